Source: an optimization exercise on an open RTL-to-GDS flow (aim: small area and a short achievable clock period). Production flows keep margins and buffers that such runs may drop.
At most, simulation tests tie the RTL to the original design; equivalence was not proved.
The runs stand in the order in which they began. Some may have run side by side, so a run need not build on the results above it, and the first need not be the original design.
Some runs may be left out. An edit can pass the tests and still lose a function that they never use.
No functional check of the RTL was part of runs 2 to 14, 17 to 22 and 26.
No activity file was given, so power comes from the tool's default toggle rates.

==> design.v <==
module alu(a, b, f, s);
  input signed [15:0] a, b;  
  input [4:0] f;  
  output signed [15:0] s;  
  reg signed [15:0] s;  
  always @(a, b, f)
    case(f)
      5'b00000  : s = b + a;
      5'b00001  : s = b - a;
      5'b00010  : s = b * a;
      5'b00011  : s = b << a;
      5'b00100  : s = b >> a;
      5'b00101 : s = b & a;
      5'b00110  : s = b | a;
      5'b00111 : s = b ^ a;
      5'b01000  : s = b && a;
      5'b01001   : s = b || a;
      5'b01010   : s = b == a;
      5'b01011   : s = b != a;
      5'b01100   : s = b >= a;
      5'b01101   : s = b <= a;
      5'b01110   : s = b > a;
      5'b01111   : s = b < a;
      5'b10000  : s = -a;
      5'b10001 : s = ~a;
      5'b10010  : s = !a;
      default : s = 16'h0000;
    endcase
endmodule
module stack(clk, load, push, pop, d, qtop, qnext);
  parameter N=16;
  input clk, load, push, pop;
  input [N-1:0] d;
  output [N-1:0] qtop, qnext;
  reg [N-1:0] q[0:3];
  assign qtop=q[0];
  assign qnext=q[1];
  always @(posedge clk)
    begin
      if (load) q[0] <= d; else if (pop) q[0] <= q[1];
      if (push) q[1] <= q[0]; else if (pop) q[1] <= q[2];
      if (push) q[2] <= q[1]; else if (pop) q[2] <= q[3];
      if (push) q[3] <= q[2]; else if (pop) q[3] <= {N{1'b0}};
    end
endmodule
module opstack(clk, num, op, x, qtop);
  input clk, num, op;
  input [15:0] x;
  output [15:0] qtop;
  wire [15:0] qnext, s;
  wire load, push, pop;
  reg [15:0] d;
  alu alu0(.a(qtop), .b(qnext), .f(x[4:0]), .s(s));
  stack stack0(clk, load, push, pop, d, qtop, qnext);
  assign load=num|op;
  assign push=num;
  assign pop=op&~x[4];
  always @(num, op, x, s)
    if (num) d=x;
    else if (op) d=s;
    else d=16'hXXXX;
endmodule
==> run.sh <==
#!/bin/bash
# synth_recipe.tcl (not shown) runs the flow's synth.tcl, then flattens the netlist and writes it again
# the make line also repeats each setting of config.mk as NAME=value (left out here)
make -C /OpenROAD-flow-scripts/flow DESIGN_CONFIG=/design/flow/config.mk WORK_HOME=/design/flow/orfs CLKGATE_MAP_FILE= SYNTH_SCRIPT=/design/flow/synth_recipe.tcl finish
==> config.mk <==
export PLATFORM = sky130hd
export DESIGN_NAME = opstack
export DESIGN_NICKNAME = opstack
export VERILOG_FILES = /design/flow/design.v
export SDC_FILE = /design/flow/constraint.sdc
export NUM_CORES = 4
export LEC_CHECK = 0
export CAP_MARGIN = 20
export CORE_MARGIN = 2
export CORE_UTILIZATION = 40
export SLEW_MARGIN = 20
==> constraint.sdc <==
create_clock -name core_clock -period 7.0 [get_ports {clk}]
set_input_delay 1.4000 -clock core_clock [delete_from_list [all_inputs] [get_ports {clk}]]
set_output_delay 1.4000 -clock core_clock [all_outputs]
set_load 0.01 [all_outputs]
==> impl_table.tex, run 1 <==
\begin{tabular}{lr}
\hline
Metric & Value \\
\hline
\multicolumn{2}{l}{\textbf{Route}} \\
\quad WL final & 43200 um \\
\quad Remaining antenna violation count after routing & 0 \\
\quad Routed length per instance & roughly 25 um \\
\quad Total DRC errors in the routed layout & 0 \\
\quad Met3 wirelength from detailed routing & 5250 um \\
\quad Via total after detailed routing & roughly 10000 \\
\quad Via/cell ratio & about 6 \\
\quad Routed length on met2 & 17800 um \\
\quad DR top layer & met4 \\
\quad Number of search-and-repair iterations in the first detailed-routing pass & 5 \\
\quad DR iter-0 viols & 1584 \\
\quad Routed met1 length & 17600 um \\
\multicolumn{2}{l}{\textbf{Logic synthesis}} \\
\quad Post-synthesis average cell area & 8.36 um\^{}2 \\
\quad Cell area after technology mapping & 11100 um\^{}2 \\
\quad Flop and latch count out of synthesis & 64 \\
\quad Proportion of synthesized chip area in sequential cells & 17.3\% \\
\quad Synth warnings & 4 \\
\quad Fraction of synthesis flops using an asynchronous set or reset pin & 0\% \\
\quad Most frequently used flop master after synthesis & edfxtp\_1 \\
\quad Post-synth EDFFs & 64 \\
\quad Synthesized netlist cell count & 1331 \\
\quad Count of unique library cells instantiated by Yosys & 84 \\
\multicolumn{2}{l}{\textbf{Global routing}} \\
\quad GR Util All Layers & 30.0\% \\
\quad Grt ovf & 0 \\
\quad Largest net degree at the start of global routing & between 60 and 70 \\
\quad Global-route wire length before repair & 64500 um \\
\quad Number of antenna violations at the first check in global routing & 0 \\
\quad Via count of the first global-routing pass & 10200 \\
\multicolumn{2}{l}{\textbf{STA}} \\
\quad Tmin final & 6.22 ns \\
\quad Worst path setup slack after routing & 0.783 ns \\
\quad Final number of max-transition violations & 0 \\
\quad Layout Skew & 0.00640 ns \\
\quad Period Utilization, post-route & 88.8\% \\
\quad Final setup vio count & 0 \\
\quad Worst-margin pin slew & 1.00 ns \\
\quad Setup repair after global routing missed its margin & no \\
\quad Endpoints failing hold & 0 \\
\quad Slew Limit Headroom & between 30\% and 40\% \\
\quad Fmax & 161 MHz \\
\quad Final setup TNS & 0 ns \\
\multicolumn{2}{l}{\textbf{Layout}} \\
\quad Largest register FFs & 64 \\
\quad Fraction of final layout cells sized beyond drive strength 1 & 9.42\% \\
\quad Biggest regs & stack0.q x64 \\
\quad Antenna diode instance count & 0 \\
\quad Register containing the most flip-flops in the final layout & stack0.q \\
\quad Area grow syn2layout & 9.54\% \\
\quad Layout Nets & 1533 \\
\quad Final Core Density & $\sim$44\% \\
\multicolumn{2}{l}{\textbf{CTS}} \\
\quad Post-CTS Repair Setup Buffers & 0 \\
\quad CTS tree & built \\
\quad \# H-tree levels & 3 \\
\quad Number of CTS-inserted buffers & 9 \\
\quad CTS resizes & 0 \\
\quad Number of buffers inserted for hold repair after clock tree synthesis & 0 \\
\quad Clock transition time at the flip-flop clock pins of the worst setup and hold paths & 0.06 ns \\
\quad Buffer depth of the longest clock path & 2 \\
\quad Sink Count & 64 \\
\quad Root buffer cell & clkbuf\_16 \\
\quad Clock latency on the worst-skew pair & approximately 0.34 ns \\
\multicolumn{2}{l}{\textbf{Place}} \\
\quad Total half-perimeter wirelength after legalization and detailed placement & 33200 um \\
\quad Weighted congestion reported at the end of routability-driven placement & $\sim$1.1 \\
\quad IO Port Bufs & 34 \\
\quad Pre-CTS setup slack & between 0.8 and 0.9 ns \\
\multicolumn{2}{l}{\textbf{Critical path}} \\
\quad Critical path data required time & 7.08 ns \\
\quad Worst setup SP type & flop \\
\quad Arrival time worst endpoint & 6.29 ns \\
\quad Maximum fanout count along the critical path & 18 \\
\quad Classification of the worst setup path & flop to flop \\
\quad Kind of capture point of the worst setup path & flop \\
\multicolumn{2}{l}{\textbf{Floorplan}} \\
\quad IO Pins & 35 \\
\quad Die X-Extent & 171 um \\
\quad Total Die Area & $\sim$30000 um\^{}2 \\
\quad Core area & around 28000 um\^{}2 \\
\quad Initial cell density of the core & 40.4\% \\
\quad Number of rows created at floorplan & 61 \\
\quad Die Ht & $\sim$170 um \\
\multicolumn{2}{l}{\textbf{Power and ir drop}} \\
\quad Worst voltage drop across the vdd grid & 0.000444 V \\
\quad Ratio of total power to cell area & 413 nW/um\^{}2 \\
\quad Total power after layout & 5.03 mW \\
\quad Leakage power figure & 5.14 nW \\
\multicolumn{2}{l}{\textbf{Run status}} \\
\quad Outcome & complete, no violations \\
\multicolumn{2}{l}{\textbf{Job}} \\
\quad Number of max-cap violations & 0 \\
\multicolumn{2}{l}{\textbf{Hold path}} \\
\quad Worst min path class & flop to flop \\
\hline
\end{tabular}
## cell families (layout without fill, tap and decap cells)
family          after synthesis  after routing  share of synthesized area, %
xor+xnor                     56             56                          4.60
buf+inv                     265            261                          9.27
flops                        64             64                          17.3
mux                          67             67                          7.81
compound gates              266            266                          16.3
simple gates                421            421                          17.7
fa+ha+maj                   192            192                          27.0
## layer usage
metal | vias to the layer above | global-route usage [%]
met4 | 0 | 15.5
met3 | 153 | 8.28
met5 | - | 0
met2 | 659 | 43.2
met1 | 5085 | 40.9
li1 | 4587 | -
## final cells by class
| cell class | count | area (um^2) |
|---|---|---|
| timing repair buffer | 71 | 613 |
| multi-input combinational | 1002 | 8190 |
| clock inverter | 7 | 119 |
| tap | 378 | 473 |
| clock buffer | 9 | 225 |
| fill | 2742 | 15400 |
| inverter | 174 | 653 |
| sequential | 64 | 1920 |
## synth_stat cells (all sizes together) (11+ instances only)
cell type	instances	area, um^2
buf	27	139
mux4	12	270
o22ai	16	100
mux2	39	439
nand3	24	125
xnor2	45	402
nor4	17	113
nor2b	11	68.8
o21ai	45	225
nor2	119	452
o21bai	13	97.6
and2	22	138
mux2i	16	160
a21o	11	82.6
clkbuf	64	240
nor3	44	241
or3	11	73.8
ha	112	1400
a221oi	12	105
inv	171	642
a211oi	16	120
nand2	141	529
edfxtp	64	1920
a21oi	62	314
fa	80	1600
## worst max-delay path, cell delays in order, from the launching register on
cell and delay (ns):
edfxtp_1 0.87, inv_2 0.11, nor2_1 0.31, fa_1 0.46
inv_1 0.10, fa_1 0.38, inv_1 0.06, ha_1 0.13
inv_1 0.04, fa_1 0.47, inv_1 0.04, ha_1 0.26
inv_1 0.05, fa_1 0.48, inv_1 0.04, ha_1 0.33
o21a_1 0.13, o31a_1 0.14, o211ai_1 0.34, a21oi_1 0.15
o31ai_1 0.39, xnor2_1 0.24, a221oi_1 0.29, a32oi_1 0.13
## cells in the final DEF (no fill, tap or decap), types with 5 or more instances in the layout
master	instances
nor2_1	117
a21oi_1	61
nand4_1	5
o21ai_1	9
nor2b_1	11
a31oi_1	8
and3_1	6
a22oi_1	10
o21ai_0	36
mux2_2	39
ha_1	112
o22ai_1	16
nand2_1	141
mux4_2	12
mux2i_1	16
o21bai_1	12
xor2_1	10
inv_1	169
a211oi_1	16
and2_1	22
nor4_1	16
nand3_1	23
edfxtp_1	64
nor3_1	41
clkbuf_16	9
o2111ai_1	8
clkdlybuf4s50_1	33
a221oi_1	12
fa_1	80
buf_4	37
nand2b_1	6
or4_1	6
or3_1	10
o211ai_1	7
a21o_1	11
xnor2_1	44
## metrics by stage
step           instances  hold WS (ns)  instance area [um^2]
5_1_grt             1705         0.561                 12200
3_3_place_gp        1689         0.526                 11800
6_report            1705         0.549                 12200
3_5_place_dp        1689         0.533                 11800
4_1_cts             1705         0.553                 12200
2_1_floorplan       1331         0.525                 11100
## final timing paths
kind	startpoint	to	slack (ns)	cells after the start
max	stack0.q[0][1]	stack0.q[0][15]	0.78	23
min	stack0.q[3][4]	stack0.q[2][4]	0.55	1
max reg2reg	stack0.q[0][1]	stack0.q[0][15]	0.78	23
min reg2reg	stack0.q[3][4]	stack0.q[2][4]	0.55	1
## where the power goes
group	total [mW]	internal, mW	switching, mW
clock	0.533	0.349	0.184
combinational	3.91	1.57	2.34
sequential	0.585	0.488	0.0969
total	5.03	2.41	2.62
==> inputs of run 2 (changes only) <==
==> design.v (replaced) <==
module alu(a, b, f, s);
  input [15:0] a, b;
  input [4:0] f;
  output reg [15:0] s;
  wire add = (f == 5'b00000);
  wire neg = (f == 5'b10000);
  wire [15:0] bz = neg ? 16'h0000 : b;
  wire [15:0] ax = add ? a : ~a;
  wire [15:0] sum = bz + ax + {15'd0, ~add};
  wire [15:0] prod;
  mul_lo mul0(.a(a), .b(b), .p(prod));
  wire [15:0] bx = b ^ a;
  wire eq = ~|bx;
  wire anz = |a, bnz = |b;
  wire lt = (b[15] ^ a[15]) ? b[15] : sum[15];
  wire big = |a[15:4];
  wire [15:0] shl = big ? 16'h0000 : (b << a[3:0]);
  wire [15:0] shr = big ? 16'h0000 : (b >> a[3:0]);
  always @(*)
    case (f)
      5'b00000  : s = sum;
      5'b00001  : s = sum;
      5'b00010  : s = prod;
      5'b00011  : s = shl;
      5'b00100  : s = shr;
      5'b00101 : s = b & a;
      5'b00110  : s = b | a;
      5'b00111 : s = bx;
      5'b01000  : s = {15'd0, anz & bnz};
      5'b01001   : s = {15'd0, anz | bnz};
      5'b01010   : s = {15'd0, eq};
      5'b01011   : s = {15'd0, ~eq};
      5'b01100   : s = {15'd0, ~lt};
      5'b01101   : s = {15'd0, lt | eq};
      5'b01110   : s = {15'd0, ~(lt | eq)};
      5'b01111   : s = {15'd0, lt};
      5'b10000  : s = sum;
      5'b10001 : s = ~a;
      5'b10010  : s = {15'd0, ~anz};
      default : s = 16'h0000;
    endcase
endmodule
module mul_lo(a, b, p);
  input [15:0] a, b;
  output [15:0] p;
  wire [15:0] pp [0:15];
  genvar gi;
  generate for (gi = 0; gi < 16; gi = gi + 1) begin : g_pp
    assign pp[gi] = b & {16{a[gi]}};
  end endgenerate
  wire s1;
  wire c2;
  wire s3;
  wire c4;
  wire s5;
  wire c6;
  wire x7;
  wire x8;
  wire x9;
  wire x10;
  wire x11;
  wire s12;
  wire c13;
  wire s14;
  wire c15;
  wire s16;
  wire c17;
  wire s18;
  wire c19;
  wire s20;
  wire c21;
  wire s22;
  wire c23;
  wire s24;
  wire c25;
  wire s26;
  wire c27;
  wire s28;
  wire c29;
  wire s30;
  wire c31;
  wire s32;
  wire c33;
  wire s34;
  wire c35;
  wire s36;
  wire c37;
  wire s38;
  wire c39;
  wire s40;
  wire c41;
  wire s42;
  wire c43;
  wire s44;
  wire c45;
  wire s46;
  wire c47;
  wire x48;
  wire x49;
  wire x50;
  wire x51;
  wire x52;
  wire x53;
  wire s54;
  wire c55;
  wire s56;
  wire c57;
  wire s58;
  wire c59;
  wire s60;
  wire c61;
  wire s62;
  wire c63;
  wire s64;
  wire c65;
  wire s66;
  wire c67;
  wire s68;
  wire c69;
  wire s70;
  wire c71;
  wire s72;
  wire c73;
  wire s74;
  wire c75;
  wire s76;
  wire c77;
  wire s78;
  wire c79;
  wire s80;
  wire c81;
  wire s82;
  wire c83;
  wire s84;
  wire c85;
  wire s86;
  wire c87;
  wire s88;
  wire c89;
  wire s90;
  wire c91;
  wire s92;
  wire c93;
  wire s94;
  wire c95;
  wire s96;
  wire c97;
  wire s98;
  wire c99;
  wire s100;
  wire c101;
  wire x102;
  wire x103;
  wire x104;
  wire x105;
  wire x106;
  wire s107;
  wire c108;
  wire s109;
  wire c110;
  wire s111;
  wire c112;
  wire s113;
  wire c114;
  wire s115;
  wire c116;
  wire s117;
  wire c118;
  wire s119;
  wire c120;
  wire s121;
  wire c122;
  wire s123;
  wire c124;
  wire s125;
  wire c126;
  wire s127;
  wire c128;
  wire s129;
  wire c130;
  wire s131;
  wire c132;
  wire s133;
  wire c134;
  wire s135;
  wire c136;
  wire s137;
  wire c138;
  wire s139;
  wire c140;
  wire s141;
  wire c142;
  wire s143;
  wire c144;
  wire s145;
  wire c146;
  wire s147;
  wire c148;
  wire x149;
  wire x150;
  wire x151;
  wire x152;
  wire s153;
  wire c154;
  wire s155;
  wire c156;
  wire s157;
  wire c158;
  wire s159;
  wire c160;
  wire s161;
  wire c162;
  wire s163;
  wire c164;
  wire s165;
  wire c166;
  wire s167;
  wire c168;
  wire s169;
  wire c170;
  wire s171;
  wire c172;
  wire s173;
  wire c174;
  wire s175;
  wire c176;
  wire x177;
  wire x178;
  wire x179;
  wire s180;
  wire c181;
  wire s182;
  wire c183;
  wire s184;
  wire c185;
  wire s186;
  wire c187;
  wire s188;
  wire c189;
  wire s190;
  wire c191;
  wire s192;
  wire c193;
  wire s194;
  wire c195;
  wire s196;
  wire c197;
  wire s198;
  wire c199;
  wire s200;
  wire c201;
  wire s202;
  wire c203;
  wire s204;
  wire c205;
  wire x206;
  wire x207;
  wire x208;
  wire x209;
  assign s1 = pp[0][13] ^ pp[1][12];
  assign c2 = pp[0][13] & pp[1][12];
  assign s3 = pp[0][14] ^ pp[1][13] ^ pp[2][12];
  assign c4 = (pp[0][14] & pp[1][13]) | (pp[0][14] & pp[2][12]) | (pp[1][13] & pp[2][12]);
  assign s5 = pp[3][11] ^ pp[4][10];
  assign c6 = pp[3][11] & pp[4][10];
  assign x7 = pp[0][15] ^ pp[1][14];
  assign x8 = pp[2][13] ^ pp[3][12];
  assign x9 = pp[4][11] ^ pp[5][10];
  assign x10 = pp[6][9] ^ pp[7][8];
  assign x11 = pp[8][7] ^ pp[9][6];
  assign s12 = pp[0][9] ^ pp[1][8];
  assign c13 = pp[0][9] & pp[1][8];
  assign s14 = pp[0][10] ^ pp[1][9] ^ pp[2][8];
  assign c15 = (pp[0][10] & pp[1][9]) | (pp[0][10] & pp[2][8]) | (pp[1][9] & pp[2][8]);
  assign s16 = pp[3][7] ^ pp[4][6];
  assign c17 = pp[3][7] & pp[4][6];
  assign s18 = pp[0][11] ^ pp[1][10] ^ pp[2][9];
  assign c19 = (pp[0][11] & pp[1][10]) | (pp[0][11] & pp[2][9]) | (pp[1][10] & pp[2][9]);
  assign s20 = pp[3][8] ^ pp[4][7] ^ pp[5][6];
  assign c21 = (pp[3][8] & pp[4][7]) | (pp[3][8] & pp[5][6]) | (pp[4][7] & pp[5][6]);
  assign s22 = pp[6][5] ^ pp[7][4];
  assign c23 = pp[6][5] & pp[7][4];
  assign s24 = pp[0][12] ^ pp[1][11] ^ pp[2][10];
  assign c25 = (pp[0][12] & pp[1][11]) | (pp[0][12] & pp[2][10]) | (pp[1][11] & pp[2][10]);
  assign s26 = pp[3][9] ^ pp[4][8] ^ pp[5][7];
  assign c27 = (pp[3][9] & pp[4][8]) | (pp[3][9] & pp[5][7]) | (pp[4][8] & pp[5][7]);
  assign s28 = pp[6][6] ^ pp[7][5] ^ pp[8][4];
  assign c29 = (pp[6][6] & pp[7][5]) | (pp[6][6] & pp[8][4]) | (pp[7][5] & pp[8][4]);
  assign s30 = pp[9][3] ^ pp[10][2];
  assign c31 = pp[9][3] & pp[10][2];
  assign s32 = pp[2][11] ^ pp[3][10] ^ pp[4][9];
  assign c33 = (pp[2][11] & pp[3][10]) | (pp[2][11] & pp[4][9]) | (pp[3][10] & pp[4][9]);
  assign s34 = pp[5][8] ^ pp[6][7] ^ pp[7][6];
  assign c35 = (pp[5][8] & pp[6][7]) | (pp[5][8] & pp[7][6]) | (pp[6][7] & pp[7][6]);
  assign s36 = pp[8][5] ^ pp[9][4] ^ pp[10][3];
  assign c37 = (pp[8][5] & pp[9][4]) | (pp[8][5] & pp[10][3]) | (pp[9][4] & pp[10][3]);
  assign s38 = pp[11][2] ^ pp[12][1] ^ pp[13][0];
  assign c39 = (pp[11][2] & pp[12][1]) | (pp[11][2] & pp[13][0]) | (pp[12][1] & pp[13][0]);
  assign s40 = pp[5][9] ^ pp[6][8] ^ pp[7][7];
  assign c41 = (pp[5][9] & pp[6][8]) | (pp[5][9] & pp[7][7]) | (pp[6][8] & pp[7][7]);
  assign s42 = pp[8][6] ^ pp[9][5] ^ pp[10][4];
  assign c43 = (pp[8][6] & pp[9][5]) | (pp[8][6] & pp[10][4]) | (pp[9][5] & pp[10][4]);
  assign s44 = pp[11][3] ^ pp[12][2] ^ pp[13][1];
  assign c45 = (pp[11][3] & pp[12][2]) | (pp[11][3] & pp[13][1]) | (pp[12][2] & pp[13][1]);
  assign s46 = pp[14][0] ^ c2 ^ s3;
  assign c47 = (pp[14][0] & c2) | (pp[14][0] & s3) | (c2 & s3);
  assign x48 = pp[10][5] ^ pp[11][4];
  assign x49 = pp[12][3] ^ pp[13][2];
  assign x50 = pp[14][1] ^ pp[15][0];
  assign x51 = c4 ^ c6;
  assign x52 = x7 ^ x8;
  assign x53 = x9 ^ x10;
  assign s54 = pp[0][6] ^ pp[1][5];
  assign c55 = pp[0][6] & pp[1][5];
  assign s56 = pp[0][7] ^ pp[1][6] ^ pp[2][5];
  assign c57 = (pp[0][7] & pp[1][6]) | (pp[0][7] & pp[2][5]) | (pp[1][6] & pp[2][5]);
  assign s58 = pp[3][4] ^ pp[4][3];
  assign c59 = pp[3][4] & pp[4][3];
  assign s60 = pp[0][8] ^ pp[1][7] ^ pp[2][6];
  assign c61 = (pp[0][8] & pp[1][7]) | (pp[0][8] & pp[2][6]) | (pp[1][7] & pp[2][6]);
  assign s62 = pp[3][5] ^ pp[4][4] ^ pp[5][3];
  assign c63 = (pp[3][5] & pp[4][4]) | (pp[3][5] & pp[5][3]) | (pp[4][4] & pp[5][3]);
  assign s64 = pp[6][2] ^ pp[7][1];
  assign c65 = pp[6][2] & pp[7][1];
  assign s66 = pp[2][7] ^ pp[3][6] ^ pp[4][5];
  assign c67 = (pp[2][7] & pp[3][6]) | (pp[2][7] & pp[4][5]) | (pp[3][6] & pp[4][5]);
  assign s68 = pp[5][4] ^ pp[6][3] ^ pp[7][2];
  assign c69 = (pp[5][4] & pp[6][3]) | (pp[5][4] & pp[7][2]) | (pp[6][3] & pp[7][2]);
  assign s70 = pp[8][1] ^ pp[9][0] ^ s12;
  assign c71 = (pp[8][1] & pp[9][0]) | (pp[8][1] & s12) | (pp[9][0] & s12);
  assign s72 = pp[5][5] ^ pp[6][4] ^ pp[7][3];
  assign c73 = (pp[5][5] & pp[6][4]) | (pp[5][5] & pp[7][3]) | (pp[6][4] & pp[7][3]);
  assign s74 = pp[8][2] ^ pp[9][1] ^ pp[10][0];
  assign c75 = (pp[8][2] & pp[9][1]) | (pp[8][2] & pp[10][0]) | (pp[9][1] & pp[10][0]);
  assign s76 = c13 ^ s14 ^ s16;
  assign c77 = (c13 & s14) | (c13 & s16) | (s14 & s16);
  assign s78 = pp[8][3] ^ pp[9][2] ^ pp[10][1];
  assign c79 = (pp[8][3] & pp[9][2]) | (pp[8][3] & pp[10][1]) | (pp[9][2] & pp[10][1]);
  assign s80 = pp[11][0] ^ c15 ^ c17;
  assign c81 = (pp[11][0] & c15) | (pp[11][0] & c17) | (c15 & c17);
  assign s82 = s18 ^ s20 ^ s22;
  assign c83 = (s18 & s20) | (s18 & s22) | (s20 & s22);
  assign s84 = pp[11][1] ^ pp[12][0] ^ c19;
  assign c85 = (pp[11][1] & pp[12][0]) | (pp[11][1] & c19) | (pp[12][0] & c19);
  assign s86 = c21 ^ c23 ^ s24;
  assign c87 = (c21 & c23) | (c21 & s24) | (c23 & s24);
  assign s88 = s26 ^ s28 ^ s30;
  assign c89 = (s26 & s28) | (s26 & s30) | (s28 & s30);
  assign s90 = s1 ^ c25 ^ c27;
  assign c91 = (s1 & c25) | (s1 & c27) | (c25 & c27);
  assign s92 = c29 ^ c31 ^ s32;
  assign c93 = (c29 & c31) | (c29 & s32) | (c31 & s32);
  assign s94 = s34 ^ s36 ^ s38;
  assign c95 = (s34 & s36) | (s34 & s38) | (s36 & s38);
  assign s96 = s5 ^ c33 ^ c35;
  assign c97 = (s5 & c33) | (s5 & c35) | (c33 & c35);
  assign s98 = c37 ^ c39 ^ s40;
  assign c99 = (c37 & c39) | (c37 & s40) | (c39 & s40);
  assign s100 = s42 ^ s44 ^ s46;
  assign c101 = (s42 & s44) | (s42 & s46) | (s44 & s46);
  assign x102 = x11 ^ c41;
  assign x103 = c43 ^ c45;
  assign x104 = c47 ^ x48;
  assign x105 = x49 ^ x50;
  assign x106 = x51 ^ x52;
  assign s107 = pp[0][4] ^ pp[1][3];
  assign c108 = pp[0][4] & pp[1][3];
  assign s109 = pp[0][5] ^ pp[1][4] ^ pp[2][3];
  assign c110 = (pp[0][5] & pp[1][4]) | (pp[0][5] & pp[2][3]) | (pp[1][4] & pp[2][3]);
  assign s111 = pp[3][2] ^ pp[4][1];
  assign c112 = pp[3][2] & pp[4][1];
  assign s113 = pp[2][4] ^ pp[3][3] ^ pp[4][2];
  assign c114 = (pp[2][4] & pp[3][3]) | (pp[2][4] & pp[4][2]) | (pp[3][3] & pp[4][2]);
  assign s115 = pp[5][1] ^ pp[6][0] ^ s54;
  assign c116 = (pp[5][1] & pp[6][0]) | (pp[5][1] & s54) | (pp[6][0] & s54);
  assign s117 = pp[5][2] ^ pp[6][1] ^ pp[7][0];
  assign c118 = (pp[5][2] & pp[6][1]) | (pp[5][2] & pp[7][0]) | (pp[6][1] & pp[7][0]);
  assign s119 = c55 ^ s56 ^ s58;
  assign c120 = (c55 & s56) | (c55 & s58) | (s56 & s58);
  assign s121 = pp[8][0] ^ c57 ^ c59;
  assign c122 = (pp[8][0] & c57) | (pp[8][0] & c59) | (c57 & c59);
  assign s123 = s60 ^ s62 ^ s64;
  assign c124 = (s60 & s62) | (s60 & s64) | (s62 & s64);
  assign s125 = c61 ^ c63 ^ c65;
  assign c126 = (c61 & c63) | (c61 & c65) | (c63 & c65);
  assign s127 = s66 ^ s68 ^ s70;
  assign c128 = (s66 & s68) | (s66 & s70) | (s68 & s70);
  assign s129 = c67 ^ c69 ^ c71;
  assign c130 = (c67 & c69) | (c67 & c71) | (c69 & c71);
  assign s131 = s72 ^ s74 ^ s76;
  assign c132 = (s72 & s74) | (s72 & s76) | (s74 & s76);
  assign s133 = c73 ^ c75 ^ c77;
  assign c134 = (c73 & c75) | (c73 & c77) | (c75 & c77);
  assign s135 = s78 ^ s80 ^ s82;
  assign c136 = (s78 & s80) | (s78 & s82) | (s80 & s82);
  assign s137 = c79 ^ c81 ^ c83;
  assign c138 = (c79 & c81) | (c79 & c83) | (c81 & c83);
  assign s139 = s84 ^ s86 ^ s88;
  assign c140 = (s84 & s86) | (s84 & s88) | (s86 & s88);
  assign s141 = c85 ^ c87 ^ c89;
  assign c142 = (c85 & c87) | (c85 & c89) | (c87 & c89);
  assign s143 = s90 ^ s92 ^ s94;
  assign c144 = (s90 & s92) | (s90 & s94) | (s92 & s94);
  assign s145 = c91 ^ c93 ^ c95;
  assign c146 = (c91 & c93) | (c91 & c95) | (c93 & c95);
  assign s147 = s96 ^ s98 ^ s100;
  assign c148 = (s96 & s98) | (s96 & s100) | (s98 & s100);
  assign x149 = x53 ^ c97;
  assign x150 = c99 ^ c101;
  assign x151 = x102 ^ x103;
  assign x152 = x104 ^ x105;
  assign s153 = pp[0][3] ^ pp[1][2];
  assign c154 = pp[0][3] & pp[1][2];
  assign s155 = pp[2][2] ^ pp[3][1] ^ pp[4][0];
  assign c156 = (pp[2][2] & pp[3][1]) | (pp[2][2] & pp[4][0]) | (pp[3][1] & pp[4][0]);
  assign s157 = pp[5][0] ^ c108 ^ s109;
  assign c158 = (pp[5][0] & c108) | (pp[5][0] & s109) | (c108 & s109);
  assign s159 = c110 ^ c112 ^ s113;
  assign c160 = (c110 & c112) | (c110 & s113) | (c112 & s113);
  assign s161 = c114 ^ c116 ^ s117;
  assign c162 = (c114 & c116) | (c114 & s117) | (c116 & s117);
  assign s163 = c118 ^ c120 ^ s121;
  assign c164 = (c118 & c120) | (c118 & s121) | (c120 & s121);
  assign s165 = c122 ^ c124 ^ s125;
  assign c166 = (c122 & c124) | (c122 & s125) | (c124 & s125);
  assign s167 = c126 ^ c128 ^ s129;
  assign c168 = (c126 & c128) | (c126 & s129) | (c128 & s129);
  assign s169 = c130 ^ c132 ^ s133;
  assign c170 = (c130 & c132) | (c130 & s133) | (c132 & s133);
  assign s171 = c134 ^ c136 ^ s137;
  assign c172 = (c134 & c136) | (c134 & s137) | (c136 & s137);
  assign s173 = c138 ^ c140 ^ s141;
  assign c174 = (c138 & c140) | (c138 & s141) | (c140 & s141);
  assign s175 = c142 ^ c144 ^ s145;
  assign c176 = (c142 & c144) | (c142 & s145) | (c144 & s145);
  assign x177 = x106 ^ c146;
  assign x178 = c148 ^ x149;
  assign x179 = x150 ^ x151;
  assign s180 = pp[0][2] ^ pp[1][1];
  assign c181 = pp[0][2] & pp[1][1];
  assign s182 = pp[2][1] ^ pp[3][0] ^ s153;
  assign c183 = (pp[2][1] & pp[3][0]) | (pp[2][1] & s153) | (pp[3][0] & s153);
  assign s184 = s107 ^ c154 ^ s155;
  assign c185 = (s107 & c154) | (s107 & s155) | (c154 & s155);
  assign s186 = s111 ^ c156 ^ s157;
  assign c187 = (s111 & c156) | (s111 & s157) | (c156 & s157);
  assign s188 = s115 ^ c158 ^ s159;
  assign c189 = (s115 & c158) | (s115 & s159) | (c158 & s159);
  assign s190 = s119 ^ c160 ^ s161;
  assign c191 = (s119 & c160) | (s119 & s161) | (c160 & s161);
  assign s192 = s123 ^ c162 ^ s163;
  assign c193 = (s123 & c162) | (s123 & s163) | (c162 & s163);
  assign s194 = s127 ^ c164 ^ s165;
  assign c195 = (s127 & c164) | (s127 & s165) | (c164 & s165);
  assign s196 = s131 ^ c166 ^ s167;
  assign c197 = (s131 & c166) | (s131 & s167) | (c166 & s167);
  assign s198 = s135 ^ c168 ^ s169;
  assign c199 = (s135 & c168) | (s135 & s169) | (c168 & s169);
  assign s200 = s139 ^ c170 ^ s171;
  assign c201 = (s139 & c170) | (s139 & s171) | (c170 & s171);
  assign s202 = s143 ^ c172 ^ s173;
  assign c203 = (s143 & c172) | (s143 & s173) | (c172 & s173);
  assign s204 = s147 ^ c174 ^ s175;
  assign c205 = (s147 & c174) | (s147 & s175) | (c174 & s175);
  assign x206 = x152 ^ c176;
  assign x207 = x177 ^ x178;
  assign x208 = x179 ^ c205;
  assign x209 = x206 ^ x207;
  wire [15:0] ra = {x208, c203, c201, c199, c197, c195, c193, c191, c189, c187, c185, c183, c181, pp[2][0], pp[0][1], pp[0][0]};
  wire [15:0] rb = {x209, s204, s202, s200, s198, s196, s194, s192, s190, s188, s186, s184, s182, s180, pp[1][0], 1'b0};
  assign p = ra + rb;
endmodule
module stack(clk, load, push, pop, d, qtop, qnext);
  parameter N=16;
  input clk, load, push, pop;
  input [N-1:0] d;
  output [N-1:0] qtop, qnext;
  reg [N-1:0] q[0:3];
  assign qtop=q[0];
  assign qnext=q[1];
  always @(posedge clk)
    begin
      if (load) q[0] <= d;
      if (push) q[1] <= q[0]; else if (pop) q[1] <= q[2];
      if (push) q[2] <= q[1]; else if (pop) q[2] <= q[3];
      if (push) q[3] <= q[2]; else if (pop) q[3] <= {N{1'b0}};
    end
endmodule
module opstack(clk, num, op, x, qtop);
  input clk, num, op;
  input [15:0] x;
  output [15:0] qtop;
  wire [15:0] qnext, s, d;
  wire load, push, pop;
  alu alu0(.a(qtop), .b(qnext), .f(x[4:0]), .s(s));
  stack stack0(clk, load, push, pop, d, qtop, qnext);
  assign load=num|op;
  assign push=num;
  assign pop=op&~x[4];
  assign d = num ? x : s;
endmodule
==> run 2 against run 1 <==
Synthesized cell count is 13% lower. Core utilization is 0.54 points higher. Still clean on timing, DRC and antenna. Global-route usage down 3.2 points. Clock power is 7.9% higher.
==> impl_table.tex, run 2 <==
\begin{tabular}{lr}
\hline
Metric & Value \\
\hline
\multicolumn{2}{l}{\textbf{Run status}} \\
\quad Outcome & complete, no violations \\
\multicolumn{2}{l}{\textbf{CTS}} \\
\quad Post-CTS Repair Setup Buffers & 0 \\
\quad Buffer depth of the longest clock path & 2 \\
\quad CTS resizes & 0 \\
\quad Sink Count & 64 \\
\quad Number of buffers inserted for hold repair after clock tree synthesis & 0 \\
\quad \# H-tree levels & 3 \\
\quad Root buffer cell & clkbuf\_16 \\
\quad Number of CTS-inserted buffers & 9 \\
\quad Clock transition time at the flip-flop clock pins of the worst setup and hold paths & approximately 0.07 ns \\
\quad Clock latency on the worst-skew pair & 0.37 ns \\
\quad CTS tree & built \\
\multicolumn{2}{l}{\textbf{Floorplan}} \\
\quad IO Pins & 35 \\
\quad Die Ht & 162 um \\
\quad Core area & 24500 um\^{}2 \\
\quad Initial cell density of the core & 41.0\% \\
\quad Total Die Area & 26300 um\^{}2 \\
\quad Die X-Extent & $\sim$160 um \\
\quad Number of rows created at floorplan & 57 \\
\multicolumn{2}{l}{\textbf{Layout}} \\
\quad Area grow syn2layout & 9.29\% \\
\quad Register containing the most flip-flops in the final layout & stack0.q \\
\quad Most common cell after layout, fill and taps aside & nand2\_1 \\
\quad Flip-flop and latch area & around 1900 um\^{}2 \\
\quad Largest register FFs & 64 \\
\quad Layout Nets & roughly 1300 \\
\quad Area occupied by multi-input gates & 7210 um\^{}2 \\
\quad Commonest cells after routing, fill and taps aside & 153 x nand2\_1, 138 x inv\_1, 115 x nor2\_1, 80 x fa\_1, 74 x ha\_1 \\
\quad Antenna diode instance count & 0 \\
\quad Final std cells w/o fill & approximately 1500 \\
\quad Biggest regs & stack0.q x64 \\
\quad Filler Cell Count & 2450 \\
\quad Fraction of final layout cells sized beyond drive strength 1 & 10.4\% \\
\multicolumn{2}{l}{\textbf{Route}} \\
\quad Routed length per instance & 23.5 um \\
\quad Total DRC errors in the routed layout & 0 \\
\quad WL final & about 35000 um \\
\quad Remaining antenna violation count after routing & 0 \\
\quad Via total after detailed routing & 8971 \\
\quad Number of search-and-repair iterations in the first detailed-routing pass & 5 \\
\quad DR iter-0 viols & 991 \\
\quad Via/cell ratio & 6.04 \\
\multicolumn{2}{l}{\textbf{STA}} \\
\quad Final number of max-transition violations & 0 \\
\quad Period Utilization, post-route & 83.3\% \\
\quad Tmin final & 5.83 ns \\
\quad Setup repair after global routing missed its margin & no \\
\quad Final setup vio count & 0 \\
\quad Slew Limit Headroom & approximately 39\% \\
\quad Final setup TNS & 0 ns \\
\quad Fmax & 171 MHz \\
\quad Endpoints failing hold & 0 \\
\quad Layout Skew & 0.0101 ns \\
\quad Worst-margin pin slew & 0.909 ns \\
\multicolumn{2}{l}{\textbf{Power and ir drop}} \\
\quad Worst voltage drop across the vdd grid & 0.000286 V \\
\quad Leakage power figure & between 4 and 5 nW \\
\quad Total power after layout & $\sim$3.4 mW \\
\quad Ratio of total power to cell area & 307 nW/um\^{}2 \\
\multicolumn{2}{l}{\textbf{Hold path}} \\
\quad Worst min path class & flop to flop \\
\multicolumn{2}{l}{\textbf{Logic synthesis}} \\
\quad Cell area after technology mapping & 10000 um\^{}2 \\
\quad Synth warnings & 4 \\
\quad Top cells by area in the synthesized netlist & edfxtp\_1 19\%, fa\_1 16\%, ha\_1 9.2\% \\
\quad Flop and latch count out of synthesis & 64 \\
\quad Post-synth EDFFs & 64 \\
\quad Synthesized netlist cell count & 1162 \\
\quad Synth cell count leaders & 153 x nand2\_1, 138 x inv\_1, 116 x nor2\_1 \\
\quad Most frequently used flop master after synthesis & edfxtp\_1 \\
\quad Most instantiated library cell after synthesis & nand2\_1 \\
\quad Proportion of synthesized chip area in sequential cells & between 10\% and 20\% \\
\quad Most area-hungry cell type in the Yosys netlist & edfxtp\_1 \\
\quad Fraction of synthesis flops using an asynchronous set or reset pin & 0\% \\
\quad Top-area cell type share of the netlist area & between 10\% and 20\% \\
\quad Count of unique library cells instantiated by Yosys & 80 \\
\quad Post-synthesis average cell area & about 8.6 um\^{}2 \\
\multicolumn{2}{l}{\textbf{Critical path}} \\
\quad Max stage delay cell, worst path & edfxtp\_1 \\
\quad Classification of the worst setup path & flop to flop \\
\quad Kind of capture point of the worst setup path & flop \\
\quad Count of buffer and inverter cells on the critical path & 3 \\
\quad Most common cell on crit path & fa\_1 \\
\quad Cell class contributing the biggest share of worst-path delay & adder cells \\
\quad Cell Chain, Critical Path & inv\_1 > nor2\_1 > fa\_1 > inv\_1 > fa\_1 > inv\_1 > fa\_1 > fa\_1 > fa\_1 > ha\_1 > and3\_1 > a31oi\_1 > a21oi\_1 > xnor2\_1 > o221ai\_1 > a22o\_1 \\
\quad Worst setup SP type & flop \\
\quad Arrival time worst endpoint & roughly 6 ns \\
\quad Critical path data required time & 7.12 ns \\
\quad Largest incremental delay on the critical path & 0.68 ns \\
\quad Maximum fanout count along the critical path & 15 \\
\multicolumn{2}{l}{\textbf{Place}} \\
\quad Weighted congestion reported at the end of routability-driven placement & 0.967 \\
\quad Dpl cells & 1470 \\
\quad IO Port Bufs & 34 \\
\quad Total half-perimeter wirelength after legalization and detailed placement & 24900 um \\
\multicolumn{2}{l}{\textbf{Job}} \\
\quad Number of max-cap violations & 0 \\
\multicolumn{2}{l}{\textbf{Global routing}} \\
\quad Grt ovf & 0 \\
\quad Largest net degree at the start of global routing & 71 \\
\quad GR Util All Layers & 26.8\% \\
\quad Via count of the first global-routing pass & 8700 \\
\quad Number of antenna violations at the first check in global routing & 1 \\
\quad Global-route wire length before repair & 52600 um \\
\hline
\end{tabular}
run 2: changes by cell type in the layout (fill, tap and decap cells not counted), sizes merged, moves of 7 or more:
cell	change
ha	-38
nor3	-32
inv	-29
a21oi	-18
a31oi	+13
nand2	+12
o21bai	-11
buf	-10
nand3	-9
o22ai	-9
a22oi	-8
or4	-7
run 2: logic make-up after synthesis:
group / share of synthesized area (%)
and+or+nand+nor: 16.4
AOI/OAI and AO/OA: 15.6
buffers and inverters: 8.97
adders and majority gates: 25.2
muxes: 9.02
DFF: 19.2
xor gates and xnor gates: 5.55
run 2: worst paths after layout:
kind	from	to	slack [ns]	cells past startpoint
max	stack0.q[1][6]	stack0.q[0][15]	1.17	16
min	stack0.q[3][14]	stack0.q[2][14]	0.55	1
max reg2reg	stack0.q[1][6]	stack0.q[0][15]	1.17	16
min reg2reg	stack0.q[3][14]	stack0.q[2][14]	0.55	1
run 2: area by class of cell:
type / instances / area share, %
clock buffers: 9 / 2.06
clock inverters: 7 / 1.14
inverters: 142 / 4.86
multi-input cells: 879 / 65.8
flip-flops and latches: 64 / 17.5
well taps: 324 / 3.70
repair buffers: 61 / 4.91
run 2: per-layer routing:
metal	GRT usage (%)	share of wire (%)
met4	10.7	4.1
met1	36.4	42
met5	0	0.037
met3	6.97	10
met2	40.8	44
run 2: worst register-to-register path, cell delays in order, from the launching register on:
cell	delay [ns]
edfxtp_1	0.68
inv_1	0.39
nor2_1	0.11
fa_1	0.52
inv_1	0.06
fa_1	0.50
inv_1	0.05
fa_1	0.39
fa_1	0.54
fa_1	0.42
ha_1	0.42
and3_1	0.19
a31oi_1	0.27
a21oi_1	0.19
xnor2_1	0.36
o221ai_1	0.25
a22o_1	0.25
run 2: stage by stage:
stage	utilization, %	hold WS, ns	area (um^2)	worst slack [ns]
detailed placement	43.4	0.535	10600	1.27
finish	44.8	0.546	11000	1.17
global placement	43.3	0.526	10600	1.28
CTS	44.8	0.549	11000	1.23
global route	44.8	0.562	11000	1.08
floorplan	-	0.520	10000	1.56
run 2: report_power, final:
part	total [mW]	leakage [nW]	internal (mW)	switching [mW]
combinational	2.24	3.65	0.891	1.35
sequential	0.554	0.669	0.479	0.0749
clock	0.575	0.171	0.353	0.221
==> inputs of run 3 (changes only) <==
--- a/config.mk
+++ b/config.mk
@@ -5,6 +5,7 @@
 export SDC_FILE = /design/flow/constraint.sdc
 export NUM_CORES = 4
 export LEC_CHECK = 0
+export ABC_CLOCK_PERIOD_IN_PS = 5000
 export CAP_MARGIN = 20
 export CORE_MARGIN = 2
 export CORE_UTILIZATION = 40
==> run 3 against run 2 <==
Still clean on timing, DRC and antenna. Die area unchanged. Total power stayed put. Synthesized cell count is the same. Sequential share of layout area unchanged. Fmax did not move. Register-to-register slack hardly changed. First-iteration DRC count did not move. Count of clock-buffer cells in the layout did not move. Largest cell class unchanged.
==> impl_table.tex, run 3 <==
\begin{tabular}{lr}
\hline
Metric & Value \\
\hline
\multicolumn{2}{l}{\textbf{Place}} \\
\quad IO Port Bufs & 34 \\
\quad Dpl cells & between 1000 and 1500 \\
\quad Weighted congestion reported at the end of routability-driven placement & 0.967 \\
\quad Pre-CTS setup slack & 1.27 ns \\
\quad Total half-perimeter wirelength after legalization and detailed placement & roughly 25000 um \\
\quad Post-detailed-placement cell area & about 11000 um\^{}2 \\
\multicolumn{2}{l}{\textbf{Hold path}} \\
\quad Worst min path class & flop to flop \\
\quad Worst hold path cell count & 1 \\
\multicolumn{2}{l}{\textbf{Floorplan}} \\
\quad Die X-Extent & about 160 um \\
\quad Core area & 24500 um\^{}2 \\
\quad Number of rows created at floorplan & 57 \\
\quad IO Pins & 35 \\
\quad Total Die Area & 26300 um\^{}2 \\
\quad Initial cell density of the core & between 40\% and 50\% \\
\quad Die Ht & around 160 um \\
\multicolumn{2}{l}{\textbf{Power and ir drop}} \\
\quad Switching share of power & 48.8\% \\
\quad Portion of total power attributed to sequential cells & 16.4\% \\
\quad Ratio of total power to cell area & 307 nW/um\^{}2 \\
\quad Comb power frac & roughly 67\% \\
\quad Internal cell power & about 1.7 mW \\
\quad Leakage power figure & 4.49 nW \\
\quad Sw Pwr & 1.64 mW \\
\quad Total power after layout & 3.37 mW \\
\quad Worst voltage drop across the vdd grid & 0.000286 V \\
\quad Proportion of power drawn by the clock network & 17.1\% \\
\multicolumn{2}{l}{\textbf{STA}} \\
\quad Final setup TNS & 0 ns \\
\quad Tmin final & 5.83 ns \\
\quad Layout Skew & 0.0101 ns \\
\quad Setup repair after global routing missed its margin & no \\
\quad Worst-margin pin slew & just over 0.9 ns \\
\quad Final number of max-transition violations & 0 \\
\quad Final setup vio count & 0 \\
\quad Endpoints failing hold & 0 \\
\quad Slew Limit Headroom & 39.4\% \\
\quad Period Utilization, post-route & 83.3\% \\
\quad Fmax & 171 MHz \\
\quad Worst path setup slack after routing & 1.17 ns \\
\multicolumn{2}{l}{\textbf{Route}} \\
\quad Remaining antenna violation count after routing & 0 \\
\quad Via/cell ratio & 6.04 \\
\quad DR iter-0 viols & a little under 1000 \\
\quad WL final & 34900 um \\
\quad Via total after detailed routing & 8971 \\
\quad Routed length per instance & 23.5 um \\
\quad Total DRC errors in the routed layout & 0 \\
\quad Number of search-and-repair iterations in the first detailed-routing pass & 5 \\
\multicolumn{2}{l}{\textbf{Logic synthesis}} \\
\quad Fraction of synthesis flops using an asynchronous set or reset pin & 0\% \\
\quad Synth warnings & 4 \\
\quad Cell area after technology mapping & roughly 10000 um\^{}2 \\
\quad Most frequently used flop master after synthesis & edfxtp\_1 \\
\quad Synthesized netlist cell count & 1162 \\
\quad Post-synthesis average cell area & roughly 8.6 um\^{}2 \\
\quad Top cells by area in the synthesized netlist & edfxtp\_1 19\%, fa\_1 16\%, ha\_1 9.2\% \\
\quad Count of unique library cells instantiated by Yosys & 80 \\
\quad Flop and latch count out of synthesis & 64 \\
\quad Most area-hungry cell type in the Yosys netlist & edfxtp\_1 \\
\quad Most instantiated library cell after synthesis & nand2\_1 \\
\quad Proportion of synthesized chip area in sequential cells & 19.2\% \\
\quad Synth cell count leaders & 153 x nand2\_1, 138 x inv\_1, 116 x nor2\_1 \\
\quad Top-area cell type share of the netlist area & 19.2\% \\
\quad Post-synth EDFFs & 64 \\
\multicolumn{2}{l}{\textbf{Layout}} \\
\quad Final std cells w/o fill & approximately 1500 \\
\quad Post-Layout Inst Area & 11000 um\^{}2 \\
\quad Antenna diode instance count & 0 \\
\quad Commonest cells after routing, fill and taps aside & 153 x nand2\_1, 138 x inv\_1, 115 x nor2\_1, 80 x fa\_1, 74 x ha\_1 \\
\quad Largest register FFs & 64 \\
\quad Fraction of final layout cells sized beyond drive strength 1 & 10.4\% \\
\quad Most common cell after layout, fill and taps aside & nand2\_1 \\
\quad Filler Cell Count & 2450 \\
\quad Layout Nets & 1330 \\
\quad Biggest regs & stack0.q x64 \\
\quad Register containing the most flip-flops in the final layout & stack0.q \\
\quad Area grow syn2layout & 9.29\% \\
\multicolumn{2}{l}{\textbf{CTS}} \\
\quad CTS resizes & 0 \\
\quad Number of buffers inserted for hold repair after clock tree synthesis & 0 \\
\quad Root buffer cell & clkbuf\_16 \\
\quad \# H-tree levels & 3 \\
\quad Buffer depth of the longest clock path & 2 \\
\quad Post-CTS Repair Setup Buffers & 0 \\
\quad CTS tree & built \\
\quad Clock transition time at the flip-flop clock pins of the worst setup and hold paths & 0.07 ns \\
\quad Number of CTS-inserted buffers & 9 \\
\quad Clock latency on the worst-skew pair & roughly 0.37 ns \\
\quad Sink Count & 64 \\
\multicolumn{2}{l}{\textbf{Global routing}} \\
\quad Grt ovf & 0 \\
\quad GR Util All Layers & 26.8\% \\
\quad Largest net degree at the start of global routing & around 70 \\
\quad Number of antenna violations at the first check in global routing & 1 \\
\quad Global-route wire length before repair & about 53000 um \\
\quad Via count of the first global-routing pass & just under 9000 \\
\multicolumn{2}{l}{\textbf{Critical path}} \\
\quad Classification of the worst setup path & flop to flop \\
\quad Worst Reg2Reg Path Length in Cells & 16 \\
\quad Worst setup SP type & flop \\
\quad Arrival time worst endpoint & 5.95 ns \\
\quad Maximum fanout count along the critical path & 15 \\
\quad Kind of capture point of the worst setup path & flop \\
\quad Critical path data required time & 7.12 ns \\
\multicolumn{2}{l}{\textbf{Run status}} \\
\quad Outcome & complete, no violations \\
\multicolumn{2}{l}{\textbf{Job}} \\
\quad Number of max-cap violations & 0 \\
\hline
\end{tabular}
==> run 3: cell type report <==
cell class,count,area [um^2],share of cell area [%]
tap,324,405,3.70
clock inverter,7,125,1.14
inverter,142,533,4.86
timing repair buffer,61,538,4.91
multi-input combinational,879,7210,65.8
clock buffer,9,225,2.06
sequential,64,1920,17.5
==> run 3: per-stage QoR <==
| stage | hold slack, ns | util (%) |
|---|---|---|
| detailed placement | 0.535 | 43.4 |
| global route | 0.562 | 44.8 |
| finish | 0.546 | 44.8 |
| CTS | 0.549 | 44.8 |
| floorplan | 0.520 | - |
| global placement | 0.526 | 43.3 |
==> run 3: logic make-up after synthesis <==
family | count (synthesis) | share of synthesized area (%)
DFF | 64 | 19.2
muxes | 69 | 9.02
adders and majority gates | 154 | 25.2
and+or+nand+nor | 369 | 16.4
xor gates and xnor gates | 62 | 5.55
buffers and inverters | 219 | 8.97
AOI/OAI and AO/OA | 225 | 15.6
==> run 3: path summary, 6_finish.rpt <==
kind,from,endpoint,slack [ns]
worst max-delay path,stack0.q[1][6],stack0.q[0][15],1.17
worst min register to register,stack0.q[3][14],stack0.q[2][14],0.55
worst min-delay path,stack0.q[3][14],stack0.q[2][14],0.55
worst max register to register,stack0.q[1][6],stack0.q[0][15],1.17
==> run 3: critical path, stage by stage, from the launching register on <==
cell and delay, ns:
edfxtp_1 0.68, inv_1 0.38, nor2_1 0.11, fa_1 0.52, inv_1 0.06, fa_1 0.50
inv_1 0.05, fa_1 0.39, fa_1 0.54, fa_1 0.42, ha_1 0.42, and3_1 0.19
a31oi_1 0.27, a21oi_1 0.19, xnor2_1 0.36, o221ai_1 0.24, a22o_1 0.25
==> run 3: metal layers <==
| layer | vias to the layer above | wire length, um | GRT usage (%) | share of wire, % |
|---|---|---|---|---|
| li1 | 3963 | - | - | - |
| met1 | 4387 | 14700 | 36.4 | 42 |
| met2 | 507 | 15300 | 40.8 | 44 |
| met3 | 112 | 3470 | 6.97 | 10 |
| met4 | 2 | 1440 | 10.7 | 4.1 |
| met5 | - | 13 | 0 | 0.037 |
==> run 3: power by group through the flow <==
| stage | clock network (mW) | registers (mW) | logic, mW |
|---|---|---|---|
| finish | 0.575 | 0.554 | 2.24 |
| floorplan | 0 | 0.521 | 1.56 |
| CTS | 0.580 | 0.551 | 2.21 |
| global placement | 0 | 0.558 | 2.18 |
| global route | 0.593 | 0.556 | 2.42 |
| detailed placement | 0 | 0.559 | 2.20 |
==> inputs of run 4 (changes only) <==
--- a/config.mk
+++ b/config.mk
@@ -5,8 +5,8 @@
 export SDC_FILE = /design/flow/constraint.sdc
 export NUM_CORES = 4
 export LEC_CHECK = 0
-export ABC_CLOCK_PERIOD_IN_PS = 5000
 export CAP_MARGIN = 20
 export CORE_MARGIN = 2
 export CORE_UTILIZATION = 40
+export SETUP_SLACK_MARGIN = 1.5
 export SLEW_MARGIN = 20
==> run 4 against run 3 <==
Still clean. Fmax increased by 5.8%. Wire length increased by 2.4%. Non-clock buffer count increased by 23. Critical path depth unchanged. Critical path type unchanged.
==> impl_table.tex, run 4 <==
\begin{tabular}{lr}
\hline
Metric & Value \\
\hline
\multicolumn{2}{l}{\textbf{Run status}} \\
\quad Outcome & complete, no violations \\
\multicolumn{2}{l}{\textbf{Global routing}} \\
\quad Number of antenna violations at the first check in global routing & 3 \\
\quad Largest net degree at the start of global routing & 71 \\
\quad GR Util All Layers & 27.3\% \\
\quad Global-route wire length before repair & 53400 um \\
\quad Grt ovf & 0 \\
\quad Via count of the first global-routing pass & 8801 \\
\multicolumn{2}{l}{\textbf{Logic synthesis}} \\
\quad Fraction of synthesis flops using an asynchronous set or reset pin & 0\% \\
\quad Flop and latch count out of synthesis & 64 \\
\quad Cell area after technology mapping & 10000 um\^{}2 \\
\quad Synth warnings & 4 \\
\quad Synth cell count leaders & 153 x nand2\_1, 138 x inv\_1, 116 x nor2\_1 \\
\quad Count of unique library cells instantiated by Yosys & 80 \\
\quad Most instantiated library cell after synthesis & nand2\_1 \\
\quad Most frequently used flop master after synthesis & edfxtp\_1 \\
\quad Post-synthesis average cell area & 8.63 um\^{}2 \\
\quad Synthesized netlist cell count & 1162 \\
\quad Top-area cell type share of the netlist area & 19.2\% \\
\quad Most area-hungry cell type in the Yosys netlist & edfxtp\_1 \\
\quad Proportion of synthesized chip area in sequential cells & 19.2\% \\
\quad Post-synth EDFFs & 64 \\
\quad Top cells by area in the synthesized netlist & edfxtp\_1 19\%, fa\_1 16\%, ha\_1 9.2\% \\
\multicolumn{2}{l}{\textbf{Power and ir drop}} \\
\quad Worst voltage drop across the vdd grid & 0.000293 V \\
\quad Total power after layout & 3.45 mW \\
\quad Ratio of total power to cell area & 308 nW/um\^{}2 \\
\quad Sw Pwr & 1.68 mW \\
\quad Internal cell power & about 1.8 mW \\
\quad Comb power frac & 68.0\% \\
\quad Switching share of power & roughly 49\% \\
\quad Proportion of power drawn by the clock network & 16.7\% \\
\quad Portion of total power attributed to sequential cells & 15.3\% \\
\quad Leakage power figure & 4.61 nW \\
\multicolumn{2}{l}{\textbf{Route}} \\
\quad Number of search-and-repair iterations in the first detailed-routing pass & 5 \\
\quad Via/cell ratio & 6.02 \\
\quad Routed length per instance & 23.6 um \\
\quad Via total after detailed routing & between 9000 and 10000 \\
\quad Total DRC errors in the routed layout & 0 \\
\quad DR iter-0 viols & roughly 1000 \\
\quad Remaining antenna violation count after routing & 0 \\
\quad WL final & 35700 um \\
\multicolumn{2}{l}{\textbf{Layout}} \\
\quad Most common cell after layout, fill and taps aside & nand2\_1 \\
\quad Layout Nets & 1353 \\
\quad Commonest cells after routing, fill and taps aside & 152 x nand2\_1, 134 x inv\_1, 115 x nor2\_1, 80 x fa\_1, 74 x ha\_1 \\
\quad Filler Cell Count & 2433 \\
\quad Antenna diode instance count & 0 \\
\quad Fraction of final layout cells sized beyond drive strength 1 & between 10 and 15\% \\
\quad Largest register FFs & 64 \\
\quad Register containing the most flip-flops in the final layout & stack0.q \\
\quad Final Core Density & 45.8\% \\
\quad Area grow syn2layout & 11.6\% \\
\quad Biggest regs & stack0.q x64 \\
\multicolumn{2}{l}{\textbf{STA}} \\
\quad Layout Skew & 0.0116 ns \\
\quad Final setup TNS & 0 ns \\
\quad Setup repair after global routing missed its margin & yes \\
\quad Slew Limit Headroom & a little under 40\% \\
\quad Tmin final & 5.51 ns \\
\quad Final setup vio count & 0 \\
\quad Endpoints failing hold & 0 \\
\quad Final number of max-transition violations & 0 \\
\quad Fmax & 181 MHz \\
\quad Worst-margin pin slew & 0.912 ns \\
\quad Period Utilization, post-route & 78.8\% \\
\quad Worst path setup slack after routing & 1.49 ns \\
\multicolumn{2}{l}{\textbf{Place}} \\
\quad Total half-perimeter wirelength after legalization and detailed placement & 24900 um \\
\quad IO Port Bufs & 34 \\
\quad Weighted congestion reported at the end of routability-driven placement & about 0.97 \\
\quad Pre-CTS setup slack & between 1 and 1.5 ns \\
\multicolumn{2}{l}{\textbf{CTS}} \\
\quad \# H-tree levels & 3 \\
\quad Root buffer cell & clkbuf\_16 \\
\quad Sink Count & 64 \\
\quad Clock transition time at the flip-flop clock pins of the worst setup and hold paths & 0.07 ns \\
\quad Number of buffers inserted for hold repair after clock tree synthesis & 0 \\
\quad Clock latency on the worst-skew pair & 0.37 ns \\
\quad Number of CTS-inserted buffers & 9 \\
\quad CTS tree & built \\
\quad Buffer depth of the longest clock path & 2 \\
\multicolumn{2}{l}{\textbf{Critical path}} \\
\quad Worst Reg2Reg Path Length in Cells & 16 \\
\quad Worst setup SP type & flop \\
\quad Critical path data required time & 7.12 ns \\
\quad R2R Setup Slk & 1.49 ns \\
\quad Capture instance of the worst register-to-register path & stack0.q[0][15] \\
\quad Arrival time worst endpoint & 5.63 ns \\
\quad Worst reg2reg path startpoint & stack0.q[0][7] \\
\quad Maximum fanout count along the critical path & 12 \\
\quad Kind of capture point of the worst setup path & flop \\
\quad Classification of the worst setup path & flop to flop \\
\multicolumn{2}{l}{\textbf{Floorplan}} \\
\quad Die Ht & 162 um \\
\quad Initial cell density of the core & 41.0\% \\
\quad Die X-Extent & between 150 and 200 um \\
\quad Number of rows created at floorplan & 57 \\
\quad IO Pins & 35 \\
\quad Core area & 24500 um\^{}2 \\
\quad Total Die Area & 26300 um\^{}2 \\
\multicolumn{2}{l}{\textbf{Job}} \\
\quad Number of max-cap violations & 0 \\
\multicolumn{2}{l}{\textbf{Hold path}} \\
\quad Endpoint of the worst hold path & stack0.q[2][0] \\
\quad Hold Startpoint & stack0.q[3][0] \\
\quad Worst min path class & flop to flop \\
\quad Worst hold path cell count & 1 \\
\hline
\end{tabular}
-- run 4: cell counts after synthesis --
Identical to the previous run, type by type.
-- run 4: layer usage --
metal | wire length [um] | GRT usage (%) | share of wire [%] | vias up
li1 | - | - | - | 4010
met1 | 14500 | 36.3 | 41 | 4428
met2 | 15600 | 41.6 | 44 | 515
met3 | 4030 | 8.04 | 11 | 122
met4 | 1550 | 11.0 | 4.3 | 4
met5 | 23 | 0 | 0.064 | -
-- run 4: per-stage QoR --
| stage | hold slack, ns | cells | area, um^2 |
|---|---|---|---|
| floorplan | 0.520 | 1162 | 10000 |
| global placement | 0.526 | 1470 | 10600 |
| detailed placement | 0.535 | 1470 | 10600 |
| CTS | 0.549 | 1505 | 11100 |
| global route | 0.562 | 1509 | 11200 |
| finish | 0.548 | 1509 | 11200 |
-- run 4: power groups by stage --
| stage | registers [mW] | clock network (mW) | logic [mW] |
|---|---|---|---|
| after floorplan | 0.521 | 0 | 1.56 |
| after global placement | 0.558 | 0 | 2.18 |
| after detailed placement | 0.559 | 0 | 2.20 |
| after CTS | 0.529 | 0.580 | 2.30 |
| after global routing | 0.531 | 0.593 | 2.53 |
| final | 0.529 | 0.575 | 2.35 |
-- run 4: worst max path at each step --
stage / slack (ns) / end / startpoint
finish: 1.49 / stack0.q[0][15] / stack0.q[0][7]
global route: 1.39 / stack0.q[0][15] / stack0.q[0][0]
CTS: 1.50 / stack0.q[0][15] / stack0.q[0][10]
detailed placement: 1.27 / stack0.q[0][15] / stack0.q[1][6]
global placement: 1.28 / stack0.q[0][15] / stack0.q[1][6]
floorplan: 1.56 / stack0.q[0][15] / stack0.q[0][2]
-- run 4: worst max-delay path, cell delays in order, from the launching register on --
cell,delay (ns)
edfxtp_1,0.83
inv_1,0.31
nor2_1,0.23
ha_1,0.15
inv_1,0.05
fa_1,0.47
inv_1,0.05
fa_1,0.39
fa_1,0.54
fa_1,0.42
ha_1,0.42
and3_1,0.19
a31oi_1,0.26
a21oi_1,0.20
xnor2_2,0.27
o221ai_1,0.23
a22o_1,0.25
-- run 4: cell type report --
type,count,area (um^2),share of cell area (%)
sequential,64,1920,17.2
clock buffer,9,225,2.01
inverter,142,548,4.90
multi-input combinational,879,7220,64.5
clock inverter,7,125,1.12
timing repair buffer,84,748,6.69
tap,324,405,3.62
-- run 4: cell families after synthesis --
kind of cell / after synthesis / synth area share [%]
AO/OA/AOI/OAI: 225 / 15.6
multiplexers: 69 / 9.02
adder cells (fa/ha/maj): 154 / 25.2
flip-flops: 64 / 19.2
AND/OR/NAND/NOR: 369 / 16.4
buffers and inverters: 219 / 8.97
XOR/XNOR: 62 / 5.55
-- run 4: timing repair --
action,in CTS,in global routing
buffers inserted,19,4
endpoints found under the setup margin,1,4
hold endpoints to repair,0,0
pin swaps,1,0
gates cloned,0,0
resized for setup,5,9
==> inputs of run 5 (changes only) <==
--- a/design.v
+++ b/design.v
@@ -1,44 +1,100 @@
-module alu(a, b, f, s);
+module alu(a, b, f, x, push, s);
   input [15:0] a, b;
   input [4:0] f;
-  output reg [15:0] s;
-  wire add = (f == 5'b00000);
-  wire neg = (f == 5'b10000);
-  wire [15:0] bz = neg ? 16'h0000 : b;
-  wire [15:0] ax = add ? a : ~a;
-  wire [15:0] sum = bz + ax + {15'd0, ~add};
-  wire [15:0] prod;
-  mul_lo mul0(.a(a), .b(b), .p(prod));
-  wire [15:0] bx = b ^ a;
-  wire eq = ~|bx;
+  input [15:0] x;
+  input push;
+  output [15:0] s;
+  wire f_add  = (f == 5'b00000);
+  wire f_sub  = (f == 5'b00001);
+  wire f_mul  = (f == 5'b00010);
+  wire f_shl  = (f == 5'b00011);
+  wire f_shr  = (f == 5'b00100);
+  wire f_band = (f == 5'b00101);
+  wire f_bor  = (f == 5'b00110);
+  wire f_bxor = (f == 5'b00111);
+  wire f_and  = (f == 5'b01000);
+  wire f_or   = (f == 5'b01001);
+  wire f_eq   = (f == 5'b01010);
+  wire f_ne   = (f == 5'b01011);
+  wire f_ge   = (f == 5'b01100);
+  wire f_le   = (f == 5'b01101);
+  wire f_gt   = (f == 5'b01110);
+  wire f_lt   = (f == 5'b01111);
+  wire f_neg  = (f == 5'b10000);
+  wire f_bnot = (f == 5'b10001);
+  wire f_not  = (f == 5'b10010);
+  wire inv = ~(f_add | f_band | f_bor | f_bxor);
+  wire zb  = f_neg | f_bnot;
+  wire [15:0] bz = zb ? 16'h0000 : b;
+  wire [15:0] ax = inv ? ~a : a;
+  wire [15:0] p = bz ^ ax;
+  wire [15:0] g = bz & ax;
+  wire [16:0] c;
+  assign c[0] = inv;
+  wire [15:0] G0, P0, G1, P1, G2, P2, G3, P3, G4, P4;
+  assign G0 = {g[15:1], g[0] | (p[0] & inv)};
+  assign P0 = {p[15:1], 1'b0};
+  genvar i;
+  generate
+    for (i = 0; i < 16; i = i + 1) begin : g_pre
+      if ((i % 2) >= 1) begin : l1
+        assign G1[i] = G0[i] | (P0[i] & G0[(i/2)*2 + 0]);
+        assign P1[i] = P0[i] & P0[(i/2)*2 + 0];
+      end else begin : l1n
+        assign G1[i] = G0[i]; assign P1[i] = P0[i];
+      end
+      if ((i % 4) >= 2) begin : l2
+        assign G2[i] = G1[i] | (P1[i] & G1[(i/4)*4 + 1]);
+        assign P2[i] = P1[i] & P1[(i/4)*4 + 1];
+      end else begin : l2n
+        assign G2[i] = G1[i]; assign P2[i] = P1[i];
+      end
+      if ((i % 8) >= 4) begin : l3
+        assign G3[i] = G2[i] | (P2[i] & G2[(i/8)*8 + 3]);
+        assign P3[i] = P2[i] & P2[(i/8)*8 + 3];
+      end else begin : l3n
+        assign G3[i] = G2[i]; assign P3[i] = P2[i];
+      end
+      if ((i % 16) >= 8) begin : l4
+        assign G4[i] = G3[i] | (P3[i] & G3[7]);
+        assign P4[i] = P3[i] & P3[7];
+      end else begin : l4n
+        assign G4[i] = G3[i]; assign P4[i] = P3[i];
+      end
+      assign c[i+1] = G4[i];
+    end
+  endgenerate
+  wire [15:0] sum = p ^ c[15:0];
+  wire eq = &p;
+  wire lt = (b[15] ^ a[15]) ? b[15] : sum[15];    
   wire anz = |a, bnz = |b;
-  wire lt = (b[15] ^ a[15]) ? b[15] : sum[15];
+  wire bit0 = (f_and & anz & bnz) | (f_or & (anz | bnz)) | (f_eq & eq) |
+              (f_ne & ~eq) | (f_ge & ~lt) | (f_le & (lt | eq)) |
+              (f_gt & ~(lt | eq)) | (f_lt & lt) | (f_not & ~anz);
   wire big = |a[15:4];
-  wire [15:0] shl = big ? 16'h0000 : (b << a[3:0]);
-  wire [15:0] shr = big ? 16'h0000 : (b >> a[3:0]);
-  always @(*)
-    case (f)
-      5'b00000  : s = sum;
-      5'b00001  : s = sum;
-      5'b00010  : s = prod;
-      5'b00011  : s = shl;
-      5'b00100  : s = shr;
-      5'b00101 : s = b & a;
-      5'b00110  : s = b | a;
-      5'b00111 : s = bx;
-      5'b01000  : s = {15'd0, anz & bnz};
-      5'b01001   : s = {15'd0, anz | bnz};
-      5'b01010   : s = {15'd0, eq};
-      5'b01011   : s = {15'd0, ~eq};
-      5'b01100   : s = {15'd0, ~lt};
-      5'b01101   : s = {15'd0, lt | eq};
-      5'b01110   : s = {15'd0, ~(lt | eq)};
-      5'b01111   : s = {15'd0, lt};
-      5'b10000  : s = sum;
-      5'b10001 : s = ~a;
-      5'b10010  : s = {15'd0, ~anz};
-      default : s = 16'h0000;
-    endcase
+  wire [15:0] br;
+  generate for (i = 0; i < 16; i = i + 1) begin : g_rev
+    assign br[i] = b[15 - i];
+  end endgenerate
+  wire [15:0] bs = f_shr ? br : b;
+  wire [15:0] sh = bs << a[3:0];
+  wire [15:0] shr;
+  generate for (i = 0; i < 16; i = i + 1) begin : g_rev2
+    assign shr[i] = sh[15 - i];
+  end endgenerate
+  wire [15:0] prod;
+  mul_lo mul0(.a(a), .b(b), .p(prod));
+  wire op_ok = ~push;
+  wire s_sum = op_ok & (f_add | f_sub | f_neg);
+  wire s_mul = op_ok & f_mul;
+  wire s_shl = op_ok & f_shl & ~big;
+  wire s_shr = op_ok & f_shr & ~big;
+  wire s_p   = op_ok & (f_bxor | f_bor | f_bnot);
+  wire s_g   = op_ok & (f_band | f_bor);
+  wire s_b0  = op_ok;
+  assign s = ({16{push}} & x) | ({16{s_sum}} & sum) | ({16{s_mul}} & prod) |
+             ({16{s_shl}} & sh) | ({16{s_shr}} & shr) | ({16{s_p}} & p) |
+             ({16{s_g}} & g) | {15'd0, s_b0 & bit0};
 endmodule
 module mul_lo(a, b, p);
   input [15:0] a, b;
@@ -490,12 +546,11 @@
   input clk, num, op;
   input [15:0] x;
   output [15:0] qtop;
-  wire [15:0] qnext, s, d;
+  wire [15:0] qnext, d;
   wire load, push, pop;
-  alu alu0(.a(qtop), .b(qnext), .f(x[4:0]), .s(s));
+  alu alu0(.a(qtop), .b(qnext), .f(x[4:0]), .x(x), .push(num), .s(d));
   stack stack0(clk, load, push, pop, d, qtop, qnext);
   assign load=num|op;
   assign push=num;
   assign pop=op&~x[4];
-  assign d = num ? x : s;
 endmodule
==> run 5 against run 4 <==
Still clean. Fmax grew 5.8%. Register-to-register slack gained 0.30 ns. Total power increased by 18%. Global-route usage fell by 3.6 points. Critical path depth decreased by 1. Wire length shrank 23%.
==> impl_table.tex, run 5 <==
\begin{tabular}{lr}
\hline
Metric & Value \\
\hline
\multicolumn{2}{l}{\textbf{Layout}} \\
\quad Largest register FFs & 64 \\
\quad Area grow syn2layout & 12.3\% \\
\quad Layout Nets & 1115 \\
\quad Final Core Density & 45.7\% \\
\quad Fraction of final layout cells sized beyond drive strength 1 & between 10 and 15\% \\
\quad Biggest regs & stack0.q x64 \\
\quad Register containing the most flip-flops in the final layout & stack0.q \\
\quad Antenna diode instance count & 0 \\
\quad Commonest cells after routing, fill and taps aside & 120 x nand2\_1, 107 x inv\_1, 83 x fa\_1, 74 x and2\_1, 64 x edfxtp\_1 \\
\quad Most common cell after layout, fill and taps aside & nand2\_1 \\
\multicolumn{2}{l}{\textbf{Logic synthesis}} \\
\quad Synth cell count leaders & 120 x nand2\_1, 107 x inv\_1, 83 x fa\_1 \\
\quad Combinational family with the most area after synthesis & adder cells \\
\quad Top cells by area in the synthesized netlist & edfxtp\_1 22\%, fa\_1 19\%, ha\_1 6.1\% \\
\quad Flop and latch count out of synthesis & 64 \\
\quad Proportion of synthesized chip area in sequential cells & $\sim$22\% \\
\quad Most area-hungry cell type in the Yosys netlist & edfxtp\_1 \\
\quad Synthesized netlist cell count & roughly 950 \\
\quad Top-area cell type share of the netlist area & a little over a fifth \\
\quad Compound-Gate Fraction of Synth Area & 11.6\% \\
\quad Post-synth EDFFs & 64 \\
\quad XOR/XNOR Fraction of Synth Area & 5.93\% \\
\quad Fraction of synthesis flops using an asynchronous set or reset pin & 0\% \\
\quad Synth warnings & 3 \\
\quad Count of unique library cells instantiated by Yosys & 62 \\
\quad Cell area after technology mapping & 8850 um\^{}2 \\
\quad Most instantiated library cell after synthesis & nand2\_1 \\
\quad Post-synthesis average cell area & 9.29 um\^{}2 \\
\quad Synth Area in Simple Gates & 17.6\% \\
\quad Most frequently used flop master after synthesis & edfxtp\_1 \\
\quad Adder-cell share of the synthesized area & 25.1\% \\
\quad Multiplexer fraction of the synthesized cell area & 10.4\% \\
\multicolumn{2}{l}{\textbf{STA}} \\
\quad Setup repair after global routing missed its margin & no \\
\quad Slew Limit Headroom & 41.1\% \\
\quad Final setup vio count & 0 \\
\quad Worst-margin pin slew & around 0.88 ns \\
\quad Tmin final & 5.21 ns \\
\quad Final number of max-transition violations & 0 \\
\quad Layout Skew & 0.0158 ns \\
\quad Fmax & 192 MHz \\
\quad Period Utilization, post-route & 74.4\% \\
\quad Worst path setup slack after routing & between 1.5 and 2 ns \\
\quad Final setup TNS & 0 ns \\
\quad Endpoints failing hold & 0 \\
\quad Worst slack on hold paths & 0.548 ns \\
\multicolumn{2}{l}{\textbf{Route}} \\
\quad Via/cell ratio & 5.91 \\
\quad Via total after detailed routing & 7419 \\
\quad Met3 wirelength from detailed routing & between 2000 and 3000 um \\
\quad Number of search-and-repair iterations in the first detailed-routing pass & 5 \\
\quad DR top layer & met4 \\
\quad WL final & between 20000 and 30000 um \\
\quad Routed length per instance & 21.9 um \\
\quad Routed met1 length & 11700 um \\
\quad Total DRC errors in the routed layout & 0 \\
\quad Routed length on met2 & 12300 um \\
\quad Remaining antenna violation count after routing & 0 \\
\quad DR iter-0 viols & about 900 \\
\multicolumn{2}{l}{\textbf{CTS}} \\
\quad Buffer depth of the longest clock path & 2 \\
\quad CTS tree & built \\
\quad Number of buffers inserted for hold repair after clock tree synthesis & 0 \\
\quad Clock transition time at the flip-flop clock pins of the worst setup and hold paths & 0.06 ns \\
\quad Root buffer cell & clkbuf\_16 \\
\quad \# H-tree levels & 3 \\
\quad Number of CTS-inserted buffers & 9 \\
\quad Clock latency on the worst-skew pair & 0.35 ns \\
\quad Sink Count & 64 \\
\multicolumn{2}{l}{\textbf{Floorplan}} \\
\quad Total Die Area & roughly 23000 um\^{}2 \\
\quad Core area & around 22000 um\^{}2 \\
\quad IO Pins & 35 \\
\quad Die X-Extent & 153 um \\
\quad Initial cell density of the core & slightly above 40\% \\
\quad Number of rows created at floorplan & between 50 and 60 \\
\quad Die Ht & 153 um \\
\multicolumn{2}{l}{\textbf{Hold path}} \\
\quad Worst min path class & flop to flop \\
\multicolumn{2}{l}{\textbf{Run status}} \\
\quad Outcome & complete, no violations \\
\multicolumn{2}{l}{\textbf{Critical path}} \\
\quad Worst setup SP type & flop \\
\quad Arrival time worst endpoint & 5.24 ns \\
\quad Maximum fanout count along the critical path & 15 \\
\quad Critical path data required time & roughly 7.0 ns \\
\quad Classification of the worst setup path & flop to flop \\
\quad Kind of capture point of the worst setup path & flop \\
\multicolumn{2}{l}{\textbf{Global routing}} \\
\quad Global-route wire length before repair & roughly 43000 um \\
\quad Via count of the first global-routing pass & about 7500 \\
\quad Largest net degree at the start of global routing & 73 \\
\quad Grt ovf & 0 \\
\quad GR Util All Layers & 23.6\% \\
\quad Number of antenna violations at the first check in global routing & 0 \\
\multicolumn{2}{l}{\textbf{Power and ir drop}} \\
\quad Ratio of total power to cell area & 411 nW/um\^{}2 \\
\quad Worst voltage drop across the vdd grid & between 0.0003 and 0.0004 V \\
\quad Total power after layout & 4.09 mW \\
\quad Leakage power figure & between 4 and 5 nW \\
\multicolumn{2}{l}{\textbf{Job}} \\
\quad Number of max-cap violations & 0 \\
\multicolumn{2}{l}{\textbf{Place}} \\
\quad IO Port Bufs & 34 \\
\quad Total half-perimeter wirelength after legalization and detailed placement & between 15000 and 20000 um \\
\quad Weighted congestion reported at the end of routability-driven placement & 0.966 \\
\quad Pre-CTS setup slack & 1.23 ns \\
\hline
\end{tabular}
run 5: cell count changes in the layout (fill, tap and decap cells not counted), sizes merged, moves of 16 or more:
cell   before  now
ha         74   43
nand2     153  121
o21ai      51   30
and2       17   74
inv       139  111
a31oi      21    5
nor2      117   26
run 5: metrics by stage:
step	cells	instance area, um^2
floorplan	953	8850
global placement	1212	9390
detailed placement	1212	9390
CTS	1231	9730
global route	1255	9950
finish	1255	9950
run 5: layer usage:
metal,global-route usage [%],up-vias
met5,0,-
met4,6.35,0
met2,36.4,376
met3,5.97,50
met1,33.3,3681
li1,-,3312
run 5: what timing repair did:
item / CTS / global route
pin swaps: 0 / 0
setup endpoints to repair: 1 / 10
gates resized for setup: 0 / 2
setup buffers: 3 / 24
run 5: cell families (layout without fill, tap and decap cells):
kind of cell	Yosys count	after routing
simple gates	307	307
buf+inv	179	201
compound gates	146	146
fa+ha+maj	128	128
mux	69	69
flops	64	64
xor+xnor	60	60
run 5: area by class of cell:
type	count	area (um^2)
clock inverter	7	71.3
inverter	110	413
sequential	64	1920
clock buffer	9	225
timing repair buffer	75	693
fill	2090	11800
multi-input combinational	710	6270
tap	280	350
run 5: power breakdown:
group | switching, mW | internal [mW] | total (mW) | leakage [nW]
clock | 0.189 | 0.276 | 0.465 | 0.139
sequential | 0.141 | 0.500 | 0.642 | 0.666
combinational | 1.67 | 1.31 | 2.98 | 3.30
run 5: path summary, 6_finish.rpt:
| check | start | endpoint | slack, ns | cells after the start |
|---|---|---|---|---|
| setup reg to reg | stack0.q[0][5] | stack0.q[0][15] | 1.79 | 15 |
| hold / removal | stack0.q[3][10] | stack0.q[2][10] | 0.55 | 1 |
| hold reg to reg | stack0.q[3][10] | stack0.q[2][10] | 0.55 | 1 |
| setup / recovery | stack0.q[0][5] | stack0.q[0][15] | 1.79 | 15 |
run 5: critical path: stages, from the launching register on:
cell and delay (ns):
edfxtp_1 0.93, nand2_1 0.15, fa_1 0.43, fa_1 0.51, inv_1 0.05, fa_1 0.49, inv_1 0.05, fa_1 0.47
inv_1 0.04, ha_1 0.34, and3_1 0.19, a31o_1 0.24, nor4_1 0.27, o41ai_1 0.16, xnor2_1 0.33, o221ai_1 0.23
==> inputs of run 6 (changes only) <==
--- a/config.mk
+++ b/config.mk
@@ -8,5 +8,4 @@
 export CAP_MARGIN = 20
 export CORE_MARGIN = 2
 export CORE_UTILIZATION = 40
-export SETUP_SLACK_MARGIN = 1.5
 export SLEW_MARGIN = 20
==> run 6 against run 5 <==
Largest cell class unchanged. Sequential share of layout area up 0.51 points. Worst hold slack lost 0.0035 ns. Final cell count fell by 2.2%. Critical endpoint unchanged.
==> impl_table.tex, run 6 <==
\begin{tabular}{lr}
\hline
Metric & Value \\
\hline
\multicolumn{2}{l}{\textbf{Run status}} \\
\quad Outcome & complete, no violations \\
\multicolumn{2}{l}{\textbf{Global routing}} \\
\quad Number of antenna violations at the first check in global routing & 0 \\
\quad Met2 Resource Use GR & 36.4\% \\
\quad Global-route wire length before repair & 43000 um \\
\quad Grt ovf & 0 \\
\quad GR Util All Layers & 23.6\% \\
\quad Met3 layer usage reported by global route & 5.86\% \\
\quad Via count of the first global-routing pass & between 7000 and 8000 \\
\quad Largest net degree at the start of global routing & 73 \\
\quad Most heavily used metal layer in global routing & met2 \\
\quad Met1 track utilization from global routing & between 30\% and 40\% \\
\multicolumn{2}{l}{\textbf{Layout}} \\
\quad Area grow syn2layout & 9.41\% \\
\quad Biggest regs & stack0.q x64 \\
\quad Layout Nets & 1088 \\
\quad Filler Cell Count & around 2100 \\
\quad Antenna diode instance count & 0 \\
\quad Most common cell after layout, fill and taps aside & nand2\_1 \\
\quad Post-Layout Inst Area & approximately 9700 um\^{}2 \\
\quad Fraction of final layout cells sized beyond drive strength 1 & 9.49\% \\
\quad Register containing the most flip-flops in the final layout & stack0.q \\
\quad Commonest cells after routing, fill and taps aside & 120 x nand2\_1, 107 x inv\_1, 83 x fa\_1, 74 x and2\_1, 64 x edfxtp\_1 \\
\quad Largest register FFs & 64 \\
\multicolumn{2}{l}{\textbf{Power and ir drop}} \\
\quad Internal cell power & 2.04 mW \\
\quad Worst voltage drop across the vdd grid & 0.000307 V \\
\quad Portion of total power attributed to sequential cells & between 15 and 20\% \\
\quad Leakage power figure & roughly 4.0 nW \\
\quad Sw Pwr & slightly below 2 mW \\
\quad Ratio of total power to cell area & 416 nW/um\^{}2 \\
\quad Switching share of power & about 50\% \\
\quad Total power after layout & $\sim$4.0 mW \\
\quad Proportion of power drawn by the clock network & 11.5\% \\
\quad Comb power frac & between 70\% and 80\% \\
\multicolumn{2}{l}{\textbf{CTS}} \\
\quad Number of buffers inserted for hold repair after clock tree synthesis & 0 \\
\quad CTS tree & built \\
\quad Clock latency on the worst-skew pair & 0.34 ns \\
\quad Buffer depth of the longest clock path & 2 \\
\quad Clock transition time at the flip-flop clock pins of the worst setup and hold paths & 0.07 ns \\
\quad Root buffer cell & clkbuf\_16 \\
\quad \# H-tree levels & 3 \\
\quad CTS resizes & 0 \\
\quad Post-CTS Repair Setup Buffers & 0 \\
\quad Number of CTS-inserted buffers & 9 \\
\quad Sink Count & 64 \\
\multicolumn{2}{l}{\textbf{Logic synthesis}} \\
\quad Most area-hungry cell type in the Yosys netlist & edfxtp\_1 \\
\quad Proportion of synthesized chip area in sequential cells & 21.7\% \\
\quad Synth warnings & 3 \\
\quad Top cells by area in the synthesized netlist & edfxtp\_1 22\%, fa\_1 19\%, ha\_1 6.1\% \\
\quad Synthesized netlist cell count & 953 \\
\quad Count of unique library cells instantiated by Yosys & 62 \\
\quad Most frequently used flop master after synthesis & edfxtp\_1 \\
\quad Top-area cell type share of the netlist area & 21.7\% \\
\quad Most instantiated library cell after synthesis & nand2\_1 \\
\quad Synth cell count leaders & 120 x nand2\_1, 107 x inv\_1, 83 x fa\_1 \\
\quad Fraction of synthesis flops using an asynchronous set or reset pin & 0\% \\
\quad Cell area after technology mapping & between 8000 and 9000 um\^{}2 \\
\quad Flop and latch count out of synthesis & 64 \\
\quad Post-synth EDFFs & 64 \\
\quad Post-synthesis average cell area & 9.29 um\^{}2 \\
\multicolumn{2}{l}{\textbf{STA}} \\
\quad Slew Limit Headroom & 34.0\% \\
\quad Period Utilization, post-route & 79.4\% \\
\quad Tmin final & 5.56 ns \\
\quad Final setup TNS & 0 ns \\
\quad Worst slack on hold paths & 0.545 ns \\
\quad Setup repair after global routing missed its margin & no \\
\quad Endpoints failing hold & 0 \\
\quad Final setup vio count & 0 \\
\quad Final number of max-transition violations & 0 \\
\quad Fmax & 180 MHz \\
\quad Worst-margin pin slew & 0.990 ns \\
\quad Layout Skew & approximately 0.012 ns \\
\multicolumn{2}{l}{\textbf{Floorplan}} \\
\quad Initial cell density of the core & approximately 41\% \\
\quad Number of rows created at floorplan & 54 \\
\quad IO Pins & 35 \\
\quad Die X-Extent & 153 um \\
\quad Core area & 21800 um\^{}2 \\
\quad Total Die Area & 23300 um\^{}2 \\
\quad Die Ht & 153 um \\
\multicolumn{2}{l}{\textbf{Critical path}} \\
\quad Worst reg2reg path startpoint & stack0.q[0][0] \\
\quad R2R Setup Slk & approximately 1.4 ns \\
\quad Kind of capture point of the worst setup path & flop \\
\quad Cell Chain, Critical Path & and2\_1 > ha\_1 > fa\_1 > inv\_1 > fa\_1 > fa\_1 > fa\_1 > inv\_1 > ha\_1 > and3\_1 > a31o\_1 > nor4\_1 > o41ai\_1 > xnor2\_1 > o221ai\_1 \\
\quad Stages on the worst setup path & 15 \\
\quad Classification of the worst setup path & flop to flop \\
\quad Maximum fanout count along the critical path & 19 \\
\quad Max stage delay cell, worst path & edfxtp\_1 \\
\quad Timing endpoint of the critical path & stack0.q[0][15] \\
\quad Capture instance of the worst register-to-register path & stack0.q[0][15] \\
\quad Worst setup SP type & flop \\
\quad Most common cell on crit path & fa\_1 \\
\quad Largest incremental delay on the critical path & 0.99 ns \\
\quad Critical path data required time & 7.02 ns \\
\quad Cell class contributing the biggest share of worst-path delay & adder cells \\
\quad Beginning of the critical path & stack0.q[0][0] \\
\quad Worst Reg2Reg Path Length in Cells & 15 \\
\quad Arrival time worst endpoint & around 5.6 ns \\
\quad Count of buffer and inverter cells on the critical path & 2 \\
\multicolumn{2}{l}{\textbf{Route}} \\
\quad WL final & 27100 um \\
\quad Number of search-and-repair iterations in the first detailed-routing pass & 6 \\
\quad DR iter-0 viols & 830 \\
\quad Via/cell ratio & 5.93 \\
\quad Routed length per instance & 22.1 um \\
\quad Total DRC errors in the routed layout & 0 \\
\quad Via total after detailed routing & 7282 \\
\quad Remaining antenna violation count after routing & 0 \\
\multicolumn{2}{l}{\textbf{Hold path}} \\
\quad Worst min path class & flop to flop \\
\multicolumn{2}{l}{\textbf{Place}} \\
\quad Post-detailed-placement cell area & 9390 um\^{}2 \\
\quad Total half-perimeter wirelength after legalization and detailed placement & 18600 um \\
\quad Weighted congestion reported at the end of routability-driven placement & 0.966 \\
\quad IO Port Bufs & 34 \\
\multicolumn{2}{l}{\textbf{Job}} \\
\quad Number of max-cap violations & 0 \\
\hline
\end{tabular}
run 6: cell counts after synthesis:
No cell type changed its count.
run 6: how the worst min path moves through the flow:
stage,from,endpoint,slack (ns),depth (start not counted)
after floorplan,stack0.q[3][12],stack0.q[2][12],0.52,1
after global placement,stack0.q[3][10],stack0.q[2][10],0.53,1
after detailed placement,stack0.q[3][10],stack0.q[2][10],0.54,1
after CTS,stack0.q[2][0],stack0.q[3][0],0.55,1
after global routing,stack0.q[3][10],stack0.q[2][10],0.56,1
final,stack0.q[2][0],stack0.q[3][0],0.54,1
run 6: through the flow:
stage | std cells | util [%] | setup slack (ns)
2_1_floorplan | 953 | - | 1.61
3_3_place_gp | 1212 | 43.1 | 1.28
3_5_place_dp | 1212 | 43.1 | 1.23
4_1_cts | 1228 | 44.5 | 1.44
5_1_grt | 1228 | 44.5 | 1.19
6_report | 1228 | 44.5 | 1.44
run 6: area by class of cell:
class / count / area, um^2 / share of cell area, %
Multi-Input combinational cell: 710 / 6270 / 64.7
Sequential cell: 64 / 1920 / 19.8
Timing Repair Buffer: 48 / 440 / 4.55
Inverter: 110 / 413 / 4.26
Tap cell: 280 / 350 / 3.62
Clock buffer: 9 / 225 / 2.32
Clock inverter: 7 / 71.3 / 0.736
run 6: cells by family (layout without fill, tap and decap cells):
group / Yosys count / count (layout) / synth area share [%]
adders and majority gates: 128 / 128 / 25.1
DFF: 64 / 64 / 21.7
and+or+nand+nor: 307 / 307 / 17.6
xor gates and xnor gates: 60 / 60 / 5.93
muxes: 69 / 69 / 10.4
AOI/OAI and AO/OA: 146 / 146 / 11.6
buffers and inverters: 179 / 174 / 7.67
run 6: metal layers:
metal,vias up,share of wire (%)
met5,-,0
met4,0,2.6
met3,58,9.1
met2,368,45
met1,3597,43
li1,3259,-
run 6: power groups by stage:
stage	logic [mW]	registers [mW]	clock network, mW
final	2.88	0.683	0.463
after global routing	3.27	0.690	0.480
after CTS	2.88	0.678	0.466
after detailed placement	2.86	0.685	0
after global placement	2.85	0.684	0
after floorplan	2.24	0.547	0
run 6: worst reg2reg max path, stage by stage (launching register included):
cell,delay [ns]
edfxtp_1,0.99
and2_1,0.26
ha_1,0.25
fa_1,0.49
inv_1,0.05
fa_1,0.38
fa_1,0.48
fa_1,0.49
inv_1,0.04
ha_1,0.34
and3_1,0.20
a31o_1,0.24
nor4_1,0.27
o41ai_1,0.17
xnor2_1,0.34
o221ai_1,0.23
==> inputs of run 7 (changes only) <==
==> design.v (replaced) <==
module alu(a, b, f, x, push, s);
  input [15:0] a, b;
  input [4:0] f;
  input [15:0] x;
  input push;
  output [15:0] s;
  wire f_add  = (f == 5'b00000);
  wire f_sub  = (f == 5'b00001);
  wire f_mul  = (f == 5'b00010);
  wire f_shl  = (f == 5'b00011);
  wire f_shr  = (f == 5'b00100);
  wire f_band = (f == 5'b00101);
  wire f_bor  = (f == 5'b00110);
  wire f_bxor = (f == 5'b00111);
  wire f_and  = (f == 5'b01000);
  wire f_or   = (f == 5'b01001);
  wire f_eq   = (f == 5'b01010);
  wire f_ne   = (f == 5'b01011);
  wire f_ge   = (f == 5'b01100);
  wire f_le   = (f == 5'b01101);
  wire f_gt   = (f == 5'b01110);
  wire f_lt   = (f == 5'b01111);
  wire f_neg  = (f == 5'b10000);
  wire f_bnot = (f == 5'b10001);
  wire f_not  = (f == 5'b10010);
  wire inv = ~(f_add | f_band | f_bor | f_bxor);
  wire zb  = f_neg | f_bnot;
  wire [15:0] bz = zb ? 16'h0000 : b;
  wire [15:0] ax = inv ? ~a : a;
  wire [15:0] p = bz ^ ax;
  wire [15:0] g = bz & ax;
  wire [16:0] c;
  assign c[0] = inv;
  wire [15:0] G0, P0, G1, P1, G2, P2, G3, P3, G4, P4;
  assign G0 = {g[15:1], g[0] | (p[0] & inv)};
  assign P0 = {p[15:1], 1'b0};
  genvar i;
  generate
    for (i = 0; i < 16; i = i + 1) begin : g_pre
      if ((i % 2) >= 1) begin : l1
        assign G1[i] = G0[i] | (P0[i] & G0[(i/2)*2 + 0]);
        assign P1[i] = P0[i] & P0[(i/2)*2 + 0];
      end else begin : l1n
        assign G1[i] = G0[i]; assign P1[i] = P0[i];
      end
      if ((i % 4) >= 2) begin : l2
        assign G2[i] = G1[i] | (P1[i] & G1[(i/4)*4 + 1]);
        assign P2[i] = P1[i] & P1[(i/4)*4 + 1];
      end else begin : l2n
        assign G2[i] = G1[i]; assign P2[i] = P1[i];
      end
      if ((i % 8) >= 4) begin : l3
        assign G3[i] = G2[i] | (P2[i] & G2[(i/8)*8 + 3]);
        assign P3[i] = P2[i] & P2[(i/8)*8 + 3];
      end else begin : l3n
        assign G3[i] = G2[i]; assign P3[i] = P2[i];
      end
      if ((i % 16) >= 8) begin : l4
        assign G4[i] = G3[i] | (P3[i] & G3[7]);
        assign P4[i] = P3[i] & P3[7];
      end else begin : l4n
        assign G4[i] = G3[i]; assign P4[i] = P3[i];
      end
      assign c[i+1] = G4[i];
    end
  endgenerate
  wire [15:0] sum = p ^ c[15:0];
  wire eq = &p;
  wire lt = (b[15] ^ a[15]) ? b[15] : sum[15];    
  wire anz = |a, bnz = |b;
  wire bit0 = (f_and & anz & bnz) | (f_or & (anz | bnz)) | (f_eq & eq) |
              (f_ne & ~eq) | (f_ge & ~lt) | (f_le & (lt | eq)) |
              (f_gt & ~(lt | eq)) | (f_lt & lt) | (f_not & ~anz);
  wire big = |a[15:4];
  wire [15:0] br;
  generate for (i = 0; i < 16; i = i + 1) begin : g_rev
    assign br[i] = b[15 - i];
  end endgenerate
  wire [15:0] bs = f_shr ? br : b;
  wire [15:0] sh = bs << a[3:0];
  wire [15:0] shr;
  generate for (i = 0; i < 16; i = i + 1) begin : g_rev2
    assign shr[i] = sh[15 - i];
  end endgenerate
  wire [15:0] prod;
  mul_lo mul0(.a(a), .b(b), .p(prod));
  wire op_ok = ~push;
  wire s_sum = op_ok & (f_add | f_sub | f_neg);
  wire s_mul = op_ok & f_mul;
  wire s_shl = op_ok & f_shl & ~big;
  wire s_shr = op_ok & f_shr & ~big;
  wire s_p   = op_ok & (f_bxor | f_bor | f_bnot);
  wire s_g   = op_ok & (f_band | f_bor);
  wire s_b0  = op_ok;
  assign s = ({16{push}} & x) | ({16{s_sum}} & sum) | ({16{s_mul}} & prod) |
             ({16{s_shl}} & sh) | ({16{s_shr}} & shr) | ({16{s_p}} & p) |
             ({16{s_g}} & g) | {15'd0, s_b0 & bit0};
endmodule
module mul_lo(a, b, p);
  input [15:0] a, b;
  output [15:0] p;
  wire [15:0] npp [0:15];
  genvar gi;
  generate for (gi = 0; gi < 16; gi = gi + 1) begin : g_pp
    assign npp[gi] = ~(b & {16{a[gi]}});
  end endgenerate
  wire s1;
  wire c2;
  wire s3;
  wire c4;
  wire s5;
  wire c6;
  wire x7;
  wire x8;
  wire x9;
  wire x10;
  wire x11;
  wire s12;
  wire c13;
  wire s14;
  wire c15;
  wire s16;
  wire c17;
  wire s18;
  wire c19;
  wire s20;
  wire c21;
  wire s22;
  wire c23;
  wire s24;
  wire c25;
  wire s26;
  wire c27;
  wire s28;
  wire c29;
  wire s30;
  wire c31;
  wire s32;
  wire c33;
  wire s34;
  wire c35;
  wire s36;
  wire c37;
  wire s38;
  wire c39;
  wire s40;
  wire c41;
  wire s42;
  wire c43;
  wire s44;
  wire c45;
  wire s46;
  wire c47;
  wire x48;
  wire x49;
  wire x50;
  wire x51;
  wire x52;
  wire x53;
  wire s54;
  wire c55;
  wire s56;
  wire c57;
  wire s58;
  wire c59;
  wire s60;
  wire c61;
  wire s62;
  wire c63;
  wire s64;
  wire c65;
  wire s66;
  wire c67;
  wire s68;
  wire c69;
  wire s70;
  wire c71;
  wire s72;
  wire c73;
  wire s74;
  wire c75;
  wire s76;
  wire c77;
  wire s78;
  wire c79;
  wire s80;
  wire c81;
  wire s82;
  wire c83;
  wire s84;
  wire c85;
  wire s86;
  wire c87;
  wire s88;
  wire c89;
  wire s90;
  wire c91;
  wire s92;
  wire c93;
  wire s94;
  wire c95;
  wire s96;
  wire c97;
  wire s98;
  wire c99;
  wire s100;
  wire c101;
  wire x102;
  wire x103;
  wire x104;
  wire x105;
  wire x106;
  wire s107;
  wire c108;
  wire s109;
  wire c110;
  wire s111;
  wire c112;
  wire s113;
  wire c114;
  wire s115;
  wire c116;
  wire s117;
  wire c118;
  wire s119;
  wire c120;
  wire s121;
  wire c122;
  wire s123;
  wire c124;
  wire s125;
  wire c126;
  wire s127;
  wire c128;
  wire s129;
  wire c130;
  wire s131;
  wire c132;
  wire s133;
  wire c134;
  wire s135;
  wire c136;
  wire s137;
  wire c138;
  wire s139;
  wire c140;
  wire s141;
  wire c142;
  wire s143;
  wire c144;
  wire s145;
  wire c146;
  wire s147;
  wire c148;
  wire x149;
  wire x150;
  wire x151;
  wire x152;
  wire s153;
  wire c154;
  wire s155;
  wire c156;
  wire s157;
  wire c158;
  wire s159;
  wire c160;
  wire s161;
  wire c162;
  wire s163;
  wire c164;
  wire s165;
  wire c166;
  wire s167;
  wire c168;
  wire s169;
  wire c170;
  wire s171;
  wire c172;
  wire s173;
  wire c174;
  wire s175;
  wire c176;
  wire x177;
  wire x178;
  wire x179;
  wire s180;
  wire c181;
  wire s182;
  wire c183;
  wire s184;
  wire c185;
  wire s186;
  wire c187;
  wire s188;
  wire c189;
  wire s190;
  wire c191;
  wire s192;
  wire c193;
  wire s194;
  wire c195;
  wire s196;
  wire c197;
  wire s198;
  wire c199;
  wire s200;
  wire c201;
  wire s202;
  wire c203;
  wire s204;
  wire c205;
  wire x206;
  wire x207;
  wire x208;
  wire x209;
  nha us1(.a(npp[0][13]), .b(npp[1][12]), .s(s1), .co(c2));
  fa us3(.a(npp[0][14]), .b(npp[1][13]), .c(npp[2][12]), .s(s3), .co(c4));
  nha us5(.a(npp[3][11]), .b(npp[4][10]), .s(s5), .co(c6));
  assign x7 = npp[0][15] ^ npp[1][14];
  assign x8 = npp[2][13] ^ npp[3][12];
  assign x9 = npp[4][11] ^ npp[5][10];
  assign x10 = npp[6][9] ^ npp[7][8];
  assign x11 = npp[8][7] ^ npp[9][6];
  nha us12(.a(npp[0][9]), .b(npp[1][8]), .s(s12), .co(c13));
  fa us14(.a(npp[0][10]), .b(npp[1][9]), .c(npp[2][8]), .s(s14), .co(c15));
  nha us16(.a(npp[3][7]), .b(npp[4][6]), .s(s16), .co(c17));
  fa us18(.a(npp[0][11]), .b(npp[1][10]), .c(npp[2][9]), .s(s18), .co(c19));
  fa us20(.a(npp[3][8]), .b(npp[4][7]), .c(npp[5][6]), .s(s20), .co(c21));
  nha us22(.a(npp[6][5]), .b(npp[7][4]), .s(s22), .co(c23));
  fa us24(.a(npp[0][12]), .b(npp[1][11]), .c(npp[2][10]), .s(s24), .co(c25));
  fa us26(.a(npp[3][9]), .b(npp[4][8]), .c(npp[5][7]), .s(s26), .co(c27));
  fa us28(.a(npp[6][6]), .b(npp[7][5]), .c(npp[8][4]), .s(s28), .co(c29));
  nha us30(.a(npp[9][3]), .b(npp[10][2]), .s(s30), .co(c31));
  fa us32(.a(npp[2][11]), .b(npp[3][10]), .c(npp[4][9]), .s(s32), .co(c33));
  fa us34(.a(npp[5][8]), .b(npp[6][7]), .c(npp[7][6]), .s(s34), .co(c35));
  fa us36(.a(npp[8][5]), .b(npp[9][4]), .c(npp[10][3]), .s(s36), .co(c37));
  fa us38(.a(npp[11][2]), .b(npp[12][1]), .c(npp[13][0]), .s(s38), .co(c39));
  fa us40(.a(npp[5][9]), .b(npp[6][8]), .c(npp[7][7]), .s(s40), .co(c41));
  fa us42(.a(npp[8][6]), .b(npp[9][5]), .c(npp[10][4]), .s(s42), .co(c43));
  fa us44(.a(npp[11][3]), .b(npp[12][2]), .c(npp[13][1]), .s(s44), .co(c45));
  fa us46(.a(npp[14][0]), .b(c2), .c(s3), .s(s46), .co(c47));
  assign x48 = npp[10][5] ^ npp[11][4];
  assign x49 = npp[12][3] ^ npp[13][2];
  assign x50 = npp[14][1] ^ npp[15][0];
  assign x51 = c4 ^ c6;
  assign x52 = x7 ^ x8;
  assign x53 = x9 ^ x10;
  nha us54(.a(npp[0][6]), .b(npp[1][5]), .s(s54), .co(c55));
  fa us56(.a(npp[0][7]), .b(npp[1][6]), .c(npp[2][5]), .s(s56), .co(c57));
  nha us58(.a(npp[3][4]), .b(npp[4][3]), .s(s58), .co(c59));
  fa us60(.a(npp[0][8]), .b(npp[1][7]), .c(npp[2][6]), .s(s60), .co(c61));
  fa us62(.a(npp[3][5]), .b(npp[4][4]), .c(npp[5][3]), .s(s62), .co(c63));
  nha us64(.a(npp[6][2]), .b(npp[7][1]), .s(s64), .co(c65));
  fa us66(.a(npp[2][7]), .b(npp[3][6]), .c(npp[4][5]), .s(s66), .co(c67));
  fa us68(.a(npp[5][4]), .b(npp[6][3]), .c(npp[7][2]), .s(s68), .co(c69));
  fa us70(.a(npp[8][1]), .b(npp[9][0]), .c(s12), .s(s70), .co(c71));
  fa us72(.a(npp[5][5]), .b(npp[6][4]), .c(npp[7][3]), .s(s72), .co(c73));
  fa us74(.a(npp[8][2]), .b(npp[9][1]), .c(npp[10][0]), .s(s74), .co(c75));
  fa us76(.a(c13), .b(s14), .c(s16), .s(s76), .co(c77));
  fa us78(.a(npp[8][3]), .b(npp[9][2]), .c(npp[10][1]), .s(s78), .co(c79));
  fa us80(.a(npp[11][0]), .b(c15), .c(c17), .s(s80), .co(c81));
  fa us82(.a(s18), .b(s20), .c(s22), .s(s82), .co(c83));
  fa us84(.a(npp[11][1]), .b(npp[12][0]), .c(c19), .s(s84), .co(c85));
  fa us86(.a(c21), .b(c23), .c(s24), .s(s86), .co(c87));
  fa us88(.a(s26), .b(s28), .c(s30), .s(s88), .co(c89));
  fa us90(.a(s1), .b(c25), .c(c27), .s(s90), .co(c91));
  fa us92(.a(c29), .b(c31), .c(s32), .s(s92), .co(c93));
  fa us94(.a(s34), .b(s36), .c(s38), .s(s94), .co(c95));
  fa us96(.a(s5), .b(c33), .c(c35), .s(s96), .co(c97));
  fa us98(.a(c37), .b(c39), .c(s40), .s(s98), .co(c99));
  fa us100(.a(s42), .b(s44), .c(s46), .s(s100), .co(c101));
  assign x102 = x11 ^ c41;
  assign x103 = c43 ^ c45;
  assign x104 = c47 ^ x48;
  assign x105 = x49 ^ x50;
  assign x106 = x51 ^ x52;
  nha us107(.a(npp[0][4]), .b(npp[1][3]), .s(s107), .co(c108));
  fa us109(.a(npp[0][5]), .b(npp[1][4]), .c(npp[2][3]), .s(s109), .co(c110));
  nha us111(.a(npp[3][2]), .b(npp[4][1]), .s(s111), .co(c112));
  fa us113(.a(npp[2][4]), .b(npp[3][3]), .c(npp[4][2]), .s(s113), .co(c114));
  fa us115(.a(npp[5][1]), .b(npp[6][0]), .c(s54), .s(s115), .co(c116));
  fa us117(.a(npp[5][2]), .b(npp[6][1]), .c(npp[7][0]), .s(s117), .co(c118));
  fa us119(.a(c55), .b(s56), .c(s58), .s(s119), .co(c120));
  fa us121(.a(npp[8][0]), .b(c57), .c(c59), .s(s121), .co(c122));
  fa us123(.a(s60), .b(s62), .c(s64), .s(s123), .co(c124));
  fa us125(.a(c61), .b(c63), .c(c65), .s(s125), .co(c126));
  fa us127(.a(s66), .b(s68), .c(s70), .s(s127), .co(c128));
  fa us129(.a(c67), .b(c69), .c(c71), .s(s129), .co(c130));
  fa us131(.a(s72), .b(s74), .c(s76), .s(s131), .co(c132));
  fa us133(.a(c73), .b(c75), .c(c77), .s(s133), .co(c134));
  fa us135(.a(s78), .b(s80), .c(s82), .s(s135), .co(c136));
  fa us137(.a(c79), .b(c81), .c(c83), .s(s137), .co(c138));
  fa us139(.a(s84), .b(s86), .c(s88), .s(s139), .co(c140));
  fa us141(.a(c85), .b(c87), .c(c89), .s(s141), .co(c142));
  fa us143(.a(s90), .b(s92), .c(s94), .s(s143), .co(c144));
  fa us145(.a(c91), .b(c93), .c(c95), .s(s145), .co(c146));
  fa us147(.a(s96), .b(s98), .c(s100), .s(s147), .co(c148));
  assign x149 = x53 ^ c97;
  assign x150 = c99 ^ c101;
  assign x151 = x102 ^ x103;
  assign x152 = x104 ^ x105;
  nha us153(.a(npp[0][3]), .b(npp[1][2]), .s(s153), .co(c154));
  fa us155(.a(npp[2][2]), .b(npp[3][1]), .c(npp[4][0]), .s(s155), .co(c156));
  fa us157(.a(npp[5][0]), .b(c108), .c(s109), .s(s157), .co(c158));
  fa us159(.a(c110), .b(c112), .c(s113), .s(s159), .co(c160));
  fa us161(.a(c114), .b(c116), .c(s117), .s(s161), .co(c162));
  fa us163(.a(c118), .b(c120), .c(s121), .s(s163), .co(c164));
  fa us165(.a(c122), .b(c124), .c(s125), .s(s165), .co(c166));
  fa us167(.a(c126), .b(c128), .c(s129), .s(s167), .co(c168));
  fa us169(.a(c130), .b(c132), .c(s133), .s(s169), .co(c170));
  fa us171(.a(c134), .b(c136), .c(s137), .s(s171), .co(c172));
  fa us173(.a(c138), .b(c140), .c(s141), .s(s173), .co(c174));
  fa us175(.a(c142), .b(c144), .c(s145), .s(s175), .co(c176));
  assign x177 = x106 ^ c146;
  assign x178 = c148 ^ x149;
  assign x179 = x150 ^ x151;
  nha us180(.a(npp[0][2]), .b(npp[1][1]), .s(s180), .co(c181));
  fa us182(.a(npp[2][1]), .b(npp[3][0]), .c(s153), .s(s182), .co(c183));
  fa us184(.a(s107), .b(c154), .c(s155), .s(s184), .co(c185));
  fa us186(.a(s111), .b(c156), .c(s157), .s(s186), .co(c187));
  fa us188(.a(s115), .b(c158), .c(s159), .s(s188), .co(c189));
  fa us190(.a(s119), .b(c160), .c(s161), .s(s190), .co(c191));
  fa us192(.a(s123), .b(c162), .c(s163), .s(s192), .co(c193));
  fa us194(.a(s127), .b(c164), .c(s165), .s(s194), .co(c195));
  fa us196(.a(s131), .b(c166), .c(s167), .s(s196), .co(c197));
  fa us198(.a(s135), .b(c168), .c(s169), .s(s198), .co(c199));
  fa us200(.a(s139), .b(c170), .c(s171), .s(s200), .co(c201));
  fa us202(.a(s143), .b(c172), .c(s173), .s(s202), .co(c203));
  fa us204(.a(s147), .b(c174), .c(s175), .s(s204), .co(c205));
  assign x206 = x152 ^ c176;
  assign x207 = x177 ^ x178;
  assign x208 = x179 ^ c205;
  assign x209 = x206 ^ x207;
  wire [15:0] ra = {x208, ~c203, ~c201, ~c199, ~c197, ~c195, ~c193, ~c191, ~c189, ~c187, ~c185, ~c183, ~c181, ~npp[2][0], ~npp[0][1], ~npp[0][0]};
  wire [15:0] rb = {~x209, ~s204, ~s202, ~s200, ~s198, ~s196, ~s194, ~s192, ~s190, ~s188, ~s186, ~s184, ~s182, ~s180, ~npp[1][0], 1'b0};
  assign p = ra + rb;
endmodule
module fa(a, b, c, s, co);
  input a, b, c;
  output s, co;
  assign s = a ^ b ^ c;
  assign co = (a & b) | (a & c) | (b & c);
endmodule
module nha(a, b, s, co);
  input a, b;
  output s, co;
  assign s = ~(a ^ b);
  assign co = a | b;
endmodule
module stack(clk, load, push, pop, d, qtop, qnext);
  parameter N=16;
  input clk, load, push, pop;
  input [N-1:0] d;
  output [N-1:0] qtop, qnext;
  reg [N-1:0] q[0:3];
  assign qtop=q[0];
  assign qnext=q[1];
  always @(posedge clk)
    begin
      if (load) q[0] <= d;
      if (push) q[1] <= q[0]; else if (pop) q[1] <= q[2];
      if (push) q[2] <= q[1]; else if (pop) q[2] <= q[3];
      if (push) q[3] <= q[2]; else if (pop) q[3] <= {N{1'b0}};
    end
endmodule
module opstack(clk, num, op, x, qtop);
  input clk, num, op;
  input [15:0] x;
  output [15:0] qtop;
  wire [15:0] qnext, d;
  wire load, push, pop;
  alu alu0(.a(qtop), .b(qnext), .f(x[4:0]), .x(x), .push(num), .s(d));
  stack stack0(clk, load, push, pop, d, qtop, qnext);
  assign load=num|op;
  assign push=num;
  assign pop=op&~x[4];
endmodule
--- a/config.mk
+++ b/config.mk
@@ -8,4 +8,6 @@
 export CAP_MARGIN = 20
 export CORE_MARGIN = 2
 export CORE_UTILIZATION = 40
+export SETUP_SLACK_MARGIN = 1.5
 export SLEW_MARGIN = 20
+export SYNTH_HIERARCHICAL = 1
==> run 7 against run 6 <==
Sequential power down 13%. Core utilization up 3.3 points. Setup slack better by 0.17 ns. First-iteration DRC count up 0.72%. Register-to-register slack better by 0.17 ns. Combinational power up 72%. Still clean. Largest cell class unchanged. Synthesized cell count down 1.8%. Final cell count up 6.2%.
==> impl_table.tex, run 7 <==
\begin{tabular}{lr}
\hline
Metric & Value \\
\hline
\multicolumn{2}{l}{\textbf{STA}} \\
\quad Endpoints failing hold & 0 \\
\quad Fmax & 186 MHz \\
\quad Setup repair after global routing missed its margin & no \\
\quad Final setup TNS & 0 ns \\
\quad Final number of max-transition violations & 0 \\
\quad Tmin final & $\sim$5.4 ns \\
\quad Worst-margin pin slew & 0.958 ns \\
\quad Period Utilization, post-route & 77.0\% \\
\quad Slew Limit Headroom & between 30 and 40\% \\
\quad Worst path setup slack after routing & between 1.5 and 2 ns \\
\quad Final setup vio count & 0 \\
\quad Layout Skew & 0.0145 ns \\
\multicolumn{2}{l}{\textbf{Critical path}} \\
\quad Worst reg2reg path startpoint & stack0.q[0][8] \\
\quad Classification of the worst setup path & flop to flop \\
\quad Cell class contributing the biggest share of worst-path delay & adder cells \\
\quad Largest incremental delay on the critical path & 0.65 ns \\
\quad Kind of capture point of the worst setup path & flop \\
\quad Cell Chain, Critical Path & nand2\_1 > fa\_1 > fa\_1 > fa\_1 > fa\_1 > fa\_2 > xnor2\_2 > xnor2\_1 > xnor2\_1 > xnor2\_1 > xnor2\_1 > xnor2\_1 > xnor2\_2 > a222oi\_1 > nand2\_1 > a21oi\_1 > o221ai\_1 \\
\quad Max stage delay cell, worst path & edfxtp\_1 \\
\quad Most common cell on crit path & xnor2\_1 \\
\quad Arrival time worst endpoint & 5.44 ns \\
\quad Maximum fanout count along the critical path & 9 \\
\quad Worst setup SP type & flop \\
\quad Beginning of the critical path & stack0.q[0][8] \\
\quad Critical path data required time & 7.05 ns \\
\quad Count of buffer and inverter cells on the critical path & 0 \\
\multicolumn{2}{l}{\textbf{Place}} \\
\quad IO Port Bufs & 34 \\
\quad Pre-CTS setup slack & 0.900 ns \\
\quad Weighted congestion reported at the end of routability-driven placement & approximately 0.94 \\
\quad Dpl cells & around 1200 \\
\quad Total half-perimeter wirelength after legalization and detailed placement & a little under 20000 um \\
\quad Post-detailed-placement cell area & 9510 um\^{}2 \\
\multicolumn{2}{l}{\textbf{CTS}} \\
\quad CTS tree & built \\
\quad Root buffer cell & clkbuf\_16 \\
\quad Number of CTS-inserted buffers & 9 \\
\quad Number of buffers inserted for hold repair after clock tree synthesis & 0 \\
\quad Clock transition time at the flip-flop clock pins of the worst setup and hold paths & 0.07 ns \\
\quad Buffer depth of the longest clock path & 2 \\
\quad Sink Count & 64 \\
\quad Clock latency on the worst-skew pair & 0.35 ns \\
\quad \# H-tree levels & 3 \\
\multicolumn{2}{l}{\textbf{Hold path}} \\
\quad Hold Startpoint & stack0.q[2][12] \\
\quad Worst min path class & flop to flop \\
\multicolumn{2}{l}{\textbf{Route}} \\
\quad WL final & 28100 um \\
\quad Number of search-and-repair iterations in the first detailed-routing pass & 5 \\
\quad Via/cell ratio & 5.83 \\
\quad Total DRC errors in the routed layout & 0 \\
\quad Routed length per instance & 21.6 um \\
\quad Via total after detailed routing & 7597 \\
\quad DR iter-0 viols & 836 \\
\quad Remaining antenna violation count after routing & 0 \\
\multicolumn{2}{l}{\textbf{Floorplan}} \\
\quad Die X-Extent & 153 um \\
\quad Total Die Area & 23500 um\^{}2 \\
\quad Initial cell density of the core & 40.8\% \\
\quad Core area & 21900 um\^{}2 \\
\quad Die Ht & 153 um \\
\quad Number of rows created at floorplan & 54 \\
\quad IO Pins & 35 \\
\multicolumn{2}{l}{\textbf{Logic synthesis}} \\
\quad Proportion of synthesized chip area in sequential cells & 21.5\% \\
\quad Flop and latch count out of synthesis & between 60 and 70 \\
\quad Most area-hungry cell type in the Yosys netlist & edfxtp\_1 \\
\quad Synth cell count leaders & 172 x nand2\_1, 98 x inv\_1, 83 x fa\_1 \\
\quad Post-synth EDFFs & 64 \\
\quad Fraction of synthesis flops using an asynchronous set or reset pin & 0\% \\
\quad Top cells by area in the synthesized netlist & edfxtp\_1 22\%, fa\_1 19\%, nand2\_1 7.2\% \\
\quad Most frequently used flop master after synthesis & edfxtp\_1 \\
\quad Synthesized netlist cell count & 936 \\
\quad Count of unique library cells instantiated by Yosys & 79 \\
\quad Cell area after technology mapping & 8930 um\^{}2 \\
\quad Top-area cell type share of the netlist area & 21.5\% \\
\quad Most instantiated library cell after synthesis & nand2\_1 \\
\quad Post-synthesis average cell area & 9.54 um\^{}2 \\
\quad Synth warnings & 9 \\
\multicolumn{2}{l}{\textbf{Layout}} \\
\quad Register containing the most flip-flops in the final layout & stack0.q \\
\quad Post-Layout Inst Area & 10500 um\^{}2 \\
\quad Biggest regs & stack0.q x64 \\
\quad Commonest cells after routing, fill and taps aside & 172 x nand2\_1, 98 x inv\_1, 83 x buf\_4, 77 x fa\_1, 64 x edfxtp\_1 \\
\quad Largest register FFs & 64 \\
\quad Area grow syn2layout & 17.3\% \\
\quad Fraction of final layout cells sized beyond drive strength 1 & between 10\% and 20\% \\
\quad Antenna diode instance count & 0 \\
\quad Final std cells w/o fill & 1304 \\
\quad Most common cell after layout, fill and taps aside & nand2\_1 \\
\quad Layout Nets & roughly 1200 \\
\multicolumn{2}{l}{\textbf{Power and ir drop}} \\
\quad Ratio of total power to cell area & between 500 and 600 nW/um\^{}2 \\
\quad Worst voltage drop across the vdd grid & 0.000511 V \\
\quad Internal cell power & 3.02 mW \\
\quad Total power after layout & 6.01 mW \\
\quad Leakage power figure & approximately 4.2 nW \\
\quad Portion of total power attributed to sequential cells & 9.9\% \\
\quad Proportion of power drawn by the clock network & 8.0\% \\
\quad Switching share of power & 49.8\% \\
\quad Comb power frac & 82.1\% \\
\quad Sw Pwr & 2.99 mW \\
\multicolumn{2}{l}{\textbf{Global routing}} \\
\quad GR Util All Layers & about a quarter \\
\quad Met1 track utilization from global routing & 33.5\% \\
\quad Global-route wire length before repair & 43300 um \\
\quad Most heavily used metal layer in global routing & met2 \\
\quad Met3 layer usage reported by global route & 4.91\% \\
\quad Largest net degree at the start of global routing & 75 \\
\quad Grt ovf & 0 \\
\quad Met2 Resource Use GR & 37.2\% \\
\quad Number of antenna violations at the first check in global routing & 0 \\
\quad Via count of the first global-routing pass & 7595 \\
\multicolumn{2}{l}{\textbf{Run status}} \\
\quad Outcome & complete, no violations \\
\multicolumn{2}{l}{\textbf{Job}} \\
\quad Number of max-cap violations & 0 \\
\hline
\end{tabular}
==> run 7: per-layer routing <==
metal,part of all wire (%),up-vias
met2,46,329
met3,8.5,40
met1,44,3774
li1,-,3454
met5,0,-
met4,2.2,0
==> run 7: area by class of cell <==
class / count / area (um^2)
clock buffers: 9 / 225
clock inverters: 7 / 77.6
fillers: 2109 / 11400
inverters: 99 / 372
multi-input cells: 721 / 6450
flip-flops and latches: 64 / 1920
well taps: 280 / 350
repair buffers: 124 / 1080
==> run 7: metrics by stage <==
stage	util [%]	hold WS, ns
after floorplan	-	0.520
after global placement	43.4	0.525
after detailed placement	43.4	0.533
after CTS	45.7	0.548
after global routing	47.9	0.555
final	47.9	0.544
==> run 7: path summary, 6_finish.rpt <==
path,to,slack [ns],cells past startpoint
setup / recovery,stack0.q[0][15],1.61,17
hold / removal,stack0.q[3][12],0.54,1
setup reg to reg,stack0.q[0][15],1.61,17
hold reg to reg,stack0.q[3][12],0.54,1
==> run 7: per-module statistics from Yosys, one instance, submodules excluded <==
module / area (um^2) / cells / flip-flops and latches / copies in the design
alu: 2950 / 378 / 0 / 1
fa: 20.0 / 1 / 0 / 78
stack: 2450 / 118 / 64 / 1
mul_lo: 1600 / 295 / 0 / 1
nha: 27.5 / 5 / 0 / 13
opstack: 12.5 / 2 / 0 / 1
==> run 7: power by group through the flow <==
stage / Clock, mW / Combinational [mW] / Sequential (mW)
floorplan: 0 / 3.22 / 0.598
CTS: 0.484 / 4.37 / 0.650
global placement: 0 / 4.19 / 0.714
global route: 0.502 / 5.40 / 0.597
finish: 0.482 / 4.94 / 0.592
detailed placement: 0 / 4.22 / 0.719
==> run 7: kinds of logic after synthesis <==
group,count (synthesis),synth area share (%)
flip-flops,64,21.5
AND/OR/NAND/NOR,308,16.6
adder cells (fa/ha/maj),128,24.9
buffers and inverters,151,7.37
XOR/XNOR,58,5.77
multiplexers,73,11.2
AO/OA/AOI/OAI,154,12.7
==> run 7: what timing repair did <==
item / 4_1_cts / 5_1_grt
setup endpoints to repair: 9 / 11
resized for setup: 2 / 25
cloned: 0 / 1
buffers inserted: 24 / 44
pin swaps: 0 / 17
==> inputs of run 8 (changes only) <==
--- a/design.v
+++ b/design.v
@@ -1,8 +1,8 @@
-module alu(a, b, f, x, push, s);
+module alu(a, b, f, x, push, op, s);
   input [15:0] a, b;
   input [4:0] f;
   input [15:0] x;
-  input push;
+  input push, op;
   output [15:0] s;
   wire f_add  = (f == 5'b00000);
   wire f_sub  = (f == 5'b00001);
@@ -84,7 +84,8 @@
   end endgenerate
   wire [15:0] prod;
   mul_lo mul0(.a(a), .b(b), .p(prod));
-  wire op_ok = ~push;
+  wire op_ok = ~push & op;
+  wire hold = ~push & ~op;
   wire s_sum = op_ok & (f_add | f_sub | f_neg);
   wire s_mul = op_ok & f_mul;
   wire s_shl = op_ok & f_shl & ~big;
@@ -94,7 +95,7 @@
   wire s_b0  = op_ok;
   assign s = ({16{push}} & x) | ({16{s_sum}} & sum) | ({16{s_mul}} & prod) |
              ({16{s_shl}} & sh) | ({16{s_shr}} & shr) | ({16{s_p}} & p) |
-             ({16{s_g}} & g) | {15'd0, s_b0 & bit0};
+             ({16{s_g}} & g) | {15'd0, s_b0 & bit0} | ({16{hold}} & a);
 endmodule
 module mul_lo(a, b, p);
   input [15:0] a, b;
@@ -447,20 +448,23 @@
   assign s = ~(a ^ b);
   assign co = a | b;
 endmodule
-module stack(clk, load, push, pop, d, qtop, qnext);
+module stack(clk, push, pop, d, qtop, qnext);
   parameter N=16;
-  input clk, load, push, pop;
+  input clk, push, pop;
   input [N-1:0] d;
   output [N-1:0] qtop, qnext;
   reg [N-1:0] q[0:3];
   assign qtop=q[0];
   assign qnext=q[1];
+  wire dn = push;             
+  wire up = pop & ~push;      
+  wire hd = ~push & ~pop;     
   always @(posedge clk)
     begin
-      if (load) q[0] <= d;
-      if (push) q[1] <= q[0]; else if (pop) q[1] <= q[2];
-      if (push) q[2] <= q[1]; else if (pop) q[2] <= q[3];
-      if (push) q[3] <= q[2]; else if (pop) q[3] <= {N{1'b0}};
+      q[0] <= d;
+      q[1] <= ({N{dn}} & q[0]) | ({N{up}} & q[2]) | ({N{hd}} & q[1]);
+      q[2] <= ({N{dn}} & q[1]) | ({N{up}} & q[3]) | ({N{hd}} & q[2]);
+      q[3] <= ({N{dn}} & q[2]) | ({N{hd}} & q[3]);
     end
 endmodule
 module opstack(clk, num, op, x, qtop);
@@ -468,10 +472,9 @@
   input [15:0] x;
   output [15:0] qtop;
   wire [15:0] qnext, d;
-  wire load, push, pop;
-  alu alu0(.a(qtop), .b(qnext), .f(x[4:0]), .x(x), .push(num), .s(d));
-  stack stack0(clk, load, push, pop, d, qtop, qnext);
-  assign load=num|op;
+  wire push, pop;
+  alu alu0(.a(qtop), .b(qnext), .f(x[4:0]), .x(x), .push(num), .op(op), .s(d));
+  stack stack0(clk, push, pop, d, qtop, qnext);
   assign push=num;
   assign pop=op&~x[4];
 endmodule
==> run 8 against run 7 <==
Register-to-register slack gained 0.09 ns. Flip-flop and latch count stayed put. Non-clock buffer count down 66. Total power shrank 34%. Critical path depth stayed put. Setup slack improved by 0.086 ns. Sequential share of layout area is 5.0 points lower. Count of clock-buffer cells in the layout rose by 1. Clock skew hardly changed. Synthesized cell count up 15%.
==> impl_table.tex, run 8 <==
\begin{tabular}{lr}
\hline
Metric & Value \\
\hline
\multicolumn{2}{l}{\textbf{CTS}} \\
\quad Clock latency on the worst-skew pair & 0.35 ns \\
\quad Root buffer cell & clkbuf\_16 \\
\quad \# H-tree levels & 3 \\
\quad Buffer depth of the longest clock path & 2 \\
\quad CTS tree & built \\
\quad Number of buffers inserted for hold repair after clock tree synthesis & 0 \\
\quad Number of CTS-inserted buffers & 9 \\
\quad Clock transition time at the flip-flop clock pins of the worst setup and hold paths & 0.07 ns \\
\quad Sink Count & between 60 and 70 \\
\multicolumn{2}{l}{\textbf{Critical path}} \\
\quad Max stage delay cell, worst path & fa\_1 \\
\quad Worst setup SP type & flop \\
\quad Maximum fanout count along the critical path & 13 \\
\quad Classification of the worst setup path & flop to flop \\
\quad Most common cell on crit path & xnor2\_1 \\
\quad Critical path data required time & 7.22 ns \\
\quad Cell class contributing the biggest share of worst-path delay & adder cells \\
\quad Worst reg2reg path startpoint & stack0.q[0][1] \\
\quad Cell Chain, Critical Path & buf\_4 > nand2\_1 > fa\_1 > fa\_1 > fa\_1 > fa\_1 > fa\_1 > xnor2\_1 > xnor2\_1 > xnor2\_1 > xnor2\_1 > xnor2\_1 > xnor2\_1 > xnor2\_1 > a221oi\_1 > o221a\_2 > o21ai\_0 \\
\quad Largest incremental delay on the critical path & 0.54 ns \\
\quad Kind of capture point of the worst setup path & flop \\
\quad Count of buffer and inverter cells on the critical path & 1 \\
\quad Beginning of the critical path & stack0.q[0][1] \\
\quad Arrival time worst endpoint & 5.52 ns \\
\multicolumn{2}{l}{\textbf{Place}} \\
\quad IO Port Bufs & 34 \\
\quad Total half-perimeter wirelength after legalization and detailed placement & 20200 um \\
\quad Weighted congestion reported at the end of routability-driven placement & 0.942 \\
\quad Dpl cells & 1349 \\
\multicolumn{2}{l}{\textbf{STA}} \\
\quad Worst-margin pin slew & between 0.9 and 1 ns \\
\quad Tmin final & 5.30 ns \\
\quad Fmax & 189 MHz \\
\quad Slew Limit Headroom & 39.2\% \\
\quad Layout Skew & 0.0148 ns \\
\quad Period Utilization, post-route & 75.7\% \\
\quad Final setup vio count & 0 \\
\quad Setup repair after global routing missed its margin & no \\
\quad Endpoints failing hold & 0 \\
\quad Final setup TNS & 0 ns \\
\quad Final number of max-transition violations & 0 \\
\multicolumn{2}{l}{\textbf{Hold path}} \\
\quad Hold Startpoint & stack0.q[2][13] \\
\quad Worst min path class & flop to flop \\
\multicolumn{2}{l}{\textbf{Route}} \\
\quad Remaining antenna violation count after routing & 0 \\
\quad WL final & between 20000 and 30000 um \\
\quad DR iter-0 viols & approximately 670 \\
\quad Via total after detailed routing & 8054 \\
\quad Total DRC errors in the routed layout & 0 \\
\quad Via/cell ratio & 5.90 \\
\quad Number of search-and-repair iterations in the first detailed-routing pass & 8 \\
\quad Routed length per instance & 20.6 um \\
\multicolumn{2}{l}{\textbf{Layout}} \\
\quad Antenna diode instance count & 0 \\
\quad Largest register FFs & 64 \\
\quad Commonest cells after routing, fill and taps aside & 214 x nand2\_1, 109 x inv\_1, 83 x fa\_1, 50 x o21ai\_1, 46 x dfxtp\_1 \\
\quad Area occupied by multi-input gates & 6940 um\^{}2 \\
\quad Fraction of final layout cells sized beyond drive strength 1 & 9.21\% \\
\quad Layout Nets & 1226 \\
\quad Area grow syn2layout & 9.58\% \\
\quad Filler Cell Count & 2182 \\
\quad Flip-flop and latch area & 1310 um\^{}2 \\
\quad Final std cells w/o fill & 1366 \\
\quad Most common cell after layout, fill and taps aside & nand2\_1 \\
\quad Register containing the most flip-flops in the final layout & stack0.q \\
\quad Biggest regs & stack0.q x64 \\
\multicolumn{2}{l}{\textbf{Logic synthesis}} \\
\quad Most area-hungry cell type in the Yosys netlist & fa\_1 \\
\quad Post-synthesis average cell area & 8.33 um\^{}2 \\
\quad Proportion of synthesized chip area in sequential cells & 14.3\% \\
\quad Synth warnings & 9 \\
\quad Fraction of synthesis flops using an asynchronous set or reset pin & 0\% \\
\quad Post-synth EDFFs & 0 \\
\quad Most instantiated library cell after synthesis & nand2\_1 \\
\quad Top-area cell type share of the netlist area & 18.5\% \\
\quad Synth cell count leaders & 214 x nand2\_1, 109 x inv\_1, 83 x fa\_1 \\
\quad Count of unique library cells instantiated by Yosys & 84 \\
\quad Synthesized netlist cell count & around 1100 \\
\quad Top cells by area in the synthesized netlist & fa\_1 18\%, dfxtp\_1 14\%, nand2\_1 8.9\% \\
\quad Cell area after technology mapping & around 9000 um\^{}2 \\
\quad Most frequently used flop master after synthesis & dfxtp\_1 \\
\quad Flop and latch count out of synthesis & 64 \\
\multicolumn{2}{l}{\textbf{Power and ir drop}} \\
\quad Leakage power figure & 3.82 nW \\
\quad Worst voltage drop across the vdd grid & 0.000194 V \\
\quad Ratio of total power to cell area & 402 nW/um\^{}2 \\
\multicolumn{2}{l}{\textbf{Floorplan}} \\
\quad Number of rows created at floorplan & between 50 and 60 \\
\quad Die X-Extent & 154 um \\
\quad Initial cell density of the core & 40.9\% \\
\quad Total Die Area & 23700 um\^{}2 \\
\quad Die Ht & between 150 and 200 um \\
\quad IO Pins & 35 \\
\quad Core area & 22000 um\^{}2 \\
\multicolumn{2}{l}{\textbf{Job}} \\
\quad Number of max-cap violations & 0 \\
\multicolumn{2}{l}{\textbf{Global routing}} \\
\quad Via count of the first global-routing pass & 7995 \\
\quad Largest net degree at the start of global routing & 89 \\
\quad Global-route wire length before repair & 45000 um \\
\quad Grt ovf & 0 \\
\quad Number of antenna violations at the first check in global routing & 0 \\
\quad GR Util All Layers & 24.1\% \\
\multicolumn{2}{l}{\textbf{Run status}} \\
\quad Outcome & complete, no violations \\
\hline
\end{tabular}
[run 8: cell count changes after synthesis, moves of 19 or more]
cell and delta:
and2_1 -33, dfxtp_1 +64, edfxtp_1 -64, mux2_2 -33, mux2i_1 +23, nand2_1 +42
nand2b_1 +19, o21ai_1 +47
[run 8: per-module statistics from Yosys, one instance, submodules excluded]
| module | flip-flops and latches | cells | area, um^2 | times used |
|---|---|---|---|---|
| alu | 0 | 417 | 3240 | 1 |
| stack | 64 | 222 | 2200 | 1 |
| mul_lo | 0 | 295 | 1600 | 1 |
| nha | 0 | 5 | 27.5 | 13 |
| fa | 0 | 1 | 20.0 | 78 |
| opstack | 0 | 1 | 13.8 | 1 |
[run 8: worst paths after layout]
| kind | end | slack [ns] | cells after the start |
|---|---|---|---|
| worst max-delay path | stack0.q[0][15] | 1.70 | 17 |
| worst min-delay path | stack0.q[3][13] | 0.46 | 2 |
| worst max register to register | stack0.q[0][15] | 1.70 | 17 |
| worst min register to register | stack0.q[3][13] | 0.46 | 2 |
[run 8: cell families after synthesis]
| group | after synthesis | synth area share [%] |
|---|---|---|
| compound gates | 223 | 17.1 |
| fa+ha+maj | 127 | 24.6 |
| flops | 64 | 14.3 |
| mux | 68 | 10.8 |
| xor+xnor | 60 | 5.93 |
| simple gates | 358 | 18.6 |
| buf+inv | 178 | 8.69 |
[run 8: layer usage]
metal	part of all wire, %	GRT usage, %	wire length (um)	vias up
met5	0	0	0	-
met2	44	37.1	12300	368
li1	-	-	-	3712
met1	44	33.6	12400	3901
met4	3.9	9.66	1080	0
met3	8.3	4.65	2330	73
[run 8: stage by stage]
| stage | utilization (%) | power [mW] | setup slack [ns] | instance area (um^2) | hold WS (ns) |
|---|---|---|---|---|---|
| after floorplan | - | 2.63 | 1.82 | 8980 | 0.437 |
| after global placement | 43.2 | 3.42 | 1.23 | 9490 | 0.452 |
| after detailed placement | 43.2 | 3.44 | 1.17 | 9490 | 0.456 |
| after CTS | 44.6 | 3.92 | 1.49 | 9790 | 0.466 |
| after global routing | 44.8 | 4.30 | 1.51 | 9840 | 0.496 |
| final | 44.8 | 3.95 | 1.70 | 9840 | 0.463 |
[run 8: worst min-delay path: stages, from the launching register on]
cell and delay [ns]:
dfxtp_1 0.32, nand2_1 0.05, o21ai_1 0.05
[run 8: cell type report]
class | count | share of cell area [%]
clock inverter | 6 | 0.610
inverter | 112 | 4.27
multi-input combinational | 836 | 70.5
clock buffer | 10 | 2.33
timing repair buffer | 58 | 5.35
tap | 280 | 3.56
sequential | 64 | 13.3
[run 8: power breakdown]
part / total [mW] / switching (mW) / internal [mW]
clock: 0.470 / 0.195 / 0.274
combinational: 2.85 / 1.63 / 1.22
sequential: 0.637 / 0.198 / 0.439
[run 8: repair_timing]
item	CTS	global route
hold endpoints to repair	0	0
resized for setup	3	23
setup endpoints to repair	3	9
buffers inserted	0	1
==> inputs of run 9 (changes only) <==
--- a/design.v
+++ b/design.v
@@ -31,39 +31,7 @@
   wire [15:0] g = bz & ax;
   wire [16:0] c;
   assign c[0] = inv;
-  wire [15:0] G0, P0, G1, P1, G2, P2, G3, P3, G4, P4;
-  assign G0 = {g[15:1], g[0] | (p[0] & inv)};
-  assign P0 = {p[15:1], 1'b0};
-  genvar i;
-  generate
-    for (i = 0; i < 16; i = i + 1) begin : g_pre
-      if ((i % 2) >= 1) begin : l1
-        assign G1[i] = G0[i] | (P0[i] & G0[(i/2)*2 + 0]);
-        assign P1[i] = P0[i] & P0[(i/2)*2 + 0];
-      end else begin : l1n
-        assign G1[i] = G0[i]; assign P1[i] = P0[i];
-      end
-      if ((i % 4) >= 2) begin : l2
-        assign G2[i] = G1[i] | (P1[i] & G1[(i/4)*4 + 1]);
-        assign P2[i] = P1[i] & P1[(i/4)*4 + 1];
-      end else begin : l2n
-        assign G2[i] = G1[i]; assign P2[i] = P1[i];
-      end
-      if ((i % 8) >= 4) begin : l3
-        assign G3[i] = G2[i] | (P2[i] & G2[(i/8)*8 + 3]);
-        assign P3[i] = P2[i] & P2[(i/8)*8 + 3];
-      end else begin : l3n
-        assign G3[i] = G2[i]; assign P3[i] = P2[i];
-      end
-      if ((i % 16) >= 8) begin : l4
-        assign G4[i] = G3[i] | (P3[i] & G3[7]);
-        assign P4[i] = P3[i] & P3[7];
-      end else begin : l4n
-        assign G4[i] = G3[i]; assign P4[i] = P3[i];
-      end
-      assign c[i+1] = G4[i];
-    end
-  endgenerate
+  prefix16 pre0(.g(g), .p(p), .ci(inv), .c(c[16:1]));
   wire [15:0] sum = p ^ c[15:0];
   wire eq = &p;
   wire lt = (b[15] ^ a[15]) ? b[15] : sum[15];    
@@ -71,6 +39,7 @@
   wire bit0 = (f_and & anz & bnz) | (f_or & (anz | bnz)) | (f_eq & eq) |
               (f_ne & ~eq) | (f_ge & ~lt) | (f_le & (lt | eq)) |
               (f_gt & ~(lt | eq)) | (f_lt & lt) | (f_not & ~anz);
+  genvar i;
   wire big = |a[15:4];
   wire [15:0] br;
   generate for (i = 0; i < 16; i = i + 1) begin : g_rev
@@ -97,6 +66,44 @@
              ({16{s_shl}} & sh) | ({16{s_shr}} & shr) | ({16{s_p}} & p) |
              ({16{s_g}} & g) | {15'd0, s_b0 & bit0} | ({16{hold}} & a);
 endmodule
+module prefix16(g, p, ci, c);
+  input [15:0] g, p;
+  input ci;
+  output [15:0] c;
+  wire [15:0] G0, P0, G1, P1, G2, P2, G3, P3, G4, P4;
+  assign G0 = {g[15:1], g[0] | (p[0] & ci)};
+  assign P0 = {p[15:1], 1'b0};
+  genvar i;
+  generate
+    for (i = 0; i < 16; i = i + 1) begin : g_pre
+      if ((i % 2) >= 1) begin : l1
+        assign G1[i] = G0[i] | (P0[i] & G0[(i/2)*2 + 0]);
+        assign P1[i] = P0[i] & P0[(i/2)*2 + 0];
+      end else begin : l1n
+        assign G1[i] = G0[i]; assign P1[i] = P0[i];
+      end
+      if ((i % 4) >= 2) begin : l2
+        assign G2[i] = G1[i] | (P1[i] & G1[(i/4)*4 + 1]);
+        assign P2[i] = P1[i] & P1[(i/4)*4 + 1];
+      end else begin : l2n
+        assign G2[i] = G1[i]; assign P2[i] = P1[i];
+      end
+      if ((i % 8) >= 4) begin : l3
+        assign G3[i] = G2[i] | (P2[i] & G2[(i/8)*8 + 3]);
+        assign P3[i] = P2[i] & P2[(i/8)*8 + 3];
+      end else begin : l3n
+        assign G3[i] = G2[i]; assign P3[i] = P2[i];
+      end
+      if ((i % 16) >= 8) begin : l4
+        assign G4[i] = G3[i] | (P3[i] & G3[7]);
+        assign P4[i] = P3[i] & P3[7];
+      end else begin : l4n
+        assign G4[i] = G3[i]; assign P4[i] = P3[i];
+      end
+      assign c[i] = G4[i];
+    end
+  endgenerate
+endmodule
 module mul_lo(a, b, p);
   input [15:0] a, b;
   output [15:0] p;
@@ -434,7 +441,11 @@
   assign x209 = x206 ^ x207;
   wire [15:0] ra = {x208, ~c203, ~c201, ~c199, ~c197, ~c195, ~c193, ~c191, ~c189, ~c187, ~c185, ~c183, ~c181, ~npp[2][0], ~npp[0][1], ~npp[0][0]};
   wire [15:0] rb = {~x209, ~s204, ~s202, ~s200, ~s198, ~s196, ~s194, ~s192, ~s190, ~s188, ~s186, ~s184, ~s182, ~s180, ~npp[1][0], 1'b0};
-  assign p = ra + rb;
+  wire [15:0] fp = ra ^ rb;
+  wire [15:0] fg = ra & rb;
+  wire [15:0] fc;
+  prefix16 pre0(.g(fg), .p(fp), .ci(1'b0), .c(fc));
+  assign p = fp ^ {fc[14:0], 1'b0};
 endmodule
 module fa(a, b, c, s, co);
   input a, b, c;
@@ -454,19 +465,30 @@
   input [N-1:0] d;
   output [N-1:0] qtop, qnext;
   reg [N-1:0] q[0:3];
+  wire [N-1:0] n1, n2, n3;
   assign qtop=q[0];
   assign qnext=q[1];
   wire dn = push;             
   wire up = pop & ~push;      
   wire hd = ~push & ~pop;     
+  sel3 #(N) m1(.s0(dn), .s1(up), .s2(hd), .a(q[0]), .b(q[2]), .c(q[1]), .y(n1));
+  sel3 #(N) m2(.s0(dn), .s1(up), .s2(hd), .a(q[1]), .b(q[3]), .c(q[2]), .y(n2));
+  sel3 #(N) m3(.s0(dn), .s1(1'b0), .s2(hd), .a(q[2]), .b({N{1'b0}}), .c(q[3]), .y(n3));
   always @(posedge clk)
     begin
       q[0] <= d;
-      q[1] <= ({N{dn}} & q[0]) | ({N{up}} & q[2]) | ({N{hd}} & q[1]);
-      q[2] <= ({N{dn}} & q[1]) | ({N{up}} & q[3]) | ({N{hd}} & q[2]);
-      q[3] <= ({N{dn}} & q[2]) | ({N{hd}} & q[3]);
+      q[1] <= n1;
+      q[2] <= n2;
+      q[3] <= n3;
     end
 endmodule
+module sel3(s0, s1, s2, a, b, c, y);
+  parameter N=16;
+  input s0, s1, s2;
+  input [N-1:0] a, b, c;
+  output [N-1:0] y;
+  assign y = ({N{s0}} & a) | ({N{s1}} & b) | ({N{s2}} & c);
+endmodule
 module opstack(clk, num, op, x, qtop);
   input clk, num, op;
   input [15:0] x;
--- a/config.mk
+++ b/config.mk
@@ -8,6 +8,6 @@
 export CAP_MARGIN = 20
 export CORE_MARGIN = 2
 export CORE_UTILIZATION = 40
-export SETUP_SLACK_MARGIN = 1.5
+export SETUP_SLACK_MARGIN = 2.5
 export SLEW_MARGIN = 20
 export SYNTH_HIERARCHICAL = 1
==> run 9 against run 8 <==
Final area up 10%. Die area down 3.2%. Critical path depth down 1. Sequential power down 12%. Clock skew down 0.0093 ns. Highest routed layer unchanged. Combinational power down 5%. Still clean. Wire length up 18%. Clock power up 3%. Global-route usage up 5.2 points.
==> impl_table.tex, run 9 <==
\begin{tabular}{lr}
\hline
Metric & Value \\
\hline
\multicolumn{2}{l}{\textbf{Run status}} \\
\quad Outcome & complete, no violations \\
\multicolumn{2}{l}{\textbf{Layout}} \\
\quad Area grow syn2layout & 24.8\% \\
\quad Flip-flop and latch area & $\sim$1400 um\^{}2 \\
\quad Area occupied by multi-input gates & 7050 um\^{}2 \\
\quad Post-Layout Inst Area & approximately 11000 um\^{}2 \\
\quad Final std cells w/o fill & 1449 \\
\quad Largest register FFs & 64 \\
\quad Layout Nets & approximately 1300 \\
\quad Biggest regs & stack0.q x64 \\
\quad Most common cell after layout, fill and taps aside & nand2\_1 \\
\quad Filler Cell Count & 2028 \\
\quad Register containing the most flip-flops in the final layout & stack0.q \\
\quad Fraction of final layout cells sized beyond drive strength 1 & 20.9\% \\
\quad Commonest cells after routing, fill and taps aside & 175 x nand2\_1, 143 x inv\_1, 75 x buf\_4, 68 x fa\_1, 48 x a222oi\_1 \\
\multicolumn{2}{l}{\textbf{Critical path}} \\
\quad Worst setup SP type & flop \\
\quad Maximum fanout count along the critical path & 5 \\
\quad Classification of the worst setup path & flop to flop \\
\quad Arrival time worst endpoint & 4.98 ns \\
\quad Kind of capture point of the worst setup path & flop \\
\quad Critical path data required time & 7.21 ns \\
\quad R2R Setup Slk & 2.24 ns \\
\quad Worst reg2reg path startpoint & stack0.q[0][0] \\
\quad Capture instance of the worst register-to-register path & stack0.q[0][15] \\
\quad Worst Reg2Reg Path Length in Cells & 16 \\
\multicolumn{2}{l}{\textbf{STA}} \\
\quad Worst slack on hold paths & around 0.47 ns \\
\quad Final setup TNS & 0 ns \\
\quad Final number of max-transition violations & 0 \\
\quad Tmin final & 4.76 ns \\
\quad Period Utilization, post-route & roughly 68\% \\
\quad Worst-margin pin slew & approximately 1.1 ns \\
\quad Endpoints failing hold & 0 \\
\quad Fmax & 210 MHz \\
\quad Slew Limit Headroom & around 28\% \\
\quad Final setup vio count & 0 \\
\quad Setup repair after global routing missed its margin & yes \\
\quad Layout Skew & 0.00556 ns \\
\multicolumn{2}{l}{\textbf{Job}} \\
\quad Number of max-cap violations & 0 \\
\multicolumn{2}{l}{\textbf{Place}} \\
\quad Dpl cells & 1352 \\
\quad Post-detailed-placement cell area & 9420 um\^{}2 \\
\quad IO Port Bufs & 34 \\
\quad Total half-perimeter wirelength after legalization and detailed placement & 21200 um \\
\quad Weighted congestion reported at the end of routability-driven placement & 1.00 \\
\multicolumn{2}{l}{\textbf{Hold path}} \\
\quad Hold Startpoint & stack0.q[3][14] \\
\quad Worst hold path cell count & 2 \\
\quad Worst min path class & flop to flop \\
\quad Endpoint of the worst hold path & stack0.q[2][14] \\
\multicolumn{2}{l}{\textbf{Route}} \\
\quad Remaining antenna violation count after routing & 0 \\
\quad DR iter-0 viols & 829 \\
\quad Routed length per instance & 22.8 um \\
\quad Via/cell ratio & 6.10 \\
\quad WL final & about 33000 um \\
\quad Number of search-and-repair iterations in the first detailed-routing pass & 7 \\
\quad Via total after detailed routing & 8832 \\
\quad Total DRC errors in the routed layout & 0 \\
\multicolumn{2}{l}{\textbf{Global routing}} \\
\quad Global-route wire length before repair & approximately 50000 um \\
\quad Grt ovf & 0 \\
\quad Number of antenna violations at the first check in global routing & 1 \\
\quad Via count of the first global-routing pass & around 8400 \\
\quad Largest net degree at the start of global routing & 55 \\
\quad GR Util All Layers & 29.3\% \\
\multicolumn{2}{l}{\textbf{Logic synthesis}} \\
\quad Cell area after technology mapping & 8680 um\^{}2 \\
\quad Synth warnings & 10 \\
\quad Synthesized netlist cell count & 1065 \\
\quad Post-synthesis average cell area & between 8 and 9 um\^{}2 \\
\multicolumn{2}{l}{\textbf{CTS}} \\
\quad Root buffer cell & clkbuf\_16 \\
\quad Number of CTS-inserted buffers & 9 \\
\quad Sink Count & 64 \\
\quad Clock latency on the worst-skew pair & $\sim$0.34 ns \\
\quad CTS tree & built \\
\quad Clock transition time at the flip-flop clock pins of the worst setup and hold paths & 0.06 ns \\
\quad \# H-tree levels & 3 \\
\quad Number of buffers inserted for hold repair after clock tree synthesis & 0 \\
\quad Buffer depth of the longest clock path & 2 \\
\multicolumn{2}{l}{\textbf{Floorplan}} \\
\quad IO Pins & 35 \\
\quad Total Die Area & 22900 um\^{}2 \\
\quad Initial cell density of the core & 41.0\% \\
\quad Number of rows created at floorplan & 53 \\
\quad Die X-Extent & 151 um \\
\quad Core area & 21200 um\^{}2 \\
\quad Die Ht & 151 um \\
\multicolumn{2}{l}{\textbf{Power and ir drop}} \\
\quad Leakage power figure & between 4 and 5 nW \\
\quad Worst voltage drop across the vdd grid & $\sim$0.00029 V \\
\quad Ratio of total power to cell area & $\sim$350 nW/um\^{}2 \\
\hline
\end{tabular}
==> run 9: cell type report <==
cell class | instances | share of cell area, %
Multi-Input combinational cell | 818 | 65.0
Sequential cell | 64 | 12.6
Timing Repair Buffer | 128 | 11.1
Inverter | 147 | 5.09
Tap cell | 275 | 3.18
Clock buffer | 10 | 2.11
Clock inverter | 6 | 0.843
Antenna cell | 1 | 0.0231
==> run 9: power by group <==
part	internal, mW	total [mW]	leakage [nW]	switching (mW)
clock network	0.314	0.486	0.154	0.173
registers	0.436	0.561	0.548	0.125
logic	1.22	2.70	3.87	1.48
total	1.97	3.75	4.57	1.78
==> run 9: worst max-delay path by stage <==
stage,startpoint,endpoint,slack [ns],cells after the start
detailed placement,x[0],stack0.q[0][0],1.14,16
finish,stack0.q[0][0],stack0.q[0][15],2.24,16
CTS,stack0.q[0][9],stack0.q[0][15],2.24,16
global route,stack0.q[0][2],stack0.q[0][15],2.12,15
global placement,x[0],stack0.q[0][0],1.22,16
floorplan,x[1],stack0.q[0][0],2.34,17
==> run 9: critical path: stages (launching register included) <==
cell,delay [ns]
dfxtp_4,0.41
nand2_4,0.06
fa_1,0.55
fa_2,0.45
fa_2,0.35
fa_1,0.49
fa_1,0.54
inv_2,0.05
ha_4,0.27
nand4_1,0.16
nor2_1,0.18
o21ai_2,0.10
a31oi_2,0.24
xor2_2,0.13
a221o_1,0.35
a221oi_2,0.20
o21ai_1,0.10
==> run 9: per-stage QoR <==
step,power (mW),util (%),setup WS (ns)
global route,4.01,51.2,2.12
detailed placement,2.77,44.5,1.14
CTS,3.53,49.7,2.24
floorplan,2.20,-,2.34
finish,3.75,51.2,2.24
global placement,2.75,44.5,1.22
==> run 9: layer usage <==
metal  wire, um  GRT usage [%]  up-vias
li1           -              -     3936
met1      14000           41.1     4388
met2      14900           46.1      425
met3       2890           4.64       83
met4       1250           9.53        0
met5          0              0        -
==> run 9: repair_timing <==
action,4_1_cts,5_1_grt
cloned,1,0
pin swaps,20,31
setup buffers,67,12
gates resized for setup,92,50
setup endpoints to repair,16,14
==> inputs of run 10 (changes only) <==
--- a/config.mk
+++ b/config.mk
@@ -8,6 +8,6 @@
 export CAP_MARGIN = 20
 export CORE_MARGIN = 2
 export CORE_UTILIZATION = 40
-export SETUP_SLACK_MARGIN = 2.5
+export SETUP_SLACK_MARGIN = 1.5
 export SLEW_MARGIN = 20
 export SYNTH_HIERARCHICAL = 1
==> run 10 against run 9 <==
Sequential share of layout area grew 0.70 points. Core utilization shrank 5.0 points. Total power shrank 14%. First-iteration DRC count grew 15%. Sequential power grew 6.1%. Area after synthesis is the same. Non-clock buffer count shrank 64. Die area is the same. Clock skew grew 0.0045 ns. Largest power group unchanged.
==> impl_table.tex, run 10 <==
\begin{tabular}{lr}
\hline
Metric & Value \\
\hline
\multicolumn{2}{l}{\textbf{Critical path}} \\
\quad Arrival time worst endpoint & 5.57 ns \\
\quad Maximum fanout count along the critical path & 10 \\
\quad Max stage delay cell, worst path & clkdlybuf4s50\_1 \\
\quad Most common cell on crit path & o2111ai\_1 \\
\quad Critical path data required time & approximately 7.2 ns \\
\quad Cell Chain, Critical Path & clkdlybuf4s50\_1 > or3\_4 > a211oi\_4 > buf\_12 > xnor2\_1 > ha\_1 > a211oi\_1 > nor2\_1 > o41ai\_2 > a31oi\_1 > xor2\_1 > maj3\_1 > and2\_1 > o31a\_1 > o2111ai\_1 > o2111ai\_1 \\
\quad Cell class contributing the biggest share of worst-path delay & compound AO/OA/AOI/OAI gates \\
\quad Largest incremental delay on the critical path & 0.59 ns \\
\quad Count of buffer and inverter cells on the critical path & 2 \\
\quad Worst setup SP type & input pin \\
\quad Kind of capture point of the worst setup path & flop \\
\quad Classification of the worst setup path & input pin to flop \\
\multicolumn{2}{l}{\textbf{STA}} \\
\quad Period Utilization, post-route & 76.6\% \\
\quad Tmin final & 5.36 ns \\
\quad Final number of max-transition violations & 0 \\
\quad Final setup TNS & 0 ns \\
\quad Worst-margin pin slew & 1.09 ns \\
\quad Worst slack on hold paths & between 0.4 and 0.5 ns \\
\quad Final setup vio count & 0 \\
\quad Layout Skew & $\sim$0.010 ns \\
\quad Endpoints failing hold & 0 \\
\quad Slew Limit Headroom & 26.8\% \\
\quad Fmax & $\sim$190 MHz \\
\quad Setup repair after global routing missed its margin & yes \\
\multicolumn{2}{l}{\textbf{Job}} \\
\quad Number of max-cap violations & 0 \\
\multicolumn{2}{l}{\textbf{Floorplan}} \\
\quad Die X-Extent & 151 um \\
\quad Total Die Area & about 23000 um\^{}2 \\
\quad IO Pins & 35 \\
\quad Number of rows created at floorplan & 53 \\
\quad Initial cell density of the core & between 40 and 50\% \\
\quad Die Ht & 151 um \\
\quad Core area & 21200 um\^{}2 \\
\multicolumn{2}{l}{\textbf{Global routing}} \\
\quad Largest net degree at the start of global routing & between 40 and 50 \\
\quad Number of antenna violations at the first check in global routing & 0 \\
\quad Via count of the first global-routing pass & 8154 \\
\quad Grt ovf & 0 \\
\quad Global-route wire length before repair & between 40000 and 50000 um \\
\quad GR Util All Layers & 27.1\% \\
\multicolumn{2}{l}{\textbf{Route}} \\
\quad Via/cell ratio & 5.99 \\
\quad Number of search-and-repair iterations in the first detailed-routing pass & 5 \\
\quad Remaining antenna violation count after routing & 0 \\
\quad DR iter-0 viols & 951 \\
\quad WL final & 30000 um \\
\quad Total DRC errors in the routed layout & 0 \\
\quad Via total after detailed routing & 8284 \\
\quad Routed length per instance & around 22 um \\
\multicolumn{2}{l}{\textbf{Layout}} \\
\quad Biggest regs & stack0.q x64 \\
\quad Layout Nets & 1245 \\
\quad Commonest cells after routing, fill and taps aside & 179 x nand2\_1, 145 x inv\_1, 78 x fa\_1, 54 x dfxtp\_1, 48 x a222oi\_1 \\
\quad Register containing the most flip-flops in the final layout & stack0.q \\
\quad Most common cell after layout, fill and taps aside & nand2\_1 \\
\quad Largest register FFs & 64 \\
\quad Fraction of final layout cells sized beyond drive strength 1 & 8.75\% \\
\quad Antenna diode instance count & 0 \\
\quad Area grow syn2layout & 12.6\% \\
\multicolumn{2}{l}{\textbf{CTS}} \\
\quad Number of CTS-inserted buffers & 9 \\
\quad \# H-tree levels & 3 \\
\quad Buffer depth of the longest clock path & 2 \\
\quad CTS tree & built \\
\quad Root buffer cell & clkbuf\_16 \\
\quad Clock latency on the worst-skew pair & roughly 0.35 ns \\
\quad Sink Count & 64 \\
\quad Clock transition time at the flip-flop clock pins of the worst setup and hold paths & 0.06 ns \\
\multicolumn{2}{l}{\textbf{Hold path}} \\
\quad Worst min path class & flop to flop \\
\multicolumn{2}{l}{\textbf{Place}} \\
\quad IO Port Bufs & 34 \\
\quad Weighted congestion reported at the end of routability-driven placement & about 0.99 \\
\quad Total half-perimeter wirelength after legalization and detailed placement & 22000 um \\
\multicolumn{2}{l}{\textbf{Power and ir drop}} \\
\quad Leakage power figure & $\sim$4.1 nW \\
\quad Worst voltage drop across the vdd grid & 0.000204 V \\
\quad Ratio of total power to cell area & 329 nW/um\^{}2 \\
\multicolumn{2}{l}{\textbf{Logic synthesis}} \\
\quad Synth warnings & 10 \\
\quad Post-synthesis average cell area & 8.15 um\^{}2 \\
\quad Cell area after technology mapping & approximately 8700 um\^{}2 \\
\quad Synthesized netlist cell count & $\sim$1100 \\
\multicolumn{2}{l}{\textbf{Run status}} \\
\quad Outcome & complete, no violations \\
\hline
\end{tabular}
[run 10: per-stage QoR]
| step | setup slack [ns] | power [mW] | utilization, % | cell area [um^2] | instances |
|---|---|---|---|---|---|
| global route | 1.47 | 3.51 | 46.2 | 9770 | 1384 |
| CTS | 1.53 | 3.20 | 45.8 | 9690 | 1380 |
| floorplan | 1.78 | 2.11 | - | 8770 | 1088 |
| finish | 1.64 | 3.22 | 46.2 | 9770 | 1384 |
| global placement | 0.845 | 2.71 | 44.2 | 9350 | 1360 |
| detailed placement | 0.811 | 2.72 | 44.2 | 9360 | 1361 |
[run 10: routing by layer]
| metal | vias up | routed length, um | track usage (%) | part of all wire, % |
|---|---|---|---|---|
| met5 | - | 0 | 0 | 0 |
| met4 | 0 | 727 | 8.13 | 2.4 |
| li1 | 3799 | - | - | - |
| met3 | 48 | 2830 | 6.90 | 9.4 |
| met1 | 4058 | 12800 | 36.8 | 43 |
| met2 | 379 | 13600 | 42.6 | 45 |
[run 10: area by class of cell]
type / instances / area (um^2)
Clock buffer: 11 / 233
Clock inverter: 5 / 65.1
Fill cell: 2077 / 11400
Inverter: 147 / 552
Multi-Input combinational cell: 818 / 6680
Sequential cell: 64 / 1300
Tap cell: 275 / 344
Timing Repair Buffer: 64 / 598
[run 10: worst paths after layout]
| check | from | endpoint | slack, ns | depth (start not counted) |
|---|---|---|---|---|
| max | x[2] | stack0.q[0][0] | 1.64 | 16 |
| min reg2reg | stack0.q[3][14] | stack0.q[2][14] | 0.46 | 2 |
| min | stack0.q[3][14] | stack0.q[2][14] | 0.46 | 2 |
| max reg2reg | stack0.q[0][8] | stack0.q[0][15] | 1.83 | 14 |
[run 10: what timing repair did]
action / 4_1_cts / 5_1_grt
setup endpoints to repair: 3 / 4
cloned: 0 / 0
pin swaps: 1 / 4
gates resized for setup: 0 / 23
setup buffers: 3 / 4
hold buffers: 0 / 0
[run 10: worst min-delay path: cells and delay by family (launching register included)]
family                 cells  cell delay, ns
flip-flops                 1            0.32
AO/OA/AOI/OAI              1            0.06
buffers and inverters      1            0.05
[run 10: power breakdown]
group	leakage (nW)	switching (mW)	internal (mW)
logic	3.43	1.25	0.916
registers	0.539	0.164	0.431
clock network	0.144	0.179	0.279
==> inputs of run 11 (changes only) <==
--- a/design.v
+++ b/design.v
@@ -23,25 +23,18 @@
   wire f_neg  = (f == 5'b10000);
   wire f_bnot = (f == 5'b10001);
   wire f_not  = (f == 5'b10010);
-  wire inv = ~(f_add | f_band | f_bor | f_bxor);
-  wire zb  = f_neg | f_bnot;
-  wire [15:0] bz = zb ? 16'h0000 : b;
-  wire [15:0] ax = inv ? ~a : a;
-  wire [15:0] p = bz ^ ax;
-  wire [15:0] g = bz & ax;
-  wire [16:0] c;
-  assign c[0] = inv;
-  prefix16 pre0(.g(g), .p(p), .ci(inv), .c(c[16:1]));
-  wire [15:0] sum = p ^ c[15:0];
-  wire eq = &p;
-  wire lt = (b[15] ^ a[15]) ? b[15] : sum[15];    
+  wire [15:0] e = ~(b ^ a);
+  wire eq = &e;
+  wire ge_u;                           
+  cmp16 cmp0(.g(b & ~a), .p(e), .c(ge_u));
+  wire lt = (b[15] ^ a[15]) ? b[15] : ~ge_u;
   wire anz = |a, bnz = |b;
   wire bit0 = (f_and & anz & bnz) | (f_or & (anz | bnz)) | (f_eq & eq) |
               (f_ne & ~eq) | (f_ge & ~lt) | (f_le & (lt | eq)) |
               (f_gt & ~(lt | eq)) | (f_lt & lt) | (f_not & ~anz);
-  genvar i;
   wire big = |a[15:4];
   wire [15:0] br;
+  genvar i;
   generate for (i = 0; i < 16; i = i + 1) begin : g_rev
     assign br[i] = b[15 - i];
   end endgenerate
@@ -51,28 +44,39 @@
   generate for (i = 0; i < 16; i = i + 1) begin : g_rev2
     assign shr[i] = sh[15 - i];
   end endgenerate
-  wire [15:0] prod;
-  mul_lo mul0(.a(a), .b(b), .p(prod));
-  wire op_ok = ~push & op;
+  wire [15:0] nra, nrb;
+  mul_rows mul0(.a(a), .b(b), .nra(nra), .nrb(nrb));
+  wire opv  = ~push & op;
   wire hold = ~push & ~op;
-  wire s_sum = op_ok & (f_add | f_sub | f_neg);
-  wire s_mul = op_ok & f_mul;
-  wire s_shl = op_ok & f_shl & ~big;
-  wire s_shr = op_ok & f_shr & ~big;
-  wire s_p   = op_ok & (f_bxor | f_bor | f_bnot);
-  wire s_g   = op_ok & (f_band | f_bor);
-  wire s_b0  = op_ok;
-  assign s = ({16{push}} & x) | ({16{s_sum}} & sum) | ({16{s_mul}} & prod) |
-             ({16{s_shl}} & sh) | ({16{s_shr}} & shr) | ({16{s_p}} & p) |
-             ({16{s_g}} & g) | {15'd0, s_b0 & bit0} | ({16{hold}} & a);
+  wire s_mul = opv & f_mul;
+  wire s_b   = opv & (f_add | f_sub);
+  wire s_ap  = opv & f_add;
+  wire s_an  = opv & (f_sub | f_neg | f_bnot);
+  wire s_and = opv & f_band;
+  wire s_or  = opv & f_bor;
+  wire s_xor = opv & f_bxor;
+  wire s_shl = opv & f_shl & ~big;
+  wire s_shr = opv & f_shr & ~big;
+  wire s_cmp = opv;
+  wire ci    = opv & (f_sub | f_neg);
+  wire [15:0] lo = ({16{push}} & x) | ({16{hold}} & a) | ({16{s_b}} & b) |
+                   ({16{s_and}} & (b & a)) | ({16{s_or}} & (b | a)) |
+                   ({16{s_xor}} & ~e) | ({16{s_shl}} & sh) |
+                   ({16{s_shr}} & shr) | {15'd0, s_cmp & bit0};
+  wire [15:0] u = ({16{s_mul}} & ~nra) | lo;
+  wire [15:0] v = ({16{s_mul}} & {~nrb[15:1], 1'b0}) | ({16{s_ap}} & a) | ({16{s_an}} & ~a);
+  wire [15:0] p = u ^ v;
+  wire [15:0] g = u & v;
+  wire [15:0] c;
+  prefix16 pre0(.g({g[15:1], g[0] | (p[0] & ci)}), .p(p), .c(c));
+  assign s = p ^ {c[14:0], ci};
 endmodule
-module prefix16(g, p, ci, c);
+module prefix16(g, p, c);
   input [15:0] g, p;
-  input ci;
   output [15:0] c;
   wire [15:0] G0, P0, G1, P1, G2, P2, G3, P3, G4, P4;
-  assign G0 = {g[15:1], g[0] | (p[0] & ci)};
-  assign P0 = {p[15:1], 1'b0};
+  assign G0 = g;
+  assign P0 = p;
   genvar i;
   generate
     for (i = 0; i < 16; i = i + 1) begin : g_pre
@@ -104,9 +108,33 @@
     end
   endgenerate
 endmodule
-module mul_lo(a, b, p);
+module cmp16(g, p, c);
+  input [15:0] g, p;
+  output c;
+  wire [15:0] g1 = {g[15:1], g[0] | p[0]};
+  wire [7:0] G1, P1;
+  wire [3:0] G2, P2;
+  wire [1:0] G3, P3;
+  genvar i;
+  generate
+    for (i = 0; i < 8; i = i + 1) begin : l1
+      assign G1[i] = g1[2*i+1] | (p[2*i+1] & g1[2*i]);
+      assign P1[i] = p[2*i+1] & p[2*i];
+    end
+    for (i = 0; i < 4; i = i + 1) begin : l2
+      assign G2[i] = G1[2*i+1] | (P1[2*i+1] & G1[2*i]);
+      assign P2[i] = P1[2*i+1] & P1[2*i];
+    end
+    for (i = 0; i < 2; i = i + 1) begin : l3
+      assign G3[i] = G2[2*i+1] | (P2[2*i+1] & G2[2*i]);
+      assign P3[i] = P2[2*i+1] & P2[2*i];
+    end
+  endgenerate
+  assign c = G3[1] | (P3[1] & G3[0]);
+endmodule
+module mul_rows(a, b, nra, nrb);
   input [15:0] a, b;
-  output [15:0] p;
+  output [15:0] nra, nrb;   
   wire [15:0] npp [0:15];
   genvar gi;
   generate for (gi = 0; gi < 16; gi = gi + 1) begin : g_pp
@@ -439,13 +467,8 @@
   assign x207 = x177 ^ x178;
   assign x208 = x179 ^ c205;
   assign x209 = x206 ^ x207;
-  wire [15:0] ra = {x208, ~c203, ~c201, ~c199, ~c197, ~c195, ~c193, ~c191, ~c189, ~c187, ~c185, ~c183, ~c181, ~npp[2][0], ~npp[0][1], ~npp[0][0]};
-  wire [15:0] rb = {~x209, ~s204, ~s202, ~s200, ~s198, ~s196, ~s194, ~s192, ~s190, ~s188, ~s186, ~s184, ~s182, ~s180, ~npp[1][0], 1'b0};
-  wire [15:0] fp = ra ^ rb;
-  wire [15:0] fg = ra & rb;
-  wire [15:0] fc;
-  prefix16 pre0(.g(fg), .p(fp), .ci(1'b0), .c(fc));
-  assign p = fp ^ {fc[14:0], 1'b0};
+  assign nra = {~x208, c203, c201, c199, c197, c195, c193, c191, c189, c187, c185, c183, c181, npp[2][0], npp[0][1], npp[0][0]};
+  assign nrb = {x209, s204, s202, s200, s198, s196, s194, s192, s190, s188, s186, s184, s182, s180, npp[1][0], 1'b1};
 endmodule
 module fa(a, b, c, s, co);
   input a, b, c;
@@ -473,7 +496,7 @@
   wire hd = ~push & ~pop;     
   sel3 #(N) m1(.s0(dn), .s1(up), .s2(hd), .a(q[0]), .b(q[2]), .c(q[1]), .y(n1));
   sel3 #(N) m2(.s0(dn), .s1(up), .s2(hd), .a(q[1]), .b(q[3]), .c(q[2]), .y(n2));
-  sel3 #(N) m3(.s0(dn), .s1(1'b0), .s2(hd), .a(q[2]), .b({N{1'b0}}), .c(q[3]), .y(n3));
+  sel2 #(N) m3(.s0(dn), .s1(hd), .a(q[2]), .b(q[3]), .y(n3));
   always @(posedge clk)
     begin
       q[0] <= d;
@@ -489,6 +512,13 @@
   output [N-1:0] y;
   assign y = ({N{s0}} & a) | ({N{s1}} & b) | ({N{s2}} & c);
 endmodule
+module sel2(s0, s1, a, b, y);
+  parameter N=16;
+  input s0, s1;
+  input [N-1:0] a, b;
+  output [N-1:0] y;
+  assign y = ({N{s0}} & a) | ({N{s1}} & b);
+endmodule
 module opstack(clk, num, op, x, qtop);
   input clk, num, op;
   input [15:0] x;
==> run 11 against run 10 <==
Largest cell class unchanged. Critical path depth grew 1. Critical endpoint is now stack0.q[0][13]. Count of clock-buffer cells in the layout shrank 2. Still clean on timing, DRC and antenna. Die area grew 2.2%. Fmax shrank 1.4%.
==> impl_table.tex, run 11 <==
\begin{tabular}{lr}
\hline
Metric & Value \\
\hline
\multicolumn{2}{l}{\textbf{Route}} \\
\quad Via total after detailed routing & 8150 \\
\quad WL final & 30300 um \\
\quad Routed length per instance & 22.7 um \\
\quad Via/cell ratio & 6.11 \\
\quad Number of search-and-repair iterations in the first detailed-routing pass & 8 \\
\quad DR iter-0 viols & between 1000 and 1500 \\
\quad Remaining antenna violation count after routing & 0 \\
\quad Total DRC errors in the routed layout & 0 \\
\multicolumn{2}{l}{\textbf{Critical path}} \\
\quad Classification of the worst setup path & input pin to flop \\
\quad Max stage delay cell, worst path & clkdlybuf4s50\_1 \\
\quad Critical path data required time & 7.22 ns \\
\quad Kind of capture point of the worst setup path & flop \\
\quad Maximum fanout count along the critical path & 14 \\
\quad Cell class contributing the biggest share of worst-path delay & compound AO/OA/AOI/OAI gates \\
\quad Most common cell on crit path & mux4\_2 \\
\quad Cell Chain, Critical Path & clkdlybuf4s50\_1 > nand2b\_2 > nor4\_4 > buf\_6 > mux4\_2 > mux4\_2 > and2\_4 > a221oi\_2 > o21ai\_1 > ha\_1 > and3\_1 > a22o\_1 > a41o\_4 > a21oi\_4 > inv\_2 > a21o\_1 > xor2\_1 \\
\quad Count of buffer and inverter cells on the critical path & 3 \\
\quad Largest incremental delay on the critical path & 0.51 ns \\
\quad Arrival time worst endpoint & 5.65 ns \\
\quad Worst setup SP type & input pin \\
\multicolumn{2}{l}{\textbf{STA}} \\
\quad Final setup TNS & 0 ns \\
\quad Worst slack on hold paths & 0.469 ns \\
\quad Fmax & 184 MHz \\
\quad Final number of max-transition violations & 0 \\
\quad Period Utilization, post-route & 77.6\% \\
\quad Worst-margin pin slew & 1.03 ns \\
\quad Tmin final & 5.43 ns \\
\quad Slew Limit Headroom & between 30\% and 40\% \\
\quad Final setup vio count & 0 \\
\quad Endpoints failing hold & 0 \\
\quad Setup repair after global routing missed its margin & yes \\
\quad Layout Skew & 0.00651 ns \\
\multicolumn{2}{l}{\textbf{Floorplan}} \\
\quad Core area & 21800 um\^{}2 \\
\quad Die Ht & roughly 150 um \\
\quad Total Die Area & between 20000 and 25000 um\^{}2 \\
\quad Die X-Extent & 153 um \\
\quad IO Pins & 35 \\
\quad Number of rows created at floorplan & 54 \\
\quad Initial cell density of the core & 40.7\% \\
\multicolumn{2}{l}{\textbf{CTS}} \\
\quad Clock latency on the worst-skew pair & 0.33 ns \\
\quad Number of CTS-inserted buffers & 9 \\
\quad \# H-tree levels & 3 \\
\quad Clock transition time at the flip-flop clock pins of the worst setup and hold paths & $\sim$0.060 ns \\
\quad Number of buffers inserted for hold repair after clock tree synthesis & 0 \\
\quad CTS tree & built \\
\quad Sink Count & between 60 and 70 \\
\quad Buffer depth of the longest clock path & 2 \\
\quad Root buffer cell & clkbuf\_16 \\
\multicolumn{2}{l}{\textbf{Layout}} \\
\quad Largest register FFs & 64 \\
\quad Commonest cells after routing, fill and taps aside & 211 x nand2\_1, 134 x inv\_1, 79 x fa\_1, 76 x ha\_1, 63 x dfxtp\_1 \\
\quad Area grow syn2layout & 8.94\% \\
\quad Fraction of final layout cells sized beyond drive strength 1 & under 10\% \\
\quad Most common cell after layout, fill and taps aside & nand2\_1 \\
\quad Antenna diode instance count & 0 \\
\quad Register containing the most flip-flops in the final layout & stack0.q \\
\quad Biggest regs & stack0.q x64 \\
\quad Layout Nets & 1223 \\
\multicolumn{2}{l}{\textbf{Power and ir drop}} \\
\quad Worst voltage drop across the vdd grid & 0.000130 V \\
\quad Internal cell power & 1.20 mW \\
\quad Sw Pwr & about 0.94 mW \\
\quad Ratio of total power to cell area & 221 nW/um\^{}2 \\
\quad Switching share of power & 43.8\% \\
\quad Total power after layout & roughly 2.1 mW \\
\quad Comb power frac & 50.6\% \\
\quad Proportion of power drawn by the clock network & 22.9\% \\
\quad Portion of total power attributed to sequential cells & 26.5\% \\
\quad Leakage power figure & 4.00 nW \\
\multicolumn{2}{l}{\textbf{Global routing}} \\
\quad Number of antenna violations at the first check in global routing & 0 \\
\quad Grt ovf & 0 \\
\quad GR Util All Layers & 26.4\% \\
\quad Global-route wire length before repair & 48200 um \\
\quad Largest net degree at the start of global routing & 60 \\
\quad Via count of the first global-routing pass & 8061 \\
\multicolumn{2}{l}{\textbf{Logic synthesis}} \\
\quad Synth warnings & 10 \\
\quad Post-synthesis average cell area & roughly 8.4 um\^{}2 \\
\quad Synthesized netlist cell count & 1060 \\
\quad Cell area after technology mapping & about 8900 um\^{}2 \\
\multicolumn{2}{l}{\textbf{Place}} \\
\quad IO Port Bufs & 34 \\
\quad Weighted congestion reported at the end of routability-driven placement & 1.00 \\
\quad Total half-perimeter wirelength after legalization and detailed placement & 22200 um \\
\multicolumn{2}{l}{\textbf{Run status}} \\
\quad Outcome & complete, no violations \\
\multicolumn{2}{l}{\textbf{Job}} \\
\quad Number of max-cap violations & 0 \\
\multicolumn{2}{l}{\textbf{Hold path}} \\
\quad Worst min path class & flop to flop \\
\hline
\end{tabular}
[run 11: routing by layer]
metal | track usage, % | part of all wire, %
met2 | 40.1 | 44
met4 | 9.44 | 3.3
met5 | 0 | 0
met3 | 4.68 | 8.9
met1 | 37.6 | 44
[run 11: final timing paths]
kind | from | endpoint | slack, ns | cells after the start
setup reg to reg | stack0.q[0][1] | stack0.q[0][15] | 1.66 | 14
setup / recovery | x[3] | stack0.q[0][13] | 1.57 | 17
hold reg to reg | stack0.q[3][14] | stack0.q[2][14] | 0.47 | 2
hold / removal | stack0.q[3][14] | stack0.q[2][14] | 0.47 | 2
[run 11: what timing repair did]
action | in CTS | in global routing
endpoints found under the setup margin | 6 | 6
gates resized for setup | 2 | 7
buffers inserted | 0 | 0
[run 11: stage by stage]
stage	cells	instance area, um^2	util (%)	worst slack, ns
after detailed placement	1318	9330	42.8	0.993
after floorplan	1060	8880	-	2.10
after global placement	1318	9330	42.8	1.04
final	1334	9680	44.3	1.57
after global routing	1334	9680	44.3	1.44
after CTS	1334	9660	44.2	1.53
[run 11: worst reg2reg max path: cells and delay by family (launching register included)]
| family | cells | cell delay [ns] |
|---|---|---|
| AO/OA/AOI/OAI | 3 | 0.62 |
| XOR/XNOR | 4 | 0.69 |
| adder cells (fa/ha/maj) | 6 | 2.81 |
| flip-flops | 1 | 0.92 |
| AND/OR/NAND/NOR | 1 | 0.18 |
[run 11: power by group through the flow]
stage | Combinational (mW) | Clock, mW | Sequential (mW)
6_report | 1.08 | 0.490 | 0.567
5_1_grt | 1.21 | 0.520 | 0.573
4_1_cts | 1.08 | 0.499 | 0.560
3_5_place_dp | 1.07 | 0 | 0.567
3_3_place_gp | 1.07 | 0 | 0.566
2_1_floorplan | 0.911 | 0 | 0.512
[run 11: final cells by class]
class | count | area [um^2]
well taps | 280 | 350
fillers | 2151 | 12100
clock buffers | 9 | 225
repair buffers | 74 | 656
inverters | 138 | 518
clock inverters | 7 | 95.1
multi-input cells | 762 | 6550
flip-flops and latches | 64 | 1280
==> inputs of run 12 (changes only) <==
--- a/config.mk
+++ b/config.mk
@@ -8,6 +8,6 @@
 export CAP_MARGIN = 20
 export CORE_MARGIN = 2
 export CORE_UTILIZATION = 40
-export SETUP_SLACK_MARGIN = 1.5
+export SETUP_SLACK_MARGIN = 2.5
 export SLEW_MARGIN = 20
 export SYNTH_HIERARCHICAL = 1
==> run 12 against run 11 <==
Still clean on timing, DRC and antenna. Total power up 3.4%. Fmax increased by 14%. Critical path depth stayed put. Combinational power rose by 12%. Largest cell class unchanged.
==> impl_table.tex, run 12 <==
\begin{tabular}{lr}
\hline
Metric & Value \\
\hline
\multicolumn{2}{l}{\textbf{Layout}} \\
\quad Final Core Density & 47.8\% \\
\quad Final std cells w/o fill & 1391 \\
\quad Post-Layout Inst Area & 10400 um\^{}2 \\
\quad Register containing the most flip-flops in the final layout & stack0.q \\
\quad Fraction of final layout cells sized beyond drive strength 1 & 18.9\% \\
\quad Largest register FFs & 64 \\
\quad Most common cell after layout, fill and taps aside & nand2\_1 \\
\quad Biggest regs & stack0.q x64 \\
\quad Area grow syn2layout & 17.3\% \\
\quad Layout Nets & roughly 1300 \\
\quad Antenna diode instance count & 0 \\
\quad Commonest cells after routing, fill and taps aside & 210 x nand2\_1, 133 x inv\_1, 83 x buf\_4, 78 x fa\_1, 76 x ha\_1 \\
\multicolumn{2}{l}{\textbf{Place}} \\
\quad Total half-perimeter wirelength after legalization and detailed placement & roughly 22000 um \\
\quad Dpl cells & roughly 1300 \\
\quad Pre-CTS setup slack & 0.980 ns \\
\quad Weighted congestion reported at the end of routability-driven placement & 1.00 \\
\quad IO Port Bufs & 34 \\
\quad Post-detailed-placement cell area & 9310 um\^{}2 \\
\multicolumn{2}{l}{\textbf{Global routing}} \\
\quad Global-route wire length before repair & 49800 um \\
\quad Grt ovf & 0 \\
\quad GR Util All Layers & 27.8\% \\
\quad Largest net degree at the start of global routing & 62 \\
\quad Via count of the first global-routing pass & 8189 \\
\quad Number of antenna violations at the first check in global routing & 0 \\
\multicolumn{2}{l}{\textbf{CTS}} \\
\quad Root buffer cell & clkbuf\_16 \\
\quad CTS tree & built \\
\quad Buffer depth of the longest clock path & 2 \\
\quad \# H-tree levels & 3 \\
\quad Clock transition time at the flip-flop clock pins of the worst setup and hold paths & $\sim$0.060 ns \\
\quad Sink Count & between 60 and 70 \\
\quad Clock latency on the worst-skew pair & 0.34 ns \\
\quad Number of CTS-inserted buffers & 9 \\
\multicolumn{2}{l}{\textbf{STA}} \\
\quad Final number of max-transition violations & 0 \\
\quad Layout Skew & around 0.0065 ns \\
\quad Fmax & 211 MHz \\
\quad Final setup TNS & 0 ns \\
\quad Slew Limit Headroom & 29.9\% \\
\quad Endpoints failing hold & 0 \\
\quad Worst slack on hold paths & between 0.4 and 0.5 ns \\
\quad Worst path setup slack after routing & 2.25 ns \\
\quad Setup repair after global routing missed its margin & yes \\
\quad Tmin final & 4.75 ns \\
\quad Period Utilization, post-route & between 60 and 70\% \\
\quad Final setup vio count & 0 \\
\quad Worst-margin pin slew & 1.05 ns \\
\multicolumn{2}{l}{\textbf{Logic synthesis}} \\
\quad Post-synthesis average cell area & $\sim$8.4 um\^{}2 \\
\quad Cell area after technology mapping & 8880 um\^{}2 \\
\quad Synth warnings & 10 \\
\quad Synthesized netlist cell count & 1060 \\
\multicolumn{2}{l}{\textbf{Run status}} \\
\quad Outcome & complete, no violations \\
\multicolumn{2}{l}{\textbf{Floorplan}} \\
\quad Initial cell density of the core & between 40\% and 50\% \\
\quad Die X-Extent & 153 um \\
\quad Core area & 21800 um\^{}2 \\
\quad Total Die Area & 23400 um\^{}2 \\
\quad Die Ht & 153 um \\
\quad Number of rows created at floorplan & 54 \\
\quad IO Pins & 35 \\
\multicolumn{2}{l}{\textbf{Critical path}} \\
\quad Critical path data required time & 7.23 ns \\
\quad Maximum fanout count along the critical path & 24 \\
\quad Kind of capture point of the worst setup path & flop \\
\quad Arrival time worst endpoint & 4.98 ns \\
\quad Worst setup SP type & input pin \\
\quad Classification of the worst setup path & input pin to flop \\
\multicolumn{2}{l}{\textbf{Route}} \\
\quad Via/cell ratio & 6.08 \\
\quad WL final & 32600 um \\
\quad DR iter-0 viols & 1204 \\
\quad Routed length per instance & between 20 and 25 um \\
\quad Via total after detailed routing & roughly 8500 \\
\quad Total DRC errors in the routed layout & 0 \\
\quad Number of search-and-repair iterations in the first detailed-routing pass & 8 \\
\quad Remaining antenna violation count after routing & 0 \\
\multicolumn{2}{l}{\textbf{Power and ir drop}} \\
\quad Worst voltage drop across the vdd grid & 0.000126 V \\
\quad Total power after layout & approximately 2.2 mW \\
\quad Ratio of total power to cell area & 212 nW/um\^{}2 \\
\quad Leakage power figure & 4.36 nW \\
\multicolumn{2}{l}{\textbf{Hold path}} \\
\quad Worst min path class & flop to flop \\
\multicolumn{2}{l}{\textbf{Job}} \\
\quad Number of max-cap violations & 0 \\
\hline
\end{tabular}
run 12: cell count changes in the layout (fill, tap and decap cells not counted), sizes merged:
| cell | change |
|---|---|
| buf | +57 |
| clkinvlp | +2 |
| bufinv | -2 |
| dlymetal6s2s | -2 |
| clkinv | -1 |
| bufbuf | +3 |
| clkdlybuf4s15 | +2 |
| clkbuf | +1 |
| clkdlybuf4s50 | -3 |
run 12: final timing paths:
kind | startpoint | end | slack [ns] | depth (start not counted)
worst max-delay path | x[0] | stack0.q[0][13] | 2.25 | 17
worst min-delay path | stack0.q[3][14] | stack0.q[2][14] | 0.47 | 2
worst max register to register | stack0.q[0][0] | stack0.q[0][15] | 2.39 | 15
worst min register to register | stack0.q[3][14] | stack0.q[2][14] | 0.47 | 2
run 12: where the power goes:
group          leakage [nW]  internal (mW)  switching [mW]
clock network         0.139          0.251           0.187
registers             0.543          0.430           0.133
logic                  3.67          0.542           0.672
run 12: worst max-delay path: stages:
cell and delay (ns):
clkdlybuf4s15_2 0.25, buf_12 0.19, nor2_2 0.16, nand3b_4 0.17, mux4_2 0.55, nand2_1 0.09, o21ai_0 0.13, o2bb2ai_1 0.21
a221o_1 0.40, ha_1 0.35, a21oi_1 0.16, o21ai_0 0.10, a41o_4 0.27, a21oi_4 0.19, inv_2 0.05, a21o_1 0.16
xor2_1 0.13
run 12: metal layers:
metal / global-route usage [%] / wire (um) / up-vias
met5: 0 / 0 / -
met4: 11.4 / 1420 / 0
met3: 7.03 / 3280 / 93
met2: 41.3 / 14200 / 482
met1: 38.8 / 13700 / 4135
li1: - / - / 3742
run 12: repair_timing:
action	CTS	global route
gates cloned	3	0
setup endpoints to repair	16	12
gates resized for setup	84	29
endpoints found under the hold margin	0	0
hold buffers	0	0
setup buffers	41	16
pin swaps	8	12
run 12: area by class of cell:
cell class | count | area [um^2]
Inverter | 138 | 531
Fill cell | 2122 | 11400
Timing Repair Buffer | 131 | 1230
Clock inverter | 6 | 43.8
Sequential cell | 64 | 1350
Multi-Input combinational cell | 762 | 6680
Tap cell | 280 | 350
Clock buffer | 10 | 239
==> inputs of run 13 (changes only) <==
--- a/design.v
+++ b/design.v
@@ -23,10 +23,12 @@
   wire f_neg  = (f == 5'b10000);
   wire f_bnot = (f == 5'b10001);
   wire f_not  = (f == 5'b10010);
-  wire [15:0] e = ~(b ^ a);
+  wire [15:0] e, ba, bo, bna;
+  eqv16 eqv0(.a(a), .b(b), .e(e));
+  lgc16 lgc0(.a(a), .b(b), .ba(ba), .bo(bo), .bna(bna));
   wire eq = &e;
   wire ge_u;                           
-  cmp16 cmp0(.g(b & ~a), .p(e), .c(ge_u));
+  cmp16 cmp0(.g(bna), .p(e), .c(ge_u));
   wire lt = (b[15] ^ a[15]) ? b[15] : ~ge_u;
   wire anz = |a, bnz = |b;
   wire bit0 = (f_and & anz & bnz) | (f_or & (anz | bnz)) | (f_eq & eq) |
@@ -60,11 +62,29 @@
   wire s_cmp = opv;
   wire ci    = opv & (f_sub | f_neg);
   wire [15:0] lo = ({16{push}} & x) | ({16{hold}} & a) | ({16{s_b}} & b) |
-                   ({16{s_and}} & (b & a)) | ({16{s_or}} & (b | a)) |
+                   ({16{s_and}} & ba) | ({16{s_or}} & bo) |
                    ({16{s_xor}} & ~e) | ({16{s_shl}} & sh) |
                    ({16{s_shr}} & shr) | {15'd0, s_cmp & bit0};
   wire [15:0] u = ({16{s_mul}} & ~nra) | lo;
   wire [15:0] v = ({16{s_mul}} & {~nrb[15:1], 1'b0}) | ({16{s_ap}} & a) | ({16{s_an}} & ~a);
+  add16 add0(.u(u), .v(v), .ci(ci), .s(s));
+endmodule
+module eqv16(a, b, e);
+  input [15:0] a, b;
+  output [15:0] e;
+  assign e = ~(b ^ a);
+endmodule
+module lgc16(a, b, ba, bo, bna);
+  input [15:0] a, b;
+  output [15:0] ba, bo, bna;
+  assign ba = b & a;
+  assign bo = b | a;
+  assign bna = b & ~a;
+endmodule
+module add16(u, v, ci, s);
+  input [15:0] u, v;
+  input ci;
+  output [15:0] s;
   wire [15:0] p = u ^ v;
   wire [15:0] g = u & v;
   wire [15:0] c;
--- a/config.mk
+++ b/config.mk
@@ -8,6 +8,7 @@
 export CAP_MARGIN = 20
 export CORE_MARGIN = 2
 export CORE_UTILIZATION = 40
+export CTS_BUF_LIST = sky130_fd_sc_hd__clkbuf_4 sky130_fd_sc_hd__clkbuf_8
 export SETUP_SLACK_MARGIN = 2.5
 export SLEW_MARGIN = 20
 export SYNTH_HIERARCHICAL = 1
==> run 13 against run 12 <==
First-iteration DRC count shrank 2.8%. Flip-flop and latch count is the same. Setup slack lost 0.0019 ns. Combinational power is essentially flat. Final cell count shrank 3.1%. Register-to-register slack lost 0.05 ns. Clock skew grew 0.011 ns. Area after synthesis shrank 2.2%. Worst hold slack gained 0.014 ns. Die area shrank 2.1%. Critical path depth shrank 1.
==> impl_table.tex, run 13 <==
\begin{tabular}{lr}
\hline
Metric & Value \\
\hline
\multicolumn{2}{l}{\textbf{Layout}} \\
\quad Register containing the most flip-flops in the final layout & stack0.q \\
\quad Layout Nets & about 1200 \\
\quad Fraction of final layout cells sized beyond drive strength 1 & 17.1\% \\
\quad Commonest cells after routing, fill and taps aside & 198 x nand2\_1, 92 x inv\_1, 77 x fa\_1, 57 x buf\_4, 42 x dfxtp\_1 \\
\quad Largest register FFs & 64 \\
\quad Area grow syn2layout & 13.5\% \\
\quad Biggest regs & stack0.q x64 \\
\quad Antenna diode instance count & 0 \\
\quad Most common cell after layout, fill and taps aside & nand2\_1 \\
\multicolumn{2}{l}{\textbf{Power and ir drop}} \\
\quad Worst voltage drop across the vdd grid & $\sim$0.00013 V \\
\quad Ratio of total power to cell area & 212 nW/um\^{}2 \\
\quad Leakage power figure & 3.81 nW \\
\quad Total power after layout & 2.09 mW \\
\multicolumn{2}{l}{\textbf{Floorplan}} \\
\quad Initial cell density of the core & between 40\% and 50\% \\
\quad Number of rows created at floorplan & 53 \\
\quad IO Pins & 35 \\
\quad Die Ht & 151 um \\
\quad Die X-Extent & 151 um \\
\quad Total Die Area & between 20000 and 25000 um\^{}2 \\
\quad Core area & around 21000 um\^{}2 \\
\multicolumn{2}{l}{\textbf{Critical path}} \\
\quad Maximum fanout count along the critical path & 3 \\
\quad Largest incremental delay on the critical path & 0.60 ns \\
\quad Worst reg2reg path startpoint & stack0.q[0][2] \\
\quad Kind of capture point of the worst setup path & flop \\
\quad Capture instance of the worst register-to-register path & stack0.q[0][15] \\
\quad Classification of the worst setup path & input pin to flop \\
\quad Count of buffer and inverter cells on the critical path & 3 \\
\quad Cell class contributing the biggest share of worst-path delay & compound AO/OA/AOI/OAI gates \\
\quad Arrival time worst endpoint & about 5 ns \\
\quad R2R Setup Slk & 2.34 ns \\
\quad Worst Reg2Reg Path Length in Cells & 17 \\
\quad Critical path data required time & roughly 7.3 ns \\
\quad Cell Chain, Critical Path & buf\_6 > buf\_6 > or4b\_4 > nor2\_8 > mux4\_2 > mux2\_4 > a32oi\_2 > nand4bb\_1 > fa\_2 > a21o\_1 > a22o\_1 > a41o\_4 > a21oi\_4 > inv\_2 > a21o\_1 > xor2\_1 \\
\quad Worst setup SP type & input pin \\
\quad Max stage delay cell, worst path & or4b\_4 \\
\multicolumn{2}{l}{\textbf{CTS}} \\
\quad CTS tree & built \\
\quad Root buffer cell & clkbuf\_8 \\
\quad \# H-tree levels & 3 \\
\quad Clock transition time at the flip-flop clock pins of the worst setup and hold paths & 0.09 ns \\
\quad Number of buffers inserted for hold repair after clock tree synthesis & 0 \\
\quad Sink Count & 64 \\
\quad Clock latency on the worst-skew pair & roughly 0.38 ns \\
\quad Number of CTS-inserted buffers & 9 \\
\quad Buffer depth of the longest clock path & 2 \\
\multicolumn{2}{l}{\textbf{STA}} \\
\quad Final setup TNS & 0 ns \\
\quad Slew Limit Headroom & 31.2\% \\
\quad Final number of max-transition violations & 0 \\
\quad Layout Skew & 0.0176 ns \\
\quad Endpoints failing hold & 0 \\
\quad Tmin final & 4.75 ns \\
\quad Final setup vio count & 0 \\
\quad Setup repair after global routing missed its margin & yes \\
\quad Fmax & approximately 210 MHz \\
\quad Worst-margin pin slew & 1.03 ns \\
\quad Period Utilization, post-route & $\sim$68\% \\
\multicolumn{2}{l}{\textbf{Route}} \\
\quad Remaining antenna violation count after routing & 0 \\
\quad Number of search-and-repair iterations in the first detailed-routing pass & 7 \\
\quad DR iter-0 viols & 1170 \\
\quad Via/cell ratio & 6.23 \\
\quad Total DRC errors in the routed layout & 0 \\
\quad Via total after detailed routing & approximately 8400 \\
\quad WL final & 30800 um \\
\quad Routed length per instance & 22.8 um \\
\multicolumn{2}{l}{\textbf{Global routing}} \\
\quad Largest net degree at the start of global routing & 59 \\
\quad GR Util All Layers & 27.5\% \\
\quad Global-route wire length before repair & 47400 um \\
\quad Via count of the first global-routing pass & 8045 \\
\quad Grt ovf & 0 \\
\quad Number of antenna violations at the first check in global routing & 0 \\
\multicolumn{2}{l}{\textbf{Run status}} \\
\quad Outcome & complete, no violations \\
\multicolumn{2}{l}{\textbf{Hold path}} \\
\quad Endpoint of the worst hold path & stack0.q[3][1] \\
\quad Worst min path class & flop to flop \\
\quad Hold Startpoint & stack0.q[3][1] \\
\quad Worst hold path cell count & 1 \\
\multicolumn{2}{l}{\textbf{Logic synthesis}} \\
\quad Cell area after technology mapping & 8690 um\^{}2 \\
\quad Synthesized netlist cell count & 1050 \\
\quad Post-synthesis average cell area & 8.27 um\^{}2 \\
\quad Synth warnings & 10 \\
\multicolumn{2}{l}{\textbf{Job}} \\
\quad Number of max-cap violations & 0 \\
\multicolumn{2}{l}{\textbf{Place}} \\
\quad Weighted congestion reported at the end of routability-driven placement & 0.972 \\
\quad Total half-perimeter wirelength after legalization and detailed placement & 21700 um \\
\quad IO Port Bufs & 34 \\
\hline
\end{tabular}
[run 13: cell type report]
type                            instances  area (um^2)
Fill cell                            2080        11300
Multi-Input combinational cell        795         6660
Sequential cell                        64         1350
Timing Repair Buffer                  104          951
Inverter                               94          357
Tap cell                              275          344
Clock buffer                            9          124
Clock inverter                          7         77.6
[run 13: worst reg2reg max path: cells and delay by family, from the launching register on]
kind / cells / cell delay [ns]
adder cells (fa/ha/maj): 6 / 2.53
AO/OA/AOI/OAI: 6 / 1.02
flip-flops: 1 / 0.43
AND/OR/NAND/NOR: 3 / 0.23
buffers and inverters: 1 / 0.19
XOR/XNOR: 1 / 0.16
[run 13: what timing repair did]
action,4_1_cts,5_1_grt
setup buffers,25,8
resized for setup,92,20
pin swaps,15,6
endpoints found under the setup margin,14,12
[run 13: metrics by stage]
| stage | hold slack [ns] | std cells | setup WS, ns | cell area [um^2] | utilization (%) |
|---|---|---|---|---|---|
| 5_1_grt | 0.490 | 1348 | 2.14 | 9860 | 46.6 |
| 2_1_floorplan | 0.437 | 1050 | 2.11 | 8700 | - |
| 3_5_place_dp | 0.456 | 1299 | 1.02 | 9090 | 43.0 |
| 6_report | 0.479 | 1348 | 2.25 | 9860 | 46.6 |
| 3_3_place_gp | 0.451 | 1299 | 1.11 | 9090 | 43.0 |
| 4_1_cts | 0.479 | 1340 | 2.30 | 9710 | 45.9 |
[run 13: per-layer routing]
layer | vias to the layer above | part of all wire (%) | GRT usage (%)
met5 | - | 0 | 0
met4 | 0 | 2.9 | 7.80
met3 | 78 | 9.6 | 5.45
met2 | 458 | 45 | 42.6
met1 | 4144 | 42 | 39.0
li1 | 3723 | - | -
[run 13: worst max-delay path by stage]
| stage | depth (start not counted) | endpoint | from |
|---|---|---|---|
| detailed placement | 15 | stack0.q[0][13] | x[4] |
| floorplan | 15 | stack0.q[0][13] | x[4] |
| global route | 16 | stack0.q[0][13] | x[3] |
| global placement | 15 | stack0.q[0][13] | x[4] |
| finish | 16 | stack0.q[0][13] | x[0] |
| CTS | 16 | stack0.q[0][13] | x[0] |
[run 13: where the power goes]
group	total [mW]	internal, mW	switching [mW]	leakage [nW]
clock	0.353	0.168	0.185	0.101
combinational	1.19	0.521	0.666	3.17
sequential	0.547	0.428	0.119	0.543
total	2.09	1.12	0.970	3.81
==> inputs of run 14 (changes only) <==
--- a/config.mk
+++ b/config.mk
@@ -8,7 +8,6 @@
 export CAP_MARGIN = 20
 export CORE_MARGIN = 2
 export CORE_UTILIZATION = 40
-export CTS_BUF_LIST = sky130_fd_sc_hd__clkbuf_4 sky130_fd_sc_hd__clkbuf_8
-export SETUP_SLACK_MARGIN = 2.5
+export SETUP_SLACK_MARGIN = 3.5
 export SLEW_MARGIN = 20
 export SYNTH_HIERARCHICAL = 1
==> run 14 against run 13 <==
Total power is 9.1% higher. Sequential share of layout area is 0.65 points lower. Area after synthesis stayed put. Critical endpoint unchanged.
==> impl_table.tex, run 14 <==
\begin{tabular}{lr}
\hline
Metric & Value \\
\hline
\multicolumn{2}{l}{\textbf{Global routing}} \\
\quad Number of antenna violations at the first check in global routing & 0 \\
\quad Met3 layer usage reported by global route & 6.30\% \\
\quad Met1 track utilization from global routing & between 40\% and 50\% \\
\quad GR Util All Layers & 28.5\% \\
\quad Via count of the first global-routing pass & 8114 \\
\quad Met2 Resource Use GR & 43.5\% \\
\quad Most heavily used metal layer in global routing & met2 \\
\quad Grt ovf & 0 \\
\quad Largest net degree at the start of global routing & 61 \\
\quad Global-route wire length before repair & 48900 um \\
\multicolumn{2}{l}{\textbf{Layout}} \\
\quad Register containing the most flip-flops in the final layout & stack0.q \\
\quad Commonest cells after routing, fill and taps aside & 198 x nand2\_1, 92 x inv\_1, 78 x fa\_1, 73 x buf\_4, 41 x dfxtp\_1 \\
\quad Filler Cell Count & 2026 \\
\quad Area occupied by multi-input gates & between 6000 and 7000 um\^{}2 \\
\quad Biggest regs & stack0.q x64 \\
\quad Largest register FFs & 64 \\
\quad Fraction of final layout cells sized beyond drive strength 1 & approximately a fifth \\
\quad Final Core Density & 48.8\% \\
\quad Area grow syn2layout & 18.8\% \\
\quad Most common cell after layout, fill and taps aside & nand2\_1 \\
\quad Flip-flop and latch area & 1340 um\^{}2 \\
\quad Layout Nets & between 1000 and 1500 \\
\quad Antenna diode instance count & 0 \\
\multicolumn{2}{l}{\textbf{STA}} \\
\quad Layout Skew & 0.00658 ns \\
\quad Worst path setup slack after routing & 2.28 ns \\
\quad Fmax & roughly 210 MHz \\
\quad Setup repair after global routing missed its margin & yes \\
\quad Tmin final & 4.72 ns \\
\quad Final setup TNS & 0 ns \\
\quad Endpoints failing hold & 0 \\
\quad Final setup vio count & 0 \\
\quad Period Utilization, post-route & 67.4\% \\
\quad Final number of max-transition violations & 0 \\
\quad Worst-margin pin slew & 1.02 ns \\
\quad Worst slack on hold paths & 0.469 ns \\
\quad Slew Limit Headroom & 31.7\% \\
\multicolumn{2}{l}{\textbf{Critical path}} \\
\quad Arrival time worst endpoint & slightly below 5 ns \\
\quad Largest incremental delay on the critical path & 0.54 ns \\
\quad Max stage delay cell, worst path & or4b\_4 \\
\quad Critical path data required time & 7.24 ns \\
\quad Most common cell on crit path & buf\_6 \\
\quad Maximum fanout count along the critical path & 6 \\
\quad Worst setup SP type & input pin \\
\quad Worst Reg2Reg Path Length in Cells & 15 \\
\quad R2R Setup Slk & 2.32 ns \\
\quad Classification of the worst setup path & input pin to flop \\
\quad Cell Chain, Critical Path & buf\_6 > buf\_6 > or4b\_4 > buf\_8 > a211oi\_4 > o21ai\_2 > and2\_0 > mux4\_2 > o21ai\_4 > ha\_4 > and3\_4 > a22o\_1 > a41o\_4 > a21oi\_4 > inv\_2 > a21o\_1 > xor2\_1 \\
\quad Kind of capture point of the worst setup path & flop \\
\multicolumn{2}{l}{\textbf{Power and ir drop}} \\
\quad Sw Pwr & 0.992 mW \\
\quad Switching share of power & between 40 and 50\% \\
\quad Leakage power figure & 4.05 nW \\
\quad Total power after layout & 2.28 mW \\
\quad Internal cell power & 1.28 mW \\
\quad Portion of total power attributed to sequential cells & 23.8\% \\
\quad Worst voltage drop across the vdd grid & between 0.00015 and 0.0002 V \\
\quad Ratio of total power to cell area & 221 nW/um\^{}2 \\
\quad Comb power frac & 53.8\% \\
\quad Proportion of power drawn by the clock network & 22.4\% \\
\multicolumn{2}{l}{\textbf{Logic synthesis}} \\
\quad Synth warnings & 10 \\
\quad Cell area after technology mapping & 8690 um\^{}2 \\
\quad Post-synthesis average cell area & 8.27 um\^{}2 \\
\quad Synthesized netlist cell count & 1050 \\
\multicolumn{2}{l}{\textbf{Route}} \\
\quad Remaining antenna violation count after routing & 0 \\
\quad DR iter-0 viols & 1129 \\
\quad Via/cell ratio & between 6 and 7 \\
\quad Number of search-and-repair iterations in the first detailed-routing pass & 7 \\
\quad Total DRC errors in the routed layout & 0 \\
\quad Via total after detailed routing & about 8500 \\
\quad Routed length per instance & 23.3 um \\
\quad WL final & 32000 um \\
\multicolumn{2}{l}{\textbf{Place}} \\
\quad Weighted congestion reported at the end of routability-driven placement & between 0.9 and 1 \\
\quad Total half-perimeter wirelength after legalization and detailed placement & about 22000 um \\
\quad IO Port Bufs & 34 \\
\quad Pre-CTS setup slack & 1.01 ns \\
\multicolumn{2}{l}{\textbf{CTS}} \\
\quad Root buffer cell & clkbuf\_16 \\
\quad Clock transition time at the flip-flop clock pins of the worst setup and hold paths & 0.06 ns \\
\quad CTS tree & built \\
\quad Buffer depth of the longest clock path & 2 \\
\quad Clock latency on the worst-skew pair & 0.35 ns \\
\quad Sink Count & 64 \\
\quad \# H-tree levels & 3 \\
\quad Number of CTS-inserted buffers & 9 \\
\quad Number of buffers inserted for hold repair after clock tree synthesis & 0 \\
\multicolumn{2}{l}{\textbf{Floorplan}} \\
\quad Die X-Extent & 151 um \\
\quad Initial cell density of the core & between 40\% and 50\% \\
\quad Die Ht & 151 um \\
\quad Total Die Area & 22900 um\^{}2 \\
\quad IO Pins & 35 \\
\quad Number of rows created at floorplan & 53 \\
\quad Core area & 21200 um\^{}2 \\
\multicolumn{2}{l}{\textbf{Hold path}} \\
\quad Worst hold path cell count & 2 \\
\quad Worst min path class & flop to flop \\
\multicolumn{2}{l}{\textbf{Job}} \\
\quad Number of max-cap violations & 0 \\
\multicolumn{2}{l}{\textbf{Run status}} \\
\quad Outcome & complete, no violations \\
\hline
\end{tabular}
==> run 14: changes by cell type in the layout (fill, tap and decap cells not counted), sizes merged <==
cell,previous run,this run
bufinv,1,2
bufbuf,0,1
clkdlybuf4s50,28,27
inv,96,95
clkbuf,9,11
buf,75,99
==> run 14: per-layer routing <==
| layer | part of all wire, % | vias to the layer above |
|---|---|---|
| met1 | 42 | 4142 |
| met4 | 3.3 | 0 |
| met2 | 44 | 469 |
| met5 | 0 | - |
| li1 | - | 3772 |
| met3 | 10 | 82 |
==> run 14: what timing repair did <==
item / 4_1_cts / 5_1_grt
setup endpoints to repair: 17 / 16
setup buffers: 33 / 26
pin swaps: 26 / 26
gates resized for setup: 83 / 51
cloned: 1 / 1
==> run 14: power groups by stage <==
stage / clock, mW / combinational (mW) / sequential [mW]
2_1_floorplan: 0 / 0.900 / 0.521
3_3_place_gp: 0 / 1.07 / 0.562
3_5_place_dp: 0 / 1.08 / 0.561
4_1_cts: 0.519 / 1.12 / 0.554
5_1_grt: 0.531 / 1.34 / 0.547
6_report: 0.509 / 1.23 / 0.542
==> run 14: per-stage QoR <==
stage	cells	cell area, um^2
3_3_place_gp	1297	9080
3_5_place_dp	1297	9080
4_1_cts	1347	9910
2_1_floorplan	1050	8700
5_1_grt	1374	10300
6_report	1374	10300
==> run 14: layout make-up <==
| class | count | share of cell area [%] |
|---|---|---|
| inverter | 94 | 3.45 |
| tap | 275 | 3.33 |
| clock inverter | 7 | 0.994 |
| clock buffer | 9 | 2.18 |
| multi-input combinational | 795 | 65.1 |
| sequential | 64 | 13.0 |
| timing repair buffer | 130 | 11.9 |
==> run 14: final timing paths <==
check	startpoint	to
worst min-delay path	stack0.q[3][14]	stack0.q[2][14]
worst min register to register	stack0.q[3][14]	stack0.q[2][14]
worst max register to register	stack0.q[1][12]	stack0.q[0][15]
worst max-delay path	x[4]	stack0.q[0][13]
==> run 14: worst max-delay path: cells and delay by family <==
family,cells,cell delay (ns)
simple gates,3,0.83
xor+xnor,1,0.13
fa+ha+maj,1,0.23
compound gates,7,1.39
buf+inv,4,0.45
mux,1,0.53
==> inputs of run 15 (changes only) <==
--- a/design.v
+++ b/design.v
@@ -40,7 +40,7 @@
   generate for (i = 0; i < 16; i = i + 1) begin : g_rev
     assign br[i] = b[15 - i];
   end endgenerate
-  wire [15:0] bs = f_shr ? br : b;
+  wire [15:0] bs = f[2] ? br : b;
   wire [15:0] sh = bs << a[3:0];
   wire [15:0] shr;
   generate for (i = 0; i < 16; i = i + 1) begin : g_rev2
@@ -65,10 +65,18 @@
                    ({16{s_and}} & ba) | ({16{s_or}} & bo) |
                    ({16{s_xor}} & ~e) | ({16{s_shl}} & sh) |
                    ({16{s_shr}} & shr) | {15'd0, s_cmp & bit0};
-  wire [15:0] u = ({16{s_mul}} & ~nra) | lo;
-  wire [15:0] v = ({16{s_mul}} & {~nrb[15:1], 1'b0}) | ({16{s_ap}} & a) | ({16{s_an}} & ~a);
+  wire [15:0] vo = ({16{s_ap}} & a) | ({16{s_an}} & ~a);
+  wire [15:0] u, v;
+  rowsel rsu(.s(s_mul), .n(nra), .o(lo), .y(u));
+  rowsel rsv(.s(s_mul), .n({nrb[15:1], 1'b1}), .o(vo), .y(v));
   add16 add0(.u(u), .v(v), .ci(ci), .s(s));
 endmodule
+module rowsel(s, n, o, y);
+  input s;
+  input [15:0] n, o;
+  output [15:0] y;
+  assign y = ({16{s}} & ~n) | o;
+endmodule
 module eqv16(a, b, e);
   input [15:0] a, b;
   output [15:0] e;
--- a/config.mk
+++ b/config.mk
@@ -8,6 +8,7 @@
 export CAP_MARGIN = 20
 export CORE_MARGIN = 2
 export CORE_UTILIZATION = 40
-export SETUP_SLACK_MARGIN = 3.5
+export CTS_BUF_LIST = sky130_fd_sc_hd__clkbuf_4 sky130_fd_sc_hd__clkbuf_8
+export SETUP_SLACK_MARGIN = 2.5
 export SLEW_MARGIN = 20
 export SYNTH_HIERARCHICAL = 1
==> run 15 against run 14 <==
Worst hold slack better by 0.0046 ns. Flip-flop and latch count stayed put. Still clean on timing, DRC and antenna. Via count down 8.3%. Global-route usage down 4.7 points. Sequential share of layout area rose by 0.63 points.
==> impl_table.tex, run 15 <==
\begin{tabular}{lr}
\hline
Metric & Value \\
\hline
\multicolumn{2}{l}{\textbf{Critical path}} \\
\quad Capture instance of the worst register-to-register path & stack0.q[0][15] \\
\quad Worst reg2reg path startpoint & stack0.q[1][14] \\
\quad Worst setup SP type & input pin \\
\quad Arrival time worst endpoint & 4.71 ns \\
\quad Worst Reg2Reg Path Length in Cells & 13 \\
\quad Critical path data required time & 7.24 ns \\
\quad Kind of capture point of the worst setup path & flop \\
\quad Classification of the worst setup path & input pin to flop \\
\quad R2R Setup Slk & 2.68 ns \\
\quad Maximum fanout count along the critical path & 10 \\
\multicolumn{2}{l}{\textbf{Logic synthesis}} \\
\quad Cell area after technology mapping & between 8000 and 9000 um\^{}2 \\
\quad Post-synthesis average cell area & 8.41 um\^{}2 \\
\quad Synth warnings & 10 \\
\quad Synthesized netlist cell count & 1031 \\
\multicolumn{2}{l}{\textbf{Route}} \\
\quad Remaining antenna violation count after routing & 0 \\
\quad Via/cell ratio & 5.85 \\
\quad Total DRC errors in the routed layout & 0 \\
\quad Number of search-and-repair iterations in the first detailed-routing pass & 8 \\
\quad WL final & about 27000 um \\
\quad Via total after detailed routing & between 7000 and 8000 \\
\quad Routed length per instance & 20.6 um \\
\quad DR iter-0 viols & 892 \\
\multicolumn{2}{l}{\textbf{Power and ir drop}} \\
\quad Portion of total power attributed to sequential cells & 26.2\% \\
\quad Internal cell power & 1.17 mW \\
\quad Leakage power figure & 4.21 nW \\
\quad Switching share of power & 44.4\% \\
\quad Sw Pwr & 0.935 mW \\
\quad Comb power frac & 56.6\% \\
\quad Worst voltage drop across the vdd grid & 0.000185 V \\
\quad Proportion of power drawn by the clock network & 17.2\% \\
\quad Ratio of total power to cell area & between 200 and 250 nW/um\^{}2 \\
\multicolumn{2}{l}{\textbf{Place}} \\
\quad Total half-perimeter wirelength after legalization and detailed placement & 18000 um \\
\quad Weighted congestion reported at the end of routability-driven placement & roughly 0.99 \\
\quad IO Port Bufs & 34 \\
\multicolumn{2}{l}{\textbf{CTS}} \\
\quad Root buffer cell & clkbuf\_8 \\
\quad Number of buffers inserted for hold repair after clock tree synthesis & 0 \\
\quad CTS tree & built \\
\quad Number of CTS-inserted buffers & 9 \\
\quad Clock transition time at the flip-flop clock pins of the worst setup and hold paths & 0.07 ns \\
\quad \# H-tree levels & 3 \\
\quad Clock latency on the worst-skew pair & 0.36 ns \\
\quad Buffer depth of the longest clock path & 2 \\
\quad Sink Count & 64 \\
\multicolumn{2}{l}{\textbf{Hold path}} \\
\quad Worst min path class & flop to flop \\
\quad Endpoint of the worst hold path & stack0.q[3][13] \\
\quad Hold Startpoint & stack0.q[3][13] \\
\quad Worst hold path cell count & 1 \\
\multicolumn{2}{l}{\textbf{Global routing}} \\
\quad GR Util All Layers & 23.8\% \\
\quad Number of antenna violations at the first check in global routing & 0 \\
\quad Global-route wire length before repair & between 40000 and 50000 um \\
\quad Via count of the first global-routing pass & 7538 \\
\quad Grt ovf & 0 \\
\quad Largest net degree at the start of global routing & 68 \\
\multicolumn{2}{l}{\textbf{STA}} \\
\quad Setup repair after global routing missed its margin & yes \\
\quad Fmax & 224 MHz \\
\quad Final setup vio count & 0 \\
\quad Period Utilization, post-route & a little under two thirds \\
\quad Layout Skew & 0.00564 ns \\
\quad Worst slack on hold paths & 0.474 ns \\
\quad Slew Limit Headroom & a little under a third \\
\quad Final number of max-transition violations & 0 \\
\quad Endpoints failing hold & 0 \\
\quad Worst-margin pin slew & 1.03 ns \\
\quad Final setup TNS & 0 ns \\
\quad Tmin final & 4.47 ns \\
\multicolumn{2}{l}{\textbf{Job}} \\
\quad Number of max-cap violations & 0 \\
\multicolumn{2}{l}{\textbf{Floorplan}} \\
\quad Core area & roughly 21000 um\^{}2 \\
\quad IO Pins & 35 \\
\quad Number of rows created at floorplan & 53 \\
\quad Die X-Extent & approximately 150 um \\
\quad Total Die Area & about 23000 um\^{}2 \\
\quad Die Ht & 151 um \\
\quad Initial cell density of the core & 41.0\% \\
\multicolumn{2}{l}{\textbf{Layout}} \\
\quad Filler Cell Count & 2047 \\
\quad Commonest cells after routing, fill and taps aside & 174 x nand2\_1, 118 x inv\_1, 78 x fa\_1, 47 x buf\_4, 43 x dfxtp\_1 \\
\quad Area grow syn2layout & 14.2\% \\
\quad Final Core Density & between 40\% and 50\% \\
\quad Largest register FFs & 64 \\
\quad Register containing the most flip-flops in the final layout & stack0.q \\
\quad Layout Nets & 1174 \\
\quad Antenna diode instance count & 0 \\
\quad Biggest regs & stack0.q x64 \\
\quad Most common cell after layout, fill and taps aside & nand2\_1 \\
\quad Fraction of final layout cells sized beyond drive strength 1 & 19.2\% \\
\multicolumn{2}{l}{\textbf{Run status}} \\
\quad Outcome & complete, no violations \\
\hline
\end{tabular}
==> run 15: cell types whose count changed in the layout (fill, tap and decap cells not counted), moves of 15 or more <==
| cell | before | now |
|---|---|---|
| nand2_1 | 198 | 174 |
| buf_4 | 73 | 47 |
| o21ai_0 | 18 | 33 |
| a21o_1 | 11 | 29 |
| inv_1 | 92 | 118 |
| o221ai_1 | 25 | 7 |
==> run 15: worst max-delay path by stage <==
stage	startpoint	endpoint	slack, ns	depth (start not counted)
after floorplan	x[2]	stack0.q[0][13]	2.50	16
after global placement	x[2]	stack0.q[0][13]	1.11	16
after detailed placement	x[2]	stack0.q[0][13]	0.98	17
after CTS	stack0.q[1][9]	stack0.q[0][14]	2.50	14
after global routing	x[2]	stack0.q[0][7]	2.41	17
final	x[2]	stack0.q[0][7]	2.53	17
==> run 15: timing repair <==
item | in CTS | in global routing
pin swaps | 0 | 16
setup buffers | 4 | 33
cloned | 0 | 1
gates resized for setup | 60 | 87
endpoints found under the setup margin | 15 | 9
==> run 15: metal layers <==
layer,part of all wire [%],up-vias,track usage [%]
li1,-,3548,-
met1,43,3798,33.2
met2,46,362,36.9
met3,8.6,58,4.31
met4,2.4,0,8.22
met5,0,-,0
==> run 15: metrics by stage <==
stage	total power [mW]	cell area, um^2	setup WS (ns)	instances
2_1_floorplan	1.47	8710	2.50	1031
3_3_place_gp	1.62	8970	1.11	1274
3_5_place_dp	1.63	8970	0.983	1274
4_1_cts	2.02	9320	2.50	1294
5_1_grt	2.28	9900	2.41	1328
6_report	2.11	9900	2.53	1328
==> run 15: power by group through the flow <==
stage | combinational (mW) | sequential [mW] | clock, mW
floorplan | 0.952 | 0.522 | 0
global placement | 1.06 | 0.566 | 0
detailed placement | 1.06 | 0.566 | 0
CTS | 1.09 | 0.559 | 0.371
global route | 1.33 | 0.560 | 0.385
finish | 1.19 | 0.552 | 0.362
==> run 15: area by class of cell <==
class | instances | area (um^2) | share of cell area, %
Timing Repair Buffer | 99 | 985 | 9.95
Tap cell | 275 | 344 | 3.48
Clock inverter | 7 | 93.8 | 0.948
Clock buffer | 9 | 124 | 1.25
Sequential cell | 64 | 1350 | 13.6
Inverter | 121 | 454 | 4.59
Multi-Input combinational cell | 753 | 6550 | 66.2
==> run 15: critical path, cell delays in order <==
cell and delay [ns]:
buf_16 0.13, buf_8 0.13, or4b_4 0.56, buf_4 0.18, buf_4 0.15, nor2_1 0.11, o21ai_0 0.11, buf_4 0.20
o21ai_0 0.16, a21o_2 0.13, ha_1 0.26, and3_1 0.18, a22o_1 0.25, or2_1 0.25, a21o_1 0.21, a21o_1 0.16
xor2_1 0.14
==> inputs of run 16 (changes only) <==
==> flow/run.sh (new file) <==
#!/bin/bash
# Standard layout, with port buffers of the smallest buffer cell.
set -e
export BUFFER_PORTS_ARGS="-buffer_cell sky130_fd_sc_hd__buf_1"
bash standard.sh > standard.log 2>&1
==> standard.sh (new file) <==
#!/bin/bash
# synth_recipe.tcl (not shown) runs the flow's synth.tcl, then flattens the netlist and writes it again
# the make line also repeats each setting of config.mk as NAME=value (left out here)
make -C /OpenROAD-flow-scripts/flow DESIGN_CONFIG=/design/flow/config.mk WORK_HOME=/design/flow/orfs CLKGATE_MAP_FILE= SYNTH_SCRIPT=/design/flow/synth_recipe.tcl "${@:-finish}"
removed: run.sh
==> run 16 against run 15 <==
Largest power group unchanged. Sequential share of layout area grew 0.51 points. Synthesized cell count is the same. Core utilization shrank 2.2 points. Wire length shrank 4.4%. First-iteration DRC count shrank 9.4%. Final cell count shrank 0.90%. Via count shrank 1.5%. Highest routed layer unchanged. Count of clock-buffer cells in the layout is the same. Critical path type unchanged. Still clean. Worst hold slack gained 0.0016 ns. Clock skew grew 0.0043 ns.
==> impl_table.tex, run 16 <==
\begin{tabular}{lr}
\hline
Metric & Value \\
\hline
\multicolumn{2}{l}{\textbf{Run status}} \\
\quad Outcome & complete, no violations \\
\multicolumn{2}{l}{\textbf{Critical path}} \\
\quad Worst Reg2Reg Path Length in Cells & 15 \\
\quad Classification of the worst setup path & input pin to flop \\
\quad Arrival time worst endpoint & 4.74 ns \\
\quad Worst setup SP type & input pin \\
\quad Maximum fanout count along the critical path & 7 \\
\quad Critical path data required time & 7.25 ns \\
\quad Kind of capture point of the worst setup path & flop \\
\multicolumn{2}{l}{\textbf{Logic synthesis}} \\
\quad Synth warnings & 10 \\
\quad Synthesized netlist cell count & around 1000 \\
\quad Post-synthesis average cell area & between 8 and 9 um\^{}2 \\
\quad Cell area after technology mapping & 8670 um\^{}2 \\
\multicolumn{2}{l}{\textbf{Route}} \\
\quad Via total after detailed routing & 7653 \\
\quad Routed length per instance & 19.8 um \\
\quad Remaining antenna violation count after routing & 0 \\
\quad Total DRC errors in the routed layout & 0 \\
\quad Via/cell ratio & between 5 and 6 \\
\quad DR iter-0 viols & 808 \\
\quad WL final & 26100 um \\
\quad Number of search-and-repair iterations in the first detailed-routing pass & 10 \\
\multicolumn{2}{l}{\textbf{Global routing}} \\
\quad Via count of the first global-routing pass & between 7000 and 8000 \\
\quad Number of antenna violations at the first check in global routing & 0 \\
\quad Grt ovf & 0 \\
\quad Global-route wire length before repair & 41400 um \\
\quad GR Util All Layers & 23.5\% \\
\quad Largest net degree at the start of global routing & 49 \\
\multicolumn{2}{l}{\textbf{STA}} \\
\quad Setup repair after global routing missed its margin & yes \\
\quad Slew Limit Headroom & 31.6\% \\
\quad Layout Skew & 0.00997 ns \\
\quad Worst slack on hold paths & 0.475 ns \\
\quad Final number of max-transition violations & 0 \\
\quad Period Utilization, post-route & 64.2\% \\
\quad Endpoints failing hold & 0 \\
\quad Tmin final & 4.49 ns \\
\quad Worst-margin pin slew & 1.02 ns \\
\quad Fmax & 223 MHz \\
\quad Final setup TNS & 0 ns \\
\quad Final setup vio count & 0 \\
\multicolumn{2}{l}{\textbf{Layout}} \\
\quad Biggest regs & stack0.q x64 \\
\quad Register containing the most flip-flops in the final layout & stack0.q \\
\quad Area grow syn2layout & 8.85\% \\
\quad Fraction of final layout cells sized beyond drive strength 1 & 15.9\% \\
\quad Largest register FFs & 64 \\
\quad Most common cell after layout, fill and taps aside & nand2\_1 \\
\quad Layout Nets & 1162 \\
\quad Antenna diode instance count & 0 \\
\quad Commonest cells after routing, fill and taps aside & 173 x nand2\_1, 118 x inv\_1, 78 x fa\_1, 45 x dfxtp\_1 \\
\multicolumn{2}{l}{\textbf{Floorplan}} \\
\quad Number of rows created at floorplan & 53 \\
\quad Total Die Area & 22900 um\^{}2 \\
\quad Initial cell density of the core & 41.0\% \\
\quad Core area & 21200 um\^{}2 \\
\quad Die Ht & 151 um \\
\quad IO Pins & 35 \\
\quad Die X-Extent & $\sim$150 um \\
\multicolumn{2}{l}{\textbf{CTS}} \\
\quad Clock latency on the worst-skew pair & roughly 0.36 ns \\
\quad CTS tree & built \\
\quad Sink Count & 64 \\
\quad Number of CTS-inserted buffers & 9 \\
\quad Buffer depth of the longest clock path & 2 \\
\quad \# H-tree levels & 3 \\
\quad Root buffer cell & clkbuf\_8 \\
\quad Clock transition time at the flip-flop clock pins of the worst setup and hold paths & 0.08 ns \\
\quad Number of buffers inserted for hold repair after clock tree synthesis & 0 \\
\multicolumn{2}{l}{\textbf{Power and ir drop}} \\
\quad Ratio of total power to cell area & 211 nW/um\^{}2 \\
\quad Leakage power figure & 4.03 nW \\
\quad Worst voltage drop across the vdd grid & between 0.0001 and 0.00015 V \\
\multicolumn{2}{l}{\textbf{Place}} \\
\quad IO Port Bufs & 34 \\
\quad Weighted congestion reported at the end of routability-driven placement & approximately 0.95 \\
\quad Total half-perimeter wirelength after legalization and detailed placement & 17700 um \\
\multicolumn{2}{l}{\textbf{Job}} \\
\quad Number of max-cap violations & 0 \\
\multicolumn{2}{l}{\textbf{Hold path}} \\
\quad Worst min path class & flop to flop \\
\quad Worst hold path cell count & 1 \\
\hline
\end{tabular}
-- run 16: cell types whose count changed in the layout (fill, tap and decap cells not counted), moves of 6 or more --
cell	previous run	this run
a221oi_1	4	10
a221oi_2	10	4
buf_1	0	28
buf_4	47	38
clkdlybuf4s50_1	27	0
-- run 16: area by class of cell --
cell class | count | area (um^2)
Inverter | 121 | 454
Timing Repair Buffer | 87 | 672
Multi-Input combinational cell | 753 | 6430
Fill cell | 2072 | 11700
Clock inverter | 7 | 78.8
Clock buffer | 9 | 124
Sequential cell | 64 | 1340
Tap cell | 275 | 344
-- run 16: stage by stage --
| stage | power [mW] | setup slack (ns) | util, % | area (um^2) | instances |
|---|---|---|---|---|---|
| 4_1_cts | 1.96 | 2.50 | 43.4 | 9170 | 1297 |
| 2_1_floorplan | 1.47 | 2.50 | - | 8710 | 1031 |
| 6_report | 1.99 | 2.51 | 44.6 | 9440 | 1316 |
| 3_5_place_dp | 1.61 | 1.36 | 41.4 | 8750 | 1273 |
| 5_1_grt | 2.16 | 2.37 | 44.6 | 9440 | 1316 |
| 3_3_place_gp | 1.60 | 1.39 | 41.4 | 8750 | 1273 |
-- run 16: routing by layer --
layer | routed length (um) | track usage (%)
met3 | 2150 | 3.70
met5 | 0 | 0
met1 | 11500 | 33.1
met2 | 12000 | 37.5
met4 | 460 | 6.31
-- run 16: critical path, cell delays in order --
cell	delay, ns
buf_2	0.18
or4b_4	0.59
buf_4	0.17
buf_4	0.15
or4_4	0.60
o221ai_1	0.27
a21o_1	0.13
ha_1	0.26
a21o_1	0.19
a21oi_1	0.18
o21bai_1	0.13
a21oi_4	0.15
inv_2	0.06
a21o_1	0.16
xor2_1	0.13
-- run 16: final timing paths --
path | from | end | slack, ns
setup / recovery | num | stack0.q[0][13] | 2.51
hold / removal | stack0.q[3][4] | stack0.q[3][4] | 0.48
setup reg to reg | stack0.q[1][1] | stack0.q[0][15] | 2.58
hold reg to reg | stack0.q[3][4] | stack0.q[3][4] | 0.48
-- run 16: timing repair --
item,in CTS,in global routing
setup endpoints to repair,13,9
gates resized for setup,45,34
pin swaps,1,11
setup buffers,7,18
gates cloned,1,1
-- run 16: power breakdown --
group,switching (mW),total (mW),internal (mW)
Clock,0.168,0.335,0.167
Combinational,0.607,1.09,0.487
Sequential,0.134,0.562,0.428
Total,0.909,1.99,1.08
==> inputs of run 17 (changes only) <==
--- a/design.v
+++ b/design.v
@@ -377,24 +377,30 @@
   wire x207;
   wire x208;
   wire x209;
-  nha us1(.a(npp[0][13]), .b(npp[1][12]), .s(s1), .co(c2));
+  xnr us1(.a(npp[0][13]), .b(npp[1][12]), .y(s1));
+  orr uc2(.a(npp[0][13]), .b(npp[1][12]), .y(c2));
   fa us3(.a(npp[0][14]), .b(npp[1][13]), .c(npp[2][12]), .s(s3), .co(c4));
-  nha us5(.a(npp[3][11]), .b(npp[4][10]), .s(s5), .co(c6));
+  xnr us5(.a(npp[3][11]), .b(npp[4][10]), .y(s5));
+  orr uc6(.a(npp[3][11]), .b(npp[4][10]), .y(c6));
   assign x7 = npp[0][15] ^ npp[1][14];
   assign x8 = npp[2][13] ^ npp[3][12];
   assign x9 = npp[4][11] ^ npp[5][10];
   assign x10 = npp[6][9] ^ npp[7][8];
   assign x11 = npp[8][7] ^ npp[9][6];
-  nha us12(.a(npp[0][9]), .b(npp[1][8]), .s(s12), .co(c13));
+  xnr us12(.a(npp[0][9]), .b(npp[1][8]), .y(s12));
+  orr uc13(.a(npp[0][9]), .b(npp[1][8]), .y(c13));
   fa us14(.a(npp[0][10]), .b(npp[1][9]), .c(npp[2][8]), .s(s14), .co(c15));
-  nha us16(.a(npp[3][7]), .b(npp[4][6]), .s(s16), .co(c17));
+  xnr us16(.a(npp[3][7]), .b(npp[4][6]), .y(s16));
+  orr uc17(.a(npp[3][7]), .b(npp[4][6]), .y(c17));
   fa us18(.a(npp[0][11]), .b(npp[1][10]), .c(npp[2][9]), .s(s18), .co(c19));
   fa us20(.a(npp[3][8]), .b(npp[4][7]), .c(npp[5][6]), .s(s20), .co(c21));
-  nha us22(.a(npp[6][5]), .b(npp[7][4]), .s(s22), .co(c23));
+  xnr us22(.a(npp[6][5]), .b(npp[7][4]), .y(s22));
+  orr uc23(.a(npp[6][5]), .b(npp[7][4]), .y(c23));
   fa us24(.a(npp[0][12]), .b(npp[1][11]), .c(npp[2][10]), .s(s24), .co(c25));
   fa us26(.a(npp[3][9]), .b(npp[4][8]), .c(npp[5][7]), .s(s26), .co(c27));
   fa us28(.a(npp[6][6]), .b(npp[7][5]), .c(npp[8][4]), .s(s28), .co(c29));
-  nha us30(.a(npp[9][3]), .b(npp[10][2]), .s(s30), .co(c31));
+  xnr us30(.a(npp[9][3]), .b(npp[10][2]), .y(s30));
+  orr uc31(.a(npp[9][3]), .b(npp[10][2]), .y(c31));
   fa us32(.a(npp[2][11]), .b(npp[3][10]), .c(npp[4][9]), .s(s32), .co(c33));
   fa us34(.a(npp[5][8]), .b(npp[6][7]), .c(npp[7][6]), .s(s34), .co(c35));
   fa us36(.a(npp[8][5]), .b(npp[9][4]), .c(npp[10][3]), .s(s36), .co(c37));
@@ -409,12 +415,15 @@
   assign x51 = c4 ^ c6;
   assign x52 = x7 ^ x8;
   assign x53 = x9 ^ x10;
-  nha us54(.a(npp[0][6]), .b(npp[1][5]), .s(s54), .co(c55));
+  xnr us54(.a(npp[0][6]), .b(npp[1][5]), .y(s54));
+  orr uc55(.a(npp[0][6]), .b(npp[1][5]), .y(c55));
   fa us56(.a(npp[0][7]), .b(npp[1][6]), .c(npp[2][5]), .s(s56), .co(c57));
-  nha us58(.a(npp[3][4]), .b(npp[4][3]), .s(s58), .co(c59));
+  xnr us58(.a(npp[3][4]), .b(npp[4][3]), .y(s58));
+  orr uc59(.a(npp[3][4]), .b(npp[4][3]), .y(c59));
   fa us60(.a(npp[0][8]), .b(npp[1][7]), .c(npp[2][6]), .s(s60), .co(c61));
   fa us62(.a(npp[3][5]), .b(npp[4][4]), .c(npp[5][3]), .s(s62), .co(c63));
-  nha us64(.a(npp[6][2]), .b(npp[7][1]), .s(s64), .co(c65));
+  xnr us64(.a(npp[6][2]), .b(npp[7][1]), .y(s64));
+  orr uc65(.a(npp[6][2]), .b(npp[7][1]), .y(c65));
   fa us66(.a(npp[2][7]), .b(npp[3][6]), .c(npp[4][5]), .s(s66), .co(c67));
   fa us68(.a(npp[5][4]), .b(npp[6][3]), .c(npp[7][2]), .s(s68), .co(c69));
   fa us70(.a(npp[8][1]), .b(npp[9][0]), .c(s12), .s(s70), .co(c71));
@@ -438,9 +447,11 @@
   assign x104 = c47 ^ x48;
   assign x105 = x49 ^ x50;
   assign x106 = x51 ^ x52;
-  nha us107(.a(npp[0][4]), .b(npp[1][3]), .s(s107), .co(c108));
+  xnr us107(.a(npp[0][4]), .b(npp[1][3]), .y(s107));
+  orr uc108(.a(npp[0][4]), .b(npp[1][3]), .y(c108));
   fa us109(.a(npp[0][5]), .b(npp[1][4]), .c(npp[2][3]), .s(s109), .co(c110));
-  nha us111(.a(npp[3][2]), .b(npp[4][1]), .s(s111), .co(c112));
+  xnr us111(.a(npp[3][2]), .b(npp[4][1]), .y(s111));
+  orr uc112(.a(npp[3][2]), .b(npp[4][1]), .y(c112));
   fa us113(.a(npp[2][4]), .b(npp[3][3]), .c(npp[4][2]), .s(s113), .co(c114));
   fa us115(.a(npp[5][1]), .b(npp[6][0]), .c(s54), .s(s115), .co(c116));
   fa us117(.a(npp[5][2]), .b(npp[6][1]), .c(npp[7][0]), .s(s117), .co(c118));
@@ -463,7 +474,8 @@
   assign x150 = c99 ^ c101;
   assign x151 = x102 ^ x103;
   assign x152 = x104 ^ x105;
-  nha us153(.a(npp[0][3]), .b(npp[1][2]), .s(s153), .co(c154));
+  xnr us153(.a(npp[0][3]), .b(npp[1][2]), .y(s153));
+  orr uc154(.a(npp[0][3]), .b(npp[1][2]), .y(c154));
   fa us155(.a(npp[2][2]), .b(npp[3][1]), .c(npp[4][0]), .s(s155), .co(c156));
   fa us157(.a(npp[5][0]), .b(c108), .c(s109), .s(s157), .co(c158));
   fa us159(.a(c110), .b(c112), .c(s113), .s(s159), .co(c160));
@@ -478,7 +490,8 @@
   assign x177 = x106 ^ c146;
   assign x178 = c148 ^ x149;
   assign x179 = x150 ^ x151;
-  nha us180(.a(npp[0][2]), .b(npp[1][1]), .s(s180), .co(c181));
+  xnr us180(.a(npp[0][2]), .b(npp[1][1]), .y(s180));
+  orr uc181(.a(npp[0][2]), .b(npp[1][1]), .y(c181));
   fa us182(.a(npp[2][1]), .b(npp[3][0]), .c(s153), .s(s182), .co(c183));
   fa us184(.a(s107), .b(c154), .c(s155), .s(s184), .co(c185));
   fa us186(.a(s111), .b(c156), .c(s157), .s(s186), .co(c187));
@@ -504,11 +517,15 @@
   assign s = a ^ b ^ c;
   assign co = (a & b) | (a & c) | (b & c);
 endmodule
-module nha(a, b, s, co);
+module xnr(a, b, y);
   input a, b;
-  output s, co;
-  assign s = ~(a ^ b);
-  assign co = a | b;
+  output y;
+  assign y = ~(a ^ b);
+endmodule
+module orr(a, b, y);
+  input a, b;
+  output y;
+  assign y = a | b;
 endmodule
 module stack(clk, push, pop, d, qtop, qnext);
   parameter N=16;
--- a/config.mk
+++ b/config.mk
@@ -9,6 +9,6 @@
 export CORE_MARGIN = 2
 export CORE_UTILIZATION = 40
 export CTS_BUF_LIST = sky130_fd_sc_hd__clkbuf_4 sky130_fd_sc_hd__clkbuf_8
-export SETUP_SLACK_MARGIN = 2.5
+export SETUP_SLACK_MARGIN = 3.0
 export SLEW_MARGIN = 20
 export SYNTH_HIERARCHICAL = 1
==> run 17 against run 16 <==
Area after synthesis is 1.9% lower. Sequential power hardly changed. Worst hold slack better by 0.0017 ns. Via count is 1.0% higher. Fmax is 1.4% higher. Critical path depth is 2 higher. First-iteration DRC count is 12% higher. Register-to-register slack better by 0.10 ns. Combinational power is 11% higher. Die area is 1.8% lower. Largest cell class unchanged.
==> impl_table.tex, run 17 <==
\begin{tabular}{lr}
\hline
Metric & Value \\
\hline
\multicolumn{2}{l}{\textbf{Critical path}} \\
\quad Arrival time worst endpoint & $\sim$4.7 ns \\
\quad Cell Chain, Critical Path & buf\_12 > buf\_8 > mux4\_2 > mux2i\_2 > nor2\_1 > a31oi\_2 > mux2\_4 > o221ai\_1 > a21o\_2 > ha\_4 > and3\_1 > a22o\_1 > a41o\_4 > a21oi\_4 > inv\_2 > a21o\_1 > xor2\_1 \\
\quad Capture instance of the worst register-to-register path & stack0.q[0][15] \\
\quad Maximum fanout count along the critical path & 5 \\
\quad Classification of the worst setup path & input pin to flop \\
\quad Largest incremental delay on the critical path & 0.55 ns \\
\quad Timing endpoint of the critical path & stack0.q[0][13] \\
\quad Max stage delay cell, worst path & mux4\_2 \\
\quad R2R Setup Slk & roughly 2.7 ns \\
\quad Beginning of the critical path & x[2] \\
\quad Worst reg2reg path startpoint & stack0.q[1][14] \\
\quad Worst Reg2Reg Path Length in Cells & 13 \\
\quad Worst setup SP type & input pin \\
\quad Kind of capture point of the worst setup path & flop \\
\quad Critical path data required time & $\sim$7.2 ns \\
\multicolumn{2}{l}{\textbf{Place}} \\
\quad IO Port Bufs & 34 \\
\quad Dpl cells & 1234 \\
\quad Total half-perimeter wirelength after legalization and detailed placement & 18100 um \\
\quad Weighted congestion reported at the end of routability-driven placement & between 0.9 and 1 \\
\multicolumn{2}{l}{\textbf{CTS}} \\
\quad Number of buffers inserted for hold repair after clock tree synthesis & 0 \\
\quad Sink Count & 64 \\
\quad Buffer depth of the longest clock path & 2 \\
\quad Number of CTS-inserted buffers & 9 \\
\quad Root buffer cell & clkbuf\_8 \\
\quad CTS tree & built \\
\quad Clock transition time at the flip-flop clock pins of the worst setup and hold paths & 0.08 ns \\
\quad Clock latency on the worst-skew pair & about 0.37 ns \\
\quad \# H-tree levels & 3 \\
\multicolumn{2}{l}{\textbf{Floorplan}} \\
\quad Total Die Area & 22400 um\^{}2 \\
\quad Core area & 21000 um\^{}2 \\
\quad Die Ht & 150 um \\
\quad Number of rows created at floorplan & 53 \\
\quad Initial cell density of the core & 40.6\% \\
\quad IO Pins & 35 \\
\quad Die X-Extent & 150 um \\
\multicolumn{2}{l}{\textbf{Layout}} \\
\quad Biggest regs & stack0.q x64 \\
\quad Layout Nets & 1143 \\
\quad Final std cells w/o fill & approximately 1300 \\
\quad Register containing the most flip-flops in the final layout & stack0.q \\
\quad Most common cell after layout, fill and taps aside & nand2\_1 \\
\quad Antenna diode instance count & 0 \\
\quad Fraction of final layout cells sized beyond drive strength 1 & between 20\% and 30\% \\
\quad Final Core Density & 47.4\% \\
\quad Commonest cells after routing, fill and taps aside & 173 x nand2\_1, 77 x fa\_1, 66 x inv\_1, 61 x buf\_4, 47 x xnor2\_1 \\
\quad Largest register FFs & between 60 and 70 \\
\quad Area grow syn2layout & 16.9\% \\
\multicolumn{2}{l}{\textbf{STA}} \\
\quad Layout Skew & about 0.021 ns \\
\quad Final number of max-transition violations & 0 \\
\quad Tmin final & 4.43 ns \\
\quad Worst-margin pin slew & roughly 1.1 ns \\
\quad Worst slack on hold paths & 0.477 ns \\
\quad Endpoints failing hold & 0 \\
\quad Period Utilization, post-route & a little over three fifths \\
\quad Fmax & 226 MHz \\
\quad Final setup TNS & 0 ns \\
\quad Slew Limit Headroom & 29.6\% \\
\quad Final setup vio count & 0 \\
\quad Setup repair after global routing missed its margin & yes \\
\multicolumn{2}{l}{\textbf{Global routing}} \\
\quad GR Util All Layers & 24.5\% \\
\quad Most heavily used metal layer in global routing & met2 \\
\quad Number of antenna violations at the first check in global routing & 0 \\
\quad Global-route wire length before repair & 42300 um \\
\quad Met3 layer usage reported by global route & 4.45\% \\
\quad Met1 track utilization from global routing & 34.8\% \\
\quad Grt ovf & 0 \\
\quad Via count of the first global-routing pass & roughly 7400 \\
\quad Largest net degree at the start of global routing & 74 \\
\quad Met2 Resource Use GR & 38.2\% \\
\multicolumn{2}{l}{\textbf{Power and ir drop}} \\
\quad Ratio of total power to cell area & roughly 210 nW/um\^{}2 \\
\quad Leakage power figure & between 3 and 4 nW \\
\quad Worst voltage drop across the vdd grid & approximately 0.00017 V \\
\multicolumn{2}{l}{\textbf{Logic synthesis}} \\
\quad Synthesized netlist cell count & 992 \\
\quad Cell area after technology mapping & roughly 8500 um\^{}2 \\
\quad Post-synthesis average cell area & 8.57 um\^{}2 \\
\quad Synth warnings & 10 \\
\multicolumn{2}{l}{\textbf{Job}} \\
\quad Number of max-cap violations & 0 \\
\multicolumn{2}{l}{\textbf{Run status}} \\
\quad Outcome & complete, no violations \\
\multicolumn{2}{l}{\textbf{Route}} \\
\quad Routed length per instance & approximately 21 um \\
\quad Number of search-and-repair iterations in the first detailed-routing pass & 6 \\
\quad Via total after detailed routing & slightly below 8000 \\
\quad Total DRC errors in the routed layout & 0 \\
\quad WL final & 27900 um \\
\quad DR iter-0 viols & 904 \\
\quad Remaining antenna violation count after routing & 0 \\
\quad Via/cell ratio & 5.90 \\
\multicolumn{2}{l}{\textbf{Hold path}} \\
\quad Worst min path class & flop to flop \\
\hline
\end{tabular}
==> run 17: cell types whose count changed in the layout (fill, tap and decap cells not counted), sizes merged <==
cell	before	now
xnor2	37	50
inv	122	69
ha	28	15
clkinv	2	3
bufbuf	1	2
or2	19	32
clkbuf	13	16
buf	82	111
==> run 17: worst min-delay path by stage <==
stage	end	from	slack, ns	cells past startpoint
finish	stack0.q[3][4]	stack0.q[3][4]	0.48	1
detailed placement	stack0.q[3][7]	stack0.q[3][7]	0.45	1
global placement	stack0.q[2][14]	stack0.q[3][14]	0.45	2
global route	stack0.q[3][3]	stack0.q[3][3]	0.49	1
CTS	stack0.q[2][14]	stack0.q[3][14]	0.47	2
floorplan	stack0.q[2][14]	stack0.q[3][14]	0.44	2
==> run 17: power breakdown <==
part | internal [mW] | total [mW] | switching (mW)
sequential | 0.430 | 0.561 | 0.131
combinational | 0.559 | 1.21 | 0.652
clock | 0.168 | 0.342 | 0.174
total | 1.16 | 2.11 | 0.958
==> run 17: timing repair <==
action	CTS	global route
pin swaps	19	14
setup buffers	37	16
resized for setup	107	45
endpoints found under the setup margin	16	13
cloned	3	4
==> run 17: layout make-up <==
cell class	instances	area (um^2)
Tap cell	275	344
Timing Repair Buffer	120	1100
Clock buffer	9	124
Fill cell	2092	11000
Inverter	69	259
Sequential cell	64	1370
Multi-Input combinational cell	766	6660
Clock inverter	7	81.3
==> run 17: stage by stage <==
stage,worst slack [ns],power [mW],cell area [um^2]
after CTS,2.64,2.05,9540
after detailed placement,1.25,1.60,8590
after floorplan,2.50,1.47,8550
final,2.57,2.11,9940
after global routing,2.44,2.28,9940
after global placement,1.29,1.60,8590
==> run 17: per-layer routing <==
| layer | part of all wire (%) | up-vias |
|---|---|---|
| li1 | - | 3512 |
| met1 | 43 | 3804 |
| met2 | 46 | 353 |
| met3 | 8.7 | 62 |
| met4 | 2.7 | 0 |
| met5 | 0 | - |
==> run 17: worst max-delay path, delay by kind of cell <==
kind            cells  cell delay, ns
buf+inv             3            0.27
xor+xnor            1            0.14
fa+ha+maj           1            0.25
mux                 3            0.97
simple gates        2            0.26
compound gates      7            1.37
==> inputs of run 18 (changes only) <==
--- a/config.mk
+++ b/config.mk
@@ -9,6 +9,6 @@
 export CORE_MARGIN = 2
 export CORE_UTILIZATION = 40
 export CTS_BUF_LIST = sky130_fd_sc_hd__clkbuf_4 sky130_fd_sc_hd__clkbuf_8
-export SETUP_SLACK_MARGIN = 3.0
+export SETUP_SLACK_MARGIN = 2.5
 export SLEW_MARGIN = 20
 export SYNTH_HIERARCHICAL = 1
==> run 18 against run 17 <==
Final cell count is 0.61% lower. Core utilization decreased by 1.7 points. Count of clock-buffer cells in the layout did not move. Largest power group unchanged.
==> impl_table.tex, run 18 <==
\begin{tabular}{lr}
\hline
Metric & Value \\
\hline
\multicolumn{2}{l}{\textbf{Place}} \\
\quad Post-detailed-placement cell area & 8600 um\^{}2 \\
\quad Pre-CTS setup slack & 1.44 ns \\
\quad Total half-perimeter wirelength after legalization and detailed placement & 17500 um \\
\quad Dpl cells & $\sim$1200 \\
\quad IO Port Bufs & 34 \\
\quad Weighted congestion reported at the end of routability-driven placement & 0.920 \\
\multicolumn{2}{l}{\textbf{Global routing}} \\
\quad Number of antenna violations at the first check in global routing & 0 \\
\quad Grt ovf & 0 \\
\quad Global-route wire length before repair & 40700 um \\
\quad GR Util All Layers & between 20\% and 30\% \\
\quad Via count of the first global-routing pass & 7216 \\
\quad Largest net degree at the start of global routing & between 70 and 80 \\
\multicolumn{2}{l}{\textbf{STA}} \\
\quad Final setup TNS & 0 ns \\
\quad Layout Skew & 0.0369 ns \\
\quad Endpoints failing hold & 0 \\
\quad Worst path setup slack after routing & 2.53 ns \\
\quad Tmin final & 4.47 ns \\
\quad Fmax & between 200 and 250 MHz \\
\quad Slew Limit Headroom & 49.5\% \\
\quad Final setup vio count & 0 \\
\quad Setup repair after global routing missed its margin & yes \\
\quad Period Utilization, post-route & 63.8\% \\
\quad Final number of max-transition violations & 0 \\
\quad Worst-margin pin slew & between 0.7 and 0.8 ns \\
\multicolumn{2}{l}{\textbf{Layout}} \\
\quad Final std cells w/o fill & 1302 \\
\quad Layout Nets & $\sim$1100 \\
\quad Most common cell after layout, fill and taps aside & nand2\_1 \\
\quad Antenna diode instance count & 0 \\
\quad Commonest cells after routing, fill and taps aside & 174 x nand2\_1, 76 x fa\_1, 66 x inv\_1, 58 x buf\_4, 47 x xnor2\_1 \\
\quad Largest register FFs & 64 \\
\quad Filler Cell Count & 2077 \\
\quad Biggest regs & stack0.q x64 \\
\quad Fraction of final layout cells sized beyond drive strength 1 & 19.4\% \\
\quad Post-Layout Inst Area & 9590 um\^{}2 \\
\quad Register containing the most flip-flops in the final layout & stack0.q \\
\quad Area grow syn2layout & 12.8\% \\
\multicolumn{2}{l}{\textbf{CTS}} \\
\quad Root buffer cell & clkbuf\_8 \\
\quad Clock transition time at the flip-flop clock pins of the worst setup and hold paths & approximately 0.08 ns \\
\quad CTS tree & built \\
\quad Buffer depth of the longest clock path & 2 \\
\quad \# H-tree levels & 3 \\
\quad Sink Count & 64 \\
\quad Clock latency on the worst-skew pair & 0.39 ns \\
\quad Number of CTS-inserted buffers & 9 \\
\quad Number of buffers inserted for hold repair after clock tree synthesis & 0 \\
\multicolumn{2}{l}{\textbf{Route}} \\
\quad WL final & 26800 um \\
\quad Routed length per instance & 20.6 um \\
\quad Total DRC errors in the routed layout & 0 \\
\quad Number of search-and-repair iterations in the first detailed-routing pass & 9 \\
\quad Via/cell ratio & 5.92 \\
\quad Remaining antenna violation count after routing & 0 \\
\quad Via total after detailed routing & $\sim$7700 \\
\quad DR iter-0 viols & around 1000 \\
\multicolumn{2}{l}{\textbf{Floorplan}} \\
\quad Initial cell density of the core & 40.6\% \\
\quad Total Die Area & $\sim$22000 um\^{}2 \\
\quad IO Pins & 35 \\
\quad Die Ht & 150 um \\
\quad Core area & approximately 21000 um\^{}2 \\
\quad Number of rows created at floorplan & 53 \\
\quad Die X-Extent & 150 um \\
\multicolumn{2}{l}{\textbf{Logic synthesis}} \\
\quad Post-synthesis average cell area & 8.57 um\^{}2 \\
\quad Synth warnings & 10 \\
\quad Cell area after technology mapping & between 8000 and 9000 um\^{}2 \\
\quad Synthesized netlist cell count & 992 \\
\multicolumn{2}{l}{\textbf{Critical path}} \\
\quad Maximum fanout count along the critical path & 6 \\
\quad Worst setup SP type & input pin \\
\quad Classification of the worst setup path & input pin to flop \\
\quad Kind of capture point of the worst setup path & flop \\
\quad Critical path data required time & 7.26 ns \\
\quad Arrival time worst endpoint & roughly 4.7 ns \\
\multicolumn{2}{l}{\textbf{Job}} \\
\quad Number of max-cap violations & 0 \\
\multicolumn{2}{l}{\textbf{Power and ir drop}} \\
\quad Ratio of total power to cell area & 221 nW/um\^{}2 \\
\quad Sw Pwr & roughly 0.95 mW \\
\quad Portion of total power attributed to sequential cells & 25.6\% \\
\quad Proportion of power drawn by the clock network & 18.0\% \\
\quad Comb power frac & a little under three fifths \\
\quad Total power after layout & 2.12 mW \\
\quad Worst voltage drop across the vdd grid & between 0.0002 and 0.00025 V \\
\quad Internal cell power & 1.18 mW \\
\quad Switching share of power & 44.6\% \\
\quad Leakage power figure & 3.81 nW \\
\multicolumn{2}{l}{\textbf{Hold path}} \\
\quad Worst min path class & flop to flop \\
\multicolumn{2}{l}{\textbf{Run status}} \\
\quad Outcome & complete, no violations \\
\hline
\end{tabular}
==> run 18: worst max-delay path, stage by stage <==
cell	delay [ns]
buf_12	0.10
buf_12	0.12
mux4_1	0.60
mux2i_2	0.20
mux2_2	0.23
mux2i_1	0.11
nand2b_1	0.09
nand4_1	0.09
a21o_2	0.21
fa_2	0.36
a21o_1	0.21
a22o_1	0.26
a41o_4	0.24
a21oi_4	0.15
inv_2	0.06
a21o_1	0.16
xor2_1	0.13
==> run 18: layout make-up <==
class | instances | area [um^2] | area share [%]
Clock buffer | 9 | 124 | 1.29
Timing Repair Buffer | 112 | 951 | 9.92
Sequential cell | 64 | 1340 | 14.0
Inverter | 69 | 259 | 2.70
Clock inverter | 7 | 103 | 1.07
Tap cell | 275 | 344 | 3.59
Multi-Input combinational cell | 766 | 6470 | 67.4
==> run 18: per-stage QoR <==
| stage | hold WS (ns) | utilization [%] |
|---|---|---|
| 6_report | 0.474 | 45.8 |
| 5_1_grt | 0.499 | 45.8 |
| 4_1_cts | 0.477 | 43.5 |
| 3_5_place_dp | 0.456 | 41.0 |
| 3_3_place_gp | 0.454 | 41.0 |
| 2_1_floorplan | 0.437 | - |
==> run 18: timing repair <==
| item | in CTS | in global routing |
|---|---|---|
| buffers inserted | 18 | 28 |
| cloned | 1 | 3 |
| setup endpoints to repair | 12 | 10 |
| pin swaps | 8 | 12 |
| resized for setup | 43 | 55 |
==> run 18: per-layer routing <==
| metal | track usage [%] | share of wire (%) | vias up |
|---|---|---|---|
| met3 | 4.73 | 8.5 | 55 |
| met5 | 0 | 0 | - |
| met4 | 7.36 | 2.2 | 0 |
| li1 | - | - | 3504 |
| met1 | 33.5 | 44 | 3800 |
| met2 | 35.8 | 45 | 345 |
==> run 18: final timing paths <==
path	startpoint	to	slack, ns	cells after the start
worst max-delay path	x[2]	stack0.q[0][13]	2.53	17
worst min-delay path	stack0.q[3][14]	stack0.q[2][14]	0.47	2
worst max register to register	stack0.q[0][8]	stack0.q[0][15]	2.66	15
worst min register to register	stack0.q[3][14]	stack0.q[2][14]	0.47	2
==> run 18: power by group through the flow <==
stage / combinational, mW / clock [mW] / sequential (mW)
after global placement: 1.04 / 0 / 0.557
after floorplan: 0.953 / 0 / 0.522
final: 1.20 / 0.381 / 0.543
after global routing: 1.33 / 0.403 / 0.550
after detailed placement: 1.05 / 0 / 0.559
after CTS: 1.09 / 0.390 / 0.552
==> inputs of run 19 (changes only) <==
--- a/config.mk
+++ b/config.mk
@@ -9,6 +9,6 @@
 export CORE_MARGIN = 2
 export CORE_UTILIZATION = 40
 export CTS_BUF_LIST = sky130_fd_sc_hd__clkbuf_4 sky130_fd_sc_hd__clkbuf_8
-export SETUP_SLACK_MARGIN = 2.5
+export SETUP_SLACK_MARGIN = 2.0
 export SLEW_MARGIN = 20
 export SYNTH_HIERARCHICAL = 1
==> run 19 against run 18 <==
Fmax down 9.6%. First-iteration DRC count shrank 30%. Core utilization down 3.4 points. Final cell count shrank 3.8%. Area after synthesis did not move. Final area shrank 7.3%. Sequential share of layout area grew 0.51 points. Register-to-register slack got worse by 0.45 ns. Global-route usage shrank 0.43 points. Flip-flop and latch count is the same. Combinational power fell by 12%.
==> impl_table.tex, run 19 <==
\begin{tabular}{lr}
\hline
Metric & Value \\
\hline
\multicolumn{2}{l}{\textbf{Floorplan}} \\
\quad Die Ht & $\sim$150 um \\
\quad Number of rows created at floorplan & 53 \\
\quad Core area & 21000 um\^{}2 \\
\quad Initial cell density of the core & 40.6\% \\
\quad Die X-Extent & 150 um \\
\quad Total Die Area & 22400 um\^{}2 \\
\quad IO Pins & 35 \\
\multicolumn{2}{l}{\textbf{STA}} \\
\quad Fmax & 202 MHz \\
\quad Endpoints failing hold & 0 \\
\quad Final setup vio count & 0 \\
\quad Slew Limit Headroom & 30.0\% \\
\quad Final setup TNS & 0 ns \\
\quad Period Utilization, post-route & 70.6\% \\
\quad Setup repair after global routing missed its margin & yes \\
\quad Layout Skew & 0.0167 ns \\
\quad Final number of max-transition violations & 0 \\
\quad Tmin final & 4.94 ns \\
\quad Worst path setup slack after routing & 2.06 ns \\
\quad Worst slack on hold paths & 0.466 ns \\
\quad Worst-margin pin slew & between 1 and 1.5 ns \\
\multicolumn{2}{l}{\textbf{Global routing}} \\
\quad Number of antenna violations at the first check in global routing & 0 \\
\quad Global-route wire length before repair & roughly 40000 um \\
\quad Largest net degree at the start of global routing & 65 \\
\quad Via count of the first global-routing pass & 7023 \\
\quad GR Util All Layers & 23.1\% \\
\quad Grt ovf & 0 \\
\multicolumn{2}{l}{\textbf{Logic synthesis}} \\
\quad Synth warnings & 10 \\
\quad Cell area after technology mapping & 8510 um\^{}2 \\
\quad Synthesized netlist cell count & 992 \\
\quad Post-synthesis average cell area & roughly 8.6 um\^{}2 \\
\multicolumn{2}{l}{\textbf{Layout}} \\
\quad Final Core Density & between 40 and 50\% \\
\quad Biggest regs & stack0.q x64 \\
\quad Commonest cells after routing, fill and taps aside & 175 x nand2\_1, 79 x fa\_1, 66 x inv\_1, 59 x dfxtp\_1, 49 x xnor2\_1 \\
\quad Antenna diode instance count & 0 \\
\quad Area grow syn2layout & 4.47\% \\
\quad Largest register FFs & 64 \\
\quad Fraction of final layout cells sized beyond drive strength 1 & about 11\% \\
\quad Most common cell after layout, fill and taps aside & nand2\_1 \\
\quad Register containing the most flip-flops in the final layout & stack0.q \\
\quad Layout Nets & roughly 1100 \\
\multicolumn{2}{l}{\textbf{Place}} \\
\quad Total half-perimeter wirelength after legalization and detailed placement & 17900 um \\
\quad IO Port Bufs & 34 \\
\quad Weighted congestion reported at the end of routability-driven placement & around 0.93 \\
\quad Pre-CTS setup slack & 1.62 ns \\
\multicolumn{2}{l}{\textbf{Critical path}} \\
\quad R2R Setup Slk & 2.21 ns \\
\quad Count of buffer and inverter cells on the critical path & 2 \\
\quad Worst reg2reg path startpoint & stack0.q[0][6] \\
\quad Capture instance of the worst register-to-register path & stack0.q[0][15] \\
\quad Cell class contributing the biggest share of worst-path delay & compound AO/OA/AOI/OAI gates \\
\quad Critical path data required time & between 7 and 8 ns \\
\quad Largest incremental delay on the critical path & 0.51 ns \\
\quad Worst Reg2Reg Path Length in Cells & 15 \\
\quad Arrival time worst endpoint & around 5.2 ns \\
\quad Kind of capture point of the worst setup path & flop \\
\quad Maximum fanout count along the critical path & 13 \\
\quad Cell Chain, Critical Path & buf\_1 > nor2b\_1 > a22oi\_1 > o21ai\_0 > a211oi\_1 > o221ai\_1 > a21o\_1 > ha\_1 > and3\_1 > a22o\_1 > a41o\_4 > a21oi\_4 > inv\_2 > a21o\_1 > xor2\_1 \\
\quad Most common cell on crit path & a21o\_1 \\
\quad Worst setup SP type & input pin \\
\quad Max stage delay cell, worst path & a211oi\_1 \\
\quad Classification of the worst setup path & input pin to flop \\
\multicolumn{2}{l}{\textbf{Job}} \\
\quad Number of max-cap violations & 0 \\
\multicolumn{2}{l}{\textbf{Route}} \\
\quad Total DRC errors in the routed layout & 0 \\
\quad Via total after detailed routing & 7347 \\
\quad Routed length per instance & 20.2 um \\
\quad Number of search-and-repair iterations in the first detailed-routing pass & 7 \\
\quad Via/cell ratio & 5.87 \\
\quad Remaining antenna violation count after routing & 0 \\
\quad WL final & between 20000 and 30000 um \\
\quad DR iter-0 viols & 709 \\
\multicolumn{2}{l}{\textbf{CTS}} \\
\quad \# H-tree levels & 3 \\
\quad Buffer depth of the longest clock path & 2 \\
\quad Sink Count & 64 \\
\quad Number of buffers inserted for hold repair after clock tree synthesis & 0 \\
\quad Post-CTS Repair Setup Buffers & 0 \\
\quad Number of CTS-inserted buffers & 9 \\
\quad Root buffer cell & clkbuf\_8 \\
\quad Clock transition time at the flip-flop clock pins of the worst setup and hold paths & 0.07 ns \\
\quad CTS tree & built \\
\quad Clock latency on the worst-skew pair & 0.37 ns \\
\multicolumn{2}{l}{\textbf{Hold path}} \\
\quad Worst min path class & flop to flop \\
\quad Worst hold path cell count & 2 \\
\quad Endpoint of the worst hold path & stack0.q[2][14] \\
\quad Hold Startpoint & stack0.q[3][14] \\
\multicolumn{2}{l}{\textbf{Power and ir drop}} \\
\quad Ratio of total power to cell area & 228 nW/um\^{}2 \\
\quad Total power after layout & slightly above 2 mW \\
\quad Worst voltage drop across the vdd grid & 0.000167 V \\
\quad Leakage power figure & 3.47 nW \\
\multicolumn{2}{l}{\textbf{Run status}} \\
\quad Outcome & complete, no violations \\
\hline
\end{tabular}
run 19: routing by layer:
layer	global-route usage [%]	share of wire (%)	vias to the layer above
li1	-	-	3396
met1	33.1	45	3623
met2	35.8	44	292
met3	4.73	8.5	36
met4	5.38	1.9	0
met5	0	0	-
run 19: worst max-delay path by stage:
stage	start	to	cells after the start
finish	x[1]	stack0.q[0][13]	15
global route	x[1]	stack0.q[0][13]	15
CTS	x[2]	stack0.q[0][13]	17
detailed placement	x[2]	stack0.q[0][13]	17
global placement	x[2]	stack0.q[0][13]	17
floorplan	x[2]	stack0.q[0][13]	17
run 19: layout make-up:
| cell class | count | area [um^2] |
|---|---|---|
| fillers | 2131 | 12100 |
| multi-input cells | 766 | 6390 |
| flip-flops and latches | 64 | 1290 |
| repair buffers | 62 | 349 |
| well taps | 275 | 344 |
| inverters | 69 | 259 |
| clock buffers | 10 | 138 |
| clock inverters | 6 | 114 |
run 19: stage by stage:
step | cells | cell area [um^2]
after global routing | 1252 | 8890
after CTS | 1252 | 8840
after floorplan | 992 | 8510
after detailed placement | 1236 | 8590
after global placement | 1236 | 8590
final | 1252 | 8890
run 19: where the power goes:
group	switching (mW)	internal [mW]
Combinational	0.602	0.460
Clock	0.163	0.248
Sequential	0.126	0.423
Total	0.891	1.13
run 19: tightest hold or removal path, delay by kind of cell, from the launching register on:
family | cells | cell delay [ns]
DFF | 1 | 0.33
AOI/OAI and AO/OA | 1 | 0.06
buffers and inverters | 1 | 0.05
run 19: what timing repair did:
action	4_1_cts	5_1_grt
resized for setup	1	14
endpoints found under the setup margin	2	8
endpoints found under the hold margin	0	0
==> inputs of run 20 (changes only) <==
--- a/config.mk
+++ b/config.mk
@@ -9,6 +9,6 @@
 export CORE_MARGIN = 2
 export CORE_UTILIZATION = 40
 export CTS_BUF_LIST = sky130_fd_sc_hd__clkbuf_4 sky130_fd_sc_hd__clkbuf_8
-export SETUP_SLACK_MARGIN = 2.0
+export SETUP_SLACK_MARGIN = 1.5
 export SLEW_MARGIN = 20
 export SYNTH_HIERARCHICAL = 1
==> run 20 against run 19 <==
Critical path depth down 1. Wire length down 0.10%. Via count down 0.18%. Worst hold slack about the same.
==> impl_table.tex, run 20 <==
\begin{tabular}{lr}
\hline
Metric & Value \\
\hline
\multicolumn{2}{l}{\textbf{Run status}} \\
\quad Outcome & complete, no violations \\
\multicolumn{2}{l}{\textbf{Floorplan}} \\
\quad IO Pins & 35 \\
\quad Core area & 21000 um\^{}2 \\
\quad Die Ht & 150 um \\
\quad Number of rows created at floorplan & 53 \\
\quad Total Die Area & $\sim$22000 um\^{}2 \\
\quad Initial cell density of the core & roughly 40\% \\
\quad Die X-Extent & 150 um \\
\multicolumn{2}{l}{\textbf{Global routing}} \\
\quad Met1 track utilization from global routing & 33.1\% \\
\quad Most heavily used metal layer in global routing & met2 \\
\quad Number of antenna violations at the first check in global routing & 0 \\
\quad Global-route wire length before repair & approximately 40000 um \\
\quad Largest net degree at the start of global routing & 65 \\
\quad Grt ovf & 0 \\
\quad GR Util All Layers & 23.1\% \\
\quad Via count of the first global-routing pass & between 7000 and 8000 \\
\quad Met2 Resource Use GR & a little over a third \\
\quad Met3 layer usage reported by global route & 4.73\% \\
\multicolumn{2}{l}{\textbf{Layout}} \\
\quad Biggest regs & stack0.q x64 \\
\quad Register containing the most flip-flops in the final layout & stack0.q \\
\quad Fraction of final layout cells sized beyond drive strength 1 & 10.2\% \\
\quad Area occupied by multi-input gates & 6370 um\^{}2 \\
\quad Most common cell after layout, fill and taps aside & nand2\_1 \\
\quad Commonest cells after routing, fill and taps aside & 175 x nand2\_1, 79 x fa\_1, 66 x inv\_1, 63 x dfxtp\_1, 49 x xnor2\_1 \\
\quad Layout Nets & roughly 1100 \\
\quad Flip-flop and latch area & 1280 um\^{}2 \\
\quad Filler Cell Count & 2134 \\
\quad Final std cells w/o fill & 1253 \\
\quad Largest register FFs & 64 \\
\quad Area grow syn2layout & 4.00\% \\
\multicolumn{2}{l}{\textbf{Route}} \\
\quad DR iter-0 viols & approximately 770 \\
\quad Number of search-and-repair iterations in the first detailed-routing pass & 6 \\
\quad Total DRC errors in the routed layout & 0 \\
\quad WL final & 25300 um \\
\quad Remaining antenna violation count after routing & 0 \\
\quad Via total after detailed routing & $\sim$7300 \\
\quad Routed length per instance & 20.2 um \\
\quad Via/cell ratio & 5.85 \\
\multicolumn{2}{l}{\textbf{STA}} \\
\quad Layout Skew & 0.0154 ns \\
\quad Period Utilization, post-route & 74.0\% \\
\quad Final number of max-transition violations & 0 \\
\quad Worst path setup slack after routing & 1.82 ns \\
\quad Final setup vio count & 0 \\
\quad Tmin final & 5.18 ns \\
\quad Slew Limit Headroom & 29.9\% \\
\quad Worst slack on hold paths & 0.466 ns \\
\quad Final setup TNS & 0 ns \\
\quad Worst-margin pin slew & approximately 1.0 ns \\
\quad Fmax & 193 MHz \\
\quad Endpoints failing hold & 0 \\
\quad Setup repair after global routing missed its margin & no \\
\multicolumn{2}{l}{\textbf{CTS}} \\
\quad Sink Count & 64 \\
\quad CTS resizes & 0 \\
\quad \# H-tree levels & 3 \\
\quad Clock latency on the worst-skew pair & 0.36 ns \\
\quad Buffer depth of the longest clock path & 2 \\
\quad Post-CTS Repair Setup Buffers & 0 \\
\quad Number of CTS-inserted buffers & 9 \\
\quad Number of buffers inserted for hold repair after clock tree synthesis & 0 \\
\quad Clock transition time at the flip-flop clock pins of the worst setup and hold paths & 0.07 ns \\
\quad CTS tree & built \\
\quad Root buffer cell & clkbuf\_8 \\
\multicolumn{2}{l}{\textbf{Critical path}} \\
\quad Most common cell on crit path & fa\_1 \\
\quad Worst setup SP type & flop \\
\quad Maximum fanout count along the critical path & 22 \\
\quad Cell Chain, Critical Path & buf\_4 > nand2\_1 > fa\_1 > fa\_1 > fa\_1 > fa\_1 > fa\_1 > xnor2\_1 > xnor2\_1 > xnor2\_1 > inv\_1 > a21o\_2 > ha\_1 > xor2\_1 \\
\quad Count of buffer and inverter cells on the critical path & 2 \\
\quad Cell class contributing the biggest share of worst-path delay & adder cells \\
\quad Kind of capture point of the worst setup path & flop \\
\quad Arrival time worst endpoint & 5.42 ns \\
\quad Classification of the worst setup path & flop to flop \\
\quad Largest incremental delay on the critical path & between 0.9 and 1 ns \\
\quad Critical path data required time & approximately 7.2 ns \\
\quad Max stage delay cell, worst path & dfxtp\_1 \\
\multicolumn{2}{l}{\textbf{Logic synthesis}} \\
\quad Synthesized netlist cell count & 992 \\
\quad Synth warnings & 10 \\
\quad Post-synthesis average cell area & approximately 8.6 um\^{}2 \\
\quad Cell area after technology mapping & around 8500 um\^{}2 \\
\multicolumn{2}{l}{\textbf{Job}} \\
\quad Number of max-cap violations & 0 \\
\multicolumn{2}{l}{\textbf{Place}} \\
\quad Dpl cells & 1236 \\
\quad IO Port Bufs & 34 \\
\quad Pre-CTS setup slack & around 1.6 ns \\
\quad Weighted congestion reported at the end of routability-driven placement & between 0.9 and 1 \\
\quad Total half-perimeter wirelength after legalization and detailed placement & 17900 um \\
\multicolumn{2}{l}{\textbf{Power and ir drop}} \\
\quad Switching share of power & about 44\% \\
\quad Proportion of power drawn by the clock network & around 20\% \\
\quad Worst voltage drop across the vdd grid & around 0.00017 V \\
\quad Sw Pwr & 0.889 mW \\
\quad Portion of total power attributed to sequential cells & 27.3\% \\
\quad Comb power frac & 52.4\% \\
\quad Ratio of total power to cell area & 228 nW/um\^{}2 \\
\quad Leakage power figure & 3.46 nW \\
\quad Internal cell power & between 1 and 1.5 mW \\
\multicolumn{2}{l}{\textbf{Hold path}} \\
\quad Worst min path class & flop to flop \\
\hline
\end{tabular}
run 20: cell count changes in the layout (fill, tap and decap cells not counted), moves of 2 or more:
cell      change
buf_4         +2
buf_6         -2
buf_1         +2
dfxtp_2       -3
dfxtp_1       +4
clkbuf_2      -2
run 20: final timing paths:
kind / startpoint / endpoint / slack [ns] / depth (start not counted)
setup / recovery: stack0.q[0][1] / stack0.q[0][15] / 1.82 / 14
hold / removal: stack0.q[3][14] / stack0.q[2][14] / 0.47 / 2
setup reg to reg: stack0.q[0][1] / stack0.q[0][15] / 1.82 / 14
hold reg to reg: stack0.q[3][14] / stack0.q[2][14] / 0.47 / 2
run 20: metal layers:
metal / part of all wire [%] / wire length (um)
met1: 46 / 11700
met2: 44 / 11200
met3: 8.0 / 2020
met4: 1.5 / 383
met5: 0 / 0
run 20: power by group through the flow:
stage               sequential [mW]  combinational (mW)  clock (mW)
finish                        0.550                1.06       0.409
global route                  0.559                1.18       0.437
CTS                           0.544                1.06       0.421
detailed placement            0.552                1.05           0
global placement              0.551                1.05           0
floorplan                     0.521               0.945           0
run 20: area by class of cell:
| type | instances | area share, % |
|---|---|---|
| tap | 275 | 3.89 |
| sequential | 64 | 14.5 |
| multi-input combinational | 766 | 72.0 |
| clock inverter | 6 | 1.29 |
| antenna | 1 | 0.0283 |
| inverter | 69 | 2.93 |
| clock buffer | 10 | 1.56 |
| timing repair buffer | 62 | 3.83 |
run 20: worst min-delay path: stages, from the launching register on:
cell and delay, ns:
dfxtp_1 0.33, a222oi_1 0.06, inv_1 0.05
run 20: per-stage QoR:
stage                     util (%)  area (um^2)  total power [mW]
after CTS                     42.2         8840              2.02
after floorplan                  -         8510              1.47
after global placement        41.0         8590              1.60
final                         42.2         8850              2.02
after detailed placement      41.0         8590              1.60
after global routing          42.2         8840              2.18
==> inputs of run 21 (changes only) <==
==> design.v (replaced) <==
module alu(a, b, f, x, push, op, s);
  input [15:0] a, b;
  input [4:0] f;
  input [15:0] x;
  input push, op;
  output [15:0] s;
  wire f_add  = (f == 5'b00000);
  wire f_sub  = (f == 5'b00001);
  wire f_mul  = (f == 5'b00010);
  wire f_shl  = (f == 5'b00011);
  wire f_shr  = (f == 5'b00100);
  wire f_band = (f == 5'b00101);
  wire f_bor  = (f == 5'b00110);
  wire f_bxor = (f == 5'b00111);
  wire f_and  = (f == 5'b01000);
  wire f_or   = (f == 5'b01001);
  wire f_eq   = (f == 5'b01010);
  wire f_ne   = (f == 5'b01011);
  wire f_ge   = (f == 5'b01100);
  wire f_le   = (f == 5'b01101);
  wire f_gt   = (f == 5'b01110);
  wire f_lt   = (f == 5'b01111);
  wire f_neg  = (f == 5'b10000);
  wire f_bnot = (f == 5'b10001);
  wire f_not  = (f == 5'b10010);
  wire [15:0] e, ba, bo, bna;
  eqv16 eqv0(.a(a), .b(b), .e(e));
  lgc16 lgc0(.a(a), .b(b), .ba(ba), .bo(bo), .bna(bna));
  wire eq = &e;
  wire ge_u;                           
  cmp16 cmp0(.g(bna), .p(e), .c(ge_u));
  wire lt = (b[15] ^ a[15]) ? b[15] : ~ge_u;
  wire anz = |a, bnz = |b;
  wire bit0 = (f_and & anz & bnz) | (f_or & (anz | bnz)) | (f_eq & eq) |
              (f_ne & ~eq) | (f_ge & ~lt) | (f_le & (lt | eq)) |
              (f_gt & ~(lt | eq)) | (f_lt & lt) | (f_not & ~anz);
  wire big = |a[15:4];
  wire [15:0] br;
  genvar i;
  generate for (i = 0; i < 16; i = i + 1) begin : g_rev
    assign br[i] = b[15 - i];
  end endgenerate
  wire [15:0] bs = f[2] ? br : b;
  wire [15:0] sh = bs << a[3:0];
  wire [15:0] shr;
  generate for (i = 0; i < 16; i = i + 1) begin : g_rev2
    assign shr[i] = sh[15 - i];
  end endgenerate
  wire [15:0] nra, nrb;
  mul_rows mul0(.a(a), .b(b), .nra(nra), .nrb(nrb));
  wire opv  = ~push & op;
  wire hold = ~push & ~op;
  wire s_mul = opv & f_mul;
  wire s_b   = opv & (f_add | f_sub);
  wire s_ap  = opv & f_add;
  wire s_an  = opv & (f_sub | f_neg | f_bnot);
  wire s_and = opv & f_band;
  wire s_or  = opv & f_bor;
  wire s_xor = opv & f_bxor;
  wire s_shl = opv & f_shl & ~big;
  wire s_shr = opv & f_shr & ~big;
  wire s_cmp = opv;
  wire ci    = opv & (f_sub | f_neg);
  wire [15:0] lo = ({16{push}} & x) | ({16{hold}} & a) | ({16{s_b}} & b) |
                   ({16{s_and}} & ba) | ({16{s_or}} & bo) |
                   ({16{s_xor}} & ~e) | ({16{s_shl}} & sh) |
                   ({16{s_shr}} & shr) | {15'd0, s_cmp & bit0};
  wire [15:0] vo = ({16{s_ap}} & a) | ({16{s_an}} & ~a);
  wire [15:0] u, v;
  rowsel rsu(.s(s_mul), .n(nra), .o(lo), .y(u));
  rowsel rsv(.s(s_mul), .n(nrb), .o(vo), .y(v));
  add16 add0(.u(u), .v(v), .ci(ci), .s(s));
endmodule
module rowsel(s, n, o, y);
  input s;
  input [15:0] n, o;
  output [15:0] y;
  assign y = ({16{s}} & ~n) | o;
endmodule
module eqv16(a, b, e);
  input [15:0] a, b;
  output [15:0] e;
  assign e = ~(b ^ a);
endmodule
module lgc16(a, b, ba, bo, bna);
  input [15:0] a, b;
  output [15:0] ba, bo, bna;
  assign ba = b & a;
  assign bo = b | a;
  assign bna = b & ~a;
endmodule
module add16(u, v, ci, s);
  input [15:0] u, v;
  input ci;
  output [15:0] s;
  wire [15:0] p = u ^ v;
  wire [15:0] g = u & v;
  wire [15:0] c;
  prefix16 pre0(.g({g[15:1], g[0] | (p[0] & ci)}), .p(p), .c(c));
  assign s = p ^ {c[14:0], ci};
endmodule
module prefix16(g, p, c);
  input [15:0] g, p;
  output [15:0] c;
  wire [15:0] G0, P0, G1, P1, G2, P2, G3, P3, G4, P4;
  assign G0 = g;
  assign P0 = p;
  genvar i;
  generate
    for (i = 0; i < 16; i = i + 1) begin : g_pre
      if ((i % 2) >= 1) begin : l1
        assign G1[i] = G0[i] | (P0[i] & G0[(i/2)*2 + 0]);
        assign P1[i] = P0[i] & P0[(i/2)*2 + 0];
      end else begin : l1n
        assign G1[i] = G0[i]; assign P1[i] = P0[i];
      end
      if ((i % 4) >= 2) begin : l2
        assign G2[i] = G1[i] | (P1[i] & G1[(i/4)*4 + 1]);
        assign P2[i] = P1[i] & P1[(i/4)*4 + 1];
      end else begin : l2n
        assign G2[i] = G1[i]; assign P2[i] = P1[i];
      end
      if ((i % 8) >= 4) begin : l3
        assign G3[i] = G2[i] | (P2[i] & G2[(i/8)*8 + 3]);
        assign P3[i] = P2[i] & P2[(i/8)*8 + 3];
      end else begin : l3n
        assign G3[i] = G2[i]; assign P3[i] = P2[i];
      end
      if ((i % 16) >= 8) begin : l4
        assign G4[i] = G3[i] | (P3[i] & G3[7]);
        assign P4[i] = P3[i] & P3[7];
      end else begin : l4n
        assign G4[i] = G3[i]; assign P4[i] = P3[i];
      end
      assign c[i] = G4[i];
    end
  endgenerate
endmodule
module cmp16(g, p, c);
  input [15:0] g, p;
  output c;
  wire [15:0] g1 = {g[15:1], g[0] | p[0]};
  wire [7:0] G1, P1;
  wire [3:0] G2, P2;
  wire [1:0] G3, P3;
  genvar i;
  generate
    for (i = 0; i < 8; i = i + 1) begin : l1
      assign G1[i] = g1[2*i+1] | (p[2*i+1] & g1[2*i]);
      assign P1[i] = p[2*i+1] & p[2*i];
    end
    for (i = 0; i < 4; i = i + 1) begin : l2
      assign G2[i] = G1[2*i+1] | (P1[2*i+1] & G1[2*i]);
      assign P2[i] = P1[2*i+1] & P1[2*i];
    end
    for (i = 0; i < 2; i = i + 1) begin : l3
      assign G3[i] = G2[2*i+1] | (P2[2*i+1] & G2[2*i]);
      assign P3[i] = P2[2*i+1] & P2[2*i];
    end
  endgenerate
  assign c = G3[1] | (P3[1] & G3[0]);
endmodule
module mul_rows(a, b, nra, nrb);
  input [15:0] a, b;
  output [15:0] nra, nrb;   
  wire [7:0] one, two, nng;
  benc0 e0(.a1(a[1]), .a0(a[0]), .one(one[0]), .two(two[0]), .nng(nng[0]));
  genvar k;
  generate for (k = 1; k < 8; k = k + 1) begin : g_enc
    benc e(.a1(a[2*k+1]), .a0(a[2*k]), .am(a[2*k-1]), .one(one[k]), .two(two[k]), .nng(nng[k]));
  end endgenerate
  wire [15:0] npp0;
  bpp0 p0_0(.one(one[0]), .ng(~nng[0]), .b(b[0]), .npp(npp0[0]));
  bpp p0[15:1](.one(one[0]), .two(two[0]), .ng(~nng[0]), .b(b[15:1]), .bm(b[14:0]), .npp(npp0[15:1]));
  wire [13:0] npp1;
  bpp0 p1_0(.one(one[1]), .ng(~nng[1]), .b(b[0]), .npp(npp1[0]));
  bpp p1[13:1](.one(one[1]), .two(two[1]), .ng(~nng[1]), .b(b[13:1]), .bm(b[12:0]), .npp(npp1[13:1]));
  wire [11:0] npp2;
  bpp0 p2_0(.one(one[2]), .ng(~nng[2]), .b(b[0]), .npp(npp2[0]));
  bpp p2[11:1](.one(one[2]), .two(two[2]), .ng(~nng[2]), .b(b[11:1]), .bm(b[10:0]), .npp(npp2[11:1]));
  wire [9:0] npp3;
  bpp0 p3_0(.one(one[3]), .ng(~nng[3]), .b(b[0]), .npp(npp3[0]));
  bpp p3[9:1](.one(one[3]), .two(two[3]), .ng(~nng[3]), .b(b[9:1]), .bm(b[8:0]), .npp(npp3[9:1]));
  wire [7:0] npp4;
  bpp0 p4_0(.one(one[4]), .ng(~nng[4]), .b(b[0]), .npp(npp4[0]));
  bpp p4[7:1](.one(one[4]), .two(two[4]), .ng(~nng[4]), .b(b[7:1]), .bm(b[6:0]), .npp(npp4[7:1]));
  wire [5:0] npp5;
  bpp0 p5_0(.one(one[5]), .ng(~nng[5]), .b(b[0]), .npp(npp5[0]));
  bpp p5[5:1](.one(one[5]), .two(two[5]), .ng(~nng[5]), .b(b[5:1]), .bm(b[4:0]), .npp(npp5[5:1]));
  wire [3:0] npp6;
  bpp0 p6_0(.one(one[6]), .ng(~nng[6]), .b(b[0]), .npp(npp6[0]));
  bpp p6[3:1](.one(one[6]), .two(two[6]), .ng(~nng[6]), .b(b[3:1]), .bm(b[2:0]), .npp(npp6[3:1]));
  wire [1:0] npp7;
  bpp0 p7_0(.one(one[7]), .ng(~nng[7]), .b(b[0]), .npp(npp7[0]));
  bpp p7[1:1](.one(one[7]), .two(two[7]), .ng(~nng[7]), .b(b[1:1]), .bm(b[0:0]), .npp(npp7[1:1]));
  wire s1;
  wire c2;
  wire s3;
  wire c4;
  wire s5;
  wire c6;
  wire s7;
  wire c8;
  wire s9;
  wire c10;
  wire s11;
  wire c12;
  wire s13;
  wire c14;
  wire s15;
  wire c16;
  wire s17;
  wire c18;
  wire x19;
  wire x20;
  wire x21;
  wire x22;
  wire s23;
  wire c24;
  wire s25;
  wire c26;
  wire s27;
  wire c28;
  wire s29;
  wire c30;
  wire s31;
  wire c32;
  wire s33;
  wire c34;
  wire s35;
  wire c36;
  wire s37;
  wire c38;
  wire s39;
  wire c40;
  wire s41;
  wire c42;
  wire s43;
  wire c44;
  wire s45;
  wire c46;
  wire s47;
  wire c48;
  wire s49;
  wire c50;
  wire s51;
  wire c52;
  wire s53;
  wire c54;
  wire x55;
  wire x56;
  wire x57;
  wire s58;
  wire c59;
  wire s60;
  wire c61;
  wire s62;
  wire c63;
  wire s64;
  wire c65;
  wire s66;
  wire c67;
  wire s68;
  wire c69;
  wire s70;
  wire c71;
  wire s72;
  wire c73;
  wire s74;
  wire c75;
  wire s76;
  wire c77;
  wire s78;
  wire c79;
  wire x80;
  wire x81;
  wire x82;
  wire s83;
  wire c84;
  wire s85;
  wire c86;
  wire s87;
  wire c88;
  wire s89;
  wire c90;
  wire s91;
  wire c92;
  wire s93;
  wire c94;
  wire s95;
  wire c96;
  wire s97;
  wire c98;
  wire s99;
  wire c100;
  wire s101;
  wire c102;
  wire s103;
  wire c104;
  wire s105;
  wire c106;
  wire s107;
  wire c108;
  wire x109;
  wire x110;
  wire x111;
  xnr us1(.a(npp0[10]), .b(npp1[8]), .y(s1));
  orr uc2(.a(npp0[10]), .b(npp1[8]), .y(c2));
  xnr us3(.a(npp0[11]), .b(npp1[9]), .y(s3));
  orr uc4(.a(npp0[11]), .b(npp1[9]), .y(c4));
  fa us5(.a(npp0[12]), .b(npp1[10]), .c(npp2[8]), .s(s5), .co(c6));
  xnr us7(.a(npp3[6]), .b(npp4[4]), .y(s7));
  orr uc8(.a(npp3[6]), .b(npp4[4]), .y(c8));
  fa us9(.a(npp0[13]), .b(npp1[11]), .c(npp2[9]), .s(s9), .co(c10));
  xnr us11(.a(npp3[7]), .b(npp4[5]), .y(s11));
  orr uc12(.a(npp3[7]), .b(npp4[5]), .y(c12));
  fa us13(.a(npp0[14]), .b(npp1[12]), .c(npp2[10]), .s(s13), .co(c14));
  fa us15(.a(npp3[8]), .b(npp4[6]), .c(npp5[4]), .s(s15), .co(c16));
  xnr us17(.a(npp6[2]), .b(npp7[0]), .y(s17));
  orr uc18(.a(npp6[2]), .b(npp7[0]), .y(c18));
  assign x19 = npp0[15] ^ npp1[13];
  assign x20 = npp2[11] ^ npp3[9];
  assign x21 = npp4[7] ^ npp5[5];
  assign x22 = npp6[3] ^ npp7[1];
  xnr us23(.a(npp0[6]), .b(npp1[4]), .y(s23));
  orr uc24(.a(npp0[6]), .b(npp1[4]), .y(c24));
  xnr us25(.a(npp0[7]), .b(npp1[5]), .y(s25));
  orr uc26(.a(npp0[7]), .b(npp1[5]), .y(c26));
  fa us27(.a(npp0[8]), .b(npp1[6]), .c(npp2[4]), .s(s27), .co(c28));
  xnr us29(.a(npp3[2]), .b(npp4[0]), .y(s29));
  orr uc30(.a(npp3[2]), .b(npp4[0]), .y(c30));
  fa us31(.a(npp0[9]), .b(npp1[7]), .c(npp2[5]), .s(s31), .co(c32));
  xnr us33(.a(npp3[3]), .b(npp4[1]), .y(s33));
  orr uc34(.a(npp3[3]), .b(npp4[1]), .y(c34));
  fa us35(.a(npp2[6]), .b(npp3[4]), .c(npp4[2]), .s(s35), .co(c36));
  fa us37(.a(npp5[0]), .b(nng[5]), .c(s1), .s(s37), .co(c38));
  fa us39(.a(npp2[7]), .b(npp3[5]), .c(npp4[3]), .s(s39), .co(c40));
  fa us41(.a(npp5[1]), .b(c2), .c(s3), .s(s41), .co(c42));
  fa us43(.a(npp5[2]), .b(npp6[0]), .c(nng[6]), .s(s43), .co(c44));
  fa us45(.a(c4), .b(s5), .c(s7), .s(s45), .co(c46));
  fa us47(.a(npp5[3]), .b(npp6[1]), .c(c6), .s(s47), .co(c48));
  fa us49(.a(c8), .b(s9), .c(s11), .s(s49), .co(c50));
  fa us51(.a(nng[7]), .b(c10), .c(c12), .s(s51), .co(c52));
  fa us53(.a(s13), .b(s15), .c(s17), .s(s53), .co(c54));
  assign x55 = c14 ^ c16;
  assign x56 = c18 ^ x19;
  assign x57 = x20 ^ x21;
  xnr us58(.a(npp0[4]), .b(npp1[2]), .y(s58));
  orr uc59(.a(npp0[4]), .b(npp1[2]), .y(c59));
  xnr us60(.a(npp0[5]), .b(npp1[3]), .y(s60));
  orr uc61(.a(npp0[5]), .b(npp1[3]), .y(c61));
  fa us62(.a(npp2[2]), .b(npp3[0]), .c(nng[3]), .s(s62), .co(c63));
  fa us64(.a(npp2[3]), .b(npp3[1]), .c(c24), .s(s64), .co(c65));
  fa us66(.a(nng[4]), .b(c26), .c(s27), .s(s66), .co(c67));
  fa us68(.a(c28), .b(c30), .c(s31), .s(s68), .co(c69));
  fa us70(.a(c32), .b(c34), .c(s35), .s(s70), .co(c71));
  fa us72(.a(c36), .b(c38), .c(s39), .s(s72), .co(c73));
  fa us74(.a(c40), .b(c42), .c(s43), .s(s74), .co(c75));
  fa us76(.a(c44), .b(c46), .c(s47), .s(s76), .co(c77));
  fa us78(.a(c48), .b(c50), .c(s51), .s(s78), .co(c79));
  assign x80 = x22 ^ c52;
  assign x81 = c54 ^ x55;
  assign x82 = x56 ^ x57;
  xnr us83(.a(npp0[2]), .b(npp1[0]), .y(s83));
  orr uc84(.a(npp0[2]), .b(npp1[0]), .y(c84));
  xnr us85(.a(npp0[3]), .b(npp1[1]), .y(s85));
  orr uc86(.a(npp0[3]), .b(npp1[1]), .y(c86));
  fa us87(.a(npp2[0]), .b(nng[2]), .c(s58), .s(s87), .co(c88));
  fa us89(.a(npp2[1]), .b(c59), .c(s60), .s(s89), .co(c90));
  fa us91(.a(s23), .b(c61), .c(s62), .s(s91), .co(c92));
  fa us93(.a(s25), .b(c63), .c(s64), .s(s93), .co(c94));
  fa us95(.a(s29), .b(c65), .c(s66), .s(s95), .co(c96));
  fa us97(.a(s33), .b(c67), .c(s68), .s(s97), .co(c98));
  fa us99(.a(s37), .b(c69), .c(s70), .s(s99), .co(c100));
  fa us101(.a(s41), .b(c71), .c(s72), .s(s101), .co(c102));
  fa us103(.a(s45), .b(c73), .c(s74), .s(s103), .co(c104));
  fa us105(.a(s49), .b(c75), .c(s76), .s(s105), .co(c106));
  fa us107(.a(s53), .b(c77), .c(s78), .s(s107), .co(c108));
  assign x109 = c79 ^ x80;
  assign x110 = x81 ^ x82;
  assign x111 = c108 ^ x109;
  assign nra = {~x110, c106, c104, c102, c100, c98, c96, c94, c92, c90, c88, c86, c84, nng[1], npp0[1], npp0[0]};
  assign nrb = {x111, s107, s105, s103, s101, s99, s97, s95, s93, s91, s89, s87, s85, s83, 1'b1, nng[0]};
endmodule
module benc(a1, a0, am, one, two, nng);
  input a1, a0, am;
  output one, two, nng;
  assign one = a0 ^ am;
  assign two = (a1 & ~a0 & ~am) | (~a1 & a0 & am);
  assign nng = ~a1;
endmodule
module benc0(a1, a0, one, two, nng);
  input a1, a0;
  output one, two, nng;
  assign one = a0;
  assign two = a1 & ~a0;
  assign nng = ~a1;
endmodule
module bpp(one, two, ng, b, bm, npp);
  input one, two, ng, b, bm;
  output npp;
  assign npp = ~(((one & b) | (two & bm)) ^ ng);
endmodule
module bpp0(one, ng, b, npp);
  input one, ng, b;
  output npp;
  assign npp = ~((one & b) ^ ng);
endmodule
module fa(a, b, c, s, co);
  input a, b, c;
  output s, co;
  assign s = a ^ b ^ c;
  assign co = (a & b) | (a & c) | (b & c);
endmodule
module xnr(a, b, y);
  input a, b;
  output y;
  assign y = ~(a ^ b);
endmodule
module orr(a, b, y);
  input a, b;
  output y;
  assign y = a | b;
endmodule
module stack(clk, push, pop, d, qtop, qnext);
  parameter N=16;
  input clk, push, pop;
  input [N-1:0] d;
  output [N-1:0] qtop, qnext;
  reg [N-1:0] q[0:3];
  wire [N-1:0] n1, n2, n3;
  assign qtop=q[0];
  assign qnext=q[1];
  wire dn = push;             
  wire up = pop & ~push;      
  wire hd = ~push & ~pop;     
  sel3 #(N) m1(.s0(dn), .s1(up), .s2(hd), .a(q[0]), .b(q[2]), .c(q[1]), .y(n1));
  sel3 #(N) m2(.s0(dn), .s1(up), .s2(hd), .a(q[1]), .b(q[3]), .c(q[2]), .y(n2));
  sel2 #(N) m3(.s0(dn), .s1(hd), .a(q[2]), .b(q[3]), .y(n3));
  always @(posedge clk)
    begin
      q[0] <= d;
      q[1] <= n1;
      q[2] <= n2;
      q[3] <= n3;
    end
endmodule
module sel3(s0, s1, s2, a, b, c, y);
  parameter N=16;
  input s0, s1, s2;
  input [N-1:0] a, b, c;
  output [N-1:0] y;
  assign y = ({N{s0}} & a) | ({N{s1}} & b) | ({N{s2}} & c);
endmodule
module sel2(s0, s1, a, b, y);
  parameter N=16;
  input s0, s1;
  input [N-1:0] a, b;
  output [N-1:0] y;
  assign y = ({N{s0}} & a) | ({N{s1}} & b);
endmodule
module opstack(clk, num, op, x, qtop);
  input clk, num, op;
  input [15:0] x;
  output [15:0] qtop;
  wire [15:0] qnext, d;
  wire push, pop;
  alu alu0(.a(qtop), .b(qnext), .f(x[4:0]), .x(x), .push(num), .op(op), .s(d));
  stack stack0(clk, push, pop, d, qtop, qnext);
  assign push=num;
  assign pop=op&~x[4];
endmodule
--- a/config.mk
+++ b/config.mk
@@ -9,6 +9,6 @@
 export CORE_MARGIN = 2
 export CORE_UTILIZATION = 40
 export CTS_BUF_LIST = sky130_fd_sc_hd__clkbuf_4 sky130_fd_sc_hd__clkbuf_8
-export SETUP_SLACK_MARGIN = 1.5
+export SETUP_SLACK_MARGIN = 2.5
 export SLEW_MARGIN = 20
 export SYNTH_HIERARCHICAL = 1
==> run 21 against run 20 <==
Sequential share of layout area is 1.4 points lower. First-iteration DRC count is 7.0% higher. Final area is 14% higher. Worst hold slack better by 0.010 ns. Critical path type is now input pin to flop.
==> impl_table.tex, run 21 <==
\begin{tabular}{lr}
\hline
Metric & Value \\
\hline
\multicolumn{2}{l}{\textbf{Run status}} \\
\quad Outcome & complete, no violations \\
\multicolumn{2}{l}{\textbf{CTS}} \\
\quad CTS tree & built \\
\quad Clock latency on the worst-skew pair & 0.34 ns \\
\quad Sink Count & 64 \\
\quad Number of CTS-inserted buffers & 9 \\
\quad Clock transition time at the flip-flop clock pins of the worst setup and hold paths & 0.07 ns \\
\quad Root buffer cell & clkbuf\_8 \\
\quad \# H-tree levels & 3 \\
\quad Number of buffers inserted for hold repair after clock tree synthesis & 0 \\
\quad Buffer depth of the longest clock path & 2 \\
\multicolumn{2}{l}{\textbf{Route}} \\
\quad Number of search-and-repair iterations in the first detailed-routing pass & 9 \\
\quad WL final & 28800 um \\
\quad Via total after detailed routing & between 7000 and 8000 \\
\quad DR iter-0 viols & 827 \\
\quad Remaining antenna violation count after routing & 0 \\
\quad Via/cell ratio & 6.05 \\
\quad Routed length per instance & 21.9 um \\
\quad Total DRC errors in the routed layout & 0 \\
\multicolumn{2}{l}{\textbf{Global routing}} \\
\quad Grt ovf & 0 \\
\quad Number of antenna violations at the first check in global routing & 0 \\
\quad Largest net degree at the start of global routing & 54 \\
\quad GR Util All Layers & 25.1\% \\
\quad Global-route wire length before repair & between 40000 and 50000 um \\
\quad Via count of the first global-routing pass & around 7500 \\
\multicolumn{2}{l}{\textbf{Floorplan}} \\
\quad IO Pins & 35 \\
\quad Die X-Extent & 152 um \\
\quad Number of rows created at floorplan & between 50 and 60 \\
\quad Initial cell density of the core & 41.0\% \\
\quad Core area & 21200 um\^{}2 \\
\quad Total Die Area & 23000 um\^{}2 \\
\quad Die Ht & $\sim$150 um \\
\multicolumn{2}{l}{\textbf{STA}} \\
\quad Period Utilization, post-route & a little over three fifths \\
\quad Worst-margin pin slew & 1.01 ns \\
\quad Setup repair after global routing missed its margin & yes \\
\quad Final number of max-transition violations & 0 \\
\quad Slew Limit Headroom & 32.4\% \\
\quad Tmin final & 4.43 ns \\
\quad Layout Skew & 0.0121 ns \\
\quad Final setup vio count & 0 \\
\quad Endpoints failing hold & 0 \\
\quad Fmax & between 200 and 250 MHz \\
\quad Final setup TNS & 0 ns \\
\multicolumn{2}{l}{\textbf{Power and ir drop}} \\
\quad Internal cell power & 1.66 mW \\
\quad Leakage power figure & 4.17 nW \\
\quad Portion of total power attributed to sequential cells & 18.2\% \\
\quad Worst voltage drop across the vdd grid & 0.000158 V \\
\quad Switching share of power & 48.7\% \\
\quad Proportion of power drawn by the clock network & 9.8\% \\
\quad Total power after layout & 3.24 mW \\
\quad Comb power frac & between 70\% and 80\% \\
\quad Sw Pwr & 1.58 mW \\
\quad Ratio of total power to cell area & about 320 nW/um\^{}2 \\
\multicolumn{2}{l}{\textbf{Critical path}} \\
\quad Max stage delay cell, worst path & mux4\_2 \\
\quad Most common cell on crit path & a21o\_1 \\
\quad Worst setup SP type & input pin \\
\quad Classification of the worst setup path & input pin to flop \\
\quad Maximum fanout count along the critical path & 7 \\
\quad Critical path data required time & 7.23 ns \\
\quad Cell Chain, Critical Path & buf\_16 > buf\_8 > mux4\_2 > and2\_4 > a31oi\_2 > mux2\_4 > a21o\_1 > o221ai\_2 > a21o\_2 > ha\_4 > a21o\_1 > a22o\_1 > or2\_1 > a21o\_1 > a21o\_1 > xor2\_1 \\
\quad Kind of capture point of the worst setup path & flop \\
\quad Arrival time worst endpoint & between 4 and 5 ns \\
\quad Largest incremental delay on the critical path & 0.51 ns \\
\multicolumn{2}{l}{\textbf{Layout}} \\
\quad Layout Nets & about 1100 \\
\quad Area grow syn2layout & 16.0\% \\
\quad Largest register FFs & 64 \\
\quad Fraction of final layout cells sized beyond drive strength 1 & $\sim$29\% \\
\quad Commonest cells after routing, fill and taps aside & 91 x xor2\_1, 79 x inv\_1, 78 x buf\_4, 64 x a22oi\_2, 53 x nand2\_1 \\
\quad Antenna diode instance count & 0 \\
\quad Filler Cell Count & 2040 \\
\quad Register containing the most flip-flops in the final layout & stack0.q \\
\quad Biggest regs & stack0.q x64 \\
\quad Final std cells w/o fill & 1316 \\
\quad Most common cell after layout, fill and taps aside & xor2\_1 \\
\multicolumn{2}{l}{\textbf{Logic synthesis}} \\
\quad Cell area after technology mapping & 8710 um\^{}2 \\
\quad Synthesized netlist cell count & 971 \\
\quad Synth warnings & 9 \\
\quad Post-synthesis average cell area & 8.97 um\^{}2 \\
\multicolumn{2}{l}{\textbf{Place}} \\
\quad IO Port Bufs & 34 \\
\quad Total half-perimeter wirelength after legalization and detailed placement & 19100 um \\
\quad Dpl cells & 1230 \\
\quad Weighted congestion reported at the end of routability-driven placement & 0.937 \\
\multicolumn{2}{l}{\textbf{Job}} \\
\quad Number of max-cap violations & 0 \\
\multicolumn{2}{l}{\textbf{Hold path}} \\
\quad Worst min path class & flop to flop \\
\hline
\end{tabular}
-- run 21: cell types whose count changed in the layout (fill, tap and decap cells not counted), moves of 6 or more --
cell	delta
a22oi_2	+64
buf_1	-6
buf_12	+9
buf_4	+50
buf_6	+7
dfxtp_1	-17
dfxtp_2	+11
dfxtp_4	+6
fa_1	-45
inv_1	+13
nand2_1	-122
nand2b_1	+7
xnor2_1	-11
xor2_1	+69
-- run 21: through the flow --
stage                     setup WS (ns)  instance area, um^2  hold WS, ns  utilization [%]
after floorplan                    2.49                 8810        0.437                -
after global placement             1.20                 8920        0.451             42.0
after detailed placement           1.08                 8920        0.457             42.0
after CTS                          2.50                 9670        0.473             45.6
after global routing               2.48                10100        0.484             47.6
final                              2.57                10100        0.476             47.6
-- run 21: what timing repair did --
item	4_1_cts	5_1_grt
cloned	0	2
resized for setup	48	42
setup endpoints to repair	14	9
pin swaps	8	18
buffers inserted	43	26
-- run 21: critical path, delay by kind of cell --
kind	cells	cell delay, ns
AOI/OAI and AO/OA	8	1.52
adders and majority gates	1	0.24
xor gates and xnor gates	1	0.13
buffers and inverters	2	0.23
muxes	2	0.70
and+or+nand+nor	2	0.44
-- run 21: power groups by stage --
stage	Sequential, mW	Combinational, mW	Clock [mW]
finish	0.588	2.33	0.318
global route	0.599	2.58	0.346
CTS	0.588	2.22	0.331
detailed placement	0.611	2.09	0
global placement	0.610	2.06	0
floorplan	0.594	2.01	0
-- run 21: area by class of cell --
cell class,count,area [um^2],area share [%]
multi-input cells,748,6880,68.2
inverters,85,330,3.27
repair buffers,129,1040,10.3
clock buffers,9,124,1.23
flip-flops and latches,64,1320,13.1
clock inverters,6,61.3,0.607
well taps,275,344,3.41
-- run 21: layer usage --
metal / vias to the layer above / GRT usage (%) / share of wire (%)
met4: 0 / 7.13 / 2.4
li1: 3637 / - / -
met5: - / 0 / 0
met1: 3909 / 36.1 / 45
met2: 375 / 39.0 / 45
met3: 43 / 3.56 / 8.0
-- run 21: worst paths after layout --
path	slack, ns	end	cells after the start	from
setup / recovery	2.57	stack0.q[0][7]	16	x[2]
hold / removal	0.48	stack0.q[3][12]	1	stack0.q[3][12]
setup reg to reg	2.63	stack0.q[0][7]	16	stack0.q[1][8]
hold reg to reg	0.48	stack0.q[3][12]	1	stack0.q[3][12]
==> inputs of run 22 (changes only) <==
--- a/config.mk
+++ b/config.mk
@@ -9,6 +9,6 @@
 export CORE_MARGIN = 2
 export CORE_UTILIZATION = 40
 export CTS_BUF_LIST = sky130_fd_sc_hd__clkbuf_4 sky130_fd_sc_hd__clkbuf_8
-export SETUP_SLACK_MARGIN = 2.5
+export SETUP_SLACK_MARGIN = 2.0
 export SLEW_MARGIN = 20
 export SYNTH_HIERARCHICAL = 1
==> run 22 against run 21 <==
Largest cell class unchanged. Fmax down 8.3%. Sequential power is 3.4% higher. Synthesized cell count stayed put. Critical path depth decreased by 1. Total power fell by 6.6%. Setup slack worse by 0.40 ns. Core utilization is 3.8 points lower. Non-clock buffer count fell by 52. Register-to-register slack lost 0.44 ns. Clock skew is essentially flat. Flip-flop and latch count is the same.
==> impl_table.tex, run 22 <==
\begin{tabular}{lr}
\hline
Metric & Value \\
\hline
\multicolumn{2}{l}{\textbf{Layout}} \\
\quad Register containing the most flip-flops in the final layout & stack0.q \\
\quad Largest register FFs & 64 \\
\quad Area grow syn2layout & 6.78\% \\
\quad Antenna diode instance count & 0 \\
\quad Commonest cells after routing, fill and taps aside & 95 x xor2\_1, 80 x inv\_1, 64 x a22oi\_2, 58 x dfxtp\_1, 54 x nand2\_1 \\
\quad Final Core Density & 43.8\% \\
\quad Layout Nets & 1055 \\
\quad Most common cell after layout, fill and taps aside & xor2\_1 \\
\quad Biggest regs & stack0.q x64 \\
\quad Fraction of final layout cells sized beyond drive strength 1 & 20.5\% \\
\multicolumn{2}{l}{\textbf{Route}} \\
\quad Via total after detailed routing & $\sim$7700 \\
\quad Remaining antenna violation count after routing & 0 \\
\quad WL final & 26800 um \\
\quad Number of search-and-repair iterations in the first detailed-routing pass & 7 \\
\quad Via/cell ratio & 6.06 \\
\quad Routed length per instance & 21.2 um \\
\quad Total DRC errors in the routed layout & 0 \\
\quad DR iter-0 viols & 811 \\
\multicolumn{2}{l}{\textbf{Logic synthesis}} \\
\quad Post-synthesis average cell area & 8.97 um\^{}2 \\
\quad Synth warnings & 9 \\
\quad Cell area after technology mapping & 8710 um\^{}2 \\
\quad Synthesized netlist cell count & 971 \\
\multicolumn{2}{l}{\textbf{Floorplan}} \\
\quad Total Die Area & about 23000 um\^{}2 \\
\quad Number of rows created at floorplan & 53 \\
\quad Die Ht & 152 um \\
\quad Initial cell density of the core & 41.0\% \\
\quad Core area & 21200 um\^{}2 \\
\quad Die X-Extent & 152 um \\
\quad IO Pins & 35 \\
\multicolumn{2}{l}{\textbf{Critical path}} \\
\quad Capture instance of the worst register-to-register path & stack0.q[0][13] \\
\quad Timing endpoint of the critical path & stack0.q[0][13] \\
\quad R2R Setup Slk & between 2 and 2.5 ns \\
\quad Worst Reg2Reg Path Length in Cells & 17 \\
\quad Most common cell on crit path & a21o\_1 \\
\quad Beginning of the critical path & x[2] \\
\quad Classification of the worst setup path & input pin to flop \\
\quad Critical path data required time & just over 7 ns \\
\quad Cell Chain, Critical Path & clkbuf\_4 > mux4\_2 > a21oi\_1 > mux2\_2 > a21o\_1 > o221ai\_2 > a21o\_2 > ha\_1 > a21o\_1 > a22o\_1 > a41o\_4 > a21oi\_4 > inv\_2 > a21o\_1 > xor2\_1 \\
\quad Max stage delay cell, worst path & mux4\_2 \\
\quad Maximum fanout count along the critical path & 14 \\
\quad Kind of capture point of the worst setup path & flop \\
\quad Arrival time worst endpoint & a little over 5 ns \\
\quad Worst setup SP type & input pin \\
\quad Largest incremental delay on the critical path & 0.55 ns \\
\quad Worst reg2reg path startpoint & stack0.q[0][2] \\
\multicolumn{2}{l}{\textbf{Power and ir drop}} \\
\quad Proportion of power drawn by the clock network & 10.2\% \\
\quad Worst voltage drop across the vdd grid & approximately 0.00022 V \\
\quad Switching share of power & 50.2\% \\
\quad Internal cell power & 1.51 mW \\
\quad Leakage power figure & $\sim$3.8 nW \\
\quad Portion of total power attributed to sequential cells & 20.1\% \\
\quad Comb power frac & 69.7\% \\
\quad Sw Pwr & 1.52 mW \\
\quad Ratio of total power to cell area & about 330 nW/um\^{}2 \\
\multicolumn{2}{l}{\textbf{Global routing}} \\
\quad Largest net degree at the start of global routing & 74 \\
\quad GR Util All Layers & 24.0\% \\
\quad Global-route wire length before repair & 42200 um \\
\quad Number of antenna violations at the first check in global routing & 1 \\
\quad Grt ovf & 0 \\
\quad Via count of the first global-routing pass & between 7000 and 8000 \\
\multicolumn{2}{l}{\textbf{STA}} \\
\quad Layout Skew & 0.0118 ns \\
\quad Endpoints failing hold & 0 \\
\quad Period Utilization, post-route & 69.1\% \\
\quad Slew Limit Headroom & 30.6\% \\
\quad Final number of max-transition violations & 0 \\
\quad Tmin final & 4.84 ns \\
\quad Final setup TNS & 0 ns \\
\quad Worst-margin pin slew & 1.04 ns \\
\quad Setup repair after global routing missed its margin & yes \\
\quad Final setup vio count & 0 \\
\quad Fmax & 207 MHz \\
\multicolumn{2}{l}{\textbf{CTS}} \\
\quad Number of buffers inserted for hold repair after clock tree synthesis & 0 \\
\quad CTS tree & built \\
\quad Buffer depth of the longest clock path & 2 \\
\quad Clock latency on the worst-skew pair & 0.36 ns \\
\quad \# H-tree levels & 3 \\
\quad Clock transition time at the flip-flop clock pins of the worst setup and hold paths & about 0.08 ns \\
\quad Number of CTS-inserted buffers & 9 \\
\quad Sink Count & 64 \\
\quad Root buffer cell & clkbuf\_8 \\
\multicolumn{2}{l}{\textbf{Hold path}} \\
\quad Worst min path class & flop to flop \\
\multicolumn{2}{l}{\textbf{Place}} \\
\quad Total half-perimeter wirelength after legalization and detailed placement & 19400 um \\
\quad IO Port Bufs & 34 \\
\quad Weighted congestion reported at the end of routability-driven placement & between 0.9 and 1 \\
\multicolumn{2}{l}{\textbf{Job}} \\
\quad Number of max-cap violations & 0 \\
\multicolumn{2}{l}{\textbf{Run status}} \\
\quad Outcome & complete, no violations \\
\hline
\end{tabular}
[run 22: repair_timing]
action,4_1_cts,5_1_grt
setup endpoints to repair,10,9
resized for setup,5,20
hold endpoints to repair,0,0
cloned,0,0
setup buffers,0,15
pin swaps,0,2
[run 22: how the worst min path moves through the flow]
stage,endpoint,slack [ns],cells past startpoint,startpoint
finish,stack0.q[2][14],0.47,2,stack0.q[3][14]
global route,stack0.q[3][9],0.49,1,stack0.q[3][9]
CTS,stack0.q[2][14],0.48,2,stack0.q[3][14]
detailed placement,stack0.q[3][8],0.46,1,stack0.q[3][8]
global placement,stack0.q[2][14],0.45,2,stack0.q[3][14]
floorplan,stack0.q[2][14],0.44,2,stack0.q[3][14]
[run 22: power groups by stage]
stage	logic, mW	clock network, mW	registers, mW
floorplan	2.00	0	0.589
detailed placement	2.07	0	0.608
global placement	2.06	0	0.605
finish	2.11	0.308	0.608
CTS	2.08	0.317	0.601
global route	2.36	0.328	0.621
[run 22: metrics by stage]
stage	hold WS, ns	total power [mW]	setup WS [ns]	instances	cell area (um^2)
after CTS	0.479	3.00	1.97	1249	9070
after global placement	0.452	2.67	1.25	1233	8870
after global routing	0.489	3.31	1.97	1264	9300
after detailed placement	0.457	2.68	1.21	1233	8870
after floorplan	0.437	2.59	2.03	971	8720
final	0.473	3.03	2.16	1264	9300
[run 22: metal layers]
layer / global-route usage [%] / share of wire, % / vias up
met4: 8.15 / 3.1 / 0
met5: 0 / 0 / -
met2: 37.1 / 44 / 319
met3: 4.13 / 7.2 / 65
li1: - / - / 3541
met1: 34.0 / 45 / 3735
[run 22: layout make-up]
class	instances	area [um^2]
sequential	64	1290
fill	2153	11900
clock inverter	6	43.8
multi-input combinational	747	6650
timing repair buffer	77	505
clock buffer	10	138
tap	275	344
inverter	85	327
[run 22: critical path: cells and delay by family]
| family | cells | cell delay, ns |
|---|---|---|
| AOI/OAI and AO/OA | 9 | 2.07 |
| muxes | 2 | 0.85 |
| xor gates and xnor gates | 1 | 0.14 |
| buffers and inverters | 2 | 0.31 |
| adders and majority gates | 1 | 0.32 |
==> inputs of run 23 (changes only) <==
==> design.v: back to that of run 15 <==
--- a/config.mk
+++ b/config.mk
@@ -7,8 +7,8 @@
 export LEC_CHECK = 0
 export CAP_MARGIN = 20
 export CORE_MARGIN = 2
-export CORE_UTILIZATION = 40
+export CORE_UTILIZATION = 65
 export CTS_BUF_LIST = sky130_fd_sc_hd__clkbuf_4 sky130_fd_sc_hd__clkbuf_8
-export SETUP_SLACK_MARGIN = 2.0
+export SETUP_SLACK_MARGIN = 2.5
 export SLEW_MARGIN = 20
 export SYNTH_HIERARCHICAL = 1
==> run 23 against run 22 <==
Wire length up 5.9%. Sequential power down about 10%. Largest power group unchanged. Worst hold slack improved by 0.0063 ns. Global-route usage increased by 15 points. Synthesized cell count rose by 6.2%. Largest cell class unchanged. Critical endpoint unchanged. Combinational power decreased by 41%. Clock skew fell by 0.0014 ns.
==> impl_table.tex, run 23 <==
\begin{tabular}{lr}
\hline
Metric & Value \\
\hline
\multicolumn{2}{l}{\textbf{Critical path}} \\
\quad Max stage delay cell, worst path & a221oi\_2 \\
\quad Worst setup SP type & input pin \\
\quad Largest incremental delay on the critical path & 0.37 ns \\
\quad Classification of the worst setup path & input pin to flop \\
\quad Cell Chain, Critical Path & buf\_2 > buf\_12 > nand2b\_1 > nor3\_4 > and3\_2 > a221oi\_2 > o221ai\_1 > a21o\_2 > ha\_1 > and3\_1 > a22o\_1 > a41o\_4 > a21oi\_4 > inv\_2 > a21o\_1 > xor2\_1 \\
\quad Arrival time worst endpoint & about 4.8 ns \\
\quad Critical path data required time & 7.26 ns \\
\quad Kind of capture point of the worst setup path & flop \\
\quad Maximum fanout count along the critical path & 19 \\
\quad Count of buffer and inverter cells on the critical path & 3 \\
\quad Cell class contributing the biggest share of worst-path delay & compound AO/OA/AOI/OAI gates \\
\multicolumn{2}{l}{\textbf{Logic synthesis}} \\
\quad Post-synthesis average cell area & 8.41 um\^{}2 \\
\quad Synthesized netlist cell count & 1031 \\
\quad Cell area after technology mapping & 8670 um\^{}2 \\
\quad Synth warnings & 10 \\
\multicolumn{2}{l}{\textbf{CTS}} \\
\quad Root buffer cell & clkbuf\_8 \\
\quad \# H-tree levels & 3 \\
\quad Clock latency on the worst-skew pair & 0.37 ns \\
\quad Buffer depth of the longest clock path & 2 \\
\quad Number of CTS-inserted buffers & 9 \\
\quad Clock transition time at the flip-flop clock pins of the worst setup and hold paths & 0.08 ns \\
\quad Sink Count & 64 \\
\quad CTS tree & built \\
\multicolumn{2}{l}{\textbf{Global routing}} \\
\quad GR Util All Layers & 39.2\% \\
\quad Number of antenna violations at the first check in global routing & 1 \\
\quad Largest net degree at the start of global routing & 49 \\
\quad Grt ovf & 0 \\
\quad Via count of the first global-routing pass & 7976 \\
\quad Global-route wire length before repair & 43100 um \\
\multicolumn{2}{l}{\textbf{Power and ir drop}} \\
\quad Leakage power figure & roughly 4.2 nW \\
\quad Worst voltage drop across the vdd grid & about 0.00022 V \\
\quad Ratio of total power to cell area & approximately 220 nW/um\^{}2 \\
\quad Total power after layout & 2.17 mW \\
\multicolumn{2}{l}{\textbf{Place}} \\
\quad IO Port Bufs & 34 \\
\quad Post-detailed-placement cell area & 8610 um\^{}2 \\
\quad Total half-perimeter wirelength after legalization and detailed placement & between 15000 and 20000 um \\
\quad Weighted congestion reported at the end of routability-driven placement & 0.964 \\
\quad Dpl cells & 1171 \\
\multicolumn{2}{l}{\textbf{Layout}} \\
\quad Biggest regs & stack0.q x64 \\
\quad Final std cells w/o fill & 1234 \\
\quad Layout Nets & 1178 \\
\quad Fraction of final layout cells sized beyond drive strength 1 & about a fifth \\
\quad Most common cell after layout, fill and taps aside & nand2\_1 \\
\quad Area grow syn2layout & 12.9\% \\
\quad Largest register FFs & 64 \\
\quad Filler Cell Count & 980 \\
\quad Final Core Density & 74.5\% \\
\quad Register containing the most flip-flops in the final layout & stack0.q \\
\quad Post-Layout Inst Area & 9790 um\^{}2 \\
\quad Commonest cells after routing, fill and taps aside & 174 x nand2\_1, 118 x inv\_1, 76 x fa\_1, 45 x buf\_4, 40 x dfxtp\_1 \\
\multicolumn{2}{l}{\textbf{STA}} \\
\quad Fmax & between 200 and 250 MHz \\
\quad Worst-margin pin slew & 1.06 ns \\
\quad Endpoints failing hold & 0 \\
\quad Tmin final & 4.49 ns \\
\quad Slew Limit Headroom & 29.2\% \\
\quad Final number of max-transition violations & 0 \\
\quad Final setup TNS & 0 ns \\
\quad Layout Skew & 0.0104 ns \\
\quad Period Utilization, post-route & between 60 and 70\% \\
\quad Final setup vio count & 0 \\
\quad Setup repair after global routing missed its margin & no \\
\multicolumn{2}{l}{\textbf{Route}} \\
\quad DR iter-0 viols & 1281 \\
\quad Via total after detailed routing & 8207 \\
\quad Routed length per instance & 23.0 um \\
\quad Remaining antenna violation count after routing & 0 \\
\quad Total DRC errors in the routed layout & 0 \\
\quad Number of search-and-repair iterations in the first detailed-routing pass & 8 \\
\quad WL final & 28400 um \\
\quad Via/cell ratio & 6.65 \\
\multicolumn{2}{l}{\textbf{Floorplan}} \\
\quad Number of rows created at floorplan & 42 \\
\quad Die X-Extent & 119 um \\
\quad Initial cell density of the core & 66.0\% \\
\quad Total Die Area & 14300 um\^{}2 \\
\quad Die Ht & 119 um \\
\quad Core area & 13100 um\^{}2 \\
\quad IO Pins & 35 \\
\multicolumn{2}{l}{\textbf{Run status}} \\
\quad Outcome & complete, no violations \\
\multicolumn{2}{l}{\textbf{Job}} \\
\quad Number of max-cap violations & 0 \\
\multicolumn{2}{l}{\textbf{Hold path}} \\
\quad Worst min path class & flop to flop \\
\hline
\end{tabular}
## run 23: worst min-delay path: stages, from the launching register on
cell and delay (ns):
dfxtp_1 0.33, a222oi_1 0.08, inv_1 0.05
## run 23: through the flow
step                      setup WS (ns)  hold WS [ns]
final                              2.51         0.479
after CTS                          2.50         0.478
after floorplan                    2.50         0.437
after global placement             1.38         0.451
after detailed placement           1.23         0.461
after global routing               2.49         0.499
## run 23: per-layer routing
metal | up-vias | wire length (um) | global-route usage (%)
li1 | 3551 | - | -
met4 | 0 | 1090 | 16.1
met1 | 3977 | 10700 | 52.0
met2 | 576 | 13200 | 61.0
met5 | - | 0 | 0
met3 | 103 | 3380 | 10.1
## run 23: report_power, final
group	internal [mW]	switching, mW	total [mW]	leakage [nW]
Clock	0.204	0.173	0.377	0.110
Combinational	0.553	0.696	1.25	3.58
Sequential	0.429	0.116	0.545	0.544
## run 23: what timing repair did
action                     CTS  global route
setup endpoints to repair   13             9
gates resized for setup     66            79
cloned                       1             3
buffers inserted             9            33
pin swaps                    3            10
hold buffers                 0             0
## run 23: final cells by class
| class | instances | area (um^2) | area share [%] |
|---|---|---|---|
| Clock buffer | 9 | 124 | 1.27 |
| Multi-Input combinational cell | 753 | 6610 | 67.5 |
| Antenna cell | 1 | 2.50 | 0.0256 |
| Inverter | 121 | 454 | 4.64 |
| Clock inverter | 7 | 103 | 1.05 |
| Timing Repair Buffer | 103 | 922 | 9.42 |
| Sequential cell | 64 | 1360 | 13.9 |
| Tap cell | 176 | 220 | 2.25 |
## run 23: path summary, 6_finish.rpt
kind                            slack [ns]            start              end  depth (start not counted)
worst max register to register        2.60  stack0.q[1][14]  stack0.q[0][15]                         13
worst min-delay path                  0.48  stack0.q[3][15]  stack0.q[2][15]                          2
worst min register to register        0.48  stack0.q[3][15]  stack0.q[2][15]                          2
worst max-delay path                  2.51              num  stack0.q[0][13]                         16
==> inputs of run 24 (changes only) <==
--- a/config.mk
+++ b/config.mk
@@ -7,8 +7,9 @@
 export LEC_CHECK = 0
 export CAP_MARGIN = 20
 export CORE_MARGIN = 2
-export CORE_UTILIZATION = 65
+export CORE_UTILIZATION = 40
 export CTS_BUF_LIST = sky130_fd_sc_hd__clkbuf_4 sky130_fd_sc_hd__clkbuf_8
-export SETUP_SLACK_MARGIN = 2.5
+export SETUP_SLACK_MARGIN = 3.0
 export SLEW_MARGIN = 20
 export SYNTH_HIERARCHICAL = 1
+export TNS_END_PERCENT = 0
==> run 24 against run 23 <==
Still clean. Total power down 1.4%. Area after synthesis unchanged. First-iteration DRC count down 38%. Register-to-register slack better by 0.09 ns. Sequential power about the same. Via count down 6.0%. Fmax up 1.1%. Setup slack better by 0.049 ns. Critical path type unchanged.
==> impl_table.tex, run 24 <==
\begin{tabular}{lr}
\hline
Metric & Value \\
\hline
\multicolumn{2}{l}{\textbf{Global routing}} \\
\quad Via count of the first global-routing pass & 7605 \\
\quad Largest net degree at the start of global routing & 74 \\
\quad GR Util All Layers & 25.0\% \\
\quad Grt ovf & 0 \\
\quad Global-route wire length before repair & 43300 um \\
\quad Number of antenna violations at the first check in global routing & 0 \\
\multicolumn{2}{l}{\textbf{Floorplan}} \\
\quad Total Die Area & 22900 um\^{}2 \\
\quad Number of rows created at floorplan & 53 \\
\quad Die Ht & 151 um \\
\quad Initial cell density of the core & 41.0\% \\
\quad IO Pins & 35 \\
\quad Die X-Extent & 151 um \\
\quad Core area & 21200 um\^{}2 \\
\multicolumn{2}{l}{\textbf{STA}} \\
\quad Period Utilization, post-route & 63.5\% \\
\quad Worst-margin pin slew & 1.04 ns \\
\quad Layout Skew & 0.0138 ns \\
\quad Slew Limit Headroom & 30.6\% \\
\quad Final number of max-transition violations & 0 \\
\quad Endpoints failing hold & 0 \\
\quad Tmin final & 4.44 ns \\
\quad Final setup vio count & 0 \\
\quad Final setup TNS & 0 ns \\
\quad Setup repair after global routing missed its margin & yes \\
\quad Fmax & between 200 and 250 MHz \\
\multicolumn{2}{l}{\textbf{Logic synthesis}} \\
\quad Cell area after technology mapping & 8670 um\^{}2 \\
\quad Post-synthesis average cell area & $\sim$8.4 um\^{}2 \\
\quad Synthesized netlist cell count & 1031 \\
\quad Synth warnings & 10 \\
\multicolumn{2}{l}{\textbf{Route}} \\
\quad Routed met1 length & 11900 um \\
\quad Via/cell ratio & 5.82 \\
\quad Met3 wirelength from detailed routing & 2100 um \\
\quad Number of search-and-repair iterations in the first detailed-routing pass & 7 \\
\quad Routed length on met2 & 12500 um \\
\quad DR top layer & met4 \\
\quad WL final & 27500 um \\
\quad Via total after detailed routing & 7714 \\
\quad Remaining antenna violation count after routing & 0 \\
\quad Routed length per instance & 20.8 um \\
\quad Total DRC errors in the routed layout & 0 \\
\quad DR iter-0 viols & 789 \\
\multicolumn{2}{l}{\textbf{Critical path}} \\
\quad Worst setup SP type & input pin \\
\quad Max stage delay cell, worst path & or4b\_4 \\
\quad Kind of capture point of the worst setup path & flop \\
\quad Critical path data required time & 7.24 ns \\
\quad Classification of the worst setup path & input pin to flop \\
\quad Arrival time worst endpoint & around 4.7 ns \\
\quad Maximum fanout count along the critical path & 7 \\
\quad Largest incremental delay on the critical path & 0.55 ns \\
\quad Most common cell on crit path & a21o\_1 \\
\quad Cell Chain, Critical Path & buf\_12 > buf\_4 > or4b\_4 > nor4\_4 > nand2b\_1 > o221ai\_1 > a21o\_1 > ha\_1 > and3\_1 > a22o\_1 > or2\_1 > a21o\_1 > a21o\_1 > xor2\_1 \\
\multicolumn{2}{l}{\textbf{CTS}} \\
\quad Number of buffers inserted for hold repair after clock tree synthesis & 0 \\
\quad Sink Count & 64 \\
\quad Buffer depth of the longest clock path & 2 \\
\quad Clock latency on the worst-skew pair & 0.37 ns \\
\quad \# H-tree levels & 3 \\
\quad Number of CTS-inserted buffers & 9 \\
\quad CTS tree & built \\
\quad Clock transition time at the flip-flop clock pins of the worst setup and hold paths & approximately 0.080 ns \\
\quad Root buffer cell & clkbuf\_8 \\
\multicolumn{2}{l}{\textbf{Run status}} \\
\quad Outcome & complete, no violations \\
\multicolumn{2}{l}{\textbf{Layout}} \\
\quad Layout Nets & 1172 \\
\quad Area occupied by multi-input gates & 6520 um\^{}2 \\
\quad Filler Cell Count & 2068 \\
\quad Register containing the most flip-flops in the final layout & stack0.q \\
\quad Flip-flop and latch area & 1350 um\^{}2 \\
\quad Antenna diode instance count & 0 \\
\quad Fraction of final layout cells sized beyond drive strength 1 & 18.8\% \\
\quad Commonest cells after routing, fill and taps aside & 174 x nand2\_1, 118 x inv\_1, 77 x fa\_1, 46 x buf\_4, 39 x dfxtp\_1 \\
\quad Most common cell after layout, fill and taps aside & nand2\_1 \\
\quad Area grow syn2layout & 11.8\% \\
\quad Biggest regs & stack0.q x64 \\
\quad Largest register FFs & 64 \\
\multicolumn{2}{l}{\textbf{Place}} \\
\quad Weighted congestion reported at the end of routability-driven placement & 0.986 \\
\quad IO Port Bufs & 34 \\
\quad Total half-perimeter wirelength after legalization and detailed placement & 18600 um \\
\multicolumn{2}{l}{\textbf{Job}} \\
\quad Number of max-cap violations & 0 \\
\multicolumn{2}{l}{\textbf{Power and ir drop}} \\
\quad Total power after layout & 2.14 mW \\
\quad Leakage power figure & 4.14 nW \\
\quad Ratio of total power to cell area & 221 nW/um\^{}2 \\
\quad Worst voltage drop across the vdd grid & 0.000211 V \\
\multicolumn{2}{l}{\textbf{Hold path}} \\
\quad Worst min path class & flop to flop \\
\hline
\end{tabular}
## run 24: metrics by stage
step / hold slack, ns / instances / cell area (um^2) / utilization (%) / setup slack [ns]
2_1_floorplan: 0.437 / 1031 / 8710 / - / 2.50
3_3_place_gp: 0.452 / 1270 / 8740 / 41.3 / 1.55
3_5_place_dp: 0.455 / 1270 / 8740 / 41.3 / 1.47
4_1_cts: 0.479 / 1320 / 9590 / 45.3 / 2.62
5_1_grt: 0.495 / 1326 / 9690 / 45.8 / 2.43
6_report: 0.474 / 1326 / 9690 / 45.8 / 2.56
## run 24: critical path: cells and delay by family
family	cells	cell delay (ns)
buffers and inverters	2	0.25
AOI/OAI and AO/OA	5	1.06
and+or+nand+nor	5	1.59
adders and majority gates	1	0.25
xor gates and xnor gates	1	0.14
## run 24: worst paths after layout
path,startpoint,end,slack [ns],cells past startpoint
worst max register to register,stack0.q[0][6],stack0.q[0][15],2.69,15
worst min-delay path,stack0.q[3][11],stack0.q[3][11],0.47,1
worst max-delay path,x[2],stack0.q[0][7],2.56,14
worst min register to register,stack0.q[3][11],stack0.q[3][11],0.47,1
## run 24: what timing repair did
item / CTS / global route
hold endpoints to repair: 0 / 0
endpoints found under the setup margin: 15 / 13
pin swaps: 14 / 3
setup buffers: 33 / 6
gates resized for setup: 92 / 14
gates cloned: 1 / 0
## run 24: final cells by class
class | count | share of cell area, %
Clock inverter | 6 | 1.19
Multi-Input combinational cell | 753 | 67.2
Timing Repair Buffer | 97 | 8.03
Clock buffer | 10 | 1.42
Sequential cell | 64 | 13.9
Inverter | 121 | 4.69
Tap cell | 275 | 3.55
## run 24: power by group
group / switching (mW) / leakage [nW] / total (mW) / internal (mW)
Sequential: 0.115 / 0.543 / 0.544 / 0.429
Combinational: 0.658 / 3.47 / 1.18 / 0.525
Clock: 0.166 / 0.123 / 0.414 / 0.248
Total: 0.939 / 4.14 / 2.14 / 1.20
## run 24: metal layers
layer | GRT usage (%) | vias to the layer above
met5 | 0 | -
met4 | 9.11 | 0
met3 | 5.06 | 69
met2 | 39.4 | 324
met1 | 33.9 | 3782
li1 | - | 3539
==> inputs of run 25 (changes only) <==
--- a/config.mk
+++ b/config.mk
@@ -9,7 +9,7 @@
 export CORE_MARGIN = 2
 export CORE_UTILIZATION = 40
 export CTS_BUF_LIST = sky130_fd_sc_hd__clkbuf_4 sky130_fd_sc_hd__clkbuf_8
-export SETUP_SLACK_MARGIN = 3.0
+export SETUP_SLACK_MARGIN = 2.5
 export SLEW_MARGIN = 20
 export SYNTH_HIERARCHICAL = 1
 export TNS_END_PERCENT = 0
==> run 25 against run 24 <==
Critical path depth up 3. Sequential share of layout area fell by 0.11 points. Synthesized cell count did not move. Total power down 4.8%. Clock power fell by about 30%. Via count grew 1.8%. Final cell count increased by 1.4%. Critical endpoint is now stack0.q[0][13].
==> impl_table.tex, run 25 <==
\begin{tabular}{lr}
\hline
Metric & Value \\
\hline
\multicolumn{2}{l}{\textbf{Route}} \\
\quad Via/cell ratio & $\sim$6 \\
\quad Remaining antenna violation count after routing & 0 \\
\quad Via total after detailed routing & 7853 \\
\quad Number of search-and-repair iterations in the first detailed-routing pass & 7 \\
\quad DR iter-0 viols & 830 \\
\quad WL final & 27800 um \\
\quad Routed length per instance & 20.7 um \\
\quad Total DRC errors in the routed layout & 0 \\
\multicolumn{2}{l}{\textbf{Global routing}} \\
\quad Largest net degree at the start of global routing & between 40 and 50 \\
\quad Most heavily used metal layer in global routing & met2 \\
\quad Grt ovf & 0 \\
\quad Met1 track utilization from global routing & approximately a third \\
\quad Number of antenna violations at the first check in global routing & 0 \\
\quad GR Util All Layers & 24.3\% \\
\quad Met3 layer usage reported by global route & 4.46\% \\
\quad Met2 Resource Use GR & 37.9\% \\
\quad Via count of the first global-routing pass & roughly 7500 \\
\quad Global-route wire length before repair & 42500 um \\
\multicolumn{2}{l}{\textbf{Floorplan}} \\
\quad Number of rows created at floorplan & 53 \\
\quad Die Ht & roughly 150 um \\
\quad Initial cell density of the core & 41.0\% \\
\quad Die X-Extent & 151 um \\
\quad Core area & 21200 um\^{}2 \\
\quad Total Die Area & 22900 um\^{}2 \\
\quad IO Pins & 35 \\
\multicolumn{2}{l}{\textbf{Layout}} \\
\quad Largest register FFs & 64 \\
\quad Filler Cell Count & roughly 2100 \\
\quad Final Core Density & 46.4\% \\
\quad Area grow syn2layout & 13.3\% \\
\quad Most common cell after layout, fill and taps aside & nand2\_1 \\
\quad Register containing the most flip-flops in the final layout & stack0.q \\
\quad Layout Nets & 1192 \\
\quad Flip-flop and latch area & 1350 um\^{}2 \\
\quad Area occupied by multi-input gates & around 6600 um\^{}2 \\
\quad Antenna diode instance count & 0 \\
\quad Fraction of final layout cells sized beyond drive strength 1 & a little over 20\% \\
\quad Commonest cells after routing, fill and taps aside & 173 x nand2\_1, 118 x inv\_1, 78 x fa\_1, 68 x buf\_4 \\
\quad Biggest regs & stack0.q x64 \\
\multicolumn{2}{l}{\textbf{Power and ir drop}} \\
\quad Switching share of power & 46.2\% \\
\quad Total power after layout & 2.04 mW \\
\quad Portion of total power attributed to sequential cells & 27.3\% \\
\quad Internal cell power & 1.10 mW \\
\quad Comb power frac & 58.4\% \\
\quad Sw Pwr & 0.941 mW \\
\quad Ratio of total power to cell area & 208 nW/um\^{}2 \\
\quad Proportion of power drawn by the clock network & 14.3\% \\
\quad Leakage power figure & roughly 4.2 nW \\
\quad Worst voltage drop across the vdd grid & 0.000157 V \\
\multicolumn{2}{l}{\textbf{CTS}} \\
\quad Clock transition time at the flip-flop clock pins of the worst setup and hold paths & 0.08 ns \\
\quad \# H-tree levels & 3 \\
\quad Number of buffers inserted for hold repair after clock tree synthesis & 0 \\
\quad Buffer depth of the longest clock path & 2 \\
\quad Clock latency on the worst-skew pair & 0.36 ns \\
\quad Number of CTS-inserted buffers & 9 \\
\quad Sink Count & 64 \\
\quad Root buffer cell & clkbuf\_8 \\
\quad CTS tree & built \\
\multicolumn{2}{l}{\textbf{Place}} \\
\quad IO Port Bufs & 34 \\
\quad Weighted congestion reported at the end of routability-driven placement & just under 1 \\
\quad Total half-perimeter wirelength after legalization and detailed placement & 18500 um \\
\quad Pre-CTS setup slack & 1.24 ns \\
\multicolumn{2}{l}{\textbf{STA}} \\
\quad Slew Limit Headroom & 30.7\% \\
\quad Worst-margin pin slew & slightly above 1 ns \\
\quad Worst slack on hold paths & 0.478 ns \\
\quad Final setup vio count & 0 \\
\quad Setup repair after global routing missed its margin & yes \\
\quad Layout Skew & 0.0123 ns \\
\quad Tmin final & 4.47 ns \\
\quad Period Utilization, post-route & a little under two thirds \\
\quad Endpoints failing hold & 0 \\
\quad Worst path setup slack after routing & 2.53 ns \\
\quad Final number of max-transition violations & 0 \\
\quad Final setup TNS & 0 ns \\
\quad Fmax & 224 MHz \\
\multicolumn{2}{l}{\textbf{Critical path}} \\
\quad Kind of capture point of the worst setup path & flop \\
\quad Arrival time worst endpoint & 4.71 ns \\
\quad R2R Setup Slk & 2.60 ns \\
\quad Worst setup SP type & input pin \\
\quad Capture instance of the worst register-to-register path & stack0.q[0][7] \\
\quad Worst reg2reg path startpoint & stack0.q[1][1] \\
\quad Worst Reg2Reg Path Length in Cells & 19 \\
\quad Critical path data required time & approximately 7.2 ns \\
\quad Classification of the worst setup path & input pin to flop \\
\quad Maximum fanout count along the critical path & 19 \\
\multicolumn{2}{l}{\textbf{Job}} \\
\quad Number of max-cap violations & 0 \\
\multicolumn{2}{l}{\textbf{Hold path}} \\
\quad Worst hold path cell count & 1 \\
\quad Hold Startpoint & stack0.q[3][4] \\
\quad Worst min path class & flop to flop \\
\quad Endpoint of the worst hold path & stack0.q[3][4] \\
\multicolumn{2}{l}{\textbf{Run status}} \\
\quad Outcome & complete, no violations \\
\multicolumn{2}{l}{\textbf{Logic synthesis}} \\
\quad Synth warnings & 10 \\
\quad Post-synthesis average cell area & 8.41 um\^{}2 \\
\quad Cell area after technology mapping & 8670 um\^{}2 \\
\quad Synthesized netlist cell count & 1031 \\
\hline
\end{tabular}
[run 25: cell count changes in the layout (fill, tap and decap cells not counted), sizes merged]
cell and change:
buf +16, bufinv -3, clkbuf +3, clkinv +2
clkinvlp +1, inv -1, nor3 +1
[run 25: cell type report]
cell class	count	share of cell area (%)
Clock buffer	10	1.40
Clock inverter	5	0.344
Inverter	121	4.62
Multi-Input combinational cell	754	67.0
Sequential cell	64	13.8
Tap cell	275	3.50
Timing Repair Buffer	116	9.31
[run 25: power groups by stage]
| stage | combinational [mW] | sequential [mW] | clock [mW] |
|---|---|---|---|
| finish | 1.19 | 0.556 | 0.291 |
| CTS | 1.07 | 0.582 | 0.296 |
| floorplan | 0.952 | 0.522 | 0 |
| detailed placement | 1.02 | 0.590 | 0 |
| global placement | 1.01 | 0.588 | 0 |
| global route | 1.33 | 0.563 | 0.314 |
[run 25: routing by layer]
| metal | share of wire, % | vias up |
|---|---|---|
| met3 | 7.5 | 45 |
| met4 | 2.2 | 0 |
| met5 | 0 | - |
| met1 | 44 | 3913 |
| li1 | - | 3583 |
| met2 | 46 | 312 |
[run 25: repair_timing]
action	in CTS	in global routing
resized for setup	59	52
setup buffers	13	43
pin swaps	5	13
setup endpoints to repair	13	9
gates cloned	2	2
[run 25: per-stage QoR]
stage	area (um^2)	instances
after floorplan	8710	1031
after global placement	8730	1270
after detailed placement	8730	1270
after CTS	9250	1300
after global routing	9820	1345
final	9820	1345
[run 25: critical path, cell delays in order]
cell,delay (ns)
clkbuf_4,0.18
buf_12,0.17
nand2b_4,0.16
nor3_4,0.06
or2b_4,0.27
buf_4,0.14
o21ai_0,0.09
a211oi_1,0.57
o221ai_1,0.35
a21o_1,0.23
ha_1,0.34
a21oi_2,0.17
o21bai_2,0.09
a21oi_4,0.14
inv_2,0.05
a21o_1,0.15
xor2_1,0.13
[run 25: worst max-delay path by stage]
stage | startpoint | to | cells past startpoint
after detailed placement | x[2] | stack0.q[0][13] | 17
after global placement | x[2] | stack0.q[0][13] | 17
after floorplan | stack0.q[1][0] | stack0.q[0][15] | 17
final | num | stack0.q[0][13] | 17
after global routing | stack0.q[0][8] | stack0.q[0][15] | 14
after CTS | stack0.q[1][5] | stack0.q[0][15] | 13
==> inputs of run 26 (changes only) <==
--- a/design.v
+++ b/design.v
@@ -48,20 +48,18 @@
   end endgenerate
   wire [15:0] nra, nrb;
   mul_rows mul0(.a(a), .b(b), .nra(nra), .nrb(nrb));
-  wire opv  = ~push & op;
-  wire hold = ~push & ~op;
-  wire s_mul = opv & f_mul;
-  wire s_b   = opv & (f_add | f_sub);
-  wire s_ap  = opv & f_add;
-  wire s_an  = opv & (f_sub | f_neg | f_bnot);
-  wire s_and = opv & f_band;
-  wire s_or  = opv & f_bor;
-  wire s_xor = opv & f_bxor;
-  wire s_shl = opv & f_shl & ~big;
-  wire s_shr = opv & f_shr & ~big;
-  wire s_cmp = opv;
-  wire ci    = opv & (f_sub | f_neg);
-  wire [15:0] lo = ({16{push}} & x) | ({16{hold}} & a) | ({16{s_b}} & b) |
+  wire s_mul = f_mul;
+  wire s_b   = f_add | f_sub;
+  wire s_ap  = f_add;
+  wire s_an  = f_sub | f_neg | f_bnot;
+  wire s_and = f_band;
+  wire s_or  = f_bor;
+  wire s_xor = f_bxor;
+  wire s_shl = f_shl & ~big;
+  wire s_shr = f_shr & ~big;
+  wire s_cmp = 1'b1;
+  wire ci    = f_sub | f_neg;
+  wire [15:0] lo = ({16{s_b}} & b) |
                    ({16{s_and}} & ba) | ({16{s_or}} & bo) |
                    ({16{s_xor}} & ~e) | ({16{s_shl}} & sh) |
                    ({16{s_shr}} & shr) | {15'd0, s_cmp & bit0};
@@ -69,7 +67,17 @@
   wire [15:0] u, v;
   rowsel rsu(.s(s_mul), .n(nra), .o(lo), .y(u));
   rowsel rsv(.s(s_mul), .n({nrb[15:1], 1'b1}), .o(vo), .y(v));
-  add16 add0(.u(u), .v(v), .ci(ci), .s(s));
+  wire [15:0] r;
+  add16 add0(.u(u), .v(v), .ci(ci), .s(r));
+  wire opv  = ~push & op;
+  wire hold = ~push & ~op;
+  topsel ts0(.sx(push), .sr(opv), .sa(hold), .x(x), .r(r), .a(a), .y(s));
+endmodule
+module topsel(sx, sr, sa, x, r, a, y);
+  input sx, sr, sa;
+  input [15:0] x, r, a;
+  output [15:0] y;
+  assign y = ({16{sx}} & x) | ({16{sr}} & r) | ({16{sa}} & a);
 endmodule
 module rowsel(s, n, o, y);
   input s;
@@ -377,24 +385,30 @@
   wire x207;
   wire x208;
   wire x209;
-  nha us1(.a(npp[0][13]), .b(npp[1][12]), .s(s1), .co(c2));
+  xnr us1(.a(npp[0][13]), .b(npp[1][12]), .y(s1));
+  orr uc2(.a(npp[0][13]), .b(npp[1][12]), .y(c2));
   fa us3(.a(npp[0][14]), .b(npp[1][13]), .c(npp[2][12]), .s(s3), .co(c4));
-  nha us5(.a(npp[3][11]), .b(npp[4][10]), .s(s5), .co(c6));
+  xnr us5(.a(npp[3][11]), .b(npp[4][10]), .y(s5));
+  orr uc6(.a(npp[3][11]), .b(npp[4][10]), .y(c6));
   assign x7 = npp[0][15] ^ npp[1][14];
   assign x8 = npp[2][13] ^ npp[3][12];
   assign x9 = npp[4][11] ^ npp[5][10];
   assign x10 = npp[6][9] ^ npp[7][8];
   assign x11 = npp[8][7] ^ npp[9][6];
-  nha us12(.a(npp[0][9]), .b(npp[1][8]), .s(s12), .co(c13));
+  xnr us12(.a(npp[0][9]), .b(npp[1][8]), .y(s12));
+  orr uc13(.a(npp[0][9]), .b(npp[1][8]), .y(c13));
   fa us14(.a(npp[0][10]), .b(npp[1][9]), .c(npp[2][8]), .s(s14), .co(c15));
-  nha us16(.a(npp[3][7]), .b(npp[4][6]), .s(s16), .co(c17));
+  xnr us16(.a(npp[3][7]), .b(npp[4][6]), .y(s16));
+  orr uc17(.a(npp[3][7]), .b(npp[4][6]), .y(c17));
   fa us18(.a(npp[0][11]), .b(npp[1][10]), .c(npp[2][9]), .s(s18), .co(c19));
   fa us20(.a(npp[3][8]), .b(npp[4][7]), .c(npp[5][6]), .s(s20), .co(c21));
-  nha us22(.a(npp[6][5]), .b(npp[7][4]), .s(s22), .co(c23));
+  xnr us22(.a(npp[6][5]), .b(npp[7][4]), .y(s22));
+  orr uc23(.a(npp[6][5]), .b(npp[7][4]), .y(c23));
   fa us24(.a(npp[0][12]), .b(npp[1][11]), .c(npp[2][10]), .s(s24), .co(c25));
   fa us26(.a(npp[3][9]), .b(npp[4][8]), .c(npp[5][7]), .s(s26), .co(c27));
   fa us28(.a(npp[6][6]), .b(npp[7][5]), .c(npp[8][4]), .s(s28), .co(c29));
-  nha us30(.a(npp[9][3]), .b(npp[10][2]), .s(s30), .co(c31));
+  xnr us30(.a(npp[9][3]), .b(npp[10][2]), .y(s30));
+  orr uc31(.a(npp[9][3]), .b(npp[10][2]), .y(c31));
   fa us32(.a(npp[2][11]), .b(npp[3][10]), .c(npp[4][9]), .s(s32), .co(c33));
   fa us34(.a(npp[5][8]), .b(npp[6][7]), .c(npp[7][6]), .s(s34), .co(c35));
   fa us36(.a(npp[8][5]), .b(npp[9][4]), .c(npp[10][3]), .s(s36), .co(c37));
@@ -409,12 +423,15 @@
   assign x51 = c4 ^ c6;
   assign x52 = x7 ^ x8;
   assign x53 = x9 ^ x10;
-  nha us54(.a(npp[0][6]), .b(npp[1][5]), .s(s54), .co(c55));
+  xnr us54(.a(npp[0][6]), .b(npp[1][5]), .y(s54));
+  orr uc55(.a(npp[0][6]), .b(npp[1][5]), .y(c55));
   fa us56(.a(npp[0][7]), .b(npp[1][6]), .c(npp[2][5]), .s(s56), .co(c57));
-  nha us58(.a(npp[3][4]), .b(npp[4][3]), .s(s58), .co(c59));
+  xnr us58(.a(npp[3][4]), .b(npp[4][3]), .y(s58));
+  orr uc59(.a(npp[3][4]), .b(npp[4][3]), .y(c59));
   fa us60(.a(npp[0][8]), .b(npp[1][7]), .c(npp[2][6]), .s(s60), .co(c61));
   fa us62(.a(npp[3][5]), .b(npp[4][4]), .c(npp[5][3]), .s(s62), .co(c63));
-  nha us64(.a(npp[6][2]), .b(npp[7][1]), .s(s64), .co(c65));
+  xnr us64(.a(npp[6][2]), .b(npp[7][1]), .y(s64));
+  orr uc65(.a(npp[6][2]), .b(npp[7][1]), .y(c65));
   fa us66(.a(npp[2][7]), .b(npp[3][6]), .c(npp[4][5]), .s(s66), .co(c67));
   fa us68(.a(npp[5][4]), .b(npp[6][3]), .c(npp[7][2]), .s(s68), .co(c69));
   fa us70(.a(npp[8][1]), .b(npp[9][0]), .c(s12), .s(s70), .co(c71));
@@ -438,9 +455,11 @@
   assign x104 = c47 ^ x48;
   assign x105 = x49 ^ x50;
   assign x106 = x51 ^ x52;
-  nha us107(.a(npp[0][4]), .b(npp[1][3]), .s(s107), .co(c108));
+  xnr us107(.a(npp[0][4]), .b(npp[1][3]), .y(s107));
+  orr uc108(.a(npp[0][4]), .b(npp[1][3]), .y(c108));
   fa us109(.a(npp[0][5]), .b(npp[1][4]), .c(npp[2][3]), .s(s109), .co(c110));
-  nha us111(.a(npp[3][2]), .b(npp[4][1]), .s(s111), .co(c112));
+  xnr us111(.a(npp[3][2]), .b(npp[4][1]), .y(s111));
+  orr uc112(.a(npp[3][2]), .b(npp[4][1]), .y(c112));
   fa us113(.a(npp[2][4]), .b(npp[3][3]), .c(npp[4][2]), .s(s113), .co(c114));
   fa us115(.a(npp[5][1]), .b(npp[6][0]), .c(s54), .s(s115), .co(c116));
   fa us117(.a(npp[5][2]), .b(npp[6][1]), .c(npp[7][0]), .s(s117), .co(c118));
@@ -463,7 +482,8 @@
   assign x150 = c99 ^ c101;
   assign x151 = x102 ^ x103;
   assign x152 = x104 ^ x105;
-  nha us153(.a(npp[0][3]), .b(npp[1][2]), .s(s153), .co(c154));
+  xnr us153(.a(npp[0][3]), .b(npp[1][2]), .y(s153));
+  orr uc154(.a(npp[0][3]), .b(npp[1][2]), .y(c154));
   fa us155(.a(npp[2][2]), .b(npp[3][1]), .c(npp[4][0]), .s(s155), .co(c156));
   fa us157(.a(npp[5][0]), .b(c108), .c(s109), .s(s157), .co(c158));
   fa us159(.a(c110), .b(c112), .c(s113), .s(s159), .co(c160));
@@ -478,7 +498,8 @@
   assign x177 = x106 ^ c146;
   assign x178 = c148 ^ x149;
   assign x179 = x150 ^ x151;
-  nha us180(.a(npp[0][2]), .b(npp[1][1]), .s(s180), .co(c181));
+  xnr us180(.a(npp[0][2]), .b(npp[1][1]), .y(s180));
+  orr uc181(.a(npp[0][2]), .b(npp[1][1]), .y(c181));
   fa us182(.a(npp[2][1]), .b(npp[3][0]), .c(s153), .s(s182), .co(c183));
   fa us184(.a(s107), .b(c154), .c(s155), .s(s184), .co(c185));
   fa us186(.a(s111), .b(c156), .c(s157), .s(s186), .co(c187));
@@ -504,11 +525,15 @@
   assign s = a ^ b ^ c;
   assign co = (a & b) | (a & c) | (b & c);
 endmodule
-module nha(a, b, s, co);
+module xnr(a, b, y);
   input a, b;
-  output s, co;
-  assign s = ~(a ^ b);
-  assign co = a | b;
+  output y;
+  assign y = ~(a ^ b);
+endmodule
+module orr(a, b, y);
+  input a, b;
+  output y;
+  assign y = a | b;
 endmodule
 module stack(clk, push, pop, d, qtop, qnext);
   parameter N=16;
--- a/config.mk
+++ b/config.mk
@@ -12,4 +12,3 @@
 export SETUP_SLACK_MARGIN = 2.5
 export SLEW_MARGIN = 20
 export SYNTH_HIERARCHICAL = 1
-export TNS_END_PERCENT = 0
==> run 26 against run 25 <==
Critical endpoint unchanged. Core utilization up 4.1 points. Still clean. Flip-flop and latch count unchanged. Critical path type unchanged. Setup slack worse by 0.24 ns.
==> impl_table.tex, run 26 <==
\begin{tabular}{lr}
\hline
Metric & Value \\
\hline
\multicolumn{2}{l}{\textbf{Job}} \\
\quad Number of max-cap violations & 0 \\
\multicolumn{2}{l}{\textbf{Layout}} \\
\quad Layout Nets & 1212 \\
\quad Most common cell after layout, fill and taps aside & nand2\_1 \\
\quad Largest register FFs & 64 \\
\quad Antenna diode instance count & 0 \\
\quad Biggest regs & stack0.q x64 \\
\quad Filler Cell Count & roughly 2000 \\
\quad Post-Layout Inst Area & 10700 um\^{}2 \\
\quad Area grow syn2layout & 23.3\% \\
\quad Fraction of final layout cells sized beyond drive strength 1 & 27.4\% \\
\quad Register containing the most flip-flops in the final layout & stack0.q \\
\quad Commonest cells after routing, fill and taps aside & 192 x nand2\_1, 86 x inv\_1, 86 x buf\_4, 59 x fa\_1, 48 x a222oi\_1 \\
\multicolumn{2}{l}{\textbf{STA}} \\
\quad Worst-margin pin slew & roughly 1.0 ns \\
\quad Final setup TNS & 0 ns \\
\quad Endpoints failing hold & 0 \\
\quad Fmax & 212 MHz \\
\quad Setup repair after global routing missed its margin & yes \\
\quad Final setup vio count & 0 \\
\quad Tmin final & 4.71 ns \\
\quad Period Utilization, post-route & 67.3\% \\
\quad Layout Skew & around 0.017 ns \\
\quad Slew Limit Headroom & 32.5\% \\
\quad Worst path setup slack after routing & 2.29 ns \\
\quad Final number of max-transition violations & 0 \\
\multicolumn{2}{l}{\textbf{Global routing}} \\
\quad Number of antenna violations at the first check in global routing & 0 \\
\quad Met2 Resource Use GR & 41.3\% \\
\quad Grt ovf & 0 \\
\quad Met1 track utilization from global routing & 37.6\% \\
\quad Via count of the first global-routing pass & 8007 \\
\quad Largest net degree at the start of global routing & 69 \\
\quad GR Util All Layers & 27.5\% \\
\quad Met3 layer usage reported by global route & 7.83\% \\
\quad Most heavily used metal layer in global routing & met2 \\
\quad Global-route wire length before repair & 47000 um \\
\multicolumn{2}{l}{\textbf{Hold path}} \\
\quad Worst min path class & flop to flop \\
\quad Worst hold path cell count & 1 \\
\multicolumn{2}{l}{\textbf{CTS}} \\
\quad Sink Count & 64 \\
\quad Buffer depth of the longest clock path & 2 \\
\quad Number of buffers inserted for hold repair after clock tree synthesis & 0 \\
\quad CTS tree & built \\
\quad Clock transition time at the flip-flop clock pins of the worst setup and hold paths & 0.09 ns \\
\quad Number of CTS-inserted buffers & 9 \\
\quad Root buffer cell & clkbuf\_8 \\
\quad \# H-tree levels & 3 \\
\quad Clock latency on the worst-skew pair & 0.39 ns \\
\multicolumn{2}{l}{\textbf{Critical path}} \\
\quad Worst Reg2Reg Path Length in Cells & 23 \\
\quad Kind of capture point of the worst setup path & flop \\
\quad Timing endpoint of the critical path & stack0.q[0][13] \\
\quad Classification of the worst setup path & input pin to flop \\
\quad Beginning of the critical path & x[2] \\
\quad Capture instance of the worst register-to-register path & stack0.q[0][13] \\
\quad Critical path data required time & $\sim$7.3 ns \\
\quad Maximum fanout count along the critical path & 7 \\
\quad Worst reg2reg path startpoint & stack0.q[1][2] \\
\quad Worst setup SP type & input pin \\
\quad Arrival time worst endpoint & 5.00 ns \\
\quad R2R Setup Slk & 2.30 ns \\
\multicolumn{2}{l}{\textbf{Logic synthesis}} \\
\quad Post-synthesis average cell area & 8.48 um\^{}2 \\
\quad Synth warnings & 10 \\
\quad Synthesized netlist cell count & 1023 \\
\quad Cell area after technology mapping & 8670 um\^{}2 \\
\multicolumn{2}{l}{\textbf{Route}} \\
\quad Number of search-and-repair iterations in the first detailed-routing pass & 8 \\
\quad Via total after detailed routing & 8425 \\
\quad DR iter-0 viols & 1012 \\
\quad WL final & between 30000 and 40000 um \\
\quad Remaining antenna violation count after routing & 0 \\
\quad Total DRC errors in the routed layout & 0 \\
\quad Routed length per instance & about 23 um \\
\quad Via/cell ratio & $\sim$6 \\
\multicolumn{2}{l}{\textbf{Place}} \\
\quad Total half-perimeter wirelength after legalization and detailed placement & 19500 um \\
\quad Post-detailed-placement cell area & 8840 um\^{}2 \\
\quad IO Port Bufs & 34 \\
\quad Weighted congestion reported at the end of routability-driven placement & a little under 1 \\
\quad Pre-CTS setup slack & 1.20 ns \\
\multicolumn{2}{l}{\textbf{Power and ir drop}} \\
\quad Total power after layout & roughly 2.2 mW \\
\quad Leakage power figure & between 4 and 5 nW \\
\quad Ratio of total power to cell area & between 200 and 250 nW/um\^{}2 \\
\quad Worst voltage drop across the vdd grid & 0.000132 V \\
\multicolumn{2}{l}{\textbf{Floorplan}} \\
\quad Core area & 21200 um\^{}2 \\
\quad Die Ht & 151 um \\
\quad Initial cell density of the core & 41.0\% \\
\quad Die X-Extent & 151 um \\
\quad IO Pins & 35 \\
\quad Number of rows created at floorplan & 53 \\
\quad Total Die Area & 22900 um\^{}2 \\
\multicolumn{2}{l}{\textbf{Run status}} \\
\quad Outcome & complete, no violations \\
\hline
\end{tabular}
-- run 26: worst min path at each step --
stage                         start              end
finish              stack0.q[3][12]  stack0.q[3][12]
global route        stack0.q[3][12]  stack0.q[3][12]
CTS                  stack0.q[3][4]   stack0.q[3][4]
detailed placement  stack0.q[3][13]  stack0.q[3][13]
global placement     stack0.q[3][8]   stack0.q[3][8]
floorplan           stack0.q[3][14]  stack0.q[2][14]
-- run 26: repair_timing --
item                                    in CTS  in global routing
cloned                                       4                  0
setup buffers                               73                 14
pin swaps                                   44                 47
endpoints found under the setup margin      13                 13
gates resized for setup                    161                 42
-- run 26: power by group --
| part | leakage, nW | switching [mW] | internal (mW) | total (mW) |
|---|---|---|---|---|
| Sequential | 0.549 | 0.0956 | 0.421 | 0.517 |
| Combinational | 3.73 | 0.666 | 0.592 | 1.26 |
| Clock | 0.125 | 0.189 | 0.241 | 0.430 |
| Total | 4.40 | 0.951 | 1.25 | 2.20 |
-- run 26: worst max-delay path, stage by stage --
cell	delay (ns)
clkbuf_16	0.13
mux4_2	0.53
nand2b_1	0.11
a31oi_2	0.11
a221o_1	0.38
a221o_1	0.35
a21o_2	0.21
ha_4	0.22
a21o_1	0.18
a22o_1	0.27
a41o_4	0.24
a21oi_4	0.18
inv_2	0.06
a21o_1	0.16
xor2_1	0.13
a222oi_1	0.27
inv_1	0.06
-- run 26: cell type report --
type	instances	area [um^2]	share of cell area (%)
sequential	64	1390	13.0
inverter	88	330	3.09
timing repair buffer	160	1440	13.5
clock inverter	7	125	1.17
tap	275	344	3.22
clock buffer	9	124	1.16
multi-input combinational	776	6940	64.9
-- run 26: routing by layer --
| metal | share of wire, % | vias up |
|---|---|---|
| met5 | 0 | - |
| met4 | 3.5 | 0 |
| met3 | 11 | 92 |
| met2 | 44 | 472 |
| met1 | 42 | 4162 |
| li1 | - | 3699 |
-- run 26: per-stage QoR --
step | instances | util (%) | hold WS (ns)
finish | 1379 | 50.6 | 0.478
global route | 1379 | 50.6 | 0.490
CTS | 1365 | 49.0 | 0.481
detailed placement | 1272 | 41.8 | 0.457
global placement | 1272 | 41.8 | 0.452
floorplan | 1023 | - | 0.437

==> afterwards: timing with drivers on the ports <==
The flow's constraints put no driver on any port. The routed layouts listed below were extracted and timed again, unchanged, in two steps.
Step 1 assumes that a clkbuf_16 drives the clock port and a buf_2 every other input.
Step 2 also shifts input and output timing later by t, the mid clock arrival at the registers, as if the neighbouring blocks saw the same clock.
Three values: ideal, step 1, step 2; two values: the first two.
| run | shift t [ns] | setup slack, ns | slew at the worst register clock pin (ns) | worst slew at a driven data input, ns | cell pins on the clock port's net |
|---|---|---|---|---|---|
| run 1 | 0.378 | 0.783 / 0.783 / 0.783 | 0.06 / 0.06 | 0.05 | 1 |
| run 2 | 0.408 | 1.167 / 1.167 / 1.167 | 0.07 / 0.07 | 0.04 | 1 |
| run 3 | 0.408 | 1.167 / 1.167 / 1.167 | 0.07 / 0.07 | 0.04 | 1 |
| run 4 | 0.408 | 1.486 / 1.486 / 1.486 | 0.07 / 0.07 | 0.04 | 1 |
| run 5 | 0.379 | 1.789 / 1.789 / 1.507 | 0.07 / 0.07 | 0.04 | 1 |
| run 6 | 0.373 | 1.443 / 1.443 / 1.157 | 0.07 / 0.07 | 0.04 | 1 |
| run 7 | 0.389 | 1.613 / 1.613 / 1.348 | 0.07 / 0.07 | 0.04 | 1 |
| run 8 | 0.386 | 1.699 / 1.699 / 1.444 | 0.07 / 0.07 | 0.04 | 1 |
| run 9 | 0.363 | 2.237 / 2.237 / 1.915 | 0.06 / 0.06 | 0.07 | 1 |
| run 10 | 0.378 | 1.639 / 1.652 / 1.274 | 0.06 / 0.06 | 0.05 | 1 |
| run 11 | 0.371 | 1.566 / 1.575 / 1.204 | 0.06 / 0.06 | 0.05 | 1 |
| run 12 | 0.390 | 2.252 / 2.277 / 1.887 | 0.06 / 0.06 | 0.05 | 1 |
| run 13 | 0.406 | 2.250 / 2.252 / 1.846 | 0.10 / 0.10 | 0.04 | 1 |
| run 14 | 0.390 | 2.279 / 2.274 / 1.884 | 0.06 / 0.06 | 0.06 | 1 |
| run 15 | 0.392 | 2.534 / 2.491 / 2.099 | 0.08 / 0.08 | 0.08 | 1 |
| run 16 | 0.392 | 2.508 / 2.487 / 2.095 | 0.08 / 0.08 | 0.06 | 1 |
| run 17 | 0.401 | 2.571 / 2.548 / 2.146 | 0.10 / 0.10 | 0.06 | 1 |
| run 18 | 0.415 | 2.533 / 2.459 / 2.043 | 0.11 / 0.11 | 0.11 | 1 |
| run 19 | 0.395 | 2.056 / 2.069 / 1.675 | 0.09 / 0.09 | 0.04 | 1 |
| run 20 | 0.394 | 1.823 / 1.823 / 1.573 | 0.09 / 0.09 | 0.04 | 1 |
| run 21 | 0.378 | 2.568 / 2.481 / 2.103 | 0.08 / 0.08 | 0.12 | 1 |
| run 22 | 0.395 | 2.165 / 2.183 / 1.788 | 0.09 / 0.09 | 0.03 | 1 |
| run 23 | 0.404 | 2.506 / 2.523 / 2.118 | 0.08 / 0.08 | 0.08 | 1 |
| run 24 | 0.397 | 2.555 / 2.545 / 2.148 | 0.09 / 0.09 | 0.06 | 1 |
| run 25 | 0.392 | 2.530 / 2.484 / 2.093 | 0.08 / 0.08 | 0.10 | 1 |
| run 26 | 0.421 | 2.286 / 2.181 / 1.760 | 0.10 / 0.10 | 0.14 | 1 |
After both steps every run listed still meets setup and hold. The setup slack of run 26, which loses most, moves by -0.105 ns with the drivers and by -0.526 ns with both steps.
